This design comes from an exercise in tuning for small area, a short achievable clock period and few clock cycles per item on the open sky130 flow, not from production work.
At most, simulation tests tie the RTL to the original design; equivalence was not proved.
Runs are listed by start time; runs that overlapped did not see each other's results, and the first one shown may already differ from the original design.
The series may have gaps, and a smaller design here may also do less where the tests do not look.
For runs 2 to 10, 15 to 20, 24, 28, 34 and 35, only the layout was checked, not whether the RTL still works.
Power is estimated from default activity; no workload was simulated.

$ cat flow/run.sh
#!/bin/bash
# synth_recipe.tcl (not shown) runs the flow's synth.tcl, then flattens the netlist and writes it again
# the make line also repeats each setting of config.mk as NAME=value (left out here)
make -C /OpenROAD-flow-scripts/flow DESIGN_CONFIG=/design/flow/config.mk WORK_HOME=/design/flow/orfs CLKGATE_MAP_FILE= SYNTH_SCRIPT=/design/flow/synth_recipe.tcl finish
$ cat flow/config.mk
export PLATFORM = sky130hd
export DESIGN_NAME = multiplyer
export DESIGN_NICKNAME = multiplyer
export VERILOG_FILES = /design/flow/design.v
export SDC_FILE = /design/flow/constraint.sdc
export NUM_CORES = 4
export LEC_CHECK = 0
export CAP_MARGIN = 20
export CORE_MARGIN = 2
export CORE_UTILIZATION = 40
export SLEW_MARGIN = 20
$ cat flow/constraint.sdc
create_clock -name core_clock -period 8.0 [get_ports {clk}]
set_input_delay 1.6000 -clock core_clock [delete_from_list [all_inputs] [get_ports {clk}]]
set_output_delay 1.6000 -clock core_clock [all_outputs]
set_load 0.01 [all_outputs]
$ cat flow/design.v
module multiplyer(
    clk,
    rst_n,
    A,
    B,
    result,
    start_sig,
    done_sig
);
    input   clk;
    input   rst_n;
    input   [31:0]A;
    input   [31:0]B;
    input   start_sig;
    output  [31:0]result;
    output  [3:0]done_sig;
    reg     [32:0]rA; 
    reg     [32:0]rB; 
    reg     rSign;
    reg     [9:0]rExp; 
    reg     [47:0]rM;
    reg     [31:0]rResult;
    reg     isOver;
    reg     isUnder;
    reg     isZero;
    reg     isDone;
    reg     [4:0]i;
    assign  done_sig = {isOver,isUnder,isZero,isDone};
    assign  result = rResult;
    always@(posedge clk or negedge rst_n)
    if(!rst_n)
    begin
        rA <= 0; 
        rB <= 0; 
        rSign <= 0;
        rExp <= 0; 
        rM <= 0;
        rResult <= 0;
        isOver <= 0;
        isUnder <= 0;
        isZero <= 0;
        isDone <= 0;
        i <= 0;
    end
    else if(start_sig)
    begin
        case (i)
            0: 
            begin
                rA <= {A[31:23],1'b1,A[22:0]};
                rB <= {B[31:23],1'b1,B[22:0]};
                rSign <= A[31]^B[31];
                isOver <= 1'b0;
                isUnder <= 1'b0;
                isZero <= 1'b0;
                i <= i + 1'b1;
            end
            1:
            begin
                if(rA[31:24]==rB[31:24]&&(rA[22:0]!=23'd0 && rB[22:0]!=23'd0)||rA[32]^rB[32])
                begin
                end
                i <= i+ 1'b1;
            end
            2:
            begin
                rExp <= rA[31:24]+rB[31:24]-8'd127;
                rM <= rA[23:0]*rB[23:0];
                i <= i+1'b1;
            end
            3:
            begin
                if(rM[47] ==  1'b1) 
                begin
                    rM <= rM;
                    rExp <= rExp + 1'b1;
                end
                else if(rM[46] ==  1'b1)
                begin
                    rM <= rM << 1;
                end else if(rM[45]==1'b1)
                begin
                    rM <= rM << 2;
                    rExp <= rExp - 1'b1;
                end
                i <= i+1'b1;
            end
            4:
            begin
                if(rExp[9:8]==2'b01)
                begin
                    isOver <= 1'b1;
                    rResult <= {1'b0,8'd127,23'd0};
                end else if(rExp[9:8]==2'b11)
                begin
                    isUnder <= 1'b1;
                    rResult <= {1'b0,8'd127,23'd0};
                end else if(rM[47:24]==24'd0)
                begin
                    isZero <= 1'b1;
                    rResult <= {1'b0,8'd127,23'd0};
                end else if(rM[23]== 1'b1) 
                    rResult <= {rSign,rExp[7:0],rM[46:24]}; 
                else
                    rResult <= {rSign,rExp[7:0],rM[46:24]};
                i <= i+1'b1;
            end
            5:
            begin
                isDone <= 1'b1;
                i <= i+1'b1;
            end
            6:
            begin
                isDone <= 1'b0;
                i <= 0;
            end
            default:i <= 0;
        endcase
    end
endmodule
==> results of run 1 <==
routing by layer:
layer / global-route usage / share of wire / wire, um / vias up
li1: - / - / - / 8682
met1: 0.271 / 0.42 / 28100 / 9972
met2: 0.360 / 0.50 / 33800 / 512
met3: 0.0291 / 0.048 / 3220 / 121
met4: 0.0773 / 0.033 / 2250 / 0
met5: 0 / 0 / 0 / -
sequential cells by signal, summed over array words and instances, names as in the netlist:
name	count
rM	48
rA	32
rResult	32
rB	31
rExp	10
i	5
isDone	1
isOver	1
isUnder	1
isZero	1
rSign	1
area by class of cell:
class / instances / area [um^2]
Clock buffer: 17 / 425
Clock inverter: 15 / 153
Fill cell: 6358 / 36700
Inverter: 571 / 2140
Multi-Input combinational cell: 1923 / 19600
Sequential cell: 163 / 4090
Tap cell: 864 / 1080
Timing Repair Buffer: 153 / 1420
worst paths after layout:
kind	from	end
worst max-delay path	rB[5]	rM[47]
worst min-delay path	i[4]	i[2]
worst max register to register	rB[5]	rM[47]
worst min register to register	i[4]	i[2]
max in group asynchronous	rst_n	rM[16]
min in group asynchronous	rst_n	rA[27]
kinds of logic after synthesis:
group,count (synthesis),synth area share
flip-flops,163,0.154
multiplexers,61,0.0258
AO/OA/AOI/OAI,325,0.0870
XOR/XNOR,56,0.0185
AND/OR/NAND/NOR,796,0.149
adder cells (fa/ha/maj),685,0.461
buffers and inverters,729,0.104
critical path, cell delays in order, from the launching register on:
cell and delay [ns]:
dfrtp_1 0.68, buf_4 0.31, nand2_1 0.10, fa_1 0.50
inv_1 0.05, fa_1 0.50, inv_1 0.06, fa_1 0.49
fa_1 0.52, inv_1 0.05, fa_1 0.49, fa_1 0.51
inv_1 0.05, fa_1 0.47, inv_1 0.04, ha_1 0.37
a21oi_1 0.25, o21ai_0 0.15, a22o_1 0.22, o41ai_2 0.43
a21oi_2 0.14, o21ai_2 0.27, o21ai_2 0.13, a221o_1 0.33
nor4_1 0.18, nor3b_1 0.08
per-stage QoR:
stage	hold slack (ns)	util	std cells	setup WS, ns
after floorplan	0.459	-	2815	1.18
after global placement	0.478	0.432	3674	0.431
after detailed placement	0.475	0.432	3674	0.395
after CTS	0.490	0.441	3706	0.353
after global routing	0.517	0.441	3706	0.0354
final	0.499	0.441	3706	0.488
cells in the final DEF (no fill, tap or decap), drive strengths merged, types with 9 or more instances in the layout:
| cell type | instances |
|---|---|
| inv | 581 |
| fa | 484 |
| nand2 | 376 |
| and2 | 285 |
| ha | 201 |
| dfrtp | 163 |
| clkdlybuf4s50 | 101 |
| o21ai | 69 |
| a21oi | 68 |
| mux2 | 58 |
| nor2 | 52 |
| buf | 51 |
| a21o | 38 |
| xnor2 | 37 |
| a222oi | 24 |
| a22o | 24 |
| xor2 | 19 |
| a221oi | 18 |
| clkbuf | 18 |
| a31oi | 13 |
| o22ai | 12 |
| nand4 | 12 |
| and3 | 11 |
| nor4 | 11 |
| nand3 | 10 |
| nor3 | 10 |
| o21bai | 9 |
==> qor.csv, run 1 <==
metric;value;unit
IO Count;103;
R2R cell count;25;
slew at the pin closest to its max-slew limit;1.09;ns
most frequent cells after synthesis;inv_1, fa_1, nand2_1, and2_1, ha_1;
initial antenna violation count;0;
Final ANT Viol Nets;0;
drt wl/cell;18.2;um
setup tns final;0;ns
WS Path Type;reg2reg;
syn_area_per_cell;9.40;um^2
All-Layer GR Usage;0.210;
Vias;19287;
Worst slew margin;0.273;
Worst EP arrival;7.90;ns
maxcap violations;0;
ANT cells;0;
Syn Nets;3567;
Synth top area share;0.366;
clock latency on the worst-skew pair;0.50;ns
hold buffer count at CTS;0;
Final nets;3581;
clock skew;0.0225;ns
Slew Viols, Final;0;
CTS Buf Count;17;
Clk pin slew, worst setup/hold paths;0.09;ns
FFs w/ async S/R, synth;1.00;
RSZ-0062 raised after global routing;false;
DRC violations left;0;
deepest clock path buffer count;2;
min Tclk post-route;7.51;ns
Post-synth EDFFs;0;
Worst Setup End Kind;flip-flop;
final setup vio count;0;
Cells after Synth;2815;
DRT Pass-1 Iters;8;
post-synth cell types;73;
post-route cell area;29000;um^2
Die Y;261;um
DRT Wirelength;67400;um
R2R setup slack;0.49;ns
hold depth;1;
CTS tree;done;
number of global-route vias before repair;21260;
Die X;261;um
clk root buf;clkbuf_16;
H-Tree Depth;4;
Initial DRC Count;1284;
main flop type after synthesis;dfrtp_1;
#FFs+latches synth;163;
hold crit path type;reg2reg;
synthesized cell area;26500;um^2
Sink Count;163;
sequential share of the synthesized area;0.154;
grt ovf;0;
most common cell in the synthesized netlist;inv_1;
Initial Utilization;0.403;
die area;68200;um^2
largest net degree at the start of global routing;101;
layout cells sized above 1;0.0612;
final hold vios;0;
area leader, netlist;fa_1;
CP Data Required Time;8.39;ns
IO buf count;102;
synth warn;1;
top cells by area, synth;fa_1, dfrtp_1, ha_1, inv_1, and2_1;
routability cong.;0.879;
placed cell area;28400;um^2
cts repair resizes;0;
vias per inst;5.20;
status;timing/DRC/antenna clean;
startpoint type of the worst setup path;flip-flop;
Layout area overhead;9.43;%
first-pass GRT wire length;112000;um
post-CTS setup buffers;0;
hpwl dp;55000;um
Rows;94;
final period utilization;0.939;
Core ar.;65600;um^2
crit-path max FO;13;
FMAX;133;MHz
Testbench counts, summed over its fixed seeds: cycles 11,200, items 1,600.
Power of run 1 is left out: the tool's default activity adds up to more than one toggle a clock period on the data nets, which glitch-free logic cannot reach.
==> run 2: changes to the inputs <==
==> flow/design.v (replaced) <==
module multiplyer(
    clk,
    rst_n,
    A,
    B,
    result,
    start_sig,
    done_sig
);
    input   clk;
    input   rst_n;
    input   [31:0]A;
    input   [31:0]B;
    input   start_sig;
    output  [31:0]result;
    output  [3:0]done_sig;
    wire    [23:0]ma = {1'b1, A[22:0]};
    wire    [23:0]mb = {1'b1, B[22:0]};
    reg     [2:0]cnt;       
    reg     [24:0]rX;          
    reg     [24:0]rY;
    reg     rC;
    reg     [8:0]rS;           
    reg     rSign;
    wire    first = (cnt == 3'd0);
    wire    done = (cnt == 3'd4);
    always @(posedge clk or negedge rst_n)
        if (!rst_n)
            cnt <= 3'd0;
        else if (start_sig && !done)
            cnt <= cnt + 1'b1;
        else
            cnt <= 3'd0;
    reg     [5:0]dig;
    always @(*)
        case (cnt)
            3'd0: dig = mb[5:0];
            3'd1: dig = mb[11:6];
            3'd2: dig = mb[17:12];
            3'd3: dig = mb[23:18];
            default: dig = 6'd0;
        endcase
    wire    [24:0]ax = first ? 25'd0 : rX;
    wire    [24:0]ay = first ? 25'd0 : rY;
    wire    ac = first ? 1'b0 : rC;
    wire pp0_0;
    wire pp0_1;
    wire pp0_2;
    wire pp0_3;
    wire pp0_4;
    wire pp0_5;
    wire pp0_6;
    wire pp0_7;
    wire pp0_8;
    wire pp0_9;
    wire pp0_10;
    wire pp0_11;
    wire pp0_12;
    wire pp0_13;
    wire pp0_14;
    wire pp0_15;
    wire pp0_16;
    wire pp0_17;
    wire pp0_18;
    wire pp0_19;
    wire pp0_20;
    wire pp0_21;
    wire pp0_22;
    wire pp1_0;
    wire pp1_1;
    wire pp1_2;
    wire pp1_3;
    wire pp1_4;
    wire pp1_5;
    wire pp1_6;
    wire pp1_7;
    wire pp1_8;
    wire pp1_9;
    wire pp1_10;
    wire pp1_11;
    wire pp1_12;
    wire pp1_13;
    wire pp1_14;
    wire pp1_15;
    wire pp1_16;
    wire pp1_17;
    wire pp1_18;
    wire pp1_19;
    wire pp1_20;
    wire pp1_21;
    wire pp1_22;
    wire pp2_0;
    wire pp2_1;
    wire pp2_2;
    wire pp2_3;
    wire pp2_4;
    wire pp2_5;
    wire pp2_6;
    wire pp2_7;
    wire pp2_8;
    wire pp2_9;
    wire pp2_10;
    wire pp2_11;
    wire pp2_12;
    wire pp2_13;
    wire pp2_14;
    wire pp2_15;
    wire pp2_16;
    wire pp2_17;
    wire pp2_18;
    wire pp2_19;
    wire pp2_20;
    wire pp2_21;
    wire pp2_22;
    wire pp3_0;
    wire pp3_1;
    wire pp3_2;
    wire pp3_3;
    wire pp3_4;
    wire pp3_5;
    wire pp3_6;
    wire pp3_7;
    wire pp3_8;
    wire pp3_9;
    wire pp3_10;
    wire pp3_11;
    wire pp3_12;
    wire pp3_13;
    wire pp3_14;
    wire pp3_15;
    wire pp3_16;
    wire pp3_17;
    wire pp3_18;
    wire pp3_19;
    wire pp3_20;
    wire pp3_21;
    wire pp3_22;
    wire pp4_0;
    wire pp4_1;
    wire pp4_2;
    wire pp4_3;
    wire pp4_4;
    wire pp4_5;
    wire pp4_6;
    wire pp4_7;
    wire pp4_8;
    wire pp4_9;
    wire pp4_10;
    wire pp4_11;
    wire pp4_12;
    wire pp4_13;
    wire pp4_14;
    wire pp4_15;
    wire pp4_16;
    wire pp4_17;
    wire pp4_18;
    wire pp4_19;
    wire pp4_20;
    wire pp4_21;
    wire pp4_22;
    wire pp5_0;
    wire pp5_1;
    wire pp5_2;
    wire pp5_3;
    wire pp5_4;
    wire pp5_5;
    wire pp5_6;
    wire pp5_7;
    wire pp5_8;
    wire pp5_9;
    wire pp5_10;
    wire pp5_11;
    wire pp5_12;
    wire pp5_13;
    wire pp5_14;
    wire pp5_15;
    wire pp5_16;
    wire pp5_17;
    wire pp5_18;
    wire pp5_19;
    wire pp5_20;
    wire pp5_21;
    wire pp5_22;
    wire s1;
    wire c2;
    wire s3;
    wire c4;
    wire s5;
    wire c6;
    wire s7;
    wire c8;
    wire s9;
    wire c10;
    wire s11;
    wire c12;
    wire s13;
    wire c14;
    wire s15;
    wire c16;
    wire s17;
    wire c18;
    wire s19;
    wire c20;
    wire s21;
    wire c22;
    wire s23;
    wire c24;
    wire s25;
    wire c26;
    wire s27;
    wire c28;
    wire s29;
    wire c30;
    wire s31;
    wire c32;
    wire s33;
    wire c34;
    wire s35;
    wire c36;
    wire s37;
    wire c38;
    wire s39;
    wire c40;
    wire s41;
    wire c42;
    wire s43;
    wire c44;
    wire s45;
    wire c46;
    wire s47;
    wire c48;
    wire s49;
    wire c50;
    wire s51;
    wire c52;
    wire s53;
    wire c54;
    wire s55;
    wire c56;
    wire s57;
    wire c58;
    wire s59;
    wire c60;
    wire s61;
    wire c62;
    wire s63;
    wire c64;
    wire s65;
    wire c66;
    wire s67;
    wire c68;
    wire s69;
    wire c70;
    wire s71;
    wire c72;
    wire s73;
    wire c74;
    wire s75;
    wire c76;
    wire s77;
    wire c78;
    wire s79;
    wire c80;
    wire s81;
    wire c82;
    wire s83;
    wire c84;
    wire s85;
    wire c86;
    wire s87;
    wire c88;
    wire s89;
    wire c90;
    wire s91;
    wire c92;
    wire s93;
    wire c94;
    wire s95;
    wire c96;
    wire s97;
    wire c98;
    wire s99;
    wire c100;
    wire s101;
    wire c102;
    wire s103;
    wire c104;
    wire s105;
    wire c106;
    wire s107;
    wire c108;
    wire s109;
    wire c110;
    wire s111;
    wire c112;
    wire s113;
    wire c114;
    wire s115;
    wire c116;
    wire s117;
    wire c118;
    wire s119;
    wire c120;
    wire s121;
    wire c122;
    wire s123;
    wire c124;
    wire s125;
    wire c126;
    wire s127;
    wire c128;
    wire s129;
    wire c130;
    wire s131;
    wire c132;
    wire s133;
    wire c134;
    wire s135;
    wire c136;
    wire s137;
    wire c138;
    wire s139;
    wire c140;
    wire s141;
    wire c142;
    wire s143;
    wire c144;
    wire s145;
    wire c146;
    wire s147;
    wire c148;
    wire s149;
    wire c150;
    wire s151;
    wire c152;
    wire s153;
    wire c154;
    wire s155;
    wire c156;
    wire s157;
    wire c158;
    wire s159;
    wire c160;
    wire s161;
    wire c162;
    wire s163;
    wire c164;
    wire s165;
    wire c166;
    wire s167;
    wire c168;
    wire s169;
    wire c170;
    wire s171;
    wire c172;
    wire s173;
    wire c174;
    wire s175;
    wire c176;
    wire s177;
    wire c178;
    wire s179;
    wire c180;
    wire s181;
    wire c182;
    wire s183;
    wire c184;
    wire s185;
    wire c186;
    wire s187;
    wire c188;
    wire s189;
    wire c190;
    wire s191;
    wire c192;
    wire s193;
    wire c194;
    wire s195;
    wire c196;
    wire s197;
    wire c198;
    wire s199;
    wire c200;
    wire s201;
    wire c202;
    wire s203;
    wire c204;
    wire s205;
    wire c206;
    wire s207;
    wire c208;
    wire s209;
    wire c210;
    wire s211;
    wire c212;
    wire s213;
    wire c214;
    wire s215;
    wire c216;
    wire s217;
    wire c218;
    wire s219;
    wire c220;
    wire s221;
    wire c222;
    wire s223;
    wire c224;
    wire s225;
    wire c226;
    wire s227;
    wire c228;
    wire s229;
    wire c230;
    wire s231;
    wire c232;
    wire s233;
    wire c234;
    wire s235;
    wire c236;
    wire s237;
    wire c238;
    wire s239;
    wire c240;
    wire s241;
    wire c242;
    wire s243;
    wire c244;
    wire s245;
    wire c246;
    wire s247;
    wire c248;
    wire s249;
    wire c250;
    wire s251;
    wire c252;
    wire s253;
    wire c254;
    wire s255;
    wire c256;
    wire s257;
    wire c258;
    wire s259;
    wire c260;
    wire s261;
    wire c262;
    wire s263;
    wire c264;
    wire s265;
    wire c266;
    wire s267;
    wire c268;
    wire s269;
    wire c270;
    wire s271;
    wire c272;
    wire s273;
    wire c274;
    wire s275;
    wire c276;
    wire s277;
    wire c278;
    wire s279;
    wire c280;
    wire s281;
    wire c282;
    wire s283;
    wire c284;
    wire s285;
    wire c286;
    wire s287;
    wire c288;
    wire s289;
    wire c290;
    assign pp0_0 = ma[0] & dig[0];
    assign pp0_1 = ma[1] & dig[0];
    assign pp0_2 = ma[2] & dig[0];
    assign pp0_3 = ma[3] & dig[0];
    assign pp0_4 = ma[4] & dig[0];
    assign pp0_5 = ma[5] & dig[0];
    assign pp0_6 = ma[6] & dig[0];
    assign pp0_7 = ma[7] & dig[0];
    assign pp0_8 = ma[8] & dig[0];
    assign pp0_9 = ma[9] & dig[0];
    assign pp0_10 = ma[10] & dig[0];
    assign pp0_11 = ma[11] & dig[0];
    assign pp0_12 = ma[12] & dig[0];
    assign pp0_13 = ma[13] & dig[0];
    assign pp0_14 = ma[14] & dig[0];
    assign pp0_15 = ma[15] & dig[0];
    assign pp0_16 = ma[16] & dig[0];
    assign pp0_17 = ma[17] & dig[0];
    assign pp0_18 = ma[18] & dig[0];
    assign pp0_19 = ma[19] & dig[0];
    assign pp0_20 = ma[20] & dig[0];
    assign pp0_21 = ma[21] & dig[0];
    assign pp0_22 = ma[22] & dig[0];
    assign pp1_0 = ma[0] & dig[1];
    assign pp1_1 = ma[1] & dig[1];
    assign pp1_2 = ma[2] & dig[1];
    assign pp1_3 = ma[3] & dig[1];
    assign pp1_4 = ma[4] & dig[1];
    assign pp1_5 = ma[5] & dig[1];
    assign pp1_6 = ma[6] & dig[1];
    assign pp1_7 = ma[7] & dig[1];
    assign pp1_8 = ma[8] & dig[1];
    assign pp1_9 = ma[9] & dig[1];
    assign pp1_10 = ma[10] & dig[1];
    assign pp1_11 = ma[11] & dig[1];
    assign pp1_12 = ma[12] & dig[1];
    assign pp1_13 = ma[13] & dig[1];
    assign pp1_14 = ma[14] & dig[1];
    assign pp1_15 = ma[15] & dig[1];
    assign pp1_16 = ma[16] & dig[1];
    assign pp1_17 = ma[17] & dig[1];
    assign pp1_18 = ma[18] & dig[1];
    assign pp1_19 = ma[19] & dig[1];
    assign pp1_20 = ma[20] & dig[1];
    assign pp1_21 = ma[21] & dig[1];
    assign pp1_22 = ma[22] & dig[1];
    assign pp2_0 = ma[0] & dig[2];
    assign pp2_1 = ma[1] & dig[2];
    assign pp2_2 = ma[2] & dig[2];
    assign pp2_3 = ma[3] & dig[2];
    assign pp2_4 = ma[4] & dig[2];
    assign pp2_5 = ma[5] & dig[2];
    assign pp2_6 = ma[6] & dig[2];
    assign pp2_7 = ma[7] & dig[2];
    assign pp2_8 = ma[8] & dig[2];
    assign pp2_9 = ma[9] & dig[2];
    assign pp2_10 = ma[10] & dig[2];
    assign pp2_11 = ma[11] & dig[2];
    assign pp2_12 = ma[12] & dig[2];
    assign pp2_13 = ma[13] & dig[2];
    assign pp2_14 = ma[14] & dig[2];
    assign pp2_15 = ma[15] & dig[2];
    assign pp2_16 = ma[16] & dig[2];
    assign pp2_17 = ma[17] & dig[2];
    assign pp2_18 = ma[18] & dig[2];
    assign pp2_19 = ma[19] & dig[2];
    assign pp2_20 = ma[20] & dig[2];
    assign pp2_21 = ma[21] & dig[2];
    assign pp2_22 = ma[22] & dig[2];
    assign pp3_0 = ma[0] & dig[3];
    assign pp3_1 = ma[1] & dig[3];
    assign pp3_2 = ma[2] & dig[3];
    assign pp3_3 = ma[3] & dig[3];
    assign pp3_4 = ma[4] & dig[3];
    assign pp3_5 = ma[5] & dig[3];
    assign pp3_6 = ma[6] & dig[3];
    assign pp3_7 = ma[7] & dig[3];
    assign pp3_8 = ma[8] & dig[3];
    assign pp3_9 = ma[9] & dig[3];
    assign pp3_10 = ma[10] & dig[3];
    assign pp3_11 = ma[11] & dig[3];
    assign pp3_12 = ma[12] & dig[3];
    assign pp3_13 = ma[13] & dig[3];
    assign pp3_14 = ma[14] & dig[3];
    assign pp3_15 = ma[15] & dig[3];
    assign pp3_16 = ma[16] & dig[3];
    assign pp3_17 = ma[17] & dig[3];
    assign pp3_18 = ma[18] & dig[3];
    assign pp3_19 = ma[19] & dig[3];
    assign pp3_20 = ma[20] & dig[3];
    assign pp3_21 = ma[21] & dig[3];
    assign pp3_22 = ma[22] & dig[3];
    assign pp4_0 = ma[0] & dig[4];
    assign pp4_1 = ma[1] & dig[4];
    assign pp4_2 = ma[2] & dig[4];
    assign pp4_3 = ma[3] & dig[4];
    assign pp4_4 = ma[4] & dig[4];
    assign pp4_5 = ma[5] & dig[4];
    assign pp4_6 = ma[6] & dig[4];
    assign pp4_7 = ma[7] & dig[4];
    assign pp4_8 = ma[8] & dig[4];
    assign pp4_9 = ma[9] & dig[4];
    assign pp4_10 = ma[10] & dig[4];
    assign pp4_11 = ma[11] & dig[4];
    assign pp4_12 = ma[12] & dig[4];
    assign pp4_13 = ma[13] & dig[4];
    assign pp4_14 = ma[14] & dig[4];
    assign pp4_15 = ma[15] & dig[4];
    assign pp4_16 = ma[16] & dig[4];
    assign pp4_17 = ma[17] & dig[4];
    assign pp4_18 = ma[18] & dig[4];
    assign pp4_19 = ma[19] & dig[4];
    assign pp4_20 = ma[20] & dig[4];
    assign pp4_21 = ma[21] & dig[4];
    assign pp4_22 = ma[22] & dig[4];
    assign pp5_0 = ma[0] & dig[5];
    assign pp5_1 = ma[1] & dig[5];
    assign pp5_2 = ma[2] & dig[5];
    assign pp5_3 = ma[3] & dig[5];
    assign pp5_4 = ma[4] & dig[5];
    assign pp5_5 = ma[5] & dig[5];
    assign pp5_6 = ma[6] & dig[5];
    assign pp5_7 = ma[7] & dig[5];
    assign pp5_8 = ma[8] & dig[5];
    assign pp5_9 = ma[9] & dig[5];
    assign pp5_10 = ma[10] & dig[5];
    assign pp5_11 = ma[11] & dig[5];
    assign pp5_12 = ma[12] & dig[5];
    assign pp5_13 = ma[13] & dig[5];
    assign pp5_14 = ma[14] & dig[5];
    assign pp5_15 = ma[15] & dig[5];
    assign pp5_16 = ma[16] & dig[5];
    assign pp5_17 = ma[17] & dig[5];
    assign pp5_18 = ma[18] & dig[5];
    assign pp5_19 = ma[19] & dig[5];
    assign pp5_20 = ma[20] & dig[5];
    assign pp5_21 = ma[21] & dig[5];
    assign pp5_22 = ma[22] & dig[5];
    assign s1 = ax[5] ^ ay[5];
    assign c2 = ax[5] & ay[5];
    assign s3 = ax[6] ^ ay[6] ^ pp0_5;
    assign c4 = (ax[6] & ay[6]) | (ax[6] & pp0_5) | (ay[6] & pp0_5);
    assign s5 = pp1_4 ^ pp2_3;
    assign c6 = pp1_4 & pp2_3;
    assign s7 = ax[7] ^ ay[7] ^ pp0_6;
    assign c8 = (ax[7] & ay[7]) | (ax[7] & pp0_6) | (ay[7] & pp0_6);
    assign s9 = pp1_5 ^ pp2_4 ^ pp3_3;
    assign c10 = (pp1_5 & pp2_4) | (pp1_5 & pp3_3) | (pp2_4 & pp3_3);
    assign s11 = ax[8] ^ ay[8] ^ pp0_7;
    assign c12 = (ax[8] & ay[8]) | (ax[8] & pp0_7) | (ay[8] & pp0_7);
    assign s13 = pp1_6 ^ pp2_5 ^ pp3_4;
    assign c14 = (pp1_6 & pp2_5) | (pp1_6 & pp3_4) | (pp2_5 & pp3_4);
    assign s15 = ax[9] ^ ay[9] ^ pp0_8;
    assign c16 = (ax[9] & ay[9]) | (ax[9] & pp0_8) | (ay[9] & pp0_8);
    assign s17 = pp1_7 ^ pp2_6 ^ pp3_5;
    assign c18 = (pp1_7 & pp2_6) | (pp1_7 & pp3_5) | (pp2_6 & pp3_5);
    assign s19 = ax[10] ^ ay[10] ^ pp0_9;
    assign c20 = (ax[10] & ay[10]) | (ax[10] & pp0_9) | (ay[10] & pp0_9);
    assign s21 = pp1_8 ^ pp2_7 ^ pp3_6;
    assign c22 = (pp1_8 & pp2_7) | (pp1_8 & pp3_6) | (pp2_7 & pp3_6);
    assign s23 = ax[11] ^ ay[11] ^ pp0_10;
    assign c24 = (ax[11] & ay[11]) | (ax[11] & pp0_10) | (ay[11] & pp0_10);
    assign s25 = pp1_9 ^ pp2_8 ^ pp3_7;
    assign c26 = (pp1_9 & pp2_8) | (pp1_9 & pp3_7) | (pp2_8 & pp3_7);
    assign s27 = ax[12] ^ ay[12] ^ pp0_11;
    assign c28 = (ax[12] & ay[12]) | (ax[12] & pp0_11) | (ay[12] & pp0_11);
    assign s29 = pp1_10 ^ pp2_9 ^ pp3_8;
    assign c30 = (pp1_10 & pp2_9) | (pp1_10 & pp3_8) | (pp2_9 & pp3_8);
    assign s31 = ax[13] ^ ay[13] ^ pp0_12;
    assign c32 = (ax[13] & ay[13]) | (ax[13] & pp0_12) | (ay[13] & pp0_12);
    assign s33 = pp1_11 ^ pp2_10 ^ pp3_9;
    assign c34 = (pp1_11 & pp2_10) | (pp1_11 & pp3_9) | (pp2_10 & pp3_9);
    assign s35 = ax[14] ^ ay[14] ^ pp0_13;
    assign c36 = (ax[14] & ay[14]) | (ax[14] & pp0_13) | (ay[14] & pp0_13);
    assign s37 = pp1_12 ^ pp2_11 ^ pp3_10;
    assign c38 = (pp1_12 & pp2_11) | (pp1_12 & pp3_10) | (pp2_11 & pp3_10);
    assign s39 = ax[15] ^ ay[15] ^ pp0_14;
    assign c40 = (ax[15] & ay[15]) | (ax[15] & pp0_14) | (ay[15] & pp0_14);
    assign s41 = pp1_13 ^ pp2_12 ^ pp3_11;
    assign c42 = (pp1_13 & pp2_12) | (pp1_13 & pp3_11) | (pp2_12 & pp3_11);
    assign s43 = ax[16] ^ ay[16] ^ pp0_15;
    assign c44 = (ax[16] & ay[16]) | (ax[16] & pp0_15) | (ay[16] & pp0_15);
    assign s45 = pp1_14 ^ pp2_13 ^ pp3_12;
    assign c46 = (pp1_14 & pp2_13) | (pp1_14 & pp3_12) | (pp2_13 & pp3_12);
    assign s47 = ax[17] ^ ay[17] ^ pp0_16;
    assign c48 = (ax[17] & ay[17]) | (ax[17] & pp0_16) | (ay[17] & pp0_16);
    assign s49 = pp1_15 ^ pp2_14 ^ pp3_13;
    assign c50 = (pp1_15 & pp2_14) | (pp1_15 & pp3_13) | (pp2_14 & pp3_13);
    assign s51 = ax[18] ^ ay[18] ^ pp0_17;
    assign c52 = (ax[18] & ay[18]) | (ax[18] & pp0_17) | (ay[18] & pp0_17);
    assign s53 = pp1_16 ^ pp2_15 ^ pp3_14;
    assign c54 = (pp1_16 & pp2_15) | (pp1_16 & pp3_14) | (pp2_15 & pp3_14);
    assign s55 = ax[19] ^ ay[19] ^ pp0_18;
    assign c56 = (ax[19] & ay[19]) | (ax[19] & pp0_18) | (ay[19] & pp0_18);
    assign s57 = pp1_17 ^ pp2_16 ^ pp3_15;
    assign c58 = (pp1_17 & pp2_16) | (pp1_17 & pp3_15) | (pp2_16 & pp3_15);
    assign s59 = ax[20] ^ ay[20] ^ pp0_19;
    assign c60 = (ax[20] & ay[20]) | (ax[20] & pp0_19) | (ay[20] & pp0_19);
    assign s61 = pp1_18 ^ pp2_17 ^ pp3_16;
    assign c62 = (pp1_18 & pp2_17) | (pp1_18 & pp3_16) | (pp2_17 & pp3_16);
    assign s63 = ax[21] ^ ay[21] ^ pp0_20;
    assign c64 = (ax[21] & ay[21]) | (ax[21] & pp0_20) | (ay[21] & pp0_20);
    assign s65 = pp1_19 ^ pp2_18 ^ pp3_17;
    assign c66 = (pp1_19 & pp2_18) | (pp1_19 & pp3_17) | (pp2_18 & pp3_17);
    assign s67 = ax[22] ^ ay[22] ^ pp0_21;
    assign c68 = (ax[22] & ay[22]) | (ax[22] & pp0_21) | (ay[22] & pp0_21);
    assign s69 = pp1_20 ^ pp2_19 ^ pp3_18;
    assign c70 = (pp1_20 & pp2_19) | (pp1_20 & pp3_18) | (pp2_19 & pp3_18);
    assign s71 = ax[23] ^ ay[23] ^ pp0_22;
    assign c72 = (ax[23] & ay[23]) | (ax[23] & pp0_22) | (ay[23] & pp0_22);
    assign s73 = pp1_21 ^ pp2_20 ^ pp3_19;
    assign c74 = (pp1_21 & pp2_20) | (pp1_21 & pp3_19) | (pp2_20 & pp3_19);
    assign s75 = ax[24] ^ ay[24] ^ dig[0];
    assign c76 = (ax[24] & ay[24]) | (ax[24] & dig[0]) | (ay[24] & dig[0]);
    assign s77 = pp1_22 ^ pp2_21 ^ pp3_20;
    assign c78 = (pp1_22 & pp2_21) | (pp1_22 & pp3_20) | (pp2_21 & pp3_20);
    assign s79 = dig[1] ^ pp2_22;
    assign c80 = dig[1] & pp2_22;
    assign s81 = ax[3] ^ ay[3];
    assign c82 = ax[3] & ay[3];
    assign s83 = ax[4] ^ ay[4] ^ pp0_3;
    assign c84 = (ax[4] & ay[4]) | (ax[4] & pp0_3) | (ay[4] & pp0_3);
    assign s85 = pp1_2 ^ pp2_1;
    assign c86 = pp1_2 & pp2_1;
    assign s87 = s1 ^ pp0_4 ^ pp1_3;
    assign c88 = (s1 & pp0_4) | (s1 & pp1_3) | (pp0_4 & pp1_3);
    assign s89 = pp2_2 ^ pp3_1 ^ pp4_0;
    assign c90 = (pp2_2 & pp3_1) | (pp2_2 & pp4_0) | (pp3_1 & pp4_0);
    assign s91 = c2 ^ pp3_2 ^ pp4_1;
    assign c92 = (c2 & pp3_2) | (c2 & pp4_1) | (pp3_2 & pp4_1);
    assign s93 = pp5_0 ^ s5 ^ s3;
    assign c94 = (pp5_0 & s5) | (pp5_0 & s3) | (s5 & s3);
    assign s95 = pp4_2 ^ pp5_1 ^ c6;
    assign c96 = (pp4_2 & pp5_1) | (pp4_2 & c6) | (pp5_1 & c6);
    assign s97 = c4 ^ s7 ^ s9;
    assign c98 = (c4 & s7) | (c4 & s9) | (s7 & s9);
    assign s99 = pp4_3 ^ pp5_2 ^ c10;
    assign c100 = (pp4_3 & pp5_2) | (pp4_3 & c10) | (pp5_2 & c10);
    assign s101 = c8 ^ s11 ^ s13;
    assign c102 = (c8 & s11) | (c8 & s13) | (s11 & s13);
    assign s103 = pp4_4 ^ pp5_3 ^ c12;
    assign c104 = (pp4_4 & pp5_3) | (pp4_4 & c12) | (pp5_3 & c12);
    assign s105 = c14 ^ s15 ^ s17;
    assign c106 = (c14 & s15) | (c14 & s17) | (s15 & s17);
    assign s107 = pp4_5 ^ pp5_4 ^ c16;
    assign c108 = (pp4_5 & pp5_4) | (pp4_5 & c16) | (pp5_4 & c16);
    assign s109 = c18 ^ s19 ^ s21;
    assign c110 = (c18 & s19) | (c18 & s21) | (s19 & s21);
    assign s111 = pp4_6 ^ pp5_5 ^ c20;
    assign c112 = (pp4_6 & pp5_5) | (pp4_6 & c20) | (pp5_5 & c20);
    assign s113 = c22 ^ s23 ^ s25;
    assign c114 = (c22 & s23) | (c22 & s25) | (s23 & s25);
    assign s115 = pp4_7 ^ pp5_6 ^ c24;
    assign c116 = (pp4_7 & pp5_6) | (pp4_7 & c24) | (pp5_6 & c24);
    assign s117 = c26 ^ s27 ^ s29;
    assign c118 = (c26 & s27) | (c26 & s29) | (s27 & s29);
    assign s119 = pp4_8 ^ pp5_7 ^ c28;
    assign c120 = (pp4_8 & pp5_7) | (pp4_8 & c28) | (pp5_7 & c28);
    assign s121 = c30 ^ s31 ^ s33;
    assign c122 = (c30 & s31) | (c30 & s33) | (s31 & s33);
    assign s123 = pp4_9 ^ pp5_8 ^ c32;
    assign c124 = (pp4_9 & pp5_8) | (pp4_9 & c32) | (pp5_8 & c32);
    assign s125 = c34 ^ s35 ^ s37;
    assign c126 = (c34 & s35) | (c34 & s37) | (s35 & s37);
    assign s127 = pp4_10 ^ pp5_9 ^ c36;
    assign c128 = (pp4_10 & pp5_9) | (pp4_10 & c36) | (pp5_9 & c36);
    assign s129 = c38 ^ s39 ^ s41;
    assign c130 = (c38 & s39) | (c38 & s41) | (s39 & s41);
    assign s131 = pp4_11 ^ pp5_10 ^ c40;
    assign c132 = (pp4_11 & pp5_10) | (pp4_11 & c40) | (pp5_10 & c40);
    assign s133 = c42 ^ s43 ^ s45;
    assign c134 = (c42 & s43) | (c42 & s45) | (s43 & s45);
    assign s135 = pp4_12 ^ pp5_11 ^ c44;
    assign c136 = (pp4_12 & pp5_11) | (pp4_12 & c44) | (pp5_11 & c44);
    assign s137 = c46 ^ s47 ^ s49;
    assign c138 = (c46 & s47) | (c46 & s49) | (s47 & s49);
    assign s139 = pp4_13 ^ pp5_12 ^ c48;
    assign c140 = (pp4_13 & pp5_12) | (pp4_13 & c48) | (pp5_12 & c48);
    assign s141 = c50 ^ s51 ^ s53;
    assign c142 = (c50 & s51) | (c50 & s53) | (s51 & s53);
    assign s143 = pp4_14 ^ pp5_13 ^ c52;
    assign c144 = (pp4_14 & pp5_13) | (pp4_14 & c52) | (pp5_13 & c52);
    assign s145 = c54 ^ s55 ^ s57;
    assign c146 = (c54 & s55) | (c54 & s57) | (s55 & s57);
    assign s147 = pp4_15 ^ pp5_14 ^ c56;
    assign c148 = (pp4_15 & pp5_14) | (pp4_15 & c56) | (pp5_14 & c56);
    assign s149 = c58 ^ s59 ^ s61;
    assign c150 = (c58 & s59) | (c58 & s61) | (s59 & s61);
    assign s151 = pp4_16 ^ pp5_15 ^ c60;
    assign c152 = (pp4_16 & pp5_15) | (pp4_16 & c60) | (pp5_15 & c60);
    assign s153 = c62 ^ s63 ^ s65;
    assign c154 = (c62 & s63) | (c62 & s65) | (s63 & s65);
    assign s155 = pp4_17 ^ pp5_16 ^ c64;
    assign c156 = (pp4_17 & pp5_16) | (pp4_17 & c64) | (pp5_16 & c64);
    assign s157 = c66 ^ s67 ^ s69;
    assign c158 = (c66 & s67) | (c66 & s69) | (s67 & s69);
    assign s159 = pp4_18 ^ pp5_17 ^ c68;
    assign c160 = (pp4_18 & pp5_17) | (pp4_18 & c68) | (pp5_17 & c68);
    assign s161 = c70 ^ s71 ^ s73;
    assign c162 = (c70 & s71) | (c70 & s73) | (s71 & s73);
    assign s163 = pp4_19 ^ pp5_18 ^ s75;
    assign c164 = (pp4_19 & pp5_18) | (pp4_19 & s75) | (pp5_18 & s75);
    assign s165 = c72 ^ c74 ^ s77;
    assign c166 = (c72 & c74) | (c72 & s77) | (c74 & s77);
    assign s167 = pp3_21 ^ pp4_20 ^ pp5_19;
    assign c168 = (pp3_21 & pp4_20) | (pp3_21 & pp5_19) | (pp4_20 & pp5_19);
    assign s169 = c76 ^ s79 ^ c78;
    assign c170 = (c76 & s79) | (c76 & c78) | (s79 & c78);
    assign s171 = dig[2] ^ pp3_22 ^ pp4_21;
    assign c172 = (dig[2] & pp3_22) | (dig[2] & pp4_21) | (pp3_22 & pp4_21);
    assign s173 = pp5_20 ^ c80;
    assign c174 = pp5_20 & c80;
    assign s175 = dig[3] ^ pp4_22;
    assign c176 = dig[3] & pp4_22;
    assign s177 = ax[2] ^ ay[2];
    assign c178 = ax[2] & ay[2];
    assign s179 = s81 ^ pp0_2 ^ pp1_1;
    assign c180 = (s81 & pp0_2) | (s81 & pp1_1) | (pp0_2 & pp1_1);
    assign s181 = c82 ^ pp3_0 ^ s85;
    assign c182 = (c82 & pp3_0) | (c82 & s85) | (pp3_0 & s85);
    assign s183 = c86 ^ c84 ^ s87;
    assign c184 = (c86 & c84) | (c86 & s87) | (c84 & s87);
    assign s185 = c88 ^ c90 ^ s91;
    assign c186 = (c88 & c90) | (c88 & s91) | (c90 & s91);
    assign s187 = c92 ^ s95 ^ c94;
    assign c188 = (c92 & s95) | (c92 & c94) | (s95 & c94);
    assign s189 = c96 ^ c98 ^ s99;
    assign c190 = (c96 & c98) | (c96 & s99) | (c98 & s99);
    assign s191 = c100 ^ c102 ^ s103;
    assign c192 = (c100 & c102) | (c100 & s103) | (c102 & s103);
    assign s193 = c104 ^ c106 ^ s107;
    assign c194 = (c104 & c106) | (c104 & s107) | (c106 & s107);
    assign s195 = c108 ^ c110 ^ s111;
    assign c196 = (c108 & c110) | (c108 & s111) | (c110 & s111);
    assign s197 = c112 ^ c114 ^ s115;
    assign c198 = (c112 & c114) | (c112 & s115) | (c114 & s115);
    assign s199 = c116 ^ c118 ^ s119;
    assign c200 = (c116 & c118) | (c116 & s119) | (c118 & s119);
    assign s201 = c120 ^ c122 ^ s123;
    assign c202 = (c120 & c122) | (c120 & s123) | (c122 & s123);
    assign s203 = c124 ^ c126 ^ s127;
    assign c204 = (c124 & c126) | (c124 & s127) | (c126 & s127);
    assign s205 = c128 ^ c130 ^ s131;
    assign c206 = (c128 & c130) | (c128 & s131) | (c130 & s131);
    assign s207 = c132 ^ c134 ^ s135;
    assign c208 = (c132 & c134) | (c132 & s135) | (c134 & s135);
    assign s209 = c136 ^ c138 ^ s139;
    assign c210 = (c136 & c138) | (c136 & s139) | (c138 & s139);
    assign s211 = c140 ^ c142 ^ s143;
    assign c212 = (c140 & c142) | (c140 & s143) | (c142 & s143);
    assign s213 = c144 ^ c146 ^ s147;
    assign c214 = (c144 & c146) | (c144 & s147) | (c146 & s147);
    assign s215 = c148 ^ c150 ^ s151;
    assign c216 = (c148 & c150) | (c148 & s151) | (c150 & s151);
    assign s217 = c152 ^ c154 ^ s155;
    assign c218 = (c152 & c154) | (c152 & s155) | (c154 & s155);
    assign s219 = c156 ^ c158 ^ s159;
    assign c220 = (c156 & c158) | (c156 & s159) | (c158 & s159);
    assign s221 = s163 ^ c160 ^ c162;
    assign c222 = (s163 & c160) | (s163 & c162) | (c160 & c162);
    assign s223 = s167 ^ c164 ^ c166;
    assign c224 = (s167 & c164) | (s167 & c166) | (c164 & c166);
    assign s225 = c168 ^ s171 ^ s173;
    assign c226 = (c168 & s171) | (c168 & s173) | (s171 & s173);
    assign s227 = pp5_21 ^ s175 ^ c172;
    assign c228 = (pp5_21 & s175) | (pp5_21 & c172) | (s175 & c172);
    assign s229 = dig[4] ^ pp5_22;
    assign c230 = dig[4] & pp5_22;
    assign s231 = ac ^ ax[0];
    assign c232 = ac & ax[0];
    assign s233 = ax[1] ^ ay[1] ^ pp0_0;
    assign c234 = (ax[1] & ay[1]) | (ax[1] & pp0_0) | (ay[1] & pp0_0);
    assign s235 = s177 ^ pp0_1 ^ pp1_0;
    assign c236 = (s177 & pp0_1) | (s177 & pp1_0) | (pp0_1 & pp1_0);
    assign s237 = c178 ^ pp2_0 ^ s179;
    assign c238 = (c178 & pp2_0) | (c178 & s179) | (pp2_0 & s179);
    assign s239 = c180 ^ s83 ^ s181;
    assign c240 = (c180 & s83) | (c180 & s181) | (s83 & s181);
    assign s241 = s89 ^ c182 ^ s183;
    assign c242 = (s89 & c182) | (s89 & s183) | (c182 & s183);
    assign s243 = c184 ^ s185 ^ s93;
    assign c244 = (c184 & s185) | (c184 & s93) | (s185 & s93);
    assign s245 = c186 ^ s97 ^ s187;
    assign c246 = (c186 & s97) | (c186 & s187) | (s97 & s187);
    assign s247 = s101 ^ c188 ^ s189;
    assign c248 = (s101 & c188) | (s101 & s189) | (c188 & s189);
    assign s249 = s105 ^ c190 ^ s191;
    assign c250 = (s105 & c190) | (s105 & s191) | (c190 & s191);
    assign s251 = s109 ^ c192 ^ s193;
    assign c252 = (s109 & c192) | (s109 & s193) | (c192 & s193);
    assign s253 = s113 ^ c194 ^ s195;
    assign c254 = (s113 & c194) | (s113 & s195) | (c194 & s195);
    assign s255 = s117 ^ c196 ^ s197;
    assign c256 = (s117 & c196) | (s117 & s197) | (c196 & s197);
    assign s257 = s121 ^ c198 ^ s199;
    assign c258 = (s121 & c198) | (s121 & s199) | (c198 & s199);
    assign s259 = s125 ^ c200 ^ s201;
    assign c260 = (s125 & c200) | (s125 & s201) | (c200 & s201);
    assign s261 = s129 ^ c202 ^ s203;
    assign c262 = (s129 & c202) | (s129 & s203) | (c202 & s203);
    assign s263 = s133 ^ c204 ^ s205;
    assign c264 = (s133 & c204) | (s133 & s205) | (c204 & s205);
    assign s265 = s137 ^ c206 ^ s207;
    assign c266 = (s137 & c206) | (s137 & s207) | (c206 & s207);
    assign s267 = s141 ^ c208 ^ s209;
    assign c268 = (s141 & c208) | (s141 & s209) | (c208 & s209);
    assign s269 = s145 ^ c210 ^ s211;
    assign c270 = (s145 & c210) | (s145 & s211) | (c210 & s211);
    assign s271 = s149 ^ c212 ^ s213;
    assign c272 = (s149 & c212) | (s149 & s213) | (c212 & s213);
    assign s273 = s153 ^ c214 ^ s215;
    assign c274 = (s153 & c214) | (s153 & s215) | (c214 & s215);
    assign s275 = s157 ^ c216 ^ s217;
    assign c276 = (s157 & c216) | (s157 & s217) | (c216 & s217);
    assign s277 = s161 ^ c218 ^ s219;
    assign c278 = (s161 & c218) | (s161 & s219) | (c218 & s219);
    assign s279 = s165 ^ c220 ^ s221;
    assign c280 = (s165 & c220) | (s165 & s221) | (c220 & s221);
    assign s281 = s169 ^ c222 ^ s223;
    assign c282 = (s169 & c222) | (s169 & s223) | (c222 & s223);
    assign s283 = c170 ^ s225 ^ c224;
    assign c284 = (c170 & s225) | (c170 & c224) | (s225 & c224);
    assign s285 = c174 ^ s227 ^ c226;
    assign c286 = (c174 & s227) | (c174 & c226) | (s227 & c226);
    assign s287 = c176 ^ s229 ^ c228;
    assign c288 = (c176 & s229) | (c176 & c228) | (s229 & c228);
    assign s289 = dig[5] ^ c230;
    assign c290 = dig[5] & c230;
    wire    [30:0]zx = {c290, s289, s287, s285, c282, c280, c278, c276, c274, c272, c270, c268, c266, c264, c262, c260, c258, c256, c254, c252, c250, c248, c246, c244, c242, c240, c238, c236, c234, c232, ay[0]};
    wire    [30:0]zy = {1'b0, c288, c286, c284, s283, s281, s279, s277, s275, s273, s271, s269, s267, s265, s263, s261, s259, s257, s255, s253, s251, s249, s247, s245, s243, s241, s239, s237, s235, s233, s231};
    wire    [6:0]zl = {1'b0, zx[5:0]} + {1'b0, zy[5:0]};
    always @(posedge clk) begin
        rX <= zx[30:6];
        rY <= zy[30:6];
        rC <= zl[6];
        rS <= {1'b0, A[30:23]} + {1'b0, B[30:23]};
        rSign <= A[31] ^ B[31];
    end
    wire    [24:0]P = rX + rY + rC;
    wire    p47 = P[24];
    wire    [22:0]M = p47 ? P[23:1] : P[22:0];
    wire    [9:0]E0 = {1'b0, rS} - 10'd127;
    wire    [9:0]E1 = {1'b0, rS} - 10'd126;
    wire    ov0 = (E0[9:8] == 2'b01);
    wire    un0 = (E0[9:8] == 2'b11);
    wire    ov1 = (E1[9:8] == 2'b01);
    wire    un1 = (E1[9:8] == 2'b11);
    wire    isOver = p47 ? ov1 : ov0;
    wire    isUnder = p47 ? un1 : un0;
    wire    ovf = p47 ? (ov1 | un1) : (ov0 | un0);
    wire    [7:0]Ex = p47 ? E1[7:0] : E0[7:0];
    assign  result = ovf ? 32'h3F800000 : {rSign, Ex, M};
    assign  done_sig = {isOver, isUnder, 1'b0, done};
endmodule
==> run 2 against run 1 <==
  * Still clean
  * Wire length decreased by 70%
  * Synthesized area decreased by 68%
  * Setup slack improved by 1.6 ns
  * Die area decreased by 68%
  * First-iteration DRC count decreased by 73%
  * Maximum frequency increased by 26%
  * Count of clock-buffer cells in the layout decreased by 4
  * Sequential share of layout area decreased by 1.2 points
  * Cell area decreased by 66%
  * Critical path type is now reg2out
  * Largest cell class unchanged
==> qor.csv, run 2 <==
metric;value;unit;change
FMAX;168;MHz;+26%
top cells by area, synth;fa_1, dfxtp_1, and2_1, ha_1, inv_1;;
Vias;6389;;-67%
most frequent cells after synthesis;inv_1, fa_1, and2_1, nand2_1, dfxtp_1;;
#FFs+latches synth;63;;-61%
vias per inst;5.00;;-4.0%
area leader, netlist;fa_1;;
hpwl dp;16800;um;-69%
Worst Setup End Kind;output port;;
most common cell in the synthesized netlist;inv_1;;
Placed Instances;1263;;-66%
Worst path slowest cell;clkdlybuf4s50_1;;
final hold vios;0;;unchanged
Post-synth EDFFs;0;;unchanged
largest net degree at the start of global routing;40;;-60%
clk root buf;clkbuf_16;;
clock latency on the worst-skew pair;0.34;ns;-0.16 ns
crit-path cells;fa_1 -> inv_1 -> fa_1 -> and2b_1 -> o31ai_2 -> a2111oi_4 -> o2111ai_4 -> a21o_2 -> nand3_1 -> or3_1 -> a211oi_1 -> clkdlybuf4s50_1;;
DRT Wirelength;20400;um;-70%
Worst EP arrival;4.36;ns;-3.54 ns
hold buffer count at CTS;0;;unchanged
hold depth;1;;unchanged
Rows;52;;-45%
Core ar.;20400;um^2;-69%
H-Tree Depth;3;;-1
IO Count;103;;unchanged
Clk pin slew, worst setup/hold paths;0.05;ns;-0.04 ns
setup tns final;0;ns;unchanged
Synth top area share;0.326;;-0.0403
min Tclk post-route;5.96;ns;-1.55 ns
delay of the slowest critical-path stage;0.57;ns;-0.11 ns
sequential share of the synthesized area;0.153;;-0.00137
Cells after Synth;918;;-67%
R2R cell count;14;;-44%
CTS Buf Count;9;;-8
post-CTS setup buffers;0;;unchanged
Final nets;1262;;-65%
DRC violations left;0;;unchanged
deepest clock path buffer count;2;;unchanged
Sink Count;63;;-61%
Sw Ratio;0.478;;
Power per Cell Area;386;nW/um^2;
synth warn;1;;unchanged
CP Data Required Time;6.40;ns;-1.99 ns
sequential power share;0.146;;
All-Layer GR Usage;0.198;;-0.0120
routability cong.;0.828;;-5.7%
top flop regs;rX: 25 flops, rY: 24 flops, rS: 9 flops;;
most common cell after layout, fill and taps aside;inv_1;;
Final ANT Viol Nets;0;;unchanged
FFs w/ async S/R, synth;0.0476;;-0.952
Layout area overhead;18.8;%;
post-route cell area;9920;um^2;-66%
Final Non-Filler Cells;1279;;-65%
CTS tree;done;;
WS Path Type;reg2out;;
IO buf count;101;;-0.98%
share of total power in the clock network;0.106;;
RSZ-0062 raised after global routing;false;;
clock skew;0.00586;ns;-0.0166 ns
static leakage;4.55;nW;
slew at the pin closest to its max-slew limit;0.966;ns;-0.124 ns
cts repair resizes;0;;unchanged
Max IR drop VDD;0.153;mV;
Syn Nets;1176;;-67%
post-synth cell types;67;;-8.2%
startpoint type of the worst setup path;flip-flop;;
crit-path max FO;20;;+7
syn_area_per_cell;9.10;um^2;-3.2%
Initial DRC Count;346;;-73%
# fillers;1931;;-70%
final period utilization;0.745;;-0.194
main flop type after synthesis;dfxtp_1;;
drt wl/cell;15.9;um;-12%
hold crit path type;reg2reg;;
maxcap violations;0;;unchanged
Psw;1.83;mW;
Pint;2.00;mW;
grt ovf;0;;unchanged
placed cell area;9620;um^2;-66%
initial antenna violation count;0;;unchanged
Storage cell area;1280;um^2;-69%
Most flops, register;rX;;
most frequent cells in the layout;inv_1, fa_1, and2_1, clkdlybuf4s50_1, nand2_1;;
layout cells sized above 1;0.0396;;-0.0216
Initial Utilization;0.410;;+0.00701
Comb pwr share;0.748;;
Die Y;149;um;-43%
final setup vio count;0;;unchanged
Slew Viols, Final;0;;unchanged
max FFs per register;25;;-48%
DRT Pass-1 Iters;7;;-1
ANT cells;0;;unchanged
number of global-route vias before repair;6739;;-68%
die area;22100;um^2;-68%
synthesized cell area;8350;um^2;-68%
Worst slew margin;0.351;;+0.0781
Die X;149;um;-43%
area of the multi-input gates;6330;um^2;-68%
Crit path top cell by count;fa_1;;
status;timing/DRC/antenna clean;;
first-pass GRT wire length;34500;um;-69%
## run 2: changes by cell type in the layout (fill, tap and decap cells not counted), sizes merged, moves of 44 or more
cell / change
o21ai: -50
dfxtp: +60
mux2: -57
inv: -417
nand2: -283
ha: -146
dfrtp: -160
and2: -164
fa: -348
buf: -44
## run 2: critical path, delay by kind of cell, from the launching register on
kind                       cells  cell delay [ns]
and+or+nand+nor                3             1.21
adders and majority gates      2             0.65
buffers and inverters          2             0.65
DFF                            1             0.32
AOI/OAI and AO/OA              5             1.18
## run 2: power by group through the flow
stage	Clock, mW	Combinational [mW]	Sequential (mW)
global placement	0	2.87	0.560
detailed placement	0	2.89	0.566
floorplan	0	1.94	0.526
global route	0.427	3.28	0.575
finish	0.406	2.87	0.561
CTS	0.417	2.91	0.561
## run 2: final timing paths
kind / from / end / slack, ns
worst max-delay path: rX[0] / done_sig[2] / 2.04
worst max register to register: cnt[0] / rC / 3.77
worst min register to register: cnt[0] / cnt[0] / 0.49
min in group asynchronous: rst_n / cnt[1] / 1.44
max in group asynchronous: rst_n / cnt[2] / 6.42
worst min-delay path: cnt[0] / cnt[0] / 0.49
## run 2: metrics by stage
stage                      util  hold slack, ns  setup WS (ns)  power [mW]
final                     0.487           0.494           2.04        3.83
after global routing      0.487           0.539           1.67        4.28
after CTS                 0.487           0.499           2.00        3.88
after detailed placement  0.472           0.494           2.38        3.46
after global placement    0.472           0.478           2.46        3.43
after floorplan               -           0.455           3.31        2.47
## run 2: cell type report
cell class / count / area share
multi-input cells: 658 / 0.638
flip-flops and latches: 63 / 0.129
repair buffers: 108 / 0.107
inverters: 164 / 0.0621
well taps: 270 / 0.0341
clock buffers: 13 / 0.0264
clock inverters: 3 / 0.00404
## run 2: cells by family after synthesis
group	Yosys count	synth area share
other cells	1	0.000449
mux	3	0.00374
fa+ha+maj	191	0.408
flops	63	0.153
simple gates	280	0.178
compound gates	153	0.135
buf+inv	197	0.0908
xor+xnor	30	0.0315
## run 2: metal layers
metal	GRT usage	vias to the layer above	wire [um]	part of all wire
met3	0.0340	18	1120	0.055
met2	0.318	150	9350	0.46
met4	0.0452	0	224	0.011
met1	0.281	3135	9690	0.48
met5	0	-	0	0
li1	-	3086	-	-
==> run 3: changes to the inputs <==
==> flow/design.v (replaced) <==
module multiplyer(
    clk,
    rst_n,
    A,
    B,
    result,
    start_sig,
    done_sig
);
    input   clk;
    input   rst_n;
    input   [31:0]A;
    input   [31:0]B;
    input   start_sig;
    output  [31:0]result;
    output  [3:0]done_sig;
    wire    [23:0]ma = {1'b1, A[22:0]};
    wire    [23:0]mb = {1'b1, B[22:0]};
    reg     [1:0]cnt;       
    reg     [24:0]rX;          
    reg     [24:0]rY;
    reg     rC;
    reg     [8:0]rS;           
    reg     rSign;
    wire    first = (cnt == 2'd0);
    wire    done = (cnt == 2'd3);
    always @(posedge clk or negedge rst_n)
        if (!rst_n)
            cnt <= 2'd0;
        else if (start_sig && !done)
            cnt <= cnt + 1'b1;
        else
            cnt <= 2'd0;
    reg     [7:0]dig;
    always @(*)
        case (cnt)
            2'd0: dig = mb[7:0];
            2'd1: dig = mb[15:8];
            2'd2: dig = mb[23:16];
            default: dig = 8'd0;
        endcase
    wire    [24:0]ax = first ? 25'd0 : rX;
    wire    [24:0]ay = first ? 25'd0 : rY;
    wire    ac = first ? 1'b0 : rC;
    wire pp0_0;
    wire pp0_1;
    wire pp0_2;
    wire pp0_3;
    wire pp0_4;
    wire pp0_5;
    wire pp0_6;
    wire pp0_7;
    wire pp0_8;
    wire pp0_9;
    wire pp0_10;
    wire pp0_11;
    wire pp0_12;
    wire pp0_13;
    wire pp0_14;
    wire pp0_15;
    wire pp0_16;
    wire pp0_17;
    wire pp0_18;
    wire pp0_19;
    wire pp0_20;
    wire pp0_21;
    wire pp0_22;
    wire pp1_0;
    wire pp1_1;
    wire pp1_2;
    wire pp1_3;
    wire pp1_4;
    wire pp1_5;
    wire pp1_6;
    wire pp1_7;
    wire pp1_8;
    wire pp1_9;
    wire pp1_10;
    wire pp1_11;
    wire pp1_12;
    wire pp1_13;
    wire pp1_14;
    wire pp1_15;
    wire pp1_16;
    wire pp1_17;
    wire pp1_18;
    wire pp1_19;
    wire pp1_20;
    wire pp1_21;
    wire pp1_22;
    wire pp2_0;
    wire pp2_1;
    wire pp2_2;
    wire pp2_3;
    wire pp2_4;
    wire pp2_5;
    wire pp2_6;
    wire pp2_7;
    wire pp2_8;
    wire pp2_9;
    wire pp2_10;
    wire pp2_11;
    wire pp2_12;
    wire pp2_13;
    wire pp2_14;
    wire pp2_15;
    wire pp2_16;
    wire pp2_17;
    wire pp2_18;
    wire pp2_19;
    wire pp2_20;
    wire pp2_21;
    wire pp2_22;
    wire pp3_0;
    wire pp3_1;
    wire pp3_2;
    wire pp3_3;
    wire pp3_4;
    wire pp3_5;
    wire pp3_6;
    wire pp3_7;
    wire pp3_8;
    wire pp3_9;
    wire pp3_10;
    wire pp3_11;
    wire pp3_12;
    wire pp3_13;
    wire pp3_14;
    wire pp3_15;
    wire pp3_16;
    wire pp3_17;
    wire pp3_18;
    wire pp3_19;
    wire pp3_20;
    wire pp3_21;
    wire pp3_22;
    wire pp4_0;
    wire pp4_1;
    wire pp4_2;
    wire pp4_3;
    wire pp4_4;
    wire pp4_5;
    wire pp4_6;
    wire pp4_7;
    wire pp4_8;
    wire pp4_9;
    wire pp4_10;
    wire pp4_11;
    wire pp4_12;
    wire pp4_13;
    wire pp4_14;
    wire pp4_15;
    wire pp4_16;
    wire pp4_17;
    wire pp4_18;
    wire pp4_19;
    wire pp4_20;
    wire pp4_21;
    wire pp4_22;
    wire pp5_0;
    wire pp5_1;
    wire pp5_2;
    wire pp5_3;
    wire pp5_4;
    wire pp5_5;
    wire pp5_6;
    wire pp5_7;
    wire pp5_8;
    wire pp5_9;
    wire pp5_10;
    wire pp5_11;
    wire pp5_12;
    wire pp5_13;
    wire pp5_14;
    wire pp5_15;
    wire pp5_16;
    wire pp5_17;
    wire pp5_18;
    wire pp5_19;
    wire pp5_20;
    wire pp5_21;
    wire pp5_22;
    wire pp6_0;
    wire pp6_1;
    wire pp6_2;
    wire pp6_3;
    wire pp6_4;
    wire pp6_5;
    wire pp6_6;
    wire pp6_7;
    wire pp6_8;
    wire pp6_9;
    wire pp6_10;
    wire pp6_11;
    wire pp6_12;
    wire pp6_13;
    wire pp6_14;
    wire pp6_15;
    wire pp6_16;
    wire pp6_17;
    wire pp6_18;
    wire pp6_19;
    wire pp6_20;
    wire pp6_21;
    wire pp6_22;
    wire pp7_0;
    wire pp7_1;
    wire pp7_2;
    wire pp7_3;
    wire pp7_4;
    wire pp7_5;
    wire pp7_6;
    wire pp7_7;
    wire pp7_8;
    wire pp7_9;
    wire pp7_10;
    wire pp7_11;
    wire pp7_12;
    wire pp7_13;
    wire pp7_14;
    wire pp7_15;
    wire pp7_16;
    wire pp7_17;
    wire pp7_18;
    wire pp7_19;
    wire pp7_20;
    wire pp7_21;
    wire pp7_22;
    wire s1;
    wire c2;
    wire s3;
    wire c4;
    wire s5;
    wire c6;
    wire s7;
    wire c8;
    wire s9;
    wire c10;
    wire s11;
    wire c12;
    wire s13;
    wire c14;
    wire s15;
    wire c16;
    wire s17;
    wire c18;
    wire s19;
    wire c20;
    wire s21;
    wire c22;
    wire s23;
    wire c24;
    wire s25;
    wire c26;
    wire s27;
    wire c28;
    wire s29;
    wire c30;
    wire s31;
    wire c32;
    wire s33;
    wire c34;
    wire s35;
    wire c36;
    wire s37;
    wire c38;
    wire s39;
    wire c40;
    wire s41;
    wire c42;
    wire s43;
    wire c44;
    wire s45;
    wire c46;
    wire s47;
    wire c48;
    wire s49;
    wire c50;
    wire s51;
    wire c52;
    wire s53;
    wire c54;
    wire s55;
    wire c56;
    wire s57;
    wire c58;
    wire s59;
    wire c60;
    wire s61;
    wire c62;
    wire s63;
    wire c64;
    wire s65;
    wire c66;
    wire s67;
    wire c68;
    wire s69;
    wire c70;
    wire s71;
    wire c72;
    wire s73;
    wire c74;
    wire s75;
    wire c76;
    wire s77;
    wire c78;
    wire s79;
    wire c80;
    wire s81;
    wire c82;
    wire s83;
    wire c84;
    wire s85;
    wire c86;
    wire s87;
    wire c88;
    wire s89;
    wire c90;
    wire s91;
    wire c92;
    wire s93;
    wire c94;
    wire s95;
    wire c96;
    wire s97;
    wire c98;
    wire s99;
    wire c100;
    wire s101;
    wire c102;
    wire s103;
    wire c104;
    wire s105;
    wire c106;
    wire s107;
    wire c108;
    wire s109;
    wire c110;
    wire s111;
    wire c112;
    wire s113;
    wire c114;
    wire s115;
    wire c116;
    wire s117;
    wire c118;
    wire s119;
    wire c120;
    wire s121;
    wire c122;
    wire s123;
    wire c124;
    wire s125;
    wire c126;
    wire s127;
    wire c128;
    wire s129;
    wire c130;
    wire s131;
    wire c132;
    wire s133;
    wire c134;
    wire s135;
    wire c136;
    wire s137;
    wire c138;
    wire s139;
    wire c140;
    wire s141;
    wire c142;
    wire s143;
    wire c144;
    wire s145;
    wire c146;
    wire s147;
    wire c148;
    wire s149;
    wire c150;
    wire s151;
    wire c152;
    wire s153;
    wire c154;
    wire s155;
    wire c156;
    wire s157;
    wire c158;
    wire s159;
    wire c160;
    wire s161;
    wire c162;
    wire s163;
    wire c164;
    wire s165;
    wire c166;
    wire s167;
    wire c168;
    wire s169;
    wire c170;
    wire s171;
    wire c172;
    wire s173;
    wire c174;
    wire s175;
    wire c176;
    wire s177;
    wire c178;
    wire s179;
    wire c180;
    wire s181;
    wire c182;
    wire s183;
    wire c184;
    wire s185;
    wire c186;
    wire s187;
    wire c188;
    wire s189;
    wire c190;
    wire s191;
    wire c192;
    wire s193;
    wire c194;
    wire s195;
    wire c196;
    wire s197;
    wire c198;
    wire s199;
    wire c200;
    wire s201;
    wire c202;
    wire s203;
    wire c204;
    wire s205;
    wire c206;
    wire s207;
    wire c208;
    wire s209;
    wire c210;
    wire s211;
    wire c212;
    wire s213;
    wire c214;
    wire s215;
    wire c216;
    wire s217;
    wire c218;
    wire s219;
    wire c220;
    wire s221;
    wire c222;
    wire s223;
    wire c224;
    wire s225;
    wire c226;
    wire s227;
    wire c228;
    wire s229;
    wire c230;
    wire s231;
    wire c232;
    wire s233;
    wire c234;
    wire s235;
    wire c236;
    wire s237;
    wire c238;
    wire s239;
    wire c240;
    wire s241;
    wire c242;
    wire s243;
    wire c244;
    wire s245;
    wire c246;
    wire s247;
    wire c248;
    wire s249;
    wire c250;
    wire s251;
    wire c252;
    wire s253;
    wire c254;
    wire s255;
    wire c256;
    wire s257;
    wire c258;
    wire s259;
    wire c260;
    wire s261;
    wire c262;
    wire s263;
    wire c264;
    wire s265;
    wire c266;
    wire s267;
    wire c268;
    wire s269;
    wire c270;
    wire s271;
    wire c272;
    wire s273;
    wire c274;
    wire s275;
    wire c276;
    wire s277;
    wire c278;
    wire s279;
    wire c280;
    wire s281;
    wire c282;
    wire s283;
    wire c284;
    wire s285;
    wire c286;
    wire s287;
    wire c288;
    wire s289;
    wire c290;
    wire s291;
    wire c292;
    wire s293;
    wire c294;
    wire s295;
    wire c296;
    wire s297;
    wire c298;
    wire s299;
    wire c300;
    wire s301;
    wire c302;
    wire s303;
    wire c304;
    wire s305;
    wire c306;
    wire s307;
    wire c308;
    wire s309;
    wire c310;
    wire s311;
    wire c312;
    wire s313;
    wire c314;
    wire s315;
    wire c316;
    wire s317;
    wire c318;
    wire s319;
    wire c320;
    wire s321;
    wire c322;
    wire s323;
    wire c324;
    wire s325;
    wire c326;
    wire s327;
    wire c328;
    wire s329;
    wire c330;
    wire s331;
    wire c332;
    wire s333;
    wire c334;
    wire s335;
    wire c336;
    wire s337;
    wire c338;
    wire s339;
    wire c340;
    wire s341;
    wire c342;
    wire s343;
    wire c344;
    wire s345;
    wire c346;
    wire s347;
    wire c348;
    wire s349;
    wire c350;
    wire s351;
    wire c352;
    wire s353;
    wire c354;
    wire s355;
    wire c356;
    wire s357;
    wire c358;
    wire s359;
    wire c360;
    wire s361;
    wire c362;
    wire s363;
    wire c364;
    wire s365;
    wire c366;
    wire s367;
    wire c368;
    wire s369;
    wire c370;
    wire s371;
    wire c372;
    wire s373;
    wire c374;
    wire s375;
    wire c376;
    wire s377;
    wire c378;
    wire s379;
    wire c380;
    wire s381;
    wire c382;
    wire s383;
    wire c384;
    wire s385;
    wire c386;
    assign pp0_0 = ma[0] & dig[0];
    assign pp0_1 = ma[1] & dig[0];
    assign pp0_2 = ma[2] & dig[0];
    assign pp0_3 = ma[3] & dig[0];
    assign pp0_4 = ma[4] & dig[0];
    assign pp0_5 = ma[5] & dig[0];
    assign pp0_6 = ma[6] & dig[0];
    assign pp0_7 = ma[7] & dig[0];
    assign pp0_8 = ma[8] & dig[0];
    assign pp0_9 = ma[9] & dig[0];
    assign pp0_10 = ma[10] & dig[0];
    assign pp0_11 = ma[11] & dig[0];
    assign pp0_12 = ma[12] & dig[0];
    assign pp0_13 = ma[13] & dig[0];
    assign pp0_14 = ma[14] & dig[0];
    assign pp0_15 = ma[15] & dig[0];
    assign pp0_16 = ma[16] & dig[0];
    assign pp0_17 = ma[17] & dig[0];
    assign pp0_18 = ma[18] & dig[0];
    assign pp0_19 = ma[19] & dig[0];
    assign pp0_20 = ma[20] & dig[0];
    assign pp0_21 = ma[21] & dig[0];
    assign pp0_22 = ma[22] & dig[0];
    assign pp1_0 = ma[0] & dig[1];
    assign pp1_1 = ma[1] & dig[1];
    assign pp1_2 = ma[2] & dig[1];
    assign pp1_3 = ma[3] & dig[1];
    assign pp1_4 = ma[4] & dig[1];
    assign pp1_5 = ma[5] & dig[1];
    assign pp1_6 = ma[6] & dig[1];
    assign pp1_7 = ma[7] & dig[1];
    assign pp1_8 = ma[8] & dig[1];
    assign pp1_9 = ma[9] & dig[1];
    assign pp1_10 = ma[10] & dig[1];
    assign pp1_11 = ma[11] & dig[1];
    assign pp1_12 = ma[12] & dig[1];
    assign pp1_13 = ma[13] & dig[1];
    assign pp1_14 = ma[14] & dig[1];
    assign pp1_15 = ma[15] & dig[1];
    assign pp1_16 = ma[16] & dig[1];
    assign pp1_17 = ma[17] & dig[1];
    assign pp1_18 = ma[18] & dig[1];
    assign pp1_19 = ma[19] & dig[1];
    assign pp1_20 = ma[20] & dig[1];
    assign pp1_21 = ma[21] & dig[1];
    assign pp1_22 = ma[22] & dig[1];
    assign pp2_0 = ma[0] & dig[2];
    assign pp2_1 = ma[1] & dig[2];
    assign pp2_2 = ma[2] & dig[2];
    assign pp2_3 = ma[3] & dig[2];
    assign pp2_4 = ma[4] & dig[2];
    assign pp2_5 = ma[5] & dig[2];
    assign pp2_6 = ma[6] & dig[2];
    assign pp2_7 = ma[7] & dig[2];
    assign pp2_8 = ma[8] & dig[2];
    assign pp2_9 = ma[9] & dig[2];
    assign pp2_10 = ma[10] & dig[2];
    assign pp2_11 = ma[11] & dig[2];
    assign pp2_12 = ma[12] & dig[2];
    assign pp2_13 = ma[13] & dig[2];
    assign pp2_14 = ma[14] & dig[2];
    assign pp2_15 = ma[15] & dig[2];
    assign pp2_16 = ma[16] & dig[2];
    assign pp2_17 = ma[17] & dig[2];
    assign pp2_18 = ma[18] & dig[2];
    assign pp2_19 = ma[19] & dig[2];
    assign pp2_20 = ma[20] & dig[2];
    assign pp2_21 = ma[21] & dig[2];
    assign pp2_22 = ma[22] & dig[2];
    assign pp3_0 = ma[0] & dig[3];
    assign pp3_1 = ma[1] & dig[3];
    assign pp3_2 = ma[2] & dig[3];
    assign pp3_3 = ma[3] & dig[3];
    assign pp3_4 = ma[4] & dig[3];
    assign pp3_5 = ma[5] & dig[3];
    assign pp3_6 = ma[6] & dig[3];
    assign pp3_7 = ma[7] & dig[3];
    assign pp3_8 = ma[8] & dig[3];
    assign pp3_9 = ma[9] & dig[3];
    assign pp3_10 = ma[10] & dig[3];
    assign pp3_11 = ma[11] & dig[3];
    assign pp3_12 = ma[12] & dig[3];
    assign pp3_13 = ma[13] & dig[3];
    assign pp3_14 = ma[14] & dig[3];
    assign pp3_15 = ma[15] & dig[3];
    assign pp3_16 = ma[16] & dig[3];
    assign pp3_17 = ma[17] & dig[3];
    assign pp3_18 = ma[18] & dig[3];
    assign pp3_19 = ma[19] & dig[3];
    assign pp3_20 = ma[20] & dig[3];
    assign pp3_21 = ma[21] & dig[3];
    assign pp3_22 = ma[22] & dig[3];
    assign pp4_0 = ma[0] & dig[4];
    assign pp4_1 = ma[1] & dig[4];
    assign pp4_2 = ma[2] & dig[4];
    assign pp4_3 = ma[3] & dig[4];
    assign pp4_4 = ma[4] & dig[4];
    assign pp4_5 = ma[5] & dig[4];
    assign pp4_6 = ma[6] & dig[4];
    assign pp4_7 = ma[7] & dig[4];
    assign pp4_8 = ma[8] & dig[4];
    assign pp4_9 = ma[9] & dig[4];
    assign pp4_10 = ma[10] & dig[4];
    assign pp4_11 = ma[11] & dig[4];
    assign pp4_12 = ma[12] & dig[4];
    assign pp4_13 = ma[13] & dig[4];
    assign pp4_14 = ma[14] & dig[4];
    assign pp4_15 = ma[15] & dig[4];
    assign pp4_16 = ma[16] & dig[4];
    assign pp4_17 = ma[17] & dig[4];
    assign pp4_18 = ma[18] & dig[4];
    assign pp4_19 = ma[19] & dig[4];
    assign pp4_20 = ma[20] & dig[4];
    assign pp4_21 = ma[21] & dig[4];
    assign pp4_22 = ma[22] & dig[4];
    assign pp5_0 = ma[0] & dig[5];
    assign pp5_1 = ma[1] & dig[5];
    assign pp5_2 = ma[2] & dig[5];
    assign pp5_3 = ma[3] & dig[5];
    assign pp5_4 = ma[4] & dig[5];
    assign pp5_5 = ma[5] & dig[5];
    assign pp5_6 = ma[6] & dig[5];
    assign pp5_7 = ma[7] & dig[5];
    assign pp5_8 = ma[8] & dig[5];
    assign pp5_9 = ma[9] & dig[5];
    assign pp5_10 = ma[10] & dig[5];
    assign pp5_11 = ma[11] & dig[5];
    assign pp5_12 = ma[12] & dig[5];
    assign pp5_13 = ma[13] & dig[5];
    assign pp5_14 = ma[14] & dig[5];
    assign pp5_15 = ma[15] & dig[5];
    assign pp5_16 = ma[16] & dig[5];
    assign pp5_17 = ma[17] & dig[5];
    assign pp5_18 = ma[18] & dig[5];
    assign pp5_19 = ma[19] & dig[5];
    assign pp5_20 = ma[20] & dig[5];
    assign pp5_21 = ma[21] & dig[5];
    assign pp5_22 = ma[22] & dig[5];
    assign pp6_0 = ma[0] & dig[6];
    assign pp6_1 = ma[1] & dig[6];
    assign pp6_2 = ma[2] & dig[6];
    assign pp6_3 = ma[3] & dig[6];
    assign pp6_4 = ma[4] & dig[6];
    assign pp6_5 = ma[5] & dig[6];
    assign pp6_6 = ma[6] & dig[6];
    assign pp6_7 = ma[7] & dig[6];
    assign pp6_8 = ma[8] & dig[6];
    assign pp6_9 = ma[9] & dig[6];
    assign pp6_10 = ma[10] & dig[6];
    assign pp6_11 = ma[11] & dig[6];
    assign pp6_12 = ma[12] & dig[6];
    assign pp6_13 = ma[13] & dig[6];
    assign pp6_14 = ma[14] & dig[6];
    assign pp6_15 = ma[15] & dig[6];
    assign pp6_16 = ma[16] & dig[6];
    assign pp6_17 = ma[17] & dig[6];
    assign pp6_18 = ma[18] & dig[6];
    assign pp6_19 = ma[19] & dig[6];
    assign pp6_20 = ma[20] & dig[6];
    assign pp6_21 = ma[21] & dig[6];
    assign pp6_22 = ma[22] & dig[6];
    assign pp7_0 = ma[0] & dig[7];
    assign pp7_1 = ma[1] & dig[7];
    assign pp7_2 = ma[2] & dig[7];
    assign pp7_3 = ma[3] & dig[7];
    assign pp7_4 = ma[4] & dig[7];
    assign pp7_5 = ma[5] & dig[7];
    assign pp7_6 = ma[6] & dig[7];
    assign pp7_7 = ma[7] & dig[7];
    assign pp7_8 = ma[8] & dig[7];
    assign pp7_9 = ma[9] & dig[7];
    assign pp7_10 = ma[10] & dig[7];
    assign pp7_11 = ma[11] & dig[7];
    assign pp7_12 = ma[12] & dig[7];
    assign pp7_13 = ma[13] & dig[7];
    assign pp7_14 = ma[14] & dig[7];
    assign pp7_15 = ma[15] & dig[7];
    assign pp7_16 = ma[16] & dig[7];
    assign pp7_17 = ma[17] & dig[7];
    assign pp7_18 = ma[18] & dig[7];
    assign pp7_19 = ma[19] & dig[7];
    assign pp7_20 = ma[20] & dig[7];
    assign pp7_21 = ma[21] & dig[7];
    assign pp7_22 = ma[22] & dig[7];
    assign s1 = ax[8] ^ ay[8];
    assign c2 = ax[8] & ay[8];
    assign s3 = ax[9] ^ ay[9] ^ pp0_8;
    assign c4 = (ax[9] & ay[9]) | (ax[9] & pp0_8) | (ay[9] & pp0_8);
    assign s5 = ax[10] ^ ay[10] ^ pp0_9;
    assign c6 = (ax[10] & ay[10]) | (ax[10] & pp0_9) | (ay[10] & pp0_9);
    assign s7 = ax[11] ^ ay[11] ^ pp0_10;
    assign c8 = (ax[11] & ay[11]) | (ax[11] & pp0_10) | (ay[11] & pp0_10);
    assign s9 = ax[12] ^ ay[12] ^ pp0_11;
    assign c10 = (ax[12] & ay[12]) | (ax[12] & pp0_11) | (ay[12] & pp0_11);
    assign s11 = ax[13] ^ ay[13] ^ pp0_12;
    assign c12 = (ax[13] & ay[13]) | (ax[13] & pp0_12) | (ay[13] & pp0_12);
    assign s13 = ax[14] ^ ay[14] ^ pp0_13;
    assign c14 = (ax[14] & ay[14]) | (ax[14] & pp0_13) | (ay[14] & pp0_13);
    assign s15 = ax[15] ^ ay[15] ^ pp0_14;
    assign c16 = (ax[15] & ay[15]) | (ax[15] & pp0_14) | (ay[15] & pp0_14);
    assign s17 = ax[16] ^ ay[16] ^ pp0_15;
    assign c18 = (ax[16] & ay[16]) | (ax[16] & pp0_15) | (ay[16] & pp0_15);
    assign s19 = ax[17] ^ ay[17] ^ pp0_16;
    assign c20 = (ax[17] & ay[17]) | (ax[17] & pp0_16) | (ay[17] & pp0_16);
    assign s21 = ax[18] ^ ay[18] ^ pp0_17;
    assign c22 = (ax[18] & ay[18]) | (ax[18] & pp0_17) | (ay[18] & pp0_17);
    assign s23 = ax[19] ^ ay[19] ^ pp0_18;
    assign c24 = (ax[19] & ay[19]) | (ax[19] & pp0_18) | (ay[19] & pp0_18);
    assign s25 = ax[20] ^ ay[20] ^ pp0_19;
    assign c26 = (ax[20] & ay[20]) | (ax[20] & pp0_19) | (ay[20] & pp0_19);
    assign s27 = ax[21] ^ ay[21] ^ pp0_20;
    assign c28 = (ax[21] & ay[21]) | (ax[21] & pp0_20) | (ay[21] & pp0_20);
    assign s29 = ax[22] ^ ay[22] ^ pp0_21;
    assign c30 = (ax[22] & ay[22]) | (ax[22] & pp0_21) | (ay[22] & pp0_21);
    assign s31 = ax[23] ^ ay[23] ^ pp0_22;
    assign c32 = (ax[23] & ay[23]) | (ax[23] & pp0_22) | (ay[23] & pp0_22);
    assign s33 = ax[24] ^ ay[24] ^ dig[0];
    assign c34 = (ax[24] & ay[24]) | (ax[24] & dig[0]) | (ay[24] & dig[0]);
    assign s35 = ax[5] ^ ay[5];
    assign c36 = ax[5] & ay[5];
    assign s37 = ax[6] ^ ay[6] ^ pp0_5;
    assign c38 = (ax[6] & ay[6]) | (ax[6] & pp0_5) | (ay[6] & pp0_5);
    assign s39 = pp1_4 ^ pp2_3;
    assign c40 = pp1_4 & pp2_3;
    assign s41 = ax[7] ^ ay[7] ^ pp0_6;
    assign c42 = (ax[7] & ay[7]) | (ax[7] & pp0_6) | (ay[7] & pp0_6);
    assign s43 = pp1_5 ^ pp2_4 ^ pp3_3;
    assign c44 = (pp1_5 & pp2_4) | (pp1_5 & pp3_3) | (pp2_4 & pp3_3);
    assign s45 = pp4_2 ^ pp5_1;
    assign c46 = pp4_2 & pp5_1;
    assign s47 = s1 ^ pp0_7 ^ pp1_6;
    assign c48 = (s1 & pp0_7) | (s1 & pp1_6) | (pp0_7 & pp1_6);
    assign s49 = pp2_5 ^ pp3_4 ^ pp4_3;
    assign c50 = (pp2_5 & pp3_4) | (pp2_5 & pp4_3) | (pp3_4 & pp4_3);
    assign s51 = pp5_2 ^ pp6_1 ^ pp7_0;
    assign c52 = (pp5_2 & pp6_1) | (pp5_2 & pp7_0) | (pp6_1 & pp7_0);
    assign s53 = c2 ^ pp1_7 ^ pp2_6;
    assign c54 = (c2 & pp1_7) | (c2 & pp2_6) | (pp1_7 & pp2_6);
    assign s55 = pp3_5 ^ pp4_4 ^ pp5_3;
    assign c56 = (pp3_5 & pp4_4) | (pp3_5 & pp5_3) | (pp4_4 & pp5_3);
    assign s57 = pp6_2 ^ pp7_1 ^ s3;
    assign c58 = (pp6_2 & pp7_1) | (pp6_2 & s3) | (pp7_1 & s3);
    assign s59 = pp1_8 ^ pp2_7 ^ pp3_6;
    assign c60 = (pp1_8 & pp2_7) | (pp1_8 & pp3_6) | (pp2_7 & pp3_6);
    assign s61 = pp4_5 ^ pp5_4 ^ pp6_3;
    assign c62 = (pp4_5 & pp5_4) | (pp4_5 & pp6_3) | (pp5_4 & pp6_3);
    assign s63 = pp7_2 ^ c4 ^ s5;
    assign c64 = (pp7_2 & c4) | (pp7_2 & s5) | (c4 & s5);
    assign s65 = pp1_9 ^ pp2_8 ^ pp3_7;
    assign c66 = (pp1_9 & pp2_8) | (pp1_9 & pp3_7) | (pp2_8 & pp3_7);
    assign s67 = pp4_6 ^ pp5_5 ^ pp6_4;
    assign c68 = (pp4_6 & pp5_5) | (pp4_6 & pp6_4) | (pp5_5 & pp6_4);
    assign s69 = pp7_3 ^ c6 ^ s7;
    assign c70 = (pp7_3 & c6) | (pp7_3 & s7) | (c6 & s7);
    assign s71 = pp1_10 ^ pp2_9 ^ pp3_8;
    assign c72 = (pp1_10 & pp2_9) | (pp1_10 & pp3_8) | (pp2_9 & pp3_8);
    assign s73 = pp4_7 ^ pp5_6 ^ pp6_5;
    assign c74 = (pp4_7 & pp5_6) | (pp4_7 & pp6_5) | (pp5_6 & pp6_5);
    assign s75 = pp7_4 ^ c8 ^ s9;
    assign c76 = (pp7_4 & c8) | (pp7_4 & s9) | (c8 & s9);
    assign s77 = pp1_11 ^ pp2_10 ^ pp3_9;
    assign c78 = (pp1_11 & pp2_10) | (pp1_11 & pp3_9) | (pp2_10 & pp3_9);
    assign s79 = pp4_8 ^ pp5_7 ^ pp6_6;
    assign c80 = (pp4_8 & pp5_7) | (pp4_8 & pp6_6) | (pp5_7 & pp6_6);
    assign s81 = pp7_5 ^ c10 ^ s11;
    assign c82 = (pp7_5 & c10) | (pp7_5 & s11) | (c10 & s11);
    assign s83 = pp1_12 ^ pp2_11 ^ pp3_10;
    assign c84 = (pp1_12 & pp2_11) | (pp1_12 & pp3_10) | (pp2_11 & pp3_10);
    assign s85 = pp4_9 ^ pp5_8 ^ pp6_7;
    assign c86 = (pp4_9 & pp5_8) | (pp4_9 & pp6_7) | (pp5_8 & pp6_7);
    assign s87 = pp7_6 ^ c12 ^ s13;
    assign c88 = (pp7_6 & c12) | (pp7_6 & s13) | (c12 & s13);
    assign s89 = pp1_13 ^ pp2_12 ^ pp3_11;
    assign c90 = (pp1_13 & pp2_12) | (pp1_13 & pp3_11) | (pp2_12 & pp3_11);
    assign s91 = pp4_10 ^ pp5_9 ^ pp6_8;
    assign c92 = (pp4_10 & pp5_9) | (pp4_10 & pp6_8) | (pp5_9 & pp6_8);
    assign s93 = pp7_7 ^ c14 ^ s15;
    assign c94 = (pp7_7 & c14) | (pp7_7 & s15) | (c14 & s15);
    assign s95 = pp1_14 ^ pp2_13 ^ pp3_12;
    assign c96 = (pp1_14 & pp2_13) | (pp1_14 & pp3_12) | (pp2_13 & pp3_12);
    assign s97 = pp4_11 ^ pp5_10 ^ pp6_9;
    assign c98 = (pp4_11 & pp5_10) | (pp4_11 & pp6_9) | (pp5_10 & pp6_9);
    assign s99 = pp7_8 ^ c16 ^ s17;
    assign c100 = (pp7_8 & c16) | (pp7_8 & s17) | (c16 & s17);
    assign s101 = pp1_15 ^ pp2_14 ^ pp3_13;
    assign c102 = (pp1_15 & pp2_14) | (pp1_15 & pp3_13) | (pp2_14 & pp3_13);
    assign s103 = pp4_12 ^ pp5_11 ^ pp6_10;
    assign c104 = (pp4_12 & pp5_11) | (pp4_12 & pp6_10) | (pp5_11 & pp6_10);
    assign s105 = pp7_9 ^ c18 ^ s19;
    assign c106 = (pp7_9 & c18) | (pp7_9 & s19) | (c18 & s19);
    assign s107 = pp1_16 ^ pp2_15 ^ pp3_14;
    assign c108 = (pp1_16 & pp2_15) | (pp1_16 & pp3_14) | (pp2_15 & pp3_14);
    assign s109 = pp4_13 ^ pp5_12 ^ pp6_11;
    assign c110 = (pp4_13 & pp5_12) | (pp4_13 & pp6_11) | (pp5_12 & pp6_11);
    assign s111 = pp7_10 ^ c20 ^ s21;
    assign c112 = (pp7_10 & c20) | (pp7_10 & s21) | (c20 & s21);
    assign s113 = pp1_17 ^ pp2_16 ^ pp3_15;
    assign c114 = (pp1_17 & pp2_16) | (pp1_17 & pp3_15) | (pp2_16 & pp3_15);
    assign s115 = pp4_14 ^ pp5_13 ^ pp6_12;
    assign c116 = (pp4_14 & pp5_13) | (pp4_14 & pp6_12) | (pp5_13 & pp6_12);
    assign s117 = pp7_11 ^ c22 ^ s23;
    assign c118 = (pp7_11 & c22) | (pp7_11 & s23) | (c22 & s23);
    assign s119 = pp1_18 ^ pp2_17 ^ pp3_16;
    assign c120 = (pp1_18 & pp2_17) | (pp1_18 & pp3_16) | (pp2_17 & pp3_16);
    assign s121 = pp4_15 ^ pp5_14 ^ pp6_13;
    assign c122 = (pp4_15 & pp5_14) | (pp4_15 & pp6_13) | (pp5_14 & pp6_13);
    assign s123 = pp7_12 ^ c24 ^ s25;
    assign c124 = (pp7_12 & c24) | (pp7_12 & s25) | (c24 & s25);
    assign s125 = pp1_19 ^ pp2_18 ^ pp3_17;
    assign c126 = (pp1_19 & pp2_18) | (pp1_19 & pp3_17) | (pp2_18 & pp3_17);
    assign s127 = pp4_16 ^ pp5_15 ^ pp6_14;
    assign c128 = (pp4_16 & pp5_15) | (pp4_16 & pp6_14) | (pp5_15 & pp6_14);
    assign s129 = pp7_13 ^ c26 ^ s27;
    assign c130 = (pp7_13 & c26) | (pp7_13 & s27) | (c26 & s27);
    assign s131 = pp1_20 ^ pp2_19 ^ pp3_18;
    assign c132 = (pp1_20 & pp2_19) | (pp1_20 & pp3_18) | (pp2_19 & pp3_18);
    assign s133 = pp4_17 ^ pp5_16 ^ pp6_15;
    assign c134 = (pp4_17 & pp5_16) | (pp4_17 & pp6_15) | (pp5_16 & pp6_15);
    assign s135 = pp7_14 ^ c28 ^ s29;
    assign c136 = (pp7_14 & c28) | (pp7_14 & s29) | (c28 & s29);
    assign s137 = pp1_21 ^ pp2_20 ^ pp3_19;
    assign c138 = (pp1_21 & pp2_20) | (pp1_21 & pp3_19) | (pp2_20 & pp3_19);
    assign s139 = pp4_18 ^ pp5_17 ^ pp6_16;
    assign c140 = (pp4_18 & pp5_17) | (pp4_18 & pp6_16) | (pp5_17 & pp6_16);
    assign s141 = pp7_15 ^ c30 ^ s31;
    assign c142 = (pp7_15 & c30) | (pp7_15 & s31) | (c30 & s31);
    assign s143 = pp1_22 ^ pp2_21 ^ pp3_20;
    assign c144 = (pp1_22 & pp2_21) | (pp1_22 & pp3_20) | (pp2_21 & pp3_20);
    assign s145 = pp4_19 ^ pp5_18 ^ pp6_17;
    assign c146 = (pp4_19 & pp5_18) | (pp4_19 & pp6_17) | (pp5_18 & pp6_17);
    assign s147 = pp7_16 ^ s33 ^ c32;
    assign c148 = (pp7_16 & s33) | (pp7_16 & c32) | (s33 & c32);
    assign s149 = dig[1] ^ pp2_22 ^ pp3_21;
    assign c150 = (dig[1] & pp2_22) | (dig[1] & pp3_21) | (pp2_22 & pp3_21);
    assign s151 = pp4_20 ^ pp5_19 ^ pp6_18;
    assign c152 = (pp4_20 & pp5_19) | (pp4_20 & pp6_18) | (pp5_19 & pp6_18);
    assign s153 = pp7_17 ^ c34;
    assign c154 = pp7_17 & c34;
    assign s155 = dig[2] ^ pp3_22 ^ pp4_21;
    assign c156 = (dig[2] & pp3_22) | (dig[2] & pp4_21) | (pp3_22 & pp4_21);
    assign s157 = pp5_20 ^ pp6_19;
    assign c158 = pp5_20 & pp6_19;
    assign s159 = dig[3] ^ pp4_22;
    assign c160 = dig[3] & pp4_22;
    assign s161 = ax[3] ^ ay[3];
    assign c162 = ax[3] & ay[3];
    assign s163 = ax[4] ^ ay[4] ^ pp0_3;
    assign c164 = (ax[4] & ay[4]) | (ax[4] & pp0_3) | (ay[4] & pp0_3);
    assign s165 = pp1_2 ^ pp2_1;
    assign c166 = pp1_2 & pp2_1;
    assign s167 = s35 ^ pp0_4 ^ pp1_3;
    assign c168 = (s35 & pp0_4) | (s35 & pp1_3) | (pp0_4 & pp1_3);
    assign s169 = pp2_2 ^ pp3_1 ^ pp4_0;
    assign c170 = (pp2_2 & pp3_1) | (pp2_2 & pp4_0) | (pp3_1 & pp4_0);
    assign s171 = c36 ^ pp3_2 ^ pp4_1;
    assign c172 = (c36 & pp3_2) | (c36 & pp4_1) | (pp3_2 & pp4_1);
    assign s173 = pp5_0 ^ s39 ^ s37;
    assign c174 = (pp5_0 & s39) | (pp5_0 & s37) | (s39 & s37);
    assign s175 = pp6_0 ^ c40 ^ s45;
    assign c176 = (pp6_0 & c40) | (pp6_0 & s45) | (c40 & s45);
    assign s177 = c38 ^ s41 ^ s43;
    assign c178 = (c38 & s41) | (c38 & s43) | (s41 & s43);
    assign s179 = c46 ^ c42 ^ c44;
    assign c180 = (c46 & c42) | (c46 & c44) | (c42 & c44);
    assign s181 = s47 ^ s49 ^ s51;
    assign c182 = (s47 & s49) | (s47 & s51) | (s49 & s51);
    assign s183 = c48 ^ c50 ^ c52;
    assign c184 = (c48 & c50) | (c48 & c52) | (c50 & c52);
    assign s185 = s53 ^ s55 ^ s57;
    assign c186 = (s53 & s55) | (s53 & s57) | (s55 & s57);
    assign s187 = c54 ^ c56 ^ s59;
    assign c188 = (c54 & c56) | (c54 & s59) | (c56 & s59);
    assign s189 = s61 ^ c58 ^ s63;
    assign c190 = (s61 & c58) | (s61 & s63) | (c58 & s63);
    assign s191 = c60 ^ c62 ^ s65;
    assign c192 = (c60 & c62) | (c60 & s65) | (c62 & s65);
    assign s193 = s67 ^ c64 ^ s69;
    assign c194 = (s67 & c64) | (s67 & s69) | (c64 & s69);
    assign s195 = c66 ^ c68 ^ s71;
    assign c196 = (c66 & c68) | (c66 & s71) | (c68 & s71);
    assign s197 = s73 ^ c70 ^ s75;
    assign c198 = (s73 & c70) | (s73 & s75) | (c70 & s75);
    assign s199 = c72 ^ c74 ^ s77;
    assign c200 = (c72 & c74) | (c72 & s77) | (c74 & s77);
    assign s201 = s79 ^ c76 ^ s81;
    assign c202 = (s79 & c76) | (s79 & s81) | (c76 & s81);
    assign s203 = c78 ^ c80 ^ s83;
    assign c204 = (c78 & c80) | (c78 & s83) | (c80 & s83);
    assign s205 = s85 ^ c82 ^ s87;
    assign c206 = (s85 & c82) | (s85 & s87) | (c82 & s87);
    assign s207 = c84 ^ c86 ^ s89;
    assign c208 = (c84 & c86) | (c84 & s89) | (c86 & s89);
    assign s209 = s91 ^ c88 ^ s93;
    assign c210 = (s91 & c88) | (s91 & s93) | (c88 & s93);
    assign s211 = c90 ^ c92 ^ s95;
    assign c212 = (c90 & c92) | (c90 & s95) | (c92 & s95);
    assign s213 = s97 ^ c94 ^ s99;
    assign c214 = (s97 & c94) | (s97 & s99) | (c94 & s99);
    assign s215 = c96 ^ c98 ^ s101;
    assign c216 = (c96 & c98) | (c96 & s101) | (c98 & s101);
    assign s217 = s103 ^ c100 ^ s105;
    assign c218 = (s103 & c100) | (s103 & s105) | (c100 & s105);
    assign s219 = c102 ^ c104 ^ s107;
    assign c220 = (c102 & c104) | (c102 & s107) | (c104 & s107);
    assign s221 = s109 ^ c106 ^ s111;
    assign c222 = (s109 & c106) | (s109 & s111) | (c106 & s111);
    assign s223 = c108 ^ c110 ^ s113;
    assign c224 = (c108 & c110) | (c108 & s113) | (c110 & s113);
    assign s225 = s115 ^ c112 ^ s117;
    assign c226 = (s115 & c112) | (s115 & s117) | (c112 & s117);
    assign s227 = c114 ^ c116 ^ s119;
    assign c228 = (c114 & c116) | (c114 & s119) | (c116 & s119);
    assign s229 = s121 ^ c118 ^ s123;
    assign c230 = (s121 & c118) | (s121 & s123) | (c118 & s123);
    assign s231 = c120 ^ c122 ^ s125;
    assign c232 = (c120 & c122) | (c120 & s125) | (c122 & s125);
    assign s233 = s127 ^ c124 ^ s129;
    assign c234 = (s127 & c124) | (s127 & s129) | (c124 & s129);
    assign s235 = c126 ^ c128 ^ s131;
    assign c236 = (c126 & c128) | (c126 & s131) | (c128 & s131);
    assign s237 = s133 ^ c130 ^ s135;
    assign c238 = (s133 & c130) | (s133 & s135) | (c130 & s135);
    assign s239 = c132 ^ c134 ^ s137;
    assign c240 = (c132 & c134) | (c132 & s137) | (c134 & s137);
    assign s241 = s139 ^ c136 ^ s141;
    assign c242 = (s139 & c136) | (s139 & s141) | (c136 & s141);
    assign s243 = c138 ^ c140 ^ s143;
    assign c244 = (c138 & c140) | (c138 & s143) | (c140 & s143);
    assign s245 = s145 ^ c142 ^ s147;
    assign c246 = (s145 & c142) | (s145 & s147) | (c142 & s147);
    assign s247 = c144 ^ c146 ^ s149;
    assign c248 = (c144 & c146) | (c144 & s149) | (c146 & s149);
    assign s249 = s151 ^ s153 ^ c148;
    assign c250 = (s151 & s153) | (s151 & c148) | (s153 & c148);
    assign s251 = pp7_18 ^ s157 ^ c150;
    assign c252 = (pp7_18 & s157) | (pp7_18 & c150) | (s157 & c150);
    assign s253 = c152 ^ c154 ^ s155;
    assign c254 = (c152 & c154) | (c152 & s155) | (c154 & s155);
    assign s255 = pp5_21 ^ pp6_20 ^ pp7_19;
    assign c256 = (pp5_21 & pp6_20) | (pp5_21 & pp7_19) | (pp6_20 & pp7_19);
    assign s257 = c158 ^ s159 ^ c156;
    assign c258 = (c158 & s159) | (c158 & c156) | (s159 & c156);
    assign s259 = dig[4] ^ pp5_22 ^ pp6_21;
    assign c260 = (dig[4] & pp5_22) | (dig[4] & pp6_21) | (pp5_22 & pp6_21);
    assign s261 = pp7_20 ^ c160;
    assign c262 = pp7_20 & c160;
    assign s263 = dig[5] ^ pp6_22;
    assign c264 = dig[5] & pp6_22;
    assign s265 = ax[2] ^ ay[2];
    assign c266 = ax[2] & ay[2];
    assign s267 = s161 ^ pp0_2 ^ pp1_1;
    assign c268 = (s161 & pp0_2) | (s161 & pp1_1) | (pp0_2 & pp1_1);
    assign s269 = c162 ^ pp3_0 ^ s165;
    assign c270 = (c162 & pp3_0) | (c162 & s165) | (pp3_0 & s165);
    assign s271 = c166 ^ c164 ^ s167;
    assign c272 = (c166 & c164) | (c166 & s167) | (c164 & s167);
    assign s273 = c168 ^ c170 ^ s171;
    assign c274 = (c168 & c170) | (c168 & s171) | (c170 & s171);
    assign s275 = c172 ^ s175 ^ c174;
    assign c276 = (c172 & s175) | (c172 & c174) | (s175 & c174);
    assign s277 = c176 ^ c178 ^ s179;
    assign c278 = (c176 & c178) | (c176 & s179) | (c178 & s179);
    assign s279 = c180 ^ c182 ^ s183;
    assign c280 = (c180 & c182) | (c180 & s183) | (c182 & s183);
    assign s281 = c184 ^ s187 ^ c186;
    assign c282 = (c184 & s187) | (c184 & c186) | (s187 & c186);
    assign s283 = c188 ^ s191 ^ c190;
    assign c284 = (c188 & s191) | (c188 & c190) | (s191 & c190);
    assign s285 = c192 ^ s195 ^ c194;
    assign c286 = (c192 & s195) | (c192 & c194) | (s195 & c194);
    assign s287 = c196 ^ s199 ^ c198;
    assign c288 = (c196 & s199) | (c196 & c198) | (s199 & c198);
    assign s289 = c200 ^ s203 ^ c202;
    assign c290 = (c200 & s203) | (c200 & c202) | (s203 & c202);
    assign s291 = c204 ^ s207 ^ c206;
    assign c292 = (c204 & s207) | (c204 & c206) | (s207 & c206);
    assign s293 = c208 ^ s211 ^ c210;
    assign c294 = (c208 & s211) | (c208 & c210) | (s211 & c210);
    assign s295 = c212 ^ s215 ^ c214;
    assign c296 = (c212 & s215) | (c212 & c214) | (s215 & c214);
    assign s297 = c216 ^ s219 ^ c218;
    assign c298 = (c216 & s219) | (c216 & c218) | (s219 & c218);
    assign s299 = c220 ^ s223 ^ c222;
    assign c300 = (c220 & s223) | (c220 & c222) | (s223 & c222);
    assign s301 = c224 ^ s227 ^ c226;
    assign c302 = (c224 & s227) | (c224 & c226) | (s227 & c226);
    assign s303 = c228 ^ s231 ^ c230;
    assign c304 = (c228 & s231) | (c228 & c230) | (s231 & c230);
    assign s305 = c232 ^ s235 ^ c234;
    assign c306 = (c232 & s235) | (c232 & c234) | (s235 & c234);
    assign s307 = c236 ^ s239 ^ c238;
    assign c308 = (c236 & s239) | (c236 & c238) | (s239 & c238);
    assign s309 = c240 ^ s243 ^ c242;
    assign c310 = (c240 & s243) | (c240 & c242) | (s243 & c242);
    assign s311 = c244 ^ s247 ^ c246;
    assign c312 = (c244 & s247) | (c244 & c246) | (s247 & c246);
    assign s313 = c248 ^ s251 ^ s253;
    assign c314 = (c248 & s251) | (c248 & s253) | (s251 & s253);
    assign s315 = s255 ^ c252 ^ c254;
    assign c316 = (s255 & c252) | (s255 & c254) | (c252 & c254);
    assign s317 = c256 ^ s259 ^ s261;
    assign c318 = (c256 & s259) | (c256 & s261) | (s259 & s261);
    assign s319 = pp7_21 ^ s263 ^ c260;
    assign c320 = (pp7_21 & s263) | (pp7_21 & c260) | (s263 & c260);
    assign s321 = dig[6] ^ pp7_22;
    assign c322 = dig[6] & pp7_22;
    assign s323 = ac ^ ax[0];
    assign c324 = ac & ax[0];
    assign s325 = ax[1] ^ ay[1] ^ pp0_0;
    assign c326 = (ax[1] & ay[1]) | (ax[1] & pp0_0) | (ay[1] & pp0_0);
    assign s327 = s265 ^ pp0_1 ^ pp1_0;
    assign c328 = (s265 & pp0_1) | (s265 & pp1_0) | (pp0_1 & pp1_0);
    assign s329 = c266 ^ pp2_0 ^ s267;
    assign c330 = (c266 & pp2_0) | (c266 & s267) | (pp2_0 & s267);
    assign s331 = c268 ^ s163 ^ s269;
    assign c332 = (c268 & s163) | (c268 & s269) | (s163 & s269);
    assign s333 = s169 ^ c270 ^ s271;
    assign c334 = (s169 & c270) | (s169 & s271) | (c270 & s271);
    assign s335 = c272 ^ s173 ^ s273;
    assign c336 = (c272 & s173) | (c272 & s273) | (s173 & s273);
    assign s337 = c274 ^ s177 ^ s275;
    assign c338 = (c274 & s177) | (c274 & s275) | (s177 & s275);
    assign s339 = s181 ^ c276 ^ s277;
    assign c340 = (s181 & c276) | (s181 & s277) | (c276 & s277);
    assign s341 = c278 ^ s279 ^ s185;
    assign c342 = (c278 & s279) | (c278 & s185) | (s279 & s185);
    assign s343 = c280 ^ s189 ^ s281;
    assign c344 = (c280 & s189) | (c280 & s281) | (s189 & s281);
    assign s345 = s193 ^ c282 ^ s283;
    assign c346 = (s193 & c282) | (s193 & s283) | (c282 & s283);
    assign s347 = s197 ^ c284 ^ s285;
    assign c348 = (s197 & c284) | (s197 & s285) | (c284 & s285);
    assign s349 = s201 ^ c286 ^ s287;
    assign c350 = (s201 & c286) | (s201 & s287) | (c286 & s287);
    assign s351 = s205 ^ c288 ^ s289;
    assign c352 = (s205 & c288) | (s205 & s289) | (c288 & s289);
    assign s353 = s209 ^ c290 ^ s291;
    assign c354 = (s209 & c290) | (s209 & s291) | (c290 & s291);
    assign s355 = s213 ^ c292 ^ s293;
    assign c356 = (s213 & c292) | (s213 & s293) | (c292 & s293);
    assign s357 = s217 ^ c294 ^ s295;
    assign c358 = (s217 & c294) | (s217 & s295) | (c294 & s295);
    assign s359 = s221 ^ c296 ^ s297;
    assign c360 = (s221 & c296) | (s221 & s297) | (c296 & s297);
    assign s361 = s225 ^ c298 ^ s299;
    assign c362 = (s225 & c298) | (s225 & s299) | (c298 & s299);
    assign s363 = s229 ^ c300 ^ s301;
    assign c364 = (s229 & c300) | (s229 & s301) | (c300 & s301);
    assign s365 = s233 ^ c302 ^ s303;
    assign c366 = (s233 & c302) | (s233 & s303) | (c302 & s303);
    assign s367 = s237 ^ c304 ^ s305;
    assign c368 = (s237 & c304) | (s237 & s305) | (c304 & s305);
    assign s369 = s241 ^ c306 ^ s307;
    assign c370 = (s241 & c306) | (s241 & s307) | (c306 & s307);
    assign s371 = s245 ^ c308 ^ s309;
    assign c372 = (s245 & c308) | (s245 & s309) | (c308 & s309);
    assign s373 = s249 ^ c310 ^ s311;
    assign c374 = (s249 & c310) | (s249 & s311) | (c310 & s311);
    assign s375 = c250 ^ s313 ^ c312;
    assign c376 = (c250 & s313) | (c250 & c312) | (s313 & c312);
    assign s377 = s257 ^ c314 ^ s315;
    assign c378 = (s257 & c314) | (s257 & s315) | (c314 & s315);
    assign s379 = c258 ^ s317 ^ c316;
    assign c380 = (c258 & s317) | (c258 & c316) | (s317 & c316);
    assign s381 = c262 ^ s319 ^ c318;
    assign c382 = (c262 & s319) | (c262 & c318) | (s319 & c318);
    assign s383 = c264 ^ s321 ^ c320;
    assign c384 = (c264 & s321) | (c264 & c320) | (s321 & c320);
    assign s385 = dig[7] ^ c322;
    assign c386 = dig[7] & c322;
    wire    [32:0]zx = {c386, s385, s383, s381, c378, s377, c374, c372, c370, c368, c366, c364, c362, c360, c358, c356, c354, c352, c350, c348, c346, c344, c342, c340, c338, c336, c334, c332, c330, c328, c326, c324, ay[0]};
    wire    [32:0]zy = {1'b0, c384, c382, c380, s379, c376, s375, s373, s371, s369, s367, s365, s363, s361, s359, s357, s355, s353, s351, s349, s347, s345, s343, s341, s339, s337, s335, s333, s331, s329, s327, s325, s323};
    wire    [8:0]zl = {1'b0, zx[7:0]} + {1'b0, zy[7:0]};
    always @(posedge clk) begin
        rX <= zx[32:8];
        rY <= zy[32:8];
        rC <= zl[8];
        rS <= {1'b0, A[30:23]} + {1'b0, B[30:23]};
        rSign <= A[31] ^ B[31];
    end
    wire    [24:0]P = rX + rY + rC;
    wire    p47 = P[24];
    wire    [22:0]M = p47 ? P[23:1] : P[22:0];
    wire    [9:0]E0 = {1'b0, rS} - 10'd127;
    wire    [9:0]E1 = {1'b0, rS} - 10'd126;
    wire    ov0 = (E0[9:8] == 2'b01);
    wire    un0 = (E0[9:8] == 2'b11);
    wire    ov1 = (E1[9:8] == 2'b01);
    wire    un1 = (E1[9:8] == 2'b11);
    wire    isOver = p47 ? ov1 : ov0;
    wire    isUnder = p47 ? un1 : un0;
    wire    ovf = p47 ? (ov1 | un1) : (ov0 | un0);
    wire    [7:0]Ex = p47 ? E1[7:0] : E0[7:0];
    assign  result = ovf ? 32'h3F800000 : {rSign, Ex, M};
    assign  done_sig = {isOver, isUnder, 1'b0, done};
endmodule
==> run 3 against run 2 <==
  * Highest routed layer unchanged
  * Largest power group unchanged
  * Setup slack better by 0.20 ns
  * Wire length up 19%
  * Sequential cell count down 1
  * Critical path type unchanged
==> qor.csv, run 3 <==
metric;value;unit;change
most common cell in the synthesized netlist;inv_1;;
hold buffer count at CTS;0;;unchanged
ANT cells;0;;unchanged
DRT Pass-1 Iters;5;;-2
final period utilization;0.720;;-0.0254
share of total power in the clock network;0.088;;-0.018
vias per inst;4.98;;-0.23%
post-synth cell types;73;;+9.0%
Clk pin slew, worst setup/hold paths;0.05;ns;about the same
Worst Setup End Kind;output port;;
Syn Nets;1381;;+17%
IO Count;103;;unchanged
reg2reg start;cnt[0];;
final hold vios;0;;unchanged
most frequent cells in the layout;inv_1, fa_1, nand2_1, clkdlybuf4s50_1, and2_1;;
min Tclk post-route;5.76;ns;-0.203 ns
#FFs+latches synth;62;;-1.6%
Rows;56;;+7.7%
RSZ-0062 raised after global routing;false;;
Final ANT Viol Nets;0;;unchanged
IO buf count;101;;unchanged
FFs w/ async S/R, synth;0.0323;;-0.0154
maxcap violations;0;;unchanged
H-Tree Depth;3;;unchanged
number of global-route vias before repair;7913;;+17%
startpoint type of the worst setup path;flip-flop;;
Slew Viols, Final;0;;unchanged
drt wl/cell;16.4;um;+2.7%
Worst slew margin;0.398;;+0.0466
Comb pwr share;0.780;;+0.032
largest net degree at the start of global routing;34;;-15%
DRT Wirelength;24200;um;+19%
area leader, netlist;fa_1;;
final setup vio count;0;;unchanged
WS Path Type;reg2out;;
DRC violations left;0;;unchanged
hold path start;cnt[0];;
Layout area overhead;16.5;%;
Die Y;159;um;+7.0%
Post-synth EDFFs;0;;unchanged
All-Layer GR Usage;0.200;;+0.00183
initial antenna violation count;0;;unchanged
routability cong.;0.894;;+7.9%
clock latency on the worst-skew pair;0.34;ns;about the same
Core ar.;23500;um^2;+16%
synth warn;1;;unchanged
post-CTS setup buffers;0;;unchanged
Initial Utilization;0.408;;-0.00265
FMAX;174;MHz;+3.5%
CP Data Required Time;6.40;ns;about the same
Power per Cell Area;392;nW/um^2;+1.4%
sequential power share;0.132;;-0.014
sequential share of the synthesized area;0.130;;-0.0224
die area;25200;um^2;+14%
Critical Path Source;rX[0];;
CTS tree;done;;
first-pass GRT wire length;40100;um;+16%
main flop type after synthesis;dfxtp_1;;
Cells after Synth;1074;;+17%
syn_area_per_cell;8.93;um^2;-1.8%
most common cell after layout, fill and taps aside;inv_1;;
Vias;7366;;+15%
crit-path max FO;15;;-25%
max FFs per register;25;;unchanged
hold slack;0.503;ns;+0.00881 ns
Initial DRC Count;268;;-23%
Most flops, register;rX;;
Synth top area share;0.376;;+0.0496
deepest clock path buffer count;2;;unchanged
Die X;159;um;+7.0%
hold crit path type;reg2reg;;
clk root buf;clkbuf_16;;
most frequent cells after synthesis;inv_1, fa_1, nand2_1, and2_1;;
Max IR drop VDD;0.226;mV;+48%
Sink Count;62;;-1.6%
slack of the critical path;2.24;ns;+0.203 ns
layout cells sized above 1;0.0388;;-0.000817
synthesized cell area;9590;um^2;+15%
grt ovf;0;;unchanged
slew at the pin closest to its max-slew limit;0.900;ns;-0.0663 ns
top cells by area, synth;fa_1, dfxtp_1, inv_1, ha_1, nand2_1;;
pre-CTS setup slack;2.25;ns;-0.131 ns
status;timing/DRC/antenna clean;;
Psw;2.15;mW;+17%
hpwl dp;20000;um;+19%
Worst EP arrival;4.16;ns;-0.20 ns
static leakage;5.23;nW;+15%
setup tns final;0;ns;unchanged
CTS Buf Count;9;;unchanged
Sw Ratio;0.490;;+0.0126
top flop regs;rX: 25 flops, rY: 24 flops, rS: 9 flops;;
clock skew;0.00627;ns;+0.000415 ns
Final nets;1461;;+16%
cts repair resizes;0;;unchanged
Pint;2.23;mW;+12%
total power;4.38;mW;+14%
## run 3: cell count changes in the layout (fill, tap and decap cells not counted), sizes merged, moves of 12 or more
cell	previous run	this run
nor2	22	34
nor2b	5	17
nand2	93	163
fa	136	180
and2	121	77
inv	164	214
## run 3: layout make-up
cell class              count  area, um^2
clock buffers              12         236
flip-flops and latches     62        1250
multi-input cells         756        7330
fillers                  2320       12400
inverters                 214         803
well taps                 319         399
repair buffers            111        1110
clock inverters             4        47.5
## run 3: metrics by stage
stage | area (um^2) | std cells | utilization
global placement | 10900 | 1461 | 0.462
global route | 11200 | 1478 | 0.475
CTS | 11200 | 1477 | 0.474
floorplan | 9590 | 1074 | -
finish | 11200 | 1478 | 0.475
detailed placement | 10900 | 1461 | 0.462
## run 3: worst paths after layout
| check | end | slack, ns | cells after the start |
|---|---|---|---|
| hold / removal | cnt[0] | 0.50 | 1 |
| setup / recovery | result[30] | 2.24 | 12 |
| setup reg to reg | rY[7] | 3.32 | 15 |
| hold reg to reg | cnt[0] | 0.50 | 1 |
| max in group asynchronous | cnt[1] | 6.46 | 1 |
| min in group asynchronous | cnt[0] | 1.43 | 1 |
## run 3: power by group through the flow
stage          combinational [mW]  clock (mW)  sequential (mW)
2_1_floorplan                2.38           0            0.538
3_3_place_gp                 3.39           0            0.586
3_5_place_dp                 3.45           0            0.585
4_1_cts                      3.46       0.394            0.579
5_1_grt                      3.94       0.404            0.593
6_report                     3.42       0.386            0.579
## run 3: worst max-delay path, stage by stage (launching register included)
cell             delay [ns]
dfxtp_1                0.37
fa_1                   0.23
inv_1                  0.06
fa_1                   0.40
nand2b_1               0.19
a211oi_2               0.30
nor2_1                 0.15
o21ai_1                0.24
nor3_2                 0.13
nor3_2                 0.69
o21ai_0                0.20
a221oi_2               0.28
clkdlybuf4s50_1        0.59
## run 3: kinds of logic after synthesis
kind of cell,Yosys count,synth area share
buffers and inverters,256,0.105
other,1,0.000391
adder cells (fa/ha/maj),240,0.454
flip-flops,62,0.130
XOR/XNOR,34,0.0318
AND/OR/NAND/NOR,344,0.174
AO/OA/AOI/OAI,137,0.105
## run 3: layer usage
layer | wire, um | global-route usage
met3 | 696 | 0.0282
met1 | 10200 | 0.239
met2 | 12700 | 0.370
met4 | 602 | 0.0624
met5 | 0 | 0
==> run 4: changes to the inputs <==
--- a/flow/config.mk
+++ b/flow/config.mk
@@ -10,2 +10,3 @@
 export CORE_UTILIZATION = 40
+export SETUP_SLACK_MARGIN = 3.6
 export SLEW_MARGIN = 20
==> run 4 against run 3 <==
  * Clock power up 5.2%
  * Synthesized area unchanged
  * Sequential cell count stayed put
  * Utilization grew 6.4 points
  * Synthesized cell count unchanged
  * Largest power group unchanged
==> qor.csv, run 4 <==
metric;value;unit;change
die area;25200;um^2;unchanged
clock latency on the worst-skew pair;0.34;ns;about the same
CP Data Required Time;6.40;ns;about the same
synth warn;1;;unchanged
Initial Utilization;0.408;;unchanged
top flop regs;rX: 25 flops, rY: 24 flops, rS: 9 flops;;
Buf/Inv on CP;6;;+4
Worst Setup End Kind;output port;;
hold depth;1;;unchanged
post-synth cell types;73;;unchanged
layout cells sized above 1;0.334;;+0.295
met2 Usage GRT;0.420;;+0.0502
#FFs+latches synth;62;;unchanged
met3 Resource Use GR;0.0379;;+0.00967
Most flops, register;rX;;
DRT Wirelength;28300;um;+17%
Worst EP arrival;3.20;ns;-0.96 ns
most used routing layer;met2;;
maxcap violations;0;;unchanged
static leakage;5.94;nW;+13%
Final nets;1558;;+6.6%
adder-cell share of the synthesized area;0.454;;unchanged
GR Layer Usage met1;0.280;;+0.0418
Worst slew margin;0.446;;+0.0480
drt wl/cell;18.0;um;+9.7%
Worst path slowest cell;fa_2;;
Sink Count;62;;unchanged
Psw;2.52;mW;+18%
Synth top area share;0.376;;unchanged
syn_area_per_cell;8.93;um^2;unchanged
crit-path max FO;7;;-8
DRC violations left;0;;unchanged
area of the multi-input gates;8000;um^2;+9.1%
ANT cells;0;;unchanged
clock skew;0.00664;ns;+0.000372 ns
vias per inst;5.07;;+1.7%
Storage cell area;1250;um^2;+0.30%
number of global-route vias before repair;8562;;+8.2%
initial antenna violation count;0;;unchanged
deepest clock path buffer count;2;;unchanged
main combinational cell family by area after synthesis;adder cells;;
crit-path cells;fa_2 -> inv_2 -> fa_2 -> nand2b_4 -> a211oi_4 -> nor2_2 -> o21a_1 -> a21oi_4 -> buf_12 -> buf_6 -> nor3_4 -> buf_4 -> buf_6 -> a22o_1 -> buf_2;;
WS Path Type;reg2out;;
IO Count;103;;unchanged
FMAX;208;MHz;+20%
total power;5.10;mW;+16%
Post-synth EDFFs;0;;unchanged
top cells by area, synth;fa_1, dfxtp_1, inv_1, ha_1, nand2_1;;
Initial DRC Count;400;;+49%
post-synthesis compound-gate area fraction;0.105;;unchanged
routability cong.;0.836;;-6.5%
sequential share of the synthesized area;0.130;;unchanged
Crit path depth;15;;+3
Slew Viols, Final;0;;unchanged
Layout area overhead;32.3;%;
Cells after Synth;1074;;unchanged
Clk pin slew, worst setup/hold paths;0.06;ns;about the same
mux contribution to synthesized area;0;;unchanged
slew at the pin closest to its max-slew limit;0.830;ns;-0.0694 ns
Vias;7981;;+8.3%
main flop type after synthesis;dfxtp_1;;
H-Tree Depth;3;;unchanged
largest net degree at the start of global routing;34;;unchanged
Max IR drop VDD;0.188;mV;-17%
grt ovf;0;;unchanged
final hold vios;0;;unchanged
RSZ-0062 raised after global routing;true;;
hold buffer count at CTS;0;;unchanged
area leader, netlist;fa_1;;
DRT Pass-1 Iters;6;;+1
share of total power in the clock network;0.080;;-0.008
most common cell in the synthesized netlist;inv_1;;
startpoint type of the worst setup path;flip-flop;;
R2R cell count;17;;+2
first-pass GRT wire length;45400;um;+13%
# fillers;2160;;-6.9%
sequential power share;0.115;;-0.017
most frequent cells after synthesis;inv_1, fa_1, nand2_1, and2_1;;
CTS Buf Count;9;;unchanged
Die Y;159;um;unchanged
min Tclk post-route;4.80;ns;-0.960 ns
most frequent cells in the layout;inv_1, nand2_1, fa_1, fa_2;;
Comb pwr share;0.806;;+0.026
Pint;2.58;mW;+15%
status;timing/DRC/antenna clean;;
Crit path max-delay family;compound AO/OA/AOI/OAI gates;;
Sw Ratio;0.495;;+0.00472
hpwl dp;19900;um;-0.30%
clk root buf;clkbuf_16;;
FFs w/ async S/R, synth;0.0323;;unchanged
Rows;56;;unchanged
CTS tree;done;;
All-Layer GR Usage;0.231;;+0.0308
xor/xnor cell area share of the yosys netlist;0.0318;;unchanged
Power per Cell Area;402;nW/um^2;+2.5%
IO buf count;101;;unchanged
max FFs per register;25;;unchanged
delay of the slowest critical-path stage;0.36;ns;-0.33 ns
Die X;159;um;unchanged
final setup vio count;0;;unchanged
final period utilization;0.600;;-0.120
Final ANT Viol Nets;0;;unchanged
setup tns final;0;ns;unchanged
synthesized cell area;9590;um^2;unchanged
most common cell after layout, fill and taps aside;inv_1;;
Core ar.;23500;um^2;unchanged
Simple-Gate Fraction of Synth Area;0.174;;unchanged
R2R setup slack;3.68;ns;+0.36 ns
hold crit path type;reg2reg;;
Syn Nets;1381;;unchanged
-- run 4: changes by cell type in the layout (fill, tap and decap cells not counted), moves of 34 or more --
cell and change:
inv_1 -63, clkdlybuf4s50_1 -69, fa_2 +68, buf_2 +37, nand2_1 -36, buf_6 +51, buf_4 +34, fa_1 -68
inv_2 +61
-- run 4: what timing repair did --
item,4_1_cts,5_1_grt
pin swaps,135,100
resized for setup,434,122
setup buffers,70,14
cloned,14,0
endpoints found under the hold margin,0,0
endpoints found under the setup margin,79,77
-- run 4: layer usage --
layer,share of wire,up-vias
met4,0.025,0
met5,0,-
met1,0.41,4046
met2,0.52,193
li1,-,3690
met3,0.042,52
-- run 4: worst reg2reg max path: stages, from the launching register on --
cell and delay [ns]:
dfrtp_1 0.39, inv_1 0.08, ha_1 0.19, buf_4 0.23, a222oi_1 0.40, nor2_2 0.09, buf_6 0.18, buf_6 0.12
buf_6 0.12, nand2_2 0.06, fa_1 0.44, fa_2 0.55, inv_2 0.04, fa_2 0.33, inv_2 0.06, fa_2 0.43
inv_2 0.07, fa_2 0.42
-- run 4: logic make-up after synthesis --
logic type | count (synthesis)
XOR/XNOR | 34
flip-flops | 62
AND/OR/NAND/NOR | 344
other | 1
buffers and inverters | 256
adder cells (fa/ha/maj) | 240
AO/OA/AOI/OAI | 137
-- run 4: final timing paths --
check,from,endpoint
max in group asynchronous,rst_n,cnt[1]
min,cnt[0],cnt[0]
max,rC,result[10]
min in group asynchronous,rst_n,cnt[0]
min reg2reg,cnt[0],cnt[0]
max reg2reg,cnt[0],rY[7]
-- run 4: per-stage QoR --
step                      worst slack, ns  hold slack, ns  std cells  utilization  area [um^2]
after floorplan                      3.39           0.465       1074            -         9630
after global placement               2.65           0.491       1461        0.463        10900
after detailed placement             2.57           0.502       1461        0.463        10900
after CTS                            3.22           0.510       1561        0.524        12300
after global routing                 3.07           0.562       1575        0.539        12700
final                                3.20           0.504       1575        0.539        12700
-- run 4: final cells by class --
class	instances	area share
Inverter	214	0.0638
Timing Repair Buffer	207	0.151
Multi-Input combinational cell	757	0.630
Sequential cell	62	0.0988
Tap cell	319	0.0314
Clock inverter	6	0.00542
Clock buffer	10	0.0188
-- run 4: power by group through the flow --
stage               combinational [mW]  sequential (mW)  clock, mW
finish                            4.11            0.585      0.406
global route                      4.57            0.599      0.427
CTS                               3.92            0.584      0.413
detailed placement                3.48            0.588          0
global placement                  3.43            0.589          0
floorplan                         2.39            0.538          0
==> run 5: changes to the inputs <==
--- a/flow/config.mk
+++ b/flow/config.mk
@@ -10,3 +10,3 @@
 export CORE_UTILIZATION = 40
-export SETUP_SLACK_MARGIN = 3.6
+export SETUP_SLACK_MARGIN = 3.0
 export SLEW_MARGIN = 20
==> run 5 against run 4 <==
  * Synthesized cell count stayed put
  * Die area stayed put
  * Non-clock buffer count is 55 lower
  * Wire length is 8.2% lower
  * Register-to-register slack better by 0.07 ns
  * Largest cell class unchanged
  * Largest power group unchanged
  * Highest routed layer unchanged
==> qor.csv, run 5 <==
metric;value;unit;change
Vias;7653;;-4.1%
clock skew;0.00520;ns;-0.00144 ns
Clk pin slew, worst setup/hold paths;0.05;ns;about the same
clk root buf;clkbuf_16;;
Power per Cell Area;390;nW/um^2;-2.9%
area leader, netlist;fa_1;;
Die X;159;um;unchanged
final hold vios;0;;unchanged
Worst EP arrival;3.47;ns;+0.27 ns
min Tclk post-route;5.07;ns;+0.272 ns
Initial DRC Count;345;;-14%
Worst Setup End Kind;output port;;
FMAX;197;MHz;-5.4%
Sink Count;62;;unchanged
slew at the pin closest to its max-slew limit;0.961;ns;+0.131 ns
maxcap violations;0;;unchanged
share of total power in the clock network;0.085;;+0.005
total power;4.55;mW;-11%
Die Y;159;um;unchanged
status;timing/DRC/antenna clean;;
DRT Wirelength;26000;um;-8.2%
die area;25200;um^2;unchanged
largest net degree at the start of global routing;34;;unchanged
clock latency on the worst-skew pair;0.34;ns;about the same
Post-synth EDFFs;0;;unchanged
FFs w/ async S/R, synth;0.0323;;unchanged
initial antenna violation count;0;;unchanged
#FFs+latches synth;62;;unchanged
Final nets;1504;;-3.5%
max FFs per register;25;;unchanged
vias per inst;5.03;;-0.71%
final period utilization;0.634;;+0.0340
Sw Ratio;0.495;;about the same
startpoint type of the worst setup path;flip-flop;;
Comb pwr share;0.787;;-0.019
Initial Utilization;0.408;;unchanged
Final Non-Filler Cells;1521;;-3.4%
static leakage;5.63;nW;-5.1%
most common cell after layout, fill and taps aside;inv_1;;
placed cell area;10900;um^2;-0.21%
CTS tree;done;;
Rows;56;;unchanged
final setup vio count;0;;unchanged
Max IR drop VDD;0.171;mV;-9.0%
hold crit path type;reg2reg;;
layout cells sized above 1;0.114;;-0.220
CTS Buf Count;9;;unchanged
DRT Pass-1 Iters;5;;-1
Synth top area share;0.376;;unchanged
DRC violations left;0;;unchanged
routability cong.;0.894;;+7.0%
crit-path max FO;14;;+7
grt ovf;0;;unchanged
All-Layer GR Usage;0.204;;-0.0265
number of global-route vias before repair;8058;;-5.9%
synthesized cell area;9590;um^2;unchanged
Most flops, register;rX;;
RSZ-0062 raised after global routing;true;;
Placed Instances;1461;;unchanged
hpwl dp;20000;um;+0.31%
setup tns final;0;ns;unchanged
Psw;2.25;mW;-11%
Pint;2.30;mW;-11%
syn_area_per_cell;8.93;um^2;unchanged
most frequent cells in the layout;inv_1, fa_1, nand2_1, and2_1, clkdlybuf4s50_1;;
Cells after Synth;1074;;unchanged
most common cell in the synthesized netlist;inv_1;;
WS Path Type;reg2out;;
top flop regs;rX: 25 flops, rY: 24 flops, rS: 9 flops;;
Worst slew margin;0.355;;-0.0912
H-Tree Depth;3;;unchanged
deepest clock path buffer count;2;;unchanged
main flop type after synthesis;dfxtp_1;;
Syn Nets;1381;;unchanged
first-pass GRT wire length;40800;um;-10%
IO Count;103;;unchanged
sequential power share;0.128;;+0.013
drt wl/cell;17.1;um;-4.9%
Core ar.;23500;um^2;unchanged
Slew Viols, Final;0;;unchanged
IO buf count;101;;unchanged
hold buffer count at CTS;0;;unchanged
most frequent cells after synthesis;inv_1, fa_1, nand2_1, and2_1;;
Final ANT Viol Nets;0;;unchanged
ANT cells;0;;unchanged
CP Data Required Time;6.40;ns;about the same
post-route cell area;11700;um^2;-8.0%
top cells by area, synth;fa_1, dfxtp_1, inv_1, ha_1, nand2_1;;
post-synth cell types;73;;unchanged
sequential share of the synthesized area;0.130;;unchanged
Layout area overhead;21.7;%;
synth warn;1;;unchanged
## run 5: cell counts after synthesis
Identical to the previous run, type by type.
## run 5: cell families (layout without fill, tap and decap cells)
family | after synthesis | after routing | synth area share
AO/OA/AOI/OAI | 137 | 137 | 0.105
XOR/XNOR | 34 | 34 | 0.0318
adder cells (fa/ha/maj) | 240 | 240 | 0.454
buffers and inverters | 256 | 382 | 0.105
flip-flops | 62 | 62 | 0.130
other | 1 | 1 | 0.000391
AND/OR/NAND/NOR | 344 | 346 | 0.174
## run 5: worst max-delay path, cell delays in order, from the launching register on
cell             delay (ns)
dfxtp_1                0.33
ha_1                   0.39
nand2_1                0.16
nor4_2                 0.42
nand3_1                0.22
o21a_4                 0.26
a21oi_4                0.25
buf_4                  0.18
nor3_4                 0.04
buf_6                  0.17
a22o_1                 0.20
clkdlybuf4s50_1        0.49
## run 5: routing by layer
layer  share of wire  track usage
met5               0            0
met4           0.023       0.0653
met2            0.52        0.380
met1            0.42        0.242
met3           0.034       0.0282
## run 5: cell type report
class	count	area, um^2
Clock buffer	12	236
Clock inverter	4	47.5
Fill cell	2291	11900
Inverter	214	803
Multi-Input combinational cell	758	7500
Sequential cell	62	1250
Tap cell	319	399
Timing Repair Buffer	152	1440
## run 5: per-stage QoR
stage	worst slack [ns]	utilization	hold WS (ns)
2_1_floorplan	3.18	-	0.465
3_3_place_gp	2.28	0.462	0.494
3_5_place_dp	2.25	0.462	0.503
4_1_cts	2.92	0.483	0.509
5_1_grt	2.75	0.496	0.547
6_report	2.93	0.496	0.500
## run 5: worst paths after layout
path	cells after the start	from	end	slack [ns]
max	11	rX[19]	result[22]	2.93
min	1	cnt[0]	cnt[0]	0.50
max reg2reg	15	cnt[0]	rY[15]	3.75
min reg2reg	1	cnt[0]	cnt[0]	0.50
max in group asynchronous	1	rst_n	cnt[1]	6.46
min in group asynchronous	1	rst_n	cnt[0]	1.42
## run 5: power groups by stage
stage          Combinational [mW]  Sequential [mW]  Clock [mW]
3_5_place_dp                 3.45            0.585           0
4_1_cts                      3.50            0.581       0.394
3_3_place_gp                 3.39            0.586           0
6_report                     3.59            0.582       0.387
2_1_floorplan                2.38            0.538           0
5_1_grt                      4.11            0.595       0.404
## run 5: timing repair
action,in CTS,in global routing
setup buffers,15,22
resized for setup,50,88
setup endpoints to repair,69,51
pin swaps,13,32
cloned,1,5
==> run 6: changes to the inputs <==
==> flow/flow/run.sh (new file) <==
#!/bin/bash
export BUFFER_PORTS_ARGS="-buffer_cell sky130_fd_sc_hd__buf_2"
bash standard.sh > standard.log 2>&1
==> flow/standard.sh (new file) <==
#!/bin/bash
# synth_recipe.tcl (not shown) runs the flow's synth.tcl, then flattens the netlist and writes it again
# the make line also repeats each setting of config.mk as NAME=value (left out here)
make -C /OpenROAD-flow-scripts/flow DESIGN_CONFIG=/design/flow/config.mk WORK_HOME=/design/flow/orfs CLKGATE_MAP_FILE= SYNTH_SCRIPT=/design/flow/synth_recipe.tcl "${@:-finish}"
removed: flow/run.sh
==> run 6 against run 5 <==
  * Still clean
  * Clock skew grew 0.0012 ns
  * Register-to-register slack lost 0.19 ns
  * Via count shrank 3.4%
  * Global-route usage shrank 0.69 points
  * Clock power grew 3%
  * Critical endpoint is now result[27]
  * Largest power group unchanged
==> qor.csv, run 6 <==
metric;value;unit;change
GR Layer Usage met1;0.237;;-0.00479
pre-CTS setup slack;2.86;ns;+0.610 ns
vias per inst;4.98;;-0.98%
die area;25200;um^2;unchanged
top cells by area, synth;fa_1, dfxtp_1, inv_1, ha_1, nand2_1;;
post-synthesis compound-gate area fraction;0.105;;unchanged
# fillers;2366;;+3.3%
FFs w/ async S/R, synth;0.0323;;unchanged
sequential share of the synthesized area;0.130;;unchanged
Syn Nets;1381;;unchanged
met3 Resource Use GR;0.0345;;+0.00627
Initial Utilization;0.408;;unchanged
H-Tree Depth;3;;unchanged
min Tclk post-route;4.86;ns;-0.208 ns
IO Count;103;;unchanged
Final ANT Viol Nets;0;;unchanged
Clk pin slew, worst setup/hold paths;0.06;ns;about the same
largest net degree at the start of global routing;34;;unchanged
adder-cell share of the synthesized area;0.454;;unchanged
CTS Buf Count;9;;unchanged
maxcap violations;0;;unchanged
Synth top area share;0.376;;unchanged
Worst Setup End Kind;output port;;
Final nets;1466;;-2.5%
first-pass GRT wire length;39500;um;-3.3%
Simple-Gate Fraction of Synth Area;0.174;;unchanged
CP Data Required Time;6.40;ns;about the same
hold depth;1;;unchanged
reg2reg start;cnt[0];;
crit-path max FO;8;;-6
DRT Pass-1 Iters;4;;-1
Comb pwr share;0.769;;-0.018
final period utilization;0.608;;-0.0260
Vias;7394;;-3.4%
Worst slew margin;0.330;;-0.0252
main flop type after synthesis;dfxtp_1;;
Power per Cell Area;395;nW/um^2;+1.2%
most frequent cells after synthesis;inv_1, fa_1, nand2_1, and2_1;;
drt wl/cell;16.2;um;-5.3%
Rows;56;;unchanged
share of total power in the clock network;0.093;;+0.008
number of global-route vias before repair;7731;;-4.1%
clock skew;0.00644;ns;+0.00124 ns
Die X;159;um;unchanged
DRC violations left;0;;unchanged
main combinational cell family by area after synthesis;adder cells;;
area of the multi-input gates;7400;um^2;-1.3%
routability cong.;0.852;;-4.7%
Post-synth EDFFs;0;;unchanged
CTS tree;done;;
RSZ-0062 raised after global routing;false;;
Slew Viols, Final;0;;unchanged
deepest clock path buffer count;2;;unchanged
grt ovf;0;;unchanged
most frequent cells in the layout;inv_1, fa_1, nand2_1, buf_2, and2_1;;
setup tns final;0;ns;unchanged
Storage cell area;1250;um^2;unchanged
Sw Ratio;0.508;;+0.0130
initial antenna violation count;3;;+3
final setup vio count;0;;unchanged
hpwl dp;19600;um;-2.1%
sequential power share;0.138;;+0.010
layout cells sized above 1;0.141;;+0.0270
max FFs per register;25;;unchanged
IO buf count;101;;unchanged
syn_area_per_cell;8.93;um^2;unchanged
hold buffer count at CTS;0;;unchanged
synth warn;1;;unchanged
Core ar.;23500;um^2;unchanged
clock latency on the worst-skew pair;0.35;ns;about the same
DRT Wirelength;24000;um;-7.6%
mux contribution to synthesized area;0;;unchanged
slack of the critical path;3.14;ns;+0.208 ns
slew at the pin closest to its max-slew limit;0.998;ns;+0.0375 ns
hold path start;cnt[0];;
WS Path Type;reg2out;;
met2 Usage GRT;0.358;;-0.0210
startpoint type of the worst setup path;flip-flop;;
Pint;2.10;mW;-8.8%
#FFs+latches synth;62;;unchanged
Reg-to-Reg End;rY[12];;
hold slack;0.505;ns;+0.00533 ns
top flop regs;rX: 25 flops, rY: 24 flops, rS: 9 flops;;
Max IR drop VDD;0.168;mV;-2.1%
xor/xnor cell area share of the yosys netlist;0.0318;;unchanged
most used routing layer;met2;;
All-Layer GR Usage;0.197;;-0.00692
post-synth cell types;73;;unchanged
Cells after Synth;1074;;unchanged
status;timing/DRC/antenna clean;;
Worst EP arrival;3.26;ns;-0.21 ns
hold crit path type;reg2reg;;
Layout area overhead;12.5;%;
area leader, netlist;fa_1;;
Most flops, register;rX;;
Hold EP;cnt[0];;
static leakage;5.31;nW;-5.6%
clk root buf;clkbuf_16;;
Initial DRC Count;313;;-9.3%
FMAX;206;MHz;+4.3%
most common cell in the synthesized netlist;inv_1;;
Sink Count;62;;unchanged
Die Y;159;um;unchanged
R2R setup slack;3.56;ns;-0.19 ns
most common cell after layout, fill and taps aside;inv_1;;
R2R cell count;13;;-2
synthesized cell area;9590;um^2;unchanged
Psw;2.17;mW;-4.0%
final hold vios;0;;unchanged
==> run 6: worst max-delay path, stage by stage (launching register included) <==
cell and delay (ns):
dfxtp_1 0.34, ha_1 0.44, a21oi_2 0.20, o21ai_1 0.14, o21ai_0 0.34, o21a_1 0.27
a21oi_4 0.08, buf_12 0.14, or3b_1 0.41, and3_1 0.17, a211oi_2 0.21, buf_2 0.17
==> run 6: through the flow <==
step | instance area, um^2 | total power [mW] | instances | utilization
detailed placement | 10400 | 3.85 | 1461 | 0.440
floorplan | 9590 | 2.92 | 1074 | -
global placement | 10400 | 3.78 | 1461 | 0.440
global route | 10800 | 4.79 | 1484 | 0.459
finish | 10800 | 4.26 | 1484 | 0.459
CTS | 10700 | 4.26 | 1476 | 0.453
==> run 6: logic make-up after synthesis <==
logic type	count (synthesis)
AO/OA/AOI/OAI	137
XOR/XNOR	34
adder cells (fa/ha/maj)	240
buffers and inverters	256
flip-flops	62
other	1
AND/OR/NAND/NOR	344
==> run 6: timing repair <==
item | CTS | global route
pin swaps | 0 | 9
setup buffers | 0 | 6
endpoints found under the setup margin | 17 | 29
gates resized for setup | 2 | 17
==> run 6: layer usage <==
| metal | vias up | wire length, um | part of all wire |
|---|---|---|---|
| met1 | 3711 | 9980 | 0.42 |
| met3 | 42 | 882 | 0.037 |
| met2 | 142 | 12400 | 0.52 |
| met5 | - | 13 | 0.00054 |
| li1 | 3497 | - | - |
| met4 | 2 | 683 | 0.028 |
==> run 6: power by group through the flow <==
stage	registers [mW]	clock network, mW	logic, mW
4_1_cts	0.585	0.403	3.27
3_5_place_dp	0.591	0	3.26
3_3_place_gp	0.592	0	3.19
6_report	0.587	0.397	3.28
2_1_floorplan	0.538	0	2.38
5_1_grt	0.600	0.416	3.77
==> run 6: worst max-delay path by stage <==
stage,from,endpoint,slack [ns],depth (start not counted)
after floorplan,B[5],rC,3.18,13
after global placement,B[0],rC,2.90,14
after detailed placement,B[0],rC,2.86,14
after CTS,rC,result[30],2.93,12
after global routing,rY[0],result[30],2.95,13
final,rX[14],result[27],3.14,11
==> run 6: final cells by class <==
class	count	share of cell area
inverter	214	0.0744
sequential	62	0.116
antenna	2	0.000464
multi-input combinational	756	0.685
tap	319	0.0370
timing repair buffer	116	0.0596
clock inverter	4	0.00440
clock buffer	11	0.0225
==> run 7: changes to the inputs <==
==> flow/design.v: back to that of run 2 <==
--- a/flow/config.mk
+++ b/flow/config.mk
@@ -10,3 +10,3 @@
 export CORE_UTILIZATION = 40
-export SETUP_SLACK_MARGIN = 3.0
+export SETUP_SLACK_MARGIN = 3.4
 export SLEW_MARGIN = 20
==> run 7 against run 6 <==
  * Still clean
  * Synthesized cell count down 15%
  * Worst hold slack improved by 0.0022 ns
  * Utilization up 3.0 points
  * Maximum frequency fell by 3.9%
  * Clock skew shrank 0.0012 ns
  * Die area decreased by 13%
  * Non-clock buffer count increased by 17
  * Power down 6.2%
  * Combinational power is 8.5% lower
  * Cell area is 7.8% lower
  * Count of clock-buffer cells in the layout up 1
==> qor.csv, run 7 <==
metric;value;unit;change
post-synthesis compound-gate area fraction;0.135;;+0.0301
hold crit path type;reg2reg;;
most frequent cells after synthesis;inv_1, fa_1, and2_1, nand2_1, dfxtp_1;;
FMAX;198;MHz;-3.9%
Vias;6625;;-10%
Worst EP arrival;3.46;ns;+0.20 ns
setup tns final;0;ns;unchanged
IO buf count;101;;unchanged
slack of the critical path;2.94;ns;-0.199 ns
Post-synth EDFFs;0;;unchanged
number of global-route vias before repair;6945;;-10%
final hold vios;0;;unchanged
clock latency on the worst-skew pair;0.34;ns;about the same
Reg-to-Reg End;rY[17];;
most common cell in the synthesized netlist;inv_1;;
largest net degree at the start of global routing;40;;+18%
Worst slew margin;0.263;;-0.0671
CP Data Required Time;6.40;ns;about the same
#FFs+latches synth;63;;+1.6%
slew at the pin closest to its max-slew limit;1.10;ns;+0.0999 ns
Rows;52;;-7.1%
Slew Viols, Final;0;;unchanged
min Tclk post-route;5.06;ns;+0.199 ns
Power per Cell Area;402;nW/um^2;+1.7%
synth warn;1;;unchanged
Most flops, register;rX;;
Crit path top cell by count;fa_2;;
pre-CTS setup slack;2.85;ns;-0.00710 ns
xor/xnor cell area share of the yosys netlist;0.0315;;-0.000365
CTS Buf Count;9;;unchanged
drt wl/cell;16.7;um;+3.0%
top cells by area, synth;fa_1, dfxtp_1, and2_1, ha_1, inv_1;;
crit-path cells;fa_2 -> inv_2 -> fa_2 -> and2b_2 -> o31ai_4 -> a2111oi_4 -> o2111ai_4 -> buf_12 -> a21oi_4 -> nor4_4 -> buf_6 -> o21ai_1 -> a221o_1 -> buf_2;;
static leakage;4.77;nW;-10%
CTS tree;done;;
syn_area_per_cell;9.10;um^2;+1.9%
top flop regs;rX: 25 flops, rY: 24 flops, rS: 9 flops;;
main flop type after synthesis;dfxtp_1;;
startpoint type of the worst setup path;flip-flop;;
clk root buf;clkbuf_16;;
Layout area overhead;19.2;%;
reg2reg start;cnt[2];;
first-pass GRT wire length;35600;um;-9.8%
final period utilization;0.633;;+0.0249
DRT Pass-1 Iters;4;;unchanged
initial antenna violation count;1;;-2
Initial DRC Count;341;;+8.9%
max FFs per register;25;;unchanged
Final ANT Viol Nets;0;;unchanged
ANT cells;0;;-2
Clk pin slew, worst setup/hold paths;0.06;ns;about the same
crit-path max FO;5;;-3
maxcap violations;0;;unchanged
hold path start;cnt[0];;
final setup vio count;0;;unchanged
Cells after Synth;918;;-15%
die area;22100;um^2;-13%
DRT Wirelength;21800;um;-9.4%
H-Tree Depth;3;;unchanged
Die X;149;um;-6.5%
Critical Path Source;rX[0];;
status;timing/DRC/antenna clean;;
Core ar.;20400;um^2;-13%
main combinational cell family by area after synthesis;adder cells;;
adder-cell share of the synthesized area;0.408;;-0.0455
Hold EP;cnt[0];;
Sink Count;63;;+1.6%
Simple-Gate Fraction of Synth Area;0.178;;+0.00394
Initial Utilization;0.410;;+0.00265
IO Count;103;;unchanged
grt ovf;0;;unchanged
Syn Nets;1176;;-15%
hold depth;1;;unchanged
WS Path Type;reg2out;;
hpwl dp;16800;um;-14%
sequential share of the synthesized area;0.153;;+0.0224
Worst Setup End Kind;output port;;
R2R cell count;12;;-1
most common cell after layout, fill and taps aside;inv_1;;
routability cong.;0.862;;+1.2%
DRC violations left;0;;unchanged
vias per inst;5.08;;+1.9%
Synth top area share;0.326;;-0.0496
post-synth cell types;67;;-8.2%
most frequent cells in the layout;inv_1, fa_1, and2_1, buf_2, nand2_1;;
RSZ-0062 raised after global routing;true;;
synthesized cell area;8350;um^2;-13%
FFs w/ async S/R, synth;0.0476;;+0.0154
delay of the slowest critical-path stage;0.39;ns;-0.05 ns
All-Layer GR Usage;0.205;;+0.00810
Die Y;149;um;-6.5%
layout cells sized above 1;0.197;;+0.0561
R2R setup slack;4.01;ns;+0.45 ns
Worst path slowest cell;fa_2;;
clock skew;0.00524;ns;-0.00120 ns
deepest clock path buffer count;2;;unchanged
Max IR drop VDD;0.149;mV;-11%
area leader, netlist;fa_1;;
mux contribution to synthesized area;0.00374;;+0.00374
Final nets;1288;;-12%
run 7: cell count changes in the layout (fill, tap and decap cells not counted), moves of 12 or more:
cell	change
fa_1	-45
inv_1	-51
and2_1	+46
nor2b_1	-12
nand2_1	-70
nand3_1	-15
run 7: layout make-up:
cell class                      instances  area (um^2)
Fill cell                            1909        10400
Sequential cell                        63         1280
Clock inverter                          4         50.0
Tap cell                              270          338
Inverter                              164          616
Clock buffer                           12          278
Timing Repair Buffer                  133          797
Multi-Input combinational cell        659         6600
run 7: timing repair:
item | 4_1_cts | 5_1_grt
buffers inserted | 13 | 10
hold buffers | 0 | 0
gates cloned | 0 | 2
pin swaps | 11 | 14
resized for setup | 29 | 40
setup endpoints to repair | 34 | 34
run 7: worst max-delay path by stage:
stage | end | slack, ns | cells past startpoint
after floorplan | result[27] | 3.43 | 11
after global placement | result[26] | 2.90 | 12
after detailed placement | result[26] | 2.85 | 12
after CTS | result[27] | 2.96 | 12
after global routing | result[26] | 2.78 | 14
final | result[26] | 2.94 | 14
run 7: cells by family (layout without fill, tap and decap cells):
group | Yosys count | after routing
AOI/OAI and AO/OA | 153 | 153
adders and majority gates | 191 | 191
other | 1 | 1
buffers and inverters | 197 | 313
muxes | 3 | 3
xor gates and xnor gates | 30 | 30
and+or+nand+nor | 280 | 281
DFF | 63 | 63
run 7: metal layers:
metal / vias up / share of wire / track usage
met5: - / 0.00055 / 0
met3: 21 / 0.041 / 0.0279
li1: 3138 / - / -
met4: 2 / 0.014 / 0.0510
met2: 166 / 0.47 / 0.333
met1: 3298 / 0.48 / 0.292
run 7: power breakdown:
group          switching, mW  total [mW]  internal (mW)
sequential            0.0903       0.564          0.474
combinational           1.75        3.00           1.26
clock                  0.154       0.430          0.277
total                   1.99        4.00           2.01
run 7: through the flow:
step	hold slack, ns	area, um^2	std cells	total power, mW	utilization
finish	0.507	9960	1305	4.00	0.489
global placement	0.476	9130	1264	3.27	0.448
floorplan	0.455	8360	918	2.47	-
CTS	0.511	9700	1293	3.87	0.477
detailed placement	0.503	9130	1264	3.30	0.448
global route	0.533	9960	1305	4.43	0.489
run 7: critical path, delay by kind of cell, from the launching register on:
family                   cells  cell delay (ns)
AO/OA/AOI/OAI                6             1.14
adder cells (fa/ha/maj)      2             0.57
buffers and inverters        4             0.52
AND/OR/NAND/NOR              2             0.56
flip-flops                   1             0.32
==> run 8: changes to the inputs <==
==> flow/design.v: back to that of run 3 <==
==> run 8 against run 7 <==
  * Utilization fell by 0.72 points
  * Sequential cell count decreased by 1
  * Cell area up 14%
  * Highest routed layer is now met4
==> qor.csv, run 8 <==
metric;value;unit;change
Sink Count;62;;-1.6%
Slew Viols, Final;0;;unchanged
Cells after Synth;1074;;+17%
clock skew;0.00545;ns;+0.000210 ns
hpwl dp;19400;um;+15%
grt ovf;0;;unchanged
Core ar.;23500;um^2;+16%
final hold vios;0;;unchanged
post-synth cell types;73;;+9.0%
reg2reg start;cnt[0];;
vias per inst;5.02;;-1.1%
Clk pin slew, worst setup/hold paths;0.06;ns;about the same
top cells by area, synth;fa_1, dfxtp_1, inv_1, ha_1, nand2_1;;
delay of the slowest critical-path stage;0.35;ns;-0.04 ns
final period utilization;0.597;;-0.0360
max FFs per register;25;;unchanged
largest net degree at the start of global routing;34;;-15%
DRT Pass-1 Iters;5;;+1
Syn Nets;1381;;+17%
RSZ-0062 raised after global routing;true;;
hold buffer count at CTS;0;;unchanged
initial antenna violation count;0;;-1
sequential share of the synthesized area;0.130;;-0.0224
drt wl/cell;16.5;um;-0.73%
routability cong.;0.838;;-2.7%
Worst slew margin;0.314;;+0.0516
Worst EP arrival;3.18;ns;-0.28 ns
FFs w/ async S/R, synth;0.0323;;-0.0154
Initial DRC Count;324;;-5.0%
crit path capture;result[9];;
main flop type after synthesis;dfxtp_1;;
most frequent cells in the layout;inv_1, fa_1, nand2_1, buf_2, and2_1;;
Post-synth EDFFs;0;;unchanged
min Tclk post-route;4.78;ns;-0.288 ns
synth warn;1;;unchanged
DRT Wirelength;25000;um;+15%
Initial Utilization;0.408;;-0.00265
hold crit path type;reg2reg;;
Vias;7574;;+14%
most common cell after layout, fill and taps aside;inv_1;;
Final Core Density;0.482;;-0.00721
syn_area_per_cell;8.93;um^2;-1.8%
number of global-route vias before repair;8142;;+17%
pre-CTS setup slack;2.95;ns;+0.100 ns
IO buf count;101;;unchanged
hold slack;0.498;ns;-0.00933 ns
die area;25200;um^2;+14%
Reg-to-Reg End;rY[6];;
DRC violations left;0;;unchanged
status;timing/DRC/antenna clean;;
deepest clock path buffer count;2;;unchanged
Die Y;159;um;+7.0%
maxcap violations;0;;unchanged
Die X;159;um;+7.0%
slack of the critical path;3.22;ns;+0.288 ns
R2R cell count;13;;+1
R2R setup slack;3.52;ns;-0.49 ns
area leader, netlist;fa_1;;
startpoint type of the worst setup path;flip-flop;;
CTS Buf Count;9;;unchanged
Final nets;1490;;+16%
Worst path slowest cell;dfxtp_2;;
Critical Path Source;rY[0];;
CP Data Required Time;6.40;ns;about the same
Rows;56;;+7.7%
Worst Setup End Kind;output port;;
H-Tree Depth;3;;unchanged
final setup vio count;0;;unchanged
CTS tree;done;;
crit-path cells;fa_2 -> inv_2 -> fa_2 -> nand2b_4 -> a211oi_4 -> nor2_2 -> o21a_2 -> a21oi_4 -> buf_12 -> buf_4 -> nor2_4 -> nor2_4 -> buf_12 -> a22o_1 -> buf_2;;
WS Path Type;reg2out;;
All-Layer GR Usage;0.208;;+0.00242
crit-path max FO;14;;+9
FMAX;209;MHz;+6.0%
IO Count;103;;unchanged
top flop regs;rX: 25 flops, rY: 24 flops, rS: 9 flops;;
clk root buf;clkbuf_16;;
clock latency on the worst-skew pair;0.34;ns;about the same
Final ANT Viol Nets;0;;unchanged
#FFs+latches synth;62;;-1.6%
most frequent cells after synthesis;inv_1, fa_1, nand2_1, and2_1;;
Synth top area share;0.376;;+0.0496
Layout area overhead;18.2;%;
synthesized cell area;9590;um^2;+15%
first-pass GRT wire length;41600;um;+17%
slew at the pin closest to its max-slew limit;1.03;ns;-0.0707 ns
layout cells sized above 1;0.235;;+0.0377
setup tns final;0;ns;unchanged
Most flops, register;rX;;
most common cell in the synthesized netlist;inv_1;;
## run 8: cell types whose count changed in the layout (fill, tap and decap cells not counted), moves of 10 or more
cell     change
nor2_1      +10
a22oi_1     -11
inv_2       +25
fa_2        +23
a21o_1      -11
inv_1       +25
and2_1      -47
nand3_1     +10
nor2b_1     +12
fa_1        +21
nand2_1     +54
nand2_2     +10
## run 8: how the worst min path moves through the flow
stage,endpoint,start,depth (start not counted)
after global routing,cnt[0],cnt[0],1
after floorplan,cnt[0],cnt[0],1
after detailed placement,cnt[0],cnt[0],1
final,cnt[0],cnt[0],1
after global placement,cnt[0],cnt[0],1
after CTS,cnt[0],cnt[0],1
## run 8: kinds of logic (layout without fill, tap and decap cells)
kind of cell,count (synthesis),after routing,share of synthesized area
other,1,2,0.000391
buffers and inverters,256,369,0.105
AND/OR/NAND/NOR,344,345,0.174
AO/OA/AOI/OAI,137,137,0.105
flip-flops,62,62,0.130
XOR/XNOR,34,34,0.0318
adder cells (fa/ha/maj),240,240,0.454
## run 8: layout make-up
cell class	instances	area, um^2
antenna	1	2.50
clock buffer	9	225
clock inverter	7	50.0
fill	2329	12200
inverter	214	803
multi-input combinational	757	7670
sequential	62	1250
tap	319	399
timing repair buffer	139	930
## run 8: per-layer routing
| metal | GRT usage | share of wire |
|---|---|---|
| met2 | 0.375 | 0.52 |
| met3 | 0.0319 | 0.034 |
| met5 | 0 | 0 |
| met4 | 0.0702 | 0.026 |
| met1 | 0.252 | 0.42 |
## run 8: critical path: cells and delay by family (launching register included)
family | cells | cell delay, ns
AND/OR/NAND/NOR | 4 | 0.42
AO/OA/AOI/OAI | 4 | 0.91
flip-flops | 1 | 0.35
adder cells (fa/ha/maj) | 2 | 0.55
buffers and inverters | 5 | 0.58
## run 8: repair_timing
item | in CTS | in global routing
buffers inserted | 19 | 6
gates resized for setup | 51 | 93
pin swaps | 48 | 56
endpoints found under the setup margin | 39 | 63
cloned | 5 | 0
## run 8: metrics by stage
step,cell area (um^2),std cells
floorplan,9630,1074
global placement,10400,1461
detailed placement,10400,1461
CTS,11000,1501
global route,11300,1507
finish,11300,1508
Power of run 8 is not shown: the default activity estimate is doubtful for this run.
--- run 9: outline of the changes from run 8 ---
flow/design.v: 1210 -> 1778 lines; modules unchanged: 0
  multiplyer: edited, 1210 -> 1778 lines, shown in part
==> module multiplyer, changes in run 9, first 88 of 1402 lines <==
@@ -25,3 +25,3 @@
     wire    first = (cnt == 2'd0);
-    wire    done = (cnt == 2'd3);
+    wire    done = (cnt == 2'd2);
     always @(posedge clk or negedge rst_n)
@@ -33,9 +33,8 @@
             cnt <= 2'd0;
-    reg     [7:0]dig;
+    reg     [11:0]dig;
     always @(*)
         case (cnt)
-            2'd0: dig = mb[7:0];
-            2'd1: dig = mb[15:8];
-            2'd2: dig = mb[23:16];
-            default: dig = 8'd0;
+            2'd0: dig = mb[11:0];
+            2'd1: dig = mb[23:12];
+            default: dig = 12'd0;
         endcase
@@ -228,2 +227,94 @@
     wire pp7_22;
+    wire pp8_0;
+    wire pp8_1;
+    wire pp8_2;
+    wire pp8_3;
+    wire pp8_4;
+    wire pp8_5;
+    wire pp8_6;
+    wire pp8_7;
+    wire pp8_8;
+    wire pp8_9;
+    wire pp8_10;
+    wire pp8_11;
+    wire pp8_12;
+    wire pp8_13;
+    wire pp8_14;
+    wire pp8_15;
+    wire pp8_16;
+    wire pp8_17;
+    wire pp8_18;
+    wire pp8_19;
+    wire pp8_20;
+    wire pp8_21;
+    wire pp8_22;
+    wire pp9_0;
+    wire pp9_1;
+    wire pp9_2;
+    wire pp9_3;
+    wire pp9_4;
+    wire pp9_5;
+    wire pp9_6;
+    wire pp9_7;
+    wire pp9_8;
+    wire pp9_9;
+    wire pp9_10;
+    wire pp9_11;
+    wire pp9_12;
+    wire pp9_13;
+    wire pp9_14;
+    wire pp9_15;
+    wire pp9_16;
+    wire pp9_17;
+    wire pp9_18;
+    wire pp9_19;
+    wire pp9_20;
+    wire pp9_21;
+    wire pp9_22;
+    wire pp10_0;
+    wire pp10_1;
+    wire pp10_2;
+    wire pp10_3;
+    wire pp10_4;
+    wire pp10_5;
+    wire pp10_6;
+    wire pp10_7;
+    wire pp10_8;
+    wire pp10_9;
+    wire pp10_10;
+    wire pp10_11;
+    wire pp10_12;
+    wire pp10_13;
+    wire pp10_14;
+    wire pp10_15;
+    wire pp10_16;
+    wire pp10_17;
+    wire pp10_18;
+    wire pp10_19;
+    wire pp10_20;
--- a/flow/config.mk
+++ b/flow/config.mk
@@ -10,3 +10,3 @@
 export CORE_UTILIZATION = 40
-export SETUP_SLACK_MARGIN = 3.4
+export SETUP_SLACK_MARGIN = 2.8
 export SLEW_MARGIN = 20
==> run 9 against run 8 <==
  * Still clean on timing, DRC and antenna
  * Utilization is 2.9 points lower
  * Worst hold slack got worse by 0.030 ns
  * Global-route usage increased by 0.48 points
  * Via count increased by 25%
  * Register-to-register slack worse by 0.38 ns
  * Setup slack worse by 0.41 ns
  * Maximum frequency shrank 8.0%
  * Die area grew 30%
  * First-iteration DRC count up 63%
  * Critical path depth down 1
  * Critical path type is now in2reg
==> qor.csv, run 9 <==
metric;value;unit;change
status;timing/DRC/antenna clean;;
CTS Buf Count;9;;unchanged
final period utilization;0.649;;+0.0518
reg2reg start;cnt[0];;
adder-cell share of the synthesized area;0.497;;+0.0435
delay of the slowest critical-path stage;0.54;ns;+0.19 ns
H-Tree Depth;3;;unchanged
WS Path Type;in2reg;;
placed cell area;13400;um^2;+29%
RSZ-0062 raised after global routing;true;;
IO Count;103;;unchanged
mux contribution to synthesized area;0.000796;;+0.000796
syn_area_per_cell;9.07;um^2;+1.6%
# fillers;3056;;+31%
most common cell in the synthesized netlist;inv_1;;
Initial Utilization;0.409;;+0.00141
first-pass GRT wire length;53900;um;+29%
synth warn;1;;unchanged
ANT cells;0;;-1
synthesized cell area;12600;um^2;+31%
DRT Wirelength;35200;um;+41%
Simple-Gate Fraction of Synth Area;0.181;;+0.00768
routability cong.;0.898;;+7.2%
Syn Nets;1792;;+30%
Layout area overhead;10.7;%;
crit path capture;rC;;
most frequent cells in the layout;inv_1, fa_1, nand2_1, and2_1, buf_2;;
Worst path slowest cell;fa_1;;
crit-path cells;buf_2 -> a22o_4 -> and2_1 -> ha_1 -> fa_1 -> fa_1 -> inv_1 -> fa_1 -> inv_1 -> fa_1 -> ha_2 -> or4_1 -> a21oi_2 -> a21oi_1;;
min Tclk post-route;5.19;ns;+0.414 ns
clock latency on the worst-skew pair;0.34;ns;about the same
post-synthesis compound-gate area fraction;0.0849;;-0.0198
layout cells sized above 1;0.123;;-0.112
top flop regs;rX: 25 flops, rY: 24 flops, rS: 9 flops;;
startpoint type of the worst setup path;primary input;;
Worst slew margin;0.496;;+0.182
Critical Path Source;B[5];;
hold crit path type;reg2reg;;
clk root buf;clkbuf_16;;
Reg-to-Reg End;rC;;
final hold vios;0;;unchanged
Vias;9485;;+25%
grt ovf;0;;unchanged
max FFs per register;25;;unchanged
DRC violations left;0;;unchanged
maxcap violations;0;;unchanged
Cells after Synth;1386;;+29%
Sink Count;62;;unchanged
#FFs+latches synth;62;;unchanged
Slew Viols, Final;0;;unchanged
deepest clock path buffer count;2;;unchanged
Final nets;1859;;+25%
CP Data Required Time;8.23;ns;+1.83 ns
crit-path max FO;12;;-2
Die Y;181;um;+14%
clock skew;0.0103;ns;+0.00483 ns
Core ar.;30700;um^2;+31%
Post-synth EDFFs;0;;unchanged
number of global-route vias before repair;10004;;+23%
Final ANT Viol Nets;0;;unchanged
DRT Pass-1 Iters;5;;unchanged
most common cell after layout, fill and taps aside;inv_1;;
sequential share of the synthesized area;0.0995;;-0.0309
Crit path top cell by count;fa_1;;
top cells by area, synth;fa_1, dfxtp_1, inv_1, and2_1, ha_1;;
hold path start;cnt[0];;
pre-CTS setup slack;2.40;ns;-0.557 ns
Die X;181;um;+14%
All-Layer GR Usage;0.212;;+0.00479
most frequent cells after synthesis;inv_1, fa_1, nand2_1, and2_1, ha_1;;
hpwl dp;25800;um;+33%
Rows;64;;+14%
Worst Setup End Kind;flip-flop;;
area leader, netlist;fa_1;;
main combinational cell family by area after synthesis;adder cells;;
final setup vio count;0;;unchanged
slew at the pin closest to its max-slew limit;0.751;ns;-0.277 ns
hold buffer count at CTS;0;;unchanged
CTS tree;done;;
post-synth cell types;68;;-6.8%
Initial DRC Count;528;;+63%
FMAX;193;MHz;-8.0%
Worst EP arrival;5.42;ns;+2.24 ns
setup tns final;0;ns;unchanged
die area;32900;um^2;+30%
drt wl/cell;19.0;um;+15%
Clk pin slew, worst setup/hold paths;0.06;ns;about the same
R2R setup slack;3.14;ns;-0.38 ns
slack of the critical path;2.81;ns;-0.414 ns
IO buf count;101;;unchanged
vias per inst;5.12;;+1.9%
post-route cell area;13900;um^2;+23%
Storage cell area;1250;um^2;-0.30%
area of the multi-input gates;10000;um^2;+31%
Most flops, register;rX;;
xor/xnor cell area share of the yosys netlist;0.0223;;-0.00953
hold slack;0.468;ns;-0.0305 ns
Synth top area share;0.427;;+0.0511
R2R cell count;16;;+3
initial antenna violation count;1;;+1
largest net degree at the start of global routing;53;;+56%
main flop type after synthesis;dfxtp_1;;
FFs w/ async S/R, synth;0.0323;;unchanged
## run 9: through the flow
stage,util,cells
detailed placement,0.437,1823
floorplan,-,1386
global route,0.453,1854
global placement,0.437,1823
finish,0.453,1854
CTS,0.448,1841
## run 9: timing repair
action | CTS | global route
gates cloned | 1 | 5
endpoints found under the setup margin | 5 | 7
pin swaps | 1 | 3
setup buffers | 1 | 8
resized for setup | 3 | 8
## run 9: logic make-up (layout without fill, tap and decap cells)
| family | count (synthesis) | after routing |
|---|---|---|
| buffers and inverters | 374 | 440 |
| and+or+nand+nor | 432 | 432 |
| AOI/OAI and AO/OA | 145 | 151 |
| other | 1 | 1 |
| DFF | 62 | 62 |
| xor gates and xnor gates | 32 | 32 |
| muxes | 1 | 1 |
| adders and majority gates | 339 | 339 |
## run 9: worst min-delay path by stage
stage | to | cells after the start
global placement | cnt[0] | 1
floorplan | cnt[0] | 1
global route | cnt[0] | 1
finish | cnt[0] | 1
detailed placement | cnt[0] | 1
CTS | cnt[0] | 1
## run 9: final cells by class
type	instances	share of cell area
clock buffer	10	0.0165
clock inverter	6	0.00620
inverter	305	0.0823
multi-input combinational	956	0.722
sequential	62	0.0899
tap	396	0.0356
timing repair buffer	119	0.0475
## run 9: routing by layer
layer | up-vias | global-route usage | share of wire | routed length (um)
met1 | 4849 | 0.264 | 0.41 | 14500
met2 | 272 | 0.376 | 0.50 | 17600
li1 | 4301 | - | - | -
met3 | 63 | 0.0270 | 0.055 | 1920
met4 | 0 | 0.0820 | 0.036 | 1260
met5 | - | 0 | 0 | 0
## run 9: worst max-delay path: cells and delay by family
kind	cells	cell delay (ns)
fa+ha+maj	6	2.33
compound gates	3	0.54
buf+inv	3	0.24
simple gates	2	0.68
Power of run 9 is not shown: the default activity estimate is doubtful for this run.
## Run 10: large edit since run 9, in outline
flow/design.v: 1778 -> 3140 lines; modules unchanged: 0
  multiplyer: edited, 1778 -> 3140 lines, shown in part
==> module multiplyer, changes in run 10, first 81 of 3159 lines <==
@@ -18,27 +18,2 @@
     wire    [23:0]mb = {1'b1, B[22:0]};
-    reg     [1:0]cnt;       
-    reg     [24:0]rX;          
-    reg     [24:0]rY;
-    reg     rC;
-    reg     [8:0]rS;           
-    reg     rSign;
-    wire    first = (cnt == 2'd0);
-    wire    done = (cnt == 2'd2);
-    always @(posedge clk or negedge rst_n)
-        if (!rst_n)
-            cnt <= 2'd0;
-        else if (start_sig && !done)
-            cnt <= cnt + 1'b1;
-        else
-            cnt <= 2'd0;
-    reg     [11:0]dig;
-    always @(*)
-        case (cnt)
-            2'd0: dig = mb[11:0];
-            2'd1: dig = mb[23:12];
-            default: dig = 12'd0;
-        endcase
-    wire    [24:0]ax = first ? 25'd0 : rX;
-    wire    [24:0]ay = first ? 25'd0 : rY;
-    wire    ac = first ? 1'b0 : rC;
     wire pp0_0;
@@ -319,2 +294,255 @@
     wire pp11_22;
+    wire pp12_0;
+    wire pp12_1;
+    wire pp12_2;
+    wire pp12_3;
+    wire pp12_4;
+    wire pp12_5;
+    wire pp12_6;
+    wire pp12_7;
+    wire pp12_8;
+    wire pp12_9;
+    wire pp12_10;
+    wire pp12_11;
+    wire pp12_12;
+    wire pp12_13;
+    wire pp12_14;
+    wire pp12_15;
+    wire pp12_16;
+    wire pp12_17;
+    wire pp12_18;
+    wire pp12_19;
+    wire pp12_20;
+    wire pp12_21;
+    wire pp12_22;
+    wire pp13_0;
+    wire pp13_1;
+    wire pp13_2;
+    wire pp13_3;
+    wire pp13_4;
+    wire pp13_5;
+    wire pp13_6;
+    wire pp13_7;
+    wire pp13_8;
+    wire pp13_9;
+    wire pp13_10;
+    wire pp13_11;
+    wire pp13_12;
+    wire pp13_13;
+    wire pp13_14;
+    wire pp13_15;
+    wire pp13_16;
+    wire pp13_17;
+    wire pp13_18;
+    wire pp13_19;
+    wire pp13_20;
+    wire pp13_21;
+    wire pp13_22;
+    wire pp14_0;
+    wire pp14_1;
+    wire pp14_2;
+    wire pp14_3;
+    wire pp14_4;
--- a/flow/config.mk
+++ b/flow/config.mk
@@ -10,3 +10,3 @@
 export CORE_UTILIZATION = 40
-export SETUP_SLACK_MARGIN = 2.8
+export SETUP_SLACK_MARGIN = 2.6
 export SLEW_MARGIN = 20
==> run 10 against run 9 <==
  * Maximum frequency shrank 1.9%
  * Clock skew shrank 0.010 ns
  * First-iteration DRC count grew 110%
  * Worst hold slack lost 0.052 ns
  * Utilization shrank 1.8 points
  * Non-clock buffer count shrank 7
  * Die area grew 54%
  * Via count grew 50%
  * Cell area grew 52%
  * Count of clock-buffer cells in the layout shrank 1
==> qor.csv, run 10 <==
metric;value;unit;change
first-pass GRT wire length;89200;um;+66%
slack of the critical path;2.71;ns;-0.100 ns
grt ovf;0;;unchanged
WS Path Type;in2reg;;
post-synth cell types;60;;-12%
Core ar.;48600;um^2;+58%
Cells after Synth;2129;;+54%
routability cong.;0.891;;-0.87%
Synth top area share;0.494;;+0.0676
most frequent cells in the layout;inv_1, fa_1, nand2_1, and2_1, ha_1;;
area leader, netlist;fa_1;;
DRC violations left;0;;unchanged
RSZ-0062 raised after global routing;true;;
Worst slew margin;0.499;;+0.00253
layout cells sized above 1;0.0734;;-0.0494
post-route cell area;21100;um^2;+52%
crit-path max FO;23;;+11
ANT cells;0;;unchanged
number of global-route vias before repair;15467;;+55%
Final ANT Viol Nets;0;;unchanged
Syn Nets;2779;;+55%
slew at the pin closest to its max-slew limit;0.752;ns;+0.00160 ns
hpwl dp;43100;um;+67%
Final nets;2811;;+51%
met2 WL;26500;um;+51%
Rows;81;;+27%
hold crit path type;reg2reg;;
syn_area_per_cell;9.19;um^2;+1.3%
clock latency on the worst-skew pair;0.36;ns;+0.02 ns
met3 WL;4880;um;+150%
clk root buf;clkbuf_16;;
maxcap violations;0;;unchanged
final setup vio count;0;;unchanged
IO buf count;101;;unchanged
status;timing/DRC/antenna clean;;
# fillers;4749;;+55%
pre-CTS setup slack;1.90;ns;-0.494 ns
most frequent cells after synthesis;inv_1, fa_1, nand2_1, and2_1, ha_1;;
DRT Pass-1 Iters;5;;unchanged
Clk pin slew, worst setup/hold paths;0.07;ns;about the same
Worst Setup End Kind;flip-flop;;
hold buffer count at CTS;0;;unchanged
final period utilization;0.661;;+0.0125
M1 WL;24000;um;+66%
Initial Utilization;0.402;;-0.00680
H-Tree Depth;3;;unchanged
Most flops, register;rY;;
Post-synth EDFFs;0;;unchanged
largest net degree at the start of global routing;29;;-45%
most common cell after layout, fill and taps aside;inv_1;;
placed cell area;20500;um^2;+53%
Die Y;225;um;+24%
#FFs+latches synth;89;;+44%
CTS Buf Count;9;;unchanged
Max IR drop VDD;0.181;mV;
DRT Wirelength;57100;um;+62%
startpoint type of the worst setup path;primary input;;
clock skew;0;ns;-0.0103 ns
initial antenna violation count;0;;-1
highest routed layer;met4;;
static leakage;10.7;nW;
IO Count;103;;unchanged
Slew Viols, Final;0;;unchanged
Vias;14248;;+50%
sequential share of the synthesized area;0.0913;;-0.00817
Layout area overhead;8.09;%;
final hold vios;0;;unchanged
synth warn;1;;unchanged
All-Layer GR Usage;0.237;;+0.0241
FMAX;189;MHz;-1.9%
CP Data Required Time;8.24;ns;about the same
min Tclk post-route;5.29;ns;+0.100 ns
CTS tree;done;;
vias per inst;5.11;;-0.11%
top flop regs;rY: 39 flops, rX: 38 flops, rS: 9 flops;;
setup tns final;0;ns;unchanged
hold slack;0.416;ns;-0.0520 ns
die area;50700;um^2;+54%
deepest clock path buffer count;2;;unchanged
main flop type after synthesis;dfxtp_1;;
top cells by area, synth;fa_1, inv_1, dfxtp_1, and2_1, ha_1;;
drt wl/cell;20.5;um;+7.9%
Die X;225;um;+24%
most common cell in the synthesized netlist;inv_1;;
max FFs per register;39;;+56%
Initial DRC Count;1127;;+110%
Sink Count;89;;+44%
FFs w/ async S/R, synth;0.0112;;-0.0210
Worst EP arrival;5.53;ns;+0.11 ns
synthesized cell area;19600;um^2;+56%
Power per Cell Area;301;nW/um^2;
-- run 10: critical path, cell delays in order --
cell    delay [ns]
buf_2         0.31
and2_1        0.28
fa_1          0.53
inv_1         0.05
fa_1          0.48
inv_1         0.06
fa_1          0.53
inv_1         0.06
fa_1          0.44
fa_1          0.61
inv_1         0.09
fa_1          0.49
-- run 10: path summary, 6_finish.rpt --
path	slack (ns)	cells after the start	from	end
hold reg to reg	0.42	1	rPhase	rPhase
setup reg to reg	7.45	1	rPhase	rPhase
hold / removal	0.42	1	rPhase	rPhase
min in group asynchronous	1.00	1	rst_n	rPhase
max in group asynchronous	6.92	1	rst_n	rPhase
setup / recovery	2.71	12	A[0]	rY[12]
-- run 10: per-stage QoR --
stage | utilization | std cells | power [mW]
after floorplan | - | 2129 | 4.27
after global placement | 0.421 | 2759 | 5.76
after detailed placement | 0.421 | 2759 | 5.93
after CTS | 0.430 | 2778 | 6.40
after global routing | 0.435 | 2788 | 7.19
final | 0.435 | 2788 | 6.37
-- run 10: cell type report --
cell class	instances	area (um^2)	area share
clock inverters	7	81.3	0.00385
well taps	622	778	0.0368
repair buffers	112	788	0.0373
flip-flops and latches	89	1790	0.0845
inverters	565	2160	0.102
multi-input cells	1384	15300	0.725
clock buffers	9	225	0.0107
-- run 10: kinds of logic (layout without fill, tap and decap cells) --
group,Yosys count,in the layout,share of synthesized area
AO/OA/AOI/OAI,163,163,0.0585
XOR/XNOR,36,36,0.0161
adder cells (fa/ha/maj),583,583,0.558
buffers and inverters,658,693,0.127
flip-flops,89,89,0.0913
other,1,1,0.000192
AND/OR/NAND/NOR,599,601,0.149
-- run 10: timing repair --
action | CTS | global route
setup buffers | 3 | 8
endpoints found under the setup margin | 45 | 25
gates resized for setup | 40 | 50
pin swaps | 0 | 4
endpoints found under the hold margin | 0 | 0
gates cloned | 0 | 2
-- run 10: per-layer routing --
metal,track usage,up-vias
met4,0.0741,0
met1,0.316,7322
met5,0,-
li1,-,6181
met3,0.0413,112
met2,0.392,633
-- run 10: report_power, final --
part           total [mW]  switching [mW]  internal (mW)
logic                5.11            3.02           2.09
clock network       0.435           0.212          0.223
registers           0.827          0.0916          0.736
==> run 11: changes to the inputs <==
==> flow/design.v (replaced) <==
module multiplyer(
    clk,
    rst_n,
    A,
    B,
    result,
    start_sig,
    done_sig
);
    input   clk;
    input   rst_n;
    input   [31:0]A;
    input   [31:0]B;
    input   start_sig;
    output  [31:0]result;
    output  [3:0]done_sig;
    wire    [23:0]ma = {1'b1, A[22:0]};
    wire    [23:0]mb = {1'b1, B[22:0]};
    reg     [1:0]cnt;       
    reg     [24:0]rX;          
    reg     [24:0]rY;
    reg     rC;
    reg     [8:0]rS;           
    reg     rSign;
    wire    first = (cnt == 2'd0);
    wire    done = (cnt == 2'd3);
    always @(posedge clk or negedge rst_n)
        if (!rst_n)
            cnt <= 2'd0;
        else if (start_sig && !done)
            cnt <= cnt + 1'b1;
        else
            cnt <= 2'd0;
    reg     [7:0]dig;
    always @(*)
        case (cnt)
            2'd0: dig = mb[7:0];
            2'd1: dig = mb[15:8];
            2'd2: dig = mb[23:16];
            default: dig = 8'd0;
        endcase
    wire    [24:0]ax = first ? 25'd0 : rX;
    wire    [24:0]ay = first ? 25'd0 : rY;
    wire    ac = first ? 1'b0 : rC;
    wire pp0_0;
    wire pp0_1;
    wire pp0_2;
    wire pp0_3;
    wire pp0_4;
    wire pp0_5;
    wire pp0_6;
    wire pp0_7;
    wire pp0_8;
    wire pp0_9;
    wire pp0_10;
    wire pp0_11;
    wire pp0_12;
    wire pp0_13;
    wire pp0_14;
    wire pp0_15;
    wire pp0_16;
    wire pp0_17;
    wire pp0_18;
    wire pp0_19;
    wire pp0_20;
    wire pp0_21;
    wire pp0_22;
    wire pp1_0;
    wire pp1_1;
    wire pp1_2;
    wire pp1_3;
    wire pp1_4;
    wire pp1_5;
    wire pp1_6;
    wire pp1_7;
    wire pp1_8;
    wire pp1_9;
    wire pp1_10;
    wire pp1_11;
    wire pp1_12;
    wire pp1_13;
    wire pp1_14;
    wire pp1_15;
    wire pp1_16;
    wire pp1_17;
    wire pp1_18;
    wire pp1_19;
    wire pp1_20;
    wire pp1_21;
    wire pp1_22;
    wire pp2_0;
    wire pp2_1;
    wire pp2_2;
    wire pp2_3;
    wire pp2_4;
    wire pp2_5;
    wire pp2_6;
    wire pp2_7;
    wire pp2_8;
    wire pp2_9;
    wire pp2_10;
    wire pp2_11;
    wire pp2_12;
    wire pp2_13;
    wire pp2_14;
    wire pp2_15;
    wire pp2_16;
    wire pp2_17;
    wire pp2_18;
    wire pp2_19;
    wire pp2_20;
    wire pp2_21;
    wire pp2_22;
    wire pp3_0;
    wire pp3_1;
    wire pp3_2;
    wire pp3_3;
    wire pp3_4;
    wire pp3_5;
    wire pp3_6;
    wire pp3_7;
    wire pp3_8;
    wire pp3_9;
    wire pp3_10;
    wire pp3_11;
    wire pp3_12;
    wire pp3_13;
    wire pp3_14;
    wire pp3_15;
    wire pp3_16;
    wire pp3_17;
    wire pp3_18;
    wire pp3_19;
    wire pp3_20;
    wire pp3_21;
    wire pp3_22;
    wire pp4_0;
    wire pp4_1;
    wire pp4_2;
    wire pp4_3;
    wire pp4_4;
    wire pp4_5;
    wire pp4_6;
    wire pp4_7;
    wire pp4_8;
    wire pp4_9;
    wire pp4_10;
    wire pp4_11;
    wire pp4_12;
    wire pp4_13;
    wire pp4_14;
    wire pp4_15;
    wire pp4_16;
    wire pp4_17;
    wire pp4_18;
    wire pp4_19;
    wire pp4_20;
    wire pp4_21;
    wire pp4_22;
    wire pp5_0;
    wire pp5_1;
    wire pp5_2;
    wire pp5_3;
    wire pp5_4;
    wire pp5_5;
    wire pp5_6;
    wire pp5_7;
    wire pp5_8;
    wire pp5_9;
    wire pp5_10;
    wire pp5_11;
    wire pp5_12;
    wire pp5_13;
    wire pp5_14;
    wire pp5_15;
    wire pp5_16;
    wire pp5_17;
    wire pp5_18;
    wire pp5_19;
    wire pp5_20;
    wire pp5_21;
    wire pp5_22;
    wire pp6_0;
    wire pp6_1;
    wire pp6_2;
    wire pp6_3;
    wire pp6_4;
    wire pp6_5;
    wire pp6_6;
    wire pp6_7;
    wire pp6_8;
    wire pp6_9;
    wire pp6_10;
    wire pp6_11;
    wire pp6_12;
    wire pp6_13;
    wire pp6_14;
    wire pp6_15;
    wire pp6_16;
    wire pp6_17;
    wire pp6_18;
    wire pp6_19;
    wire pp6_20;
    wire pp6_21;
    wire pp6_22;
    wire pp7_0;
    wire pp7_1;
    wire pp7_2;
    wire pp7_3;
    wire pp7_4;
    wire pp7_5;
    wire pp7_6;
    wire pp7_7;
    wire pp7_8;
    wire pp7_9;
    wire pp7_10;
    wire pp7_11;
    wire pp7_12;
    wire pp7_13;
    wire pp7_14;
    wire pp7_15;
    wire pp7_16;
    wire pp7_17;
    wire pp7_18;
    wire pp7_19;
    wire pp7_20;
    wire pp7_21;
    wire pp7_22;
    wire s1;
    wire c2;
    wire s3;
    wire c4;
    wire s5;
    wire c6;
    wire s7;
    wire c8;
    wire s9;
    wire c10;
    wire s11;
    wire c12;
    wire s13;
    wire c14;
    wire s15;
    wire c16;
    wire s17;
    wire c18;
    wire s19;
    wire c20;
    wire s21;
    wire c22;
    wire s23;
    wire c24;
    wire s25;
    wire c26;
    wire s27;
    wire c28;
    wire s29;
    wire c30;
    wire s31;
    wire c32;
    wire s33;
    wire c34;
    wire s35;
    wire c36;
    wire s37;
    wire c38;
    wire s39;
    wire c40;
    wire s41;
    wire c42;
    wire s43;
    wire c44;
    wire s45;
    wire c46;
    wire s47;
    wire c48;
    wire s49;
    wire c50;
    wire s51;
    wire c52;
    wire s53;
    wire c54;
    wire s55;
    wire c56;
    wire s57;
    wire c58;
    wire s59;
    wire c60;
    wire s61;
    wire c62;
    wire s63;
    wire c64;
    wire s65;
    wire c66;
    wire s67;
    wire c68;
    wire s69;
    wire c70;
    wire s71;
    wire c72;
    wire s73;
    wire c74;
    wire s75;
    wire c76;
    wire s77;
    wire c78;
    wire s79;
    wire c80;
    wire s81;
    wire c82;
    wire s83;
    wire c84;
    wire s85;
    wire c86;
    wire s87;
    wire c88;
    wire s89;
    wire c90;
    wire s91;
    wire c92;
    wire s93;
    wire c94;
    wire s95;
    wire c96;
    wire s97;
    wire c98;
    wire s99;
    wire c100;
    wire s101;
    wire c102;
    wire s103;
    wire c104;
    wire s105;
    wire c106;
    wire s107;
    wire c108;
    wire s109;
    wire c110;
    wire s111;
    wire c112;
    wire s113;
    wire c114;
    wire s115;
    wire c116;
    wire s117;
    wire c118;
    wire s119;
    wire c120;
    wire s121;
    wire c122;
    wire s123;
    wire c124;
    wire s125;
    wire c126;
    wire s127;
    wire c128;
    wire s129;
    wire c130;
    wire s131;
    wire c132;
    wire s133;
    wire c134;
    wire s135;
    wire c136;
    wire s137;
    wire c138;
    wire s139;
    wire c140;
    wire s141;
    wire c142;
    wire s143;
    wire c144;
    wire s145;
    wire c146;
    wire s147;
    wire c148;
    wire s149;
    wire c150;
    wire s151;
    wire c152;
    wire s153;
    wire c154;
    wire s155;
    wire c156;
    wire s157;
    wire c158;
    wire s159;
    wire c160;
    wire s161;
    wire c162;
    wire s163;
    wire c164;
    wire s165;
    wire c166;
    wire s167;
    wire c168;
    wire s169;
    wire c170;
    wire s171;
    wire c172;
    wire s173;
    wire c174;
    wire s175;
    wire c176;
    wire s177;
    wire c178;
    wire s179;
    wire c180;
    wire s181;
    wire c182;
    wire s183;
    wire c184;
    wire s185;
    wire c186;
    wire s187;
    wire c188;
    wire s189;
    wire c190;
    wire s191;
    wire c192;
    wire s193;
    wire c194;
    wire s195;
    wire c196;
    wire s197;
    wire c198;
    wire s199;
    wire c200;
    wire s201;
    wire c202;
    wire s203;
    wire c204;
    wire s205;
    wire c206;
    wire s207;
    wire c208;
    wire s209;
    wire c210;
    wire s211;
    wire c212;
    wire s213;
    wire c214;
    wire s215;
    wire c216;
    wire s217;
    wire c218;
    wire s219;
    wire c220;
    wire s221;
    wire c222;
    wire s223;
    wire c224;
    wire s225;
    wire c226;
    wire s227;
    wire c228;
    wire s229;
    wire c230;
    wire s231;
    wire c232;
    wire s233;
    wire c234;
    wire s235;
    wire c236;
    wire s237;
    wire c238;
    wire s239;
    wire c240;
    wire s241;
    wire c242;
    wire s243;
    wire c244;
    wire s245;
    wire c246;
    wire s247;
    wire c248;
    wire s249;
    wire c250;
    wire s251;
    wire c252;
    wire s253;
    wire c254;
    wire s255;
    wire c256;
    wire s257;
    wire c258;
    wire s259;
    wire c260;
    wire s261;
    wire c262;
    wire s263;
    wire c264;
    wire s265;
    wire c266;
    wire s267;
    wire c268;
    wire s269;
    wire c270;
    wire s271;
    wire c272;
    wire s273;
    wire c274;
    wire s275;
    wire c276;
    wire s277;
    wire c278;
    wire s279;
    wire c280;
    wire s281;
    wire c282;
    wire s283;
    wire c284;
    wire s285;
    wire c286;
    wire s287;
    wire c288;
    wire s289;
    wire c290;
    wire s291;
    wire c292;
    wire s293;
    wire c294;
    wire s295;
    wire c296;
    wire s297;
    wire c298;
    wire s299;
    wire c300;
    wire s301;
    wire c302;
    wire s303;
    wire c304;
    wire s305;
    wire c306;
    wire s307;
    wire c308;
    wire s309;
    wire c310;
    wire s311;
    wire c312;
    wire s313;
    wire c314;
    wire s315;
    wire c316;
    wire s317;
    wire c318;
    wire s319;
    wire c320;
    wire s321;
    wire c322;
    wire s323;
    wire c324;
    wire s325;
    wire c326;
    wire s327;
    wire c328;
    wire s329;
    wire c330;
    wire s331;
    wire c332;
    wire s333;
    wire c334;
    wire s335;
    wire c336;
    wire s337;
    wire c338;
    wire s339;
    wire c340;
    wire s341;
    wire c342;
    wire s343;
    wire c344;
    wire s345;
    wire c346;
    wire s347;
    wire c348;
    wire s349;
    wire c350;
    wire s351;
    wire c352;
    wire s353;
    wire c354;
    wire s355;
    wire c356;
    wire s357;
    wire c358;
    wire s359;
    wire c360;
    wire s361;
    wire c362;
    wire s363;
    wire c364;
    wire s365;
    wire c366;
    wire s367;
    wire c368;
    wire s369;
    wire c370;
    wire s371;
    wire c372;
    wire s373;
    wire c374;
    wire s375;
    wire c376;
    wire s377;
    wire c378;
    wire s379;
    wire c380;
    wire s381;
    wire c382;
    wire s383;
    wire c384;
    wire s385;
    wire c386;
    assign pp0_0 = ma[0] & dig[0];
    assign pp0_1 = ma[1] & dig[0];
    assign pp0_2 = ma[2] & dig[0];
    assign pp0_3 = ma[3] & dig[0];
    assign pp0_4 = ma[4] & dig[0];
    assign pp0_5 = ma[5] & dig[0];
    assign pp0_6 = ma[6] & dig[0];
    assign pp0_7 = ma[7] & dig[0];
    assign pp0_8 = ma[8] & dig[0];
    assign pp0_9 = ma[9] & dig[0];
    assign pp0_10 = ma[10] & dig[0];
    assign pp0_11 = ma[11] & dig[0];
    assign pp0_12 = ma[12] & dig[0];
    assign pp0_13 = ma[13] & dig[0];
    assign pp0_14 = ma[14] & dig[0];
    assign pp0_15 = ma[15] & dig[0];
    assign pp0_16 = ma[16] & dig[0];
    assign pp0_17 = ma[17] & dig[0];
    assign pp0_18 = ma[18] & dig[0];
    assign pp0_19 = ma[19] & dig[0];
    assign pp0_20 = ma[20] & dig[0];
    assign pp0_21 = ma[21] & dig[0];
    assign pp0_22 = ma[22] & dig[0];
    assign pp1_0 = ma[0] & dig[1];
    assign pp1_1 = ma[1] & dig[1];
    assign pp1_2 = ma[2] & dig[1];
    assign pp1_3 = ma[3] & dig[1];
    assign pp1_4 = ma[4] & dig[1];
    assign pp1_5 = ma[5] & dig[1];
    assign pp1_6 = ma[6] & dig[1];
    assign pp1_7 = ma[7] & dig[1];
    assign pp1_8 = ma[8] & dig[1];
    assign pp1_9 = ma[9] & dig[1];
    assign pp1_10 = ma[10] & dig[1];
    assign pp1_11 = ma[11] & dig[1];
    assign pp1_12 = ma[12] & dig[1];
    assign pp1_13 = ma[13] & dig[1];
    assign pp1_14 = ma[14] & dig[1];
    assign pp1_15 = ma[15] & dig[1];
    assign pp1_16 = ma[16] & dig[1];
    assign pp1_17 = ma[17] & dig[1];
    assign pp1_18 = ma[18] & dig[1];
    assign pp1_19 = ma[19] & dig[1];
    assign pp1_20 = ma[20] & dig[1];
    assign pp1_21 = ma[21] & dig[1];
    assign pp1_22 = ma[22] & dig[1];
    assign pp2_0 = ma[0] & dig[2];
    assign pp2_1 = ma[1] & dig[2];
    assign pp2_2 = ma[2] & dig[2];
    assign pp2_3 = ma[3] & dig[2];
    assign pp2_4 = ma[4] & dig[2];
    assign pp2_5 = ma[5] & dig[2];
    assign pp2_6 = ma[6] & dig[2];
    assign pp2_7 = ma[7] & dig[2];
    assign pp2_8 = ma[8] & dig[2];
    assign pp2_9 = ma[9] & dig[2];
    assign pp2_10 = ma[10] & dig[2];
    assign pp2_11 = ma[11] & dig[2];
    assign pp2_12 = ma[12] & dig[2];
    assign pp2_13 = ma[13] & dig[2];
    assign pp2_14 = ma[14] & dig[2];
    assign pp2_15 = ma[15] & dig[2];
    assign pp2_16 = ma[16] & dig[2];
    assign pp2_17 = ma[17] & dig[2];
    assign pp2_18 = ma[18] & dig[2];
    assign pp2_19 = ma[19] & dig[2];
    assign pp2_20 = ma[20] & dig[2];
    assign pp2_21 = ma[21] & dig[2];
    assign pp2_22 = ma[22] & dig[2];
    assign pp3_0 = ma[0] & dig[3];
    assign pp3_1 = ma[1] & dig[3];
    assign pp3_2 = ma[2] & dig[3];
    assign pp3_3 = ma[3] & dig[3];
    assign pp3_4 = ma[4] & dig[3];
    assign pp3_5 = ma[5] & dig[3];
    assign pp3_6 = ma[6] & dig[3];
    assign pp3_7 = ma[7] & dig[3];
    assign pp3_8 = ma[8] & dig[3];
    assign pp3_9 = ma[9] & dig[3];
    assign pp3_10 = ma[10] & dig[3];
    assign pp3_11 = ma[11] & dig[3];
    assign pp3_12 = ma[12] & dig[3];
    assign pp3_13 = ma[13] & dig[3];
    assign pp3_14 = ma[14] & dig[3];
    assign pp3_15 = ma[15] & dig[3];
    assign pp3_16 = ma[16] & dig[3];
    assign pp3_17 = ma[17] & dig[3];
    assign pp3_18 = ma[18] & dig[3];
    assign pp3_19 = ma[19] & dig[3];
    assign pp3_20 = ma[20] & dig[3];
    assign pp3_21 = ma[21] & dig[3];
    assign pp3_22 = ma[22] & dig[3];
    assign pp4_0 = ma[0] & dig[4];
    assign pp4_1 = ma[1] & dig[4];
    assign pp4_2 = ma[2] & dig[4];
    assign pp4_3 = ma[3] & dig[4];
    assign pp4_4 = ma[4] & dig[4];
    assign pp4_5 = ma[5] & dig[4];
    assign pp4_6 = ma[6] & dig[4];
    assign pp4_7 = ma[7] & dig[4];
    assign pp4_8 = ma[8] & dig[4];
    assign pp4_9 = ma[9] & dig[4];
    assign pp4_10 = ma[10] & dig[4];
    assign pp4_11 = ma[11] & dig[4];
    assign pp4_12 = ma[12] & dig[4];
    assign pp4_13 = ma[13] & dig[4];
    assign pp4_14 = ma[14] & dig[4];
    assign pp4_15 = ma[15] & dig[4];
    assign pp4_16 = ma[16] & dig[4];
    assign pp4_17 = ma[17] & dig[4];
    assign pp4_18 = ma[18] & dig[4];
    assign pp4_19 = ma[19] & dig[4];
    assign pp4_20 = ma[20] & dig[4];
    assign pp4_21 = ma[21] & dig[4];
    assign pp4_22 = ma[22] & dig[4];
    assign pp5_0 = ma[0] & dig[5];
    assign pp5_1 = ma[1] & dig[5];
    assign pp5_2 = ma[2] & dig[5];
    assign pp5_3 = ma[3] & dig[5];
    assign pp5_4 = ma[4] & dig[5];
    assign pp5_5 = ma[5] & dig[5];
    assign pp5_6 = ma[6] & dig[5];
    assign pp5_7 = ma[7] & dig[5];
    assign pp5_8 = ma[8] & dig[5];
    assign pp5_9 = ma[9] & dig[5];
    assign pp5_10 = ma[10] & dig[5];
    assign pp5_11 = ma[11] & dig[5];
    assign pp5_12 = ma[12] & dig[5];
    assign pp5_13 = ma[13] & dig[5];
    assign pp5_14 = ma[14] & dig[5];
    assign pp5_15 = ma[15] & dig[5];
    assign pp5_16 = ma[16] & dig[5];
    assign pp5_17 = ma[17] & dig[5];
    assign pp5_18 = ma[18] & dig[5];
    assign pp5_19 = ma[19] & dig[5];
    assign pp5_20 = ma[20] & dig[5];
    assign pp5_21 = ma[21] & dig[5];
    assign pp5_22 = ma[22] & dig[5];
    assign pp6_0 = ma[0] & dig[6];
    assign pp6_1 = ma[1] & dig[6];
    assign pp6_2 = ma[2] & dig[6];
    assign pp6_3 = ma[3] & dig[6];
    assign pp6_4 = ma[4] & dig[6];
    assign pp6_5 = ma[5] & dig[6];
    assign pp6_6 = ma[6] & dig[6];
    assign pp6_7 = ma[7] & dig[6];
    assign pp6_8 = ma[8] & dig[6];
    assign pp6_9 = ma[9] & dig[6];
    assign pp6_10 = ma[10] & dig[6];
    assign pp6_11 = ma[11] & dig[6];
    assign pp6_12 = ma[12] & dig[6];
    assign pp6_13 = ma[13] & dig[6];
    assign pp6_14 = ma[14] & dig[6];
    assign pp6_15 = ma[15] & dig[6];
    assign pp6_16 = ma[16] & dig[6];
    assign pp6_17 = ma[17] & dig[6];
    assign pp6_18 = ma[18] & dig[6];
    assign pp6_19 = ma[19] & dig[6];
    assign pp6_20 = ma[20] & dig[6];
    assign pp6_21 = ma[21] & dig[6];
    assign pp6_22 = ma[22] & dig[6];
    assign pp7_0 = ma[0] & dig[7];
    assign pp7_1 = ma[1] & dig[7];
    assign pp7_2 = ma[2] & dig[7];
    assign pp7_3 = ma[3] & dig[7];
    assign pp7_4 = ma[4] & dig[7];
    assign pp7_5 = ma[5] & dig[7];
    assign pp7_6 = ma[6] & dig[7];
    assign pp7_7 = ma[7] & dig[7];
    assign pp7_8 = ma[8] & dig[7];
    assign pp7_9 = ma[9] & dig[7];
    assign pp7_10 = ma[10] & dig[7];
    assign pp7_11 = ma[11] & dig[7];
    assign pp7_12 = ma[12] & dig[7];
    assign pp7_13 = ma[13] & dig[7];
    assign pp7_14 = ma[14] & dig[7];
    assign pp7_15 = ma[15] & dig[7];
    assign pp7_16 = ma[16] & dig[7];
    assign pp7_17 = ma[17] & dig[7];
    assign pp7_18 = ma[18] & dig[7];
    assign pp7_19 = ma[19] & dig[7];
    assign pp7_20 = ma[20] & dig[7];
    assign pp7_21 = ma[21] & dig[7];
    assign pp7_22 = ma[22] & dig[7];
    assign s1 = ax[8] ^ ay[8];
    assign c2 = ax[8] & ay[8];
    assign s3 = ax[9] ^ ay[9] ^ pp0_8;
    assign c4 = (ax[9] & ay[9]) | (ax[9] & pp0_8) | (ay[9] & pp0_8);
    assign s5 = ax[10] ^ ay[10] ^ pp0_9;
    assign c6 = (ax[10] & ay[10]) | (ax[10] & pp0_9) | (ay[10] & pp0_9);
    assign s7 = ax[11] ^ ay[11] ^ pp0_10;
    assign c8 = (ax[11] & ay[11]) | (ax[11] & pp0_10) | (ay[11] & pp0_10);
    assign s9 = ax[12] ^ ay[12] ^ pp0_11;
    assign c10 = (ax[12] & ay[12]) | (ax[12] & pp0_11) | (ay[12] & pp0_11);
    assign s11 = ax[13] ^ ay[13] ^ pp0_12;
    assign c12 = (ax[13] & ay[13]) | (ax[13] & pp0_12) | (ay[13] & pp0_12);
    assign s13 = ax[14] ^ ay[14] ^ pp0_13;
    assign c14 = (ax[14] & ay[14]) | (ax[14] & pp0_13) | (ay[14] & pp0_13);
    assign s15 = ax[15] ^ ay[15] ^ pp0_14;
    assign c16 = (ax[15] & ay[15]) | (ax[15] & pp0_14) | (ay[15] & pp0_14);
    assign s17 = ax[16] ^ ay[16] ^ pp0_15;
    assign c18 = (ax[16] & ay[16]) | (ax[16] & pp0_15) | (ay[16] & pp0_15);
    assign s19 = ax[17] ^ ay[17] ^ pp0_16;
    assign c20 = (ax[17] & ay[17]) | (ax[17] & pp0_16) | (ay[17] & pp0_16);
    assign s21 = ax[18] ^ ay[18] ^ pp0_17;
    assign c22 = (ax[18] & ay[18]) | (ax[18] & pp0_17) | (ay[18] & pp0_17);
    assign s23 = ax[19] ^ ay[19] ^ pp0_18;
    assign c24 = (ax[19] & ay[19]) | (ax[19] & pp0_18) | (ay[19] & pp0_18);
    assign s25 = ax[20] ^ ay[20] ^ pp0_19;
    assign c26 = (ax[20] & ay[20]) | (ax[20] & pp0_19) | (ay[20] & pp0_19);
    assign s27 = ax[21] ^ ay[21] ^ pp0_20;
    assign c28 = (ax[21] & ay[21]) | (ax[21] & pp0_20) | (ay[21] & pp0_20);
    assign s29 = ax[22] ^ ay[22] ^ pp0_21;
    assign c30 = (ax[22] & ay[22]) | (ax[22] & pp0_21) | (ay[22] & pp0_21);
    assign s31 = ax[23] ^ ay[23] ^ pp0_22;
    assign c32 = (ax[23] & ay[23]) | (ax[23] & pp0_22) | (ay[23] & pp0_22);
    assign s33 = ax[24] ^ ay[24] ^ dig[0];
    assign c34 = (ax[24] & ay[24]) | (ax[24] & dig[0]) | (ay[24] & dig[0]);
    assign s35 = ax[5] ^ ay[5];
    assign c36 = ax[5] & ay[5];
    assign s37 = ax[6] ^ ay[6] ^ pp0_5;
    assign c38 = (ax[6] & ay[6]) | (ax[6] & pp0_5) | (ay[6] & pp0_5);
    assign s39 = pp1_4 ^ pp2_3;
    assign c40 = pp1_4 & pp2_3;
    assign s41 = ax[7] ^ ay[7] ^ pp0_6;
    assign c42 = (ax[7] & ay[7]) | (ax[7] & pp0_6) | (ay[7] & pp0_6);
    assign s43 = pp1_5 ^ pp2_4 ^ pp3_3;
    assign c44 = (pp1_5 & pp2_4) | (pp1_5 & pp3_3) | (pp2_4 & pp3_3);
    assign s45 = pp4_2 ^ pp5_1;
    assign c46 = pp4_2 & pp5_1;
    assign s47 = s1 ^ pp0_7 ^ pp1_6;
    assign c48 = (s1 & pp0_7) | (s1 & pp1_6) | (pp0_7 & pp1_6);
    assign s49 = pp2_5 ^ pp3_4 ^ pp4_3;
    assign c50 = (pp2_5 & pp3_4) | (pp2_5 & pp4_3) | (pp3_4 & pp4_3);
    assign s51 = pp5_2 ^ pp6_1 ^ pp7_0;
    assign c52 = (pp5_2 & pp6_1) | (pp5_2 & pp7_0) | (pp6_1 & pp7_0);
    assign s53 = c2 ^ pp1_7 ^ pp2_6;
    assign c54 = (c2 & pp1_7) | (c2 & pp2_6) | (pp1_7 & pp2_6);
    assign s55 = pp3_5 ^ pp4_4 ^ pp5_3;
    assign c56 = (pp3_5 & pp4_4) | (pp3_5 & pp5_3) | (pp4_4 & pp5_3);
    assign s57 = pp6_2 ^ pp7_1 ^ s3;
    assign c58 = (pp6_2 & pp7_1) | (pp6_2 & s3) | (pp7_1 & s3);
    assign s59 = pp1_8 ^ pp2_7 ^ pp3_6;
    assign c60 = (pp1_8 & pp2_7) | (pp1_8 & pp3_6) | (pp2_7 & pp3_6);
    assign s61 = pp4_5 ^ pp5_4 ^ pp6_3;
    assign c62 = (pp4_5 & pp5_4) | (pp4_5 & pp6_3) | (pp5_4 & pp6_3);
    assign s63 = pp7_2 ^ c4 ^ s5;
    assign c64 = (pp7_2 & c4) | (pp7_2 & s5) | (c4 & s5);
    assign s65 = pp1_9 ^ pp2_8 ^ pp3_7;
    assign c66 = (pp1_9 & pp2_8) | (pp1_9 & pp3_7) | (pp2_8 & pp3_7);
    assign s67 = pp4_6 ^ pp5_5 ^ pp6_4;
    assign c68 = (pp4_6 & pp5_5) | (pp4_6 & pp6_4) | (pp5_5 & pp6_4);
    assign s69 = pp7_3 ^ c6 ^ s7;
    assign c70 = (pp7_3 & c6) | (pp7_3 & s7) | (c6 & s7);
    assign s71 = pp1_10 ^ pp2_9 ^ pp3_8;
    assign c72 = (pp1_10 & pp2_9) | (pp1_10 & pp3_8) | (pp2_9 & pp3_8);
    assign s73 = pp4_7 ^ pp5_6 ^ pp6_5;
    assign c74 = (pp4_7 & pp5_6) | (pp4_7 & pp6_5) | (pp5_6 & pp6_5);
    assign s75 = pp7_4 ^ c8 ^ s9;
    assign c76 = (pp7_4 & c8) | (pp7_4 & s9) | (c8 & s9);
    assign s77 = pp1_11 ^ pp2_10 ^ pp3_9;
    assign c78 = (pp1_11 & pp2_10) | (pp1_11 & pp3_9) | (pp2_10 & pp3_9);
    assign s79 = pp4_8 ^ pp5_7 ^ pp6_6;
    assign c80 = (pp4_8 & pp5_7) | (pp4_8 & pp6_6) | (pp5_7 & pp6_6);
    assign s81 = pp7_5 ^ c10 ^ s11;
    assign c82 = (pp7_5 & c10) | (pp7_5 & s11) | (c10 & s11);
    assign s83 = pp1_12 ^ pp2_11 ^ pp3_10;
    assign c84 = (pp1_12 & pp2_11) | (pp1_12 & pp3_10) | (pp2_11 & pp3_10);
    assign s85 = pp4_9 ^ pp5_8 ^ pp6_7;
    assign c86 = (pp4_9 & pp5_8) | (pp4_9 & pp6_7) | (pp5_8 & pp6_7);
    assign s87 = pp7_6 ^ c12 ^ s13;
    assign c88 = (pp7_6 & c12) | (pp7_6 & s13) | (c12 & s13);
    assign s89 = pp1_13 ^ pp2_12 ^ pp3_11;
    assign c90 = (pp1_13 & pp2_12) | (pp1_13 & pp3_11) | (pp2_12 & pp3_11);
    assign s91 = pp4_10 ^ pp5_9 ^ pp6_8;
    assign c92 = (pp4_10 & pp5_9) | (pp4_10 & pp6_8) | (pp5_9 & pp6_8);
    assign s93 = pp7_7 ^ c14 ^ s15;
    assign c94 = (pp7_7 & c14) | (pp7_7 & s15) | (c14 & s15);
    assign s95 = pp1_14 ^ pp2_13 ^ pp3_12;
    assign c96 = (pp1_14 & pp2_13) | (pp1_14 & pp3_12) | (pp2_13 & pp3_12);
    assign s97 = pp4_11 ^ pp5_10 ^ pp6_9;
    assign c98 = (pp4_11 & pp5_10) | (pp4_11 & pp6_9) | (pp5_10 & pp6_9);
    assign s99 = pp7_8 ^ c16 ^ s17;
    assign c100 = (pp7_8 & c16) | (pp7_8 & s17) | (c16 & s17);
    assign s101 = pp1_15 ^ pp2_14 ^ pp3_13;
    assign c102 = (pp1_15 & pp2_14) | (pp1_15 & pp3_13) | (pp2_14 & pp3_13);
    assign s103 = pp4_12 ^ pp5_11 ^ pp6_10;
    assign c104 = (pp4_12 & pp5_11) | (pp4_12 & pp6_10) | (pp5_11 & pp6_10);
    assign s105 = pp7_9 ^ c18 ^ s19;
    assign c106 = (pp7_9 & c18) | (pp7_9 & s19) | (c18 & s19);
    assign s107 = pp1_16 ^ pp2_15 ^ pp3_14;
    assign c108 = (pp1_16 & pp2_15) | (pp1_16 & pp3_14) | (pp2_15 & pp3_14);
    assign s109 = pp4_13 ^ pp5_12 ^ pp6_11;
    assign c110 = (pp4_13 & pp5_12) | (pp4_13 & pp6_11) | (pp5_12 & pp6_11);
    assign s111 = pp7_10 ^ c20 ^ s21;
    assign c112 = (pp7_10 & c20) | (pp7_10 & s21) | (c20 & s21);
    assign s113 = pp1_17 ^ pp2_16 ^ pp3_15;
    assign c114 = (pp1_17 & pp2_16) | (pp1_17 & pp3_15) | (pp2_16 & pp3_15);
    assign s115 = pp4_14 ^ pp5_13 ^ pp6_12;
    assign c116 = (pp4_14 & pp5_13) | (pp4_14 & pp6_12) | (pp5_13 & pp6_12);
    assign s117 = pp7_11 ^ c22 ^ s23;
    assign c118 = (pp7_11 & c22) | (pp7_11 & s23) | (c22 & s23);
    assign s119 = pp1_18 ^ pp2_17 ^ pp3_16;
    assign c120 = (pp1_18 & pp2_17) | (pp1_18 & pp3_16) | (pp2_17 & pp3_16);
    assign s121 = pp4_15 ^ pp5_14 ^ pp6_13;
    assign c122 = (pp4_15 & pp5_14) | (pp4_15 & pp6_13) | (pp5_14 & pp6_13);
    assign s123 = pp7_12 ^ c24 ^ s25;
    assign c124 = (pp7_12 & c24) | (pp7_12 & s25) | (c24 & s25);
    assign s125 = pp1_19 ^ pp2_18 ^ pp3_17;
    assign c126 = (pp1_19 & pp2_18) | (pp1_19 & pp3_17) | (pp2_18 & pp3_17);
    assign s127 = pp4_16 ^ pp5_15 ^ pp6_14;
    assign c128 = (pp4_16 & pp5_15) | (pp4_16 & pp6_14) | (pp5_15 & pp6_14);
    assign s129 = pp7_13 ^ c26 ^ s27;
    assign c130 = (pp7_13 & c26) | (pp7_13 & s27) | (c26 & s27);
    assign s131 = pp1_20 ^ pp2_19 ^ pp3_18;
    assign c132 = (pp1_20 & pp2_19) | (pp1_20 & pp3_18) | (pp2_19 & pp3_18);
    assign s133 = pp4_17 ^ pp5_16 ^ pp6_15;
    assign c134 = (pp4_17 & pp5_16) | (pp4_17 & pp6_15) | (pp5_16 & pp6_15);
    assign s135 = pp7_14 ^ c28 ^ s29;
    assign c136 = (pp7_14 & c28) | (pp7_14 & s29) | (c28 & s29);
    assign s137 = pp1_21 ^ pp2_20 ^ pp3_19;
    assign c138 = (pp1_21 & pp2_20) | (pp1_21 & pp3_19) | (pp2_20 & pp3_19);
    assign s139 = pp4_18 ^ pp5_17 ^ pp6_16;
    assign c140 = (pp4_18 & pp5_17) | (pp4_18 & pp6_16) | (pp5_17 & pp6_16);
    assign s141 = pp7_15 ^ c30 ^ s31;
    assign c142 = (pp7_15 & c30) | (pp7_15 & s31) | (c30 & s31);
    assign s143 = pp1_22 ^ pp2_21 ^ pp3_20;
    assign c144 = (pp1_22 & pp2_21) | (pp1_22 & pp3_20) | (pp2_21 & pp3_20);
    assign s145 = pp4_19 ^ pp5_18 ^ pp6_17;
    assign c146 = (pp4_19 & pp5_18) | (pp4_19 & pp6_17) | (pp5_18 & pp6_17);
    assign s147 = pp7_16 ^ s33 ^ c32;
    assign c148 = (pp7_16 & s33) | (pp7_16 & c32) | (s33 & c32);
    assign s149 = dig[1] ^ pp2_22 ^ pp3_21;
    assign c150 = (dig[1] & pp2_22) | (dig[1] & pp3_21) | (pp2_22 & pp3_21);
    assign s151 = pp4_20 ^ pp5_19 ^ pp6_18;
    assign c152 = (pp4_20 & pp5_19) | (pp4_20 & pp6_18) | (pp5_19 & pp6_18);
    assign s153 = pp7_17 ^ c34;
    assign c154 = pp7_17 & c34;
    assign s155 = dig[2] ^ pp3_22 ^ pp4_21;
    assign c156 = (dig[2] & pp3_22) | (dig[2] & pp4_21) | (pp3_22 & pp4_21);
    assign s157 = pp5_20 ^ pp6_19;
    assign c158 = pp5_20 & pp6_19;
    assign s159 = dig[3] ^ pp4_22;
    assign c160 = dig[3] & pp4_22;
    assign s161 = ax[3] ^ ay[3];
    assign c162 = ax[3] & ay[3];
    assign s163 = ax[4] ^ ay[4] ^ pp0_3;
    assign c164 = (ax[4] & ay[4]) | (ax[4] & pp0_3) | (ay[4] & pp0_3);
    assign s165 = pp1_2 ^ pp2_1;
    assign c166 = pp1_2 & pp2_1;
    assign s167 = s35 ^ pp0_4 ^ pp1_3;
    assign c168 = (s35 & pp0_4) | (s35 & pp1_3) | (pp0_4 & pp1_3);
    assign s169 = pp2_2 ^ pp3_1 ^ pp4_0;
    assign c170 = (pp2_2 & pp3_1) | (pp2_2 & pp4_0) | (pp3_1 & pp4_0);
    assign s171 = c36 ^ pp3_2 ^ pp4_1;
    assign c172 = (c36 & pp3_2) | (c36 & pp4_1) | (pp3_2 & pp4_1);
    assign s173 = pp5_0 ^ s39 ^ s37;
    assign c174 = (pp5_0 & s39) | (pp5_0 & s37) | (s39 & s37);
    assign s175 = pp6_0 ^ c40 ^ s45;
    assign c176 = (pp6_0 & c40) | (pp6_0 & s45) | (c40 & s45);
    assign s177 = c38 ^ s41 ^ s43;
    assign c178 = (c38 & s41) | (c38 & s43) | (s41 & s43);
    assign s179 = c46 ^ c42 ^ c44;
    assign c180 = (c46 & c42) | (c46 & c44) | (c42 & c44);
    assign s181 = s47 ^ s49 ^ s51;
    assign c182 = (s47 & s49) | (s47 & s51) | (s49 & s51);
    assign s183 = c48 ^ c50 ^ c52;
    assign c184 = (c48 & c50) | (c48 & c52) | (c50 & c52);
    assign s185 = s53 ^ s55 ^ s57;
    assign c186 = (s53 & s55) | (s53 & s57) | (s55 & s57);
    assign s187 = c54 ^ c56 ^ s59;
    assign c188 = (c54 & c56) | (c54 & s59) | (c56 & s59);
    assign s189 = s61 ^ c58 ^ s63;
    assign c190 = (s61 & c58) | (s61 & s63) | (c58 & s63);
    assign s191 = c60 ^ c62 ^ s65;
    assign c192 = (c60 & c62) | (c60 & s65) | (c62 & s65);
    assign s193 = s67 ^ c64 ^ s69;
    assign c194 = (s67 & c64) | (s67 & s69) | (c64 & s69);
    assign s195 = c66 ^ c68 ^ s71;
    assign c196 = (c66 & c68) | (c66 & s71) | (c68 & s71);
    assign s197 = s73 ^ c70 ^ s75;
    assign c198 = (s73 & c70) | (s73 & s75) | (c70 & s75);
    assign s199 = c72 ^ c74 ^ s77;
    assign c200 = (c72 & c74) | (c72 & s77) | (c74 & s77);
    assign s201 = s79 ^ c76 ^ s81;
    assign c202 = (s79 & c76) | (s79 & s81) | (c76 & s81);
    assign s203 = c78 ^ c80 ^ s83;
    assign c204 = (c78 & c80) | (c78 & s83) | (c80 & s83);
    assign s205 = s85 ^ c82 ^ s87;
    assign c206 = (s85 & c82) | (s85 & s87) | (c82 & s87);
    assign s207 = c84 ^ c86 ^ s89;
    assign c208 = (c84 & c86) | (c84 & s89) | (c86 & s89);
    assign s209 = s91 ^ c88 ^ s93;
    assign c210 = (s91 & c88) | (s91 & s93) | (c88 & s93);
    assign s211 = c90 ^ c92 ^ s95;
    assign c212 = (c90 & c92) | (c90 & s95) | (c92 & s95);
    assign s213 = s97 ^ c94 ^ s99;
    assign c214 = (s97 & c94) | (s97 & s99) | (c94 & s99);
    assign s215 = c96 ^ c98 ^ s101;
    assign c216 = (c96 & c98) | (c96 & s101) | (c98 & s101);
    assign s217 = s103 ^ c100 ^ s105;
    assign c218 = (s103 & c100) | (s103 & s105) | (c100 & s105);
    assign s219 = c102 ^ c104 ^ s107;
    assign c220 = (c102 & c104) | (c102 & s107) | (c104 & s107);
    assign s221 = s109 ^ c106 ^ s111;
    assign c222 = (s109 & c106) | (s109 & s111) | (c106 & s111);
    assign s223 = c108 ^ c110 ^ s113;
    assign c224 = (c108 & c110) | (c108 & s113) | (c110 & s113);
    assign s225 = s115 ^ c112 ^ s117;
    assign c226 = (s115 & c112) | (s115 & s117) | (c112 & s117);
    assign s227 = c114 ^ c116 ^ s119;
    assign c228 = (c114 & c116) | (c114 & s119) | (c116 & s119);
    assign s229 = s121 ^ c118 ^ s123;
    assign c230 = (s121 & c118) | (s121 & s123) | (c118 & s123);
    assign s231 = c120 ^ c122 ^ s125;
    assign c232 = (c120 & c122) | (c120 & s125) | (c122 & s125);
    assign s233 = s127 ^ c124 ^ s129;
    assign c234 = (s127 & c124) | (s127 & s129) | (c124 & s129);
    assign s235 = c126 ^ c128 ^ s131;
    assign c236 = (c126 & c128) | (c126 & s131) | (c128 & s131);
    assign s237 = s133 ^ c130 ^ s135;
    assign c238 = (s133 & c130) | (s133 & s135) | (c130 & s135);
    assign s239 = c132 ^ c134 ^ s137;
    assign c240 = (c132 & c134) | (c132 & s137) | (c134 & s137);
    assign s241 = s139 ^ c136 ^ s141;
    assign c242 = (s139 & c136) | (s139 & s141) | (c136 & s141);
    assign s243 = c138 ^ c140 ^ s143;
    assign c244 = (c138 & c140) | (c138 & s143) | (c140 & s143);
    assign s245 = s145 ^ c142 ^ s147;
    assign c246 = (s145 & c142) | (s145 & s147) | (c142 & s147);
    assign s247 = c144 ^ c146 ^ s149;
    assign c248 = (c144 & c146) | (c144 & s149) | (c146 & s149);
    assign s249 = s151 ^ s153 ^ c148;
    assign c250 = (s151 & s153) | (s151 & c148) | (s153 & c148);
    assign s251 = pp7_18 ^ s157 ^ c150;
    assign c252 = (pp7_18 & s157) | (pp7_18 & c150) | (s157 & c150);
    assign s253 = c152 ^ c154 ^ s155;
    assign c254 = (c152 & c154) | (c152 & s155) | (c154 & s155);
    assign s255 = pp5_21 ^ pp6_20 ^ pp7_19;
    assign c256 = (pp5_21 & pp6_20) | (pp5_21 & pp7_19) | (pp6_20 & pp7_19);
    assign s257 = c158 ^ s159 ^ c156;
    assign c258 = (c158 & s159) | (c158 & c156) | (s159 & c156);
    assign s259 = dig[4] ^ pp5_22 ^ pp6_21;
    assign c260 = (dig[4] & pp5_22) | (dig[4] & pp6_21) | (pp5_22 & pp6_21);
    assign s261 = pp7_20 ^ c160;
    assign c262 = pp7_20 & c160;
    assign s263 = dig[5] ^ pp6_22;
    assign c264 = dig[5] & pp6_22;
    assign s265 = ax[2] ^ ay[2];
    assign c266 = ax[2] & ay[2];
    assign s267 = s161 ^ pp0_2 ^ pp1_1;
    assign c268 = (s161 & pp0_2) | (s161 & pp1_1) | (pp0_2 & pp1_1);
    assign s269 = c162 ^ pp3_0 ^ s165;
    assign c270 = (c162 & pp3_0) | (c162 & s165) | (pp3_0 & s165);
    assign s271 = c166 ^ c164 ^ s167;
    assign c272 = (c166 & c164) | (c166 & s167) | (c164 & s167);
    assign s273 = c168 ^ c170 ^ s171;
    assign c274 = (c168 & c170) | (c168 & s171) | (c170 & s171);
    assign s275 = c172 ^ s175 ^ c174;
    assign c276 = (c172 & s175) | (c172 & c174) | (s175 & c174);
    assign s277 = c176 ^ c178 ^ s179;
    assign c278 = (c176 & c178) | (c176 & s179) | (c178 & s179);
    assign s279 = c180 ^ c182 ^ s183;
    assign c280 = (c180 & c182) | (c180 & s183) | (c182 & s183);
    assign s281 = c184 ^ s187 ^ c186;
    assign c282 = (c184 & s187) | (c184 & c186) | (s187 & c186);
    assign s283 = c188 ^ s191 ^ c190;
    assign c284 = (c188 & s191) | (c188 & c190) | (s191 & c190);
    assign s285 = c192 ^ s195 ^ c194;
    assign c286 = (c192 & s195) | (c192 & c194) | (s195 & c194);
    assign s287 = c196 ^ s199 ^ c198;
    assign c288 = (c196 & s199) | (c196 & c198) | (s199 & c198);
    assign s289 = c200 ^ s203 ^ c202;
    assign c290 = (c200 & s203) | (c200 & c202) | (s203 & c202);
    assign s291 = c204 ^ s207 ^ c206;
    assign c292 = (c204 & s207) | (c204 & c206) | (s207 & c206);
    assign s293 = c208 ^ s211 ^ c210;
    assign c294 = (c208 & s211) | (c208 & c210) | (s211 & c210);
    assign s295 = c212 ^ s215 ^ c214;
    assign c296 = (c212 & s215) | (c212 & c214) | (s215 & c214);
    assign s297 = c216 ^ s219 ^ c218;
    assign c298 = (c216 & s219) | (c216 & c218) | (s219 & c218);
    assign s299 = c220 ^ s223 ^ c222;
    assign c300 = (c220 & s223) | (c220 & c222) | (s223 & c222);
    assign s301 = c224 ^ s227 ^ c226;
    assign c302 = (c224 & s227) | (c224 & c226) | (s227 & c226);
    assign s303 = c228 ^ s231 ^ c230;
    assign c304 = (c228 & s231) | (c228 & c230) | (s231 & c230);
    assign s305 = c232 ^ s235 ^ c234;
    assign c306 = (c232 & s235) | (c232 & c234) | (s235 & c234);
    assign s307 = c236 ^ s239 ^ c238;
    assign c308 = (c236 & s239) | (c236 & c238) | (s239 & c238);
    assign s309 = c240 ^ s243 ^ c242;
    assign c310 = (c240 & s243) | (c240 & c242) | (s243 & c242);
    assign s311 = c244 ^ s247 ^ c246;
    assign c312 = (c244 & s247) | (c244 & c246) | (s247 & c246);
    assign s313 = c248 ^ s251 ^ s253;
    assign c314 = (c248 & s251) | (c248 & s253) | (s251 & s253);
    assign s315 = s255 ^ c252 ^ c254;
    assign c316 = (s255 & c252) | (s255 & c254) | (c252 & c254);
    assign s317 = c256 ^ s259 ^ s261;
    assign c318 = (c256 & s259) | (c256 & s261) | (s259 & s261);
    assign s319 = pp7_21 ^ s263 ^ c260;
    assign c320 = (pp7_21 & s263) | (pp7_21 & c260) | (s263 & c260);
    assign s321 = dig[6] ^ pp7_22;
    assign c322 = dig[6] & pp7_22;
    assign s323 = ac ^ ax[0];
    assign c324 = ac & ax[0];
    assign s325 = ax[1] ^ ay[1] ^ pp0_0;
    assign c326 = (ax[1] & ay[1]) | (ax[1] & pp0_0) | (ay[1] & pp0_0);
    assign s327 = s265 ^ pp0_1 ^ pp1_0;
    assign c328 = (s265 & pp0_1) | (s265 & pp1_0) | (pp0_1 & pp1_0);
    assign s329 = c266 ^ pp2_0 ^ s267;
    assign c330 = (c266 & pp2_0) | (c266 & s267) | (pp2_0 & s267);
    assign s331 = c268 ^ s163 ^ s269;
    assign c332 = (c268 & s163) | (c268 & s269) | (s163 & s269);
    assign s333 = s169 ^ c270 ^ s271;
    assign c334 = (s169 & c270) | (s169 & s271) | (c270 & s271);
    assign s335 = c272 ^ s173 ^ s273;
    assign c336 = (c272 & s173) | (c272 & s273) | (s173 & s273);
    assign s337 = c274 ^ s177 ^ s275;
    assign c338 = (c274 & s177) | (c274 & s275) | (s177 & s275);
    assign s339 = s181 ^ c276 ^ s277;
    assign c340 = (s181 & c276) | (s181 & s277) | (c276 & s277);
    assign s341 = c278 ^ s279 ^ s185;
    assign c342 = (c278 & s279) | (c278 & s185) | (s279 & s185);
    assign s343 = c280 ^ s189 ^ s281;
    assign c344 = (c280 & s189) | (c280 & s281) | (s189 & s281);
    assign s345 = s193 ^ c282 ^ s283;
    assign c346 = (s193 & c282) | (s193 & s283) | (c282 & s283);
    assign s347 = s197 ^ c284 ^ s285;
    assign c348 = (s197 & c284) | (s197 & s285) | (c284 & s285);
    assign s349 = s201 ^ c286 ^ s287;
    assign c350 = (s201 & c286) | (s201 & s287) | (c286 & s287);
    assign s351 = s205 ^ c288 ^ s289;
    assign c352 = (s205 & c288) | (s205 & s289) | (c288 & s289);
    assign s353 = s209 ^ c290 ^ s291;
    assign c354 = (s209 & c290) | (s209 & s291) | (c290 & s291);
    assign s355 = s213 ^ c292 ^ s293;
    assign c356 = (s213 & c292) | (s213 & s293) | (c292 & s293);
    assign s357 = s217 ^ c294 ^ s295;
    assign c358 = (s217 & c294) | (s217 & s295) | (c294 & s295);
    assign s359 = s221 ^ c296 ^ s297;
    assign c360 = (s221 & c296) | (s221 & s297) | (c296 & s297);
    assign s361 = s225 ^ c298 ^ s299;
    assign c362 = (s225 & c298) | (s225 & s299) | (c298 & s299);
    assign s363 = s229 ^ c300 ^ s301;
    assign c364 = (s229 & c300) | (s229 & s301) | (c300 & s301);
    assign s365 = s233 ^ c302 ^ s303;
    assign c366 = (s233 & c302) | (s233 & s303) | (c302 & s303);
    assign s367 = s237 ^ c304 ^ s305;
    assign c368 = (s237 & c304) | (s237 & s305) | (c304 & s305);
    assign s369 = s241 ^ c306 ^ s307;
    assign c370 = (s241 & c306) | (s241 & s307) | (c306 & s307);
    assign s371 = s245 ^ c308 ^ s309;
    assign c372 = (s245 & c308) | (s245 & s309) | (c308 & s309);
    assign s373 = s249 ^ c310 ^ s311;
    assign c374 = (s249 & c310) | (s249 & s311) | (c310 & s311);
    assign s375 = c250 ^ s313 ^ c312;
    assign c376 = (c250 & s313) | (c250 & c312) | (s313 & c312);
    assign s377 = s257 ^ c314 ^ s315;
    assign c378 = (s257 & c314) | (s257 & s315) | (c314 & s315);
    assign s379 = c258 ^ s317 ^ c316;
    assign c380 = (c258 & s317) | (c258 & c316) | (s317 & c316);
    assign s381 = c262 ^ s319 ^ c318;
    assign c382 = (c262 & s319) | (c262 & c318) | (s319 & c318);
    assign s383 = c264 ^ s321 ^ c320;
    assign c384 = (c264 & s321) | (c264 & c320) | (s321 & c320);
    assign s385 = dig[7] ^ c322;
    assign c386 = dig[7] & c322;
    wire    [32:0]zx = {c386, s385, s383, s381, c378, s377, c374, c372, c370, c368, c366, c364, c362, c360, c358, c356, c354, c352, c350, c348, c346, c344, c342, c340, c338, c336, c334, c332, c330, c328, c326, c324, ay[0]};
    wire    [32:0]zy = {1'b0, c384, c382, c380, s379, c376, s375, s373, s371, s369, s367, s365, s363, s361, s359, s357, s355, s353, s351, s349, s347, s345, s343, s341, s339, s337, s335, s333, s331, s329, s327, s325, s323};
    wire    [8:0]zl = {1'b0, zx[7:0]} + {1'b0, zy[7:0]};
    always @(posedge clk) begin
        rX <= zx[32:8];
        rY <= zy[32:8];
        rC <= zl[8];
        rS <= {1'b0, A[30:23]} + {1'b0, B[30:23]};
        rSign <= A[31] ^ B[31];
    end
    wire    [24:0]P = rX + rY + rC;
    wire    p47 = P[24];
    wire    [9:0]E0 = {1'b0, rS} - 10'd127;
    wire    [9:0]E1 = {1'b0, rS} - 10'd126;
    wire    ov0 = (E0[9:8] == 2'b01);
    wire    un0 = (E0[9:8] == 2'b11);
    wire    ov1 = (E1[9:8] == 2'b01);
    wire    un1 = (E1[9:8] == 2'b11);
    wire    ok0 = ~(ov0 | un0);
    wire    ok1 = ~(ov1 | un1);
    wire    [8:0]R0 = ok0 ? {rSign, E0[7:0]} : 9'h07F;
    wire    [8:0]R1 = ok1 ? {rSign, E1[7:0]} : 9'h07F;
    wire    [22:0]M0 = P[22:0] & {23{ok0}};
    wire    [22:0]M1 = P[23:1] & {23{ok1}};
    assign  result = p47 ? {R1, M1} : {R0, M0};
    assign  done_sig = {p47 ? ov1 : ov0, p47 ? un1 : un0, 1'b0, done};
endmodule
--- a/flow/config.mk
+++ b/flow/config.mk
@@ -10,3 +10,3 @@
 export CORE_UTILIZATION = 40
-export SETUP_SLACK_MARGIN = 2.6
+export SETUP_SLACK_MARGIN = 3.0
 export SLEW_MARGIN = 20
==> run 11 against run 10 <==
  * Still clean on timing, DRC and antenna
  * Utilization up 4.0 points
  * Worst hold slack better by 0.082 ns
  * Cell area down 47%
  * Count of clock-buffer cells in the layout up 2
  * Die area down 50%
  * Synthesized cell count down 49%
  * Synthesized area down 50%
  * Setup slack better by 0.38 ns
  * Cell count down 46%
  * Maximum frequency up 7.6%
  * Highest routed layer unchanged
==> qor.csv, run 11 <==
metric;value;unit;change
maxcap violations;0;;unchanged
Worst Setup End Kind;output port;;
slew at the pin closest to its max-slew limit;1.10;ns;+0.351 ns
clk root buf;clkbuf_16;;
pre-CTS setup slack;2.49;ns;+0.584 ns
Final ANT Viol Nets;0;;unchanged
WS Path Type;reg2out;;
synthesized cell area;9700;um^2;-50%
CP Data Required Time;6.40;ns;-1.84 ns
layout cells sized above 1;0.141;;+0.0675
Die X;160;um;-29%
initial antenna violation count;0;;unchanged
Layout area overhead;15.5;%;
clock latency on the worst-skew pair;0.34;ns;-0.02 ns
Syn Nets;1399;;-50%
area leader, netlist;fa_1;;
most common cell after layout, fill and taps aside;inv_1;;
FFs w/ async S/R, synth;0.0323;;+0.0210
most frequent cells in the layout;inv_1, fa_1, nand2_1, buf_2, and2_1;;
Final nets;1501;;-47%
Initial DRC Count;383;;-66%
final period utilization;0.614;;-0.0469
All-Layer GR Usage;0.200;;-0.0369
DRT Pass-1 Iters;7;;+2
DRC violations left;0;;unchanged
#FFs+latches synth;62;;-30%
Die Y;160;um;-29%
Vias;7653;;-46%
deepest clock path buffer count;2;;unchanged
startpoint type of the worst setup path;flip-flop;;
min Tclk post-route;4.91;ns;-0.375 ns
max FFs per register;25;;-36%
number of global-route vias before repair;7940;;-49%
Synth top area share;0.372;;-0.123
RSZ-0062 raised after global routing;true;;
setup tns final;0;ns;unchanged
main flop type after synthesis;dfxtp_1;;
grt ovf;0;;unchanged
clock skew;0.0137;ns;+0.0137 ns
Core ar.;23600;um^2;-51%
IO buf count;101;;unchanged
Cells after Synth;1092;;-49%
first-pass GRT wire length;40800;um;-54%
ANT cells;0;;unchanged
Post-synth EDFFs;0;;unchanged
H-Tree Depth;3;;unchanged
most common cell in the synthesized netlist;inv_1;;
DRT Wirelength;24600;um;-57%
Sink Count;62;;-30%
hold crit path type;reg2reg;;
Rows;56;;-31%
routability cong.;0.809;;-9.1%
Final Core Density;0.474;;+0.0397
top flop regs;rX: 25 flops, rY: 24 flops, rS: 9 flops;;
final hold vios;0;;unchanged
Initial Utilization;0.411;;+0.00858
hpwl dp;19800;um;-54%
FMAX;203;MHz;+7.6%
synth warn;1;;unchanged
vias per inst;5.04;;-1.3%
most frequent cells after synthesis;inv_1, fa_1, nand2_1, and2_1;;
syn_area_per_cell;8.88;um^2;-3.3%
Clk pin slew, worst setup/hold paths;0.06;ns;about the same
Most flops, register;rX;;
Worst EP arrival;3.31;ns;-2.22 ns
slack of the critical path;3.09;ns;+0.375 ns
die area;25500;um^2;-50%
crit-path max FO;6;;-74%
largest net degree at the start of global routing;59;;+100%
drt wl/cell;16.2;um;-21%
Worst slew margin;0.263;;-0.235
post-synth cell types;62;;+3.3%
CTS tree;done;;
sequential share of the synthesized area;0.129;;+0.0377
CTS Buf Count;9;;unchanged
status;timing/DRC/antenna clean;;
IO Count;103;;unchanged
top cells by area, synth;fa_1, dfxtp_1, inv_1, ha_1, nand2_1;;
R2R setup slack;3.60;ns;-3.85 ns
final setup vio count;0;;unchanged
hold buffer count at CTS;0;;unchanged
Slew Viols, Final;0;;unchanged
[run 11: cell count changes after synthesis, sizes merged, moves of 11 or more]
cell | previous run | this run
a21o | 24 | 13
a22o | 16 | 0
and2 | 220 | 74
clkbuf | 84 | 34
dfxtp | 88 | 60
fa | 483 | 180
ha | 100 | 60
inv | 560 | 216
nand2 | 257 | 138
nand2b | 4 | 39
nand3 | 12 | 28
nor2 | 77 | 31
[run 11: what timing repair did]
item | 4_1_cts | 5_1_grt
pin swaps | 4 | 6
buffers inserted | 10 | 8
resized for setup | 9 | 13
endpoints found under the setup margin | 33 | 25
gates cloned | 1 | 1
[run 11: worst paths after layout]
| path | from | end | cells after the start |
|---|---|---|---|
| hold / removal | cnt[0] | cnt[0] | 1 |
| min in group asynchronous | rst_n | cnt[0] | 1 |
| max in group asynchronous | rst_n | cnt[1] | 1 |
| setup reg to reg | cnt[0] | rY[13] | 15 |
| setup / recovery | rX[0] | result[1] | 14 |
| hold reg to reg | cnt[0] | cnt[0] | 1 |
[run 11: kinds of logic (layout without fill, tap and decap cells)]
logic type                 after synthesis  after routing  synth area share
AOI/OAI and AO/OA                      140            140             0.103
xor gates and xnor gates                32             34            0.0297
adders and majority gates              240            240             0.449
buffers and inverters                  257            362             0.102
DFF                                     62             62             0.129
muxes                                    4              4           0.00464
other                                    1              1          0.000387
and+or+nand+nor                        356            356             0.183
[run 11: cell type report]
cell class | instances | area, um^2
repair buffers | 130 | 763
multi-input cells | 775 | 7630
well taps | 319 | 399
flip-flops and latches | 62 | 1250
inverters | 216 | 811
fillers | 2288 | 12400
clock inverters | 5 | 106
clock buffers | 11 | 243
[run 11: per-stage QoR]
step / std cells / hold WS, ns / cell area, um^2
after global routing: 1518 / 0.521 / 11200
final: 1518 / 0.498 / 11200
after global placement: 1482 / 0.486 / 10500
after detailed placement: 1482 / 0.490 / 10500
after CTS: 1509 / 0.497 / 11000
after floorplan: 1092 / 0.463 / 9700
[run 11: critical path: stages (launching register included)]
cell	delay (ns)
dfxtp_2	0.33
fa_2	0.41
inv_2	0.07
fa_2	0.20
nand2b_4	0.14
a21oi_4	0.06
o21ai_2	0.21
o21ai_2	0.12
a311oi_4	0.36
buf_6	0.18
xnor2_4	0.11
buf_6	0.19
or3_1	0.34
o31ai_1	0.08
buf_2	0.18
[run 11: per-layer routing]
metal / share of wire / track usage / up-vias
li1: - / - / 3595
met1: 0.44 / 0.262 / 3878
met2: 0.51 / 0.347 / 141
met4: 0.023 / 0.0624 / 0
met3: 0.028 / 0.0223 / 39
met5: 0 / 0 / -
Testbench counts for the RTL of run 11, summed over its fixed seeds: cycles 6,400, items 1,600.
Power of run 11 is not shown: the default activity estimate is doubtful for this run.
==> run 12: changes to the inputs <==
==> flow/flow/run.sh (replaced) <==
#!/bin/bash
set -uo pipefail
export BUFFER_PORTS_ARGS="-buffer_cell sky130_fd_sc_hd__buf_2"
bash standard.sh synth > synth.log 2>&1 || exit 1
R=$(sed -n 's/.*WORK_HOME=\([^ ]*\).*/\1/p' standard.sh | head -1)/results/$FLOW_PLATFORM/multiplyer/base
cp $R/1_2_yosys.v yosys_orig.v
python3 flow/polopt.py yosys_orig.v yosys_pol.v > polopt.log 2>&1
cat > equiv.ys <<EOS
read_liberty -ignore_miss_func $FLOW_HOME/platforms/$FLOW_PLATFORM/lib/sky130_fd_sc_hd__tt_025C_1v80.lib
read_verilog yosys_orig.v
rename $FLOW_TOP gold
read_verilog yosys_pol.v
rename $FLOW_TOP gate
rename -hide gold/w:* gold/x:* %d
rename -hide gate/w:* gate/x:* %d
rename -hide gold/c:_* gate/c:_*
equiv_make gold gate eq
hierarchy -top eq
flatten
async2sync
equiv_simple
equiv_status -assert
EOS
if yosys -s equiv.ys > equiv.log 2>&1; then
  cp yosys_pol.v $R/1_2_yosys.v
  rm -f $R/1_synth.odb
  echo "polarity rewrite used" >> polopt.log
else
  echo "equivalence failed; keeping synthesized netlist" >> polopt.log
fi
bash standard.sh > standard.log 2>&1
==> flow/flow/polopt.py (new file) <==
#!/usr/bin/env python3
"""Inverter minimisation on a mapped sky130 netlist by full-adder polarity.

A full adder is self-dual: FA(~a, ~b, ~c) = (~sum, ~cout).  Yosys's
extract_fa leaves many inverters between full adders; this pass chooses for
every fa_* cell whether it computes the true or the complemented signals so
that as few signals as possible need an inverter, then rewires the netlist
with at most one inverter per signal.  Flip-flops, ports and all other cells
are left as they are.

usage: polopt.py in.v out.v
"""
import re
import sys
import random
from collections import defaultdict

OUTPINS = {"X", "Y", "SUM", "COUT", "Q", "Q_N", "HI", "LO"}

src = open(sys.argv[1]).read()
cell_re = re.compile(r"^(\s*)(sky130_fd_sc_hd__\w+)\s+(\S+)\s*\((.*?)\);\n", re.S | re.M)
pin_re = re.compile(r"\.(\w+)\(([^()]*)\)")

cells = []   # dict(type, name, pins: list[(pin, net)], span)
for m in cell_re.finditer(src):
    pins = [(p, n.strip()) for p, n in pin_re.findall(m.group(4))]
    cells.append(dict(type=m.group(2), name=m.group(3), pins=pins, span=m.span()))

# ports
outports = set()
for m in re.finditer(r"^\s*output\s+(\[(\d+):(\d+)\]\s*)?(\S+?)\s*;", src, re.M):
    if m.group(1):
        hi, lo = int(m.group(2)), int(m.group(3))
        for i in range(min(hi, lo), max(hi, lo) + 1):
            outports.add(f"{m.group(4)}[{i}]")
    else:
        outports.add(m.group(4))

driver = {}
for ci, c in enumerate(cells):
    for p, n in c["pins"]:
        if p in OUTPINS:
            driver[n] = (ci, p)

is_inv = lambda c: re.match(r"sky130_fd_sc_hd__inv_\d+$", c["type"]) is not None
is_fa = lambda c: re.match(r"sky130_fd_sc_hd__fa_\d+$", c["type"]) is not None

removable = set()
for ci, c in enumerate(cells):
    if is_inv(c):
        y = dict(c["pins"])["Y"]
        if y not in outports:
            removable.add(ci)


def base(n):
    pol = 0
    seen = 0
    while n in driver and driver[n][0] in removable:
        ci = driver[n][0]
        n = dict(cells[ci]["pins"])["A"]
        pol ^= 1
        seen += 1
        if seen > 100:
            raise Exception("inverter loop")
    return n, pol


# consumers: (cell index, pin index, base, pol)
cons = defaultdict(list)   # base -> list of (ci, pi, pol)
for ci, c in enumerate(cells):
    if ci in removable:
        continue
    for pi, (p, n) in enumerate(c["pins"]):
        if p in OUTPINS:
            continue
        if n.startswith("1'") or n == "":
            continue
        b, pol = base(n)
        cons[b].append((ci, pi, pol))

fa_cells = [ci for ci, c in enumerate(cells) if is_fa(c)]
flip = defaultdict(int)

# the base nets driven by each FA and the bases each FA reads
fa_out = {ci: [n for p, n in cells[ci]["pins"] if p in OUTPINS] for ci in fa_cells}
fa_in_bases = defaultdict(set)
for b, lst in cons.items():
    for ci, pi, pol in lst:
        if ci in flip or is_fa(cells[ci]):
            fa_in_bases[ci].add(b)


def phys(b):
    d = driver.get(b)
    if d and is_fa(cells[d[0]]):
        return flip[d[0]]
    return 0


def cost(b):
    ph = phys(b)
    for ci, pi, pol in cons.get(b, ()):
        req = pol ^ (flip[ci] if is_fa(cells[ci]) else 0)
        if req != ph:
            return 1
    return 0


def affected(ci):
    return set(fa_out[ci]) | fa_in_bases[ci]


total = sum(cost(b) for b in list(cons.keys()))
sys.stderr.write(f"removable inverters {len(removable)}, full adders {len(fa_cells)}, "
                 f"inverted signals before {total}\n")
improved = True
rounds = 0
while improved and rounds < 50:
    improved = False
    rounds += 1
    order = fa_cells[:]
    random.Random(rounds).shuffle(order)
    for ci in order:
        aff = affected(ci)
        before = sum(cost(b) for b in aff)
        flip[ci] ^= 1
        after = sum(cost(b) for b in aff)
        if after < before:
            improved = True
            total += after - before
        else:
            flip[ci] ^= 1
sys.stderr.write(f"inverted signals after {total} ({sum(flip[c] for c in fa_cells)} adders flipped)\n")

# rewrite
newpins = {ci: list(c["pins"]) for ci, c in enumerate(cells)}
newcells = []
newwires = []
k = 0
for b, lst in cons.items():
    ph = phys(b)
    invnet = None
    for ci, pi, pol in lst:
        req = pol ^ (flip[ci] if is_fa(cells[ci]) else 0)
        p, _ = newpins[ci][pi]
        if req == ph:
            newpins[ci][pi] = (p, b)
        else:
            if invnet is None:
                k += 1
                invnet = f"_polinv{k}_"
                newwires.append(invnet)
                newcells.append(f"  sky130_fd_sc_hd__inv_1 _polinvc{k}_ (\n    .A({b} ),\n    .Y({invnet} )\n  );\n")
            newpins[ci][pi] = (p, invnet)

out = []
pos = 0
for ci, c in enumerate(cells):
    s, e = c["span"]
    out.append(src[pos:s])
    pos = e
    if ci in removable:
        continue
    m = cell_re.match(src, s)
    ind = m.group(1)
    body = ",\n".join(f"    .{p}({n} )" for p, n in newpins[ci])
    out.append(f"{ind}{c['type']} {c['name']} (\n{body}\n  );\n")
tail = src[pos:]
i = tail.rfind("endmodule")
out.append(tail[:i] + "".join(newcells) + tail[i:])
text = "".join(out)
# declare the new wires after the module header
decl = "".join(f"  wire {w};\n" for w in newwires)
j = text.index(");", text.index("module")) + 3
text = text[:j] + decl + text[j:]
open(sys.argv[2], "w").write(text)
==> run 12 against run 11 <==
  * Setup slack improved by 0.018 ns
  * Register-to-register slack gained 0.02 ns
  * Sequential share of layout area grew 0.67 points
  * Non-clock buffer count shrank 4
  * Global-route usage grew 0.78 points
  * Cell area fell by 5.6%
  * Synthesized cell count decreased by 11%
  * Maximum frequency grew 0.36%
  * Die area decreased by 4.3%
  * Via count is 6.9% lower
  * Clock skew is 0.0041 ns lower
  * First-iteration DRC count increased by 15%
==> qor.csv, run 12 <==
metric;value;unit;change
hold crit path type;reg2reg;;
DRT Pass-1 Iters;5;;-2
Cells after Synth;977;;-11%
number of global-route vias before repair;7639;;-3.8%
initial antenna violation count;0;;unchanged
total power;4.36;mW;
Final Core Density;0.466;;-0.00884
placed cell area;10000;um^2;-4.4%
Comb pwr share;0.781;;
top flop regs;rX: 25 flops, rY: 24 flops, rS: 9 flops;;
Final Non-Filler Cells;1363;;-10%
slack of the critical path;3.10;ns;+0.0177 ns
Worst Setup End Kind;output port;;
Sink Count;62;;unchanged
max FFs per register;25;;unchanged
grt ovf;0;;unchanged
final hold vios;0;;unchanged
synthesized cell area;9270;um^2;-4.5%
min Tclk post-route;4.90;ns;-0.0177 ns
Core ar.;22700;um^2;-3.8%
drt wl/cell;17.4;um;+6.9%
status;timing/DRC/antenna clean;;
hold buffer count at CTS;0;;unchanged
Rows;55;;-1.8%
Worst slew margin;0.227;;-0.0364
Slew Viols, Final;0;;unchanged
final period utilization;0.612;;-0.00222
All-Layer GR Usage;0.208;;+0.00784
startpoint type of the worst setup path;flip-flop;;
H-Tree Depth;3;;unchanged
largest net degree at the start of global routing;54;;-8.5%
CTS tree;done;;
Placed Instances;1334;;-10%
WS Path Type;reg2out;;
setup tns final;0;ns;unchanged
clock latency on the worst-skew pair;0.34;ns;about the same
share of total power in the clock network;0.085;;
Final ANT Viol Nets;0;;unchanged
maxcap violations;0;;unchanged
synth warn;1;;unchanged
Syn Nets;1284;;-8.2%
IO Count;103;;unchanged
vias per inst;5.23;;+3.7%
Die X;156;um;-2.2%
first-pass GRT wire length;39600;um;-2.9%
routability cong.;0.851;;+5.2%
Sw Ratio;0.505;;
RSZ-0062 raised after global routing;true;;
static leakage;4.99;nW;
Power per Cell Area;412;nW/um^2;
IO buf count;101;;unchanged
crit-path max FO;4;;-2
CTS Buf Count;9;;unchanged
Layout area overhead;14.1;%;
syn_area_per_cell;9.48;um^2;+6.8%
clock skew;0.00957;ns;-0.00409 ns
slew at the pin closest to its max-slew limit;1.16;ns;+0.0522 ns
Die Y;156;um;-2.2%
hold slack;0.505;ns;+0.00722 ns
Psw;2.20;mW;
Final nets;1380;;-8.1%
DRT Wirelength;23600;um;-4.0%
CP Data Required Time;6.40;ns;about the same
post-route cell area;10600;um^2;-5.6%
ANT cells;0;;unchanged
Worst EP arrival;3.30;ns;about the same
pre-CTS setup slack;2.72;ns;+0.230 ns
Pint;2.16;mW;
Initial DRC Count;439;;+15%
Max IR drop VDD;0.151;mV;
R2R setup slack;3.62;ns;+0.02 ns
Vias;7124;;-6.9%
die area;24400;um^2;-4.3%
Clk pin slew, worst setup/hold paths;0.06;ns;about the same
DRC violations left;0;;unchanged
final setup vio count;0;;unchanged
Initial Utilization;0.408;;-0.00267
clk root buf;clkbuf_16;;
most common cell after layout, fill and taps aside;fa_1;;
hpwl dp;19200;um;-2.8%
Most flops, register;rX;;
deepest clock path buffer count;2;;unchanged
FMAX;204;MHz;+0.36%
most frequent cells in the layout;fa_1, nand2_1, buf_2, inv_1, and2_1;;
sequential power share;0.134;;
layout cells sized above 1;0.153;;+0.0121
run 12: cell count changes in the layout (fill, tap and decap cells not counted), sizes merged:
cell,previous run,this run
clkbuf,11,9
clkinv,1,3
buf,130,126
bufinv,3,0
inv,216,104
xor2,15,13
run 12: power by group through the flow:
stage | registers, mW | clock network, mW | logic [mW]
after floorplan | 0.541 | 0 | 2.28
after global placement | 0.583 | 0 | 3.27
after detailed placement | 0.585 | 0 | 3.31
after CTS | 0.580 | 0.378 | 3.36
after global routing | 0.597 | 0.393 | 3.88
final | 0.583 | 0.371 | 3.40
run 12: layout make-up:
class | count | area [um^2]
inverter | 101 | 379
multi-input combinational | 773 | 7570
fill | 2207 | 12100
sequential | 62 | 1250
clock buffer | 9 | 225
clock inverter | 7 | 56.3
tap | 285 | 357
timing repair buffer | 126 | 728
run 12: worst paths after layout:
| check | from | to | cells past startpoint |
|---|---|---|---|
| max | rY[0] | done_sig[2] | 14 |
| min | cnt[0] | cnt[0] | 1 |
| max in group asynchronous | rst_n | cnt[1] | 1 |
| min in group asynchronous | rst_n | cnt[0] | 1 |
| min reg2reg | cnt[0] | cnt[0] | 1 |
| max reg2reg | cnt[0] | rC | 16 |
run 12: worst max-delay path, stage by stage, from the launching register on:
cell and delay (ns):
dfxtp_2 0.33, fa_2 0.41, inv_2 0.07, fa_2 0.20
nand2b_4 0.14, a21oi_4 0.06, o21ai_2 0.20, o21ai_2 0.12
a311oi_4 0.31, buf_12 0.17, xor2_4 0.07, buf_6 0.16
or3_4 0.35, a211oi_2 0.20, buf_2 0.15
run 12: timing repair:
item,in CTS,in global routing
resized for setup,8,18
hold endpoints to repair,0,0
setup endpoints to repair,33,21
pin swaps,4,12
setup buffers,7,5
run 12: layer usage:
| layer | global-route usage | up-vias | share of wire |
|---|---|---|---|
| li1 | - | 3360 | - |
| met1 | 0.274 | 3588 | 0.44 |
| met2 | 0.366 | 141 | 0.51 |
| met3 | 0.0206 | 35 | 0.028 |
| met4 | 0.0542 | 0 | 0.018 |
| met5 | 0 | - | 0 |
==> run 13: changes to the inputs <==
--- a/flow/config.mk
+++ b/flow/config.mk
@@ -10,3 +10,3 @@
 export CORE_UTILIZATION = 40
-export SETUP_SLACK_MARGIN = 3.0
+export SETUP_SLACK_MARGIN = 2.5
 export SLEW_MARGIN = 20
==> run 13 against run 12 <==
  * Still clean
  * Maximum frequency decreased by 6.4%
  * Via count decreased by 0.98%
  * Synthesized area unchanged
  * Clock power about the same
  * Cell area decreased by 1.6%
  * Combinational power decreased by 3%
==> qor.csv, run 13 <==
metric;value;unit;change
Worst path slowest cell;fa_1;;
hpwl dp;19200;um;unchanged
initial antenna violation count;0;;unchanged
Most flops, register;rX;;
Worst slew margin;0.198;;-0.0286
synth warn;1;;unchanged
Vias;7054;;-0.98%
crit-path cells;fa_1 -> inv_1 -> fa_1 -> nand2b_1 -> a21oi_1 -> o21ai_2 -> o21ai_2 -> a311oi_4 -> xor2_4 -> buf_4 -> or3_1 -> a211oi_1 -> buf_2;;
die area;24400;um^2;unchanged
static leakage;4.92;nW;-1.3%
Sink Count;62;;unchanged
final setup vio count;0;;unchanged
crit-path max FO;15;;+11
number of global-route vias before repair;7557;;-1.1%
synthesized cell area;9270;um^2;unchanged
vias per inst;5.21;;-0.32%
Rows;55;;unchanged
RSZ-0062 raised after global routing;false;;
Max IR drop VDD;0.149;mV;-1.0%
Final ANT Viol Nets;0;;unchanged
first-pass GRT wire length;39200;um;-0.84%
most common cell after layout, fill and taps aside;fa_1;;
All-Layer GR Usage;0.206;;-0.00155
WS Path Type;reg2out;;
hold buffer count at CTS;0;;unchanged
pre-CTS setup slack;2.72;ns;unchanged
CP Data Required Time;6.40;ns;about the same
Clk pin slew, worst setup/hold paths;0.06;ns;about the same
DRT Wirelength;23500;um;-0.63%
ANT cells;0;;unchanged
final period utilization;0.654;;+0.0418
Pint;2.09;mW;-3.1%
status;timing/DRC/antenna clean;;
top flop regs;rX: 25 flops, rY: 24 flops, rS: 9 flops;;
setup tns final;0;ns;unchanged
share of total power in the clock network;0.087;;+0.002
clock latency on the worst-skew pair;0.34;ns;about the same
DRC violations left;0;;unchanged
H-Tree Depth;3;;unchanged
largest net degree at the start of global routing;54;;unchanged
layout cells sized above 1;0.135;;-0.0184
Slew Viols, Final;0;;unchanged
Final nets;1371;;-0.65%
maxcap violations;0;;unchanged
Layout area overhead;12.3;%;
FMAX;191;MHz;-6.4%
sequential power share;0.136;;+0.002
CTS Buf Count;9;;unchanged
hold crit path type;reg2reg;;
Comb pwr share;0.776;;-0.005
min Tclk post-route;5.23;ns;+0.334 ns
Syn Nets;1284;;unchanged
Die X;156;um;unchanged
Worst EP arrival;3.63;ns;+0.33 ns
drt wl/cell;17.4;um;about the same
Crit path max-delay family;compound AO/OA/AOI/OAI gates;;
CTS tree;done;;
clock skew;0.00840;ns;-0.00117 ns
total power;4.25;mW;-2.5%
Psw;2.16;mW;-1.9%
IO Count;103;;unchanged
DRT Pass-1 Iters;5;;unchanged
delay of the slowest critical-path stage;0.39;ns;-0.02 ns
startpoint type of the worst setup path;flip-flop;;
routability cong.;0.851;;unchanged
hold slack;0.504;ns;-0.00137 ns
Sw Ratio;0.508;;+0.00295
most frequent cells in the layout;fa_1, nand2_1, inv_1, buf_2, and2_1;;
IO buf count;101;;unchanged
slew at the pin closest to its max-slew limit;1.20;ns;+0.0427 ns
Core ar.;22700;um^2;unchanged
deepest clock path buffer count;2;;unchanged
Worst Setup End Kind;output port;;
Power per Cell Area;408;nW/um^2;-0.93%
Cells after Synth;977;;unchanged
final hold vios;0;;unchanged
slack of the critical path;2.77;ns;-0.334 ns
Buf/Inv on CP;3;;-1
grt ovf;0;;unchanged
Initial Utilization;0.408;;unchanged
max FFs per register;25;;unchanged
clk root buf;clkbuf_16;;
Die Y;156;um;unchanged
syn_area_per_cell;9.48;um^2;unchanged
Initial DRC Count;388;;-12%
-- run 13: power by group through the flow --
stage / Sequential (mW) / Combinational, mW / Clock (mW)
CTS: 0.579 / 3.32 / 0.378
floorplan: 0.541 / 2.28 / 0
detailed placement: 0.585 / 3.31 / 0
global route: 0.593 / 3.77 / 0.393
global placement: 0.583 / 3.27 / 0
finish: 0.578 / 3.30 / 0.371
-- run 13: layer usage --
metal / up-vias / part of all wire / track usage
met2: 144 / 0.51 / 0.365
met3: 27 / 0.030 / 0.0194
met5: - / 0 / 0
met4: 0 / 0.015 / 0.0494
li1: 3337 / - / -
met1: 3546 / 0.45 / 0.273
-- run 13: path summary, 6_finish.rpt --
path,start,end,slack [ns],depth (start not counted)
worst max-delay path,rY[0],done_sig[2],2.77,13
worst min-delay path,cnt[0],cnt[0],0.50,1
worst max register to register,cnt[0],rC,3.62,16
worst min register to register,cnt[0],cnt[0],0.50,1
max in group asynchronous,rst_n,cnt[1],6.87,1
min in group asynchronous,rst_n,cnt[0],1.03,1
-- run 13: metrics by stage --
stage,area [um^2],cells,util
4_1_cts,10300,1352,0.455
3_3_place_gp,10000,1334,0.442
3_5_place_dp,10000,1334,0.442
2_1_floorplan,9270,977,-
6_report,10400,1354,0.458
5_1_grt,10400,1354,0.458
-- run 13: worst reg2reg max path: stages, from the launching register on --
cell,delay [ns]
dfrtp_1,0.41
inv_1,0.10
ha_1,0.28
buf_4,0.44
a222oi_1,0.20
nor2_1,0.12
buf_4,0.30
and2_1,0.19
ha_1,0.24
fa_1,0.51
fa_1,0.49
ha_1,0.30
o21a_1,0.10
o21a_1,0.16
o21a_1,0.16
o21ai_0,0.14
nand2b_1,0.10
-- run 13: area by class of cell --
type | count | area [um^2]
Fill cell | 2217 | 12300
Multi-Input combinational cell | 773 | 7500
Sequential cell | 62 | 1250
Timing Repair Buffer | 117 | 633
Inverter | 101 | 379
Tap cell | 285 | 357
Clock buffer | 9 | 225
Clock inverter | 7 | 56.3
-- run 13: repair_timing --
item                                    4_1_cts  5_1_grt
buffers inserted                              2        1
pin swaps                                     1        1
gates resized for setup                       0        5
endpoints found under the setup margin       10       16
==> run 14: changes to the inputs <==
--- a/flow/flow/run.sh
+++ b/flow/flow/run.sh
@@ -5,6 +5,7 @@
 R=$(sed -n 's/.*WORK_HOME=\([^ ]*\).*/\1/p' standard.sh | head -1)/results/$FLOW_PLATFORM/multiplyer/base
+LIB=$FLOW_HOME/platforms/$FLOW_PLATFORM/lib/sky130_fd_sc_hd__tt_025C_1v80.lib
 cp $R/1_2_yosys.v yosys_orig.v
-python3 flow/polopt.py yosys_orig.v yosys_pol.v > polopt.log 2>&1
+python3 flow/polopt2.py $LIB yosys_orig.v yosys_pol.v > polopt.log 2>&1
 cat > equiv.ys <<EOS
-read_liberty -ignore_miss_func $FLOW_HOME/platforms/$FLOW_PLATFORM/lib/sky130_fd_sc_hd__tt_025C_1v80.lib
+read_liberty -ignore_miss_func $LIB
 read_verilog yosys_orig.v
@@ -23,3 +24,3 @@
 EOS
-if yosys -s equiv.ys > equiv.log 2>&1; then
+if [ -s yosys_pol.v ] && yosys -s equiv.ys > equiv.log 2>&1; then
   cp yosys_pol.v $R/1_2_yosys.v
==> flow/flow/polopt2.py (new file) <==
#!/usr/bin/env python3
"""Inverter minimisation on a mapped sky130 netlist by output polarity.

Every full adder is self-dual (FA(~a,~b,~c) = (~sum,~cout)), and many
single-output gates have a complementary cell with the same inputs
(and2/nand2, a21o/a21oi, xor2/xnor2, ...).  This pass chooses for each full
adder and each such gate whether it produces its signal true or
complemented, so that the inverters between cells plus the gates' area are
as small as possible, and rewires the netlist with at most one inverter per
signal.  Flip-flops, half adders, ports and other cells keep their
function; the result is logically equivalent (checked by the flow with Yosys).

usage: polopt2.py liberty in.v out.v
"""
import re
import sys
import random
import itertools
from collections import defaultdict

libf, inf, outf = sys.argv[1:4]
OUTPINS = {"X", "Y", "SUM", "COUT", "Q", "Q_N", "HI", "LO"}
INV_AREA = 3.7536

# ---- liberty: area, single-output function truth tables, complements ----
lib = open(libf).read()
libcells = {}
for m in re.finditer(r'cell \("(sky130_fd_sc_hd__\w+)"\) \{', lib):
    name = m.group(1)
    start = m.end()
    nxt = lib.find('\n    cell (', start)
    blk = lib[start:nxt if nxt > 0 else len(lib)]
    am = re.search(r'area : ([\d.]+)', blk)
    if not am or 'ff (' in blk or 'latch (' in blk or 'statetable' in blk:
        continue
    funcs = re.findall(r'pin \("(\w+)"\) \{(?:(?!pin \().)*?direction : "output";(?:(?!pin \().)*?function : "([^"]*)"', blk, re.S)
    ins = re.findall(r'pin \("(\w+)"\) \{\s*(?:[^{}]*?)direction : "input"', blk)
    libcells[name] = (float(am.group(1)), funcs, tuple(sorted(ins)))


def truth(func, ins):
    expr = func.replace('!', '~')
    tt = 0
    for i, vals in enumerate(itertools.product((0, 1), repeat=len(ins))):
        env = dict(zip(ins, vals))
        if eval(expr, {}, env) & 1:
            tt |= 1 << i
    return tt


bad = re.compile(r'lpflow|probe|clk|dly|buf_|bufinv|bufbuf|einv|ebuf|conb|diode|tap|fill|decap|mux2i|lsbuf')
sig = {}
for name, (area, funcs, ins) in libcells.items():
    if len(funcs) != 1 or bad.search(name) or not ins:
        continue
    sig[name] = (ins, truth(funcs[0][1], ins), funcs[0][0], area)
bykey = defaultdict(list)
for name, (ins, tt, op, area) in sig.items():
    bykey[(ins, tt)].append((area, name))
comp = {}
for name, (ins, tt, op, area) in sig.items():
    full = (1 << (1 << len(ins))) - 1
    c = bykey.get((ins, tt ^ full))
    if c:
        comp[name] = min(c)[1]

# ---- netlist ----
src = open(inf).read()
cell_re = re.compile(r"^(\s*)(sky130_fd_sc_hd__\w+)\s+(\S+)\s*\((.*?)\);\n", re.S | re.M)
pin_re = re.compile(r"\.(\w+)\(([^()]*)\)")
cells = []
for m in cell_re.finditer(src):
    pins = [(p, n.strip()) for p, n in pin_re.findall(m.group(4))]
    cells.append(dict(type=m.group(2), name=m.group(3), pins=pins, span=m.span(), ind=m.group(1)))

outports = set()
for m in re.finditer(r"^\s*output\s+(\[(\d+):(\d+)\]\s*)?(\S+?)\s*;", src, re.M):
    if m.group(1):
        hi, lo = int(m.group(2)), int(m.group(3))
        for i in range(min(hi, lo), max(hi, lo) + 1):
            outports.add(f"{m.group(4)}[{i}]")
    else:
        outports.add(m.group(4))

driver = {}
for ci, c in enumerate(cells):
    for p, n in c["pins"]:
        if p in OUTPINS:
            driver[n] = (ci, p)

is_inv = lambda t: re.match(r"sky130_fd_sc_hd__inv_\d+$", t) is not None
is_fa = lambda t: re.match(r"sky130_fd_sc_hd__fa_\d+$", t) is not None

removable = set()
for ci, c in enumerate(cells):
    if is_inv(c["type"]) and dict(c["pins"])["Y"] not in outports:
        removable.add(ci)

# gates that may swap to their complement: not driving a port directly
swappable = set()
for ci, c in enumerate(cells):
    if ci in removable or c["type"] not in comp:
        continue
    outs = [n for p, n in c["pins"] if p in OUTPINS]
    if len(outs) == 1 and outs[0] not in outports:
        swappable.add(ci)
fas = set(ci for ci, c in enumerate(cells) if is_fa(c["type"]))


def base(n):
    pol = 0
    for _ in range(1000):
        if n in driver and driver[n][0] in removable:
            n = dict(cells[driver[n][0]]["pins"])["A"]
            pol ^= 1
        else:
            return n, pol
    raise Exception("inverter loop")


cons = defaultdict(list)   # base -> [(ci, pi, pol)]
reads = defaultdict(set)   # ci -> bases it reads
for ci, c in enumerate(cells):
    if ci in removable:
        continue
    for pi, (p, n) in enumerate(c["pins"]):
        if p in OUTPINS or n.startswith("1'") or n == "":
            continue
        b, pol = base(n)
        cons[b].append((ci, pi, pol))
        reads[ci].add(b)
outs_of = {ci: [n for p, n in cells[ci]["pins"] if p in OUTPINS] for ci in range(len(cells))}

flip = defaultdict(int)


def phys(b):
    d = driver.get(b)
    if d and (d[0] in fas or d[0] in swappable):
        return flip[d[0]]
    return 0


def inv_needed(b):
    ph = phys(b)
    for ci, pi, pol in cons.get(b, ()):
        if (pol ^ (flip[ci] if ci in fas else 0)) != ph:
            return 1
    return 0


def gate_area(ci):
    t = cells[ci]["type"]
    return sig[comp[t]][3] if flip[ci] else sig[t][3]


def local(ci):
    bs = set(outs_of[ci])
    if ci in fas:
        bs |= reads[ci]
    a = sum(inv_needed(b) for b in bs) * INV_AREA
    if ci in swappable:
        a += gate_area(ci)
    return a


allbases = list(cons.keys())
before_inv = sum(inv_needed(b) for b in allbases)
vars_ = sorted(fas | swappable)
import math
rng = random.Random(1)
cur = sum(inv_needed(b) for b in allbases) * INV_AREA + sum(gate_area(c) for c in swappable)
best = cur
bestflip = dict(flip)
T0, T1, steps = 4.0, 0.05, 200000
for st in range(steps):
    T = T0 * (T1 / T0) ** (st / steps)
    ci = vars_[rng.randrange(len(vars_))]
    a0 = local(ci)
    flip[ci] ^= 1
    a1 = local(ci)
    d = a1 - a0
    if d <= 0 or rng.random() < math.exp(-d / T):
        cur += d
        if cur < best - 1e-9:
            best = cur
            bestflip = dict(flip)
    else:
        flip[ci] ^= 1
flip = defaultdict(int, bestflip)
after_inv = sum(inv_needed(b) for b in allbases)
sys.stderr.write(f"removable inverters {len(removable)} -> signals needing an inverter "
                 f"{before_inv} -> {after_inv}; adders flipped {sum(flip[c] for c in fas)}, "
                 f"gates swapped {sum(flip[c] for c in swappable)} of {len(swappable)}\n")

# ---- rewrite ----
newpins = {ci: list(c["pins"]) for ci, c in enumerate(cells)}
newtype = {ci: c["type"] for ci, c in enumerate(cells)}
for ci in swappable:
    if flip[ci]:
        t = cells[ci]["type"]
        nt = comp[t]
        op_old = sig[t][2]
        op_new = sig[nt][2]
        newtype[ci] = nt
        newpins[ci] = [(op_new if p == op_old else p, n) for p, n in newpins[ci]]
newcells = []
newwires = []
k = 0
for b, lst in cons.items():
    ph = phys(b)
    invnet = None
    for ci, pi, pol in lst:
        req = pol ^ (flip[ci] if ci in fas else 0)
        p, _ = newpins[ci][pi]
        if req == ph:
            newpins[ci][pi] = (p, b)
        else:
            if invnet is None:
                k += 1
                invnet = f"_polinv{k}_"
                newwires.append(invnet)
                newcells.append(f"  sky130_fd_sc_hd__inv_1 _polinvc{k}_ (\n    .A({b} ),\n    .Y({invnet} )\n  );\n")
            newpins[ci][pi] = (p, invnet)

out = []
pos = 0
for ci, c in enumerate(cells):
    s, e = c["span"]
    out.append(src[pos:s])
    pos = e
    if ci in removable:
        continue
    body = ",\n".join(f"    .{p}({n} )" for p, n in newpins[ci])
    out.append(f"{c['ind']}{newtype[ci]} {c['name']} (\n{body}\n  );\n")
tail = src[pos:]
i = tail.rfind("endmodule")
out.append(tail[:i] + "".join(newcells) + tail[i:])
text = "".join(out)
decl = "".join(f"  wire {w};\n" for w in newwires)
j = text.index(");", text.index("module")) + 3
text = text[:j] + decl + text[j:]
open(outf, "w").write(text)
--- a/flow/config.mk
+++ b/flow/config.mk
@@ -10,3 +10,3 @@
 export CORE_UTILIZATION = 40
-export SETUP_SLACK_MARGIN = 2.5
+export SETUP_SLACK_MARGIN = 3.0
 export SLEW_MARGIN = 20
removed: flow/flow/polopt.py
==> run 14 against run 13 <==
  * Still clean
  * Utilization grew 0.94 points
  * Cell count decreased by 1.6%
  * First-iteration DRC count grew 5.2%
  * Via count rose by 0.58%
  * Wire length fell by 1.1%
  * Cell area up 1.1%
  * Sequential share of layout area is 0.097 points lower
  * Synthesized cell count down 3.7%
  * Setup slack improved by 0.19 ns
  * Global-route usage grew 0.19 points
  * Critical endpoint unchanged
==> qor.csv, run 14 <==
metric;value;unit;change
status;timing/DRC/antenna clean;;
hold slack;0.490;ns;-0.0137 ns
most common cell after layout, fill and taps aside;fa_1;;
final period utilization;0.630;;-0.0239
Clk pin slew, worst setup/hold paths;0.06;ns;about the same
Die X;155;um;-0.92%
number of global-route vias before repair;7667;;+1.5%
first-pass GRT wire length;39600;um;+0.83%
Final nets;1351;;-1.5%
ANT cells;0;;unchanged
final setup vio count;0;;unchanged
Slew Viols, Final;0;;unchanged
reg2reg start;cnt[0];;
most frequent cells in the layout;fa_1, nand2_1, buf_2, inv_1, ha_1;;
drt wl/cell;17.4;um;+0.45%
clock latency on the worst-skew pair;0.35;ns;about the same
CP Data Required Time;6.40;ns;about the same
Cells after Synth;941;;-3.7%
Syn Nets;1248;;-2.8%
Worst Setup End Kind;output port;;
DRT Wirelength;23200;um;-1.1%
slack of the critical path;2.96;ns;+0.191 ns
Hold EP;cnt[0];;
IO buf count;101;;unchanged
Reg-to-Reg End;rC;;
Layout area overhead;15.7;%;
CTS tree;done;;
crit-path max FO;3;;-12
top flop regs;rX: 25 flops, rY: 24 flops, rS: 9 flops;;
Final ANT Viol Nets;0;;unchanged
maxcap violations;0;;unchanged
R2R setup slack;3.63;ns;about the same
final hold vios;0;;unchanged
min Tclk post-route;5.04;ns;-0.191 ns
H-Tree Depth;3;;unchanged
deepest clock path buffer count;2;;unchanged
Vias;7095;;+0.58%
synthesized cell area;9090;um^2;-1.9%
Worst slew margin;0.137;;-0.0617
syn_area_per_cell;9.66;um^2;+1.9%
pre-CTS setup slack;2.70;ns;-0.0162 ns
vias per inst;5.32;;+2.2%
IO Count;103;;unchanged
layout cells sized above 1;0.169;;+0.0342
placed cell area;9870;um^2;-1.8%
startpoint type of the worst setup path;flip-flop;;
DRT Pass-1 Iters;5;;unchanged
hold buffer count at CTS;0;;unchanged
post-route cell area;10500;um^2;+1.1%
Worst EP arrival;3.44;ns;-0.19 ns
WS Path Type;reg2out;;
Initial Utilization;0.404;;-0.00399
synth warn;1;;unchanged
R2R cell count;14;;-2
Rows;55;;unchanged
Sink Count;62;;unchanged
clk root buf;clkbuf_16;;
Initial DRC Count;408;;+5.2%
All-Layer GR Usage;0.208;;+0.00190
hold depth;1;;unchanged
initial antenna violation count;0;;unchanged
Most flops, register;rX;;
largest net degree at the start of global routing;59;;+9.3%
DRC violations left;0;;unchanged
CTS Buf Count;9;;unchanged
max FFs per register;25;;unchanged
routability cong.;0.846;;-0.67%
RSZ-0062 raised after global routing;true;;
hold crit path type;reg2reg;;
clock skew;0.0113;ns;+0.00293 ns
hpwl dp;18400;um;-4.4%
FMAX;198;MHz;+3.8%
slew at the pin closest to its max-slew limit;1.29;ns;+0.0922 ns
Core ar.;22500;um^2;-0.91%
grt ovf;0;;unchanged
Die Y;155;um;-0.92%
die area;24000;um^2;-1.8%
setup tns final;0;ns;unchanged
hold path start;cnt[0];;
==> run 14: cell types whose count changed in the layout (fill, tap and decap cells not counted), sizes merged, moves of 5 or more <==
| cell | previous run | this run |
|---|---|---|
| and2 | 74 | 69 |
| and2b | 0 | 6 |
| buf | 117 | 131 |
| clkinvlp | 1 | 7 |
| inv | 104 | 63 |
| nand2 | 138 | 143 |
| nand2b | 39 | 33 |
==> run 14: timing repair <==
action | 4_1_cts | 5_1_grt
pin swaps | 6 | 14
cloned | 1 | 1
gates resized for setup | 16 | 31
setup endpoints to repair | 33 | 32
buffers inserted | 9 | 9
==> run 14: cell type report <==
class,instances,area (um^2)
Tap cell,285,357
Sequential cell,62,1250
Multi-Input combinational cell,773,7580
Timing Repair inverter,2,15.0
Clock buffer,9,225
Fill cell,2137,12000
Inverter,65,251
Clock inverter,6,87.6
Timing Repair Buffer,131,756
==> run 14: per-layer routing <==
metal	track usage	up-vias	wire (um)
met4	0.0534	0	335
met5	0	-	0
met2	0.364	131	11900
met3	0.0238	28	663
met1	0.276	3639	10400
li1	-	3297	-
==> run 14: how the worst max path moves through the flow <==
stage / from / to / depth (start not counted)
2_1_floorplan: B[1] / rC / 12
3_3_place_gp: rX[0] / done_sig[2] / 14
3_5_place_dp: rX[0] / done_sig[2] / 14
4_1_cts: rY[0] / done_sig[2] / 14
5_1_grt: rC / result[28] / 15
6_report: rC / done_sig[2] / 14
==> run 14: through the flow <==
stage	utilization	cells
2_1_floorplan	-	941
3_3_place_gp	0.439	1298
3_5_place_dp	0.439	1298
4_1_cts	0.459	1323
5_1_grt	0.468	1333
6_report	0.468	1333
==> run 14: worst max-delay path, stage by stage, from the launching register on <==
cell and delay, ns:
dfxtp_2 0.34, fa_2 0.22, inv_2 0.05, fa_2 0.38, nand2b_4 0.16, a21oi_4 0.14
o21ai_2 0.08, o21ai_2 0.16, a311o_1 0.24, clkinvlp_4 0.19, xnor2_4 0.21, clkinvlp_4 0.17
or3_4 0.39, a211oi_2 0.19, buf_2 0.16
Power of run 14 is not shown: the default activity estimate is doubtful for this run.
==> run 15: changes to the inputs <==
==> flow/design.v: back to that of run 9 <==
==> flow/flow/run.sh (replaced) <==
#!/bin/bash
set -uo pipefail
export BUFFER_PORTS_ARGS="-buffer_cell sky130_fd_sc_hd__buf_2"
bash standard.sh synth > synth.log 2>&1 || exit 1
R=$(sed -n 's/.*WORK_HOME=\([^ ]*\).*/\1/p' standard.sh | head -1)/results/$FLOW_PLATFORM/multiplyer/base
LIB=$FLOW_HOME/platforms/$FLOW_PLATFORM/lib/sky130_fd_sc_hd__tt_025C_1v80.lib
cp $R/1_2_yosys.v yosys_orig.v
python3 flow/polopt2.py $LIB yosys_orig.v yosys_pol.v > polopt.log 2>&1
python3 flow/cutff.py yosys_orig.v orig_comb.v
python3 flow/cutff.py yosys_pol.v pol_comb.v
cat > equiv.ys <<EOS
read_liberty -ignore_miss_func $LIB
read_verilog orig_comb.v
rename $FLOW_TOP gold
read_verilog pol_comb.v
rename $FLOW_TOP gate
flatten
miter -equiv -flatten gold gate miter
hierarchy -top miter
techmap
opt -fast
aigmap
write_aiger -zinit miter.aig
EOS
ABC=$(dirname $(command -v yosys))/yosys-abc
if [ -s yosys_pol.v ] && yosys -s equiv.ys > equiv.log 2>&1 && \
   $ABC -c "read miter.aig; print_stats; iprove" > cec.log 2>&1 && \
   grep -q "^UNSATISFIABLE" cec.log; then
  cp yosys_pol.v $R/1_2_yosys.v
  rm -f $R/1_synth.odb
  echo "polarity rewrite used" >> polopt.log
else
  echo "equivalence not proven; keeping synthesized netlist" >> polopt.log
fi
bash standard.sh > standard.log 2>&1
==> flow/flow/cutff.py (new file) <==
#!/usr/bin/env python3
"""Make a combinational copy of a mapped netlist for equivalence checking:
every flip-flop instance is removed, its Q net becomes input port
q_<n> and each of its inputs (D, RESET_B, ...) output port d_<n>_<pin>,
where <n> is the instance's position among the flip-flops sorted by name.

usage: cutff.py in.v out.v"""
import re, sys
src = open(sys.argv[1]).read()
cell_re = re.compile(r"^(\s*)(sky130_fd_sc_hd__\w+)\s+(\S+)\s*\((.*?)\);\n", re.S | re.M)
pin_re = re.compile(r"\.(\w+)\(([^()]*)\)")
ffs = []
for m in cell_re.finditer(src):
    if re.search(r"__(df|sdf|edf|dl)", m.group(2)):
        ffs.append((m.group(3), m.span(), [(p, n.strip()) for p, n in pin_re.findall(m.group(4))]))
ffs.sort()
ports, assigns, decls = [], [], []
spans = set()
for i, (name, span, pins) in enumerate(ffs):
    spans.add(span)
    for p, n in pins:
        if p in ("Q",):
            ports.append(f"q_{i}_{p}")
            decls.append(f"  input q_{i}_{p};\n")
            assigns.append(f"  assign {n} = q_{i}_{p};\n")
        elif p in ("Q_N",):
            ports.append(f"q_{i}_{p}")
            decls.append(f"  input q_{i}_{p};\n")
            assigns.append(f"  assign {n} = q_{i}_{p};\n")
        elif p not in ("CLK", "CLK_N", "GATE"):
            ports.append(f"d_{i}_{p}")
            decls.append(f"  output d_{i}_{p};\n")
            assigns.append(f"  assign d_{i}_{p} = {n} ;\n")
out = []
pos = 0
for m in cell_re.finditer(src):
    if m.span() in spans:
        out.append(src[pos:m.start()])
        pos = m.end()
out.append(src[pos:])
text = "".join(out)
i = text.index(");", text.index("module"))
text = text[:i] + "".join(", " + p for p in ports) + text[i:]
j = text.index(";", i) + 1
text = text[:j] + "\n" + "".join(decls) + text[j:]
k = text.rfind("endmodule")
text = text[:k] + "".join(assigns) + text[k:]
open(sys.argv[2], "w").write(text)
--- a/flow/config.mk
+++ b/flow/config.mk
@@ -10,3 +10,3 @@
 export CORE_UTILIZATION = 40
-export SETUP_SLACK_MARGIN = 3.0
+export SETUP_SLACK_MARGIN = 2.8
 export SLEW_MARGIN = 20
==> run 15 against run 14 <==
  * Cell area up 25%
  * Non-clock buffer count up 2
  * Count of clock-buffer cells in the layout unchanged
  * Highest routed layer unchanged
==> qor.csv, run 15 <==
metric;value;unit;change
largest net degree at the start of global routing;51;;-14%
Crit path top cell by count;fa_1;;
DRT Pass-1 Iters;5;;unchanged
layout cells sized above 1;0.157;;-0.0118
Placed Instances;1579;;+22%
# fillers;2732;;+28%
Worst Setup End Kind;flip-flop;;
most common cell after layout, fill and taps aside;fa_1;;
hpwl dp;24400;um;+33%
delay of the slowest critical-path stage;0.56;ns;+0.17 ns
Rows;62;;+13%
hold slack;0.472;ns;-0.0180 ns
status;timing/DRC/antenna clean;;
crit-path max FO;7;;+4
R2R setup slack;3.04;ns;-0.59 ns
Storage cell area;1250;um^2;about the same
Worst EP arrival;5.36;ns;+1.92 ns
Final ANT Viol Nets;0;;unchanged
WS Path Type;in2reg;;
Crit path max-delay family;adder cells;;
first-pass GRT wire length;51500;um;+30%
CTS tree;done;;
Die X;175;um;+13%
Hold EP;cnt[0];;
Clk pin slew, worst setup/hold paths;0.07;ns;about the same
max FFs per register;25;;unchanged
RSZ-0062 raised after global routing;true;;
final hold vios;0;;unchanged
CP Data Required Time;8.23;ns;+1.83 ns
CTS Buf Count;9;;unchanged
Core ar.;28700;um^2;+28%
slew at the pin closest to its max-slew limit;0.963;ns;-0.328 ns
H-Tree Depth;3;;unchanged
Die Y;175;um;+13%
most frequent cells in the layout;fa_1, nand2_1, buf_2, and2_1, ha_1;;
die area;30500;um^2;+27%
Buf/Inv on CP;1;;-3
startpoint type of the worst setup path;primary input;;
DRT Wirelength;33100;um;+42%
Initial DRC Count;550;;+35%
synth warn;1;;unchanged
final period utilization;0.641;;+0.0111
drt wl/cell;20.4;um;+17%
Final Non-Filler Cells;1625;;+22%
maxcap violations;0;;unchanged
Sink Count;62;;unchanged
ANT cells;0;;unchanged
Worst path slowest cell;fa_1;;
Initial Utilization;0.406;;+0.00148
Syn Nets;1561;;+25%
routability cong.;0.845;;-0.11%
number of global-route vias before repair;9696;;+26%
synthesized cell area;11600;um^2;+28%
top flop regs;rX: 25 flops, rY: 24 flops, rS: 9 flops;;
Layout area overhead;13.3;%;
IO Count;103;;unchanged
grt ovf;0;;unchanged
pre-CTS setup slack;2.16;ns;-0.542 ns
Worst slew margin;0.358;;+0.221
vias per inst;5.39;;+1.2%
setup tns final;0;ns;unchanged
Vias;8756;;+23%
reg2reg start;cnt[0];;
Reg-to-Reg End;rC;;
Most flops, register;rX;;
initial antenna violation count;0;;unchanged
hold crit path type;reg2reg;;
clock skew;0.0117;ns;+0.000332 ns
deepest clock path buffer count;2;;unchanged
area of the multi-input gates;10000;um^2;+32%
slack of the critical path;2.87;ns;-0.0886 ns
crit-path cells;buf_2 -> a22o_4 -> and2_4 -> fa_1 -> fa_1 -> fa_2 -> fa_1 -> fa_1 -> ha_2 -> or4_4 -> a21oi_2 -> a21oi_1;;
final setup vio count;0;;unchanged
Slew Viols, Final;0;;unchanged
DRC violations left;0;;unchanged
hold depth;1;;unchanged
min Tclk post-route;5.13;ns;+0.0886 ns
hold path start;cnt[0];;
Cells after Synth;1155;;+23%
Final nets;1642;;+22%
clock latency on the worst-skew pair;0.34;ns;about the same
FMAX;195;MHz;-1.7%
clk root buf;clkbuf_16;;
R2R cell count;13;;-1
IO buf count;101;;unchanged
All-Layer GR Usage;0.220;;+0.0117
syn_area_per_cell;10.1;um^2;+4.3%
[run 15: area by class of cell]
type                    instances  area share
clock inverters                 7     0.00968
inverters                      74      0.0221
well taps                     384      0.0364
multi-input cells             955       0.760
repair buffers                133      0.0590
flip-flops and latches         62      0.0951
repair inverters                1    0.000569
clock buffers                   9      0.0171
[run 15: metrics by stage]
stage	util	cell area [um^2]
after floorplan	-	11700
after global placement	0.434	12500
after detailed placement	0.434	12500
after CTS	0.450	12900
after global routing	0.459	13200
final	0.459	13200
[run 15: routing by layer]
layer / track usage / wire [um] / vias to the layer above
met4: 0.0944 / 1620 / 0
met5: 0 / 0 / -
met2: 0.394 / 16900 / 305
li1: - / - / 3857
met1: 0.266 / 12800 / 4504
met3: 0.0285 / 1810 / 90
[run 15: worst max-delay path by stage]
stage           from          to  cells past startpoint
5_1_grt        rY[0]  result[26]                     18
3_5_place_dp    B[4]          rC                     12
6_report        B[1]          rC                     12
3_3_place_gp    B[4]          rC                     12
4_1_cts        rX[0]  result[26]                     18
2_1_floorplan   B[1]          rC                     12
[run 15: repair_timing]
item / in CTS / in global routing
gates resized for setup: 11 / 29
hold buffers: 0 / 0
pin swaps: 1 / 11
gates cloned: 1 / 5
endpoints found under the setup margin: 33 / 35
buffers inserted: 8 / 16
Power of run 15 is not shown: the default activity estimate is doubtful for this run.
==> run 16: changes to the inputs <==
==> flow/design.v: back to that of run 10 <==
--- a/flow/config.mk
+++ b/flow/config.mk
@@ -10,3 +10,3 @@
 export CORE_UTILIZATION = 40
-export SETUP_SLACK_MARGIN = 2.8
+export SETUP_SLACK_MARGIN = 2.6
 export SLEW_MARGIN = 20
==> run 16 against run 15 <==
  * Cell count increased by 43%
  * Sequential share of layout area decreased by 0.27 points
  * Wire length increased by 65%
  * Die area increased by 52%
  * Non-clock buffer count decreased by 23
  * Maximum frequency decreased by 4.2%
  * Count of clock-buffer cells in the layout increased by 1
  * Largest cell class unchanged
  * Global-route usage increased by 2.5 points
  * Clock skew decreased by 0.012 ns
  * Still clean
  * First-iteration DRC count increased by 75%
==> qor.csv, run 16 <==
metric;value;unit;change
WS Path Type;in2reg;;
Final nets;2376;;+45%
clock skew;0;ns;-0.0117 ns
H-Tree Depth;3;;unchanged
Die Y;215;um;+23%
FMAX;187;MHz;-4.2%
drt wl/cell;23.4;um;+15%
IO buf count;101;;unchanged
static leakage;8.33;nW;
setup tns final;0;ns;unchanged
area of the multi-input gates;15300;um^2;+52%
Syn Nets;2346;;+50%
Initial Utilization;0.405;;about the same
Worst slew margin;0.484;;+0.126
top flop regs;rY: 39 flops, rX: 38 flops, rS: 9 flops;;
Clk pin slew, worst setup/hold paths;0.08;ns;about the same
grt ovf;0;;unchanged
Final Non-Filler Cells;2325;;+43%
crit-path max FO;16;;+9
clk root buf;clkbuf_16;;
DRT Wirelength;54500;um;+65%
Power per Cell Area;329;nW/um^2;
# fillers;4204;;+54%
layout cells sized above 1;0.0861;;-0.0711
Die X;215;um;+23%
vias per inst;5.50;;+2.1%
final hold vios;0;;unchanged
synth warn;1;;unchanged
DRC violations left;0;;unchanged
most common cell after layout, fill and taps aside;fa_1;;
synthesized cell area;17900;um^2;+54%
Worst Setup End Kind;flip-flop;;
CTS Buf Count;9;;unchanged
Worst EP arrival;5.62;ns;+0.26 ns
slew at the pin closest to its max-slew limit;0.774;ns;-0.189 ns
min Tclk post-route;5.35;ns;+0.225 ns
IO Count;103;;unchanged
Max IR drop VDD;0.233;mV;
Cells after Synth;1696;;+47%
final setup vio count;0;;unchanged
Initial DRC Count;961;;+75%
initial antenna violation count;2;;+2
CP Data Required Time;8.27;ns;+0.04 ns
Core ar.;44100;um^2;+54%
status;timing/DRC/antenna clean;;
Final ANT Viol Nets;0;;unchanged
DRT Pass-1 Iters;5;;unchanged
number of global-route vias before repair;14299;;+47%
most frequent cells in the layout;fa_1, nand2_1, and2_1, inv_1, ha_1;;
clock latency on the worst-skew pair;0.35;ns;about the same
All-Layer GR Usage;0.245;;+0.0254
RSZ-0062 raised after global routing;false;;
Storage cell area;1790;um^2;+43%
Slew Viols, Final;0;;unchanged
max FFs per register;39;;+56%
hold crit path type;reg2reg;;
CTS tree;done;;
startpoint type of the worst setup path;primary input;;
largest net degree at the start of global routing;29;;-43%
Layout area overhead;8.14;%;
final period utilization;0.669;;+0.0281
syn_area_per_cell;10.5;um^2;+4.6%
Placed Instances;2298;;+46%
hpwl dp;40000;um;+64%
Rows;77;;+24%
Most flops, register;rY;;
Sink Count;89;;+44%
Vias;12785;;+46%
first-pass GRT wire length;84600;um;+64%
maxcap violations;0;;unchanged
routability cong.;0.928;;+9.9%
die area;46400;um^2;+52%
deepest clock path buffer count;2;;unchanged
## run 16: cell count changes in the layout (fill, tap and decap cells not counted), moves of 7 or more
cell,before,now
a21oi_1,24,42
and2_1,85,131
buf_2,101,63
clkbuf_4,0,14
dfxtp_1,58,88
fa_1,263,481
ha_1,69,100
inv_1,65,123
nand2_1,154,285
nor2_1,26,60
nor2b_1,36,7
or2_0,0,15
or2b_1,11,0
xnor2_1,19,26
## run 16: area by class of cell
cell class / count / area share
Antenna cell: 2 / 0.000259
Clock buffer: 10 / 0.0124
Clock inverter: 6 / 0.00375
Inverter: 132 / 0.0267
Multi-Input combinational cell: 1384 / 0.790
Sequential cell: 89 / 0.0924
Tap cell: 592 / 0.0383
Timing Repair Buffer: 110 / 0.0365
## run 16: worst paths after layout
kind / start / slack [ns] / depth (start not counted) / to
min reg2reg: rPhase / 0.42 / 1 / rPhase
min in group asynchronous: rst_n / 1.01 / 1 / rPhase
max reg2reg: rPhase / 7.45 / 1 / rPhase
min: rPhase / 0.42 / 1 / rPhase
max in group asynchronous: rst_n / 6.91 / 1 / rPhase
max: A[7] / 2.65 / 11 / rY[18]
## run 16: metrics by stage
| stage | instance area [um^2] | hold slack (ns) | power [mW] | worst slack (ns) | util |
|---|---|---|---|---|---|
| CTS | 19200 | 0.424 | 6.36 | 2.60 | 0.435 |
| global placement | 18800 | 0.409 | 5.77 | 1.90 | 0.426 |
| finish | 19300 | 0.419 | 6.37 | 2.65 | 0.438 |
| detailed placement | 18800 | 0.416 | 5.88 | 1.87 | 0.426 |
| global route | 19300 | 0.434 | 7.08 | 2.60 | 0.438 |
| floorplan | 17900 | 0.404 | 4.29 | 2.62 | - |
## run 16: where the power goes
group          leakage (nW)  switching (mW)  internal [mW]  total [mW]
sequential            0.754          0.0958          0.737       0.833
combinational          7.42            2.88           2.21        5.09
clock                 0.155           0.193          0.255       0.448
## run 16: critical path, cell delays in order
cell and delay, ns:
buf_4 0.24, clkinv_2 0.24, or2_0 0.28, fa_1 0.43, fa_1 0.52, fa_1 0.44
fa_1 0.46, fa_1 0.40, fa_1 0.46, fa_1 0.50, inv_1 0.04
## run 16: routing by layer
metal | vias up | track usage | wire length [um]
met5 | - | 0 | 0
met4 | 0 | 0.111 | 2390
met3 | 167 | 0.0636 | 5230
met2 | 667 | 0.396 | 25600
met1 | 6639 | 0.311 | 21300
li1 | 5312 | - | -
## run 16: what timing repair did
action                     CTS  global route
gates resized for setup     33            30
setup endpoints to repair   53            32
cloned                       1             1
setup buffers                2             5
hold buffers                 0             0
pin swaps                    1             1
## Run 17: large edit since run 16, in outline
flow/design.v: 3140 -> 1779 lines; modules unchanged: 0
  multiplyer: edited, 3140 -> 1779 lines, shown in part
==> module multiplyer, changes in run 17, first 81 of 3160 lines <==
@@ -18,2 +18,27 @@
     wire    [23:0]mb = {1'b1, B[22:0]};
+    reg     [1:0]cnt;       
+    reg     [24:0]rX;          
+    reg     [24:0]rY;
+    reg     rC;
+    reg     [8:0]rS;           
+    reg     rSign;
+    wire    first = (cnt == 2'd0);
+    wire    done = (cnt == 2'd2);
+    always @(posedge clk or negedge rst_n)
+        if (!rst_n)
+            cnt <= 2'd0;
+        else if (start_sig && !done)
+            cnt <= cnt + 1'b1;
+        else
+            cnt <= 2'd0;
+    reg     [11:0]dig;
+    always @(*)
+        case (cnt)
+            2'd0: dig = mb[11:0];
+            2'd1: dig = mb[23:12];
+            default: dig = 12'd0;
+        endcase
+    wire    [24:0]ax = first ? 25'd0 : rX;
+    wire    [24:0]ay = first ? 25'd0 : rY;
+    wire    ac = first ? 1'b0 : rC;
     wire pp0_0;
@@ -294,255 +319,2 @@
     wire pp11_22;
-    wire pp12_0;
-    wire pp12_1;
-    wire pp12_2;
-    wire pp12_3;
-    wire pp12_4;
-    wire pp12_5;
-    wire pp12_6;
-    wire pp12_7;
-    wire pp12_8;
-    wire pp12_9;
-    wire pp12_10;
-    wire pp12_11;
-    wire pp12_12;
-    wire pp12_13;
-    wire pp12_14;
-    wire pp12_15;
-    wire pp12_16;
-    wire pp12_17;
-    wire pp12_18;
-    wire pp12_19;
-    wire pp12_20;
-    wire pp12_21;
-    wire pp12_22;
-    wire pp13_0;
-    wire pp13_1;
-    wire pp13_2;
-    wire pp13_3;
-    wire pp13_4;
-    wire pp13_5;
-    wire pp13_6;
-    wire pp13_7;
-    wire pp13_8;
-    wire pp13_9;
-    wire pp13_10;
-    wire pp13_11;
-    wire pp13_12;
-    wire pp13_13;
-    wire pp13_14;
-    wire pp13_15;
-    wire pp13_16;
-    wire pp13_17;
-    wire pp13_18;
-    wire pp13_19;
-    wire pp13_20;
-    wire pp13_21;
-    wire pp13_22;
-    wire pp14_0;
-    wire pp14_1;
-    wire pp14_2;
-    wire pp14_3;
-    wire pp14_4;
--- a/flow/config.mk
+++ b/flow/config.mk
@@ -10,3 +10,3 @@
 export CORE_UTILIZATION = 40
-export SETUP_SLACK_MARGIN = 2.6
+export SETUP_SLACK_MARGIN = 2.8
 export SLEW_MARGIN = 20
==> run 17 against run 16 <==
  * Still clean
  * Utilization increased by 0.90 points
  * Worst hold slack improved by 0.049 ns
  * Count of clock-buffer cells in the layout unchanged
  * Critical endpoint is now rC
==> qor.csv, run 17 <==
metric;value;unit;change
final period utilization;0.639;;-0.0301
final hold vios;0;;unchanged
Cells after Synth;1166;;-31%
maxcap violations;0;;unchanged
FMAX;196;MHz;+4.7%
crit-path max FO;13;;-3
most frequent cells in the layout;fa_1, nand2_1, buf_2, and2_0, and2_1;;
CTS Buf Count;9;;unchanged
layout cells sized above 1;0.131;;+0.0450
grt ovf;0;;unchanged
CP Data Required Time;8.23;ns;-0.04 ns
top flop regs;rX: 25 flops, rY: 24 flops, rS: 9 flops;;
min Tclk post-route;5.11;ns;-0.241 ns
Worst EP arrival;5.35;ns;-0.27 ns
IO Count;103;;unchanged
IO buf count;101;;unchanged
Most flops, register;rX;;
drt wl/cell;19.8;um;-16%
hold path start;cnt[0];;
synth warn;1;;unchanged
Placed Instances;1592;;-31%
R2R cell count;10;;+9
setup tns final;0;ns;unchanged
hold depth;1;;unchanged
Sink Count;62;;-30%
Reg-to-Reg End;rY[14];;
WS Path Type;in2reg;;
final setup vio count;0;;unchanged
reg2reg start;cnt[0];;
Initial Utilization;0.408;;+0.00230
RSZ-0062 raised after global routing;true;;
status;timing/DRC/antenna clean;;
clock latency on the worst-skew pair;0.34;ns;about the same
first-pass GRT wire length;51700;um;-39%
Die Y;175;um;-19%
Layout area overhead;9.74;%;
CTS tree;done;;
Initial DRC Count;516;;-46%
vias per inst;5.28;;-3.9%
DRC violations left;0;;unchanged
slew at the pin closest to its max-slew limit;1.04;ns;+0.263 ns
syn_area_per_cell;10.1;um^2;-4.6%
hpwl dp;25100;um;-37%
largest net degree at the start of global routing;56;;+93%
Worst slew margin;0.308;;-0.176
clock skew;0.00760;ns;+0.00760 ns
Worst Setup End Kind;flip-flop;;
Final Non-Filler Cells;1613;;-31%
Slew Viols, Final;0;;unchanged
All-Layer GR Usage;0.220;;-0.0246
Vias;8521;;-33%
hold crit path type;reg2reg;;
H-Tree Depth;3;;unchanged
Syn Nets;1572;;-33%
Hold EP;cnt[0];;
routability cong.;0.863;;-7.0%
deepest clock path buffer count;2;;unchanged
Die X;175;um;-19%
Clk pin slew, worst setup/hold paths;0.06;ns;-0.02 ns
Final nets;1629;;-31%
max FFs per register;25;;-36%
Core ar.;28800;um^2;-35%
startpoint type of the worst setup path;primary input;;
die area;30700;um^2;-34%
Rows;62;;-19%
Final Core Density;0.447;;+0.00901
clk root buf;clkbuf_16;;
initial antenna violation count;0;;-2
DRT Pass-1 Iters;5;;unchanged
number of global-route vias before repair;9394;;-34%
DRT Wirelength;31900;um;-41%
R2R setup slack;3.06;ns;-4.39 ns
Final ANT Viol Nets;0;;unchanged
most common cell after layout, fill and taps aside;fa_1;;
synthesized cell area;11700;um^2;-34%
[run 17: worst max-delay path by stage]
stage               slack (ns)  startpoint    endpoint  depth (start not counted)
finish                    2.89        B[3]          rC                         11
global route              2.79        B[0]          rC                         13
CTS                       2.79       rX[0]  result[28]                         15
detailed placement        2.25        B[2]          rC                         10
global placement          2.33        B[2]          rC                         10
floorplan                 2.80        B[0]          rC                         12
[run 17: what timing repair did]
action | in CTS | in global routing
pin swaps | 1 | 2
gates cloned | 2 | 0
hold buffers | 0 | 0
endpoints found under the setup margin | 27 | 45
gates resized for setup | 9 | 12
buffers inserted | 2 | 0
[run 17: layout make-up]
type | instances | area [um^2]
Antenna cell | 1 | 2.50
Fill cell | 2781 | 15900
Timing Repair inverter | 1 | 7.51
Clock buffer | 10 | 239
Timing Repair Buffer | 112 | 596
Inverter | 79 | 300
Tap cell | 384 | 480
Clock inverter | 6 | 43.8
Sequential cell | 62 | 1250
Multi-Input combinational cell | 958 | 9950
[run 17: metrics by stage]
stage / area (um^2) / worst slack, ns / hold WS (ns)
3_5_place_dp: 12500 / 2.25 / 0.461
2_1_floorplan: 11700 / 2.80 / 0.437
5_1_grt: 12900 / 2.79 / 0.488
4_1_cts: 12800 / 2.79 / 0.469
6_report: 12900 / 2.89 / 0.468
3_3_place_gp: 12500 / 2.33 / 0.457
[run 17: layer usage]
metal | track usage | share of wire
met5 | 0 | 0
met3 | 0.0279 | 0.044
met4 | 0.0740 | 0.032
met1 | 0.285 | 0.42
met2 | 0.382 | 0.50
[run 17: critical path: stages]
cell and delay (ns):
buf_2 0.10, a22o_4 0.32, buf_4 0.20, and2_0 0.19, fa_1 0.56, fa_1 0.45
fa_2 0.41, fa_1 0.51, fa_1 0.49, ha_1 0.30, a31o_2 0.20
Power of run 17 is not shown: the default activity estimate is doubtful for this run.
==> run 18: changes to the inputs <==
--- a/flow/config.mk
+++ b/flow/config.mk
@@ -10,2 +10,4 @@
 export CORE_UTILIZATION = 40
+export CTS_BUF_LIST = sky130_fd_sc_hd__clkbuf_4 sky130_fd_sc_hd__clkbuf_8
+export CTS_CLUSTER_SIZE = 30
 export SETUP_SLACK_MARGIN = 2.8
==> run 18 against run 17 <==
  * Sequential cell count unchanged
  * Critical path depth is the same
  * Setup slack improved by 0.043 ns
  * Register-to-register slack better by 0.03 ns
  * Synthesized area unchanged
  * Cell area decreased by 0.62%
  * Synthesized cell count unchanged
  * Die area unchanged
  * Global-route usage grew 0.073 points
  * Worst hold slack gained 0.0039 ns
  * Maximum frequency up 0.84%
  * Count of clock-buffer cells in the layout unchanged
==> qor.csv, run 18 <==
metric;value;unit;change
H-Tree Depth;3;;unchanged
final hold vios;0;;unchanged
min Tclk post-route;5.07;ns;-0.0427 ns
Core ar.;28800;um^2;unchanged
routability cong.;0.863;;unchanged
Most flops, register;rX;;
die area;30700;um^2;unchanged
CTS Buf Count;9;;unchanged
Sink Count;62;;unchanged
most frequent cells in the layout;fa_1, nand2_1, buf_2, and2_0, and2_1;;
most common cell after layout, fill and taps aside;fa_1;;
IO buf count;101;;unchanged
final period utilization;0.634;;-0.00534
clock skew;0.0177;ns;+0.0101 ns
setup tns final;0;ns;unchanged
Crit path top cell by count;fa_1;;
crit-path cells;buf_2 -> a22o_4 -> buf_4 -> and2_0 -> fa_1 -> fa_1 -> fa_2 -> fa_1 -> fa_1 -> ha_1 -> a31o_2;;
Worst EP arrival;5.34;ns;about the same
clk root buf;clkbuf_8;;
status;timing/DRC/antenna clean;;
maxcap violations;0;;unchanged
Layout area overhead;9.06;%;
delay of the slowest critical-path stage;0.56;ns;about the same
initial antenna violation count;0;;unchanged
All-Layer GR Usage;0.221;;+0.000726
largest net degree at the start of global routing;56;;unchanged
Worst slew margin;0.333;;+0.0242
first-pass GRT wire length;51700;um;unchanged
max FFs per register;25;;unchanged
Syn Nets;1572;;unchanged
startpoint type of the worst setup path;primary input;;
Die X;175;um;unchanged
pre-CTS setup slack;2.25;ns;unchanged
Vias;8514;;-0.082%
R2R cell count;10;;unchanged
Final Core Density;0.444;;-0.00278
DRC violations left;0;;unchanged
placed cell area;12500;um^2;unchanged
Worst Setup End Kind;flip-flop;;
hpwl dp;25100;um;unchanged
# fillers;2800;;+0.68%
clock latency on the worst-skew pair;0.37;ns;+0.03 ns
Worst path slowest cell;fa_1;;
vias per inst;5.28;;about the same
Storage cell area;1250;um^2;unchanged
post-route cell area;12800;um^2;-0.62%
synthesized cell area;11700;um^2;unchanged
WS Path Type;in2reg;;
DRT Pass-1 Iters;5;;unchanged
Die Y;175;um;unchanged
ANT cells;0;;-1
layout cells sized above 1;0.136;;+0.00489
slew at the pin closest to its max-slew limit;1.00;ns;-0.0363 ns
Final ANT Viol Nets;0;;unchanged
Initial Utilization;0.408;;unchanged
CP Data Required Time;8.27;ns;+0.04 ns
Cells after Synth;1166;;unchanged
number of global-route vias before repair;9382;;-0.13%
deepest clock path buffer count;2;;unchanged
CTS tree;done;;
RSZ-0062 raised after global routing;true;;
Rows;62;;unchanged
IO Count;103;;unchanged
top flop regs;rX: 25 flops, rY: 24 flops, rS: 9 flops;;
Clk pin slew, worst setup/hold paths;0.09;ns;+0.03 ns
Slew Viols, Final;0;;unchanged
synth warn;1;;unchanged
slack of the critical path;2.93;ns;+0.0427 ns
Initial DRC Count;543;;+5.2%
hold depth;1;;unchanged
DRT Wirelength;32000;um;+0.33%
Final nets;1629;;unchanged
grt ovf;0;;unchanged
area of the multi-input gates;9970;um^2;+0.24%
crit-path max FO;13;;unchanged
FMAX;197;MHz;+0.84%
hold crit path type;reg2reg;;
drt wl/cell;19.9;um;+0.39%
final setup vio count;0;;unchanged
syn_area_per_cell;10.1;um^2;unchanged
## run 18: cell count changes in the layout (fill, tap and decap cells not counted), moves of 3 or more
cell / before / now
clkbuf_16: 9 / 0
ha_1: 71 / 67
clkbuf_8: 1 / 10
ha_2: 1 / 4
## run 18: worst max-delay path, delay by kind of cell
family / cells / cell delay (ns)
adder cells (fa/ha/maj): 6 / 2.72
AO/OA/AOI/OAI: 2 / 0.52
buffers and inverters: 2 / 0.30
AND/OR/NAND/NOR: 1 / 0.18
## run 18: through the flow
step,hold WS [ns],std cells
after global routing,0.491,1612
after detailed placement,0.461,1592
after global placement,0.457,1592
final,0.472,1612
after CTS,0.473,1612
after floorplan,0.437,1166
## run 18: area by class of cell
type,count,share of cell area
repair buffers,112,0.0466
clock inverters,6,0.00342
inverters,79,0.0235
flip-flops and latches,62,0.0979
clock buffers,10,0.0108
multi-input cells,958,0.780
well taps,384,0.0376
repair inverters,1,0.000587
## run 18: metal layers
layer  track usage  wire length [um]
met1         0.284             13400
met2         0.382             16100
met3        0.0302              1440
met4        0.0792              1060
met5             0                 0
## run 18: what timing repair did
item	CTS	global route
pin swaps	1	2
gates cloned	2	0
endpoints found under the setup margin	27	46
gates resized for setup	9	19
buffers inserted	2	0
hold buffers	0	0
## run 18: worst paths after layout
kind	slack (ns)	start	end
max	2.93	B[3]	rC
min	0.47	cnt[0]	cnt[0]
max reg2reg	3.09	cnt[0]	rY[14]
min reg2reg	0.47	cnt[0]	cnt[0]
max in group asynchronous	6.91	rst_n	cnt[1]
min in group asynchronous	1.00	rst_n	cnt[0]
Power of run 18 is not shown: the default activity estimate is doubtful for this run.
--- run 19: outline of the changes from run 18 ---
flow/design.v: 1779 -> 1171 lines; modules unchanged: 0
  multiplyer: edited, 1779 -> 1171 lines, shown in part
==> module multiplyer, changes in run 19, first 71 of 1826 lines <==
@@ -19,4 +19,4 @@
     reg     [1:0]cnt;       
-    reg     [24:0]rX;          
-    reg     [24:0]rY;
+    reg     [26:0]rX;          
+    reg     [26:0]rY;
     reg     rC;
@@ -33,12 +33,15 @@
             cnt <= 2'd0;
-    reg     [11:0]dig;
+    reg     [12:0]dig;
+    reg     [11:0]mx;
     always @(*)
         case (cnt)
-            2'd0: dig = mb[11:0];
-            2'd1: dig = mb[23:12];
-            default: dig = 12'd0;
+            2'd0: begin dig = {mb[11:0], 1'b0}; mx = ma[11:0]; end
+            2'd1: begin dig = {mb[23:12], mb[11]}; mx = ma[23:12]; end
+            default: begin dig = 13'd0; mx = 12'd0; end
         endcase
-    wire    [24:0]ax = first ? 25'd0 : rX;
-    wire    [24:0]ay = first ? 25'd0 : rY;
+    wire    last = (cnt == 2'd1);
+    wire    [26:0]ax = first ? 27'd0 : rX;
+    wire    [26:0]ay = first ? 27'd0 : rY;
     wire    ac = first ? 1'b0 : rC;
+    wire one0, two0, neg0, nneg0;
     wire pp0_0;
@@ -66,2 +69,5 @@
     wire pp0_22;
+    wire pp0_23;
+    wire pp0_24;
+    wire one1, two1, neg1, nneg1;
     wire pp1_0;
@@ -89,2 +95,5 @@
     wire pp1_22;
+    wire pp1_23;
+    wire pp1_24;
+    wire one2, two2, neg2, nneg2;
     wire pp2_0;
@@ -112,2 +121,5 @@
     wire pp2_22;
+    wire pp2_23;
+    wire pp2_24;
+    wire one3, two3, neg3, nneg3;
     wire pp3_0;
@@ -135,2 +147,5 @@
     wire pp3_22;
+    wire pp3_23;
+    wire pp3_24;
+    wire one4, two4, neg4, nneg4;
     wire pp4_0;
@@ -158,2 +173,5 @@
     wire pp4_22;
+    wire pp4_23;
+    wire pp4_24;
+    wire one5, two5, neg5, nneg5;
     wire pp5_0;
@@ -181,140 +199,4 @@
     wire pp5_22;
-    wire pp6_0;
-    wire pp6_1;
-    wire pp6_2;
-    wire pp6_3;
-    wire pp6_4;
-    wire pp6_5;
-    wire pp6_6;
-    wire pp6_7;
-    wire pp6_8;
-    wire pp6_9;
--- a/flow/config.mk
+++ b/flow/config.mk
@@ -10,4 +10,2 @@
 export CORE_UTILIZATION = 40
-export CTS_BUF_LIST = sky130_fd_sc_hd__clkbuf_4 sky130_fd_sc_hd__clkbuf_8
-export CTS_CLUSTER_SIZE = 30
 export SETUP_SLACK_MARGIN = 2.8
==> run 19 against run 18 <==
  * Cell count is 4.5% lower
  * Via count increased by 4.8%
  * Global-route usage grew 1.1 points
  * Count of clock-buffer cells in the layout grew 2
  * Highest routed layer unchanged
==> qor.csv, run 19 <==
metric;value;unit;change
status;timing/DRC/antenna clean;;
Hold EP;cnt[0];;
R2R cell count;15;;+5
clk root buf;clkbuf_16;;
RSZ-0062 raised after global routing;true;;
hold depth;1;;unchanged
Crit path top cell by count;fa_1;;
IO Count;103;;unchanged
final period utilization;0.638;;+0.00457
hpwl dp;25100;um;-0.14%
maxcap violations;0;;unchanged
synth warn;1;;unchanged
Reg-to-Reg End;rC;;
synthesized cell area;10900;um^2;-7.0%
CTS tree;done;;
reg2reg start;cnt[1];;
syn_area_per_cell;9.95;um^2;-1.1%
clock latency on the worst-skew pair;0.34;ns;-0.03 ns
Die X;169;um;-3.5%
Final ANT Viol Nets;0;;unchanged
clock skew;0.0136;ns;-0.00407 ns
Layout area overhead;15.8;%;
hold path start;cnt[0];;
number of global-route vias before repair;9124;;-2.7%
min Tclk post-route;5.11;ns;+0.0366 ns
Worst slew margin;0.321;;-0.0115
DRT Wirelength;32900;um;+2.8%
grt ovf;0;;unchanged
largest net degree at the start of global routing;65;;+16%
Final nets;1504;;-7.7%
ANT cells;0;;unchanged
layout cells sized above 1;0.196;;+0.0602
hold buffer count at CTS;0;;unchanged
Rows;60;;-3.2%
Cells after Synth;1097;;-5.9%
Initial Utilization;0.406;;-0.00152
CP Data Required Time;8.20;ns;-0.07 ns
vias per inst;5.80;;+9.7%
Final Non-Filler Cells;1539;;-4.5%
WS Path Type;in2reg;;
DRC violations left;0;;unchanged
top flop regs;rX: 26 flops, rY: 25 flops, rS: 9 flops;;
H-Tree Depth;3;;unchanged
crit-path max FO;6;;-7
initial antenna violation count;0;;unchanged
delay of the slowest critical-path stage;0.55;ns;about the same
DRT Pass-1 Iters;5;;unchanged
Worst EP arrival;5.31;ns;-0.03 ns
first-pass GRT wire length;51300;um;-0.75%
Die Y;169;um;-3.5%
Worst path slowest cell;fa_1;;
Slew Viols, Final;0;;unchanged
FMAX;196;MHz;-0.72%
Vias;8920;;+4.8%
setup tns final;0;ns;unchanged
Worst Setup End Kind;flip-flop;;
CTS Buf Count;9;;unchanged
final hold vios;0;;unchanged
deepest clock path buffer count;2;;unchanged
All-Layer GR Usage;0.232;;+0.0111
most common cell after layout, fill and taps aside;fa_1;;
Syn Nets;1408;;-10%
routability cong.;0.903;;+4.6%
slew at the pin closest to its max-slew limit;1.01;ns;+0.00994 ns
Sink Count;64;;+3.2%
Initial DRC Count;721;;+33%
Clk pin slew, worst setup/hold paths;0.06;ns;-0.03 ns
final setup vio count;0;;unchanged
max FFs per register;26;;+4.0%
die area;28600;um^2;-6.8%
crit-path cells;buf_2 -> a22o_4 -> nand2b_4 -> o21ai_4 -> a22oi_2 -> xor2_1 -> fa_1 -> fa_2 -> fa_1 -> fa_1 -> ha_4 -> a2111oi_4 -> o221ai_1;;
drt wl/cell;21.4;um;+7.6%
# fillers;2613;;-6.7%
most frequent cells in the layout;fa_1, a22oi_1, xnor2_1, buf_2, xor2_1;;
hold crit path type;reg2reg;;
Core ar.;26900;um^2;-6.6%
R2R setup slack;3.09;ns;about the same
Most flops, register;rX;;
IO buf count;101;;unchanged
startpoint type of the worst setup path;primary input;;
Placed Instances;1469;;-7.7%
[run 19: timing repair]
| item | 4_1_cts | 5_1_grt |
|---|---|---|
| gates resized for setup | 9 | 24 |
| buffers inserted | 27 | 24 |
| pin swaps | 7 | 26 |
| cloned | 1 | 1 |
| setup endpoints to repair | 39 | 23 |
[run 19: worst max-delay path: cells and delay by family]
family / cells / cell delay (ns)
buffers and inverters: 1 / 0.10
adder cells (fa/ha/maj): 5 / 2.19
XOR/XNOR: 1 / 0.18
AND/OR/NAND/NOR: 1 / 0.18
AO/OA/AOI/OAI: 5 / 1.06
[run 19: layout make-up]
cell class | count | area, um^2 | share of cell area
inverters | 32 | 135 | 0.0107
multi-input cells | 920 | 9440 | 0.747
clock inverters | 4 | 53.8 | 0.00426
clock buffers | 12 | 246 | 0.0195
flip-flops and latches | 64 | 1290 | 0.102
well taps | 341 | 427 | 0.0338
repair buffers | 166 | 1050 | 0.0828
[run 19: worst max-delay path by stage]
stage	from	endpoint	cells after the start	slack, ns
2_1_floorplan	B[17]	rC	17	2.62
3_3_place_gp	B[12]	rC	13	1.94
3_5_place_dp	B[12]	rC	13	1.88
4_1_cts	B[12]	rC	12	2.75
5_1_grt	B[13]	rC	14	2.74
6_report	B[12]	rC	13	2.89
[run 19: stage by stage]
stage / hold WS, ns / setup slack (ns) / utilization / area (um^2)
3_5_place_dp: 0.471 / 1.88 / 0.437 / 11800
4_1_cts: 0.479 / 2.75 / 0.459 / 12300
2_1_floorplan: 0.436 / 2.62 / - / 11100
6_report: 0.471 / 2.89 / 0.470 / 12600
3_3_place_gp: 0.474 / 1.94 / 0.437 / 11800
5_1_grt: 0.503 / 2.74 / 0.470 / 12600
[run 19: routing by layer]
layer  track usage  vias to the layer above  part of all wire
met5             0                        -                 0
met4        0.0910                        0             0.041
met3        0.0462                       68             0.072
met2         0.379                      343              0.47
met1         0.304                     4440              0.42
li1              -                     4069                 -
Power of run 19 is not shown: default switching activity piles up to over one toggle a cycle in this logic, so the estimate is an artifact.
--- run 20: outline of the changes from run 19 ---
flow/design.v: 1171 -> 1785 lines; modules unchanged: 0
  multiplyer: edited, 1171 -> 1785 lines, shown in part
==> module multiplyer, changes in run 20, first 65 of 1837 lines <==
@@ -19,5 +19,7 @@
     reg     [1:0]cnt;       
-    reg     [26:0]rX;          
-    reg     [26:0]rY;
+    reg     [24:0]rX;          
+    reg     [24:0]rY;
     reg     rC;
+    reg     [2:0]rDX;        
+    reg     [2:0]rDY;
     reg     [8:0]rS;           
@@ -33,15 +35,14 @@
             cnt <= 2'd0;
-    reg     [12:0]dig;
-    reg     [11:0]mx;
+    reg     [11:0]dig;
     always @(*)
         case (cnt)
-            2'd0: begin dig = {mb[11:0], 1'b0}; mx = ma[11:0]; end
-            2'd1: begin dig = {mb[23:12], mb[11]}; mx = ma[23:12]; end
-            default: begin dig = 13'd0; mx = 12'd0; end
+            2'd0: dig = mb[11:0];
+            2'd1: dig = mb[23:12];
+            default: dig = 12'd0;
         endcase
-    wire    last = (cnt == 2'd1);
-    wire    [26:0]ax = first ? 27'd0 : rX;
-    wire    [26:0]ay = first ? 27'd0 : rY;
-    wire    ac = first ? 1'b0 : rC;
-    wire one0, two0, neg0, nneg0;
+    wire    [24:0]ax = first ? 25'd0 : rX;
+    wire    [24:0]ay = first ? 25'd0 : rY;
+    wire    [3:0]dl = {1'b0, rDX} + {1'b0, rDY} + rC;
+    wire    cin = dl[3];
+    wire    ac = first ? 1'b0 : cin;
     wire pp0_0;
@@ -69,5 +70,2 @@
     wire pp0_22;
-    wire pp0_23;
-    wire pp0_24;
-    wire one1, two1, neg1, nneg1;
     wire pp1_0;
@@ -95,5 +93,2 @@
     wire pp1_22;
-    wire pp1_23;
-    wire pp1_24;
-    wire one2, two2, neg2, nneg2;
     wire pp2_0;
@@ -121,5 +116,2 @@
     wire pp2_22;
-    wire pp2_23;
-    wire pp2_24;
-    wire one3, two3, neg3, nneg3;
     wire pp3_0;
@@ -147,5 +139,2 @@
     wire pp3_22;
-    wire pp3_23;
-    wire pp3_24;
-    wire one4, two4, neg4, nneg4;
     wire pp4_0;
@@ -173,5 +162,2 @@
     wire pp4_22;
-    wire pp4_23;
-    wire pp4_24;
-    wire one5, two5, neg5, nneg5;
     wire pp5_0;
--- a/flow/config.mk
+++ b/flow/config.mk
@@ -10,2 +10,4 @@
 export CORE_UTILIZATION = 40
+export CTS_BUF_LIST = sky130_fd_sc_hd__clkbuf_4 sky130_fd_sc_hd__clkbuf_8
+export CTS_CLUSTER_SIZE = 30
 export SETUP_SLACK_MARGIN = 2.8
==> run 20 against run 19 <==
  * Synthesized cell count increased by 5.2%
  * Wire length shrank 0.19%
  * Synthesized area rose by 8.0%
  * Critical path depth increased by 1
  * Critical endpoint is now result[19]
  * Global-route usage shrank 1.1 points
  * Critical path type is now reg2out
==> qor.csv, run 20 <==
metric;value;unit;change
Syn Nets;1560;;+11%
synthesized cell area;11800;um^2;+8.0%
met2 WL;17100;um;+10%
clk root buf;clkbuf_8;;
Worst EP arrival;3.64;ns;-1.67 ns
DRT Wirelength;32800;um;-0.19%
grt ovf;0;;unchanged
All-Layer GR Usage;0.221;;-0.0107
WS Path Type;reg2out;;
Clk pin slew, worst setup/hold paths;0.08;ns;+0.02 ns
hold crit path type;reg2reg;;
maxcap violations;0;;unchanged
Initial Utilization;0.409;;+0.00251
most common cell after layout, fill and taps aside;fa_1;;
startpoint type of the worst setup path;flip-flop;;
ANT cells;0;;unchanged
DRT Pass-1 Iters;7;;+2
Die Y;176;um;+3.8%
Final nets;1626;;+8.1%
Rows;62;;+3.3%
# fillers;2838;;+8.6%
crit path capture;result[19];;
largest net degree at the start of global routing;63;;-3.1%
Most flops, register;rX;;
crit-path max FO;3;;-3
deepest clock path buffer count;2;;unchanged
drt wl/cell;20.4;um;-4.5%
met3 WL;1420;um;-40%
Core ar.;28900;um^2;+7.4%
Slew Viols, Final;0;;unchanged
synth warn;1;;unchanged
Worst slew margin;0.354;;+0.0332
RSZ-0062 raised after global routing;true;;
IO buf count;101;;unchanged
Cells after Synth;1154;;+5.2%
min Tclk post-route;5.24;ns;+0.130 ns
first-pass GRT wire length;51900;um;+1.1%
clock skew;0.0162;ns;+0.00262 ns
final period utilization;0.655;;+0.0162
highest routed layer;met4;;
status;timing/DRC/antenna clean;;
layout cells sized above 1;0.143;;-0.0533
vias per inst;5.35;;-7.6%
IO Count;103;;unchanged
final hold vios;0;;unchanged
Layout area overhead;10.1;%;
R2R cell count;10;;-5
most frequent cells in the layout;fa_1, nand2_1, buf_2, and2_1, inv_1;;
CTS Buf Count;9;;unchanged
hpwl dp;25200;um;+0.69%
setup tns final;0;ns;unchanged
CP Data Required Time;6.40;ns;-1.80 ns
Sink Count;68;;+6.3%
Die X;176;um;+3.8%
die area;30900;um^2;+7.8%
Final ANT Viol Nets;0;;unchanged
reg2reg start;cnt[0];;
R2R setup slack;3.07;ns;-0.02 ns
FMAX;191;MHz;-2.5%
hold buffer count at CTS;0;;unchanged
routability cong.;0.857;;-5.1%
M1 WL;13000;um;-5.2%
clock latency on the worst-skew pair;0.39;ns;+0.05 ns
number of global-route vias before repair;9598;;+5.2%
H-Tree Depth;3;;unchanged
syn_area_per_cell;10.2;um^2;+2.7%
top flop regs;rX: 25 flops, rY: 24 flops, rS: 9 flops;;
initial antenna violation count;0;;unchanged
Worst Setup End Kind;output port;;
CTS tree;done;;
Initial DRC Count;414;;-43%
max FFs per register;25;;-3.8%
DRC violations left;0;;unchanged
final setup vio count;0;;unchanged
Critical Path Source;rDX[0];;
slew at the pin closest to its max-slew limit;0.968;ns;-0.0425 ns
Reg-to-Reg End;rY[1];;
Vias;8615;;-3.4%
==> run 20: layout make-up <==
class	instances	area [um^2]	area share
tap	384	480	0.0370
inverter	82	312	0.0240
timing repair inverter	2	12.5	0.000964
sequential	68	1370	0.106
clock buffer	10	138	0.0106
multi-input combinational	939	9970	0.768
timing repair buffer	118	633	0.0488
clock inverter	6	63.8	0.00492
==> run 20: layer usage <==
metal  GRT usage  vias to the layer above
li1            -                     3824
met1       0.265                     4459
met2       0.396                      247
met3      0.0372                       85
met4      0.0902                        0
met5           0                        -
==> run 20: worst min-delay path by stage <==
stage / slack [ns] / to / from / cells past startpoint
floorplan: 0.44 / cnt[0] / cnt[0] / 1
global placement: 0.46 / cnt[0] / cnt[0] / 1
detailed placement: 0.48 / cnt[0] / cnt[0] / 1
CTS: 0.49 / cnt[0] / cnt[0] / 1
global route: 0.53 / cnt[0] / cnt[0] / 1
finish: 0.48 / cnt[0] / cnt[0] / 1
==> run 20: critical path, stage by stage (launching register included) <==
cell,delay (ns)
dfxtp_2,0.33
ha_4,0.24
a211oi_4,0.26
o21bai_2,0.13
fa_2,0.35
a21o_1,0.20
a221o_1,0.31
inv_2,0.07
or3_4,0.12
nand4bb_1,0.16
a221o_1,0.42
a31oi_2,0.24
xnor2_2,0.10
a22o_1,0.21
buf_2,0.13
==> run 20: timing repair <==
action,CTS,global route
pin swaps,15,13
resized for setup,15,19
endpoints found under the setup margin,61,27
buffers inserted,5,3
cloned,0,2
==> run 20: through the flow <==
step | hold WS (ns) | utilization | area (um^2) | setup slack [ns] | std cells
3_3_place_gp | 0.456 | 0.436 | 12600 | 2.47 | 1583
4_1_cts | 0.488 | 0.446 | 12900 | 2.68 | 1604
3_5_place_dp | 0.476 | 0.436 | 12600 | 2.41 | 1583
5_1_grt | 0.526 | 0.450 | 13000 | 2.59 | 1609
2_1_floorplan | 0.437 | - | 11800 | 3.04 | 1154
6_report | 0.480 | 0.450 | 13000 | 2.76 | 1609
Power of run 20 is not shown: the default activity estimate is doubtful for this run.
--- run 21: outline of the changes from run 20 ---
flow/design.v: 1785 -> 1177 lines; modules unchanged: 0
  multiplyer: edited, 1785 -> 1177 lines, shown in part
==> module multiplyer, changes in run 21, first 69 of 1828 lines <==
@@ -19,4 +19,4 @@
     reg     [1:0]cnt;       
-    reg     [24:0]rX;          
-    reg     [24:0]rY;
+    reg     [26:0]rX;          
+    reg     [26:0]rY;
     reg     rC;
@@ -35,11 +35,13 @@
             cnt <= 2'd0;
-    reg     [11:0]dig;
+    reg     [12:0]dig;
+    reg     [11:0]mx;
     always @(*)
         case (cnt)
-            2'd0: dig = mb[11:0];
-            2'd1: dig = mb[23:12];
-            default: dig = 12'd0;
+            2'd0: begin dig = {mb[11:0], 1'b0}; mx = ma[11:0]; end
+            2'd1: begin dig = {mb[23:12], mb[11]}; mx = ma[23:12]; end
+            default: begin dig = 13'd0; mx = 12'd0; end
         endcase
-    wire    [24:0]ax = first ? 25'd0 : rX;
-    wire    [24:0]ay = first ? 25'd0 : rY;
+    wire    last = (cnt == 2'd1);
+    wire    [26:0]ax = first ? 27'd0 : rX;
+    wire    [26:0]ay = first ? 27'd0 : rY;
     wire    [3:0]dl = {1'b0, rDX} + {1'b0, rDY} + rC;
@@ -47,2 +49,3 @@
     wire    ac = first ? 1'b0 : cin;
+    wire one0, two0, neg0, nneg0;
     wire pp0_0;
@@ -70,2 +73,5 @@
     wire pp0_22;
+    wire pp0_23;
+    wire pp0_24;
+    wire one1, two1, neg1, nneg1;
     wire pp1_0;
@@ -93,2 +99,5 @@
     wire pp1_22;
+    wire pp1_23;
+    wire pp1_24;
+    wire one2, two2, neg2, nneg2;
     wire pp2_0;
@@ -116,2 +125,5 @@
     wire pp2_22;
+    wire pp2_23;
+    wire pp2_24;
+    wire one3, two3, neg3, nneg3;
     wire pp3_0;
@@ -139,2 +151,5 @@
     wire pp3_22;
+    wire pp3_23;
+    wire pp3_24;
+    wire one4, two4, neg4, nneg4;
     wire pp4_0;
@@ -162,2 +177,5 @@
     wire pp4_22;
+    wire pp4_23;
+    wire pp4_24;
+    wire one5, two5, neg5, nneg5;
     wire pp5_0;
@@ -185,140 +203,4 @@
     wire pp5_22;
-    wire pp6_0;
-    wire pp6_1;
-    wire pp6_2;
-    wire pp6_3;
-    wire pp6_4;
-    wire pp6_5;
==> run 21 against run 20 <==
  * Sequential cell count grew 2
  * Non-clock buffer count grew 3
  * Maximum frequency grew 3.9%
  * Synthesized cell count shrank 6.0%
  * Worst hold slack lost 0.0031 ns
  * Cell count shrank 7.6%
  * Wire length shrank 1.5%
==> qor.csv, run 21 <==
metric;value;unit;change
DRT Wirelength;32300;um;-1.5%
Initial DRC Count;769;;+86%
hold crit path type;reg2reg;;
Cells after Synth;1085;;-6.0%
Sink Count;70;;+2.9%
IO Count;103;;unchanged
R2R cell count;12;;+2
clock skew;0.0117;ns;-0.00448 ns
die area;28700;um^2;-7.1%
RSZ-0062 raised after global routing;false;;
Layout area overhead;10.1;%;about the same
Slew Viols, Final;0;;unchanged
grt ovf;0;;unchanged
Worst EP arrival;5.29;ns;+1.65 ns
reg2reg start;cnt[0];;
All-Layer GR Usage;0.227;;+0.00554
deepest clock path buffer count;2;;unchanged
Worst Setup End Kind;flip-flop;;
largest net degree at the start of global routing;74;;+17%
WS Path Type;in2reg;;
synthesized cell area;10900;um^2;-7.2%
slew at the pin closest to its max-slew limit;0.915;ns;-0.0532 ns
Critical Path Source;B[5];;
hpwl dp;24600;um;-2.7%
most common cell after layout, fill and taps aside;fa_1;;
Core ar.;26900;um^2;-6.9%
Final ANT Viol Nets;0;;unchanged
number of global-route vias before repair;8781;;-8.5%
CTS tree;done;;
first-pass GRT wire length;49800;um;-4.0%
final hold vios;0;;unchanged
Reg-to-Reg End;rY[8];;
Worst slew margin;0.390;;+0.0354
top flop regs;rX: 26 flops, rY: 25 flops, rS: 9 flops;;
Initial Utilization;0.407;;-0.00158
Syn Nets;1396;;-11%
IO buf count;101;;unchanged
clock latency on the worst-skew pair;0.38;ns;about the same
Die X;169;um;-3.6%
H-Tree Depth;3;;unchanged
max FFs per register;26;;+4.0%
Die Y;169;um;-3.6%
CP Data Required Time;8.25;ns;+1.85 ns
crit path capture;rY[8];;
final setup vio count;0;;unchanged
crit-path max FO;24;;+21
setup tns final;0;ns;unchanged
status;timing/DRC/antenna clean;;
layout cells sized above 1;0.150;;+0.00723
vias per inst;5.74;;+7.1%
syn_area_per_cell;10.1;um^2;-1.3%
ANT cells;0;;unchanged
routability cong.;0.890;;+3.9%
Most flops, register;rX;;
initial antenna violation count;0;;unchanged
Vias;8528;;-1.0%
synth warn;1;;unchanged
most frequent cells in the layout;fa_1, a22oi_1, xnor2_1, buf_2, ha_1;;
maxcap violations;0;;unchanged
CTS Buf Count;9;;unchanged
final period utilization;0.630;;-0.0243
R2R setup slack;3.17;ns;+0.10 ns
startpoint type of the worst setup path;primary input;;
drt wl/cell;21.7;um;+6.6%
FMAX;198;MHz;+3.9%
DRC violations left;0;;unchanged
Clk pin slew, worst setup/hold paths;0.08;ns;about the same
DRT Pass-1 Iters;6;;-1
clk root buf;clkbuf_8;;
Final nets;1452;;-11%
Rows;60;;-3.2%
min Tclk post-route;5.04;ns;-0.194 ns
## run 21: worst min-delay path by stage
stage / from / end / slack [ns] / cells past startpoint
6_report: cnt[0] / cnt[0] / 0.48 / 1
2_1_floorplan: cnt[0] / cnt[0] / 0.44 / 1
3_5_place_dp: cnt[0] / cnt[0] / 0.47 / 1
4_1_cts: cnt[0] / cnt[0] / 0.48 / 1
5_1_grt: cnt[0] / cnt[0] / 0.51 / 1
3_3_place_gp: cnt[0] / cnt[0] / 0.46 / 1
## run 21: cell type report
class	count	area, um^2
fillers	2638	14800
multi-input cells	904	9170
flip-flops and latches	70	1410
repair buffers	121	681
well taps	341	427
clock buffers	11	151
inverters	35	139
clock inverters	5	56.3
## run 21: through the flow
stage                     hold slack, ns  instances  cell area [um^2]  setup WS [ns]   util
final                              0.477       1487             12000           2.96  0.448
after global routing               0.512       1487             12000           2.80  0.448
after CTS                          0.477       1480             11900           2.69  0.444
after detailed placement           0.466       1460             11600           2.13  0.433
after global placement             0.460       1460             11600           2.24  0.433
after floorplan                    0.437       1085             10900           2.83      -
## run 21: layer usage
layer,vias to the layer above,global-route usage,routed length (um)
li1,3931,-,-
met1,4239,0.302,13700
met2,313,0.371,15300
met3,45,0.0462,2530
met4,0,0.0762,831
met5,-,0,0
## run 21: timing repair
action / CTS / global route
hold buffers: 0 / 0
pin swaps: 0 / 5
cloned: 0 / 2
gates resized for setup: 10 / 15
setup buffers: 4 / 5
setup endpoints to repair: 50 / 55
## run 21: critical path, cell delays in order
cell and delay, ns:
buf_2 0.10, a22oi_1 0.38, inv_1 0.15, ha_2 0.72, a22oi_1 0.19, xnor2_1 0.30, fa_1 0.46, fa_1 0.40
fa_1 0.56, fa_1 0.42
Testbench counts for the RTL of run 21, summed over its fixed seeds: cycles 4,800, items 1,600.
Power of run 21 is left out: the tool's default activity adds up to more than one toggle a clock period on the data nets, which glitch-free logic cannot reach.
==> run 22: changes to the inputs <==
--- a/flow/config.mk
+++ b/flow/config.mk
@@ -12,3 +12,3 @@
 export CTS_CLUSTER_SIZE = 30
-export SETUP_SLACK_MARGIN = 2.8
+export SETUP_SLACK_MARGIN = 3.1
 export SLEW_MARGIN = 20
==> run 22 against run 21 <==
  * Still clean
  * Sequential share of layout area decreased by 0.51 points
  * Sequential cell count unchanged
  * Non-clock buffer count increased by 30
  * Register-to-register slack improved by 0.20 ns
  * Via count increased by 2.9%
  * Setup slack improved by 0.13 ns
  * Maximum frequency increased by 2.6%
  * Critical path depth increased by 7
  * Cell area increased by 4.7%
  * Critical endpoint is now result[28]
==> qor.csv, run 22 <==
metric;value;unit;change
DRC violations left;0;;unchanged
CTS Buf Count;9;;unchanged
Syn Nets;1396;;unchanged
Worst Setup End Kind;output port;;
vias per inst;5.78;;+0.82%
FMAX;203;MHz;+2.6%
min Tclk post-route;4.91;ns;-0.128 ns
DRT Wirelength;33700;um;+4.3%
hold crit path type;reg2reg;;
hpwl dp;24900;um;+1.2%
synthesized cell area;10900;um^2;unchanged
clock latency on the worst-skew pair;0.40;ns;+0.02 ns
Layout area overhead;15.3;%;
grt ovf;0;;unchanged
H-Tree Depth;3;;unchanged
die area;28700;um^2;unchanged
Die Y;169;um;unchanged
Placed Instances;1462;;+0.14%
final period utilization;0.614;;-0.0160
Vias;8777;;+2.9%
Clk pin slew, worst setup/hold paths;0.10;ns;+0.02 ns
drt wl/cell;22.2;um;+2.1%
Rows;60;;unchanged
Cells after Synth;1085;;unchanged
final setup vio count;0;;unchanged
initial antenna violation count;0;;unchanged
Final Non-Filler Cells;1518;;+2.1%
IO buf count;101;;unchanged
Most flops, register;rX;;
Die X;169;um;unchanged
DRT Pass-1 Iters;6;;unchanged
Worst EP arrival;3.31;ns;-1.98 ns
Worst slew margin;0.610;;+0.220
synth warn;1;;unchanged
most common cell after layout, fill and taps aside;fa_1;;
CTS tree;done;;
slew at the pin closest to its max-slew limit;0.586;ns;-0.330 ns
final hold vios;0;;unchanged
Core ar.;26900;um^2;unchanged
CP Data Required Time;6.40;ns;-1.85 ns
Final ANT Viol Nets;0;;unchanged
top flop regs;rX: 26 flops, rY: 25 flops, rS: 9 flops;;
layout cells sized above 1;0.200;;+0.0497
slack of the critical path;3.09;ns;+0.128 ns
number of global-route vias before repair;8947;;+1.9%
deepest clock path buffer count;2;;unchanged
WS Path Type;reg2out;;
hold buffer count at CTS;0;;unchanged
maxcap violations;0;;unchanged
Initial DRC Count;801;;+4.2%
max FFs per register;26;;unchanged
syn_area_per_cell;10.1;um^2;unchanged
pre-CTS setup slack;2.15;ns;+0.0129 ns
IO Count;103;;unchanged
first-pass GRT wire length;51800;um;+4.1%
routability cong.;0.881;;-0.99%
clk root buf;clkbuf_8;;
clock skew;0.0251;ns;+0.0134 ns
largest net degree at the start of global routing;59;;-20%
RSZ-0062 raised after global routing;true;;
Sink Count;70;;unchanged
Final nets;1482;;+2.1%
status;timing/DRC/antenna clean;;
All-Layer GR Usage;0.237;;+0.00968
setup tns final;0;ns;unchanged
crit-path max FO;6;;-75%
post-route cell area;12600;um^2;+4.7%
Slew Viols, Final;0;;unchanged
startpoint type of the worst setup path;flip-flop;;
most frequent cells in the layout;fa_1, a22oi_1, xnor2_1, buf_2, ha_1;;
Initial Utilization;0.407;;unchanged
placed cell area;11700;um^2;+0.26%
-- run 22: final cells by class --
class	instances	area [um^2]
Inverter	35	145
Antenna cell	1	2.50
Multi-Input combinational cell	904	9450
Timing Repair Buffer	151	933
Tap cell	341	427
Fill cell	2562	14300
Clock inverter	5	81.3
Sequential cell	70	1410
Clock buffer	11	151
-- run 22: repair_timing --
action,in CTS,in global routing
hold endpoints to repair,0,0
setup endpoints to repair,78,61
buffers inserted,22,15
pin swaps,14,34
resized for setup,43,42
cloned,1,1
-- run 22: worst paths after layout --
check | from | to | slack [ns] | cells past startpoint
max | rDY[0] | result[28] | 3.09 | 17
min | cnt[0] | cnt[0] | 0.49 | 1
max reg2reg | cnt[1] | rY[11] | 3.37 | 16
min reg2reg | cnt[0] | cnt[0] | 0.49 | 1
max in group asynchronous | rst_n | cnt[1] | 6.94 | 1
min in group asynchronous | rst_n | cnt[0] | 0.97 | 1
-- run 22: metal layers --
layer  global-route usage  share of wire
met1                0.319           0.42
met2                0.386           0.46
met3               0.0422          0.078
met4               0.0784          0.033
met5                    0              0
-- run 22: metrics by stage --
stage | hold WS [ns] | utilization
final | 0.489 | 0.469
after global placement | 0.459 | 0.434
after CTS | 0.489 | 0.456
after detailed placement | 0.474 | 0.434
after global routing | 0.519 | 0.469
after floorplan | 0.437 | -
-- run 22: worst max-delay path: stages (launching register included) --
cell and delay (ns):
dfxtp_2 0.33, ha_4 0.22, a211o_1 0.31, inv_2 0.09
buf_4 0.11, o211ai_1 0.08, buf_4 0.16, nand4b_1 0.15
inv_2 0.07, o211ai_1 0.17, inv_1 0.08, o21a_1 0.18
inv_2 0.09, and3_4 0.23, and2b_1 0.13, inv_1 0.07
a221o_1 0.32, buf_2 0.14
Power of run 22 is left out for the same reason.
==> run 23: changes to the inputs <==
--- a/flow/config.mk
+++ b/flow/config.mk
@@ -9,6 +9,7 @@
 export CORE_MARGIN = 2
-export CORE_UTILIZATION = 40
+export CORE_UTILIZATION = 60
 export CTS_BUF_LIST = sky130_fd_sc_hd__clkbuf_4 sky130_fd_sc_hd__clkbuf_8
 export CTS_CLUSTER_SIZE = 30
-export SETUP_SLACK_MARGIN = 3.1
+export PLACE_DENSITY = 0.75
+export SETUP_SLACK_MARGIN = 2.8
 export SLEW_MARGIN = 20
==> run 23 against run 22 <==
  * Still clean on timing, DRC and antenna
  * Sequential share of layout area up 0.69 points
  * Via count up 0.42%
  * Global-route usage up 8.5 points
  * Register-to-register slack worse by 0.16 ns
  * Synthesized cell count unchanged
  * Worst hold slack worse by 0.025 ns
  * First-iteration DRC count up 26%
  * Cell count down 9.5%
  * Critical path depth down 7
  * Clock skew down 0.00058 ns
  * Largest cell class unchanged
  * Highest routed layer unchanged
==> qor.csv, run 23 <==
metric;value;unit;change
Buf/Inv on CP;2;;-6
Critical Path Source;B[5];;
vias per inst;6.41;;+11%
hold buffer count at CTS;0;;unchanged
slew at the pin closest to its max-slew limit;0.825;ns;+0.239 ns
hold crit path type;reg2reg;;
deepest clock path buffer count;2;;unchanged
initial antenna violation count;0;;unchanged
crit-path cells;buf_2 -> a22oi_1 -> inv_1 -> ha_2 -> a22oi_1 -> xnor2_1 -> fa_1 -> fa_1 -> fa_1 -> fa_1;;
min Tclk post-route;5.02;ns;+0.110 ns
FMAX;199;MHz;-2.2%
clk root buf;clkbuf_8;;
Sink Count;70;;unchanged
Crit path top cell by count;fa_1;;
ANT cells;0;;-1
final setup vio count;0;;unchanged
Clk pin slew, worst setup/hold paths;0.09;ns;about the same
delay of the slowest critical-path stage;0.70;ns;+0.37 ns
Die X;139;um;-18%
clock latency on the worst-skew pair;0.38;ns;-0.02 ns
Slew Viols, Final;0;;unchanged
Layout area overhead;8.44;%;
synthesized cell area;10900;um^2;unchanged
number of global-route vias before repair;8891;;-0.63%
max FFs per register;26;;unchanged
All-Layer GR Usage;0.322;;+0.0849
most common cell after layout, fill and taps aside;fa_1;;
IO buf count;101;;unchanged
Core ar.;17900;um^2;-33%
maxcap violations;0;;unchanged
Worst EP arrival;5.27;ns;+1.96 ns
drt wl/cell;22.2;um;-0.19%
hold path start;cnt[0];;
layout cells sized above 1;0.150;;-0.0496
synth warn;1;;unchanged
routability cong.;0.929;;+5.4%
reg2reg start;cnt[1];;
# fillers;1466;;-43%
startpoint type of the worst setup path;primary input;;
grt ovf;0;;unchanged
Crit path max-delay family;adder cells;;
CP Data Required Time;8.25;ns;+1.85 ns
Rows;49;;-18%
Syn Nets;1396;;unchanged
final period utilization;0.628;;+0.0137
R2R cell count;14;;-2
DRC violations left;0;;unchanged
hpwl dp;22900;um;-8.0%
clock skew;0.0245;ns;-0.000577 ns
Initial DRC Count;1008;;+26%
Die Y;139;um;-18%
final hold vios;0;;unchanged
DRT Pass-1 Iters;6;;unchanged
Hold EP;cnt[0];;
IO Count;103;;unchanged
Worst Setup End Kind;flip-flop;;
Final nets;1451;;-2.1%
R2R setup slack;3.21;ns;-0.16 ns
most frequent cells in the layout;fa_1, a22oi_1, xnor2_1, buf_2, ha_1;;
RSZ-0062 raised after global routing;false;;
Vias;8814;;+0.42%
Worst path slowest cell;ha_2;;
syn_area_per_cell;10.1;um^2;unchanged
die area;19300;um^2;-33%
Reg-to-Reg End;rY[9];;
hold depth;1;;unchanged
Initial Utilization;0.611;;+0.204
Cells after Synth;1085;;unchanged
CTS tree;done;;
setup tns final;0;ns;unchanged
top flop regs;rX: 26 flops, rY: 25 flops, rS: 9 flops;;
CTS Buf Count;9;;unchanged
Final ANT Viol Nets;0;;unchanged
first-pass GRT wire length;48700;um;-6.1%
Worst slew margin;0.450;;-0.159
largest net degree at the start of global routing;67;;+14%
WS Path Type;in2reg;;
DRT Wirelength;30500;um;-9.7%
crit-path max FO;24;;+18
Most flops, register;rX;;
H-Tree Depth;3;;unchanged
status;timing/DRC/antenna clean;;
## run 23: cell count changes in the layout (fill, tap and decap cells not counted), moves of 4 or more
cell	change
a22oi_1	+4
a22oi_2	-4
buf_4	-23
buf_6	-6
ha_1	+5
ha_4	-7
inv_1	+4
## run 23: timing repair
| action | in CTS | in global routing |
|---|---|---|
| setup endpoints to repair | 44 | 59 |
| setup buffers | 6 | 3 |
| pin swaps | 0 | 4 |
| resized for setup | 12 | 14 |
| cloned | 0 | 1 |
## run 23: layout make-up
cell class                      count  area (um^2)  share of cell area
Clock buffer                       12          153              0.0129
Inverter                           35          143              0.0120
Clock inverter                      4         55.1             0.00464
Timing Repair Buffer              121          663              0.0559
Tap cell                          229          287              0.0242
Sequential cell                    70         1410               0.119
Multi-Input combinational cell    903         9150               0.771
## run 23: stage by stage
stage | setup slack (ns) | instances | cell area (um^2) | utilization | hold slack [ns]
after floorplan | 2.83 | 1085 | 10900 | - | 0.437
after global placement | 2.25 | 1348 | 11500 | 0.642 | 0.460
after detailed placement | 2.16 | 1348 | 11500 | 0.642 | 0.459
after CTS | 2.81 | 1370 | 11800 | 0.658 | 0.469
after global routing | 2.78 | 1374 | 11900 | 0.662 | 0.499
final | 2.98 | 1374 | 11900 | 0.662 | 0.464
## run 23: worst max-delay path by stage
stage / endpoint / cells past startpoint
2_1_floorplan: rC / 13
3_3_place_gp: rY[3] / 11
3_5_place_dp: rY[14] / 11
4_1_cts: rY[9] / 14
5_1_grt: result[20] / 14
6_report: rY[3] / 10
## run 23: layer usage
layer	vias to the layer above	GRT usage	routed length, um
li1	3935	-	-
met1	4297	0.434	12100
met2	511	0.518	14300
met3	71	0.0732	3170
met4	0	0.107	935
met5	-	0	0
Power of run 23 is left out for the same reason.
==> run 24: changes to the inputs <==
--- a/flow/design.v
+++ b/flow/design.v
@@ -44,2 +44,5 @@
     wire    last = (cnt == 2'd1);
+    wire    [1:0]it;            
+    assign  it[0] = (cnt == 2'd0);
+    assign  it[1] = (cnt == 2'd1);
     wire    [26:0]ax = first ? 27'd0 : rX;
@@ -50,2 +53,4 @@
     wire one0, two0, neg0, nneg0;
+    wire one0_0, two0_0, neg0_0;
+    wire one0_1, two0_1, neg0_1;
     wire pp0_0;
@@ -76,2 +81,4 @@
     wire one1, two1, neg1, nneg1;
+    wire one1_0, two1_0, neg1_0;
+    wire one1_1, two1_1, neg1_1;
     wire pp1_0;
@@ -102,2 +109,4 @@
     wire one2, two2, neg2, nneg2;
+    wire one2_0, two2_0, neg2_0;
+    wire one2_1, two2_1, neg2_1;
     wire pp2_0;
@@ -128,2 +137,4 @@
     wire one3, two3, neg3, nneg3;
+    wire one3_0, two3_0, neg3_0;
+    wire one3_1, two3_1, neg3_1;
     wire pp3_0;
@@ -154,2 +165,4 @@
     wire one4, two4, neg4, nneg4;
+    wire one4_0, two4_0, neg4_0;
+    wire one4_1, two4_1, neg4_1;
     wire pp4_0;
@@ -180,2 +193,4 @@
     wire one5, two5, neg5, nneg5;
+    wire one5_0, two5_0, neg5_0;
+    wire one5_1, two5_1, neg5_1;
     wire pp5_0;
@@ -589,5 +604,11 @@
     wire c384;
-    assign one0 = dig[1] ^ dig[0];
-    assign two0 = (dig[2] & ~dig[1] & ~dig[0]) | (~dig[2] & dig[1] & dig[0]);
-    assign neg0 = dig[2] & ~(dig[1] & dig[0]);
+    assign one0_0 = mb[0] ^ 1'b0;
+    assign two0_0 = (mb[1] & ~mb[0] & ~1'b0) | (~mb[1] & mb[0] & 1'b0);
+    assign neg0_0 = mb[1] & ~(mb[0] & 1'b0);
+    assign one0_1 = mb[12] ^ mb[11];
+    assign two0_1 = (mb[13] & ~mb[12] & ~mb[11]) | (~mb[13] & mb[12] & mb[11]);
+    assign neg0_1 = mb[13] & ~(mb[12] & mb[11]);
+    assign one0 = (it[0] & one0_0) | (it[1] & one0_1);
+    assign two0 = (it[0] & two0_0) | (it[1] & two0_1);
+    assign neg0 = (it[0] & neg0_0) | (it[1] & neg0_1);
     assign nneg0 = ~neg0;
@@ -618,5 +639,11 @@
     assign pp0_24 = ((one0 & 1'b0) | (two0 & ma[23])) ^ neg0;
-    assign one1 = dig[3] ^ dig[2];
-    assign two1 = (dig[4] & ~dig[3] & ~dig[2]) | (~dig[4] & dig[3] & dig[2]);
-    assign neg1 = dig[4] & ~(dig[3] & dig[2]);
+    assign one1_0 = mb[2] ^ mb[1];
+    assign two1_0 = (mb[3] & ~mb[2] & ~mb[1]) | (~mb[3] & mb[2] & mb[1]);
+    assign neg1_0 = mb[3] & ~(mb[2] & mb[1]);
+    assign one1_1 = mb[14] ^ mb[13];
+    assign two1_1 = (mb[15] & ~mb[14] & ~mb[13]) | (~mb[15] & mb[14] & mb[13]);
+    assign neg1_1 = mb[15] & ~(mb[14] & mb[13]);
+    assign one1 = (it[0] & one1_0) | (it[1] & one1_1);
+    assign two1 = (it[0] & two1_0) | (it[1] & two1_1);
+    assign neg1 = (it[0] & neg1_0) | (it[1] & neg1_1);
     assign nneg1 = ~neg1;
@@ -647,5 +674,11 @@
     assign pp1_24 = ((one1 & 1'b0) | (two1 & ma[23])) ^ neg1;
-    assign one2 = dig[5] ^ dig[4];
-    assign two2 = (dig[6] & ~dig[5] & ~dig[4]) | (~dig[6] & dig[5] & dig[4]);
-    assign neg2 = dig[6] & ~(dig[5] & dig[4]);
+    assign one2_0 = mb[4] ^ mb[3];
+    assign two2_0 = (mb[5] & ~mb[4] & ~mb[3]) | (~mb[5] & mb[4] & mb[3]);
+    assign neg2_0 = mb[5] & ~(mb[4] & mb[3]);
+    assign one2_1 = mb[16] ^ mb[15];
+    assign two2_1 = (mb[17] & ~mb[16] & ~mb[15]) | (~mb[17] & mb[16] & mb[15]);
+    assign neg2_1 = mb[17] & ~(mb[16] & mb[15]);
+    assign one2 = (it[0] & one2_0) | (it[1] & one2_1);
+    assign two2 = (it[0] & two2_0) | (it[1] & two2_1);
+    assign neg2 = (it[0] & neg2_0) | (it[1] & neg2_1);
     assign nneg2 = ~neg2;
@@ -676,5 +709,11 @@
     assign pp2_24 = ((one2 & 1'b0) | (two2 & ma[23])) ^ neg2;
-    assign one3 = dig[7] ^ dig[6];
-    assign two3 = (dig[8] & ~dig[7] & ~dig[6]) | (~dig[8] & dig[7] & dig[6]);
-    assign neg3 = dig[8] & ~(dig[7] & dig[6]);
+    assign one3_0 = mb[6] ^ mb[5];
+    assign two3_0 = (mb[7] & ~mb[6] & ~mb[5]) | (~mb[7] & mb[6] & mb[5]);
+    assign neg3_0 = mb[7] & ~(mb[6] & mb[5]);
+    assign one3_1 = mb[18] ^ mb[17];
+    assign two3_1 = (mb[19] & ~mb[18] & ~mb[17]) | (~mb[19] & mb[18] & mb[17]);
+    assign neg3_1 = mb[19] & ~(mb[18] & mb[17]);
+    assign one3 = (it[0] & one3_0) | (it[1] & one3_1);
+    assign two3 = (it[0] & two3_0) | (it[1] & two3_1);
+    assign neg3 = (it[0] & neg3_0) | (it[1] & neg3_1);
     assign nneg3 = ~neg3;
@@ -705,5 +744,11 @@
     assign pp3_24 = ((one3 & 1'b0) | (two3 & ma[23])) ^ neg3;
-    assign one4 = dig[9] ^ dig[8];
-    assign two4 = (dig[10] & ~dig[9] & ~dig[8]) | (~dig[10] & dig[9] & dig[8]);
-    assign neg4 = dig[10] & ~(dig[9] & dig[8]);
+    assign one4_0 = mb[8] ^ mb[7];
+    assign two4_0 = (mb[9] & ~mb[8] & ~mb[7]) | (~mb[9] & mb[8] & mb[7]);
+    assign neg4_0 = mb[9] & ~(mb[8] & mb[7]);
+    assign one4_1 = mb[20] ^ mb[19];
+    assign two4_1 = (mb[21] & ~mb[20] & ~mb[19]) | (~mb[21] & mb[20] & mb[19]);
+    assign neg4_1 = mb[21] & ~(mb[20] & mb[19]);
+    assign one4 = (it[0] & one4_0) | (it[1] & one4_1);
+    assign two4 = (it[0] & two4_0) | (it[1] & two4_1);
+    assign neg4 = (it[0] & neg4_0) | (it[1] & neg4_1);
     assign nneg4 = ~neg4;
@@ -734,5 +779,11 @@
     assign pp4_24 = ((one4 & 1'b0) | (two4 & ma[23])) ^ neg4;
-    assign one5 = dig[11] ^ dig[10];
-    assign two5 = (dig[12] & ~dig[11] & ~dig[10]) | (~dig[12] & dig[11] & dig[10]);
-    assign neg5 = dig[12] & ~(dig[11] & dig[10]);
+    assign one5_0 = mb[10] ^ mb[9];
+    assign two5_0 = (mb[11] & ~mb[10] & ~mb[9]) | (~mb[11] & mb[10] & mb[9]);
+    assign neg5_0 = mb[11] & ~(mb[10] & mb[9]);
+    assign one5_1 = mb[22] ^ mb[21];
+    assign two5_1 = (mb[23] & ~mb[22] & ~mb[21]) | (~mb[23] & mb[22] & mb[21]);
+    assign neg5_1 = mb[23] & ~(mb[22] & mb[21]);
+    assign one5 = (it[0] & one5_0) | (it[1] & one5_1);
+    assign two5 = (it[0] & two5_0) | (it[1] & two5_1);
+    assign neg5 = (it[0] & neg5_0) | (it[1] & neg5_1);
     assign nneg5 = ~neg5;
--- a/flow/config.mk
+++ b/flow/config.mk
@@ -9,6 +9,5 @@
 export CORE_MARGIN = 2
-export CORE_UTILIZATION = 60
+export CORE_UTILIZATION = 40
 export CTS_BUF_LIST = sky130_fd_sc_hd__clkbuf_4 sky130_fd_sc_hd__clkbuf_8
 export CTS_CLUSTER_SIZE = 30
-export PLACE_DENSITY = 0.75
 export SETUP_SLACK_MARGIN = 2.8
==> run 24 against run 23 <==
  * Critical path type is now reg2out
  * Sequential cell count unchanged
  * Non-clock buffer count increased by 7
  * Die area increased by 50%
  * Largest cell class unchanged
  * Maximum frequency decreased by 6.8%
  * Still clean on timing, DRC and antenna
  * Highest routed layer unchanged
  * Setup slack got worse by 0.37 ns
  * First-iteration DRC count decreased by 26%
  * Via count increased by 0.14%
  * Cell area increased by 4.0%
  * Critical path depth increased by 9
  * Clock skew about the same
  * Utilization decreased by 21 points
==> qor.csv, run 24 <==
metric;value;unit;change
CTS tree;done;;
crit-path max FO;3;;-88%
hpwl dp;24700;um;+8.0%
Core ar.;27000;um^2;+51%
ANT cells;0;;unchanged
Initial DRC Count;745;;-26%
Rows;60;;+22%
Die Y;170;um;+22%
placed cell area;11800;um^2;+2.6%
hold crit path type;reg2reg;;
initial antenna violation count;0;;unchanged
most frequent cells in the layout;fa_1, xnor2_1, a22oi_1, buf_2, ha_1;;
CP Data Required Time;6.40;ns;-1.85 ns
Final Core Density;0.456;;-0.206
first-pass GRT wire length;50800;um;+4.3%
DRT Pass-1 Iters;5;;-1
Cells after Synth;1107;;+2.0%
RSZ-0062 raised after global routing;true;;
FMAX;186;MHz;-6.8%
syn_area_per_cell;9.97;um^2;-1.1%
CTS Buf Count;9;;unchanged
final hold vios;0;;unchanged
final setup vio count;0;;unchanged
number of global-route vias before repair;8961;;+0.79%
Sink Count;70;;unchanged
routability cong.;0.857;;-7.8%
status;timing/DRC/antenna clean;;
vias per inst;5.85;;-8.9%
DRC violations left;0;;unchanged
hold buffer count at CTS;0;;unchanged
IO buf count;101;;unchanged
All-Layer GR Usage;0.228;;-0.0937
DRT Wirelength;32500;um;+6.6%
clock skew;0.0249;ns;+0.000428 ns
min Tclk post-route;5.39;ns;+0.365 ns
startpoint type of the worst setup path;flip-flop;;
Worst slew margin;0.273;;-0.177
clock latency on the worst-skew pair;0.39;ns;about the same
Final nets;1481;;+2.1%
clk root buf;clkbuf_8;;
Worst Setup End Kind;output port;;
slew at the pin closest to its max-slew limit;1.09;ns;+0.265 ns
Die X;170;um;+22%
setup tns final;0;ns;unchanged
Layout area overhead;11.8;%;
Most flops, register;rX;;
top flop regs;rX: 26 flops, rY: 25 flops, rS: 9 flops;;
Initial Utilization;0.408;;-0.203
maxcap violations;0;;unchanged
IO Count;103;;unchanged
drt wl/cell;21.5;um;-3.0%
layout cells sized above 1;0.164;;+0.0140
grt ovf;0;;unchanged
final period utilization;0.674;;+0.0457
hold slack;0.468;ns;+0.00343 ns
synthesized cell area;11000;um^2;+0.87%
# fillers;2589;;+77%
die area;28900;um^2;+50%
Vias;8826;;+0.14%
area of the multi-input gates;9440;um^2;+3.2%
Final ANT Viol Nets;0;;unchanged
Storage cell area;1410;um^2;+0.18%
Clk pin slew, worst setup/hold paths;0.10;ns;about the same
deepest clock path buffer count;2;;unchanged
WS Path Type;reg2out;;
Slew Viols, Final;0;;unchanged
Worst EP arrival;3.79;ns;-1.48 ns
H-Tree Depth;3;;unchanged
Syn Nets;1424;;+2.0%
max FFs per register;26;;unchanged
most common cell after layout, fill and taps aside;fa_1;;
synth warn;1;;unchanged
largest net degree at the start of global routing;65;;-3.0%
post-route cell area;12300;um^2;+4.0%
[run 24: cell count changes in the layout (fill, tap and decap cells not counted), moves of 8 or more]
cell / previous run / this run
and2b_1: 31 / 17
ha_1: 74 / 82
nand3_1: 14 / 4
o21ai_0: 16 / 25
nor2b_1: 24 / 35
xnor2_1: 128 / 144
xor2_1: 58 / 39
[run 24: what timing repair did]
action / 4_1_cts / 5_1_grt
resized for setup: 21 / 30
endpoints found under the setup margin: 32 / 68
pin swaps: 12 / 16
setup buffers: 5 / 10
gates cloned: 1 / 1
[run 24: area by class of cell]
type	instances	share of cell area
Multi-Input combinational cell	923	0.765
Sequential cell	70	0.115
Timing Repair Buffer	128	0.0583
Tap cell	341	0.0346
Clock buffer	11	0.0113
Inverter	32	0.0109
Clock inverter	5	0.00487
[run 24: worst max-delay path, stage by stage, from the launching register on]
cell and delay [ns]:
dfxtp_2 0.33, ha_4 0.24, a211oi_4 0.25, o21bai_2 0.11
fa_2 0.34, a21o_1 0.20, a2111o_1 0.36, inv_1 0.07
o21ba_4 0.14, or4b_4 0.13, inv_4 0.04, o221ai_2 0.13
inv_2 0.08, nor4_2 0.16, inv_1 0.07, a311o_1 0.27
inv_2 0.07, xnor2_2 0.06, a22o_1 0.21, buf_2 0.14
[run 24: per-stage QoR]
step / instances / setup WS [ns]
global placement: 1477 / 2.53
global route: 1510 / 2.48
detailed placement: 1477 / 2.48
CTS: 1499 / 2.53
finish: 1510 / 2.61
floorplan: 1107 / 2.93
[run 24: routing by layer]
metal / up-vias / track usage / share of wire
met5: - / 0 / 0
met4: 0 / 0.0803 / 0.033
li1: 4011 / - / -
met3: 61 / 0.0256 / 0.050
met1: 4447 / 0.309 / 0.44
met2: 307 / 0.378 / 0.48
[run 24: path summary, 6_finish.rpt]
| check | start | endpoint | slack [ns] | depth (start not counted) |
|---|---|---|---|---|
| max in group asynchronous | rst_n | cnt[0] | 6.94 | 1 |
| worst min-delay path | cnt[0] | cnt[0] | 0.47 | 1 |
| worst min register to register | cnt[0] | cnt[0] | 0.47 | 1 |
| min in group asynchronous | rst_n | cnt[1] | 0.96 | 1 |
| worst max-delay path | rDY[0] | result[22] | 2.61 | 19 |
| worst max register to register | cnt[1] | rY[15] | 3.15 | 12 |
Power of run 24 is not shown: the default activity estimate is doubtful for this run.
==> run 25: changes to the inputs <==
==> flow/design.v: back to that of run 21 <==
--- a/flow/config.mk
+++ b/flow/config.mk
@@ -7,7 +7,9 @@
 export LEC_CHECK = 0
+export ABC_AREA = 1
 export CAP_MARGIN = 20
 export CORE_MARGIN = 2
-export CORE_UTILIZATION = 40
+export CORE_UTILIZATION = 60
 export CTS_BUF_LIST = sky130_fd_sc_hd__clkbuf_4 sky130_fd_sc_hd__clkbuf_8
 export CTS_CLUSTER_SIZE = 30
+export PLACE_DENSITY = 0.75
 export SETUP_SLACK_MARGIN = 2.8
==> run 25 against run 24 <==
  * Via count grew 21%
  * Maximum frequency grew 5.5%
  * Sequential cell count is the same
  * First-iteration DRC count grew 37%
  * Synthesized area grew 9.8%
  * Synthesized cell count grew 39%
  * Die area shrank 26%
  * Global-route usage grew 9.8 points
  * Register-to-register slack lost 0.20 ns
  * Critical path depth shrank 7
  * Critical path type is now in2reg
  * Critical endpoint is now rY[11]
  * Largest cell class unchanged
==> qor.csv, run 25 <==
metric;value;unit;change
DRT Wirelength;34400;um;+6.0%
die area;21300;um^2;-26%
reg2reg start;cnt[0];;
CP Data Required Time;8.25;ns;+1.85 ns
min Tclk post-route;5.11;ns;-0.281 ns
IO Count;103;;unchanged
routability cong.;0.926;;+8.0%
area of the multi-input gates;9490;um^2;+0.58%
All-Layer GR Usage;0.326;;+0.0976
deepest clock path buffer count;2;;unchanged
Layout area overhead;6.74;%;
Worst EP arrival;5.36;ns;+1.57 ns
clock skew;0.0173;ns;-0.00759 ns
drt wl/cell;18.6;um;-14%
Worst slew margin;0.423;;+0.150
final period utilization;0.638;;-0.0352
CTS Buf Count;9;;unchanged
final hold vios;0;;unchanged
Clk pin slew, worst setup/hold paths;0.08;ns;-0.02 ns
IO buf count;101;;unchanged
Worst Setup End Kind;flip-flop;;
most common cell after layout, fill and taps aside;nand2_1;;
status;timing/DRC/antenna clean;;
hold depth;1;;unchanged
vias per inst;5.76;;-1.4%
Sink Count;70;;unchanged
R2R setup slack;2.95;ns;-0.20 ns
Vias;10682;;+21%
setup tns final;0;ns;unchanged
DRT Pass-1 Iters;6;;+1
crit-path max FO;23;;+20
syn_area_per_cell;7.89;um^2;-21%
R2R cell count;14;;+2
most frequent cells in the layout;nand2_1, inv_1, fa_1, o22ai_1;;
Die X;146;um;-14%
clk root buf;clkbuf_8;;
largest net degree at the start of global routing;43;;-34%
Final ANT Viol Nets;0;;unchanged
Final nets;1895;;+28%
first-pass GRT wire length;54700;um;+7.8%
top flop regs;rX: 26 flops, rY: 25 flops, rS: 9 flops;;
hold crit path type;reg2reg;;
hpwl dp;27100;um;+9.7%
Storage cell area;1410;um^2;-0.18%
Most flops, register;rX;;
synth warn;1;;unchanged
slew at the pin closest to its max-slew limit;0.865;ns;-0.225 ns
# fillers;1733;;-33%
DRC violations left;0;;unchanged
grt ovf;0;;unchanged
synthesized cell area;12100;um^2;+9.8%
H-Tree Depth;3;;unchanged
Slew Viols, Final;0;;unchanged
startpoint type of the worst setup path;primary input;;
Reg-to-Reg End;rY[11];;
final setup vio count;0;;unchanged
layout cells sized above 1;0.111;;-0.0535
Hold EP;cnt[0];;
Initial DRC Count;1019;;+37%
Initial Utilization;0.617;;+0.208
ANT cells;0;;unchanged
Die Y;146;um;-14%
number of global-route vias before repair;10574;;+18%
RSZ-0062 raised after global routing;true;;
Cells after Synth;1535;;+39%
maxcap violations;0;;unchanged
Core ar.;19700;um^2;-27%
Syn Nets;1846;;+30%
initial antenna violation count;0;;unchanged
max FFs per register;26;;unchanged
CTS tree;done;;
clock latency on the worst-skew pair;0.38;ns;about the same
FMAX;196;MHz;+5.5%
hold path start;cnt[0];;
WS Path Type;in2reg;;
Rows;51;;-15%
run 25: cell count changes in the layout (fill, tap and decap cells not counted), moves of 62 or more:
cell | previous run | this run
xnor2_1 | 144 | 57
nand2_1 | 43 | 314
xor2_1 | 39 | 101
o22ai_1 | 0 | 114
a22oi_1 | 135 | 0
inv_1 | 25 | 209
nand3_1 | 4 | 66
run 25: how the worst max path moves through the flow:
| stage | start | end | slack (ns) |
|---|---|---|---|
| 3_3_place_gp | B[19] | rY[8] | 2.38 |
| 6_report | B[19] | rY[11] | 2.89 |
| 3_5_place_dp | B[19] | rY[4] | 2.27 |
| 5_1_grt | B[0] | rC | 2.67 |
| 4_1_cts | B[15] | rC | 2.89 |
| 2_1_floorplan | B[11] | rC | 2.90 |
run 25: critical path, stage by stage:
cell and delay (ns):
buf_2 0.09, inv_1 0.04, o22a_1 0.23, inv_1 0.13
ha_1 0.34, inv_1 0.62, o22ai_1 0.18, xor2_1 0.19
fa_1 0.48, fa_1 0.46, fa_1 0.54, fa_1 0.42
run 25: what timing repair did:
action                                  4_1_cts  5_1_grt
hold buffers                                  0        0
endpoints found under the setup margin       45       27
gates resized for setup                       4       12
hold endpoints to repair                      0        0
gates cloned                                  0        3
buffers inserted                              5        1
run 25: final cells by class:
| class | count | share of cell area |
|---|---|---|
| multi-input cells | 1165 | 0.734 |
| flip-flops and latches | 70 | 0.109 |
| inverters | 219 | 0.0662 |
| repair buffers | 116 | 0.0488 |
| well taps | 265 | 0.0256 |
| clock buffers | 9 | 0.00958 |
| clock inverters | 7 | 0.00493 |
| repair inverters | 3 | 0.00174 |
run 25: metal layers:
metal | track usage | part of all wire
met1 | 0.426 | 0.40
met2 | 0.521 | 0.45
met3 | 0.0672 | 0.10
met4 | 0.153 | 0.049
met5 | 0 | 0
run 25: through the flow:
step                      hold slack, ns  std cells  worst slack [ns]   util  area (um^2)
after floorplan                    0.437       1535              2.90      -        12100
after global placement             0.464       1829              2.38  0.642        12600
after detailed placement           0.457       1829              2.27  0.642        12600
after CTS                          0.473       1850              2.89  0.654        12900
after global routing               0.489       1854              2.67  0.658        12900
final                              0.472       1854              2.89  0.658        12900
Testbench counts for the RTL of run 25, summed over its fixed seeds: cycles 4,800, items 1,600.
Power of run 25 is left out: the tool's default activity adds up to more than one toggle a clock period on the data nets, which glitch-free logic cannot reach.
==> run 26: changes to the inputs <==
--- a/flow/flow/polopt2.py
+++ b/flow/flow/polopt2.py
@@ -98,2 +98,3 @@
 
+fas = set(ci for ci, c in enumerate(cells) if is_fa(c["type"]))
 # gates that may swap to their complement: not driving a port directly
@@ -106,3 +107,2 @@
         swappable.add(ci)
-fas = set(ci for ci, c in enumerate(cells) if is_fa(c["type"]))
 
@@ -132,2 +132,4 @@
 outs_of = {ci: [n for p, n in cells[ci]["pins"] if p in OUTPINS] for ci in range(len(cells))}
+swappable = set(ci for ci in swappable
+                if cons.get(outs_of[ci][0]) and all(x[0] in fas for x in cons[outs_of[ci][0]]))
 
--- a/flow/config.mk
+++ b/flow/config.mk
@@ -7,3 +7,2 @@
 export LEC_CHECK = 0
-export ABC_AREA = 1
 export CAP_MARGIN = 20
==> run 26 against run 25 <==
  * Wire length fell by 11%
  * Critical endpoint is now rY[15]
  * Via count is 18% lower
  * Non-clock buffer count up 7
  * Maximum frequency rose by 0.98%
  * Synthesized area fell by 9.6%
  * Critical path depth is the same
  * Register-to-register slack better by 0.24 ns
  * Cell area shrank 8.1%
  * Still clean
  * Sequential cell count did not move
==> qor.csv, run 26 <==
metric;value;unit;change
FMAX;198;MHz;+0.98%
hpwl dp;23000;um;-15%
crit path capture;rY[15];;
Layout area overhead;8.47;%;
largest net degree at the start of global routing;48;;+12%
max FFs per register;26;;unchanged
Cells after Synth;1077;;-30%
final setup vio count;0;;unchanged
clock latency on the worst-skew pair;0.38;ns;about the same
Critical Path Source;B[5];;
Die X;139;um;-4.8%
Clk pin slew, worst setup/hold paths;0.08;ns;about the same
Reg-to-Reg End;rY[15];;
RSZ-0062 raised after global routing;true;;
IO buf count;101;;unchanged
most common cell after layout, fill and taps aside;fa_1;;
synthesized cell area;11000;um^2;-9.6%
R2R setup slack;3.19;ns;+0.24 ns
most frequent cells in the layout;fa_1, a22oi_1, xnor2_1, buf_2, ha_1;;
DRT Wirelength;30600;um;-11%
Initial DRC Count;900;;-12%
drt wl/cell;22.4;um;+21%
CTS Buf Count;9;;unchanged
slew at the pin closest to its max-slew limit;0.745;ns;-0.120 ns
Final ANT Viol Nets;0;;unchanged
hold crit path type;reg2reg;;
synth warn;1;;unchanged
clk root buf;clkbuf_8;;
reg2reg start;cnt[1];;
die area;19400;um^2;-9.3%
Worst EP arrival;5.32;ns;-0.04 ns
layout cells sized above 1;0.158;;+0.0475
All-Layer GR Usage;0.319;;-0.00634
routability cong.;0.934;;+0.94%
Sink Count;70;;unchanged
CP Data Required Time;8.27;ns;+0.02 ns
min Tclk post-route;5.06;ns;-0.0496 ns
setup tns final;0;ns;unchanged
R2R cell count;14;;unchanged
Slew Viols, Final;0;;unchanged
vias per inst;6.44;;+12%
first-pass GRT wire length;48200;um;-12%
ANT cells;0;;unchanged
DRT Pass-1 Iters;6;;unchanged
status;timing/DRC/antenna clean;;
Rows;49;;-3.9%
hold path start;cnt[0];;
IO Count;103;;unchanged
Initial Utilization;0.610;;-0.00649
crit-path max FO;21;;-8.7%
Core ar.;18000;um^2;-8.6%
syn_area_per_cell;10.2;um^2;+29%
maxcap violations;0;;unchanged
Final Core Density;0.662;;+0.00363
final hold vios;0;;unchanged
initial antenna violation count;0;;unchanged
Die Y;139;um;-4.8%
# fillers;1434;;-17%
DRC violations left;0;;unchanged
WS Path Type;in2reg;;
H-Tree Depth;3;;unchanged
Vias;8793;;-18%
CTS tree;done;;
top flop regs;rX: 26 flops, rY: 25 flops, rS: 9 flops;;
deepest clock path buffer count;2;;unchanged
Worst Setup End Kind;flip-flop;;
Worst slew margin;0.503;;+0.0806
number of global-route vias before repair;8818;;-17%
grt ovf;0;;unchanged
Syn Nets;1388;;-25%
Final nets;1444;;-24%
Most flops, register;rX;;
final period utilization;0.632;;-0.00620
startpoint type of the worst setup path;primary input;;
clock skew;0.0131;ns;-0.00420 ns
==> run 26: changes by cell type in the layout (fill, tap and decap cells not counted), sizes merged, moves of 17 or more <==
cell,change
nand3,-51
and2b,+30
o22a,-20
o22ai,-127
a22oi,+141
a22o,+30
nand2,-282
xnor2,+71
and2,-44
nor2b,+24
xor2,-43
inv,-190
a21o,+17
nor2,-56
==> run 26: cell type report <==
type | count | area (um^2) | share of cell area
Inverter | 27 | 116 | 0.00979
Tap cell | 229 | 287 | 0.0241
Timing Repair Buffer | 123 | 683 | 0.0575
Clock buffer | 10 | 131 | 0.0111
Multi-Input combinational cell | 902 | 9200 | 0.774
Sequential cell | 70 | 1410 | 0.119
Clock inverter | 5 | 61.3 | 0.00516
==> run 26: routing by layer <==
layer / routed length (um) / global-route usage / vias up / part of all wire
met5: 0 / 0 / - / 0
met2: 14300 / 0.504 / 478 / 0.47
li1: - / - / 3917 / -
met4: 1100 / 0.122 / 0 / 0.036
met3: 3080 / 0.0780 / 82 / 0.10
met1: 12100 / 0.429 / 4316 / 0.40
==> run 26: metrics by stage <==
step	instances	hold WS, ns	instance area, um^2	setup slack, ns
after floorplan	1077	0.437	11000	2.83
final	1366	0.471	11900	2.94
after CTS	1360	0.490	11800	2.84
after global placement	1341	0.461	11500	2.34
after global routing	1366	0.513	11900	2.73
after detailed placement	1341	0.478	11500	2.30
==> run 26: how the worst min path moves through the flow <==
stage                   to  cells past startpoint
CTS                 cnt[0]                      1
detailed placement  cnt[0]                      1
floorplan           cnt[0]                      1
finish              cnt[0]                      1
global route        cnt[0]                      1
global placement    cnt[0]                      1
==> run 26: critical path: stages <==
cell        delay, ns
buf_2            0.10
a22oi_1          0.43
inv_1            0.19
ha_4             0.20
nor2_2           0.09
buf_4            0.38
clkinvlp_4       0.26
xor2_1           0.23
fa_1             0.52
fa_1             0.40
fa_1             0.52
fa_1             0.41
==> run 26: repair_timing <==
| action | 4_1_cts | 5_1_grt |
|---|---|---|
| gates resized for setup | 9 | 13 |
| setup buffers | 4 | 6 |
| pin swaps | 0 | 1 |
| hold buffers | 0 | 0 |
| setup endpoints to repair | 41 | 50 |
Power of run 26 is left out for the same reason.
==> run 27: changes to the inputs <==
--- a/flow/config.mk
+++ b/flow/config.mk
@@ -13,3 +13,3 @@
 export PLACE_DENSITY = 0.75
-export SETUP_SLACK_MARGIN = 2.8
+export SETUP_SLACK_MARGIN = 2.5
 export SLEW_MARGIN = 20
==> run 27 against run 26 <==
  * Still clean on timing, DRC and antenna
  * Die area stayed put
  * Wire length is 1.1% lower
  * Cell area is 0.95% lower
  * Via count is 0.84% lower
  * Non-clock buffer count is 5 lower
  * Count of clock-buffer cells in the layout stayed put
  * Sequential share of layout area is 0.11 points higher
  * Cell count is 0.37% lower
  * Utilization is 0.63 points lower
  * Clock skew is 0.0033 ns higher
  * Critical path depth is 1 higher
  * Sequential cell count stayed put
  * Critical endpoint is now result[20]
==> qor.csv, run 27 <==
metric;value;unit;change
Worst Setup End Kind;output port;;
Worst EP arrival;3.61;ns;-1.71 ns
routability cong.;0.934;;unchanged
Vias;8719;;-0.84%
Core ar.;18000;um^2;unchanged
number of global-route vias before repair;8774;;-0.50%
largest net degree at the start of global routing;48;;unchanged
DRT Wirelength;30200;um;-1.1%
synth warn;1;;unchanged
first-pass GRT wire length;47900;um;-0.63%
most common cell after layout, fill and taps aside;fa_1;;
Rows;49;;unchanged
final setup vio count;0;;unchanged
deepest clock path buffer count;2;;unchanged
hold slack;0.479;ns;+0.00765 ns
max FFs per register;26;;unchanged
clk root buf;clkbuf_8;;
All-Layer GR Usage;0.317;;-0.00208
DRC violations left;0;;unchanged
Syn Nets;1388;;unchanged
Slew Viols, Final;0;;unchanged
clock skew;0.0164;ns;+0.00325 ns
Die X;139;um;unchanged
initial antenna violation count;0;;unchanged
CP Data Required Time;6.40;ns;-1.87 ns
Initial DRC Count;863;;-4.1%
most frequent cells in the layout;fa_1, a22oi_1, xnor2_1, buf_2, ha_1;;
min Tclk post-route;5.21;ns;+0.148 ns
CTS Buf Count;9;;unchanged
Layout area overhead;7.44;%;
RSZ-0062 raised after global routing;false;;
status;timing/DRC/antenna clean;;
Final nets;1439;;-0.35%
layout cells sized above 1;0.144;;-0.0143
maxcap violations;0;;unchanged
WS Path Type;reg2out;;
drt wl/cell;22.2;um;-0.72%
die area;19400;um^2;unchanged
startpoint type of the worst setup path;flip-flop;;
Final ANT Viol Nets;0;;unchanged
hold crit path type;reg2reg;;
synthesized cell area;11000;um^2;unchanged
setup tns final;0;ns;unchanged
ANT cells;0;;unchanged
Cells after Synth;1077;;unchanged
grt ovf;0;;unchanged
clock latency on the worst-skew pair;0.38;ns;about the same
H-Tree Depth;3;;unchanged
FMAX;192;MHz;-2.8%
crit-path max FO;3;;-86%
Die Y;139;um;unchanged
final period utilization;0.651;;+0.0185
Initial Utilization;0.610;;unchanged
Worst slew margin;0.361;;-0.143
CTS tree;done;;
top flop regs;rX: 26 flops, rY: 25 flops, rS: 9 flops;;
Clk pin slew, worst setup/hold paths;0.09;ns;about the same
syn_area_per_cell;10.2;um^2;unchanged
slew at the pin closest to its max-slew limit;0.959;ns;+0.214 ns
IO Count;103;;unchanged
DRT Pass-1 Iters;9;;+3
Most flops, register;rX;;
final hold vios;0;;unchanged
Sink Count;70;;unchanged
vias per inst;6.41;;-0.48%
hold buffer count at CTS;0;;unchanged
IO buf count;101;;unchanged
hpwl dp;23000;um;unchanged
==> run 27: per-stage QoR <==
stage	cells	util	setup WS, ns	area, um^2
final	1361	0.655	2.79	11800
after global routing	1361	0.655	2.50	11800
after CTS	1356	0.653	2.60	11700
after detailed placement	1341	0.642	2.30	11500
after global placement	1341	0.642	2.34	11500
after floorplan	1077	-	2.83	11000
==> run 27: repair_timing <==
item,CTS,global route
setup endpoints to repair,0,37
buffers inserted,0,5
gates resized for setup,0,6
==> run 27: cell type report <==
type / count / area (um^2)
well taps: 229 / 287
fillers: 1436 / 6190
inverters: 27 / 105
clock buffers: 10 / 131
clock inverters: 5 / 61.3
repair buffers: 118 / 633
multi-input cells: 902 / 9150
flip-flops and latches: 70 / 1410
==> run 27: worst paths after layout <==
path / from / to / slack [ns] / depth (start not counted)
max in group asynchronous: rst_n / cnt[1] / 6.93 / 1
min in group asynchronous: rst_n / cnt[0] / 0.98 / 1
max: rDX[0] / result[20] / 2.79 / 13
min: cnt[0] / cnt[0] / 0.48 / 1
max reg2reg: cnt[0] / rY[15] / 2.90 / 14
min reg2reg: cnt[0] / cnt[0] / 0.48 / 1
==> run 27: metal layers <==
| layer | vias to the layer above | part of all wire | track usage |
|---|---|---|---|
| li1 | 3906 | - | - |
| met1 | 4278 | 0.40 | 0.426 |
| met2 | 452 | 0.46 | 0.503 |
| met3 | 83 | 0.10 | 0.0770 |
| met4 | 0 | 0.036 | 0.116 |
| met5 | - | 0 | 0 |
==> run 27: worst max-delay path: stages, from the launching register on <==
cell and delay, ns:
dfxtp_1 0.31, ha_1 0.30, a211oi_2 0.29, o21bai_1 0.17
fa_1 0.45, a211oi_1 0.31, o21ai_0 0.23, nand3_1 0.16
a31oi_1 0.14, o21ai_1 0.23, a21oi_1 0.11, xor2_1 0.16
a22o_1 0.23, buf_2 0.13
Power of run 27 is left out for the same reason.
==> run 28: changes to the inputs <==
--- a/flow/design.v
+++ b/flow/design.v
@@ -22,4 +22,4 @@
     reg     rC;
-    reg     [2:0]rDX;        
-    reg     [2:0]rDY;
+    reg     [3:0]rDX;        
+    reg     [3:0]rDY;
     reg     [8:0]rS;           
@@ -46,4 +46,4 @@
     wire    [26:0]ay = first ? 27'd0 : rY;
-    wire    [3:0]dl = {1'b0, rDX} + {1'b0, rDY} + rC;
-    wire    cin = dl[3];
+    wire    [4:0]dl = {1'b0, rDX} + {1'b0, rDY} + rC;
+    wire    cin = dl[4];
     wire    ac = first ? 1'b0 : cin;
@@ -1149,3 +1149,3 @@
     wire    [38:0]zy = {1'b0, 1'b0, c382, c380, c378, s377, c374, s373, s371, s369, s367, s365, s363, s361, s359, s357, s355, s353, s351, s349, s347, s345, s343, s341, s339, s337, s335, s333, s331, s329, s327, s325, s323, s321, s319, s317, s315, s313, s311};
-    wire    [9:0]zl = {1'b0, zx[8:0]} + {1'b0, zy[8:0]};
+    wire    [8:0]zl = {1'b0, zx[7:0]} + {1'b0, zy[7:0]};
     always @(posedge clk) begin
@@ -1153,5 +1153,5 @@
         rY <= zy[38:12];
-        rC <= zl[9];
-        rDX <= zx[11:9];
-        rDY <= zy[11:9];
+        rC <= zl[8];
+        rDX <= zx[11:8];
+        rDY <= zy[11:8];
         rS <= {1'b0, A[30:23]} + {1'b0, B[30:23]};
--- a/flow/config.mk
+++ b/flow/config.mk
@@ -13,3 +13,3 @@
 export PLACE_DENSITY = 0.75
-export SETUP_SLACK_MARGIN = 2.5
+export SETUP_SLACK_MARGIN = 2.8
 export SLEW_MARGIN = 20
==> run 28 against run 27 <==
  * Count of clock-buffer cells in the layout fell by 1
  * Via count grew 6.7%
  * Synthesized area increased by 2.3%
  * Worst hold slack gained 0.033 ns
  * Cell area is 6.1% higher
  * Critical path type unchanged
  * Largest cell class unchanged
==> qor.csv, run 28 <==
metric;value;unit;change
Syn Nets;1430;;+3.0%
Final Non-Filler Cells;1418;;+4.2%
largest net degree at the start of global routing;52;;+8.3%
initial antenna violation count;0;;unchanged
maxcap violations;0;;unchanged
H-Tree Depth;3;;unchanged
crit-path max FO;4;;+1
CTS Buf Count;9;;unchanged
deepest clock path buffer count;2;;unchanged
Initial Utilization;0.618;;+0.00788
DRC violations left;0;;unchanged
Placed Instances;1379;;+2.8%
hold crit path type;reg2reg;;
final hold vios;0;;unchanged
Critical Path Source;rDY[3];;
reg2reg start;cnt[1];;
setup tns final;0;ns;unchanged
slew at the pin closest to its max-slew limit;1.01;ns;+0.0471 ns
Most flops, register;rX;;
most common cell after layout, fill and taps aside;fa_1;;
Die Y;141;um;+1.1%
clock skew;0.0120;ns;-0.00440 ns
Sink Count;72;;+2.9%
Final Core Density;0.688;;+0.0327
IO Count;103;;unchanged
Final ANT Viol Nets;0;;unchanged
Cells after Synth;1117;;+3.7%
Rows;49;;unchanged
Core ar.;18100;um^2;+1.0%
drt wl/cell;22.9;um;+3.2%
Die X;141;um;+1.1%
DRT Wirelength;32500;um;+7.5%
most frequent cells in the layout;fa_1, xnor2_1, a22oi_1, buf_2, ha_1;;
hold buffer count at CTS;0;;unchanged
hpwl dp;24400;um;+6.4%
status;timing/DRC/antenna clean;;
Reg-to-Reg End;rY[14];;
final period utilization;0.649;;-0.00212
slack of the critical path;2.81;ns;+0.0170 ns
layout cells sized above 1;0.191;;+0.0469
IO buf count;101;;unchanged
routability cong.;0.942;;+0.85%
Worst slew margin;0.312;;-0.0487
Slew Viols, Final;0;;unchanged
hold path start;cnt[0];;
WS Path Type;reg2out;;
top flop regs;rX: 26 flops, rY: 25 flops, rS: 9 flops;;
DRT Pass-1 Iters;6;;-3
final setup vio count;0;;unchanged
ANT cells;0;;unchanged
number of global-route vias before repair;9484;;+8.1%
crit path capture;result[21];;
FMAX;193;MHz;+0.33%
CP Data Required Time;6.40;ns;about the same
Clk pin slew, worst setup/hold paths;0.08;ns;about the same
die area;19800;um^2;+2.3%
Layout area overhead;11.4;%;
clock latency on the worst-skew pair;0.37;ns;about the same
first-pass GRT wire length;51000;um;+6.4%
Worst Setup End Kind;output port;;
synth warn;1;;unchanged
R2R cell count;11;;-3
CTS tree;done;;
max FFs per register;26;;unchanged
clk root buf;clkbuf_8;;
Worst EP arrival;3.59;ns;-0.02 ns
R2R setup slack;3.11;ns;+0.21 ns
RSZ-0062 raised after global routing;true;;
All-Layer GR Usage;0.330;;+0.0133
syn_area_per_cell;10.0;um^2;-1.3%
Final nets;1497;;+4.0%
synthesized cell area;11200;um^2;+2.3%
Vias;9304;;+6.7%
Initial DRC Count;904;;+4.8%
grt ovf;0;;unchanged
pre-CTS setup slack;1.64;ns;-0.661 ns
vias per inst;6.56;;+2.4%
startpoint type of the worst setup path;flip-flop;;
min Tclk post-route;5.19;ns;-0.0170 ns
run 28: cell count changes in the layout (fill, tap and decap cells not counted), moves of 7 or more:
cell	before	now
xnor2_1	128	151
xor2_1	58	37
buf_4	17	32
nor2b_1	24	35
and2b_1	30	20
fa_1	164	154
nand2_1	38	30
a22o_1	32	25
inv_1	26	33
nand3_1	14	7
run 28: final cells by class:
class | count | area (um^2)
inverter | 35 | 135
fill | 1437 | 5660
clock inverter | 7 | 120
clock buffer | 9 | 124
multi-input combinational | 933 | 9620
tap | 229 | 287
sequential | 72 | 1460
timing repair buffer | 133 | 746
run 28: how the worst min path moves through the flow:
stage,to,slack (ns),cells past startpoint
final,cnt[0],0.51,1
after global routing,cnt[0],0.53,1
after CTS,cnt[0],0.51,1
after detailed placement,cnt[0],0.49,1
after global placement,cnt[0],0.49,1
after floorplan,cnt[0],0.46,1
run 28: worst max-delay path, stage by stage (launching register included):
cell and delay (ns):
dfxtp_2 0.34, ha_4 0.27, nand3_4 0.08, a2bb2oi_4 0.16, nand2_2 0.08, inv_2 0.05
fa_2 0.39, nor2b_4 0.14, o21bai_2 0.08, a211oi_2 0.21, buf_4 0.16, o311ai_4 0.15
a211oi_2 0.27, o211ai_1 0.16, and3b_2 0.25, o32ai_2 0.25, buf_2 0.17
run 28: what timing repair did:
action,4_1_cts,5_1_grt
endpoints found under the hold margin,0,0
pin swaps,10,22
gates resized for setup,32,33
setup buffers,9,14
endpoints found under the setup margin,71,59
run 28: stage by stage:
stage,cell area (um^2),hold slack [ns]
finish,12500,0.512
global route,12500,0.533
CTS,12200,0.510
detailed placement,11800,0.492
global placement,11800,0.485
floorplan,11200,0.464
run 28: metal layers:
layer / up-vias / global-route usage / routed length (um)
li1: 4096 / - / -
met1: 4578 / 0.428 / 12600
met2: 518 / 0.541 / 15500
met3: 112 / 0.0639 / 2750
met4: 0 / 0.151 / 1640
met5: - / 0 / 0
Power of run 28 is left out for the same reason.
==> run 29: changes to the inputs <==
--- a/flow/design.v
+++ b/flow/design.v
@@ -22,4 +22,4 @@
     reg     rC;
-    reg     [3:0]rDX;        
-    reg     [3:0]rDY;
+    reg     [2:0]rDX;        
+    reg     [2:0]rDY;
     reg     [8:0]rS;           
@@ -46,4 +46,4 @@
     wire    [26:0]ay = first ? 27'd0 : rY;
-    wire    [4:0]dl = {1'b0, rDX} + {1'b0, rDY} + rC;
-    wire    cin = dl[4];
+    wire    [3:0]dl = {1'b0, rDX} + {1'b0, rDY} + rC;
+    wire    cin = dl[3];
     wire    ac = first ? 1'b0 : cin;
@@ -1149,3 +1149,3 @@
     wire    [38:0]zy = {1'b0, 1'b0, c382, c380, c378, s377, c374, s373, s371, s369, s367, s365, s363, s361, s359, s357, s355, s353, s351, s349, s347, s345, s343, s341, s339, s337, s335, s333, s331, s329, s327, s325, s323, s321, s319, s317, s315, s313, s311};
-    wire    [8:0]zl = {1'b0, zx[7:0]} + {1'b0, zy[7:0]};
+    wire    [9:0]zl = {1'b0, zx[8:0]} + {1'b0, zy[8:0]};
     always @(posedge clk) begin
@@ -1153,5 +1153,5 @@
         rY <= zy[38:12];
-        rC <= zl[8];
-        rDX <= zx[11:8];
-        rDY <= zy[11:8];
+        rC <= zl[9];
+        rDX <= zx[11:9];
+        rDY <= zy[11:9];
         rS <= {1'b0, A[30:23]} + {1'b0, B[30:23]};
--- a/flow/config.mk
+++ b/flow/config.mk
@@ -13,3 +13,3 @@
 export PLACE_DENSITY = 0.75
-export SETUP_SLACK_MARGIN = 2.8
+export SETUP_SLACK_MARGIN = 3.0
 export SLEW_MARGIN = 20
==> run 29 against run 28 <==
  * Critical endpoint is now rY[15]
  * Largest cell class unchanged
  * Still clean
  * Worst hold slack got worse by 0.036 ns
  * Maximum frequency is 5.4% higher
  * Highest routed layer unchanged
  * Cell count decreased by 3.3%
  * Critical path depth shrank 4
  * Cell area decreased by 3.0%
  * Sequential share of layout area hardly changed
==> qor.csv, run 29 <==
metric;value;unit;change
status;timing/DRC/antenna clean;;
Die X;139;um;-1.1%
FMAX;203;MHz;+5.4%
vias per inst;6.46;;-1.6%
startpoint type of the worst setup path;primary input;;
Cells after Synth;1077;;-3.6%
grt ovf;0;;unchanged
clock latency on the worst-skew pair;0.38;ns;about the same
max FFs per register;26;;unchanged
All-Layer GR Usage;0.331;;+0.00105
IO buf count;101;;unchanged
crit-path max FO;24;;+20
Sink Count;70;;-2.8%
CP Data Required Time;8.27;ns;+1.87 ns
clock skew;0.0145;ns;+0.00252 ns
clk root buf;clkbuf_8;;
layout cells sized above 1;0.172;;-0.0193
Worst Setup End Kind;flip-flop;;
DRC violations left;0;;unchanged
min Tclk post-route;4.92;ns;-0.266 ns
Final ANT Viol Nets;0;;unchanged
CTS Buf Count;9;;unchanged
drt wl/cell;23.1;um;+0.86%
IO Count;103;;unchanged
final setup vio count;0;;unchanged
Initial Utilization;0.610;;-0.00788
setup tns final;0;ns;unchanged
Clk pin slew, worst setup/hold paths;0.10;ns;+0.02 ns
final period utilization;0.615;;-0.0332
hold buffer count at CTS;0;;unchanged
Die Y;139;um;-1.1%
hpwl dp;22900;um;-6.2%
deepest clock path buffer count;2;;unchanged
Syn Nets;1388;;-2.9%
initial antenna violation count;0;;unchanged
Final nets;1448;;-3.3%
most common cell after layout, fill and taps aside;fa_1;;
Initial DRC Count;995;;+10%
largest net degree at the start of global routing;41;;-21%
first-pass GRT wire length;50200;um;-1.5%
Layout area overhead;10.5;%;
DRT Wirelength;31700;um;-2.5%
Rows;49;;unchanged
routability cong.;0.942;;about the same
Slew Viols, Final;0;;unchanged
Most flops, register;rX;;
maxcap violations;0;;unchanged
delay of the slowest critical-path stage;0.50;ns;+0.11 ns
Worst path slowest cell;fa_1;;
most frequent cells in the layout;fa_1, a22oi_1, xnor2_1, buf_2, ha_1;;
synth warn;1;;unchanged
DRT Pass-1 Iters;6;;unchanged
Crit path top cell by count;fa_1;;
final hold vios;0;;unchanged
top flop regs;rX: 26 flops, rY: 25 flops, rS: 9 flops;;
syn_area_per_cell;10.2;um^2;+1.4%
die area;19400;um^2;-2.2%
hold crit path type;reg2reg;;
Core ar.;18000;um^2;-1.0%
crit-path cells;buf_2 -> a22oi_2 -> inv_1 -> ha_4 -> nor2_2 -> buf_6 -> inv_1 -> xor2_1 -> fa_1 -> fa_1 -> fa_1 -> fa_1;;
ANT cells;0;;unchanged
CTS tree;done;;
RSZ-0062 raised after global routing;true;;
WS Path Type;in2reg;;
number of global-route vias before repair;9144;;-3.6%
synthesized cell area;11000;um^2;-2.3%
H-Tree Depth;3;;unchanged
Vias;8855;;-4.8%
Worst slew margin;0.509;;+0.198
Worst EP arrival;5.19;ns;+1.60 ns
slew at the pin closest to its max-slew limit;0.734;ns;-0.272 ns
run 29: path summary, 6_finish.rpt:
| kind | slack, ns | cells after the start | endpoint | startpoint |
|---|---|---|---|---|
| max | 3.08 | 12 | rY[15] | B[7] |
| max in group asynchronous | 6.92 | 1 | cnt[1] | rst_n |
| min reg2reg | 0.48 | 1 | cnt[0] | cnt[0] |
| min | 0.48 | 1 | cnt[0] | cnt[0] |
| max reg2reg | 3.20 | 14 | rC | cnt[0] |
| min in group asynchronous | 0.99 | 1 | cnt[0] | rst_n |
run 29: repair_timing:
action | 4_1_cts | 5_1_grt
hold endpoints to repair | 0 | 0
gates resized for setup | 24 | 27
gates cloned | 1 | 0
buffers inserted | 7 | 7
setup endpoints to repair | 68 | 63
pin swaps | 1 | 11
run 29: routing by layer:
layer | vias to the layer above | track usage | part of all wire
li1 | 3930 | - | -
met1 | 4278 | 0.437 | 0.39
met2 | 527 | 0.531 | 0.46
met3 | 120 | 0.0760 | 0.11
met4 | 0 | 0.139 | 0.050
met5 | - | 0 | 0
run 29: critical path, delay by kind of cell:
family | cells | cell delay, ns
fa+ha+maj | 5 | 1.97
buf+inv | 4 | 0.88
compound gates | 1 | 0.34
xor+xnor | 1 | 0.28
simple gates | 1 | 0.10
run 29: final cells by class:
| cell class | instances | area (um^2) |
|---|---|---|
| clock inverter | 7 | 86.3 |
| tap | 229 | 287 |
| inverter | 27 | 113 |
| fill | 1422 | 5850 |
| sequential | 70 | 1410 |
| clock buffer | 9 | 124 |
| timing repair buffer | 126 | 746 |
| multi-input combinational | 903 | 9350 |
run 29: stage by stage:
step	std cells	hold WS (ns)	area, um^2	worst slack [ns]	utilization
floorplan	1077	0.437	11000	2.97	-
global placement	1340	0.460	11500	2.21	0.642
detailed placement	1340	0.461	11500	2.09	0.642
CTS	1364	0.473	11900	2.79	0.663
global route	1371	0.511	12100	2.93	0.674
finish	1371	0.476	12100	3.08	0.674
Testbench counts for the RTL of run 29, summed over its fixed seeds: cycles 4,800, items 1,600.
Power of run 29 is left out for the same reason.
==> run 30: changes to the inputs <==
--- a/flow/flow/run.sh
+++ b/flow/flow/run.sh
@@ -2,3 +2,3 @@
 set -uo pipefail
-export BUFFER_PORTS_ARGS="-buffer_cell sky130_fd_sc_hd__buf_2"
+export BUFFER_PORTS_ARGS="-buffer_cell sky130_fd_sc_hd__buf_1"
 bash standard.sh synth > synth.log 2>&1 || exit 1
--- a/flow/config.mk
+++ b/flow/config.mk
@@ -15 +15,2 @@
 export SLEW_MARGIN = 20
+export TNS_END_PERCENT = 20
==> run 30 against run 29 <==
  * Cell area increased by 0.18%
  * Die area unchanged
  * Count of clock-buffer cells in the layout unchanged
  * Utilization increased by 0.12 points
  * Setup slack got worse by 0.037 ns
  * Maximum frequency decreased by 0.76%
  * Clock skew increased by 0.0038 ns
  * Synthesized area unchanged
  * Cell count increased by 0.58%
  * Synthesized cell count unchanged
  * Worst hold slack improved by 0.0098 ns
  * Critical endpoint is now rY[4]
  * Largest cell class unchanged
==> qor.csv, run 30 <==
metric;value;unit;change
clk root buf;clkbuf_8;;
min Tclk post-route;4.96;ns;+0.0375 ns
Layout area overhead;10.7;%;
All-Layer GR Usage;0.337;;+0.00557
CP Data Required Time;8.27;ns;about the same
first-pass GRT wire length;50400;um;+0.33%
DRT Pass-1 Iters;6;;unchanged
Final nets;1456;;+0.55%
ANT cells;0;;unchanged
Syn Nets;1388;;unchanged
crit-path max FO;12;;-50%
H-Tree Depth;3;;unchanged
Slew Viols, Final;0;;unchanged
die area;19400;um^2;unchanged
number of global-route vias before repair;9032;;-1.2%
top flop regs;rX: 26 flops, rY: 25 flops, rS: 9 flops;;
Initial Utilization;0.610;;unchanged
post-route cell area;12100;um^2;+0.18%
CTS Buf Count;9;;unchanged
drt wl/cell;23.9;um;+3.5%
layout cells sized above 1;0.0957;;-0.0760
synthesized cell area;11000;um^2;unchanged
syn_area_per_cell;10.2;um^2;unchanged
IO Count;103;;unchanged
largest net degree at the start of global routing;45;;+9.8%
Die Y;139;um;unchanged
Placed Instances;1339;;-0.075%
initial antenna violation count;0;;unchanged
synth warn;1;;unchanged
grt ovf;0;;unchanged
# fillers;1398;;-1.7%
WS Path Type;in2reg;;
Most flops, register;rX;;
most common cell after layout, fill and taps aside;fa_1;;
Final Non-Filler Cells;1379;;+0.58%
DRT Wirelength;33000;um;+4.1%
clock latency on the worst-skew pair;0.40;ns;+0.02 ns
Final Core Density;0.675;;+0.00118
Storage cell area;1410;um^2;about the same
R2R setup slack;3.19;ns;about the same
hold crit path type;reg2reg;;
final hold vios;0;;unchanged
reg2reg start;cnt[1];;
deepest clock path buffer count;2;;unchanged
status;timing/DRC/antenna clean;;
CTS tree;done;;
Worst slew margin;0.264;;-0.245
Worst EP arrival;5.23;ns;+0.04 ns
Critical Path Source;B[9];;
Clk pin slew, worst setup/hold paths;0.09;ns;about the same
Vias;9041;;+2.1%
max FFs per register;26;;unchanged
final setup vio count;0;;unchanged
Initial DRC Count;809;;-19%
RSZ-0062 raised after global routing;true;;
Core ar.;18000;um^2;unchanged
clock skew;0.0183;ns;+0.00378 ns
vias per inst;6.56;;+1.5%
Rows;49;;unchanged
most frequent cells in the layout;fa_1, a22oi_1, xnor2_1, buf_1, ha_1;;
Die X;139;um;unchanged
placed cell area;11400;um^2;-1.2%
routability cong.;0.989;;+5.0%
Cells after Synth;1077;;unchanged
Worst Setup End Kind;flip-flop;;
R2R cell count;14;;unchanged
IO buf count;101;;unchanged
Final ANT Viol Nets;0;;unchanged
Sink Count;70;;unchanged
maxcap violations;0;;unchanged
DRC violations left;0;;unchanged
setup tns final;0;ns;unchanged
Reg-to-Reg End;rY[4];;
slew at the pin closest to its max-slew limit;1.10;ns;+0.368 ns
area of the multi-input gates;9410;um^2;+0.68%
hold buffer count at CTS;0;;unchanged
startpoint type of the worst setup path;primary input;;
crit path capture;rY[4];;
hpwl dp;23200;um;+1.1%
FMAX;202;MHz;-0.76%
final period utilization;0.620;;+0.00469
==> run 30: cell count changes in the layout (fill, tap and decap cells not counted), moves of 2 or more <==
cell       previous run  this run
buf_4                18        26
buf_2               101         1
o21ai_1               6         8
a31oi_4               0         2
a211oi_2              1         3
o21ai_0              16        14
inv_8                 2         0
a31oi_2               2         0
clkbuf_2              0         2
bufinv_16             1         3
buf_1                 0        98
==> run 30: cell type report <==
cell class | count | share of cell area
multi-input combinational | 904 | 0.776
sequential | 70 | 0.116
timing repair buffer | 133 | 0.0550
tap | 229 | 0.0236
clock buffer | 9 | 0.0102
clock inverter | 7 | 0.0100
inverter | 27 | 0.00928
==> run 30: worst min path at each step <==
| stage | end | start | cells past startpoint | slack, ns |
|---|---|---|---|---|
| 2_1_floorplan | cnt[0] | cnt[0] | 1 | 0.44 |
| 3_3_place_gp | cnt[0] | cnt[0] | 1 | 0.46 |
| 3_5_place_dp | cnt[0] | cnt[0] | 1 | 0.48 |
| 4_1_cts | cnt[0] | cnt[0] | 1 | 0.49 |
| 5_1_grt | cnt[0] | cnt[0] | 1 | 0.54 |
| 6_report | cnt[0] | cnt[0] | 1 | 0.49 |
==> run 30: through the flow <==
stage          hold WS (ns)  setup slack, ns
2_1_floorplan         0.437             2.92
3_3_place_gp          0.465             1.82
3_5_place_dp          0.480             1.81
4_1_cts               0.492             2.95
5_1_grt               0.536             2.91
6_report              0.486             3.04
==> run 30: what timing repair did <==
item | in CTS | in global routing
resized for setup | 27 | 35
setup buffers | 10 | 12
endpoints found under the setup margin | 76 | 59
cloned | 1 | 1
pin swaps | 5 | 16
==> run 30: layer usage <==
layer	up-vias	track usage	share of wire
met3	139	0.0925	0.11
met5	-	0	0
met2	581	0.535	0.45
met1	4380	0.433	0.37
li1	3941	-	-
met4	0	0.153	0.061
==> run 30: worst max-delay path, cell delays in order <==
cell and delay (ns):
buf_1 0.08, a22oi_2 0.35, nand2_1 0.10, o21ai_1 0.40, a32o_4 0.45, a22oi_1 0.13
xnor2_1 0.27, fa_1 0.50, fa_1 0.41, fa_1 0.53, fa_1 0.40
Power of run 30 is left out for the same reason.
==> run 31: changes to the inputs <==
--- a/flow/config.mk
+++ b/flow/config.mk
@@ -9,8 +9,7 @@
 export CORE_MARGIN = 2
-export CORE_UTILIZATION = 60
+export CORE_UTILIZATION = 70
 export CTS_BUF_LIST = sky130_fd_sc_hd__clkbuf_4 sky130_fd_sc_hd__clkbuf_8
 export CTS_CLUSTER_SIZE = 30
-export PLACE_DENSITY = 0.75
+export PLACE_DENSITY = 0.85
 export SETUP_SLACK_MARGIN = 3.0
 export SLEW_MARGIN = 20
-export TNS_END_PERCENT = 20
==> run 31 against run 30 <==
  * Global-route usage increased by 7.5 points
  * Synthesized cell count unchanged
  * Synthesized area unchanged
  * Critical path type unchanged
  * Still clean
  * Utilization increased by 12 points
  * Cell count decreased by 1.3%
  * Via count increased by 3.3%
  * Maximum frequency decreased by 0.37%
  * Wire length increased by 2.1%
==> qor.csv, run 31 <==
metric;value;unit;change
deepest clock path buffer count;2;;unchanged
Final ANT Viol Nets;0;;unchanged
Initial Utilization;0.718;;+0.108
most common cell after layout, fill and taps aside;fa_1;;
Worst path slowest cell;fa_1;;
clock latency on the worst-skew pair;0.39;ns;about the same
Slew Viols, Final;0;;unchanged
status;timing/DRC/antenna clean;;
Initial DRC Count;1202;;+49%
routability cong.;0.985;;-0.39%
DRT Wirelength;33700;um;+2.1%
Most flops, register;rX;;
first-pass GRT wire length;51500;um;+2.2%
number of global-route vias before repair;9434;;+4.5%
Syn Nets;1388;;unchanged
Clk pin slew, worst setup/hold paths;0.10;ns;about the same
CP Data Required Time;8.28;ns;about the same
Sink Count;70;;unchanged
Worst slew margin;0.315;;+0.0510
final hold vios;0;;unchanged
final setup vio count;0;;unchanged
# fillers;970;;-31%
top flop regs;rX: 26 flops, rY: 25 flops, rS: 9 flops;;
Die X;129;um;-7.2%
startpoint type of the worst setup path;primary input;;
synth warn;1;;unchanged
IO buf count;101;;unchanged
CTS Buf Count;9;;unchanged
final period utilization;0.622;;+0.00228
Buf/Inv on CP;3;;+2
min Tclk post-route;4.98;ns;+0.0183 ns
Vias;9341;;+3.3%
Final nets;1456;;unchanged
synthesized cell area;11000;um^2;unchanged
Cells after Synth;1077;;unchanged
Worst Setup End Kind;flip-flop;;
All-Layer GR Usage;0.412;;+0.0745
H-Tree Depth;3;;unchanged
clock skew;0.0153;ns;-0.00302 ns
Die Y;129;um;-7.2%
clk root buf;clkbuf_8;;
initial antenna violation count;0;;unchanged
maxcap violations;0;;unchanged
hold crit path type;reg2reg;;
delay of the slowest critical-path stage;0.52;ns;about the same
vias per inst;6.86;;+4.7%
setup tns final;0;ns;unchanged
die area;16700;um^2;-14%
DRC violations left;0;;unchanged
layout cells sized above 1;0.0939;;-0.00174
DRT Pass-1 Iters;7;;+1
RSZ-0062 raised after global routing;true;;
slew at the pin closest to its max-slew limit;1.03;ns;-0.0754 ns
max FFs per register;26;;unchanged
Core ar.;15300;um^2;-15%
Crit path max-delay family;adder cells;;
hold buffer count at CTS;0;;unchanged
most frequent cells in the layout;fa_1, a22oi_1, xnor2_1, buf_1, ha_1;;
crit-path cells;buf_1 -> a22o_1 -> ha_4 -> nor2_4 -> clkinvlp_4 -> buf_4 -> xor2_1 -> fa_1 -> fa_1 -> ha_1 -> o21a_1 -> o21a_1 -> o21ai_0 -> nand2b_1 -> a21oi_1 -> o21ai_0;;
grt ovf;0;;unchanged
largest net degree at the start of global routing;43;;-4.4%
syn_area_per_cell;10.2;um^2;unchanged
CTS tree;done;;
drt wl/cell;24.7;um;+3.5%
ANT cells;0;;unchanged
FMAX;201;MHz;-0.37%
hpwl dp;23300;um;+0.47%
Worst EP arrival;5.26;ns;+0.03 ns
Layout area overhead;10.1;%;
WS Path Type;in2reg;;
Rows;45;;-8.2%
crit-path max FO;10;;-2
IO Count;103;;unchanged
[run 31: final cells by class]
cell class	count	area, um^2	area share
well taps	211	264	0.0219
repair buffers	134	679	0.0563
inverters	27	113	0.00933
flip-flops and latches	70	1410	0.117
multi-input cells	903	9380	0.777
clock inverters	7	96.3	0.00798
clock buffers	9	124	0.0103
[run 31: what timing repair did]
action | CTS | global route
gates cloned | 1 | 0
setup endpoints to repair | 74 | 59
pin swaps | 5 | 10
setup buffers | 18 | 5
gates resized for setup | 27 | 31
[run 31: final timing paths]
check	from	endpoint	slack, ns	depth (start not counted)
worst max-delay path	B[0]	rC	3.02	16
worst min-delay path	cnt[0]	cnt[0]	0.49	1
worst max register to register	cnt[0]	rC	3.20	14
worst min register to register	cnt[0]	cnt[0]	0.49	1
max in group asynchronous	rst_n	cnt[1]	6.90	1
min in group asynchronous	rst_n	cnt[0]	0.97	1
[run 31: stage by stage]
step | cell area (um^2) | utilization | instances | hold slack, ns | setup WS (ns)
floorplan | 11000 | - | 1077 | 0.437 | 2.97
global placement | 11400 | 0.745 | 1321 | 0.459 | 1.90
detailed placement | 11400 | 0.745 | 1321 | 0.468 | 1.84
CTS | 11900 | 0.777 | 1356 | 0.482 | 2.88
global route | 12100 | 0.791 | 1361 | 0.504 | 2.90
finish | 12100 | 0.791 | 1361 | 0.491 | 3.02
[run 31: metal layers]
metal,part of all wire,track usage,vias to the layer above
met3,0.13,0.121,216
met2,0.45,0.650,685
met4,0.072,0.228,0
met5,0,0,-
met1,0.35,0.511,4494
li1,-,-,3946
[run 31: worst register-to-register path, cell delays in order, from the launching register on]
cell and delay (ns):
dfrtp_1 0.42, inv_1 0.12, ha_4 0.37, buf_6 0.34, a22oi_2 0.17, or3_1 0.43, nand2_4 0.33, a22oi_1 0.15
xnor2_1 0.20, fa_1 0.58, fa_1 0.54, fa_1 0.49, ha_1 0.32, a21oi_1 0.14, o21ai_0 0.09
Power of run 31 is left out for the same reason.
==> run 32: changes to the inputs <==
--- a/flow/config.mk
+++ b/flow/config.mk
@@ -9,6 +9,6 @@
 export CORE_MARGIN = 2
-export CORE_UTILIZATION = 70
+export CORE_UTILIZATION = 60
 export CTS_BUF_LIST = sky130_fd_sc_hd__clkbuf_4 sky130_fd_sc_hd__clkbuf_8
 export CTS_CLUSTER_SIZE = 30
-export PLACE_DENSITY = 0.85
+export PLACE_DENSITY = 0.75
 export SETUP_SLACK_MARGIN = 3.0
==> run 32 against run 31 <==
  * Maximum frequency grew 2.3%
  * Register-to-register slack improved by 0.04 ns
  * Setup slack improved by 0.11 ns
  * Count of clock-buffer cells in the layout unchanged
  * Critical path depth fell by 3
  * Worst hold slack got worse by 0.024 ns
  * Non-clock buffer count grew 6
  * Utilization shrank 12 points
  * Cell area increased by 0.28%
  * Die area grew 16%
  * Critical path type unchanged
==> qor.csv, run 32 <==
metric;value;unit;change
CP Data Required Time;8.28;ns;about the same
hold path start;cnt[0];;
crit-path max FO;16;;+6
setup tns final;0;ns;unchanged
Buf/Inv on CP;4;;+1
maxcap violations;0;;unchanged
final period utilization;0.609;;-0.0138
H-Tree Depth;3;;unchanged
Die X;139;um;+7.8%
pre-CTS setup slack;1.77;ns;-0.0727 ns
RSZ-0062 raised after global routing;true;;
clk root buf;clkbuf_8;;
met3 WL;3680;um;-13%
deepest clock path buffer count;2;;unchanged
Syn Nets;1388;;unchanged
M1 WL;12300;um;+3.9%
slew at the pin closest to its max-slew limit;1.12;ns;+0.0930 ns
delay of the slowest critical-path stage;0.54;ns;+0.02 ns
drt wl/cell;23.4;um;-5.2%
Final nets;1462;;+0.41%
DRT Wirelength;32500;um;-3.5%
Crit path depth;13;;-3
DRC violations left;0;;unchanged
hold crit path type;reg2reg;;
final hold vios;0;;unchanged
Cells after Synth;1077;;unchanged
Initial Utilization;0.610;;-0.108
startpoint type of the worst setup path;primary input;;
hpwl dp;23200;um;-0.54%
status;timing/DRC/antenna clean;;
Worst EP arrival;5.15;ns;-0.11 ns
ANT cells;0;;unchanged
top flop regs;rX: 26 flops, rY: 25 flops, rS: 9 flops;;
Crit path top cell by count;fa_1;;
Crit path max-delay family;adder cells;;
final setup vio count;0;;unchanged
hold buffer count at CTS;0;;unchanged
DRT Pass-1 Iters;6;;-1
Initial DRC Count;806;;-33%
syn_area_per_cell;10.2;um^2;unchanged
Reg-to-Reg End;rY[14];;
most common cell after layout, fill and taps aside;fa_1;;
CTS Buf Count;9;;unchanged
layout cells sized above 1;0.0960;;+0.00211
CTS tree;done;;
Clk pin slew, worst setup/hold paths;0.10;ns;about the same
min Tclk post-route;4.87;ns;-0.110 ns
Sink Count;70;;unchanged
Vias;9013;;-3.5%
# fillers;1400;;+44%
max FFs per register;26;;unchanged
slack of the critical path;3.13;ns;+0.110 ns
synthesized cell area;11000;um^2;unchanged
Critical Path Source;B[1];;
WS Path Type;in2reg;;
largest net degree at the start of global routing;41;;-4.7%
Most flops, register;rX;;
All-Layer GR Usage;0.336;;-0.0756
placed cell area;11400;um^2;+0.20%
IO buf count;101;;unchanged
number of global-route vias before repair;9148;;-3.0%
post-route cell area;12100;um^2;+0.28%
initial antenna violation count;0;;unchanged
clock skew;0.0183;ns;+0.00304 ns
synth warn;1;;unchanged
grt ovf;0;;unchanged
Worst path slowest cell;fa_1;;
Final ANT Viol Nets;0;;unchanged
clock latency on the worst-skew pair;0.39;ns;about the same
Rows;49;;+8.9%
highest routed layer;met4;;
FMAX;205;MHz;+2.3%
IO Count;103;;unchanged
crit path capture;rY[14];;
R2R setup slack;3.24;ns;+0.04 ns
Worst slew margin;0.252;;-0.0628
Final Non-Filler Cells;1385;;+1.8%
first-pass GRT wire length;50200;um;-2.4%
routability cong.;1.00;;+2.0%
Core ar.;18000;um^2;+18%
met2 WL;14900;um;-2.1%
R2R cell count;14;;unchanged
Worst Setup End Kind;flip-flop;;
Slew Viols, Final;0;;unchanged
crit-path cells;buf_1 -> a22oi_2 -> buf_4 -> inv_1 -> or2_1 -> o22ai_4 -> buf_6 -> a22oi_1 -> xor2_1 -> fa_1 -> fa_1 -> fa_1 -> fa_1;;
Layout area overhead;10.4;%;
Placed Instances;1339;;+1.4%
Die Y;139;um;+7.8%
die area;19400;um^2;+16%
most frequent cells in the layout;fa_1, a22oi_1, xnor2_1, buf_1, ha_1;;
reg2reg start;cnt[0];;
vias per inst;6.51;;-5.2%
run 32: through the flow:
stage               hold slack, ns   util
finish                       0.468  0.674
detailed placement           0.458  0.634
floorplan                    0.437      -
global placement             0.462  0.634
global route                 0.508  0.674
CTS                          0.471  0.659
run 32: what timing repair did:
action                     4_1_cts  5_1_grt
resized for setup               27       25
buffers inserted                12       17
pin swaps                        4       13
setup endpoints to repair       77       54
cloned                           1        0
run 32: final cells by class:
type | instances | area (um^2) | share of cell area
multi-input combinational | 903 | 9350 | 0.773
sequential | 70 | 1410 | 0.117
timing repair buffer | 140 | 718 | 0.0594
tap | 229 | 287 | 0.0237
clock buffer | 9 | 124 | 0.0102
inverter | 27 | 113 | 0.00931
clock inverter | 7 | 97.6 | 0.00807
run 32: how the worst min path moves through the flow:
stage	to	slack (ns)	cells after the start
2_1_floorplan	cnt[0]	0.44	1
3_3_place_gp	cnt[0]	0.46	1
3_5_place_dp	cnt[0]	0.46	1
4_1_cts	cnt[0]	0.47	1
5_1_grt	cnt[0]	0.51	1
6_report	cnt[0]	0.47	1
run 32: routing by layer:
| metal | vias to the layer above | track usage |
|---|---|---|
| met4 | 0 | 0.161 |
| met3 | 124 | 0.107 |
| met1 | 4346 | 0.419 |
| met5 | - | 0 |
| li1 | 3957 | - |
| met2 | 586 | 0.532 |
Power of run 32 is left out for the same reason.
==> run 33: changes to the inputs <==
--- a/flow/config.mk
+++ b/flow/config.mk
@@ -13,3 +13,3 @@
 export PLACE_DENSITY = 0.75
-export SETUP_SLACK_MARGIN = 3.0
+export SETUP_SLACK_MARGIN = 3.2
 export SLEW_MARGIN = 20
==> run 33 against run 32 <==
  * Critical path depth fell by 1
  * Highest routed layer unchanged
  * Still clean
  * Global-route usage rose by 0.25 points
  * Largest cell class unchanged
  * Register-to-register slack better by 0.20 ns
==> qor.csv, run 33 <==
metric;value;unit;change
Buf/Inv on CP;3;;-1
die area;19400;um^2;unchanged
most common cell after layout, fill and taps aside;fa_1;;
Syn Nets;1388;;unchanged
maxcap violations;0;;unchanged
IO Count;103;;unchanged
crit-path max FO;11;;-5
clock latency on the worst-skew pair;0.38;ns;about the same
final period utilization;0.593;;-0.0154
slew at the pin closest to its max-slew limit;1.11;ns;-0.0141 ns
Cells after Synth;1077;;unchanged
Most flops, register;rX;;
initial antenna violation count;0;;unchanged
clk root buf;clkbuf_8;;
largest net degree at the start of global routing;65;;+59%
FMAX;211;MHz;+2.6%
Vias;9145;;+1.5%
number of global-route vias before repair;9222;;+0.81%
Die X;139;um;unchanged
synthesized cell area;11000;um^2;unchanged
status;timing/DRC/antenna clean;;
Worst EP arrival;4.99;ns;-0.16 ns
hpwl dp;22600;um;-2.3%
Worst Setup End Kind;flip-flop;;
setup tns final;0;ns;unchanged
Worst path slowest cell;fa_1;;
All-Layer GR Usage;0.339;;+0.00255
most frequent cells in the layout;fa_1, a22oi_1, xnor2_1, buf_1, ha_1;;
grt ovf;0;;unchanged
delay of the slowest critical-path stage;0.55;ns;about the same
Crit path max-delay family;adder cells;;
area of the multi-input gates;9570;um^2;+2.3%
Final Non-Filler Cells;1396;;+0.79%
final setup vio count;0;;unchanged
ANT cells;0;;unchanged
Worst slew margin;0.263;;+0.0102
Crit path top cell by count;fa_1;;
RSZ-0062 raised after global routing;true;;
layout cells sized above 1;0.134;;+0.0377
clock skew;0.0169;ns;-0.00136 ns
routability cong.;0.939;;-6.5%
CTS tree;done;;
Initial DRC Count;1031;;+28%
DRT Pass-1 Iters;7;;+1
Die Y;139;um;unchanged
Layout area overhead;13.8;%;
synth warn;1;;unchanged
max FFs per register;26;;unchanged
Placed Instances;1337;;-0.15%
Final nets;1473;;+0.75%
vias per inst;6.55;;+0.67%
min Tclk post-route;4.75;ns;-0.123 ns
Final ANT Viol Nets;0;;unchanged
Sink Count;70;;unchanged
DRC violations left;0;;unchanged
Rows;49;;unchanged
final hold vios;0;;unchanged
IO buf count;101;;unchanged
Core ar.;18000;um^2;unchanged
drt wl/cell;23.8;um;+1.3%
H-Tree Depth;3;;unchanged
Storage cell area;1410;um^2;+0.18%
syn_area_per_cell;10.2;um^2;unchanged
CTS Buf Count;9;;unchanged
Slew Viols, Final;0;;unchanged
Initial Utilization;0.610;;unchanged
CP Data Required Time;8.24;ns;-0.04 ns
hold crit path type;reg2reg;;
top flop regs;rX: 26 flops, rY: 25 flops, rS: 9 flops;;
Clk pin slew, worst setup/hold paths;0.09;ns;about the same
startpoint type of the worst setup path;primary input;;
# fillers;1380;;-1.4%
crit-path cells;buf_1 -> a22oi_2 -> inv_2 -> or2_1 -> o22ai_4 -> buf_12 -> a22oi_1 -> xnor2_1 -> fa_1 -> fa_1 -> fa_1 -> fa_1;;
DRT Wirelength;33200;um;+2.1%
deepest clock path buffer count;2;;unchanged
first-pass GRT wire length;51100;um;+1.6%
WS Path Type;in2reg;;
## run 33: final timing paths
path,from,to,slack (ns),depth (start not counted)
setup / recovery,B[1],rY[11],3.25,12
hold / removal,cnt[0],cnt[0],0.47,1
hold reg to reg,cnt[0],cnt[0],0.47,1
max in group asynchronous,rst_n,cnt[1],6.89,1
min in group asynchronous,rst_n,cnt[0],0.99,1
setup reg to reg,cnt[1],rY[3],3.44,12
## run 33: final cells by class
| cell class | instances | share of cell area |
|---|---|---|
| timing repair buffer | 147 | 0.0681 |
| clock inverter | 5 | 0.00652 |
| sequential | 70 | 0.113 |
| tap | 229 | 0.0230 |
| multi-input combinational | 907 | 0.768 |
| clock buffer | 11 | 0.0121 |
| inverter | 27 | 0.00923 |
## run 33: what timing repair did
| item | in CTS | in global routing |
|---|---|---|
| hold buffers | 0 | 0 |
| pin swaps | 18 | 40 |
| gates resized for setup | 43 | 52 |
| setup endpoints to repair | 78 | 59 |
| gates cloned | 4 | 1 |
| buffers inserted | 17 | 21 |
## run 33: per-layer routing
layer  track usage  vias to the layer above  share of wire
met5             0                        -              0
met4         0.133                        0          0.048
met3        0.0711                      137           0.11
met2         0.543                      605           0.46
met1         0.452                     4418           0.38
li1              -                     3985              -
## run 33: through the flow
stage | cell area (um^2) | utilization | setup WS (ns) | hold slack [ns]
2_1_floorplan | 11100 | - | 3.20 | 0.437
3_3_place_gp | 11400 | 0.637 | 2.44 | 0.460
3_5_place_dp | 11400 | 0.637 | 2.29 | 0.462
4_1_cts | 12000 | 0.670 | 3.20 | 0.474
5_1_grt | 12500 | 0.694 | 3.12 | 0.499
6_report | 12500 | 0.694 | 3.25 | 0.471
Power of run 33 is left out for the same reason.
==> run 34: changes to the inputs <==
--- a/flow/design.v
+++ b/flow/design.v
@@ -24,4 +24,5 @@
     reg     [2:0]rDY;
-    reg     [8:0]rS;           
+    reg     [8:0]rS1;          
     reg     rSign;
+    wire    [9:0]S1w = {1'b0, A[30:23], 1'b1} + {1'b0, B[30:23], 1'b1};
     wire    first = (cnt == 2'd0);
@@ -1156,3 +1157,3 @@
         rDY <= zy[11:9];
-        rS <= {1'b0, A[30:23]} + {1'b0, B[30:23]};
+        rS1 <= S1w[9:1];
         rSign <= A[31] ^ B[31];
@@ -1162,12 +1163,13 @@
     wire    p47 = P[24];
-    wire    [9:0]E0 = {1'b0, rS} - 10'd127;
-    wire    [9:0]E1 = {1'b0, rS} - 10'd126;
-    wire    ov0 = (E0[9:8] == 2'b01);
-    wire    un0 = (E0[9:8] == 2'b11);
-    wire    ov1 = (E1[9:8] == 2'b01);
-    wire    un1 = (E1[9:8] == 2'b11);
+    wire    [7:0]Ex0 = rS1[7:0] ^ 8'h80;
+    wire    [7:0]Ex1 = (rS1[7:0] + 8'd1) ^ 8'h80;
+    wire    all7 = &rS1[6:0];
+    wire    ov0 = rS1[8] & rS1[7];                   
+    wire    un0 = ~rS1[8] & ~rS1[7];                 
+    wire    ov1 = rS1[8] & (rS1[7] | all7);          
+    wire    un1 = ~rS1[8] & ~rS1[7] & ~all7;         
     wire    ok0 = ~(ov0 | un0);
     wire    ok1 = ~(ov1 | un1);
-    wire    [8:0]R0 = ok0 ? {rSign, E0[7:0]} : 9'h07F;
-    wire    [8:0]R1 = ok1 ? {rSign, E1[7:0]} : 9'h07F;
+    wire    [8:0]R0 = ok0 ? {rSign, Ex0} : 9'h07F;
+    wire    [8:0]R1 = ok1 ? {rSign, Ex1} : 9'h07F;
     wire    [22:0]M0 = P[22:0] & {23{ok0}};
--- a/flow/config.mk
+++ b/flow/config.mk
@@ -13,3 +13,3 @@
 export PLACE_DENSITY = 0.75
-export SETUP_SLACK_MARGIN = 3.2
+export SETUP_SLACK_MARGIN = 3.0
 export SLEW_MARGIN = 20
==> run 34 against run 33 <==
  * Still clean on timing, DRC and antenna
  * Global-route usage shrank 0.88 points
  * Sequential share of layout area grew 0.19 points
  * First-iteration DRC count up 4.3%
  * Cell count is 0.57% higher
  * Utilization shrank 1.3 points
  * Via count up 0.60%
  * Critical path depth shrank 1
  * Setup slack worse by 0.17 ns
  * Worst hold slack improved by 0.014 ns
  * Clock skew grew 0.0034 ns
  * Maximum frequency shrank 3.5%
  * Non-clock buffer count unchanged
  * Critical endpoint is now rY[13]
  * Largest cell class unchanged
  * Highest routed layer unchanged
==> qor.csv, run 34 <==
metric;value;unit;change
crit-path cells;buf_1 -> a22oi_2 -> inv_1 -> ha_4 -> buf_4 -> a22oi_1 -> xnor2_1 -> fa_1 -> fa_1 -> fa_1 -> fa_1;;
syn_area_per_cell;10.0;um^2;-1.3%
clk root buf;clkbuf_8;;
Die X;139;um;+0.11%
Crit path max-delay family;adder cells;;
clock latency on the worst-skew pair;0.38;ns;about the same
setup tns final;0;ns;unchanged
number of global-route vias before repair;9182;;-0.43%
final setup vio count;0;;unchanged
H-Tree Depth;3;;unchanged
Worst EP arrival;5.18;ns;+0.19 ns
RSZ-0062 raised after global routing;true;;
Crit path top cell by count;fa_1;;
FMAX;203;MHz;-3.5%
Worst slew margin;0.371;;+0.109
hold slack;0.485;ns;+0.0142 ns
Final nets;1484;;+0.75%
Initial Utilization;0.611;;+0.00139
most frequent cells in the layout;fa_1, a22oi_1, xnor2_1, buf_1, ha_1;;
Layout area overhead;11.4;%;
drt wl/cell;23.0;um;-3.3%
synthesized cell area;11000;um^2;+0.23%
WS Path Type;in2reg;;
min Tclk post-route;4.92;ns;+0.170 ns
Vias;9200;;+0.60%
Die Y;139;um;+0.11%
ANT cells;0;;unchanged
grt ovf;0;;unchanged
DRT Wirelength;32300;um;-2.7%
delay of the slowest critical-path stage;0.53;ns;-0.02 ns
slack of the critical path;3.08;ns;-0.171 ns
routability cong.;0.907;;-3.5%
synth warn;1;;unchanged
All-Layer GR Usage;0.330;;-0.00881
Worst path slowest cell;fa_1;;
layout cells sized above 1;0.105;;-0.0290
# fillers;1404;;+1.7%
top flop regs;rX: 26 flops, rY: 25 flops, rS1: 9 flops;;
Final Core Density;0.681;;-0.0127
Final ANT Viol Nets;0;;unchanged
DRC violations left;0;;unchanged
slew at the pin closest to its max-slew limit;0.943;ns;-0.163 ns
max FFs per register;26;;unchanged
CP Data Required Time;8.26;ns;+0.02 ns
final hold vios;0;;unchanged
Worst Setup End Kind;flip-flop;;
IO Count;103;;unchanged
hold crit path type;reg2reg;;
final period utilization;0.615;;+0.0213
clock skew;0.0203;ns;+0.00336 ns
first-pass GRT wire length;50100;um;-1.9%
status;timing/DRC/antenna clean;;
Slew Viols, Final;0;;unchanged
Core ar.;18000;um^2;unchanged
IO buf count;101;;unchanged
maxcap violations;0;;unchanged
DRT Pass-1 Iters;7;;unchanged
Cells after Synth;1094;;+1.6%
Rows;49;;unchanged
vias per inst;6.55;;about the same
area of the multi-input gates;9430;um^2;-1.5%
Syn Nets;1407;;+1.4%
hpwl dp;23300;um;+3.1%
die area;19400;um^2;+0.22%
Most flops, register;rX;;
CTS Buf Count;9;;unchanged
Clk pin slew, worst setup/hold paths;0.09;ns;about the same
CTS tree;done;;
Buf/Inv on CP;3;;unchanged
Initial DRC Count;1075;;+4.3%
deepest clock path buffer count;2;;unchanged
hold buffer count at CTS;0;;unchanged
most common cell after layout, fill and taps aside;fa_1;;
initial antenna violation count;0;;unchanged
pre-CTS setup slack;2.07;ns;-0.219 ns
Sink Count;70;;unchanged
Storage cell area;1410;um^2;-0.18%
crit-path max FO;13;;+2
largest net degree at the start of global routing;42;;-35%
startpoint type of the worst setup path;primary input;;
[run 34: path summary, 6_finish.rpt]
kind / depth (start not counted) / end / slack (ns) / startpoint
max: 11 / rY[13] / 3.08 / B[1]
min: 1 / cnt[0] / 0.49 / cnt[0]
max reg2reg: 17 / rC / 3.27 / cnt[0]
min reg2reg: 1 / cnt[0] / 0.49 / cnt[0]
max in group asynchronous: 1 / cnt[1] / 6.90 / rst_n
min in group asynchronous: 1 / cnt[0] / 0.98 / rst_n
[run 34: repair_timing]
item	CTS	global route
setup buffers	19	17
setup endpoints to repair	78	72
pin swaps	16	25
cloned	1	1
resized for setup	38	26
[run 34: metrics by stage]
stage          instances  cell area, um^2
6_report            1404            12200
5_1_grt             1404            12200
4_1_cts             1386            12000
3_5_place_dp        1351            11400
3_3_place_gp        1351            11400
2_1_floorplan       1094            11000
[run 34: metal layers]
metal	GRT usage	vias to the layer above	wire length (um)
met1	0.432	4495	12500
met4	0.157	0	1830
met2	0.522	548	14700
met5	0	-	0
li1	-	4008	-
met3	0.0747	149	3220
[run 34: area by class of cell]
type	instances	share of cell area
Clock buffer	11	0.0119
Clock inverter	4	0.00389
Inverter	35	0.0117
Multi-Input combinational cell	908	0.770
Sequential cell	70	0.115
Tap cell	229	0.0234
Timing Repair Buffer	147	0.0634
[run 34: worst reg2reg max path, cell delays in order (launching register included)]
cell	delay, ns
dfrtp_1	0.41
inv_1	0.12
ha_4	0.35
buf_6	0.34
a22oi_2	0.20
inv_1	0.17
nand2_1	0.08
o21ai_1	0.13
buf_4	0.31
a22oi_1	0.14
xor2_1	0.20
fa_1	0.44
fa_1	0.51
fa_1	0.49
ha_1	0.23
or3_1	0.36
o21ai_0	0.07
a21oi_1	0.06
Power of run 34 is left out for the same reason.
==> run 35: changes to the inputs <==
--- a/flow/design.v
+++ b/flow/design.v
@@ -24,5 +24,4 @@
     reg     [2:0]rDY;
-    reg     [8:0]rS1;          
+    reg     [8:0]rS;           
     reg     rSign;
-    wire    [9:0]S1w = {1'b0, A[30:23], 1'b1} + {1'b0, B[30:23], 1'b1};
     wire    first = (cnt == 2'd0);
@@ -51,2 +50,3 @@
     wire one0, two0, neg0, nneg0;
+    wire oneh0, twoh0, negh0;
     wire pp0_0;
@@ -77,2 +77,3 @@
     wire one1, two1, neg1, nneg1;
+    wire oneh1, twoh1, negh1;
     wire pp1_0;
@@ -103,2 +104,3 @@
     wire one2, two2, neg2, nneg2;
+    wire oneh2, twoh2, negh2;
     wire pp2_0;
@@ -129,2 +131,3 @@
     wire one3, two3, neg3, nneg3;
+    wire oneh3, twoh3, negh3;
     wire pp3_0;
@@ -155,2 +158,3 @@
     wire one4, two4, neg4, nneg4;
+    wire oneh4, twoh4, negh4;
     wire pp4_0;
@@ -181,2 +185,3 @@
     wire one5, two5, neg5, nneg5;
+    wire oneh5, twoh5, negh5;
     wire pp5_0;
@@ -594,2 +599,5 @@
     assign nneg0 = ~neg0;
+    assign oneh0 = (dig[1] | dig[0]) & ~(dig[1] & dig[0]);
+    assign twoh0 = ~((dig[2] | ~dig[1] | ~dig[0]) & (~dig[2] | dig[1] | dig[0]));
+    assign negh0 = ~(~dig[2] | (dig[1] & dig[0]));
     assign pp0_0 = ((one0 & ma[0]) | (two0 & 1'b0)) ^ neg0;
@@ -607,14 +615,14 @@
     assign pp0_12 = ((one0 & ma[12]) | (two0 & ma[11])) ^ neg0;
-    assign pp0_13 = ((one0 & ma[13]) | (two0 & ma[12])) ^ neg0;
-    assign pp0_14 = ((one0 & ma[14]) | (two0 & ma[13])) ^ neg0;
-    assign pp0_15 = ((one0 & ma[15]) | (two0 & ma[14])) ^ neg0;
-    assign pp0_16 = ((one0 & ma[16]) | (two0 & ma[15])) ^ neg0;
-    assign pp0_17 = ((one0 & ma[17]) | (two0 & ma[16])) ^ neg0;
-    assign pp0_18 = ((one0 & ma[18]) | (two0 & ma[17])) ^ neg0;
-    assign pp0_19 = ((one0 & ma[19]) | (two0 & ma[18])) ^ neg0;
-    assign pp0_20 = ((one0 & ma[20]) | (two0 & ma[19])) ^ neg0;
-    assign pp0_21 = ((one0 & ma[21]) | (two0 & ma[20])) ^ neg0;
-    assign pp0_22 = ((one0 & ma[22]) | (two0 & ma[21])) ^ neg0;
-    assign pp0_23 = ((one0 & ma[23]) | (two0 & ma[22])) ^ neg0;
-    assign pp0_24 = ((one0 & 1'b0) | (two0 & ma[23])) ^ neg0;
+    assign pp0_13 = ((oneh0 & ma[13]) | (twoh0 & ma[12])) ^ negh0;
+    assign pp0_14 = ((oneh0 & ma[14]) | (twoh0 & ma[13])) ^ negh0;
+    assign pp0_15 = ((oneh0 & ma[15]) | (twoh0 & ma[14])) ^ negh0;
+    assign pp0_16 = ((oneh0 & ma[16]) | (twoh0 & ma[15])) ^ negh0;
+    assign pp0_17 = ((oneh0 & ma[17]) | (twoh0 & ma[16])) ^ negh0;
+    assign pp0_18 = ((oneh0 & ma[18]) | (twoh0 & ma[17])) ^ negh0;
+    assign pp0_19 = ((oneh0 & ma[19]) | (twoh0 & ma[18])) ^ negh0;
+    assign pp0_20 = ((oneh0 & ma[20]) | (twoh0 & ma[19])) ^ negh0;
+    assign pp0_21 = ((oneh0 & ma[21]) | (twoh0 & ma[20])) ^ negh0;
+    assign pp0_22 = ((oneh0 & ma[22]) | (twoh0 & ma[21])) ^ negh0;
+    assign pp0_23 = ((oneh0 & ma[23]) | (twoh0 & ma[22])) ^ negh0;
+    assign pp0_24 = ((oneh0 & 1'b0) | (twoh0 & ma[23])) ^ negh0;
     assign one1 = dig[3] ^ dig[2];
@@ -623,2 +631,5 @@
     assign nneg1 = ~neg1;
+    assign oneh1 = (dig[3] | dig[2]) & ~(dig[3] & dig[2]);
+    assign twoh1 = ~((dig[4] | ~dig[3] | ~dig[2]) & (~dig[4] | dig[3] | dig[2]));
+    assign negh1 = ~(~dig[4] | (dig[3] & dig[2]));
     assign pp1_0 = ((one1 & ma[0]) | (two1 & 1'b0)) ^ neg1;
@@ -636,14 +647,14 @@
     assign pp1_12 = ((one1 & ma[12]) | (two1 & ma[11])) ^ neg1;
-    assign pp1_13 = ((one1 & ma[13]) | (two1 & ma[12])) ^ neg1;
-    assign pp1_14 = ((one1 & ma[14]) | (two1 & ma[13])) ^ neg1;
-    assign pp1_15 = ((one1 & ma[15]) | (two1 & ma[14])) ^ neg1;
-    assign pp1_16 = ((one1 & ma[16]) | (two1 & ma[15])) ^ neg1;
-    assign pp1_17 = ((one1 & ma[17]) | (two1 & ma[16])) ^ neg1;
-    assign pp1_18 = ((one1 & ma[18]) | (two1 & ma[17])) ^ neg1;
-    assign pp1_19 = ((one1 & ma[19]) | (two1 & ma[18])) ^ neg1;
-    assign pp1_20 = ((one1 & ma[20]) | (two1 & ma[19])) ^ neg1;
-    assign pp1_21 = ((one1 & ma[21]) | (two1 & ma[20])) ^ neg1;
-    assign pp1_22 = ((one1 & ma[22]) | (two1 & ma[21])) ^ neg1;
-    assign pp1_23 = ((one1 & ma[23]) | (two1 & ma[22])) ^ neg1;
-    assign pp1_24 = ((one1 & 1'b0) | (two1 & ma[23])) ^ neg1;
+    assign pp1_13 = ((oneh1 & ma[13]) | (twoh1 & ma[12])) ^ negh1;
+    assign pp1_14 = ((oneh1 & ma[14]) | (twoh1 & ma[13])) ^ negh1;
+    assign pp1_15 = ((oneh1 & ma[15]) | (twoh1 & ma[14])) ^ negh1;
+    assign pp1_16 = ((oneh1 & ma[16]) | (twoh1 & ma[15])) ^ negh1;
+    assign pp1_17 = ((oneh1 & ma[17]) | (twoh1 & ma[16])) ^ negh1;
+    assign pp1_18 = ((oneh1 & ma[18]) | (twoh1 & ma[17])) ^ negh1;
+    assign pp1_19 = ((oneh1 & ma[19]) | (twoh1 & ma[18])) ^ negh1;
+    assign pp1_20 = ((oneh1 & ma[20]) | (twoh1 & ma[19])) ^ negh1;
+    assign pp1_21 = ((oneh1 & ma[21]) | (twoh1 & ma[20])) ^ negh1;
+    assign pp1_22 = ((oneh1 & ma[22]) | (twoh1 & ma[21])) ^ negh1;
+    assign pp1_23 = ((oneh1 & ma[23]) | (twoh1 & ma[22])) ^ negh1;
+    assign pp1_24 = ((oneh1 & 1'b0) | (twoh1 & ma[23])) ^ negh1;
     assign one2 = dig[5] ^ dig[4];
@@ -652,2 +663,5 @@
     assign nneg2 = ~neg2;
+    assign oneh2 = (dig[5] | dig[4]) & ~(dig[5] & dig[4]);
+    assign twoh2 = ~((dig[6] | ~dig[5] | ~dig[4]) & (~dig[6] | dig[5] | dig[4]));
+    assign negh2 = ~(~dig[6] | (dig[5] & dig[4]));
     assign pp2_0 = ((one2 & ma[0]) | (two2 & 1'b0)) ^ neg2;
@@ -665,14 +679,14 @@
     assign pp2_12 = ((one2 & ma[12]) | (two2 & ma[11])) ^ neg2;
-    assign pp2_13 = ((one2 & ma[13]) | (two2 & ma[12])) ^ neg2;
-    assign pp2_14 = ((one2 & ma[14]) | (two2 & ma[13])) ^ neg2;
-    assign pp2_15 = ((one2 & ma[15]) | (two2 & ma[14])) ^ neg2;
-    assign pp2_16 = ((one2 & ma[16]) | (two2 & ma[15])) ^ neg2;
-    assign pp2_17 = ((one2 & ma[17]) | (two2 & ma[16])) ^ neg2;
-    assign pp2_18 = ((one2 & ma[18]) | (two2 & ma[17])) ^ neg2;
-    assign pp2_19 = ((one2 & ma[19]) | (two2 & ma[18])) ^ neg2;
-    assign pp2_20 = ((one2 & ma[20]) | (two2 & ma[19])) ^ neg2;
-    assign pp2_21 = ((one2 & ma[21]) | (two2 & ma[20])) ^ neg2;
-    assign pp2_22 = ((one2 & ma[22]) | (two2 & ma[21])) ^ neg2;
-    assign pp2_23 = ((one2 & ma[23]) | (two2 & ma[22])) ^ neg2;
-    assign pp2_24 = ((one2 & 1'b0) | (two2 & ma[23])) ^ neg2;
+    assign pp2_13 = ((oneh2 & ma[13]) | (twoh2 & ma[12])) ^ negh2;
+    assign pp2_14 = ((oneh2 & ma[14]) | (twoh2 & ma[13])) ^ negh2;
+    assign pp2_15 = ((oneh2 & ma[15]) | (twoh2 & ma[14])) ^ negh2;
+    assign pp2_16 = ((oneh2 & ma[16]) | (twoh2 & ma[15])) ^ negh2;
+    assign pp2_17 = ((oneh2 & ma[17]) | (twoh2 & ma[16])) ^ negh2;
+    assign pp2_18 = ((oneh2 & ma[18]) | (twoh2 & ma[17])) ^ negh2;
+    assign pp2_19 = ((oneh2 & ma[19]) | (twoh2 & ma[18])) ^ negh2;
+    assign pp2_20 = ((oneh2 & ma[20]) | (twoh2 & ma[19])) ^ negh2;
+    assign pp2_21 = ((oneh2 & ma[21]) | (twoh2 & ma[20])) ^ negh2;
+    assign pp2_22 = ((oneh2 & ma[22]) | (twoh2 & ma[21])) ^ negh2;
+    assign pp2_23 = ((oneh2 & ma[23]) | (twoh2 & ma[22])) ^ negh2;
+    assign pp2_24 = ((oneh2 & 1'b0) | (twoh2 & ma[23])) ^ negh2;
     assign one3 = dig[7] ^ dig[6];
@@ -681,2 +695,5 @@
     assign nneg3 = ~neg3;
+    assign oneh3 = (dig[7] | dig[6]) & ~(dig[7] & dig[6]);
+    assign twoh3 = ~((dig[8] | ~dig[7] | ~dig[6]) & (~dig[8] | dig[7] | dig[6]));
+    assign negh3 = ~(~dig[8] | (dig[7] & dig[6]));
     assign pp3_0 = ((one3 & ma[0]) | (two3 & 1'b0)) ^ neg3;
@@ -694,14 +711,14 @@
     assign pp3_12 = ((one3 & ma[12]) | (two3 & ma[11])) ^ neg3;
-    assign pp3_13 = ((one3 & ma[13]) | (two3 & ma[12])) ^ neg3;
-    assign pp3_14 = ((one3 & ma[14]) | (two3 & ma[13])) ^ neg3;
-    assign pp3_15 = ((one3 & ma[15]) | (two3 & ma[14])) ^ neg3;
-    assign pp3_16 = ((one3 & ma[16]) | (two3 & ma[15])) ^ neg3;
-    assign pp3_17 = ((one3 & ma[17]) | (two3 & ma[16])) ^ neg3;
-    assign pp3_18 = ((one3 & ma[18]) | (two3 & ma[17])) ^ neg3;
-    assign pp3_19 = ((one3 & ma[19]) | (two3 & ma[18])) ^ neg3;
-    assign pp3_20 = ((one3 & ma[20]) | (two3 & ma[19])) ^ neg3;
-    assign pp3_21 = ((one3 & ma[21]) | (two3 & ma[20])) ^ neg3;
-    assign pp3_22 = ((one3 & ma[22]) | (two3 & ma[21])) ^ neg3;
-    assign pp3_23 = ((one3 & ma[23]) | (two3 & ma[22])) ^ neg3;
-    assign pp3_24 = ((one3 & 1'b0) | (two3 & ma[23])) ^ neg3;
+    assign pp3_13 = ((oneh3 & ma[13]) | (twoh3 & ma[12])) ^ negh3;
+    assign pp3_14 = ((oneh3 & ma[14]) | (twoh3 & ma[13])) ^ negh3;
+    assign pp3_15 = ((oneh3 & ma[15]) | (twoh3 & ma[14])) ^ negh3;
+    assign pp3_16 = ((oneh3 & ma[16]) | (twoh3 & ma[15])) ^ negh3;
+    assign pp3_17 = ((oneh3 & ma[17]) | (twoh3 & ma[16])) ^ negh3;
+    assign pp3_18 = ((oneh3 & ma[18]) | (twoh3 & ma[17])) ^ negh3;
+    assign pp3_19 = ((oneh3 & ma[19]) | (twoh3 & ma[18])) ^ negh3;
+    assign pp3_20 = ((oneh3 & ma[20]) | (twoh3 & ma[19])) ^ negh3;
+    assign pp3_21 = ((oneh3 & ma[21]) | (twoh3 & ma[20])) ^ negh3;
+    assign pp3_22 = ((oneh3 & ma[22]) | (twoh3 & ma[21])) ^ negh3;
+    assign pp3_23 = ((oneh3 & ma[23]) | (twoh3 & ma[22])) ^ negh3;
+    assign pp3_24 = ((oneh3 & 1'b0) | (twoh3 & ma[23])) ^ negh3;
     assign one4 = dig[9] ^ dig[8];
@@ -710,2 +727,5 @@
     assign nneg4 = ~neg4;
+    assign oneh4 = (dig[9] | dig[8]) & ~(dig[9] & dig[8]);
+    assign twoh4 = ~((dig[10] | ~dig[9] | ~dig[8]) & (~dig[10] | dig[9] | dig[8]));
+    assign negh4 = ~(~dig[10] | (dig[9] & dig[8]));
     assign pp4_0 = ((one4 & ma[0]) | (two4 & 1'b0)) ^ neg4;
@@ -723,14 +743,14 @@
     assign pp4_12 = ((one4 & ma[12]) | (two4 & ma[11])) ^ neg4;
-    assign pp4_13 = ((one4 & ma[13]) | (two4 & ma[12])) ^ neg4;
-    assign pp4_14 = ((one4 & ma[14]) | (two4 & ma[13])) ^ neg4;
-    assign pp4_15 = ((one4 & ma[15]) | (two4 & ma[14])) ^ neg4;
-    assign pp4_16 = ((one4 & ma[16]) | (two4 & ma[15])) ^ neg4;
-    assign pp4_17 = ((one4 & ma[17]) | (two4 & ma[16])) ^ neg4;
-    assign pp4_18 = ((one4 & ma[18]) | (two4 & ma[17])) ^ neg4;
-    assign pp4_19 = ((one4 & ma[19]) | (two4 & ma[18])) ^ neg4;
-    assign pp4_20 = ((one4 & ma[20]) | (two4 & ma[19])) ^ neg4;
-    assign pp4_21 = ((one4 & ma[21]) | (two4 & ma[20])) ^ neg4;
-    assign pp4_22 = ((one4 & ma[22]) | (two4 & ma[21])) ^ neg4;
-    assign pp4_23 = ((one4 & ma[23]) | (two4 & ma[22])) ^ neg4;
-    assign pp4_24 = ((one4 & 1'b0) | (two4 & ma[23])) ^ neg4;
+    assign pp4_13 = ((oneh4 & ma[13]) | (twoh4 & ma[12])) ^ negh4;
+    assign pp4_14 = ((oneh4 & ma[14]) | (twoh4 & ma[13])) ^ negh4;
+    assign pp4_15 = ((oneh4 & ma[15]) | (twoh4 & ma[14])) ^ negh4;
+    assign pp4_16 = ((oneh4 & ma[16]) | (twoh4 & ma[15])) ^ negh4;
+    assign pp4_17 = ((oneh4 & ma[17]) | (twoh4 & ma[16])) ^ negh4;
+    assign pp4_18 = ((oneh4 & ma[18]) | (twoh4 & ma[17])) ^ negh4;
+    assign pp4_19 = ((oneh4 & ma[19]) | (twoh4 & ma[18])) ^ negh4;
+    assign pp4_20 = ((oneh4 & ma[20]) | (twoh4 & ma[19])) ^ negh4;
+    assign pp4_21 = ((oneh4 & ma[21]) | (twoh4 & ma[20])) ^ negh4;
+    assign pp4_22 = ((oneh4 & ma[22]) | (twoh4 & ma[21])) ^ negh4;
+    assign pp4_23 = ((oneh4 & ma[23]) | (twoh4 & ma[22])) ^ negh4;
+    assign pp4_24 = ((oneh4 & 1'b0) | (twoh4 & ma[23])) ^ negh4;
     assign one5 = dig[11] ^ dig[10];
@@ -739,2 +759,5 @@
     assign nneg5 = ~neg5;
+    assign oneh5 = (dig[11] | dig[10]) & ~(dig[11] & dig[10]);
+    assign twoh5 = ~((dig[12] | ~dig[11] | ~dig[10]) & (~dig[12] | dig[11] | dig[10]));
+    assign negh5 = ~(~dig[12] | (dig[11] & dig[10]));
     assign pp5_0 = ((one5 & ma[0]) | (two5 & 1'b0)) ^ neg5;
@@ -752,14 +775,14 @@
     assign pp5_12 = ((one5 & ma[12]) | (two5 & ma[11])) ^ neg5;
-    assign pp5_13 = ((one5 & ma[13]) | (two5 & ma[12])) ^ neg5;
-    assign pp5_14 = ((one5 & ma[14]) | (two5 & ma[13])) ^ neg5;
-    assign pp5_15 = ((one5 & ma[15]) | (two5 & ma[14])) ^ neg5;
-    assign pp5_16 = ((one5 & ma[16]) | (two5 & ma[15])) ^ neg5;
-    assign pp5_17 = ((one5 & ma[17]) | (two5 & ma[16])) ^ neg5;
-    assign pp5_18 = ((one5 & ma[18]) | (two5 & ma[17])) ^ neg5;
-    assign pp5_19 = ((one5 & ma[19]) | (two5 & ma[18])) ^ neg5;
-    assign pp5_20 = ((one5 & ma[20]) | (two5 & ma[19])) ^ neg5;
-    assign pp5_21 = ((one5 & ma[21]) | (two5 & ma[20])) ^ neg5;
-    assign pp5_22 = ((one5 & ma[22]) | (two5 & ma[21])) ^ neg5;
-    assign pp5_23 = ((one5 & ma[23]) | (two5 & ma[22])) ^ neg5;
-    assign pp5_24 = ((one5 & 1'b0) | (two5 & ma[23])) ^ neg5;
+    assign pp5_13 = ((oneh5 & ma[13]) | (twoh5 & ma[12])) ^ negh5;
+    assign pp5_14 = ((oneh5 & ma[14]) | (twoh5 & ma[13])) ^ negh5;
+    assign pp5_15 = ((oneh5 & ma[15]) | (twoh5 & ma[14])) ^ negh5;
+    assign pp5_16 = ((oneh5 & ma[16]) | (twoh5 & ma[15])) ^ negh5;
+    assign pp5_17 = ((oneh5 & ma[17]) | (twoh5 & ma[16])) ^ negh5;
+    assign pp5_18 = ((oneh5 & ma[18]) | (twoh5 & ma[17])) ^ negh5;
+    assign pp5_19 = ((oneh5 & ma[19]) | (twoh5 & ma[18])) ^ negh5;
+    assign pp5_20 = ((oneh5 & ma[20]) | (twoh5 & ma[19])) ^ negh5;
+    assign pp5_21 = ((oneh5 & ma[21]) | (twoh5 & ma[20])) ^ negh5;
+    assign pp5_22 = ((oneh5 & ma[22]) | (twoh5 & ma[21])) ^ negh5;
+    assign pp5_23 = ((oneh5 & ma[23]) | (twoh5 & ma[22])) ^ negh5;
+    assign pp5_24 = ((oneh5 & 1'b0) | (twoh5 & ma[23])) ^ negh5;
     assign s1 = ax[25] ^ ay[25];
@@ -1157,3 +1180,3 @@
         rDY <= zy[11:9];
-        rS1 <= S1w[9:1];
+        rS <= {1'b0, A[30:23]} + {1'b0, B[30:23]};
         rSign <= A[31] ^ B[31];
@@ -1163,9 +1186,10 @@
     wire    p47 = P[24];
-    wire    [7:0]Ex0 = rS1[7:0] ^ 8'h80;
-    wire    [7:0]Ex1 = (rS1[7:0] + 8'd1) ^ 8'h80;
-    wire    all7 = &rS1[6:0];
-    wire    ov0 = rS1[8] & rS1[7];                   
-    wire    un0 = ~rS1[8] & ~rS1[7];                 
-    wire    ov1 = rS1[8] & (rS1[7] | all7);          
-    wire    un1 = ~rS1[8] & ~rS1[7] & ~all7;         
+    wire    [9:0]E0 = {1'b0, rS} - 10'd127;
+    wire    [9:0]E1 = {1'b0, rS} - 10'd126;
+    wire    [7:0]Ex0 = E0[7:0];
+    wire    [7:0]Ex1 = E1[7:0];
+    wire    ov0 = (E0[9:8] == 2'b01);
+    wire    un0 = (E0[9:8] == 2'b11);
+    wire    ov1 = (E1[9:8] == 2'b01);
+    wire    un1 = (E1[9:8] == 2'b11);
     wire    ok0 = ~(ov0 | un0);
==> run 35 against run 34 <==
  * Still clean
  * Wire length about the same
  * Critical path depth is 3 higher
  * Synthesized cell count down 2.0%
  * Via count is 1.6% lower
  * Die area is 0.98% lower
  * Worst hold slack worse by 0.0024 ns
  * Count of clock-buffer cells in the layout is the same
  * Clock skew is 0.0055 ns lower
  * Utilization is 1.1 points higher
  * Sequential share of layout area fell by 0.078 points
  * Register-to-register slack worse by 0.08 ns
==> qor.csv, run 35 <==
metric;value;unit;change
routability cong.;0.938;;+3.4%
slew at the pin closest to its max-slew limit;1.03;ns;+0.0874 ns
Die Y;139;um;-0.49%
final hold vios;0;;unchanged
number of global-route vias before repair;9205;;+0.25%
grt ovf;0;;unchanged
area of the multi-input gates;9500;um^2;+0.78%
Rows;49;;unchanged
Final ANT Viol Nets;0;;unchanged
Die X;139;um;-0.49%
hold crit path type;reg2reg;;
Worst slew margin;0.313;;-0.0583
startpoint type of the worst setup path;flip-flop;;
Final Core Density;0.692;;+0.0106
slack of the critical path;2.84;ns;-0.247 ns
crit-path max FO;3;;-10
Clk pin slew, worst setup/hold paths;0.08;ns;about the same
CP Data Required Time;6.40;ns;-1.86 ns
H-Tree Depth;3;;unchanged
maxcap violations;0;;unchanged
Reg-to-Reg End;rY[6];;
layout cells sized above 1;0.128;;+0.0238
FMAX;194;MHz;-4.8%
Initial DRC Count;840;;-22%
CTS tree;done;;
Layout area overhead;13.5;%;
vias per inst;6.52;;-0.50%
Vias;9056;;-1.6%
Syn Nets;1383;;-1.7%
syn_area_per_cell;10.1;um^2;+1.0%
DRT Pass-1 Iters;7;;unchanged
status;timing/DRC/antenna clean;;
most common cell after layout, fill and taps aside;fa_1;;
pre-CTS setup slack;2.15;ns;+0.0809 ns
RSZ-0062 raised after global routing;true;;
Worst Setup End Kind;output port;;
Slew Viols, Final;0;;unchanged
crit path capture;result[22];;
Worst EP arrival;3.56;ns;-1.62 ns
die area;19200;um^2;-0.98%
# fillers;1401;;-0.21%
most frequent cells in the layout;fa_1, a22oi_1, xnor2_1, buf_1, ha_1;;
Critical Path Source;rDX[0];;
Core ar.;17800;um^2;-0.68%
DRT Wirelength;32300;um;about the same
R2R setup slack;3.19;ns;-0.08 ns
hold depth;1;;unchanged
largest net degree at the start of global routing;68;;+62%
min Tclk post-route;5.16;ns;+0.247 ns
Storage cell area;1410;um^2;+0.18%
drt wl/cell;23.2;um;+1.1%
final setup vio count;0;;unchanged
Initial Utilization;0.609;;-0.00204
WS Path Type;reg2out;;
DRC violations left;0;;unchanged
top flop regs;rX: 26 flops, rY: 25 flops, rS: 9 flops;;
clk root buf;clkbuf_8;;
clock skew;0.0148;ns;-0.00549 ns
Placed Instances;1334;;-1.3%
IO buf count;101;;unchanged
hpwl dp;22600;um;-3.1%
All-Layer GR Usage;0.335;;+0.00500
IO Count;103;;unchanged
first-pass GRT wire length;50100;um;about the same
Final Non-Filler Cells;1389;;-1.1%
Sink Count;70;;unchanged
CTS Buf Count;9;;unchanged
hold buffer count at CTS;0;;unchanged
synthesized cell area;10900;um^2;-1.0%
synth warn;1;;unchanged
clock latency on the worst-skew pair;0.38;ns;about the same
deepest clock path buffer count;2;;unchanged
reg2reg start;cnt[0];;
Cells after Synth;1072;;-2.0%
initial antenna violation count;0;;unchanged
R2R cell count;14;;-3
Most flops, register;rX;;
Final nets;1467;;-1.1%
ANT cells;0;;unchanged
setup tns final;0;ns;unchanged
max FFs per register;26;;unchanged
final period utilization;0.645;;+0.0309
==> run 35: layer usage <==
layer,global-route usage,wire length [um],vias up
met1,0.417,11500,4392
met2,0.533,14800,566
met5,0,0,-
met4,0.175,2050,0
met3,0.0977,3850,144
li1,-,-,3954
==> run 35: area by class of cell <==
class / count / area share
tap: 229 / 0.0232
inverter: 32 / 0.0109
sequential: 70 / 0.115
clock buffer: 11 / 0.0118
multi-input combinational: 892 / 0.770
clock inverter: 4 / 0.00385
timing repair buffer: 151 / 0.0658
==> run 35: worst min path at each step <==
stage                         to  slack (ns)   start
after floorplan           cnt[0]        0.44  cnt[0]
after global placement    cnt[0]        0.46  cnt[0]
after detailed placement  cnt[0]        0.47  cnt[0]
after CTS                 cnt[0]        0.48  cnt[0]
after global routing      cnt[0]        0.50  cnt[0]
final                     cnt[0]        0.48  cnt[0]
==> run 35: metrics by stage <==
stage	hold slack, ns	instance area, um^2
2_1_floorplan	0.437	10900
3_3_place_gp	0.460	11400
3_5_place_dp	0.472	11400
4_1_cts	0.482	12000
5_1_grt	0.501	12300
6_report	0.483	12300
==> run 35: worst max-delay path: stages (launching register included) <==
cell and delay [ns]:
dfxtp_2 0.33, ha_4 0.24, a211oi_4 0.27, o21bai_2 0.13
fa_2 0.35, a21o_1 0.21, a2111oi_4 0.31, o21ba_4 0.20
o21ai_4 0.06, a41oi_2 0.26, o211ai_1 0.16, a311oi_2 0.26
xor2_1 0.19, o21ai_1 0.08, buf_2 0.14
==> run 35: repair_timing <==
item	CTS	global route
gates resized for setup	65	34
pin swaps	28	28
endpoints found under the setup margin	76	58
buffers inserted	22	14
cloned	2	2
Power of run 35 is left out for the same reason.

==> separate check: timing with driven ports <==
Ports are ideal in the flow. The routed layouts listed here were re-timed in OpenROAD. Step 1 assumes that a clkbuf_16 drives the clock port and a buf_2 every other input. Step 2 adds t to the input delays and takes it off the output delays; t is the mean of the earliest and latest rising clock arrival at the registers after step 1. Input paths then give back, and output paths get back, about the clock's delay inside the block. a / b / c = ideal / step 1 / step 2; a / b = the first two.
| run | t, ns | setup WS [ns] | clock arrival spread, ns | worst register clock-pin slew, ns | worst data-port slew with drivers (ns) |
|---|---|---|---|---|---|
| run 1 | 0.544 | 0.488 / 0.488 / 0.488 | 0.025 / 0.025 | 0.09 / 0.09 | 0.06 |
| run 2 | 0.388 | 2.038 / 1.991 / 2.379 | 0.006 / 0.006 | 0.06 / 0.06 | 0.04 |
| run 3 | 0.377 | 2.241 / 2.197 / 2.232 | 0.007 / 0.006 | 0.06 / 0.06 | 0.05 |
| run 4 | 0.382 | 3.201 / 3.155 / 2.889 | 0.007 / 0.007 | 0.06 / 0.06 | 0.06 |
| run 5 | 0.381 | 2.928 / 2.884 / 2.769 | 0.006 / 0.006 | 0.06 / 0.06 | 0.05 |
| run 6 | 0.389 | 3.136 / 3.090 / 2.858 | 0.007 / 0.007 | 0.06 / 0.06 | 0.06 |
| run 7 | 0.385 | 2.937 / 2.889 / 3.273 | 0.006 / 0.005 | 0.06 / 0.06 | 0.06 |
| run 8 | 0.383 | 3.225 / 3.183 / 2.959 | 0.006 / 0.006 | 0.06 / 0.06 | 0.07 |
| run 9 | 0.391 | 2.810 / 2.836 / 2.445 | 0.010 / 0.010 | 0.06 / 0.06 | 0.03 |
| run 10 | 0.416 | 2.710 / 2.730 / 2.313 | 0.010 / 0.009 | 0.07 / 0.07 | 0.06 |
| run 11 | 0.383 | 3.085 / 3.041 / 2.963 | 0.017 / 0.017 | 0.07 / 0.07 | 0.04 |
| run 12 | 0.382 | 3.103 / 3.056 / 2.879 | 0.009 / 0.010 | 0.06 / 0.06 | 0.04 |
| run 13 | 0.382 | 2.769 / 2.722 / 2.830 | 0.009 / 0.009 | 0.06 / 0.06 | 0.04 |
| run 14 | 0.390 | 2.960 / 2.915 / 2.894 | 0.012 / 0.013 | 0.06 / 0.06 | 0.04 |
| run 15 | 0.378 | 2.871 / 2.882 / 2.510 | 0.012 / 0.012 | 0.07 / 0.07 | 0.03 |
| run 16 | 0.412 | 2.646 / 2.672 / 2.260 | 0.017 / 0.016 | 0.08 / 0.08 | 0.06 |
| run 17 | 0.376 | 2.888 / 2.908 / 2.532 | 0.007 / 0.007 | 0.06 / 0.06 | 0.04 |
| run 18 | 0.405 | 2.930 / 2.949 / 2.546 | 0.018 / 0.017 | 0.09 / 0.09 | 0.04 |
| run 19 | 0.376 | 2.894 / 2.910 / 2.534 | 0.014 / 0.014 | 0.06 / 0.06 | 0.03 |
| run 20 | 0.424 | 2.764 / 2.720 / 2.638 | 0.016 / 0.016 | 0.09 / 0.09 | 0.04 |
| run 21 | 0.414 | 2.958 / 2.982 / 2.568 | 0.014 / 0.014 | 0.09 / 0.09 | 0.03 |
| run 22 | 0.425 | 3.086 / 3.044 / 2.805 | 0.025 / 0.025 | 0.10 / 0.10 | 0.04 |
| run 23 | 0.407 | 2.976 / 2.997 / 2.590 | 0.025 / 0.025 | 0.09 / 0.09 | 0.03 |
| run 24 | 0.422 | 2.611 / 2.569 / 2.552 | 0.024 / 0.025 | 0.10 / 0.10 | 0.04 |
| run 25 | 0.408 | 2.892 / 2.913 / 2.505 | 0.018 / 0.018 | 0.10 / 0.10 | 0.04 |
| run 26 | 0.413 | 2.942 / 2.948 / 2.547 | 0.016 / 0.016 | 0.09 / 0.09 | 0.03 |
| run 27 | 0.411 | 2.794 / 2.758 / 2.404 | 0.016 / 0.017 | 0.09 / 0.09 | 0.03 |
| run 28 | 0.404 | 2.811 / 2.773 / 2.584 | 0.012 / 0.012 | 0.08 / 0.08 | 0.05 |
| run 29 | 0.415 | 3.077 / 3.095 / 2.680 | 0.015 / 0.016 | 0.10 / 0.10 | 0.04 |
| run 30 | 0.431 | 3.039 / 3.058 / 2.627 | 0.018 / 0.018 | 0.10 / 0.10 | 0.03 |
| run 31 | 0.423 | 3.021 / 3.028 / 2.604 | 0.015 / 0.015 | 0.10 / 0.10 | 0.04 |
| run 32 | 0.423 | 3.131 / 3.095 / 2.727 | 0.018 / 0.018 | 0.10 / 0.10 | 0.03 |
| run 33 | 0.412 | 3.254 / 3.212 / 2.865 | 0.017 / 0.017 | 0.09 / 0.09 | 0.03 |
| run 34 | 0.409 | 3.084 / 3.070 / 2.683 | 0.020 / 0.020 | 0.09 / 0.09 | 0.04 |
| run 35 | 0.416 | 2.837 / 2.797 / 2.766 | 0.015 / 0.014 | 0.09 / 0.09 | 0.04 |
After both steps setup and hold are still met in every run listed. The setup slack of run 31, which loses most, moves by +0.007 ns with the drivers and by -0.417 ns with both steps.
